From an optimization exercise on the open Yosys and OpenROAD flow, aimed at small area and a short achievable clock period; shortcuts taken in it are not production practice.
Where RTL was checked, it was by simulation tests only, not by an equivalence proof against the original.
Runs are listed by start time; runs that overlapped did not see each other's results, and the first one shown may already differ from the original design.
The series may have gaps, and a smaller design here may also do less where the tests do not look.
The RTL of runs 2 to 13, 17, 19 to 21, 24, 25, 30, 31, 36 and 37 was laid out without a check of its function.
No driver is modelled on the clock port, so clocking that relies on it looks cheaper here than on a real chip.

===== design.v =====
		`timescale 1ns / 1ps
module lab4_2( 
              input wire      mode,
              input wire[2:0] opCode,
              input wire[3:0] value,
              input clk,
              input reset,
              output reg[9:0] result,
              output reg cacheFull,
              output reg invalidOp,
              output reg overflow);
	reg [2:0] opcode_array[0:31];
	reg [3:0] value_array[0:31];
	integer i;
	reg [10:0] counter;
	reg [10:0] counter2;
	reg [20:0] p0;
	reg [20:0] p1;
	reg [10:0] temp_for_p0_p1_change;	
	reg temp_for_bit_change;
	reg [6:0] PC;
	reg [6:0] begin_PC;
	reg flag;
    always @(posedge clk or posedge reset) begin 
		if(reset) begin
			for(i=0;i<32;i=i+1)begin
				opcode_array[i] = 0;
				value_array[i] = 0;
			end
		   invalidOp = 0;  
			cacheFull = 0;
			overflow = 0;
		   counter = 0;	  
		   counter2= 0;	  
		   p0 = 0;	  
		   p1 = 0;  
		   PC = 0;
		   flag = 0;
		   begin_PC = 0;
		   result = 0;
		end else begin
			if(mode == 1) begin 
				temp_for_p0_p1_change = p0;
			   if(opcode_array[PC] == 0) begin		  
					p0 = p0 + value_array[PC]; 			  
			   end
			   if(opcode_array[PC] == 1) begin
					p0 = p0 + p1 + value_array[PC];				  
			   end
			   if(opcode_array[PC] == 2) begin
					p0 = p0 * p1 + value_array[PC];					
			   end
			   if(opcode_array[PC] == 4) begin 
					counter2 = 0;
					for(i=0;i<10;i=i+1) begin			
						if(p0[i] == 1) counter2 = counter2 + 1; 						
					end			
					p0 = counter2;	  
			   end
			   if(opcode_array[PC] == 5) begin
					for(i=0;i<5;i=i+1) begin
						temp_for_bit_change = p0[i];			
						p0[i] = p0[9-i];			
						p0[9-i] = temp_for_bit_change;
					end
			   end
			   if(opcode_array[PC] == 6) begin					
					begin_PC = value_array[PC];
			   end
			   flag = 0;
			   for(i=10;i<21;i=i+1)begin				  
					if (p0[i] == 1) flag = 1;
					p0[i] = 0;
			   end
				if(flag == 0) begin		
					overflow = 0;	
				end	
				else begin	
					overflow = 1;	
				end
				PC = PC + 1;
				if(PC >= counter) begin  
					PC = begin_PC;			  
				end
				p1 = temp_for_p0_p1_change; 
				result = p0;
			end else begin 
				if(opCode == 3 || opCode == 7)begin	
					invalidOp = 1;	
				end else begin			
					invalidOp = 0;	
					if(counter > 31) begin		
						cacheFull = 1;		
					end else begin	
						opcode_array[counter] = opCode;	
						value_array[counter] = value;	
						counter = counter + 1;
					end
				end
			end
		end 		
    end
endmodule

===== run.sh =====
#!/bin/bash
# synth_recipe.tcl (not shown) runs the flow's synth.tcl, then flattens the netlist and writes it again
# the make line also repeats each setting of config.mk as NAME=value (left out here)
make -C /OpenROAD-flow-scripts/flow DESIGN_CONFIG=/design/flow/config.mk WORK_HOME=/design/flow/orfs CLKGATE_MAP_FILE= SYNTH_SCRIPT=/design/flow/synth_recipe.tcl finish

===== constraint.sdc =====
create_clock -name core_clock -period 12.5 [get_ports {clk}]
set_input_delay 2.5000 -clock core_clock [delete_from_list [all_inputs] [get_ports {clk}]]
set_output_delay 2.5000 -clock core_clock [all_outputs]
set_load 0.01 [all_outputs]

===== config.mk =====
export PLATFORM = sky130hd
export DESIGN_NAME = lab4_2
export DESIGN_NICKNAME = lab4_2
export VERILOG_FILES = /design/flow/design.v
export SDC_FILE = /design/flow/constraint.sdc
export NUM_CORES = 4
export LEC_CHECK = 0
export CAP_MARGIN = 20
export CORE_MARGIN = 2
export CORE_UTILIZATION = 40
export SLEW_MARGIN = 20

==> results.sh, run 1 <==
export IMPL_timing_hold_worst_start="counter[7]$_DFFE_PP0P_"
export IMPL_io_pins=23
export IMPL_htreeDepth=1
export IMPL_path_clk_slew_ns=0.06
export IMPL_cts_path_max_buffers=3
export IMPL_synth_top_area_cell="sky130_fd_sc_hd__dfrtp_1"
export IMPL_maxSlewViolCount=0
export IMPL_synthCells=1902
export IMPL_startpoint="PC[1]$_DFFE_PP0P_"
export IMPL_rows=81
export IMPL_cts_buffers=30
export IMPL_synth_flop_cell="sky130_fd_sc_hd__dfrtp_1"
export IMPL_timing_final_crit_period_ns=12.05
export IMPL_number_of_buffers_and_inverters_on_the_critical_path=6
export IMPL_timing_worst_slew_pin_value_ns=1.115
export IMPL_clock_tree_from_tritoncts="built"
export IMPL_crit_path_start_kind="flop"
export IMPL_drt_pass1_iter_count=5
export IMPL_finish_net_count=2148
export IMPL_holdBufCountCts=0
export IMPL_synth_edf_count=0
export IMPL_detailedRoute_firstIterationViolations=1356
export IMPL_report_final_hold_viol_count=0
export IMPL_postLayoutCoreUtil=0.4563
export IMPL_worst_path_max_delay_cell="sky130_fd_sc_hd__fa_2"
export IMPL_die_width_um=225.8
export IMPL_clock_sink_count=272
export IMPL_die_area_sq_um=51010
export IMPL_timing_fmax_ghz=0.08298
export IMPL_arrival_ns=12.51
export IMPL_synth_cell_area_sq_um=19690
export IMPL_antenna_violating_nets_post_route=0
export IMPL_number_of_antenna_violations_at_the_first_check_in_global_routing=0
export IMPL_synth_most_common_cell="sky130_fd_sc_hd__dfrtp_1"
export IMPL_cp_max_fo=9
export IMPL_floorplan_initialDensity=0.4038
export IMPL_clock_insertion_delay_worst_skew_ns=0.58
export IMPL_grt_use_total=0.2430
export IMPL_synthDominantCellAreaShare=0.3457
export IMPL_globalRoute_totalOverflow=0
export IMPL_syn_area_per_cell_sq_um=10.35
export IMPL_critical_path_max_stage_delay_ns=0.53
export IMPL_via_count_of_the_first_global_routing_pass=15150
export IMPL_post_dp_hpwl_um=44670
export IMPL_postSynth_asyncResetShare=1.000
export IMPL_cp_top_family="adder cells"
export IMPL_setup_worst_path_end_class="flop"
export IMPL_ys_top_cells_by_count="sky130_fd_sc_hd__dfrtp_1, sky130_fd_sc_hd__mux2_2, sky130_fd_sc_hd__nand2_1"
export IMPL_post_route_period_util=0.9641
export IMPL_path_class="reg -> reg"
export IMPL_io_buffers=22
export IMPL_syn_num_nets=2112
export IMPL_grt_first_pass_wirelength_um=94210
export IMPL_distinct_cell_type_count_of_the_synthesized_netlist=104
export IMPL_num_vias=15150
export IMPL_post_synth_main_area_contributors="sky130_fd_sc_hd__dfrtp_1, sky130_fd_sc_hd__mux2_2, sky130_fd_sc_hd__fa_1"
export IMPL_cap_violations=0
export IMPL_critical_path_reg2reg_startpoint="PC[1]$_DFFE_PP0P_"
export IMPL_run_status="complete, no violations"
export IMPL_share_of_final_layout_standard_cells_stronger_than_drive_strength_1=0.2411
export IMPL_crit_path_frequent_cell="sky130_fd_sc_hd__ha_1"
export IMPL_drc_errors=0
export IMPL_worstHoldPathType="reg -> reg"
export IMPL_maximum_number_of_pins_on_one_net_before_global_route_repair=120
export IMPL_wire_per_inst_um=23.25
export IMPL_core_area_sq_um=48750
export IMPL_diodes=0
export IMPL_slew_headroom=0.2538
export IMPL_viasPerCell=5.768
export IMPL_postRouteWirelength_um=61040
export IMPL_critical_path_required_ns=12.96
export IMPL_die_height_um=225.8
export IMPL_timing_final_setup_violations=0
export IMPL_root_buffer="sky130_fd_sc_hd__clkbuf_16"
export IMPL_synth_seq_cells=272
export IMPL_layout_area_overhead_vs_synth_pct=13.00
export IMPL_final_setup_skew_ns=0.02218
export IMPL_synth_warnings=3
export IMPL_yosysSeqAreaShare=0.3457
export IMPL_place_congestion=0.9299
==> timing repair <==
action                                 4_1_cts  5_1_grt
resized for setup                            4       35
setup buffers                                0        7
setup endpoints to repair                    1        6
endpoints found under the hold margin        0        0
pin swaps                                    0       13
==> flip-flops by register name (all words and copies together) (netlist names), 7 cells and up <==
signal and count:
opcode_array 96, PC 7, value_array 128, counter 11, begin_PC 7, p1 10
p0 10
==> per-layer routing <==
layer  vias to the layer above  GRT usage  wire length (um)
met4                         0    0.05148              1396
met5                         -          0                 0
li1                       6786          -                 -
met1                      7758     0.3557             27940
met2                       510     0.3846             27950
met3                        94    0.03071              3753
==> path summary, 6_finish.rpt <==
| kind | slack (ns) | depth (start not counted) | end |
|---|---|---|---|
| min in group asynchronous | 2.51 | 2 | PC[6]$_DFFE_PP0P_ |
| max | 0.45 | 54 | p0[4]$_DFFE_PP0P_ |
| max in group asynchronous | 8.35 | 3 | PC[3]$_DFFE_PP0P_ |
| min | 0.38 | 0 | counter[7]$_DFFE_PP0P_ |
| min reg2reg | 0.38 | 0 | counter[7]$_DFFE_PP0P_ |
| max reg2reg | 0.45 | 54 | p0[4]$_DFFE_PP0P_ |
==> cells by family after synthesis <==
kind of cell               synth area share
and+or+nand+nor                      0.1191
AOI/OAI and AO/OA                    0.1328
muxes                                0.1585
DFF                                  0.3457
buffers and inverters               0.05224
adders and majority gates            0.1603
xor gates and xnor gates            0.03127
==> area by class of cell <==
type / instances / area (sq um)
Clock buffer: 42 / 865.8
Multi-Input combinational cell: 1371 / 12050
Tap cell: 664 / 830.8
Sequential cell: 272 / 6810
Timing Repair Buffer: 115 / 940.9
Clock inverter: 14 / 187.7
Fill cell: 4600 / 26500
Inverter: 148 / 563.0
==> placed cells by master (no fill, tap or decap), types with 7 or more instances in the layout <==
cell / count
sky130_fd_sc_hd__dfrtp_1: 269
sky130_fd_sc_hd__mux2_2: 241
sky130_fd_sc_hd__nand2_1: 171
sky130_fd_sc_hd__inv_1: 145
sky130_fd_sc_hd__ha_1: 104
sky130_fd_sc_hd__buf_4: 91
sky130_fd_sc_hd__fa_1: 86
sky130_fd_sc_hd__a21oi_1: 76
sky130_fd_sc_hd__nor2_1: 71
sky130_fd_sc_hd__and2_1: 60
sky130_fd_sc_hd__o21ai_0: 47
sky130_fd_sc_hd__xnor2_1: 42
sky130_fd_sc_hd__nand3_1: 37
sky130_fd_sc_hd__a22oi_1: 31
sky130_fd_sc_hd__clkbuf_16: 30
sky130_fd_sc_hd__mux2i_1: 27
sky130_fd_sc_hd__clkdlybuf4s50_1: 20
sky130_fd_sc_hd__o21bai_1: 18
sky130_fd_sc_hd__a21o_1: 18
sky130_fd_sc_hd__nor2b_1: 16
sky130_fd_sc_hd__nand4_1: 16
sky130_fd_sc_hd__nand2b_1: 15
sky130_fd_sc_hd__a31oi_1: 14
sky130_fd_sc_hd__a22o_1: 14
sky130_fd_sc_hd__o211ai_1: 13
sky130_fd_sc_hd__nor3_1: 13
sky130_fd_sc_hd__o22ai_1: 13
sky130_fd_sc_hd__or3_1: 10
sky130_fd_sc_hd__xor2_1: 10
sky130_fd_sc_hd__and3_1: 10
sky130_fd_sc_hd__o21ai_1: 9
sky130_fd_sc_hd__o21a_1: 8
sky130_fd_sc_hd__a21oi_2: 8
sky130_fd_sc_hd__o31ai_1: 8
sky130_fd_sc_hd__or2_2: 7
sky130_fd_sc_hd__ha_2: 7
sky130_fd_sc_hd__clkbuf_8: 7
sky130_fd_sc_hd__clkinv_2: 7
==> worst reg2reg max path, delay by kind of cell, from the launching register on <==
family                     cells  cell delay, ns
buffers and inverters          6            0.49
DFF                            1            0.42
AOI/OAI and AO/OA             17            2.97
muxes                          3            0.38
and+or+nand+nor               10            1.92
adders and majority gates     18            5.77
==> through the flow <==
stage | TNS, ns | setup WS [ns] | cell area [sq um] | std cells | hold slack (ns)
5_1_grt | -0.02440 | -0.02440 | 22250 | 2626 | 0.3879
3_3_place_gp | 0 | 0.2570 | 20930 | 2562 | 0.3658
2_1_floorplan | 0 | 0.001148 | 19710 | 1902 | 0.4294
6_report | 0 | 0.4486 | 22250 | 2626 | 0.3757
3_5_place_dp | -0.05778 | -0.05778 | 20950 | 2562 | 0.3656
4_1_cts | 0 | 0.01593 | 22020 | 2618 | 0.3815
Power of run 1 is left out: the tool's default activity adds up to more than one toggle a clock period on the data nets, which glitch-free logic cannot reach.
==> inputs of run 2 (changes only) <==
==> design.v (replaced) <==
`timescale 1ns / 1ps
module lab4_2( 
              input wire      mode,
              input wire[2:0] opCode,
              input wire[3:0] value,
              input clk,
              input reset,
              output reg[9:0] result,
              output reg cacheFull,
              output reg invalidOp,
              output reg overflow);
	reg [223:0] cache;
	reg [5:0]   counter;
	reg [4:0]   PC;
	reg [3:0]   begin_PC;
	reg [9:0]   p1;           
	integer i, j;
	always @(posedge clk) begin
		for (i = 0; i < 32; i = i + 1)
			if (!counter[5] && counter[4:0] == i)
				cache[i*7 +: 7] <= {opCode, value};
	end
	wire       valid = counter[5] | (PC < counter[4:0]);
	wire [6:0] ent   = cache[PC*7 +: 7];
	wire [2:0] op    = valid ? ent[6:4] : 3'd0;
	wire [3:0] v     = valid ? ent[3:0] : 4'd0;
	wire [9:0] p0 = result;
	reg  [10:0] mlo;
	reg         mhi;
	always @* begin
		mlo = {7'd0, v};
		for (i = 0; i < 10; i = i + 1)
			mlo = mlo + ({11{p1[i]}} & ({1'b0, p0} << i));
		mhi = 1'b0;
		for (i = 0; i < 10; i = i + 1)
			for (j = 0; j < 10; j = j + 1)
				if (i + j >= 10) mhi = mhi | (p0[i] & p1[j]);
	end
	wire [11:0] sum = p0 + (op[0] ? p1 : 10'd0) + v;
	reg [3:0] pop;
	always @* begin
		pop = 0;
		for (i = 0; i < 10; i = i + 1) pop = pop + p0[i];
	end
	wire [9:0] rev = {p0[0], p0[1], p0[2], p0[3], p0[4], p0[5], p0[6], p0[7], p0[8], p0[9]};
	reg [9:0] n;
	reg       ovf;
	always @* begin
		case (op)
			3'd0, 3'd1: begin n = sum[9:0]; ovf = |sum[11:10]; end
			3'd2:       begin n = mlo[9:0]; ovf = mhi | mlo[10]; end
			3'd4:       begin n = {6'd0, pop}; ovf = 1'b0; end
			3'd5:       begin n = rev; ovf = 1'b0; end
			default:    begin n = p0; ovf = 1'b0; end
		endcase
	end
	wire [3:0] nbegin = (op == 3'd6) ? v : begin_PC;
	wire [5:0] pc1    = PC + 1'b1;
	always @(posedge clk or posedge reset) begin
		if (reset) begin
			result    <= 0;
			cacheFull <= 0;
			invalidOp <= 0;
			overflow  <= 0;
			counter   <= 0;
			PC        <= 0;
			begin_PC  <= 0;
			p1        <= 0;
		end else if (mode) begin
			result   <= n;
			overflow <= ovf;
			p1       <= p0;
			begin_PC <= nbegin;
			PC       <= (pc1 >= counter) ? {1'b0, nbegin} : pc1[4:0];
		end else if (opCode[1:0] == 2'b11) begin
			invalidOp <= 1'b1;
		end else begin
			invalidOp <= 1'b0;
			if (counter[5]) cacheFull <= 1'b1;
			else            counter   <= counter + 1'b1;
		end
	end
endmodule
==> results.sh, run 2 <==
export IMPL_clock_sink_count=262
export IMPL_synth_top_area_cell="sky130_fd_sc_hd__edfxtp_1"
export IMPL_cp_max_fo=33
export IMPL_crit_path_start_kind="flop"
export IMPL_antenna_violating_nets_post_route=0
export IMPL_cts_post_setup_buffers_inserted=0
export IMPL_worstHoldPathType="reg -> reg"
export IMPL_worst_r2r_path_depth=22
export IMPL_cts_buffers=29
export IMPL_post_synth_main_area_contributors="sky130_fd_sc_hd__edfxtp_1, sky130_fd_sc_hd__mux4_2, sky130_fd_sc_hd__fa_1"
export IMPL_maxSlewViolCount=0
export IMPL_fillerInstances=2941
export IMPL_largest_register_ffs=224
export IMPL_floorplan_initialDensity=0.4064
export IMPL_setup_worst_path_end_class="flop"
export IMPL_timing_hold_worst_path_depth=2
export IMPL_grt_first_pass_wirelength_um=50050
export IMPL_critical_path_required_ns=12.94
export IMPL_timing_hold_worst_start="invalidOp$_DFFE_PP0N_"
export IMPL_timing_final_crit_period_ns=6.629
export IMPL_slew_headroom=0.3351
export IMPL_number_of_buffers_and_inverters_on_the_critical_path=4
export IMPL_ys_top_cells_by_count="sky130_fd_sc_hd__edfxtp_1, sky130_fd_sc_hd__nand2_1, sky130_fd_sc_hd__inv_1"
export IMPL_maximum_number_of_pins_on_one_net_before_global_route_repair=39
export IMPL_root_buffer="sky130_fd_sc_hd__clkbuf_16"
export IMPL_viasPerCell=5.494
export IMPL_critical_path_reg2reg_startpoint="PC[0]$_DFFE_PP0P_"
export IMPL_most_common_layout_cells="sky130_fd_sc_hd__edfxtp_1, sky130_fd_sc_hd__nand2_1, sky130_fd_sc_hd__inv_1"
export IMPL_share_of_final_layout_standard_cells_stronger_than_drive_strength_1=0.1443
export IMPL_diodes=0
export IMPL_postRouteWirelength_um=31670
export IMPL_path_class="reg -> reg"
export IMPL_clock_insertion_delay_worst_skew_ns=0.56
export IMPL_cts_path_max_buffers=3
export IMPL_synth_flop_cell="sky130_fd_sc_hd__edfxtp_1"
export IMPL_path_clk_slew_ns=0.06
export IMPL_post_cts_resized=0
export IMPL_holdBufCountCts=0
export IMPL_number_of_antenna_violations_at_the_first_check_in_global_routing=0
export IMPL_cp_cell_sequence="buf_4 -> inv_1 -> ha_1 -> nor2b_1 -> o21a_1 -> o21ai_0 -> a211oi_1 -> nor2_1 -> fa_1 -> fa_1 -> fa_1 -> ha_1 -> ha_1 -> ha_1 -> inv_1 -> fa_1 -> inv_1 -> a21o_1 -> a21oi_1 -> xnor2_1 -> a221o_1 -> a2bb2oi_1"
export IMPL_htreeDepth=1
export IMPL_num_vias=7829
export IMPL_run_status="complete, no violations"
export IMPL_setup_reg_to_reg_worst_slack_ns=5.87
export IMPL_synth_most_common_cell="sky130_fd_sc_hd__edfxtp_1"
export IMPL_die_width_um=188.8
export IMPL_finish_net_count=1070
export IMPL_syn_num_nets=1043
export IMPL_report_final_hold_viol_count=0
export IMPL_grt_setup_unrepaired="no"
export IMPL_distinct_cell_type_count_of_the_synthesized_netlist=64
export IMPL_rows=67
export IMPL_timing_worst_slew_pin_value_ns=0.9936
export IMPL_r2r_end="result[9]$_DFFE_PP0P_"
export IMPL_yosysSeqAreaShare=0.5620
export IMPL_synth_seq_cells=262
export IMPL_drc_errors=0
export IMPL_synth_cell_area_sq_um=13660
export IMPL_synthDominantCellAreaShare=0.4924
export IMPL_drt_pass1_iter_count=7
export IMPL_synth_warnings=1
export IMPL_synth_edf_count=224
export IMPL_grt_use_total=0.1845
export IMPL_cp_top_family="adder cells"
export IMPL_timing_final_setup_violations=0
export IMPL_final_layout_setup_total_negative_slack_ns=0
export IMPL_layout_area_overhead_vs_synth_pct=11.80
export IMPL_wire_per_inst_um=22.22
export IMPL_arrival_ns=7.06
export IMPL_io_pins=23
export IMPL_detailedRoute_firstIterationViolations=763
export IMPL_globalRoute_totalOverflow=0
export IMPL_cap_violations=0
export IMPL_syn_area_per_cell_sq_um=14.74
export IMPL_most_frequent_standard_cell_in_the_layout_excluding_fill_and_tap_cells="sky130_fd_sc_hd__edfxtp_1"
export IMPL_clock_tree_from_tritoncts="built"
export IMPL_critical_path_max_stage_delay_ns=0.71
export IMPL_timing_fmax_ghz=0.1509
export IMPL_post_dp_hpwl_um=20510
export IMPL_whs_endpoint="invalidOp$_DFFE_PP0N_"
export IMPL_io_buffers=22
export IMPL_post_route_period_util=0.5303
export IMPL_final_setup_skew_ns=0.02374
export IMPL_postSynth_asyncResetShare=0.1450
export IMPL_die_area_sq_um=35650
export IMPL_die_height_um=188.8
export IMPL_synthCells=927
export IMPL_worst_path_max_delay_cell="sky130_fd_sc_hd__dfrtp_4"
export IMPL_core_area_sq_um=33620
export IMPL_place_congestion=0.8377
export IMPL_via_count_of_the_first_global_routing_pass=8089
run 2: cell types whose count changed in the layout (fill, tap and decap cells not counted), moves of 55 or more:
cell	delta
sky130_fd_sc_hd__dfrtp_1	-234
sky130_fd_sc_hd__mux2_2	-229
sky130_fd_sc_hd__edfxtp_1	+224
sky130_fd_sc_hd__nand2_1	-107
sky130_fd_sc_hd__inv_1	-85
sky130_fd_sc_hd__buf_4	-76
sky130_fd_sc_hd__a21oi_1	-55
run 2: metal layers:
layer	vias to the layer above	global-route usage	wire length [um]	share of wire
met1	4054	0.2711	14590	0.46
li1	3483	-	-	-
met2	247	0.2852	14440	0.46
met3	45	0.03595	2069	0.065
met5	-	0	0	0
met4	0	0.04147	575	0.018
run 2: tightest hold or removal path, delay by kind of cell, from the launching register on:
family | cells | cell delay (ns)
flops | 1 | 0.35
simple gates | 1 | 0.05
compound gates | 1 | 0.06
run 2: per-stage QoR:
step | worst slack (ns) | hold slack, ns | instance area [sq um] | utilization | cells
floorplan | 6.823 | 0.4795 | 13660 | - | 927
global placement | 5.969 | 0.4742 | 14340 | 0.4264 | 1371
detailed placement | 5.864 | 0.4869 | 14340 | 0.4264 | 1371
CTS | 5.824 | 0.5019 | 15280 | 0.4546 | 1425
global route | 5.305 | 0.5230 | 15270 | 0.4543 | 1425
finish | 5.871 | 0.4948 | 15270 | 0.4543 | 1425
run 2: area by class of cell:
class | count | area [sq um] | share of cell area
tap | 448 | 560.5 | 0.03670
clock inverter | 20 | 202.7 | 0.01327
multi-input combinational | 564 | 5533 | 0.3623
inverter | 60 | 225.2 | 0.01475
clock buffer | 34 | 744.5 | 0.04875
timing repair buffer | 37 | 322.8 | 0.02114
sequential | 262 | 7684 | 0.5031
run 2: cells by family (layout without fill, tap and decap cells):
group / count (synthesis) / count (layout) / share of synthesized area
AO/OA/AOI/OAI: 101 / 101 / 0.05148
XOR/XNOR: 32 / 32 / 0.02052
adder cells (fa/ha/maj): 106 / 106 / 0.1235
buffers and inverters: 101 / 151 / 0.03297
flip-flops: 262 / 262 / 0.5620
multiplexers: 105 / 105 / 0.1290
AND/OR/NAND/NOR: 220 / 220 / 0.08060
run 2: worst max-delay path by stage:
stage                                       end  cells after the start              start  slack (ns)
after floorplan           result[9]$_DFFE_PP0P_                     23  PC[1]$_DFFE_PP0P_        6.82
after global placement    result[9]$_DFFE_PP0P_                     22  PC[0]$_DFFE_PP0P_        5.97
after detailed placement  result[9]$_DFFE_PP0P_                     22  PC[0]$_DFFE_PP0P_        5.86
after CTS                 result[9]$_DFFE_PP0P_                     22  PC[0]$_DFFE_PP0P_        5.82
after global routing      result[9]$_DFFE_PP0P_                     22  PC[0]$_DFFE_PP0P_        5.30
final                     result[9]$_DFFE_PP0P_                     22  PC[0]$_DFFE_PP0P_        5.87
Power of run 2 is not shown: the default activity estimate is doubtful for this run.
==> inputs of run 3 (changes only) <==
--- a/config.mk
+++ b/config.mk
@@ -5,6 +5,7 @@
 export SDC_FILE = /design/flow/constraint.sdc
 export NUM_CORES = 4
 export LEC_CHECK = 0
+export ABC_CLOCK_PERIOD_IN_PS = 3000
 export CAP_MARGIN = 20
 export CORE_MARGIN = 2
 export CORE_UTILIZATION = 40
==> results.sh, run 3 <==
export IMPL_path_depth=22
export IMPL_drt_pass1_iter_count=7
export IMPL_synth_fa_ha_area_frac=0.1235
export IMPL_timing_worst_slew_pin_value_ns=0.9936
export IMPL_io_buffers=22
export IMPL_cp_top_family="adder cells"
export IMPL_worst_path_max_delay_cell="sky130_fd_sc_hd__dfrtp_4"
export IMPL_postRouteWirelength_um=31670
export IMPL_number_of_buffers_and_inverters_on_the_critical_path=4
export IMPL_synth_top_area_cell="sky130_fd_sc_hd__edfxtp_1"
export IMPL_timing_final_crit_period_ns=6.629
export IMPL_cts_post_setup_buffers_inserted=0
export IMPL_distinct_cell_type_count_of_the_synthesized_netlist=64
export IMPL_clock_sink_count=262
export IMPL_final_setup_skew_ns=0.02374
export IMPL_antenna_violating_nets_post_route=0
export IMPL_timing_hold_worst_start="invalidOp$_DFFE_PP0N_"
export IMPL_diodes=0
export IMPL_synthCells=927
export IMPL_grt_use_total=0.1845
export IMPL_critical_path_reg2reg_startpoint="PC[0]$_DFFE_PP0P_"
export IMPL_worst_r2r_path_depth=22
export IMPL_layout_area_overhead_vs_synth_pct=11.80
export IMPL_clock_tree_from_tritoncts="built"
export IMPL_syn_area_per_cell_sq_um=14.74
export IMPL_htreeDepth=1
export IMPL_die_width_um=188.8
export IMPL_core_area_sq_um=33620
export IMPL_report_final_hold_viol_count=0
export IMPL_finish_net_count=1070
export IMPL_most_common_layout_cells="sky130_fd_sc_hd__edfxtp_1, sky130_fd_sc_hd__nand2_1, sky130_fd_sc_hd__inv_1"
export IMPL_timing_final_setup_violations=0
export IMPL_synth_compound_gate_area_share=0.05147
export IMPL_crit_path_start_kind="flop"
export IMPL_synth_cell_area_sq_um=13660
export IMPL_holdBufCountCts=0
export IMPL_post_synth_main_area_contributors="sky130_fd_sc_hd__edfxtp_1, sky130_fd_sc_hd__mux4_2, sky130_fd_sc_hd__fa_1"
export IMPL_place_congestion=0.8377
export IMPL_globalRoute_totalOverflow=0
export IMPL_path_clk_slew_ns=0.06
export IMPL_root_buffer="sky130_fd_sc_hd__clkbuf_16"
export IMPL_ys_top_cells_by_count="sky130_fd_sc_hd__edfxtp_1, sky130_fd_sc_hd__nand2_1, sky130_fd_sc_hd__inv_1"
export IMPL_floorplan_initialDensity=0.4064
export IMPL_critical_path_required_ns=12.94
export IMPL_setup_worst_path_end_class="flop"
export IMPL_syn_num_nets=1043
export IMPL_yosysSeqAreaShare=0.5620
export IMPL_postSynth_asyncResetShare=0.1450
export IMPL_post_route_period_util=0.5303
export IMPL_arrival_ns=7.06
export IMPL_synth_seq_cells=262
export IMPL_cap_violations=0
export IMPL_grt_first_pass_wirelength_um=50050
export IMPL_muxShareOfSynthArea=0.1290
export IMPL_cp_max_fo=33
export IMPL_post_dp_hpwl_um=20510
export IMPL_via_count_of_the_first_global_routing_pass=8089
export IMPL_slew_headroom=0.3351
export IMPL_num_vias=7829
export IMPL_synth_flop_cell="sky130_fd_sc_hd__edfxtp_1"
export IMPL_run_status="complete, no violations"
export IMPL_rows=67
export IMPL_post_cts_resized=0
export IMPL_worst_setup_path_endpoint="result[9]$_DFFE_PP0P_"
export IMPL_wire_per_inst_um=22.22
export IMPL_io_pins=23
export IMPL_cp_cell_sequence="buf_4 -> inv_1 -> ha_1 -> nor2b_1 -> o21a_1 -> o21ai_0 -> a211oi_1 -> nor2_1 -> fa_1 -> fa_1 -> fa_1 -> ha_1 -> ha_1 -> ha_1 -> inv_1 -> fa_1 -> inv_1 -> a21o_1 -> a21oi_1 -> xnor2_1 -> a221o_1 -> a2bb2oi_1"
export IMPL_clock_insertion_delay_worst_skew_ns=0.56
export IMPL_die_height_um=188.8
export IMPL_largest_family_of_logic_cells_by_synthesized_area="multiplexers"
export IMPL_cts_path_max_buffers=3
export IMPL_most_frequent_standard_cell_in_the_layout_excluding_fill_and_tap_cells="sky130_fd_sc_hd__edfxtp_1"
export IMPL_die_area_sq_um=35650
export IMPL_synthXorXnorAreaFrac=0.02052
export IMPL_path_class="reg -> reg"
export IMPL_r2r_end="result[9]$_DFFE_PP0P_"
export IMPL_timing_fmax_ghz=0.1509
export IMPL_number_of_antenna_violations_at_the_first_check_in_global_routing=0
export IMPL_share_of_final_layout_standard_cells_stronger_than_drive_strength_1=0.1443
export IMPL_grt_setup_unrepaired="no"
export IMPL_detailedRoute_firstIterationViolations=763
export IMPL_final_layout_setup_total_negative_slack_ns=0
export IMPL_critical_path_max_stage_delay_ns=0.71
export IMPL_synth_most_common_cell="sky130_fd_sc_hd__edfxtp_1"
export IMPL_viasPerCell=5.494
export IMPL_largest_register_ffs=224
export IMPL_postLayoutCoreUtil=0.4543
export IMPL_maximum_number_of_pins_on_one_net_before_global_route_repair=39
export IMPL_synthDominantCellAreaShare=0.4924
export IMPL_worstHoldPathType="reg -> reg"
export IMPL_synth_warnings=1
export IMPL_startpoint="PC[0]$_DFFE_PP0P_"
export IMPL_setup_reg_to_reg_worst_slack_ns=5.87
export IMPL_maxSlewViolCount=0
export IMPL_cts_buffers=29
export IMPL_post_synth_and_or_nand_nor_area_fraction=0.08060
export IMPL_synth_edf_count=224
export IMPL_drc_errors=0
run 3: cell counts in the layout (fill, tap and decap cells not counted):
No cell type changed its count.
run 3: worst min-delay path by stage:
stage	to	slack, ns	cells after the start
finish	invalidOp$_DFFE_PP0N_	0.49	2
global route	invalidOp$_DFFE_PP0N_	0.52	2
CTS	invalidOp$_DFFE_PP0N_	0.50	2
floorplan	counter[3]$_DFFE_PP0P_	0.48	1
detailed placement	invalidOp$_DFFE_PP0N_	0.49	2
global placement	invalidOp$_DFFE_PP0N_	0.47	2
run 3: through the flow:
stage / area, sq um / hold WS (ns) / setup WS (ns) / cells
finish: 15270 / 0.4948 / 5.871 / 1425
global route: 15270 / 0.5230 / 5.305 / 1425
CTS: 15280 / 0.5019 / 5.824 / 1425
detailed placement: 14340 / 0.4869 / 5.864 / 1371
global placement: 14340 / 0.4742 / 5.969 / 1371
floorplan: 13660 / 0.4795 / 6.823 / 927
run 3: cell families (layout without fill, tap and decap cells):
kind of cell | count (synthesis) | in the layout
compound gates | 101 | 101
xor+xnor | 32 | 32
fa+ha+maj | 106 | 106
buf+inv | 101 | 151
flops | 262 | 262
mux | 105 | 105
simple gates | 220 | 220
run 3: worst register-to-register path: cells and delay by family (launching register included):
family	cells	cell delay [ns]
compound gates	7	1.50
buf+inv	4	0.94
flops	1	0.71
simple gates	2	0.45
xor+xnor	1	0.14
fa+ha+maj	8	2.73
run 3: layer usage:
metal,share of wire,up-vias,track usage
li1,-,3483,-
met1,0.46,4054,0.2711
met2,0.46,247,0.2852
met3,0.065,45,0.03595
met4,0.018,0,0.04147
met5,0,-,0
run 3: cell type report:
type                    count  area [sq um]
clock buffers              34         744.5
inverters                  60         225.2
flip-flops and latches    262          7684
well taps                 448         560.5
repair buffers             37         322.8
clock inverters            20         202.7
fillers                  2941         18340
multi-input cells         564          5533
Power of run 3 is not shown: the default activity estimate is doubtful for this run.
==> inputs of run 4 (changes only) <==
==> design.v (replaced) <==
`timescale 1ns / 1ps
module lab4_2( 
              input wire      mode,
              input wire[2:0] opCode,
              input wire[3:0] value,
              input clk,
              input reset,
              output reg[9:0] result,
              output reg cacheFull,
              output reg invalidOp,
              output reg overflow);
	reg [223:0] cache;
	reg [5:0]   counter;
	reg [4:0]   PC;
	reg [3:0]   begin_PC;
	reg [9:0]   p1;           
	reg [6:0]   IR;           
	integer i, j;
	always @(posedge clk) begin
		for (i = 0; i < 32; i = i + 1)
			if (!counter[5] && counter[4:0] == i)
				cache[i*7 +: 7] <= {opCode, value};
	end
	wire [9:0] p0 = result;
	wire [2:0] op = IR[6:4];
	wire [3:0] v  = IR[3:0];
	wire is1 = op[0] & ~op[2];
	wire is2 = op[1] & ~op[2];
	wire ar  = ~op[2];
	wire [9:0] pp0 = p0 & {10{p1[0] | ~is2}};
	wire [9:0] r1  = is2 ? {p0[8:0] & {9{p1[1]}}, 1'b0} : (p1 & {10{is1}});
	wire [9:0] pp2 = p0 & {10{p1[2] & is2}};
	wire [9:0] pp3 = p0 & {10{p1[3] & is2}};
	wire [9:0] pp4 = p0 & {10{p1[4] & is2}};
	wire [9:0] pp5 = p0 & {10{p1[5] & is2}};
	wire [9:0] pp6 = p0 & {10{p1[6] & is2}};
	wire [9:0] pp7 = p0 & {10{p1[7] & is2}};
	wire [9:0] pp8 = p0 & {10{p1[8] & is2}};
	wire [9:0] pp9 = p0 & {10{p1[9] & is2}};
	wire t_s1;
	wire t_c2;
	wire t_s3;
	wire t_c4;
	wire t_s5;
	wire t_c6;
	wire t_s7;
	wire t_c8;
	wire t_s9;
	wire t_c10;
	wire t_s11;
	wire t_c12;
	wire t_s13;
	wire t_c14;
	wire t_s15;
	wire t_c16;
	wire t_s17;
	wire t_c18;
	wire t_s19;
	wire t_c20;
	wire t_s21;
	wire t_c22;
	wire t_s23;
	wire t_c24;
	wire t_s25;
	wire t_c26;
	wire t_s27;
	wire t_c28;
	wire t_s29;
	wire t_c30;
	wire t_s31;
	wire t_c32;
	wire t_s33;
	wire t_c34;
	wire t_s35;
	wire t_c36;
	wire t_s37;
	wire t_c38;
	wire t_s39;
	wire t_c40;
	wire t_s41;
	wire t_c42;
	wire t_s43;
	wire t_c44;
	wire t_s45;
	wire t_c46;
	wire t_s47;
	wire t_c48;
	wire t_s49;
	wire t_c50;
	wire t_s51;
	wire t_c52;
	wire t_s53;
	wire t_c54;
	wire t_s55;
	wire t_c56;
	wire t_s57;
	wire t_c58;
	wire t_s59;
	wire t_c60;
	wire t_s61;
	wire t_c62;
	wire t_s63;
	wire t_c64;
	wire t_s65;
	wire t_c66;
	wire t_s67;
	wire t_c68;
	wire t_s69;
	wire t_c70;
	wire t_s71;
	wire t_c72;
	wire t_s73;
	wire t_c74;
	wire t_s75;
	wire t_c76;
	wire t_s77;
	wire t_c78;
	wire t_s79;
	wire t_c80;
	assign t_s1 = pp0[9] ^ r1[9];
	assign t_c2 = pp0[9] & r1[9];
	assign t_s3 = pp0[6] ^ r1[6];
	assign t_c4 = pp0[6] & r1[6];
	assign t_s5 = pp0[7] ^ r1[7] ^ pp2[5];
	assign t_c6 = (pp0[7] & r1[7]) | (pp0[7] & pp2[5]) | (r1[7] & pp2[5]);
	assign t_s7 = pp3[4] ^ pp4[3];
	assign t_c8 = pp3[4] & pp4[3];
	assign t_s9 = pp0[8] ^ r1[8] ^ pp2[6];
	assign t_c10 = (pp0[8] & r1[8]) | (pp0[8] & pp2[6]) | (r1[8] & pp2[6]);
	assign t_s11 = pp3[5] ^ pp4[4] ^ pp5[3];
	assign t_c12 = (pp3[5] & pp4[4]) | (pp3[5] & pp5[3]) | (pp4[4] & pp5[3]);
	assign t_s13 = pp6[2] ^ pp7[1];
	assign t_c14 = pp6[2] & pp7[1];
	assign t_s15 = pp2[7] ^ pp3[6] ^ pp4[5];
	assign t_c16 = (pp2[7] & pp3[6]) | (pp2[7] & pp4[5]) | (pp3[6] & pp4[5]);
	assign t_s17 = pp5[4] ^ pp6[3] ^ pp7[2];
	assign t_c18 = (pp5[4] & pp6[3]) | (pp5[4] & pp7[2]) | (pp6[3] & pp7[2]);
	assign t_s19 = pp8[1] ^ pp9[0] ^ t_s1;
	assign t_c20 = (pp8[1] & pp9[0]) | (pp8[1] & t_s1) | (pp9[0] & t_s1);
	assign t_s21 = pp0[3] ^ r1[3];
	assign t_c22 = pp0[3] & r1[3];
	assign t_s23 = pp0[4] ^ r1[4] ^ pp2[2];
	assign t_c24 = (pp0[4] & r1[4]) | (pp0[4] & pp2[2]) | (r1[4] & pp2[2]);
	assign t_s25 = pp0[5] ^ r1[5] ^ pp2[3];
	assign t_c26 = (pp0[5] & r1[5]) | (pp0[5] & pp2[3]) | (r1[5] & pp2[3]);
	assign t_s27 = pp3[2] ^ pp4[1];
	assign t_c28 = pp3[2] & pp4[1];
	assign t_s29 = pp2[4] ^ pp3[3] ^ pp4[2];
	assign t_c30 = (pp2[4] & pp3[3]) | (pp2[4] & pp4[2]) | (pp3[3] & pp4[2]);
	assign t_s31 = pp5[1] ^ pp6[0] ^ t_s3;
	assign t_c32 = (pp5[1] & pp6[0]) | (pp5[1] & t_s3) | (pp6[0] & t_s3);
	assign t_s33 = pp5[2] ^ pp6[1] ^ pp7[0];
	assign t_c34 = (pp5[2] & pp6[1]) | (pp5[2] & pp7[0]) | (pp6[1] & pp7[0]);
	assign t_s35 = t_s5 ^ t_s7 ^ t_c4;
	assign t_c36 = (t_s5 & t_s7) | (t_s5 & t_c4) | (t_s7 & t_c4);
	assign t_s37 = pp8[0] ^ t_s9 ^ t_s11;
	assign t_c38 = (pp8[0] & t_s9) | (pp8[0] & t_s11) | (t_s9 & t_s11);
	assign t_s39 = t_s13 ^ t_c6 ^ t_c8;
	assign t_c40 = (t_s13 & t_c6) | (t_s13 & t_c8) | (t_c6 & t_c8);
	assign t_s41 = t_s15 ^ t_s17 ^ t_s19;
	assign t_c42 = (t_s15 & t_s17) | (t_s15 & t_s19) | (t_s17 & t_s19);
	assign t_s43 = t_c10 ^ t_c12 ^ t_c14;
	assign t_c44 = (t_c10 & t_c12) | (t_c10 & t_c14) | (t_c12 & t_c14);
	assign t_s45 = pp0[2] ^ r1[2];
	assign t_c46 = pp0[2] & r1[2];
	assign t_s47 = pp2[1] ^ pp3[0] ^ v[3];
	assign t_c48 = (pp2[1] & pp3[0]) | (pp2[1] & v[3]) | (pp3[0] & v[3]);
	assign t_s49 = pp3[1] ^ pp4[0] ^ t_s23;
	assign t_c50 = (pp3[1] & pp4[0]) | (pp3[1] & t_s23) | (pp4[0] & t_s23);
	assign t_s51 = pp5[0] ^ t_s25 ^ t_s27;
	assign t_c52 = (pp5[0] & t_s25) | (pp5[0] & t_s27) | (t_s25 & t_s27);
	assign t_s53 = t_s29 ^ t_s31 ^ t_c26;
	assign t_c54 = (t_s29 & t_s31) | (t_s29 & t_c26) | (t_s31 & t_c26);
	assign t_s55 = t_s33 ^ t_s35 ^ t_c30;
	assign t_c56 = (t_s33 & t_s35) | (t_s33 & t_c30) | (t_s35 & t_c30);
	assign t_s57 = t_s37 ^ t_s39 ^ t_c34;
	assign t_c58 = (t_s37 & t_s39) | (t_s37 & t_c34) | (t_s39 & t_c34);
	assign t_s59 = t_s41 ^ t_s43 ^ t_c38;
	assign t_c60 = (t_s41 & t_s43) | (t_s41 & t_c38) | (t_s43 & t_c38);
	assign t_s61 = pp0[0] ^ r1[0];
	assign t_c62 = pp0[0] & r1[0];
	assign t_s63 = pp0[1] ^ r1[1] ^ v[1];
	assign t_c64 = (pp0[1] & r1[1]) | (pp0[1] & v[1]) | (r1[1] & v[1]);
	assign t_s65 = pp2[0] ^ v[2] ^ t_s45;
	assign t_c66 = (pp2[0] & v[2]) | (pp2[0] & t_s45) | (v[2] & t_s45);
	assign t_s67 = t_s21 ^ t_s47 ^ t_c46;
	assign t_c68 = (t_s21 & t_s47) | (t_s21 & t_c46) | (t_s47 & t_c46);
	assign t_s69 = t_c22 ^ t_s49 ^ t_c48;
	assign t_c70 = (t_c22 & t_s49) | (t_c22 & t_c48) | (t_s49 & t_c48);
	assign t_s71 = t_c24 ^ t_s51 ^ t_c50;
	assign t_c72 = (t_c24 & t_s51) | (t_c24 & t_c50) | (t_s51 & t_c50);
	assign t_s73 = t_c28 ^ t_s53 ^ t_c52;
	assign t_c74 = (t_c28 & t_s53) | (t_c28 & t_c52) | (t_s53 & t_c52);
	assign t_s75 = t_c32 ^ t_s55 ^ t_c54;
	assign t_c76 = (t_c32 & t_s55) | (t_c32 & t_c54) | (t_s55 & t_c54);
	assign t_s77 = t_c36 ^ t_s57 ^ t_c56;
	assign t_c78 = (t_c36 & t_s57) | (t_c36 & t_c56) | (t_s57 & t_c56);
	assign t_s79 = t_c40 ^ t_s59 ^ t_c58;
	assign t_c80 = (t_c40 & t_s59) | (t_c40 & t_c58) | (t_s59 & t_c58);
	wire [9:0]  ra = {t_s79, t_s77, t_s75, t_s73, t_s71, t_s69, t_s67, t_s65, t_s63, v[0]};
	wire [9:0]  rb = {t_c78, t_c76, t_c74, t_c72, t_c70, t_c68, t_c66, t_c64, t_c62, t_s61};
	wire [10:0] S  = ra + rb;
	reg hi;
	always @* begin
		hi = 1'b0;
		for (i = 1; i < 10; i = i + 1)
			for (j = 10 - i; j < 10; j = j + 1)
				hi = hi | (p0[i] & p1[j]);
	end
	wire ovf = ar & (S[10] | t_c2 | t_c16 | t_c18 | t_c20 | t_c42 | t_c44 | t_c60 | t_c80 | (is2 & hi));
	reg [3:0] pop;
	always @* begin
		pop = 0;
		for (i = 0; i < 10; i = i + 1) pop = pop + p0[i];
	end
	wire [9:0] rev = {p0[0], p0[1], p0[2], p0[3], p0[4], p0[5], p0[6], p0[7], p0[8], p0[9]};
	reg [9:0] n;
	always @* begin
		case (op)
			3'd4:    n = {6'd0, pop};
			3'd5:    n = rev;
			3'd6:    n = p0;
			default: n = S[9:0];
		endcase
	end
	wire       is6    = op[2] & op[1];
	wire [3:0] nbegin = is6 ? v : begin_PC;
	wire [5:0] pc1    = PC + 1'b1;
	wire       wrap   = pc1 >= counter;
	wire [4:0] npc    = wrap ? {1'b0, nbegin} : pc1[4:0];
	wire       nvalid = ~wrap | ({2'b0, nbegin} < counter);
	wire [6:0] nent   = cache[npc*7 +: 7];
	always @(posedge clk or posedge reset) begin
		if (reset) begin
			result    <= 0;
			cacheFull <= 0;
			invalidOp <= 0;
			overflow  <= 0;
			counter   <= 0;
			PC        <= 0;
			begin_PC  <= 0;
			p1        <= 0;
			IR        <= 0;
		end else if (mode) begin
			result   <= n;
			overflow <= ovf;
			p1       <= p0;
			begin_PC <= nbegin;
			PC       <= npc;
			IR       <= nvalid ? nent : 7'd0;
		end else if (opCode[1:0] == 2'b11) begin
			invalidOp <= 1'b1;
		end else begin
			invalidOp <= 1'b0;
			if (counter[5]) cacheFull <= 1'b1;
			else begin
				counter <= counter + 1'b1;
				if ({1'b0, PC} == counter) IR <= {opCode, value};
			end
		end
	end
endmodule
--- a/config.mk
+++ b/config.mk
@@ -5,7 +5,6 @@
 export SDC_FILE = /design/flow/constraint.sdc
 export NUM_CORES = 4
 export LEC_CHECK = 0
-export ABC_CLOCK_PERIOD_IN_PS = 3000
 export CAP_MARGIN = 20
 export CORE_MARGIN = 2
 export CORE_UTILIZATION = 40
==> results.sh, run 4 <==
export IMPL_yosysSeqAreaShare=0.5861
export IMPL_worstHoldPathType="reg -> reg"
export IMPL_run_status="complete, no violations"
export IMPL_final_layout_setup_total_negative_slack_ns=0
export IMPL_maxSlewViolCount=0
export IMPL_distinct_cell_type_count_of_the_synthesized_netlist=56
export IMPL_htreeDepth=1
export IMPL_rows=67
export IMPL_ys_top_cells_by_count="sky130_fd_sc_hd__edfxtp_1, sky130_fd_sc_hd__nand2_1, sky130_fd_sc_hd__inv_1"
export IMPL_post_dp_hpwl_um=20800
export IMPL_grt_first_pass_wirelength_um=50230
export IMPL_drt_pass1_iter_count=6
export IMPL_report_final_hold_viol_count=0
export IMPL_crit_path_start_kind="flop"
export IMPL_timing_worst_slew_pin_value_ns=0.9921
export IMPL_largest_register_ffs=224
export IMPL_syn_num_nets=1150
export IMPL_clock_sink_count=269
export IMPL_num_vias=8471
export IMPL_cap_violations=0
export IMPL_place_congestion=0.8802
export IMPL_die_width_um=187.0
export IMPL_floorplan_initialDensity=0.4026
export IMPL_grt_setup_unrepaired="no"
export IMPL_post_route_period_util=0.3950
export IMPL_globalRoute_totalOverflow=0
export IMPL_synthCells=1065
export IMPL_synth_warnings=1
export IMPL_core_area_sq_um=33280
export IMPL_post_synth_main_area_contributors="sky130_fd_sc_hd__edfxtp_1, sky130_fd_sc_hd__dfrtp_1, sky130_fd_sc_hd__fa_1"
export IMPL_cts_path_max_buffers=3
export IMPL_syn_area_per_cell_sq_um=12.58
export IMPL_io_buffers=22
export IMPL_cts_buffers=30
export IMPL_diodes=0
export IMPL_clock_tree_from_tritoncts="built"
export IMPL_post_cts_resized=0
export IMPL_synth_flop_cell="sky130_fd_sc_hd__edfxtp_1"
export IMPL_grt_use_total=0.1855
export IMPL_synth_seq_cells=269
export IMPL_layout_area_overhead_vs_synth_pct=12.36
export IMPL_number_of_antenna_violations_at_the_first_check_in_global_routing=0
export IMPL_slew_headroom=0.3386
export IMPL_cts_post_setup_buffers_inserted=0
export IMPL_viasPerCell=5.469
export IMPL_timing_fmax_ghz=0.2025
export IMPL_postSynth_asyncResetShare=0.1673
export IMPL_cp_max_fo=62
export IMPL_setup_worst_path_end_class="flop"
export IMPL_via_count_of_the_first_global_routing_pass=8343
export IMPL_synth_top_area_cell="sky130_fd_sc_hd__edfxtp_1"
export IMPL_synth_most_common_cell="sky130_fd_sc_hd__edfxtp_1"
export IMPL_most_common_layout_cells="sky130_fd_sc_hd__edfxtp_1, sky130_fd_sc_hd__nand2_1, sky130_fd_sc_hd__inv_1"
export IMPL_share_of_final_layout_standard_cells_stronger_than_drive_strength_1=0.1035
export IMPL_synth_cell_area_sq_um=13400
export IMPL_most_frequent_standard_cell_in_the_layout_excluding_fill_and_tap_cells="sky130_fd_sc_hd__edfxtp_1"
export IMPL_synthDominantCellAreaShare=0.5021
export IMPL_antenna_violating_nets_post_route=0
export IMPL_finish_net_count=1162
export IMPL_path_class="reg -> reg"
export IMPL_detailedRoute_firstIterationViolations=857
export IMPL_arrival_ns=5.40
export IMPL_die_area_sq_um=34970
export IMPL_postRouteWirelength_um=32310
export IMPL_timing_final_crit_period_ns=4.938
export IMPL_final_setup_skew_ns=0.02769
export IMPL_path_clk_slew_ns=0.07
export IMPL_critical_path_required_ns=12.96
export IMPL_clock_insertion_delay_worst_skew_ns=0.57
export IMPL_holdBufCountCts=0
export IMPL_maximum_number_of_pins_on_one_net_before_global_route_repair=63
export IMPL_timing_final_setup_violations=0
export IMPL_io_pins=23
export IMPL_drc_errors=0
export IMPL_wire_per_inst_um=20.86
export IMPL_die_height_um=187.0
export IMPL_synth_edf_count=224
export IMPL_root_buffer="sky130_fd_sc_hd__clkbuf_16"
run 4: cell types whose count changed after synthesis, sizes merged, moves of 10 or more:
cell    before  now
a21oi       21   42
a311oi       0   20
and2        50    7
and3        10   49
clkbuf      19   30
ha          58   36
mux2        16   48
mux2i       35   50
mux4        54    0
nand2       64  139
nor2        49   64
o21bai       2   12
o22ai        1   14
xnor2       27   12
run 4: path summary, 6_finish.rpt:
path	start	end	slack, ns	cells after the start
worst min register to register	cacheFull$_DFFE_PP0P_	cacheFull$_DFFE_PP0P_	0.45	1
worst min-delay path	cacheFull$_DFFE_PP0P_	cacheFull$_DFFE_PP0P_	0.45	1
min in group asynchronous	reset	IR[1]$_DFFE_PP0P_	2.41	2
max in group asynchronous	reset	p1[6]$_DFFE_PP0P_	9.56	2
worst max register to register	PC[0]$_DFFE_PP0P_	IR[0]$_DFFE_PP0P_	7.56	12
worst max-delay path	PC[0]$_DFFE_PP0P_	IR[0]$_DFFE_PP0P_	7.56	12
run 4: critical path, stage by stage, from the launching register on:
cell and delay, ns:
sky130_fd_sc_hd__dfrtp_1 0.46, sky130_fd_sc_hd__nand3_1 0.14, sky130_fd_sc_hd__xnor2_1 0.42, sky130_fd_sc_hd__ha_1 0.21
sky130_fd_sc_hd__o2111ai_1 0.12, sky130_fd_sc_hd__a32oi_2 0.84, sky130_fd_sc_hd__mux2_4 0.65, sky130_fd_sc_hd__buf_4 0.67
sky130_fd_sc_hd__nand2_1 0.34, sky130_fd_sc_hd__o22ai_1 0.23, sky130_fd_sc_hd__nor3_1 0.10, sky130_fd_sc_hd__a211o_1 0.27
sky130_fd_sc_hd__o32a_1 0.29
run 4: kinds of logic after synthesis:
logic type	after synthesis	synth area share
simple gates	308	0.1042
flops	269	0.5861
compound gates	171	0.08947
buf+inv	126	0.03857
mux	98	0.07798
fa+ha+maj	75	0.09189
xor+xnor	18	0.01177
run 4: final cells by class:
cell class              count  area, sq um
fillers                  3046        18230
flip-flops and latches    269         7853
multi-input cells         670         5069
clock buffers              36        773.2
well taps                 448        560.5
repair buffers             38        335.3
inverters                  68        256.5
clock inverters            20        206.4
run 4: stage by stage:
| step | area [sq um] | hold WS, ns | worst slack [ns] | std cells | utilization |
|---|---|---|---|---|---|
| floorplan | 13400 | 0.4726 | 8.063 | 1065 | - |
| global placement | 14070 | 0.4439 | 7.505 | 1493 | 0.4227 |
| detailed placement | 14070 | 0.4504 | 7.386 | 1493 | 0.4227 |
| CTS | 15050 | 0.4607 | 7.379 | 1549 | 0.4521 |
| global route | 15050 | 0.4665 | 7.264 | 1549 | 0.4523 |
| finish | 15050 | 0.4545 | 7.562 | 1549 | 0.4523 |
run 4: per-layer routing:
metal / wire (um) / track usage
met4: 815 / 0.04792
met1: 15040 / 0.2743
met2: 14480 / 0.2867
met5: 0 / 0
met3: 1976 / 0.02852
Power of run 4 is not shown: the default activity estimate is doubtful for this run.
==> inputs of run 5 (changes only) <==
==> flow/run.sh (new file) <==
#!/bin/bash
set -euo pipefail
bash standard.sh SETUP_SLACK_MARGIN=8.5 finish > standard.log 2>&1
==> standard.sh (new file) <==
#!/bin/bash
# synth_recipe.tcl (not shown) runs the flow's synth.tcl, then flattens the netlist and writes it again
# the make line also repeats each setting of config.mk as NAME=value (left out here)
make -C /OpenROAD-flow-scripts/flow DESIGN_CONFIG=/design/flow/config.mk WORK_HOME=/design/flow/orfs CLKGATE_MAP_FILE= SYNTH_SCRIPT=/design/flow/synth_recipe.tcl "${@:-finish}"
removed: run.sh
==> results.sh, run 5 <==
export IMPL_run_status="complete, no violations"
export IMPL_timing_final_setup_violations=0
export IMPL_final_layout_setup_total_negative_slack_ns=0
export IMPL_clock_tree_from_tritoncts="built"
export IMPL_post_dp_hpwl_um=21100
export IMPL_path_clk_slew_ns=0.06
export IMPL_timing_worst_slew_pin_value_ns=0.8505
export IMPL_synthXorXnorAreaFrac=0.01177
export IMPL_io_buffers=22
export IMPL_synth_warnings=1
export IMPL_synth_flop_cell="sky130_fd_sc_hd__edfxtp_1"
export IMPL_synth_cell_area_sq_um=13400
export IMPL_synth_compound_gate_area_share=0.08947
export IMPL_distinct_cell_type_count_of_the_synthesized_netlist=56
export IMPL_worstHoldPathType="reg -> reg"
export IMPL_post_synth_main_area_contributors="sky130_fd_sc_hd__edfxtp_1, sky130_fd_sc_hd__dfrtp_1, sky130_fd_sc_hd__fa_1"
export IMPL_postSynth_asyncResetShare=0.1673
export IMPL_detailedRoute_firstIterationViolations=848
export IMPL_arrival_ns=4.58
export IMPL_htreeDepth=1
export IMPL_num_vias=8928
export IMPL_timing_fmax_ghz=0.2397
export IMPL_antenna_violating_nets_post_route=0
export IMPL_wire_per_inst_um=21.95
export IMPL_syn_num_nets=1150
export IMPL_core_area_sq_um=33280
export IMPL_layout_area_overhead_vs_synth_pct=18.75
export IMPL_root_buffer="sky130_fd_sc_hd__clkbuf_16"
export IMPL_post_synth_and_or_nand_nor_area_fraction=0.1042
export IMPL_synthDominantCellAreaShare=0.5021
export IMPL_postRouteWirelength_um=35190
export IMPL_yosysSeqAreaShare=0.5861
export IMPL_diodes=0
export IMPL_largest_register_ffs=224
export IMPL_share_of_final_layout_standard_cells_stronger_than_drive_strength_1=0.1905
export IMPL_via_count_of_the_first_global_routing_pass=8694
export IMPL_crit_path_start_kind="flop"
export IMPL_maxSlewViolCount=0
export IMPL_report_final_hold_viol_count=0
export IMPL_drc_errors=0
export IMPL_maximum_number_of_pins_on_one_net_before_global_route_repair=63
export IMPL_synthCells=1065
export IMPL_post_route_period_util=0.3338
export IMPL_number_of_antenna_violations_at_the_first_check_in_global_routing=0
export IMPL_cap_violations=0
export IMPL_final_setup_skew_ns=0.02627
export IMPL_globalRoute_totalOverflow=0
export IMPL_die_width_um=187.0
export IMPL_largest_family_of_logic_cells_by_synthesized_area="simple AND/OR/NAND/NOR gates"
export IMPL_grt_use_total=0.1992
export IMPL_critical_path_required_ns=12.91
export IMPL_viasPerCell=5.570
export IMPL_place_congestion=0.8711
export IMPL_synth_top_area_cell="sky130_fd_sc_hd__edfxtp_1"
export IMPL_most_common_layout_cells="sky130_fd_sc_hd__edfxtp_1, sky130_fd_sc_hd__nand2_1, sky130_fd_sc_hd__nor2_1"
export IMPL_ys_top_cells_by_count="sky130_fd_sc_hd__edfxtp_1, sky130_fd_sc_hd__nand2_1, sky130_fd_sc_hd__inv_1"
export IMPL_timing_final_crit_period_ns=4.172
export IMPL_drt_pass1_iter_count=5
export IMPL_die_area_sq_um=34970
export IMPL_setup_worst_path_end_class="flop"
export IMPL_fillerInstances=2963
export IMPL_die_height_um=187.0
export IMPL_clock_insertion_delay_worst_skew_ns=0.57
export IMPL_holdBufCountCts=0
export IMPL_slew_headroom=0.4324
export IMPL_finish_net_count=1218
export IMPL_path_class="reg -> reg"
export IMPL_most_frequent_standard_cell_in_the_layout_excluding_fill_and_tap_cells="sky130_fd_sc_hd__edfxtp_1"
export IMPL_cts_buffers=29
export IMPL_cts_path_max_buffers=3
export IMPL_grt_setup_unrepaired="yes"
export IMPL_syn_area_per_cell_sq_um=12.58
export IMPL_rows=67
export IMPL_synth_edf_count=224
export IMPL_clock_sink_count=269
export IMPL_synth_fa_ha_area_frac=0.09189
export IMPL_cp_max_fo=4
export IMPL_io_pins=23
export IMPL_muxShareOfSynthArea=0.07798
export IMPL_grt_first_pass_wirelength_um=54030
export IMPL_synth_seq_cells=269
export IMPL_floorplan_initialDensity=0.4026
export IMPL_synth_most_common_cell="sky130_fd_sc_hd__edfxtp_1"
run 5: cell counts after synthesis:
Identical to the previous run, type by type.
run 5: path summary, 6_finish.rpt:
path / startpoint / to / slack [ns] / depth (start not counted)
worst min register to register: cacheFull$_DFFE_PP0P_ / cacheFull$_DFFE_PP0P_ / 0.47 / 1
max in group asynchronous: reset / result[1]$_DFFE_PP0P_ / 9.51 / 2
min in group asynchronous: reset / cacheFull$_DFFE_PP0P_ / 2.41 / 2
worst max register to register: IR[4]$_DFFE_PP0P_ / result[8]$_DFFE_PP0P_ / 8.33 / 14
worst min-delay path: cacheFull$_DFFE_PP0P_ / cacheFull$_DFFE_PP0P_ / 0.47 / 1
worst max-delay path: IR[4]$_DFFE_PP0P_ / result[8]$_DFFE_PP0P_ / 8.33 / 14
run 5: metal layers:
metal / vias to the layer above / wire length [um] / track usage
li1: 4022 / - / -
met1: 4502 / 15760 / 0.2938
met2: 345 / 16250 / 0.3124
met3: 59 / 2206 / 0.02420
met4: 0 / 974 / 0.05342
met5: - / 0 / 0
run 5: through the flow:
step                      hold WS [ns]  cells  utilization  setup WS [ns]  area [sq um]
final                           0.4733   1603       0.4781          8.328         15910
after global routing            0.5053   1603       0.4781          8.188         15910
after CTS                       0.4731   1589       0.4703          8.342         15650
after detailed placement        0.4565   1490       0.4234          7.301         14090
after global placement          0.4544   1490       0.4232          7.347         14090
after floorplan                 0.4726   1065            -          8.361         13460
run 5: cells by family (layout without fill, tap and decap cells):
| logic type | after synthesis | after routing |
|---|---|---|
| muxes | 98 | 99 |
| and+or+nand+nor | 308 | 310 |
| DFF | 269 | 269 |
| adders and majority gates | 75 | 75 |
| AOI/OAI and AO/OA | 171 | 171 |
| xor gates and xnor gates | 18 | 18 |
| buffers and inverters | 126 | 213 |
run 5: area by class of cell:
cell class	count	area, sq um	share of cell area
clock buffers	38	789.5	0.04962
clock inverters	15	216.5	0.01360
inverters	68	257.7	0.01620
multi-input cells	673	5336	0.3354
flip-flops and latches	269	7874	0.4949
well taps	448	560.5	0.03523
repair buffers	92	875.8	0.05505
run 5: repair_timing:
action	CTS	global route
pin swaps	14	8
resized for setup	54	24
cloned	3	2
endpoints found under the hold margin	0	0
buffers inserted	43	12
setup endpoints to repair	25	14
run 5: worst max-delay path, cell delays in order (launching register included):
cell and delay, ns:
sky130_fd_sc_hd__dfrtp_4 0.51, sky130_fd_sc_hd__nor3b_4 0.19, sky130_fd_sc_hd__buf_4 0.14, sky130_fd_sc_hd__a22o_1 0.24, sky130_fd_sc_hd__fa_1 0.51, sky130_fd_sc_hd__fa_1 0.50, sky130_fd_sc_hd__inv_1 0.05, sky130_fd_sc_hd__fa_1 0.49
sky130_fd_sc_hd__fa_1 0.52, sky130_fd_sc_hd__inv_2 0.05, sky130_fd_sc_hd__ha_4 0.25, sky130_fd_sc_hd__a21oi_2 0.18, sky130_fd_sc_hd__xnor2_1 0.10, sky130_fd_sc_hd__a211oi_1 0.21, sky130_fd_sc_hd__a21oi_1 0.06
Power of run 5 is left out: the tool's default activity adds up to more than one toggle a clock period on the data nets, which glitch-free logic cannot reach.
==> inputs of run 6 (changes only) <==
==> design.v (replaced) <==
`timescale 1ns / 1ps
module lab4_2( 
              input wire      mode,
              input wire[2:0] opCode,
              input wire[3:0] value,
              input clk,
              input reset,
              output reg[9:0] result,
              output reg cacheFull,
              output reg invalidOp,
              output reg overflow);
	reg [223:0] cache;
	reg [5:0]   counter;
	reg [4:0]   PC;
	reg [3:0]   begin_PC;
	reg [9:0]   p1;           
	reg [6:0]   IR;           
	reg         last;         
	integer i, j;
	always @(posedge clk) begin
		for (i = 0; i < 32; i = i + 1)
			if (!counter[5] && counter[4:0] == i)
				cache[i*7 +: 7] <= {opCode, value};
	end
	wire [9:0] p0 = result;
	wire [2:0] op = IR[6:4];
	wire [3:0] v  = IR[3:0];
	wire [9:0] pp0 = p0 & {10{p1[0]}};
	wire [9:0] pp1 = p0 & {10{p1[1]}};
	wire [9:0] pp2 = p0 & {10{p1[2]}};
	wire [9:0] pp3 = p0 & {10{p1[3]}};
	wire [9:0] pp4 = p0 & {10{p1[4]}};
	wire [9:0] pp5 = p0 & {10{p1[5]}};
	wire [9:0] pp6 = p0 & {10{p1[6]}};
	wire [9:0] pp7 = p0 & {10{p1[7]}};
	wire [9:0] pp8 = p0 & {10{p1[8]}};
	wire [9:0] pp9 = p0 & {10{p1[9]}};
	wire t0;
	wire t1;
	wire t2;
	wire t3;
	wire t4;
	wire t5;
	wire t6;
	wire t7;
	wire t8;
	wire t9;
	wire t10;
	wire t11;
	wire t12;
	wire t13;
	wire t14;
	wire t15;
	wire t16;
	wire t17;
	wire t18;
	wire t19;
	wire t20;
	wire t21;
	wire t22;
	wire t23;
	wire t24;
	wire t25;
	wire t26;
	wire t27;
	wire t28;
	wire t29;
	wire t30;
	wire t31;
	wire t32;
	wire t33;
	wire t34;
	wire t35;
	wire t36;
	wire t37;
	wire t38;
	wire t39;
	wire t40;
	wire t41;
	wire t42;
	wire t43;
	wire t44;
	wire t45;
	wire t46;
	wire t47;
	wire t48;
	wire t49;
	wire t50;
	wire t51;
	wire t52;
	wire t53;
	wire t54;
	wire t55;
	wire t56;
	wire t57;
	wire t58;
	wire t59;
	wire t60;
	wire t61;
	assign t0 = pp0[6] ^ pp1[5];
	assign t1 = pp0[6] & pp1[5];
	assign t2 = pp0[7] ^ pp1[6] ^ pp2[5];
	assign t3 = (pp0[7] & pp1[6]) | (pp0[7] & pp2[5]) | (pp1[6] & pp2[5]);
	assign t4 = pp3[4] ^ pp4[3];
	assign t5 = pp3[4] & pp4[3];
	assign t6 = pp0[8] ^ pp1[7] ^ pp2[6];
	assign t7 = (pp0[8] & pp1[7]) | (pp0[8] & pp2[6]) | (pp1[7] & pp2[6]);
	assign t8 = pp3[5] ^ pp4[4] ^ pp5[3];
	assign t9 = (pp3[5] & pp4[4]) | (pp3[5] & pp5[3]) | (pp4[4] & pp5[3]);
	assign t10 = pp6[2] ^ pp7[1];
	assign t11 = pp6[2] & pp7[1];
	assign t12 = pp0[3] ^ pp1[2];
	assign t13 = pp0[3] & pp1[2];
	assign t14 = pp0[4] ^ pp1[3] ^ pp2[2];
	assign t15 = (pp0[4] & pp1[3]) | (pp0[4] & pp2[2]) | (pp1[3] & pp2[2]);
	assign t16 = pp0[5] ^ pp1[4] ^ pp2[3];
	assign t17 = (pp0[5] & pp1[4]) | (pp0[5] & pp2[3]) | (pp1[4] & pp2[3]);
	assign t18 = pp3[2] ^ pp4[1];
	assign t19 = pp3[2] & pp4[1];
	assign t20 = pp2[4] ^ pp3[3] ^ pp4[2];
	assign t21 = (pp2[4] & pp3[3]) | (pp2[4] & pp4[2]) | (pp3[3] & pp4[2]);
	assign t22 = pp5[1] ^ pp6[0] ^ t0;
	assign t23 = (pp5[1] & pp6[0]) | (pp5[1] & t0) | (pp6[0] & t0);
	assign t24 = pp5[2] ^ pp6[1] ^ pp7[0];
	assign t25 = (pp5[2] & pp6[1]) | (pp5[2] & pp7[0]) | (pp6[1] & pp7[0]);
	assign t26 = t2 ^ t4 ^ t1;
	assign t27 = (t2 & t4) | (t2 & t1) | (t4 & t1);
	assign t28 = pp8[0] ^ t6 ^ t8;
	assign t29 = (pp8[0] & t6) | (pp8[0] & t8) | (t6 & t8);
	assign t30 = t10 ^ t3 ^ t5;
	assign t31 = (t10 & t3) | (t10 & t5) | (t3 & t5);
	assign t32 = pp0[2] ^ pp1[1];
	assign t33 = pp0[2] & pp1[1];
	assign t34 = pp2[1] ^ pp3[0] ^ v[3];
	assign t35 = (pp2[1] & pp3[0]) | (pp2[1] & v[3]) | (pp3[0] & v[3]);
	assign t36 = pp3[1] ^ pp4[0] ^ t14;
	assign t37 = (pp3[1] & pp4[0]) | (pp3[1] & t14) | (pp4[0] & t14);
	assign t38 = pp5[0] ^ t16 ^ t18;
	assign t39 = (pp5[0] & t16) | (pp5[0] & t18) | (t16 & t18);
	assign t40 = t20 ^ t22 ^ t17;
	assign t41 = (t20 & t22) | (t20 & t17) | (t22 & t17);
	assign t42 = t24 ^ t26 ^ t21;
	assign t43 = (t24 & t26) | (t24 & t21) | (t26 & t21);
	assign t44 = t28 ^ t30 ^ t25;
	assign t45 = (t28 & t30) | (t28 & t25) | (t30 & t25);
	assign t46 = pp0[1] ^ pp1[0];
	assign t47 = pp0[1] & pp1[0];
	assign t48 = pp2[0] ^ v[2] ^ t32;
	assign t49 = (pp2[0] & v[2]) | (pp2[0] & t32) | (v[2] & t32);
	assign t50 = t12 ^ t34 ^ t33;
	assign t51 = (t12 & t34) | (t12 & t33) | (t34 & t33);
	assign t52 = t13 ^ t36 ^ t35;
	assign t53 = (t13 & t36) | (t13 & t35) | (t36 & t35);
	assign t54 = t15 ^ t38 ^ t37;
	assign t55 = (t15 & t38) | (t15 & t37) | (t38 & t37);
	assign t56 = t19 ^ t40 ^ t39;
	assign t57 = (t19 & t40) | (t19 & t39) | (t40 & t39);
	assign t58 = t23 ^ t42 ^ t41;
	assign t59 = (t23 & t42) | (t23 & t41) | (t42 & t41);
	assign t60 = t27 ^ t44 ^ t43;
	assign t61 = (t27 & t44) | (t27 & t43) | (t44 & t43);
	wire [8:0] ra = {t60, t58, t56, t54, t52, t50, t48, v[1], pp0[0]};
	wire [8:0] rb = {t59, t57, t55, t53, t51, t49, t47, t46, v[0]};
	wire [9:0] lo = ra + rb;
	wire [17-1:0] c9 = {pp0[9], pp1[8], pp2[7], pp3[6], pp4[5], pp5[4], pp6[3], pp7[2], pp8[1], pp9[0], t7, t9, t11, t29, t31, t45, t61};
	reg par9, any9, two9;
	always @* begin
		par9 = 1'b0; any9 = 1'b0; two9 = 1'b0;
		for (i = 0; i < 17; i = i + 1) begin
			par9 = par9 ^ c9[i];
			two9 = two9 | (any9 & c9[i]);
			any9 = any9 | c9[i];
		end
	end
	reg hi;
	always @* begin
		hi = 1'b0;
		for (i = 1; i < 10; i = i + 1)
			for (j = 10 - i; j < 10; j = j + 1)
				hi = hi | (p0[i] & p1[j]);
	end
	wire [9:0] mul_n   = {par9 ^ lo[9], lo[8:0]};
	wire       mul_ovf = hi | two9 | (any9 & lo[9]);
	wire [11:0] sum = p0 + (op[0] ? p1 : 10'd0) + v;
	reg [3:0] pop;
	always @* begin
		pop = 0;
		for (i = 0; i < 10; i = i + 1) pop = pop + p0[i];
	end
	wire [9:0] rev = {p0[0], p0[1], p0[2], p0[3], p0[4], p0[5], p0[6], p0[7], p0[8], p0[9]};
	reg [9:0] n;
	reg       ovf;
	always @* begin
		case (op)
			3'd2:       begin n = mul_n;       ovf = mul_ovf; end
			3'd0, 3'd1: begin n = sum[9:0];    ovf = |sum[11:10]; end
			3'd4:       begin n = {6'd0, pop}; ovf = 1'b0; end
			3'd5:       begin n = rev;         ovf = 1'b0; end
			default:    begin n = p0;          ovf = 1'b0; end
		endcase
	end
	wire       is6    = op[2] & op[1];
	wire [3:0] nbegin = is6 ? v : begin_PC;
	wire [4:0] pc1    = PC + 1'b1;
	wire [4:0] npc    = last ? {1'b0, nbegin} : pc1;
	wire       nvalid = ~last | ({2'b0, nbegin} < counter);
	wire [6:0] nent   = cache[npc*7 +: 7];
	always @(posedge clk or posedge reset) begin
		if (reset) begin
			result    <= 0;
			cacheFull <= 0;
			invalidOp <= 0;
			overflow  <= 0;
			counter   <= 0;
			PC        <= 0;
			begin_PC  <= 0;
			p1        <= 0;
			IR        <= 0;
			last      <= 1'b1;
		end else if (mode) begin
			result   <= n;
			overflow <= ovf;
			p1       <= p0;
			begin_PC <= nbegin;
			PC       <= npc;
			IR       <= nvalid ? nent : 7'd0;
			last     <= ({1'b0, npc} + 1'b1) >= counter;
		end else if (opCode[1:0] == 2'b11) begin
			invalidOp <= 1'b1;
		end else begin
			invalidOp <= 1'b0;
			if (counter[5]) cacheFull <= 1'b1;
			else begin
				counter <= counter + 1'b1;
				last    <= {1'b0, PC} >= counter;
				if ({1'b0, PC} == counter) IR <= {opCode, value};
			end
		end
	end
endmodule
==> run.sh (new file) <==
#!/bin/bash
# synth_recipe.tcl (not shown) runs the flow's synth.tcl, then flattens the netlist and writes it again
# the make line also repeats each setting of config.mk as NAME=value (left out here)
make -C /OpenROAD-flow-scripts/flow DESIGN_CONFIG=/design/flow/config.mk WORK_HOME=/design/flow/orfs CLKGATE_MAP_FILE= SYNTH_SCRIPT=/design/flow/synth_recipe.tcl finish
removed: flow/run.sh
removed: standard.sh
==> results.sh, run 6 <==
export IMPL_synth_cell_area_sq_um=14280
export IMPL_htreeDepth=1
export IMPL_synth_flop_cell="sky130_fd_sc_hd__edfxtp_1"
export IMPL_postSynth_asyncResetShare=0.1704
export IMPL_crit_path_frequent_cell="sky130_fd_sc_hd__fa_1"
export IMPL_slew_headroom=0.2873
export IMPL_diodes=0
export IMPL_grt_first_pass_wirelength_um=55690
export IMPL_most_common_layout_cells="sky130_fd_sc_hd__edfxtp_1, sky130_fd_sc_hd__nand2_1, sky130_fd_sc_hd__nor2_1"
export IMPL_final_setup_skew_ns=0.01623
export IMPL_core_area_sq_um=35400
export IMPL_worstHoldPathType="reg -> reg"
export IMPL_path_clk_slew_ns=0.06
export IMPL_grt_use_total=0.1949
export IMPL_cap_violations=0
export IMPL_num_vias=9605
export IMPL_globalRoute_totalOverflow=0
export IMPL_crit_path_start_kind="flop"
export IMPL_cts_post_setup_buffers_inserted=0
export IMPL_syn_num_nets=1350
export IMPL_setup_reg_to_reg_worst_slack_ns=7.41
export IMPL_most_frequent_standard_cell_in_the_layout_excluding_fill_and_tap_cells="sky130_fd_sc_hd__edfxtp_1"
export IMPL_placed_area_sq_um=14900
export IMPL_arrival_ns=5.49
export IMPL_number_of_antenna_violations_at_the_first_check_in_global_routing=0
export IMPL_detailedRoute_firstIterationViolations=713
export IMPL_setup_worst_path_end_class="flop"
export IMPL_viasPerCell=5.558
export IMPL_via_count_of_the_first_global_routing_pass=9480
export IMPL_ys_top_cells_by_count="sky130_fd_sc_hd__edfxtp_1, sky130_fd_sc_hd__nand2_1, sky130_fd_sc_hd__nor2_1"
export IMPL_distinct_cell_type_count_of_the_synthesized_netlist=61
export IMPL_final_cell_area_sq_um=15820
export IMPL_timing_worst_slew_pin_value_ns=1.042
export IMPL_worst_path_max_delay_cell="sky130_fd_sc_hd__dfrtp_1"
export IMPL_timing_final_setup_violations=0
export IMPL_drt_pass1_iter_count=5
export IMPL_drc_errors=0
export IMPL_clock_sink_count=270
export IMPL_finish_net_count=1348
export IMPL_clock_insertion_delay_worst_skew_ns=0.55
export IMPL_timing_hold_worst_path_depth=1
export IMPL_grt_setup_unrepaired="no"
export IMPL_layout_area_overhead_vs_synth_pct=10.77
export IMPL_cts_buffers=28
export IMPL_cts_path_max_buffers=3
export IMPL_critical_path_max_stage_delay_ns=0.57
export IMPL_final_layout_setup_total_negative_slack_ns=0
export IMPL_yosysSeqAreaShare=0.5515
export IMPL_floorplan_initialDensity=0.4036
export IMPL_clock_tree_from_tritoncts="built"
export IMPL_root_buffer="sky130_fd_sc_hd__clkbuf_16"
export IMPL_synthCells=1247
export IMPL_post_route_period_util=0.4070
export IMPL_critical_path_reg2reg_startpoint="result[3]$_DFFE_PP0P_"
export IMPL_critical_path_required_ns=12.91
export IMPL_io_pins=23
export IMPL_synth_most_common_cell="sky130_fd_sc_hd__edfxtp_1"
export IMPL_report_final_hold_viol_count=0
export IMPL_timing_final_crit_period_ns=5.087
export IMPL_die_height_um=193.0
export IMPL_post_dp_hpwl_um=22880
export IMPL_post_synth_main_area_contributors="sky130_fd_sc_hd__edfxtp_1, sky130_fd_sc_hd__dfrtp_1, sky130_fd_sc_hd__nand2_1"
export IMPL_largest_register_ffs=224
export IMPL_postRouteWirelength_um=35400
export IMPL_holdWs_ns=0.4663
export IMPL_synth_top_area_cell="sky130_fd_sc_hd__edfxtp_1"
export IMPL_timing_fmax_ghz=0.1966
export IMPL_synth_warnings=1
export IMPL_maxSlewViolCount=0
export IMPL_syn_area_per_cell_sq_um=11.46
export IMPL_post_cts_resized=0
export IMPL_synthDominantCellAreaShare=0.4709
export IMPL_io_buffers=22
export IMPL_synth_seq_cells=270
export IMPL_whs_endpoint="cacheFull$_DFFE_PP0P_"
export IMPL_run_status="complete, no violations"
export IMPL_path_class="reg -> reg"
export IMPL_share_of_final_layout_standard_cells_stronger_than_drive_strength_1=0.08287
export IMPL_synth_edf_count=224
export IMPL_rows=69
export IMPL_cp_cell_sequence="and2_1 -> fa_1 -> fa_1 -> inv_1 -> fa_1 -> fa_1 -> inv_1 -> ha_1 -> and3_1 -> a311oi_1 -> xnor3_1 -> a2111oi_0 -> a21oi_1"
export IMPL_die_area_sq_um=37240
export IMPL_fillerInstances=3218
export IMPL_worst_r2r_path_depth=13
export IMPL_place_congestion=0.8088
export IMPL_maximum_number_of_pins_on_one_net_before_global_route_repair=65
export IMPL_cp_max_fo=15
export IMPL_r2r_end="result[9]$_DFFE_PP0P_"
export IMPL_timing_hold_worst_start="cacheFull$_DFFE_PP0P_"
export IMPL_holdBufCountCts=0
export IMPL_die_width_um=193.0
export IMPL_wire_per_inst_um=20.49
export IMPL_antenna_violating_nets_post_route=0
run 6: cell count changes after synthesis, moves of 20 or more:
cell                      delta
sky130_fd_sc_hd__ha_1       +20
sky130_fd_sc_hd__mux2i_1    -37
sky130_fd_sc_hd__nand4_1    +22
sky130_fd_sc_hd__mux2_2     -32
sky130_fd_sc_hd__nand2_1    +83
sky130_fd_sc_hd__and2_1     +41
sky130_fd_sc_hd__nand3_1    +35
run 6: how the worst max path moves through the flow:
| stage | depth (start not counted) | start | slack [ns] | to |
|---|---|---|---|---|
| 5_1_grt | 13 | result[3]$_DFFE_PP0P_ | 7.15 | result[9]$_DFFE_PP0P_ |
| 4_1_cts | 13 | result[3]$_DFFE_PP0P_ | 7.44 | result[9]$_DFFE_PP0P_ |
| 3_5_place_dp | 13 | result[3]$_DFFE_PP0P_ | 7.47 | result[9]$_DFFE_PP0P_ |
| 3_3_place_gp | 13 | result[3]$_DFFE_PP0P_ | 7.56 | result[9]$_DFFE_PP0P_ |
| 6_report | 13 | result[3]$_DFFE_PP0P_ | 7.41 | result[9]$_DFFE_PP0P_ |
| 2_1_floorplan | 14 | result[3]$_DFFE_PP0P_ | 7.73 | result[9]$_DFFE_PP0P_ |
run 6: cells by family after synthesis:
family / after synthesis / share of synthesized area
and+or+nand+nor: 487 / 0.1584
DFF: 270 / 0.5515
AOI/OAI and AO/OA: 197 / 0.09714
buffers and inverters: 129 / 0.03775
adders and majority gates: 95 / 0.1023
xor gates and xnor gates: 35 / 0.02242
muxes: 34 / 0.03039
run 6: layout make-up:
cell class                 instances  area [sq um]  share of cell area
clock buffer                      32         737.0             0.04657
clock inverter                    20         175.2             0.01107
inverter                          57         217.7             0.01376
multi-input combinational        848          5883              0.3718
sequential                       270          7879              0.4979
tap                              461         576.8             0.03645
timing repair buffer              40         355.3             0.02246
run 6: critical path: cells and delay by family (launching register included):
| kind | cells | cell delay [ns] |
|---|---|---|
| compound gates | 3 | 0.96 |
| xor+xnor | 1 | 0.50 |
| fa+ha+maj | 5 | 2.37 |
| buf+inv | 2 | 0.09 |
| flops | 1 | 0.57 |
| simple gates | 2 | 0.46 |
run 6: through the flow:
stage,util,instances,setup slack (ns)
detailed placement,0.4210,1676,7.466
global route,0.4470,1728,7.146
global placement,0.4208,1676,7.564
CTS,0.4467,1728,7.441
floorplan,-,1247,7.725
finish,0.4470,1728,7.413
run 6: routing by layer:
| metal | track usage | vias to the layer above | routed length [um] | part of all wire |
|---|---|---|---|---|
| met1 | 0.2719 | 4782 | 15840 | 0.45 |
| met2 | 0.3242 | 260 | 16970 | 0.48 |
| met4 | 0.05682 | 0 | 952 | 0.027 |
| met3 | 0.01991 | 53 | 1644 | 0.046 |
| met5 | 0 | - | 0 | 0 |
| li1 | - | 4510 | - | - |
Power of run 6 is not shown: the default activity estimate is doubtful for this run.
==> inputs of run 7 (changes only) <==
==> flow/run.sh (new file) <==
#!/bin/bash
set -euo pipefail
bash standard.sh SETUP_SLACK_MARGIN=8.5 finish > standard.log 2>&1
==> standard.sh (new file) <==
#!/bin/bash
# synth_recipe.tcl (not shown) runs the flow's synth.tcl, then flattens the netlist and writes it again
# the make line also repeats each setting of config.mk as NAME=value (left out here)
make -C /OpenROAD-flow-scripts/flow DESIGN_CONFIG=/design/flow/config.mk WORK_HOME=/design/flow/orfs CLKGATE_MAP_FILE= SYNTH_SCRIPT=/design/flow/synth_recipe.tcl "${@:-finish}"
removed: run.sh
==> results.sh, run 7 <==
export IMPL_timing_final_setup_violations=0
export IMPL_dp_slack_ns=7.750
export IMPL_drc_errors=0
export IMPL_root_buffer="sky130_fd_sc_hd__clkbuf_16"
export IMPL_diodes=0
export IMPL_grt_setup_unrepaired="yes"
export IMPL_cp_top_family="adder cells"
export IMPL_die_area_sq_um=37240
export IMPL_synth_fa_ha_area_frac=0.1023
export IMPL_synthCells=1247
export IMPL_syn_area_per_cell_sq_um=11.46
export IMPL_fillerInstances=3162
export IMPL_maximum_number_of_pins_on_one_net_before_global_route_repair=65
export IMPL_globalRoute_totalOverflow=0
export IMPL_report_final_hold_viol_count=0
export IMPL_multiInputGateArea_sq_um=6038
export IMPL_slew_headroom=0.2804
export IMPL_worst_path_max_delay_cell="sky130_fd_sc_hd__fa_1"
export IMPL_crit_path_frequent_cell="sky130_fd_sc_hd__fa_1"
export IMPL_core_area_sq_um=35400
export IMPL_muxShareOfSynthArea=0.03039
export IMPL_arrival_ns=4.80
export IMPL_worstHoldPathType="reg -> reg"
export IMPL_place_congestion=0.8363
export IMPL_htreeDepth=1
export IMPL_synthDominantCellAreaShare=0.4709
export IMPL_via_count_of_the_first_global_routing_pass=9804
export IMPL_floorplan_initialDensity=0.4036
export IMPL_syn_num_nets=1350
export IMPL_largest_register_ffs=224
export IMPL_path_class="reg -> reg"
export IMPL_timing_final_crit_period_ns=4.397
export IMPL_number_of_buffers_and_inverters_on_the_critical_path=2
export IMPL_finalWorstSetupSlack_ns=8.103
export IMPL_critical_path_max_stage_delay_ns=0.51
export IMPL_cts_path_max_buffers=3
export IMPL_synth_compound_gate_area_share=0.09714
export IMPL_synthXorXnorAreaFrac=0.02242
export IMPL_path_clk_slew_ns=0.06
export IMPL_largest_family_of_logic_cells_by_synthesized_area="simple AND/OR/NAND/NOR gates"
export IMPL_layout_area_overhead_vs_synth_pct=14.68
export IMPL_final_setup_skew_ns=0.01943
export IMPL_clock_insertion_delay_worst_skew_ns=0.56
export IMPL_post_route_period_util=0.3517
export IMPL_rows=69
export IMPL_drt_pass1_iter_count=5
export IMPL_critical_path_required_ns=12.91
export IMPL_grt_first_pass_wirelength_um=56680
export IMPL_synth_edf_count=224
export IMPL_timing_worst_slew_pin_value_ns=1.071
export IMPL_distinct_cell_type_count_of_the_synthesized_netlist=61
export IMPL_io_pins=23
export IMPL_die_height_um=193.0
export IMPL_die_width_um=193.0
export IMPL_synth_flop_cell="sky130_fd_sc_hd__edfxtp_1"
export IMPL_clock_sink_count=270
export IMPL_finish_net_count=1377
export IMPL_share_of_final_layout_standard_cells_stronger_than_drive_strength_1=0.1358
export IMPL_timing_fmax_ghz=0.2275
export IMPL_postSynth_asyncResetShare=0.1704
export IMPL_synth_most_common_cell="sky130_fd_sc_hd__edfxtp_1"
export IMPL_wire_per_inst_um=20.76
export IMPL_synth_cell_area_sq_um=14280
export IMPL_crit_path_start_kind="flop"
export IMPL_cts_buffers=28
export IMPL_setup_worst_path_end_class="flop"
export IMPL_synth_seq_cells=270
export IMPL_final_layout_setup_total_negative_slack_ns=0
export IMPL_clock_tree_from_tritoncts="built"
export IMPL_grt_use_total=0.1992
export IMPL_detailedRoute_firstIterationViolations=679
export IMPL_post_synth_and_or_nand_nor_area_fraction=0.1584
export IMPL_yosysSeqAreaShare=0.5515
export IMPL_sequential_cell_area_in_the_final_layout_sq_um=7896
export IMPL_synth_top_area_cell="sky130_fd_sc_hd__edfxtp_1"
export IMPL_post_synth_main_area_contributors="sky130_fd_sc_hd__edfxtp_1, sky130_fd_sc_hd__dfrtp_1, sky130_fd_sc_hd__nand2_1"
export IMPL_cp_cell_sequence="and2_4 -> fa_1 -> fa_1 -> inv_1 -> fa_1 -> fa_2 -> inv_2 -> fa_1 -> xnor2_2 -> xnor2_1 -> xnor2_1 -> xnor3_1 -> a2111oi_2 -> a21oi_1"
export IMPL_cp_max_fo=6
export IMPL_viasPerCell=5.567
export IMPL_synth_warnings=1
export IMPL_ys_top_cells_by_count="sky130_fd_sc_hd__edfxtp_1, sky130_fd_sc_hd__nand2_1, sky130_fd_sc_hd__nor2_1"
export IMPL_antenna_violating_nets_post_route=0
export IMPL_number_of_antenna_violations_at_the_first_check_in_global_routing=0
export IMPL_cap_violations=0
export IMPL_maxSlewViolCount=0
export IMPL_io_buffers=22
export IMPL_run_status="complete, no violations"
export IMPL_num_vias=9782
export IMPL_most_common_layout_cells="sky130_fd_sc_hd__edfxtp_1, sky130_fd_sc_hd__nand2_1, sky130_fd_sc_hd__nor2_1"
export IMPL_post_dp_hpwl_um=22560
export IMPL_holdBufCountCts=0
export IMPL_most_frequent_standard_cell_in_the_layout_excluding_fill_and_tap_cells="sky130_fd_sc_hd__edfxtp_1"
export IMPL_postRouteWirelength_um=36470
-- run 7: cell families after synthesis --
logic type | after synthesis
XOR/XNOR | 35
AO/OA/AOI/OAI | 197
flip-flops | 270
AND/OR/NAND/NOR | 487
adder cells (fa/ha/maj) | 95
multiplexers | 34
buffers and inverters | 129
-- run 7: metrics by stage --
stage | area [sq um] | hold WS, ns | std cells | utilization
3_5_place_dp | 14970 | 0.4524 | 1679 | 0.4228
5_1_grt | 16380 | 0.4802 | 1757 | 0.4628
2_1_floorplan | 14370 | 0.4408 | 1247 | -
3_3_place_gp | 14960 | 0.4530 | 1679 | 0.4226
6_report | 16380 | 0.4619 | 1757 | 0.4628
4_1_cts | 16300 | 0.4656 | 1757 | 0.4604
-- run 7: path summary, 6_finish.rpt --
check / from / to / slack, ns / cells past startpoint
max in group asynchronous: reset / result[3]$_DFFE_PP0P_ / 9.44 / 2
min reg2reg: cacheFull$_DFFE_PP0P_ / cacheFull$_DFFE_PP0P_ / 0.46 / 1
min: cacheFull$_DFFE_PP0P_ / cacheFull$_DFFE_PP0P_ / 0.46 / 1
min in group asynchronous: reset / p1[8]$_DFFE_PP0P_ / 2.42 / 2
max: p1[0]$_DFFE_PP0P_ / result[9]$_DFFE_PP0P_ / 8.10 / 14
max reg2reg: p1[0]$_DFFE_PP0P_ / result[9]$_DFFE_PP0P_ / 8.10 / 14
-- run 7: layer usage --
layer,part of all wire,global-route usage
met1,0.44,0.2689
met2,0.49,0.3351
met3,0.043,0.02317
met4,0.028,0.06789
met5,0,0
-- run 7: cell type report --
type,instances,area share
multi-input cells,848,0.3686
well taps,461,0.03521
clock inverters,18,0.01902
flip-flops and latches,270,0.4820
clock buffers,34,0.04476
inverters,57,0.01329
repair buffers,69,0.03712
-- run 7: worst register-to-register path, cell delays in order, from the launching register on --
cell and delay, ns:
sky130_fd_sc_hd__dfrtp_2 0.45, sky130_fd_sc_hd__and2_4 0.18, sky130_fd_sc_hd__fa_1 0.47, sky130_fd_sc_hd__fa_1 0.51
sky130_fd_sc_hd__inv_1 0.05, sky130_fd_sc_hd__fa_1 0.47, sky130_fd_sc_hd__fa_2 0.37, sky130_fd_sc_hd__inv_2 0.07
sky130_fd_sc_hd__fa_1 0.44, sky130_fd_sc_hd__xnor2_2 0.18, sky130_fd_sc_hd__xnor2_1 0.15, sky130_fd_sc_hd__xnor2_1 0.16
sky130_fd_sc_hd__xnor3_1 0.36, sky130_fd_sc_hd__a2111oi_2 0.31, sky130_fd_sc_hd__a21oi_1 0.08
-- run 7: repair_timing --
action | in CTS | in global routing
buffers inserted | 26 | 0
resized for setup | 44 | 18
setup endpoints to repair | 21 | 15
pin swaps | 12 | 12
Power of run 7 is not shown: the default activity estimate is doubtful for this run.
==> inputs of run 8 (changes only) <==
==> design.v: back to that of run 4 <==
==> run.sh (new file) <==
#!/bin/bash
# synth_recipe.tcl (not shown) runs the flow's synth.tcl, then flattens the netlist and writes it again
# the make line also repeats each setting of config.mk as NAME=value (left out here)
make -C /OpenROAD-flow-scripts/flow DESIGN_CONFIG=/design/flow/config.mk WORK_HOME=/design/flow/orfs CLKGATE_MAP_FILE= SYNTH_SCRIPT=/design/flow/synth_recipe.tcl finish
--- a/config.mk
+++ b/config.mk
@@ -7,5 +7,7 @@
 export LEC_CHECK = 0
 export CAP_MARGIN = 20
 export CORE_MARGIN = 2
-export CORE_UTILIZATION = 40
+export CORE_UTILIZATION = 60
+export CTS_BUF_LIST = sky130_fd_sc_hd__clkbuf_8
+export CTS_CLUSTER_SIZE = 40
 export SLEW_MARGIN = 20
removed: flow/run.sh
removed: standard.sh
==> results.sh, run 8 <==
export IMPL_run_status="complete, no violations"
export IMPL_stdcell_count=1408
export IMPL_viasPerCell=6.096
export IMPL_cap_violations=0
export IMPL_timing_fmax_ghz=0.2038
export IMPL_worst_path_max_delay_cell="sky130_fd_sc_hd__a32oi_2"
export IMPL_io_buffers=22
export IMPL_antenna_violating_nets_post_route=0
export IMPL_worstHoldPathType="reg -> reg"
export IMPL_postSynth_asyncResetShare=0.1673
export IMPL_post_route_period_util=0.3925
export IMPL_die_width_um=153.4
export IMPL_crit_path_frequent_cell="sky130_fd_sc_hd__mux2i_1"
export IMPL_cp_max_fo=62
export IMPL_cp_cell_sequence="nand3_1 -> xnor2_1 -> ha_1 -> o2111ai_1 -> a32oi_2 -> mux2_4 -> buf_4 -> mux2i_1 -> mux2i_1 -> mux2_2 -> a211o_1 -> o32a_1"
export IMPL_post_synth_main_area_contributors="sky130_fd_sc_hd__edfxtp_1, sky130_fd_sc_hd__dfrtp_1, sky130_fd_sc_hd__fa_1"
export IMPL_cp_top_family="compound AO/OA/AOI/OAI gates"
export IMPL_floorplan_initialDensity=0.6120
export IMPL_path_class="reg -> reg"
export IMPL_setup_worst_path_end_class="flop"
export IMPL_maximum_number_of_pins_on_one_net_before_global_route_repair=63
export IMPL_timing_final_crit_period_ns=4.906
export IMPL_cts_buffers=46
export IMPL_synthCells=1065
export IMPL_syn_area_per_cell_sq_um=12.58
export IMPL_critical_path_max_stage_delay_ns=0.79
export IMPL_io_pins=23
export IMPL_post_dp_hpwl_um=21150
export IMPL_final_setup_skew_ns=0.02140
export IMPL_synthDominantCellAreaShare=0.5021
export IMPL_wire_per_inst_um=23.02
export IMPL_drc_errors=0
export IMPL_final_layout_setup_total_negative_slack_ns=0
export IMPL_grt_setup_unrepaired="no"
export IMPL_placed_cells_incl_taps=1325
export IMPL_clock_sink_count=269
export IMPL_largest_register_ffs=224
export IMPL_slew_headroom=0.3903
export IMPL_finish_net_count=1178
export IMPL_maxSlewViolCount=0
export IMPL_post_cts_resized=0
export IMPL_crit_path_start_kind="flop"
export IMPL_holdWs_ns=0.4629
export IMPL_critical_path_required_ns=12.94
export IMPL_die_area_sq_um=23540
export IMPL_rows=54
export IMPL_num_vias=8583
export IMPL_die_height_um=153.4
export IMPL_place_congestion=0.9376
export IMPL_number_of_antenna_violations_at_the_first_check_in_global_routing=0
export IMPL_via_count_of_the_first_global_routing_pass=8313
export IMPL_clock_tree_from_tritoncts="built"
export IMPL_number_of_buffers_and_inverters_on_the_critical_path=1
export IMPL_holdBufCountCts=0
export IMPL_syn_num_nets=1150
export IMPL_synth_top_area_cell="sky130_fd_sc_hd__edfxtp_1"
export IMPL_synth_seq_cells=269
export IMPL_synth_warnings=1
export IMPL_report_final_hold_viol_count=0
export IMPL_arrival_ns=5.35
export IMPL_grt_first_pass_wirelength_um=50000
export IMPL_layout_area_overhead_vs_synth_pct=10.10
export IMPL_yosysSeqAreaShare=0.5861
export IMPL_ys_top_cells_by_count="sky130_fd_sc_hd__edfxtp_1, sky130_fd_sc_hd__nand2_1, sky130_fd_sc_hd__inv_1"
export IMPL_synth_cell_area_sq_um=13400
export IMPL_clock_insertion_delay_worst_skew_ns=0.56
export IMPL_core_area_sq_um=21890
export IMPL_globalRoute_totalOverflow=0
export IMPL_root_buffer="sky130_fd_sc_hd__clkbuf_8"
export IMPL_synth_edf_count=224
export IMPL_timing_final_setup_violations=0
export IMPL_detailedRoute_firstIterationViolations=771
export IMPL_distinct_cell_type_count_of_the_synthesized_netlist=56
export IMPL_most_common_layout_cells="sky130_fd_sc_hd__edfxtp_1, sky130_fd_sc_hd__nand2_1, sky130_fd_sc_hd__inv_1"
export IMPL_synth_most_common_cell="sky130_fd_sc_hd__edfxtp_1"
export IMPL_grt_use_total=0.2802
export IMPL_cts_post_setup_buffers_inserted=0
export IMPL_timing_worst_slew_pin_value_ns=0.9145
export IMPL_htreeDepth=2
export IMPL_cts_path_max_buffers=3
export IMPL_drt_pass1_iter_count=5
export IMPL_synth_flop_cell="sky130_fd_sc_hd__edfxtp_1"
export IMPL_final_cell_area_sq_um=14750
export IMPL_share_of_final_layout_standard_cells_stronger_than_drive_strength_1=0.1179
export IMPL_diodes=0
export IMPL_path_clk_slew_ns=0.06
export IMPL_placed_area_sq_um=13860
export IMPL_postRouteWirelength_um=32410
export IMPL_most_frequent_standard_cell_in_the_layout_excluding_fill_and_tap_cells="sky130_fd_sc_hd__edfxtp_1"
-- run 8: cell types whose count changed in the layout (fill, tap and decap cells not counted), sizes merged, moves of 20 or more --
| cell | delta |
|---|---|
| nand4 | -22 |
| nand3 | -35 |
| ha | -20 |
| buf | -31 |
| mux2 | +33 |
| inv | +24 |
| mux2i | +37 |
| nand2 | -83 |
| and2 | -41 |
-- run 8: layout make-up --
cell class                 count  area (sq um)
sequential                   269          7853
fill                        1626          7139
multi-input combinational    670          5069
clock buffer                  48         660.6
tap                          280         350.3
timing repair buffer          38         335.3
inverter                      68         256.5
clock inverter                35         227.7
-- run 8: kinds of logic (layout without fill, tap and decap cells) --
group | count (synthesis) | count (layout) | synth area share
adder cells (fa/ha/maj) | 75 | 75 | 0.09189
AND/OR/NAND/NOR | 308 | 308 | 0.1042
multiplexers | 98 | 98 | 0.07798
XOR/XNOR | 18 | 18 | 0.01177
AO/OA/AOI/OAI | 171 | 171 | 0.08947
buffers and inverters | 126 | 189 | 0.03857
flip-flops | 269 | 269 | 0.5861
-- run 8: routing by layer --
layer,up-vias,global-route usage,share of wire
li1,3943,-,-
met3,67,0.06096,0.078
met1,4248,0.4152,0.44
met5,-,0,0
met2,325,0.4175,0.45
met4,0,0.09262,0.027
-- run 8: final timing paths --
kind | startpoint | to | slack (ns) | depth (start not counted)
max | PC[0]$_DFFE_PP0P_ | IR[0]$_DFFE_PP0P_ | 7.59 | 12
min | cacheFull$_DFFE_PP0P_ | cacheFull$_DFFE_PP0P_ | 0.46 | 1
max reg2reg | PC[0]$_DFFE_PP0P_ | IR[0]$_DFFE_PP0P_ | 7.59 | 12
min reg2reg | cacheFull$_DFFE_PP0P_ | cacheFull$_DFFE_PP0P_ | 0.46 | 1
max in group asynchronous | reset | p1[4]$_DFFE_PP0P_ | 9.52 | 2
min in group asynchronous | reset | cacheFull$_DFFE_PP0P_ | 2.42 | 2
-- run 8: stage by stage --
stage	utilization	setup slack [ns]
after detailed placement	0.6330	7.449
after CTS	0.6736	7.442
final	0.6739	7.594
after floorplan	-	8.063
after global routing	0.6739	7.299
after global placement	0.6330	7.495
Power of run 8 is left out: the tool's default activity adds up to more than one toggle a clock period on the data nets, which glitch-free logic cannot reach.
==> inputs of run 9 (changes only) <==
--- a/config.mk
+++ b/config.mk
@@ -7,7 +7,7 @@
 export LEC_CHECK = 0
 export CAP_MARGIN = 20
 export CORE_MARGIN = 2
-export CORE_UTILIZATION = 60
-export CTS_BUF_LIST = sky130_fd_sc_hd__clkbuf_8
-export CTS_CLUSTER_SIZE = 40
+export CORE_UTILIZATION = 40
+export CTS_BUF_LIST = sky130_fd_sc_hd__clkbuf_4
+export CTS_CLUSTER_SIZE = 30
 export SLEW_MARGIN = 20
==> results.sh, run 9 <==
export IMPL_grt_setup_unrepaired="no"
export IMPL_cp_top_family="compound AO/OA/AOI/OAI gates"
export IMPL_arrival_ns=5.47
export IMPL_post_synth_main_area_contributors="sky130_fd_sc_hd__edfxtp_1, sky130_fd_sc_hd__dfrtp_1, sky130_fd_sc_hd__fa_1"
export IMPL_share_of_final_layout_standard_cells_stronger_than_drive_strength_1=0.1602
export IMPL_number_of_antenna_violations_at_the_first_check_in_global_routing=1
export IMPL_fillerInstances=3109
export IMPL_cp_max_fo=62
export IMPL_detailedRoute_firstIterationViolations=718
export IMPL_io_pins=23
export IMPL_run_status="complete, no violations"
export IMPL_rows=67
export IMPL_ys_top_cells_by_count="sky130_fd_sc_hd__edfxtp_1, sky130_fd_sc_hd__nand2_1, sky130_fd_sc_hd__inv_1"
export IMPL_largest_register_ffs=224
export IMPL_clock_insertion_delay_worst_skew_ns=0.74
export IMPL_final_cell_area_sq_um=15050
export IMPL_timing_final_crit_period_ns=4.901
export IMPL_setup_worst_path_end_class="flop"
export IMPL_worst_r2r_path_depth=12
export IMPL_cap_violations=0
export IMPL_core_area_sq_um=33280
export IMPL_finish_net_count=1207
export IMPL_timing_fmax_ghz=0.2040
export IMPL_critical_path_required_ns=13.07
export IMPL_timing_final_setup_violations=0
export IMPL_timing_hold_worst_start="cacheFull$_DFFE_PP0P_"
export IMPL_slew_headroom=0.3433
export IMPL_synth_flop_cell="sky130_fd_sc_hd__edfxtp_1"
export IMPL_num_vias=8744
export IMPL_cp_cell_sequence="nand3_1 -> xnor2_1 -> ha_1 -> o2111ai_1 -> a32oi_2 -> mux2_4 -> buf_4 -> nand2_1 -> o22ai_1 -> nor3_1 -> a211o_1 -> o32a_1"
export IMPL_synth_seq_cells=269
export IMPL_placed_area_sq_um=14070
export IMPL_globalRoute_totalOverflow=0
export IMPL_wire_per_inst_um=20.06
export IMPL_distinct_cell_type_count_of_the_synthesized_netlist=56
export IMPL_die_height_um=187.0
export IMPL_synth_warnings=1
export IMPL_cts_post_setup_buffers_inserted=0
export IMPL_syn_num_nets=1150
export IMPL_timing_worst_slew_pin_value_ns=0.9851
export IMPL_number_of_buffers_and_inverters_on_the_critical_path=1
export IMPL_htreeDepth=3
export IMPL_floorplan_initialDensity=0.4026
export IMPL_yosysSeqAreaShare=0.5861
export IMPL_post_cts_resized=0
export IMPL_maximum_number_of_pins_on_one_net_before_global_route_repair=63
export IMPL_cts_buffers=75
export IMPL_critical_path_reg2reg_startpoint="PC[2]$_DFFE_PP0P_"
export IMPL_place_congestion=0.8802
export IMPL_drc_errors=0
export IMPL_critical_path_max_stage_delay_ns=0.84
export IMPL_syn_area_per_cell_sq_um=12.58
export IMPL_die_width_um=187.0
export IMPL_most_common_layout_cells="sky130_fd_sc_hd__edfxtp_1, sky130_fd_sc_hd__nand2_1, sky130_fd_sc_hd__clkbuf_4"
export IMPL_crit_path_start_kind="flop"
export IMPL_synth_top_area_cell="sky130_fd_sc_hd__edfxtp_1"
export IMPL_cts_path_max_buffers=3
export IMPL_grt_first_pass_wirelength_um=51160
export IMPL_clock_sink_count=269
export IMPL_path_depth=12
export IMPL_clock_tree_from_tritoncts="built"
export IMPL_holdWs_ns=0.4555
export IMPL_synth_cell_area_sq_um=13400
export IMPL_synth_most_common_cell="sky130_fd_sc_hd__edfxtp_1"
export IMPL_final_setup_skew_ns=0.07363
export IMPL_timing_hold_worst_path_depth=1
export IMPL_die_area_sq_um=34970
export IMPL_most_frequent_standard_cell_in_the_layout_excluding_fill_and_tap_cells="sky130_fd_sc_hd__edfxtp_1"
export IMPL_layout_area_overhead_vs_synth_pct=12.31
export IMPL_viasPerCell=5.368
export IMPL_maxSlewViolCount=0
export IMPL_post_dp_hpwl_um=20800
export IMPL_root_buffer="sky130_fd_sc_hd__clkbuf_4"
export IMPL_report_final_hold_viol_count=0
export IMPL_worst_path_max_delay_cell="sky130_fd_sc_hd__a32oi_2"
export IMPL_post_route_period_util=0.3921
export IMPL_via_count_of_the_first_global_routing_pass=8736
export IMPL_holdBufCountCts=0
export IMPL_path_class="reg -> reg"
export IMPL_final_layout_setup_total_negative_slack_ns=0
export IMPL_postRouteWirelength_um=32690
export IMPL_synthCells=1065
export IMPL_worstHoldPathType="reg -> reg"
export IMPL_antenna_violating_nets_post_route=0
export IMPL_path_clk_slew_ns=0.07
export IMPL_synthDominantCellAreaShare=0.5021
export IMPL_synth_edf_count=224
export IMPL_drt_pass1_iter_count=6
export IMPL_io_buffers=22
export IMPL_startpoint="PC[2]$_DFFE_PP0P_"
export IMPL_grt_use_total=0.1900
export IMPL_postSynth_asyncResetShare=0.1673
==> run 9: cell count changes in the layout (fill, tap and decap cells not counted), moves of 2 or more <==
cell	change
sky130_fd_sc_hd__inv_1	-13
sky130_fd_sc_hd__bufinv_16	-2
sky130_fd_sc_hd__clkinv_4	+2
sky130_fd_sc_hd__clkbuf_4	+108
sky130_fd_sc_hd__clkinv_2	-6
sky130_fd_sc_hd__clkbuf_8	-48
sky130_fd_sc_hd__clkinv_1	+9
==> run 9: layout make-up <==
cell class | count | area, sq um | share of cell area
Tap cell | 448 | 560.5 | 0.03725
Multi-Input combinational cell | 670 | 5069 | 0.3369
Clock inverter | 27 | 160.2 | 0.01064
Timing Repair Buffer | 38 | 335.3 | 0.02229
Sequential cell | 269 | 7853 | 0.5219
Antenna cell | 1 | 2.502 | 0.0001663
Clock buffer | 108 | 810.8 | 0.05388
Inverter | 68 | 256.5 | 0.01705
==> run 9: through the flow <==
step	cells	setup slack, ns	util
after floorplan	1065	8.063	-
after global placement	1493	7.505	0.4227
after detailed placement	1493	7.386	0.4227
after CTS	1628	7.431	0.4519
after global routing	1629	7.243	0.4521
final	1629	7.599	0.4521
==> run 9: path summary, 6_finish.rpt <==
check	to	slack, ns
max in group asynchronous	p1[0]$_DFFE_PP0P_	9.64
worst max register to register	IR[0]$_DFFE_PP0P_	7.60
worst max-delay path	IR[0]$_DFFE_PP0P_	7.60
worst min register to register	cacheFull$_DFFE_PP0P_	0.46
min in group asynchronous	result[0]$_DFFE_PP0P_	2.28
worst min-delay path	cacheFull$_DFFE_PP0P_	0.46
==> run 9: cell families (layout without fill, tap and decap cells) <==
| group | count (synthesis) | count (layout) | share of synthesized area |
|---|---|---|---|
| DFF | 269 | 269 | 0.5861 |
| muxes | 98 | 98 | 0.07798 |
| other | 0 | 1 | 0 |
| AOI/OAI and AO/OA | 171 | 171 | 0.08947 |
| adders and majority gates | 75 | 75 | 0.09189 |
| buffers and inverters | 126 | 241 | 0.03857 |
| xor gates and xnor gates | 18 | 18 | 0.01177 |
| and+or+nand+nor | 308 | 308 | 0.1042 |
==> run 9: per-layer routing <==
metal | vias to the layer above | GRT usage | share of wire
met2 | 305 | 0.2895 | 0.45
met1 | 4317 | 0.2702 | 0.46
met3 | 77 | 0.03977 | 0.066
li1 | 4045 | - | -
met4 | 0 | 0.06685 | 0.026
met5 | - | 0 | 0
==> run 9: worst reg2reg max path, delay by kind of cell (launching register included) <==
kind / cells / cell delay [ns]
AOI/OAI and AO/OA: 5 / 1.74
xor gates and xnor gates: 1 / 0.42
adders and majority gates: 1 / 0.22
buffers and inverters: 1 / 0.69
DFF: 1 / 0.44
muxes: 1 / 0.65
and+or+nand+nor: 3 / 0.61
Power of run 9 is not shown: the default activity estimate is doubtful for this run.
==> inputs of run 10 (changes only) <==
--- a/config.mk
+++ b/config.mk
@@ -8,6 +8,6 @@
 export CAP_MARGIN = 20
 export CORE_MARGIN = 2
 export CORE_UTILIZATION = 40
-export CTS_BUF_LIST = sky130_fd_sc_hd__clkbuf_4
-export CTS_CLUSTER_SIZE = 30
+export CTS_CLUSTER_DIAMETER = 100
+export CTS_CLUSTER_SIZE = 24
 export SLEW_MARGIN = 20
==> results.sh, run 10 <==
export IMPL_holdBufCountCts=0
export IMPL_critical_path_required_ns=12.91
export IMPL_globalRoute_totalOverflow=0
export IMPL_clock_sink_count=269
export IMPL_largest_register_ffs=224
export IMPL_post_dp_hpwl_um=20800
export IMPL_sequential_cell_area_in_the_final_layout_sq_um=7853
export IMPL_detailedRoute_firstIterationViolations=807
export IMPL_worstHoldPathType="reg -> reg"
export IMPL_diodes=0
export IMPL_most_common_layout_cells="sky130_fd_sc_hd__edfxtp_1, sky130_fd_sc_hd__nand2_1, sky130_fd_sc_hd__inv_1"
export IMPL_num_vias=8360
export IMPL_io_buffers=22
export IMPL_largest_family_of_logic_cells_by_synthesized_area="simple AND/OR/NAND/NOR gates"
export IMPL_critical_path_reg2reg_startpoint="PC[0]$_DFFE_PP0P_"
export IMPL_final_layout_setup_total_negative_slack_ns=0
export IMPL_synth_most_common_cell="sky130_fd_sc_hd__edfxtp_1"
export IMPL_grt_use_total=0.1839
export IMPL_setup_worst_path_end_class="flop"
export IMPL_postRouteWirelength_um=31860
export IMPL_drt_pass1_iter_count=5
export IMPL_synth_edf_count=224
export IMPL_grt_first_pass_wirelength_um=49840
export IMPL_most_frequent_standard_cell_in_the_layout_excluding_fill_and_tap_cells="sky130_fd_sc_hd__edfxtp_1"
export IMPL_timing_fmax_ghz=0.2038
export IMPL_startpoint="PC[0]$_DFFE_PP0P_"
export IMPL_viasPerCell=5.504
export IMPL_cp_max_fo=62
export IMPL_wire_per_inst_um=20.98
export IMPL_synth_top_area_cell="sky130_fd_sc_hd__edfxtp_1"
export IMPL_floorplan_initialDensity=0.4026
export IMPL_timing_final_setup_violations=0
export IMPL_clock_tree_from_tritoncts="built"
export IMPL_cts_buffers=15
export IMPL_synth_seq_cells=269
export IMPL_postSynth_asyncResetShare=0.1673
export IMPL_syn_num_nets=1150
export IMPL_post_cts_resized=0
export IMPL_finish_net_count=1147
export IMPL_number_of_antenna_violations_at_the_first_check_in_global_routing=0
export IMPL_distinct_cell_type_count_of_the_synthesized_netlist=56
export IMPL_die_width_um=187.0
export IMPL_grt_setup_unrepaired="no"
export IMPL_yosysSeqAreaShare=0.5861
export IMPL_synth_compound_gate_area_share=0.08947
export IMPL_final_cell_area_sq_um=14510
export IMPL_syn_area_per_cell_sq_um=12.58
export IMPL_htreeDepth=1
export IMPL_maximum_number_of_pins_on_one_net_before_global_route_repair=63
export IMPL_post_synth_and_or_nand_nor_area_fraction=0.1042
export IMPL_via_count_of_the_first_global_routing_pass=8162
export IMPL_antenna_violating_nets_post_route=0
export IMPL_synthXorXnorAreaFrac=0.01177
export IMPL_muxShareOfSynthArea=0.07798
export IMPL_cts_post_setup_buffers_inserted=0
export IMPL_clock_insertion_delay_worst_skew_ns=0.51
export IMPL_slew_headroom=0.3573
export IMPL_report_final_hold_viol_count=0
export IMPL_path_class="reg -> reg"
export IMPL_arrival_ns=5.31
export IMPL_crit_path_start_kind="flop"
export IMPL_multiInputGateArea_sq_um=5069
export IMPL_die_area_sq_um=34970
export IMPL_ys_top_cells_by_count="sky130_fd_sc_hd__edfxtp_1, sky130_fd_sc_hd__nand2_1, sky130_fd_sc_hd__inv_1"
export IMPL_timing_hold_worst_start="cacheFull$_DFFE_PP0P_"
export IMPL_synth_flop_cell="sky130_fd_sc_hd__edfxtp_1"
export IMPL_place_congestion=0.8802
export IMPL_path_clk_slew_ns=0.10
export IMPL_placed_area_sq_um=14070
export IMPL_share_of_final_layout_standard_cells_stronger_than_drive_strength_1=0.08497
export IMPL_post_synth_main_area_contributors="sky130_fd_sc_hd__edfxtp_1, sky130_fd_sc_hd__dfrtp_1, sky130_fd_sc_hd__fa_1"
export IMPL_run_status="complete, no violations"
export IMPL_root_buffer="sky130_fd_sc_hd__clkbuf_16"
export IMPL_synthDominantCellAreaShare=0.5021
export IMPL_synth_fa_ha_area_frac=0.09189
export IMPL_synthCells=1065
export IMPL_cap_violations=0
export IMPL_maxSlewViolCount=0
export IMPL_rows=67
export IMPL_timing_worst_slew_pin_value_ns=0.9641
export IMPL_timing_final_crit_period_ns=4.907
export IMPL_cts_path_max_buffers=3
export IMPL_synth_cell_area_sq_um=13400
export IMPL_core_area_sq_um=33280
export IMPL_post_route_period_util=0.3925
export IMPL_io_pins=23
export IMPL_final_setup_skew_ns=0.02679
export IMPL_layout_area_overhead_vs_synth_pct=8.321
export IMPL_die_height_um=187.0
export IMPL_drc_errors=0
export IMPL_synth_warnings=1
export IMPL_fillerInstances=3097
## run 10: cell counts after synthesis
No cell type changed its count.
## run 10: kinds of logic after synthesis
group / Yosys count
muxes: 98
buffers and inverters: 126
DFF: 269
and+or+nand+nor: 308
AOI/OAI and AO/OA: 171
xor gates and xnor gates: 18
adders and majority gates: 75
## run 10: area by class of cell
type	instances	share of cell area
tap	448	0.03862
sequential	269	0.5411
clock buffer	23	0.02793
clock inverter	3	0.002328
inverter	68	0.01767
timing repair buffer	38	0.02311
multi-input combinational	670	0.3493
## run 10: final timing paths
kind,end,slack [ns],cells after the start
setup / recovery,IR[6]$_DFFE_PP0P_,7.59,12
hold / removal,cacheFull$_DFFE_PP0P_,0.46,1
setup reg to reg,IR[6]$_DFFE_PP0P_,7.59,12
hold reg to reg,cacheFull$_DFFE_PP0P_,0.46,1
max in group asynchronous,p1[4]$_DFFE_PP0P_,9.50,2
min in group asynchronous,cacheFull$_DFFE_PP0P_,2.46,2
## run 10: per-stage QoR
step | hold slack, ns | cells | utilization | setup slack, ns
after floorplan | 0.4726 | 1065 | - | 8.063
after global placement | 0.4439 | 1493 | 0.4227 | 7.505
after detailed placement | 0.4504 | 1493 | 0.4227 | 7.386
after CTS | 0.4718 | 1519 | 0.4359 | 7.360
after global routing | 0.4793 | 1519 | 0.4361 | 7.240
final | 0.4649 | 1519 | 0.4361 | 7.593
## run 10: per-layer routing
layer  share of wire  GRT usage  vias to the layer above
met3           0.056    0.02702                       44
met5               0          0                        -
met1            0.47     0.2729                     4199
met4           0.022    0.04121                        0
met2            0.45     0.2870                      269
li1                -          -                     3848
## run 10: critical path, cell delays in order, from the launching register on
cell,delay [ns]
sky130_fd_sc_hd__dfrtp_1,0.48
sky130_fd_sc_hd__nand3_1,0.15
sky130_fd_sc_hd__xnor2_1,0.42
sky130_fd_sc_hd__ha_1,0.21
sky130_fd_sc_hd__o2111ai_1,0.13
sky130_fd_sc_hd__a32oi_2,0.83
sky130_fd_sc_hd__mux2_4,0.65
sky130_fd_sc_hd__buf_4,0.68
sky130_fd_sc_hd__mux2i_1,0.27
sky130_fd_sc_hd__mux2i_1,0.12
sky130_fd_sc_hd__a211o_1,0.35
sky130_fd_sc_hd__and4_1,0.18
sky130_fd_sc_hd__o32a_1,0.27
Power of run 10 is not shown: the default activity estimate is doubtful for this run.
==> inputs of run 11 (changes only) <==
==> design.v (replaced) <==
`timescale 1ns / 1ps
module lab4_2( 
              input wire      mode,
              input wire[2:0] opCode,
              input wire[3:0] value,
              input clk,
              input reset,
              output reg[9:0] result,
              output reg cacheFull,
              output reg invalidOp,
              output reg overflow);
	reg [223:0] cache;
	reg [5:0]   counter;
	reg [5:0]   PN;           
	reg [3:0]   begin_PC;
	reg [9:0]   p1;           
	reg [11:0]  B3;           
	reg [6:0]   IR;           
	reg         last;         
	integer i;
	always @(posedge clk) begin
		for (i = 0; i < 32; i = i + 1)
			if (!counter[5] && counter[4:0] == i)
				cache[i*7 +: 7] <= {opCode, value};
	end
	wire [9:0] p0 = result;
	wire [2:0] op = IR[6:4];
	wire [3:0] v  = IR[3:0];
	wire is1 = op[0] & ~op[2];
	wire is2 = op[1] & ~op[2];
	wire ar  = ~op[2];
	wire [4:0] s1, s2, s3;
	genvar k;
	generate
		for (k = 0; k < 5; k = k + 1) begin : dig
			wire a1 = p0[2*k+1], a0 = p0[2*k];
			if (k == 0) begin : d0
				assign s1[k] = (is2 & ~a1 & a0) | is1;
			end else begin : dk
				assign s1[k] = is2 & ~a1 & a0;
			end
			assign s2[k] = is2 & a1 & ~a0;
			assign s3[k] = is2 & a1 & a0;
		end
	endgenerate
	wire [10:0] B2 = {p1, 1'b0};
	wire [9:0] r0 = ({10{s1[0]}} & p1)      | ({10{s2[0]}} & B2[9:0]) | ({10{s3[0]}} & B3[9:0]);
	wire [7:0] r1 = ({8{s1[1]}}  & p1[7:0]) | ({8{s2[1]}}  & B2[7:0]) | ({8{s3[1]}}  & B3[7:0]);
	wire [5:0] r2 = ({6{s1[2]}}  & p1[5:0]) | ({6{s2[2]}}  & B2[5:0]) | ({6{s3[2]}}  & B3[5:0]);
	wire [3:0] r3 = ({4{s1[3]}}  & p1[3:0]) | ({4{s2[3]}}  & B2[3:0]) | ({4{s3[3]}}  & B3[3:0]);
	wire [1:0] r4 = ({2{s1[4]}}  & p1[1:0]) | ({2{s2[4]}}  & B2[1:0]) | ({2{s3[4]}}  & B3[1:0]);
	wire [9:0] q  = p0 & {10{~op[1]}};
	wire t0;
	wire t1;
	wire t2;
	wire t3;
	wire t4;
	wire t5;
	wire t6;
	wire t7;
	wire t8;
	wire t9;
	wire t10;
	wire t11;
	wire t12;
	wire t13;
	wire t14;
	wire t15;
	wire t16;
	wire t17;
	wire t18;
	wire t19;
	wire t20;
	wire t21;
	wire t22;
	wire t23;
	wire t24;
	wire t25;
	wire t26;
	wire t27;
	wire t28;
	wire t29;
	wire t30;
	wire t31;
	wire t32;
	wire t33;
	wire t34;
	wire t35;
	wire t36;
	wire t37;
	wire t38;
	wire t39;
	wire t40;
	wire t41;
	wire t42;
	wire t43;
	wire t44;
	wire t45;
	wire t46;
	wire t47;
	assign t0 = q[6] ^ r0[6];
	assign t1 = q[6] & r0[6];
	assign t2 = q[7] ^ r0[7] ^ r1[5];
	assign t3 = (q[7] & r0[7]) | (q[7] & r1[5]) | (r0[7] & r1[5]);
	assign t4 = q[8] ^ r0[8] ^ r1[6];
	assign t5 = (q[8] & r0[8]) | (q[8] & r1[6]) | (r0[8] & r1[6]);
	assign t6 = r2[4] ^ r3[2];
	assign t7 = r2[4] & r3[2];
	assign t8 = q[9] ^ r0[9] ^ r1[7];
	assign t9 = (q[9] & r0[9]) | (q[9] & r1[7]) | (r0[9] & r1[7]);
	assign t10 = r2[5] ^ r3[3] ^ r4[1];
	assign t11 = (r2[5] & r3[3]) | (r2[5] & r4[1]) | (r3[3] & r4[1]);
	assign t12 = v[2] ^ q[2];
	assign t13 = v[2] & q[2];
	assign t14 = v[3] ^ q[3] ^ r0[3];
	assign t15 = (v[3] & q[3]) | (v[3] & r0[3]) | (q[3] & r0[3]);
	assign t16 = q[4] ^ r0[4] ^ r1[2];
	assign t17 = (q[4] & r0[4]) | (q[4] & r1[2]) | (r0[4] & r1[2]);
	assign t18 = q[5] ^ r0[5] ^ r1[3];
	assign t19 = (q[5] & r0[5]) | (q[5] & r1[3]) | (r0[5] & r1[3]);
	assign t20 = r1[4] ^ r2[2] ^ r3[0];
	assign t21 = (r1[4] & r2[2]) | (r1[4] & r3[0]) | (r2[2] & r3[0]);
	assign t22 = r2[3] ^ r3[1] ^ t2;
	assign t23 = (r2[3] & r3[1]) | (r2[3] & t2) | (r3[1] & t2);
	assign t24 = r4[0] ^ t4 ^ t6;
	assign t25 = (r4[0] & t4) | (r4[0] & t6) | (t4 & t6);
	assign t26 = t8 ^ t10 ^ t5;
	assign t27 = (t8 & t10) | (t8 & t5) | (t10 & t5);
	assign t28 = v[0] ^ q[0];
	assign t29 = v[0] & q[0];
	assign t30 = v[1] ^ q[1] ^ r0[1];
	assign t31 = (v[1] & q[1]) | (v[1] & r0[1]) | (q[1] & r0[1]);
	assign t32 = r0[2] ^ r1[0] ^ t12;
	assign t33 = (r0[2] & r1[0]) | (r0[2] & t12) | (r1[0] & t12);
	assign t34 = r1[1] ^ t14 ^ t13;
	assign t35 = (r1[1] & t14) | (r1[1] & t13) | (t14 & t13);
	assign t36 = r2[0] ^ t16 ^ t15;
	assign t37 = (r2[0] & t16) | (r2[0] & t15) | (t16 & t15);
	assign t38 = r2[1] ^ t18 ^ t17;
	assign t39 = (r2[1] & t18) | (r2[1] & t17) | (t18 & t17);
	assign t40 = t0 ^ t20 ^ t19;
	assign t41 = (t0 & t20) | (t0 & t19) | (t20 & t19);
	assign t42 = t1 ^ t22 ^ t21;
	assign t43 = (t1 & t22) | (t1 & t21) | (t22 & t21);
	assign t44 = t3 ^ t24 ^ t23;
	assign t45 = (t3 & t24) | (t3 & t23) | (t24 & t23);
	assign t46 = t7 ^ t26 ^ t25;
	assign t47 = (t7 & t26) | (t7 & t25) | (t26 & t25);
	wire [9:0]  ra = {t46, t44, t42, t40, t38, t36, t34, t32, t30, r0[0]};
	wire [9:0]  rb = {t45, t43, t41, t39, t37, t35, t33, t31, t29, t28};
	wire [10:0] S  = ra + rb;
	wire big = (s1[1] & (|p1[9:8])) | (s2[1] & (|p1[9:7])) | (s3[1] & (|B3[11:8])) |
	           (s1[2] & (|p1[9:6])) | (s2[2] & (|p1[9:5])) | (s3[2] & (|B3[11:6])) |
	           (s1[3] & (|p1[9:4])) | (s2[3] & (|p1[9:3])) | (s3[3] & (|B3[11:4])) |
	           (s1[4] & (|p1[9:2])) | (s2[4] & (|p1[9:1])) | (s3[4] & (|B3[11:2])) |
	           (s2[0] & p1[9]) | (s3[0] & (|B3[11:10]));
	wire ovf_ar = S[10] | t9 | t11 | t27 | t47 | big;
	reg [3:0] pop;
	always @* begin
		pop = 0;
		for (i = 0; i < 10; i = i + 1) pop = pop + p0[i];
	end
	wire [9:0] rev = {p0[0], p0[1], p0[2], p0[3], p0[4], p0[5], p0[6], p0[7], p0[8], p0[9]};
	reg [9:0] n;
	reg       ovf;
	always @* begin
		if (ar) begin
			n = S[9:0]; ovf = ovf_ar;
		end else begin
			ovf = 1'b0;
			case (op[1:0])
				2'd0:    n = {6'd0, pop};
				2'd1:    n = rev;
				default: n = p0;
			endcase
		end
	end
	wire       is6    = op[2] & op[1];
	wire [3:0] nbegin = is6 ? v : begin_PC;
	wire [4:0] npc    = last ? {1'b0, nbegin} : PN[4:0];
	wire [5:0] npn    = npc + 1'b1;
	wire       nvalid = ~last | ({2'b0, nbegin} < counter);
	wire [6:0] nent   = cache[npc*7 +: 7];
	wire [5:0] cnt1   = counter + 1'b1;
	always @(posedge clk or posedge reset) begin
		if (reset) begin
			result    <= 0;
			cacheFull <= 0;
			invalidOp <= 0;
			overflow  <= 0;
			counter   <= 0;
			PN        <= 6'd1;
			begin_PC  <= 0;
			p1        <= 0;
			B3        <= 0;
			IR        <= 0;
			last      <= 1'b1;
		end else if (mode) begin
			result   <= n;
			overflow <= ovf;
			p1       <= p0;
			B3       <= {2'b0, p0} + {1'b0, p0, 1'b0};
			begin_PC <= nbegin;
			PN       <= npn;
			IR       <= nvalid ? nent : 7'd0;
			last     <= npn >= counter;
		end else if (opCode[1:0] == 2'b11) begin
			invalidOp <= 1'b1;
		end else begin
			invalidOp <= 1'b0;
			if (counter[5]) cacheFull <= 1'b1;
			else begin
				counter <= cnt1;
				last    <= PN > counter;
				if (PN == cnt1) IR <= {opCode, value};
			end
		end
	end
endmodule
==> flow/run.sh (new file) <==
#!/bin/bash
set -euo pipefail
bash standard.sh SETUP_SLACK_MARGIN=8.5 finish > standard.log 2>&1
==> standard.sh (new file) <==
#!/bin/bash
# synth_recipe.tcl (not shown) runs the flow's synth.tcl, then flattens the netlist and writes it again
# the make line also repeats each setting of config.mk as NAME=value (left out here)
make -C /OpenROAD-flow-scripts/flow DESIGN_CONFIG=/design/flow/config.mk WORK_HOME=/design/flow/orfs CLKGATE_MAP_FILE= SYNTH_SCRIPT=/design/flow/synth_recipe.tcl "${@:-finish}"
removed: run.sh
==> results.sh, run 11 <==
export IMPL_distinct_cell_type_count_of_the_synthesized_netlist=69
export IMPL_maximum_number_of_pins_on_one_net_before_global_route_repair=60
export IMPL_synth_most_common_cell="sky130_fd_sc_hd__edfxtp_1"
export IMPL_num_vias=9827
export IMPL_timing_final_crit_period_ns=4.008
export IMPL_place_congestion=0.9103
export IMPL_post_dp_hpwl_um=23900
export IMPL_finish_net_count=1356
export IMPL_layout_area_overhead_vs_synth_pct=11.41
export IMPL_path_clk_slew_ns=0.09
export IMPL_worstHoldPathType="reg -> reg"
export IMPL_drt_pass1_iter_count=8
export IMPL_syn_num_nets=1325
export IMPL_synth_edf_count=224
export IMPL_wire_per_inst_um=22.32
export IMPL_antenna_violating_nets_post_route=0
export IMPL_most_frequent_standard_cell_in_the_layout_excluding_fill_and_tap_cells="sky130_fd_sc_hd__edfxtp_1"
export IMPL_synthDominantCellAreaShare=0.4617
export IMPL_placed_cells_incl_taps=1663
export IMPL_cts_path_max_buffers=3
export IMPL_critical_path_required_ns=12.88
export IMPL_syn_area_per_cell_sq_um=11.78
export IMPL_io_pins=23
export IMPL_synth_flop_cell="sky130_fd_sc_hd__edfxtp_1"
export IMPL_synth_seq_cells=282
export IMPL_post_route_period_util=0.3207
export IMPL_run_status="complete, no violations"
export IMPL_globalRoute_totalOverflow=0
export IMPL_arrival_ns=4.38
export IMPL_slew_headroom=0.2578
export IMPL_path_class="reg -> reg"
export IMPL_grt_setup_unrepaired="yes"
export IMPL_io_buffers=22
export IMPL_ys_top_cells_by_count="sky130_fd_sc_hd__edfxtp_1, sky130_fd_sc_hd__nand2_1, sky130_fd_sc_hd__nor2_1"
export IMPL_synth_warnings=1
export IMPL_via_count_of_the_first_global_routing_pass=9532
export IMPL_fillerInstances=3348
export IMPL_worst_r2r_path_depth=17
export IMPL_cp_max_fo=8
export IMPL_clock_insertion_delay_worst_skew_ns=0.53
export IMPL_grt_first_pass_wirelength_um=58390
export IMPL_maxSlewViolCount=0
export IMPL_synth_top_area_cell="sky130_fd_sc_hd__edfxtp_1"
export IMPL_drc_errors=0
export IMPL_die_area_sq_um=37960
export IMPL_floorplan_initialDensity=0.4076
export IMPL_stdcell_count=1740
export IMPL_whs_endpoint="cacheFull$_DFFE_PP0P_"
export IMPL_postRouteWirelength_um=38840
export IMPL_final_layout_setup_total_negative_slack_ns=0
export IMPL_core_area_sq_um=35740
export IMPL_largest_register_ffs=224
export IMPL_yosysSeqAreaShare=0.5615
export IMPL_final_setup_skew_ns=0.02218
export IMPL_timing_final_setup_violations=0
export IMPL_crit_path_start_kind="flop"
export IMPL_report_final_hold_viol_count=0
export IMPL_timing_worst_slew_pin_value_ns=1.111
export IMPL_r2r_end="result[9]$_DFFE_PP0P_"
export IMPL_cp_cell_sequence="nor2b_4 -> buf_6 -> nand2_4 -> nor2_4 -> a222oi_1 -> inv_1 -> fa_1 -> inv_1 -> fa_2 -> fa_1 -> inv_2 -> ha_4 -> a21o_1 -> a41oi_2 -> xor2_1 -> o21ai_1 -> a21boi_2"
export IMPL_worst_path_max_delay_cell="sky130_fd_sc_hd__fa_1"
export IMPL_synth_cell_area_sq_um=14570
export IMPL_timing_hold_worst_path_depth=1
export IMPL_viasPerCell=5.648
export IMPL_diodes=0
export IMPL_share_of_final_layout_standard_cells_stronger_than_drive_strength_1=0.1360
export IMPL_post_synth_main_area_contributors="sky130_fd_sc_hd__edfxtp_1, sky130_fd_sc_hd__dfrtp_1, sky130_fd_sc_hd__mux2i_1"
export IMPL_root_buffer="sky130_fd_sc_hd__clkbuf_16"
export IMPL_cp_top_family="adder cells"
export IMPL_number_of_buffers_and_inverters_on_the_critical_path=4
export IMPL_critical_path_max_stage_delay_ns=0.56
export IMPL_cap_violations=0
export IMPL_die_height_um=194.8
export IMPL_synthCells=1237
export IMPL_postLayoutCoreUtil=0.4541
export IMPL_most_common_layout_cells="sky130_fd_sc_hd__edfxtp_1, sky130_fd_sc_hd__nand2_1, sky130_fd_sc_hd__nor2_1"
export IMPL_clock_sink_count=282
export IMPL_die_width_um=194.8
export IMPL_setup_reg_to_reg_worst_slack_ns=8.49
export IMPL_timing_fmax_ghz=0.2495
export IMPL_setup_worst_path_end_class="flop"
export IMPL_cts_buffers=17
export IMPL_postSynth_asyncResetShare=0.2057
export IMPL_clock_tree_from_tritoncts="built"
export IMPL_rows=69
export IMPL_number_of_antenna_violations_at_the_first_check_in_global_routing=1
export IMPL_critical_path_reg2reg_startpoint="IR[5]$_DFFE_PP0P_"
export IMPL_timing_hold_worst_start="cacheFull$_DFFE_PP0P_"
export IMPL_detailedRoute_firstIterationViolations=968
export IMPL_htreeDepth=1
export IMPL_grt_use_total=0.2013
run 11: changes by cell type after synthesis, moves of 14 or more:
| cell | change |
|---|---|
| sky130_fd_sc_hd__o21ai_0 | +27 |
| sky130_fd_sc_hd__and3_1 | -45 |
| sky130_fd_sc_hd__nand2_1 | +37 |
| sky130_fd_sc_hd__a311oi_1 | -17 |
| sky130_fd_sc_hd__a21oi_1 | +23 |
| sky130_fd_sc_hd__mux2_2 | -14 |
| sky130_fd_sc_hd__buf_4 | +19 |
| sky130_fd_sc_hd__buf_2 | -16 |
| sky130_fd_sc_hd__nor2_1 | +29 |
| sky130_fd_sc_hd__mux2i_1 | +23 |
| sky130_fd_sc_hd__ha_1 | +14 |
run 11: area by class of cell:
type	instances	area (sq um)	share of cell area
Tap cell	461	576.8	0.03554
Clock buffer	23	447.9	0.02760
Sequential cell	282	8205	0.5056
Timing Repair Buffer	83	744.5	0.04587
Clock inverter	7	75.07	0.004626
Inverter	64	260.3	0.01604
Multi-Input combinational cell	820	5919	0.3647
run 11: logic make-up (layout without fill, tap and decap cells):
kind of cell               after synthesis  in the layout  synth area share
buffers and inverters                  137            177           0.04483
AOI/OAI and AO/OA                      228            229            0.1039
adders and majority gates               78             78           0.08142
muxes                                  107            107           0.07661
xor gates and xnor gates                24             24           0.01443
and+or+nand+nor                        381            382            0.1172
DFF                                    282            282            0.5615
run 11: how the worst max path moves through the flow:
stage,startpoint,to,cells after the start
global route,IR[6]$_DFFE_PP0P_,overflow$_DFFE_PP0P_,16
detailed placement,IR[5]$_DFFE_PP0P_,overflow$_DFFE_PP0P_,15
CTS,IR[6]$_DFFE_PP0P_,overflow$_DFFE_PP0P_,15
floorplan,IR[5]$_DFFE_PP0P_,result[9]$_DFFE_PP0P_,18
finish,IR[5]$_DFFE_PP0P_,result[9]$_DFFE_PP0P_,17
global placement,opCode[0],IR[0]$_DFFE_PP0P_,6
run 11: layer usage:
| layer | GRT usage | vias to the layer above | wire [um] |
|---|---|---|---|
| li1 | - | 4516 | - |
| met1 | 0.2792 | 4935 | 17200 |
| met2 | 0.3320 | 314 | 18330 |
| met3 | 0.02655 | 62 | 2206 |
| met4 | 0.05852 | 0 | 1107 |
| met5 | 0 | - | 0 |
run 11: timing repair:
action | CTS | global route
gates resized for setup | 52 | 17
pin swaps | 15 | 9
setup endpoints to repair | 28 | 15
cloned | 1 | 2
hold buffers | 0 | 0
buffers inserted | 35 | 9
run 11: metrics by stage:
step                worst slack (ns)  cell area [sq um]  hold WS (ns)
floorplan                      8.533              14590        0.4693
global placement               7.671              15090        0.4598
detailed placement             7.596              15090        0.4642
CTS                            8.496              16060        0.4864
global route                   8.300              16230        0.5045
finish                         8.492              16230        0.4809
Power of run 11 is not shown: the default activity estimate is doubtful for this run.
==> inputs of run 12 (changes only) <==
==> run.sh (new file) <==
#!/bin/bash
# synth_recipe.tcl (not shown) runs the flow's synth.tcl, then flattens the netlist and writes it again
# the make line also repeats each setting of config.mk as NAME=value (left out here)
make -C /OpenROAD-flow-scripts/flow DESIGN_CONFIG=/design/flow/config.mk WORK_HOME=/design/flow/orfs CLKGATE_MAP_FILE= SYNTH_SCRIPT=/design/flow/synth_recipe.tcl finish
removed: flow/run.sh
removed: standard.sh
==> results.sh, run 12 <==
export IMPL_path_clk_slew_ns=0.09
export IMPL_via_count_of_the_first_global_routing_pass=9330
export IMPL_post_route_period_util=0.4011
export IMPL_largest_register_ffs=224
export IMPL_share_of_final_layout_standard_cells_stronger_than_drive_strength_1=0.07661
export IMPL_ys_top_cells_by_count="sky130_fd_sc_hd__edfxtp_1, sky130_fd_sc_hd__nand2_1, sky130_fd_sc_hd__nor2_1"
export IMPL_setup_reg_to_reg_worst_slack_ns=7.49
export IMPL_critical_path_max_stage_delay_ns=0.90
export IMPL_dp_slack_ns=7.523
export IMPL_grt_setup_unrepaired="no"
export IMPL_syn_area_per_cell_sq_um=11.78
export IMPL_drc_errors=0
export IMPL_num_vias=9546
export IMPL_layout_area_overhead_vs_synth_pct=6.965
export IMPL_die_height_um=194.8
export IMPL_maximum_number_of_pins_on_one_net_before_global_route_repair=62
export IMPL_synth_seq_cells=282
export IMPL_crit_path_start_kind="flop"
export IMPL_worstHoldPathType="reg -> reg"
export IMPL_number_of_antenna_violations_at_the_first_check_in_global_routing=0
export IMPL_path_class="reg -> reg"
export IMPL_cp_max_fo=23
export IMPL_floorplan_initialDensity=0.4076
export IMPL_die_area_sq_um=37960
export IMPL_grt_first_pass_wirelength_um=56660
export IMPL_viasPerCell=5.655
export IMPL_synthCells=1237
export IMPL_worst_path_max_delay_cell="sky130_fd_sc_hd__dfrtp_1"
export IMPL_post_cts_resized=0
export IMPL_largest_family_of_logic_cells_by_synthesized_area="simple AND/OR/NAND/NOR gates"
export IMPL_grt_util_met1=0.2678
export IMPL_synth_most_common_cell="sky130_fd_sc_hd__edfxtp_1"
export IMPL_report_final_hold_viol_count=0
export IMPL_cts_post_setup_buffers_inserted=0
export IMPL_cp_top_family="adder cells"
export IMPL_rows=69
export IMPL_setup_worst_path_end_class="flop"
export IMPL_met3_demand_to_capacity_share_in_global_routing=0.02568
export IMPL_most_common_layout_cells="sky130_fd_sc_hd__edfxtp_1, sky130_fd_sc_hd__nand2_1, sky130_fd_sc_hd__nor2_1"
export IMPL_finish_net_count=1309
export IMPL_place_congestion=0.8889
export IMPL_grt_use_total=0.1932
export IMPL_synth_compound_gate_area_share=0.1039
export IMPL_root_buffer="sky130_fd_sc_hd__clkbuf_16"
export IMPL_htreeDepth=1
export IMPL_post_dp_hpwl_um=24450
export IMPL_global_route_usage_met2=0.3194
export IMPL_postRouteWirelength_um=36930
export IMPL_maxSlewViolCount=0
export IMPL_final_layout_setup_total_negative_slack_ns=0
export IMPL_antenna_violating_nets_post_route=0
export IMPL_yosysSeqAreaShare=0.5615
export IMPL_number_of_buffers_and_inverters_on_the_critical_path=4
export IMPL_cap_violations=0
export IMPL_synth_top_area_cell="sky130_fd_sc_hd__edfxtp_1"
export IMPL_muxShareOfSynthArea=0.07661
export IMPL_synth_flop_cell="sky130_fd_sc_hd__edfxtp_1"
export IMPL_diodes=0
export IMPL_wire_per_inst_um=21.88
export IMPL_synth_edf_count=224
export IMPL_synth_warnings=1
export IMPL_io_buffers=22
export IMPL_arrival_ns=5.37
export IMPL_slew_headroom=0.3631
export IMPL_post_synth_and_or_nand_nor_area_fraction=0.1172
export IMPL_synth_fa_ha_area_frac=0.08142
export IMPL_timing_final_setup_violations=0
export IMPL_clock_tree_from_tritoncts="built"
export IMPL_globalRoute_totalOverflow=0
export IMPL_drt_pass1_iter_count=5
export IMPL_cts_path_max_buffers=3
export IMPL_synthXorXnorAreaFrac=0.01443
export IMPL_synthDominantCellAreaShare=0.4617
export IMPL_clock_insertion_delay_worst_skew_ns=0.53
export IMPL_most_frequent_standard_cell_in_the_layout_excluding_fill_and_tap_cells="sky130_fd_sc_hd__edfxtp_1"
export IMPL_syn_num_nets=1325
export IMPL_grt_most_used_layer="met2"
export IMPL_run_status="complete, no violations"
export IMPL_postSynth_asyncResetShare=0.2057
export IMPL_critical_path_required_ns=12.86
export IMPL_synth_cell_area_sq_um=14570
export IMPL_timing_fmax_ghz=0.1995
export IMPL_timing_final_crit_period_ns=5.014
export IMPL_clock_sink_count=282
export IMPL_holdBufCountCts=0
export IMPL_final_setup_skew_ns=0.02408
export IMPL_timing_worst_slew_pin_value_ns=0.9533
export IMPL_io_pins=23
export IMPL_post_synth_main_area_contributors="sky130_fd_sc_hd__edfxtp_1, sky130_fd_sc_hd__dfrtp_1, sky130_fd_sc_hd__mux2i_1"
export IMPL_die_width_um=194.8
export IMPL_detailedRoute_firstIterationViolations=933
export IMPL_core_area_sq_um=35740
export IMPL_cts_buffers=17
export IMPL_finalWorstSetupSlack_ns=7.486
export IMPL_cp_cell_sequence="nor2b_1 -> buf_4 -> nand2_1 -> nor2_1 -> a222oi_1 -> inv_1 -> fa_1 -> inv_1 -> fa_1 -> fa_1 -> inv_1 -> ha_1 -> a21o_1 -> a41oi_1 -> xor2_1 -> o21ai_0 -> a21boi_0"
export IMPL_distinct_cell_type_count_of_the_synthesized_netlist=69
==> run 12: path summary, 6_finish.rpt <==
kind / startpoint / to / cells past startpoint
setup / recovery: IR[5]$_DFFE_PP0P_ / result[9]$_DFFE_PP0P_ / 17
hold / removal: cacheFull$_DFFE_PP0P_ / cacheFull$_DFFE_PP0P_ / 1
setup reg to reg: IR[5]$_DFFE_PP0P_ / result[9]$_DFFE_PP0P_ / 17
hold reg to reg: cacheFull$_DFFE_PP0P_ / cacheFull$_DFFE_PP0P_ / 1
max in group asynchronous: reset / IR[6]$_DFFE_PP0P_ / 3
min in group asynchronous: reset / p1[5]$_DFFE_PP0P_ / 3
==> run 12: routing by layer <==
metal  share of wire  wire, um
met4           0.027      1007
met3           0.052      1909
met5               0         0
met1            0.45     16530
met2            0.47     17490
==> run 12: area by class of cell <==
| cell class | count | area [sq um] |
|---|---|---|
| tap | 461 | 576.8 |
| timing repair buffer | 38 | 335.3 |
| fill | 3382 | 20160 |
| clock inverter | 7 | 72.57 |
| clock buffer | 18 | 429.2 |
| multi-input combinational | 818 | 5742 |
| inverter | 64 | 245.2 |
| sequential | 282 | 8182 |
==> run 12: cells by family (layout without fill, tap and decap cells) <==
kind of cell	after synthesis	in the layout
and+or+nand+nor	381	381
DFF	282	282
AOI/OAI and AO/OA	228	228
buffers and inverters	137	127
muxes	107	107
adders and majority gates	78	78
xor gates and xnor gates	24	24
==> run 12: metrics by stage <==
stage,hold WS (ns),util,std cells,cell area [sq um]
detailed placement,0.4514,0.4217,1663,15070
global placement,0.4498,0.4217,1663,15070
global route,0.5145,0.4360,1688,15580
CTS,0.4735,0.4357,1688,15570
finish,0.4671,0.4360,1688,15580
floorplan,0.4693,-,1237,14570
==> run 12: worst register-to-register path: stages, from the launching register on <==
cell                       delay (ns)
sky130_fd_sc_hd__dfrtp_1         0.90
sky130_fd_sc_hd__nor2b_1         0.22
sky130_fd_sc_hd__buf_4           0.21
sky130_fd_sc_hd__nand2_1         0.09
sky130_fd_sc_hd__nor2_1          0.53
sky130_fd_sc_hd__a222oi_1        0.18
sky130_fd_sc_hd__inv_1           0.12
sky130_fd_sc_hd__fa_1            0.41
sky130_fd_sc_hd__inv_1           0.08
sky130_fd_sc_hd__fa_1            0.43
sky130_fd_sc_hd__fa_1            0.51
sky130_fd_sc_hd__inv_1           0.04
sky130_fd_sc_hd__ha_1            0.33
sky130_fd_sc_hd__a21o_1          0.19
sky130_fd_sc_hd__a41oi_1         0.20
sky130_fd_sc_hd__xor2_1          0.16
sky130_fd_sc_hd__o21ai_0         0.08
sky130_fd_sc_hd__a21boi_0        0.15
Power of run 12 is not shown: the default activity estimate is doubtful for this run.
==> inputs of run 13 (changes only) <==
==> design.v: back to that of run 4 <==
==> flow/run.sh (new file) <==
#!/bin/bash
# Standard layout with two changes to how it is made:
#  - timing repair is asked for more setup margin than the clock period
#    needs, so it keeps shortening the worst paths;
#  - the port buffers are buf_4 cells (every port still gets its buffer).
set -euo pipefail
bash standard.sh SETUP_SLACK_MARGIN=9 \
  "BUFFER_PORTS_ARGS=-buffer_cell sky130_fd_sc_hd__buf_4" finish > standard.log 2>&1
==> standard.sh (new file) <==
#!/bin/bash
# synth_recipe.tcl (not shown) runs the flow's synth.tcl, then flattens the netlist and writes it again
# the make line also repeats each setting of config.mk as NAME=value (left out here)
make -C /OpenROAD-flow-scripts/flow DESIGN_CONFIG=/design/flow/config.mk WORK_HOME=/design/flow/orfs CLKGATE_MAP_FILE= SYNTH_SCRIPT=/design/flow/synth_recipe.tcl "${@:-finish}"
removed: run.sh
==> results.sh, run 13 <==
export IMPL_via_count_of_the_first_global_routing_pass=8769
export IMPL_slew_headroom=0.4329
export IMPL_most_frequent_standard_cell_in_the_layout_excluding_fill_and_tap_cells="sky130_fd_sc_hd__edfxtp_1"
export IMPL_timing_final_crit_period_ns=4.305
export IMPL_critical_path_required_ns=12.91
export IMPL_share_of_final_layout_standard_cells_stronger_than_drive_strength_1=0.2480
export IMPL_finish_net_count=1223
export IMPL_holdBufCountCts=0
export IMPL_synthCells=1065
export IMPL_synthDominantCellAreaShare=0.5021
export IMPL_cap_violations=0
export IMPL_diodes=0
export IMPL_die_area_sq_um=34970
export IMPL_detailedRoute_firstIterationViolations=744
export IMPL_postSynth_asyncResetShare=0.1673
export IMPL_arrival_ns=4.71
export IMPL_cp_cell_sequence="nor2b_4 -> buf_12 -> and2_4 -> buf_4 -> a22o_4 -> ha_4 -> fa_1 -> fa_1 -> fa_1 -> inv_1 -> fa_1 -> inv_2 -> ha_4 -> and3_4 -> o21ai_1 -> a22oi_1"
export IMPL_post_synth_main_area_contributors="sky130_fd_sc_hd__edfxtp_1, sky130_fd_sc_hd__dfrtp_1, sky130_fd_sc_hd__fa_1"
export IMPL_cts_buffers=15
export IMPL_drc_errors=0
export IMPL_die_height_um=187.0
export IMPL_most_common_layout_cells="sky130_fd_sc_hd__edfxtp_1, sky130_fd_sc_hd__nand2_1, sky130_fd_sc_hd__buf_4"
export IMPL_final_layout_setup_total_negative_slack_ns=0
export IMPL_synth_warnings=1
export IMPL_postRouteWirelength_um=36510
export IMPL_synth_flop_cell="sky130_fd_sc_hd__edfxtp_1"
export IMPL_multiInputGateArea_sq_um=5583
export IMPL_fillerInstances=2919
export IMPL_syn_num_nets=1150
export IMPL_distinct_cell_type_count_of_the_synthesized_netlist=56
export IMPL_io_buffers=22
export IMPL_synth_top_area_cell="sky130_fd_sc_hd__edfxtp_1"
export IMPL_cp_top_family="adder cells"
export IMPL_critical_path_max_stage_delay_ns=0.50
export IMPL_crit_path_frequent_cell="sky130_fd_sc_hd__fa_1"
export IMPL_timing_worst_slew_pin_value_ns=0.8476
export IMPL_synth_cell_area_sq_um=13400
export IMPL_path_class="reg -> reg"
export IMPL_sequential_cell_area_in_the_final_layout_sq_um=7879
export IMPL_timing_final_setup_violations=0
export IMPL_final_setup_skew_ns=0.02880
export IMPL_antenna_violating_nets_post_route=0
export IMPL_grt_setup_unrepaired="yes"
export IMPL_number_of_buffers_and_inverters_on_the_critical_path=4
export IMPL_path_clk_slew_ns=0.10
export IMPL_worst_path_max_delay_cell="sky130_fd_sc_hd__fa_1"
export IMPL_synth_most_common_cell="sky130_fd_sc_hd__edfxtp_1"
export IMPL_clock_sink_count=269
export IMPL_maximum_number_of_pins_on_one_net_before_global_route_repair=45
export IMPL_post_route_period_util=0.3444
export IMPL_cp_max_fo=4
export IMPL_cts_path_max_buffers=3
export IMPL_post_dp_hpwl_um=21290
export IMPL_drt_pass1_iter_count=5
export IMPL_grt_use_total=0.2035
export IMPL_synth_seq_cells=269
export IMPL_root_buffer="sky130_fd_sc_hd__clkbuf_16"
export IMPL_grt_first_pass_wirelength_um=54810
export IMPL_postLayoutCoreUtil=0.4778
export IMPL_layout_area_overhead_vs_synth_pct=18.69
export IMPL_timing_fmax_ghz=0.2323
export IMPL_rows=67
export IMPL_yosysSeqAreaShare=0.5861
export IMPL_wire_per_inst_um=22.92
export IMPL_core_area_sq_um=33280
export IMPL_place_congestion=0.9103
export IMPL_clock_tree_from_tritoncts="built"
export IMPL_ys_top_cells_by_count="sky130_fd_sc_hd__edfxtp_1, sky130_fd_sc_hd__nand2_1, sky130_fd_sc_hd__inv_1"
export IMPL_largest_register_ffs=224
export IMPL_run_status="complete, no violations"
export IMPL_number_of_antenna_violations_at_the_first_check_in_global_routing=0
export IMPL_num_vias=8990
export IMPL_globalRoute_totalOverflow=0
export IMPL_report_final_hold_viol_count=0
export IMPL_syn_area_per_cell_sq_um=12.58
export IMPL_worstHoldPathType="reg -> reg"
export IMPL_synth_edf_count=224
export IMPL_viasPerCell=5.643
export IMPL_maxSlewViolCount=0
export IMPL_die_width_um=187.0
export IMPL_floorplan_initialDensity=0.4026
export IMPL_htreeDepth=1
export IMPL_crit_path_start_kind="flop"
export IMPL_clock_insertion_delay_worst_skew_ns=0.50
export IMPL_io_pins=23
export IMPL_setup_worst_path_end_class="flop"
-- run 13: cell types whose count changed in the layout (fill, tap and decap cells not counted), sizes merged, moves of 23 or more --
cell   previous run  this run
nor2             93        64
and3              4        49
nand2           176       139
mux2i            74        50
o21ai            48        21
a21oi            65        42
buf              17       109
-- run 13: routing by layer --
layer,part of all wire,global-route usage
met1,0.44,0.2922
met2,0.46,0.3240
met3,0.076,0.03415
met4,0.025,0.04823
met5,0,0
-- run 13: cell type report --
cell class | count | area share
clock inverter | 3 | 0.001495
multi-input combinational | 672 | 0.3511
tap | 448 | 0.03525
timing repair buffer | 112 | 0.07530
clock buffer | 21 | 0.02502
inverter | 68 | 0.01637
sequential | 269 | 0.4955
-- run 13: final timing paths --
check / start / endpoint / slack, ns / depth (start not counted)
worst max-delay path: IR[5]$_DFFE_PP0P_ / result[9]$_DFFE_PP0P_ / 8.20 / 16
worst min-delay path: cacheFull$_DFFE_PP0P_ / cacheFull$_DFFE_PP0P_ / 0.50 / 1
worst max register to register: IR[5]$_DFFE_PP0P_ / result[9]$_DFFE_PP0P_ / 8.20 / 16
worst min register to register: cacheFull$_DFFE_PP0P_ / cacheFull$_DFFE_PP0P_ / 0.50 / 1
max in group asynchronous: reset / IR[4]$_DFFE_PP0P_ / 9.91 / 3
min in group asynchronous: reset / p1[4]$_DFFE_PP0P_ / 2.05 / 2
-- run 13: repair_timing --
action	in CTS	in global routing
buffers inserted	59	19
gates cloned	6	1
gates resized for setup	104	59
pin swaps	43	49
endpoints found under the setup margin	31	29
-- run 13: through the flow --
step	cell area [sq um]	setup slack (ns)	hold slack, ns	std cells
2_1_floorplan	13480	8.361	0.4726	1065
3_3_place_gp	13990	7.648	0.4497	1483
3_5_place_dp	14020	7.589	0.4615	1484
4_1_cts	15490	8.242	0.5038	1573
5_1_grt	15900	8.058	0.5121	1593
6_report	15900	8.195	0.4983	1593
-- run 13: kinds of logic after synthesis --
group / Yosys count / synth area share
flip-flops: 269 / 0.5861
AO/OA/AOI/OAI: 171 / 0.08947
buffers and inverters: 126 / 0.03857
adder cells (fa/ha/maj): 75 / 0.09189
XOR/XNOR: 18 / 0.01177
AND/OR/NAND/NOR: 308 / 0.1042
multiplexers: 98 / 0.07798
-- run 13: worst reg2reg max path: stages (launching register included) --
cell and delay, ns:
sky130_fd_sc_hd__dfrtp_2 0.46, sky130_fd_sc_hd__nor2b_4 0.15, sky130_fd_sc_hd__buf_12 0.13, sky130_fd_sc_hd__and2_4 0.17, sky130_fd_sc_hd__buf_4 0.13, sky130_fd_sc_hd__a22o_4 0.23
sky130_fd_sc_hd__ha_4 0.24, sky130_fd_sc_hd__fa_1 0.49, sky130_fd_sc_hd__fa_1 0.45, sky130_fd_sc_hd__fa_1 0.50, sky130_fd_sc_hd__inv_1 0.05, sky130_fd_sc_hd__fa_1 0.49
sky130_fd_sc_hd__inv_2 0.05, sky130_fd_sc_hd__ha_4 0.28, sky130_fd_sc_hd__and3_4 0.17, sky130_fd_sc_hd__o21ai_1 0.05, sky130_fd_sc_hd__a22oi_1 0.18
Power of run 13 is left out: the tool's default activity adds up to more than one toggle a clock period on the data nets, which glitch-free logic cannot reach.
==> inputs of run 14 (changes only) <==
==> design.v (replaced) <==
`timescale 1ns / 1ps
module lab4_2( 
              input wire      mode,
              input wire[2:0] opCode,
              input wire[3:0] value,
              input clk,
              input reset,
              output reg[9:0] result,
              output reg cacheFull,
              output reg invalidOp,
              output reg overflow);
	reg [223:0] cache;
	reg [5:0]   counter;
	reg [5:0]   PN;           
	reg [3:0]   begin_PC;
	reg [9:0]   p1;           
	reg [11:0]  B3;           
	reg [6:0]   IR;           
	reg         last;         
	integer i;
	always @(posedge clk) begin
		for (i = 0; i < 32; i = i + 1)
			if (!counter[5] && counter[4:0] == i)
				cache[i*7 +: 7] <= {opCode, value};
	end
	wire [9:0] p0 = result;
	wire [2:0] op = IR[6:4];
	wire [3:0] v  = IR[3:0];
	wire is1 = op[0] & ~op[2];
	wire is2 = op[1] & ~op[2];
	wire ar  = ~op[2];
	wire [4:0] s1, s2, s3;
	genvar k;
	generate
		for (k = 0; k < 5; k = k + 1) begin : dig
			wire a1 = p0[2*k+1], a0 = p0[2*k];
			if (k == 0) begin : d0
				assign s1[k] = (is2 & ~a1 & a0) | is1;
			end else begin : dk
				assign s1[k] = is2 & ~a1 & a0;
			end
			assign s2[k] = is2 & a1 & ~a0;
			assign s3[k] = is2 & a1 & a0;
		end
	endgenerate
	wire [10:0] B2 = {p1, 1'b0};
	wire [9:0] r0 = ({10{s1[0]}} & p1)      | ({10{s2[0]}} & B2[9:0]) | ({10{s3[0]}} & B3[9:0]);
	wire [7:0] r1 = ({8{s1[1]}}  & p1[7:0]) | ({8{s2[1]}}  & B2[7:0]) | ({8{s3[1]}}  & B3[7:0]);
	wire [5:0] r2 = ({6{s1[2]}}  & p1[5:0]) | ({6{s2[2]}}  & B2[5:0]) | ({6{s3[2]}}  & B3[5:0]);
	wire [3:0] r3 = ({4{s1[3]}}  & p1[3:0]) | ({4{s2[3]}}  & B2[3:0]) | ({4{s3[3]}}  & B3[3:0]);
	wire [1:0] r4 = ({2{s1[4]}}  & p1[1:0]) | ({2{s2[4]}}  & B2[1:0]) | ({2{s3[4]}}  & B3[1:0]);
	wire [9:0] q  = p0 & {10{~op[1]}};
	wire t0;
	wire t1;
	wire t2;
	wire t3;
	wire t4;
	wire t5;
	wire t6;
	wire t7;
	wire t8;
	wire t9;
	wire t10;
	wire t11;
	wire t12;
	wire t13;
	wire t14;
	wire t15;
	wire t16;
	wire t17;
	wire t18;
	wire t19;
	wire t20;
	wire t21;
	wire t22;
	wire t23;
	wire t24;
	wire t25;
	wire t26;
	wire t27;
	wire t28;
	wire t29;
	wire t30;
	wire t31;
	wire t32;
	wire t33;
	wire t34;
	wire t35;
	wire t36;
	wire t37;
	wire t38;
	wire t39;
	wire t40;
	wire t41;
	wire t42;
	wire t43;
	wire t44;
	wire t45;
	wire t46;
	wire t47;
	assign t0 = q[6] ^ r0[6];
	assign t1 = q[6] & r0[6];
	assign t2 = q[7] ^ r0[7] ^ r1[5];
	assign t3 = (q[7] & r0[7]) | (q[7] & r1[5]) | (r0[7] & r1[5]);
	assign t4 = q[8] ^ r0[8] ^ r1[6];
	assign t5 = (q[8] & r0[8]) | (q[8] & r1[6]) | (r0[8] & r1[6]);
	assign t6 = r2[4] ^ r3[2];
	assign t7 = r2[4] & r3[2];
	assign t8 = q[9] ^ r0[9] ^ r1[7];
	assign t9 = (q[9] & r0[9]) | (q[9] & r1[7]) | (r0[9] & r1[7]);
	assign t10 = r2[5] ^ r3[3] ^ r4[1];
	assign t11 = (r2[5] & r3[3]) | (r2[5] & r4[1]) | (r3[3] & r4[1]);
	assign t12 = v[2] ^ q[2];
	assign t13 = v[2] & q[2];
	assign t14 = v[3] ^ q[3] ^ r0[3];
	assign t15 = (v[3] & q[3]) | (v[3] & r0[3]) | (q[3] & r0[3]);
	assign t16 = q[4] ^ r0[4] ^ r1[2];
	assign t17 = (q[4] & r0[4]) | (q[4] & r1[2]) | (r0[4] & r1[2]);
	assign t18 = q[5] ^ r0[5] ^ r1[3];
	assign t19 = (q[5] & r0[5]) | (q[5] & r1[3]) | (r0[5] & r1[3]);
	assign t20 = r1[4] ^ r2[2] ^ r3[0];
	assign t21 = (r1[4] & r2[2]) | (r1[4] & r3[0]) | (r2[2] & r3[0]);
	assign t22 = r2[3] ^ r3[1] ^ t2;
	assign t23 = (r2[3] & r3[1]) | (r2[3] & t2) | (r3[1] & t2);
	assign t24 = r4[0] ^ t4 ^ t6;
	assign t25 = (r4[0] & t4) | (r4[0] & t6) | (t4 & t6);
	assign t26 = t8 ^ t10 ^ t5;
	assign t27 = (t8 & t10) | (t8 & t5) | (t10 & t5);
	assign t28 = v[0] ^ q[0];
	assign t29 = v[0] & q[0];
	assign t30 = v[1] ^ q[1] ^ r0[1];
	assign t31 = (v[1] & q[1]) | (v[1] & r0[1]) | (q[1] & r0[1]);
	assign t32 = r0[2] ^ r1[0] ^ t12;
	assign t33 = (r0[2] & r1[0]) | (r0[2] & t12) | (r1[0] & t12);
	assign t34 = r1[1] ^ t14 ^ t13;
	assign t35 = (r1[1] & t14) | (r1[1] & t13) | (t14 & t13);
	assign t36 = r2[0] ^ t16 ^ t15;
	assign t37 = (r2[0] & t16) | (r2[0] & t15) | (t16 & t15);
	assign t38 = r2[1] ^ t18 ^ t17;
	assign t39 = (r2[1] & t18) | (r2[1] & t17) | (t18 & t17);
	assign t40 = t0 ^ t20 ^ t19;
	assign t41 = (t0 & t20) | (t0 & t19) | (t20 & t19);
	assign t42 = t1 ^ t22 ^ t21;
	assign t43 = (t1 & t22) | (t1 & t21) | (t22 & t21);
	assign t44 = t3 ^ t24 ^ t23;
	assign t45 = (t3 & t24) | (t3 & t23) | (t24 & t23);
	assign t46 = t7 ^ t26 ^ t25;
	assign t47 = (t7 & t26) | (t7 & t25) | (t26 & t25);
	wire [9:0]  ra = {t46, t44, t42, t40, t38, t36, t34, t32, t30, r0[0]};
	wire [9:0]  rb = {t45, t43, t41, t39, t37, t35, t33, t31, t29, t28};
	wire [10:0] S  = ra + rb;
	wire big = (s1[1] & (|p1[9:8])) | (s2[1] & (|p1[9:7])) | (s3[1] & (|B3[11:8])) |
	           (s1[2] & (|p1[9:6])) | (s2[2] & (|p1[9:5])) | (s3[2] & (|B3[11:6])) |
	           (s1[3] & (|p1[9:4])) | (s2[3] & (|p1[9:3])) | (s3[3] & (|B3[11:4])) |
	           (s1[4] & (|p1[9:2])) | (s2[4] & (|p1[9:1])) | (s3[4] & (|B3[11:2])) |
	           (s2[0] & p1[9]) | (s3[0] & (|B3[11:10]));
	wire ovf_ar = S[10] | t9 | t11 | t27 | t47 | big;
	reg [3:0] pop;
	always @* begin
		pop = 0;
		for (i = 0; i < 10; i = i + 1) pop = pop + p0[i];
	end
	wire [9:0] rev = {p0[0], p0[1], p0[2], p0[3], p0[4], p0[5], p0[6], p0[7], p0[8], p0[9]};
	reg [9:0] n;
	reg       ovf;
	always @* begin
		if (ar) begin
			n = S[9:0]; ovf = ovf_ar;
		end else begin
			ovf = 1'b0;
			case (op[1:0])
				2'd0:    n = {6'd0, pop};
				2'd1:    n = rev;
				default: n = p0;
			endcase
		end
	end
	wire       is6    = op[2] & op[1];
	wire [3:0] nbegin = is6 ? v : begin_PC;
	wire [4:0] npc    = last ? {1'b0, nbegin} : PN[4:0];
	wire [5:0] npn    = npc + 1'b1;
	wire       nvalid = ~last | ({2'b0, nbegin} < counter);
	wire [6:0] nent   = cache[npc*7 +: 7];
	wire [5:0] cnt1   = counter + 1'b1;
	always @(posedge clk or posedge reset) begin
		if (reset) begin
			result    <= 0;
			cacheFull <= 0;
			invalidOp <= 0;
			overflow  <= 0;
			counter   <= 0;
			PN        <= 6'd1;
			begin_PC  <= 0;
			p1        <= 0;
			B3        <= 0;
			IR        <= 0;
			last      <= 1'b1;
		end else if (mode) begin
			result   <= n;
			overflow <= ovf;
			p1       <= p0;
			B3       <= {2'b0, p0} + {1'b0, p0, 1'b0};
			begin_PC <= nbegin;
			PN       <= npn;
			IR       <= nvalid ? nent : 7'd0;
			last     <= npn >= counter;
		end else begin
			if (!counter[5] && PN == cnt1)
				IR <= (opCode[1:0] == 2'b11) ? 7'd0 : {opCode, value};
			if (opCode[1:0] == 2'b11) begin
				invalidOp <= 1'b1;
			end else begin
				invalidOp <= 1'b0;
				if (counter[5]) cacheFull <= 1'b1;
				else begin
					counter <= cnt1;
					last    <= PN > counter;
				end
			end
		end
	end
endmodule
--- a/config.mk
+++ b/config.mk
@@ -8,6 +8,6 @@
 export CAP_MARGIN = 20
 export CORE_MARGIN = 2
 export CORE_UTILIZATION = 40
-export CTS_CLUSTER_DIAMETER = 100
-export CTS_CLUSTER_SIZE = 24
+export CTS_CLUSTER_DIAMETER = 120
+export CTS_CLUSTER_SIZE = 32
 export SLEW_MARGIN = 20
==> results.sh, run 14 <==
export IMPL_worst_path_max_delay_cell="sky130_fd_sc_hd__dfrtp_1"
export IMPL_most_common_layout_cells="sky130_fd_sc_hd__edfxtp_1, sky130_fd_sc_hd__nand2_1, sky130_fd_sc_hd__nor2_1"
export IMPL_synth_edf_count=224
export IMPL_synthDominantCellAreaShare=0.4636
export IMPL_rows=69
export IMPL_crit_path_start_kind="flop"
export IMPL_viasPerCell=5.709
export IMPL_detailedRoute_firstIterationViolations=978
export IMPL_final_setup_skew_ns=0.02230
export IMPL_holdBufCountCts=0
export IMPL_antenna_violating_nets_post_route=0
export IMPL_run_status="complete, no violations"
export IMPL_synth_cell_area_sq_um=14510
export IMPL_distinct_cell_type_count_of_the_synthesized_netlist=70
export IMPL_yosysSeqAreaShare=0.5639
export IMPL_ys_top_cells_by_count="sky130_fd_sc_hd__edfxtp_1, sky130_fd_sc_hd__nand2_1, sky130_fd_sc_hd__nor2_1"
export IMPL_finish_net_count=1388
export IMPL_number_of_buffers_and_inverters_on_the_critical_path=3
export IMPL_number_of_antenna_violations_at_the_first_check_in_global_routing=0
export IMPL_arrival_ns=1.27
export IMPL_most_frequent_standard_cell_in_the_layout_excluding_fill_and_tap_cells="sky130_fd_sc_hd__edfxtp_1"
export IMPL_worstHoldPathType="reg -> reg"
export IMPL_postSynth_asyncResetShare=0.2057
export IMPL_holdWs_ns=0.5120
export IMPL_place_congestion=0.8956
export IMPL_path_class="reg -> out"
export IMPL_postLayoutCoreUtil=0.4591
export IMPL_timing_final_crit_period_ns=3.767
export IMPL_critical_path_required_ns=10.00
export IMPL_post_synth_main_area_contributors="sky130_fd_sc_hd__edfxtp_1, sky130_fd_sc_hd__dfrtp_1, sky130_fd_sc_hd__nand2_1"
export IMPL_crit_path_frequent_cell="sky130_fd_sc_hd__buf_6"
export IMPL_setup_worst_path_end_class="primary output"
export IMPL_synth_flop_cell="sky130_fd_sc_hd__edfxtp_1"
export IMPL_wire_per_inst_um=22.24
export IMPL_grt_use_total=0.2055
export IMPL_postRouteWirelength_um=39250
export IMPL_critical_path_max_stage_delay_ns=0.41
export IMPL_grt_setup_unrepaired="yes"
export IMPL_drc_errors=0
export IMPL_layout_area_overhead_vs_synth_pct=12.84
export IMPL_clock_sink_count=282
export IMPL_slew_headroom=0.3721
export IMPL_syn_area_per_cell_sq_um=11.54
export IMPL_clock_tree_from_tritoncts="built"
export IMPL_syn_num_nets=1345
export IMPL_cp_max_fo=4
export IMPL_die_width_um=194.4
export IMPL_die_height_um=194.4
export IMPL_maxSlewViolCount=0
export IMPL_htreeDepth=1
export IMPL_timing_final_setup_violations=0
export IMPL_globalRoute_totalOverflow=0
export IMPL_largest_register_ffs=224
export IMPL_via_count_of_the_first_global_routing_pass=9864
export IMPL_cts_path_max_buffers=3
export IMPL_drt_pass1_iter_count=18
export IMPL_synthCells=1257
export IMPL_num_vias=10080
export IMPL_io_buffers=22
export IMPL_setup_reg_to_reg_worst_slack_ns=8.74
export IMPL_floorplan_initialDensity=0.4069
export IMPL_synth_most_common_cell="sky130_fd_sc_hd__edfxtp_1"
export IMPL_synth_seq_cells=282
export IMPL_path_clk_slew_ns=0.11
export IMPL_root_buffer="sky130_fd_sc_hd__clkbuf_16"
export IMPL_cts_buffers=13
export IMPL_synth_top_area_cell="sky130_fd_sc_hd__edfxtp_1"
export IMPL_report_final_hold_viol_count=0
export IMPL_timing_fmax_ghz=0.2655
export IMPL_timing_worst_slew_pin_value_ns=0.9384
export IMPL_synth_warnings=1
export IMPL_die_area_sq_um=37810
export IMPL_placed_cells_incl_taps=1678
export IMPL_cp_top_family="flip-flops"
export IMPL_stdcell_count=1765
export IMPL_final_layout_setup_total_negative_slack_ns=0
export IMPL_share_of_final_layout_standard_cells_stronger_than_drive_strength_1=0.1741
export IMPL_maximum_number_of_pins_on_one_net_before_global_route_repair=67
export IMPL_post_dp_hpwl_um=24380
export IMPL_core_area_sq_um=35660
export IMPL_cap_violations=0
export IMPL_io_pins=23
export IMPL_post_route_period_util=0.3014
export IMPL_diodes=0
export IMPL_clock_insertion_delay_worst_skew_ns=0.52
export IMPL_grt_first_pass_wirelength_um=59980
export IMPL_cp_cell_sequence="buf_12 -> buf_6 -> buf_6"
run 14: cell type report:
type | count | area [sq um]
Clock inverter | 5 | 47.55
Multi-Input combinational cell | 839 | 6000
Timing Repair Buffer | 96 | 883.3
Tap cell | 461 | 576.8
Sequential cell | 282 | 8205
Inverter | 68 | 307.8
Clock buffer | 14 | 350.3
Fill cell | 3229 | 19280
run 14: timing repair:
action | in CTS | in global routing
setup buffers | 53 | 14
pin swaps | 27 | 31
gates resized for setup | 91 | 38
endpoints found under the setup margin | 32 | 32
cloned | 1 | 0
run 14: stage by stage:
stage | cell area [sq um] | setup slack (ns)
final | 16370 | 8.733
after global routing | 16370 | 8.586
after global placement | 14980 | 7.896
after detailed placement | 14980 | 7.750
after floorplan | 14630 | 8.863
after CTS | 16120 | 8.747
run 14: logic make-up after synthesis:
logic type | count (synthesis) | share of synthesized area
adder cells (fa/ha/maj) | 78 | 0.08176
flip-flops | 282 | 0.5639
multiplexers | 84 | 0.05994
AO/OA/AOI/OAI | 233 | 0.1062
buffers and inverters | 137 | 0.04649
XOR/XNOR | 25 | 0.01509
AND/OR/NAND/NOR | 418 | 0.1267
run 14: final timing paths:
kind | from | to | depth (start not counted)
worst max-delay path | result[5]$_DFFE_PP0P_ | result[5] | 3
worst min-delay path | PN[0]$_DFFE_PP1P_ | PN[0]$_DFFE_PP1P_ | 2
worst max register to register | IR[5]$_DFFE_PP0P_ | result[9]$_DFFE_PP0P_ | 16
worst min register to register | PN[0]$_DFFE_PP1P_ | PN[0]$_DFFE_PP1P_ | 2
max in group asynchronous | reset | result[9]$_DFFE_PP0P_ | 3
min in group asynchronous | reset | invalidOp$_DFFE_PP0N_ | 3
run 14: worst reg2reg max path: cells and delay by family, from the launching register on:
| family | cells | cell delay (ns) |
|---|---|---|
| flops | 1 | 0.57 |
| buf+inv | 5 | 0.47 |
| simple gates | 2 | 0.12 |
| compound gates | 5 | 0.98 |
| fa+ha+maj | 4 | 1.54 |
run 14: per-layer routing:
layer	routed length (um)	vias to the layer above	global-route usage
met1	16890	5037	0.2748
met3	2129	84	0.02030
met2	18660	349	0.3462
met5	0	-	0
li1	-	4606	-
met4	1566	0	0.07949
Power of run 14 is not shown: the default activity estimate is doubtful for this run.
==> inputs of run 15 (changes only) <==
--- a/config.mk
+++ b/config.mk
@@ -7,7 +7,7 @@
 export LEC_CHECK = 0
 export CAP_MARGIN = 20
 export CORE_MARGIN = 2
-export CORE_UTILIZATION = 40
-export CTS_CLUSTER_DIAMETER = 120
-export CTS_CLUSTER_SIZE = 32
+export CORE_UTILIZATION = 60
+export CTS_CLUSTER_DIAMETER = 100
+export CTS_CLUSTER_SIZE = 24
 export SLEW_MARGIN = 20
==> results.sh, run 15 <==
export IMPL_crit_path_frequent_cell="sky130_fd_sc_hd__buf_6"
export IMPL_grt_first_pass_wirelength_um=59280
export IMPL_synth_most_common_cell="sky130_fd_sc_hd__edfxtp_1"
export IMPL_arrival_ns=1.28
export IMPL_setup_worst_path_end_class="primary output"
export IMPL_timing_worst_slew_pin_value_ns=1.031
export IMPL_viasPerCell=6.323
export IMPL_worstHoldPathType="reg -> reg"
export IMPL_die_area_sq_um=25440
export IMPL_grt_use_total=0.3061
export IMPL_final_layout_setup_total_negative_slack_ns=0
export IMPL_worst_path_max_delay_cell="sky130_fd_sc_hd__dfrtp_4"
export IMPL_synth_fa_ha_area_frac=0.08176
export IMPL_worst_r2r_path_depth=15
export IMPL_cts_buffers=16
export IMPL_post_dp_hpwl_um=24440
export IMPL_clock_insertion_delay_worst_skew_ns=0.51
export IMPL_share_of_final_layout_standard_cells_stronger_than_drive_strength_1=0.1658
export IMPL_finish_net_count=1382
export IMPL_postSynth_asyncResetShare=0.2057
export IMPL_drt_pass1_iter_count=6
export IMPL_synth_top_area_cell="sky130_fd_sc_hd__edfxtp_1"
export IMPL_drc_errors=0
export IMPL_most_frequent_standard_cell_in_the_layout_excluding_fill_and_tap_cells="sky130_fd_sc_hd__edfxtp_1"
export IMPL_synthDominantCellAreaShare=0.4636
export IMPL_antenna_violating_nets_post_route=0
export IMPL_cts_path_max_buffers=3
export IMPL_synth_flop_cell="sky130_fd_sc_hd__edfxtp_1"
export IMPL_slew_headroom=0.3116
export IMPL_run_status="complete, no violations"
export IMPL_via_count_of_the_first_global_routing_pass=9956
export IMPL_num_vias=10260
export IMPL_wire_per_inst_um=23.79
export IMPL_core_area_sq_um=23610
export IMPL_setup_reg_to_reg_worst_slack_ns=8.78
export IMPL_rows=56
export IMPL_synthXorXnorAreaFrac=0.01509
export IMPL_layout_area_overhead_vs_synth_pct=11.34
export IMPL_critical_path_required_ns=10.00
export IMPL_path_class="reg -> out"
export IMPL_critical_path_max_stage_delay_ns=0.54
export IMPL_synth_edf_count=224
export IMPL_cp_max_fo=5
export IMPL_timing_final_setup_violations=0
export IMPL_syn_num_nets=1345
export IMPL_muxShareOfSynthArea=0.05994
export IMPL_die_height_um=159.5
export IMPL_synth_seq_cells=282
export IMPL_holdBufCountCts=0
export IMPL_path_clk_slew_ns=0.09
export IMPL_postRouteWirelength_um=38590
export IMPL_synthCells=1257
export IMPL_cp_cell_sequence="buf_6 -> buf_6"
export IMPL_clock_tree_from_tritoncts="built"
export IMPL_worst_setup_path_endpoint="result[7]"
export IMPL_startpoint="result[7]$_DFFE_PP0P_"
export IMPL_report_final_hold_viol_count=0
export IMPL_post_synth_and_or_nand_nor_area_fraction=0.1267
export IMPL_cap_violations=0
export IMPL_timing_fmax_ghz=0.2643
export IMPL_maxSlewViolCount=0
export IMPL_ys_top_cells_by_count="sky130_fd_sc_hd__edfxtp_1, sky130_fd_sc_hd__nand2_1, sky130_fd_sc_hd__nor2_1"
export IMPL_largest_register_ffs=224
export IMPL_place_congestion=0.9288
export IMPL_syn_area_per_cell_sq_um=11.54
export IMPL_number_of_antenna_violations_at_the_first_check_in_global_routing=0
export IMPL_htreeDepth=1
export IMPL_globalRoute_totalOverflow=0
export IMPL_r2r_end="result[9]$_DFFE_PP0P_"
export IMPL_post_route_period_util=0.3027
export IMPL_maximum_number_of_pins_on_one_net_before_global_route_repair=61
export IMPL_synth_warnings=1
export IMPL_synth_cell_area_sq_um=14510
export IMPL_synth_compound_gate_area_share=0.1062
export IMPL_grt_setup_unrepaired="yes"
export IMPL_diodes=0
export IMPL_detailedRoute_firstIterationViolations=1108
export IMPL_yosysSeqAreaShare=0.5639
export IMPL_die_width_um=159.5
export IMPL_crit_path_start_kind="flop"
export IMPL_post_synth_main_area_contributors="sky130_fd_sc_hd__edfxtp_1, sky130_fd_sc_hd__dfrtp_1, sky130_fd_sc_hd__nand2_1"
export IMPL_critical_path_reg2reg_startpoint="IR[5]$_DFFE_PP0P_"
export IMPL_distinct_cell_type_count_of_the_synthesized_netlist=70
export IMPL_timing_final_crit_period_ns=3.783
export IMPL_final_setup_skew_ns=0.03179
export IMPL_most_common_layout_cells="sky130_fd_sc_hd__edfxtp_1, sky130_fd_sc_hd__nand2_1, sky130_fd_sc_hd__nor2_1"
export IMPL_largest_family_of_logic_cells_by_synthesized_area="simple AND/OR/NAND/NOR gates"
export IMPL_io_pins=23
export IMPL_clock_sink_count=282
export IMPL_floorplan_initialDensity=0.6144
export IMPL_timing_hold_worst_start="PN[0]$_DFFE_PP1P_"
export IMPL_root_buffer="sky130_fd_sc_hd__clkbuf_16"
export IMPL_io_buffers=22
run 15: cell families (layout without fill, tap and decap cells):
logic type	Yosys count	in the layout
xor gates and xnor gates	25	25
buffers and inverters	137	181
and+or+nand+nor	418	418
adders and majority gates	78	78
muxes	84	84
AOI/OAI and AO/OA	233	235
DFF	282	282
run 15: layout make-up:
| class | count | area (sq um) |
|---|---|---|
| Clock inverter | 3 | 41.29 |
| Sequential cell | 282 | 8204 |
| Inverter | 68 | 297.8 |
| Timing Repair Buffer | 86 | 783.3 |
| Fill cell | 1762 | 7460 |
| Tap cell | 319 | 399.1 |
| Clock buffer | 24 | 451.7 |
| Multi-Input combinational cell | 840 | 5976 |
run 15: per-layer routing:
layer  global-route usage  wire length [um]
met5             0.001894                 0
met2               0.4864             17900
met4               0.1467              2035
met1               0.4232             15600
met3              0.03803              3053
run 15: critical path, delay by kind of cell, from the launching register on:
kind / cells / cell delay, ns
flip-flops: 1 / 0.54
buffers and inverters: 2 / 0.25
run 15: how the worst min path moves through the flow:
stage | end | slack (ns) | depth (start not counted)
6_report | PN[0]$_DFFE_PP1P_ | 0.51 | 2
5_1_grt | PN[0]$_DFFE_PP1P_ | 0.52 | 2
4_1_cts | PN[0]$_DFFE_PP1P_ | 0.51 | 2
3_5_place_dp | cacheFull$_DFFE_PP0P_ | 0.46 | 1
3_3_place_gp | cacheFull$_DFFE_PP0P_ | 0.44 | 1
2_1_floorplan | begin_PC[0]$_DFFE_PP0P_ | 0.47 | 1
run 15: timing repair:
action | 4_1_cts | 5_1_grt
gates resized for setup | 78 | 38
pin swaps | 19 | 37
endpoints found under the hold margin | 0 | 0
buffers inserted | 46 | 11
setup endpoints to repair | 31 | 32
gates cloned | 1 | 1
run 15: through the flow:
stage                     hold slack, ns  utilization  cell area [sq um]  setup slack, ns  cells
final                             0.5080       0.6841              16150            8.717   1622
after floorplan                   0.4693            -              14630            8.863   1257
after detailed placement          0.4637       0.6267              14800            7.768   1536
after global placement            0.4414       0.6267              14800            7.912   1536
after global routing              0.5205       0.6841              16150            8.605   1622
after CTS                         0.5110       0.6742              15920            8.813   1610
Power of run 15 is not shown: the default activity estimate is doubtful for this run.
==> inputs of run 16 (changes only) <==
--- a/config.mk
+++ b/config.mk
@@ -7,7 +7,7 @@
 export LEC_CHECK = 0
 export CAP_MARGIN = 20
 export CORE_MARGIN = 2
-export CORE_UTILIZATION = 60
+export CORE_UTILIZATION = 40
 export CTS_CLUSTER_DIAMETER = 100
 export CTS_CLUSTER_SIZE = 24
 export SLEW_MARGIN = 20
==> results.sh, run 16 <==
export IMPL_htreeDepth=1
export IMPL_share_of_final_layout_standard_cells_stronger_than_drive_strength_1=0.1651
export IMPL_synth_edf_count=224
export IMPL_yosysSeqAreaShare=0.5639
export IMPL_syn_area_per_cell_sq_um=11.54
export IMPL_synth_seq_cells=282
export IMPL_critical_path_max_stage_delay_ns=0.52
export IMPL_floorplan_initialDensity=0.4069
export IMPL_cp_cell_sequence="buf_4 -> buf_6"
export IMPL_clock_insertion_delay_worst_skew_ns=0.52
export IMPL_synth_warnings=1
export IMPL_cp_max_fo=3
export IMPL_slew_headroom=0.4776
export IMPL_worst_path_max_delay_cell="sky130_fd_sc_hd__dfrtp_4"
export IMPL_placed_area_sq_um=14980
export IMPL_timing_final_setup_violations=0
export IMPL_io_buffers=22
export IMPL_startpoint="result[9]$_DFFE_PP0P_"
export IMPL_post_route_period_util=0.3045
export IMPL_worstHoldPathType="reg -> reg"
export IMPL_synth_cell_area_sq_um=14510
export IMPL_largest_register_ffs=224
export IMPL_timing_hold_worst_start="PN[0]$_DFFE_PP1P_"
export IMPL_report_final_hold_viol_count=0
export IMPL_synth_most_common_cell="sky130_fd_sc_hd__edfxtp_1"
export IMPL_drc_errors=0
export IMPL_wire_per_inst_um=22.19
export IMPL_finish_net_count=1379
export IMPL_detailedRoute_firstIterationViolations=935
export IMPL_rows=69
export IMPL_postSynth_asyncResetShare=0.2057
export IMPL_synth_flop_cell="sky130_fd_sc_hd__edfxtp_1"
export IMPL_final_layout_setup_total_negative_slack_ns=0
export IMPL_io_pins=23
export IMPL_crit_path_start_kind="flop"
export IMPL_via_count_of_the_first_global_routing_pass=9880
export IMPL_die_area_sq_um=37810
export IMPL_viasPerCell=5.685
export IMPL_synthCells=1257
export IMPL_num_vias=9988
export IMPL_globalRoute_totalOverflow=0
export IMPL_setup_worst_path_end_class="primary output"
export IMPL_final_cell_area_sq_um=16270
export IMPL_ys_top_cells_by_count="sky130_fd_sc_hd__edfxtp_1, sky130_fd_sc_hd__nand2_1, sky130_fd_sc_hd__nor2_1"
export IMPL_layout_area_overhead_vs_synth_pct=12.16
export IMPL_distinct_cell_type_count_of_the_synthesized_netlist=70
export IMPL_most_frequent_standard_cell_in_the_layout_excluding_fill_and_tap_cells="sky130_fd_sc_hd__edfxtp_1"
export IMPL_cts_path_max_buffers=3
export IMPL_die_height_um=194.4
export IMPL_grt_setup_unrepaired="yes"
export IMPL_core_area_sq_um=35660
export IMPL_maxSlewViolCount=0
export IMPL_drt_pass1_iter_count=17
export IMPL_syn_num_nets=1345
export IMPL_timing_worst_slew_pin_value_ns=0.7820
export IMPL_synthDominantCellAreaShare=0.4636
export IMPL_clock_sink_count=282
export IMPL_grt_first_pass_wirelength_um=59800
export IMPL_cts_buffers=16
export IMPL_maximum_number_of_pins_on_one_net_before_global_route_repair=67
export IMPL_final_setup_skew_ns=0.04045
export IMPL_arrival_ns=1.31
export IMPL_critical_path_required_ns=10.00
export IMPL_clock_tree_from_tritoncts="built"
export IMPL_timing_fmax_ghz=0.2627
export IMPL_diodes=0
export IMPL_post_synth_main_area_contributors="sky130_fd_sc_hd__edfxtp_1, sky130_fd_sc_hd__dfrtp_1, sky130_fd_sc_hd__nand2_1"
export IMPL_cap_violations=0
export IMPL_most_common_layout_cells="sky130_fd_sc_hd__edfxtp_1, sky130_fd_sc_hd__nand2_1, sky130_fd_sc_hd__nor2_1"
export IMPL_number_of_antenna_violations_at_the_first_check_in_global_routing=0
export IMPL_root_buffer="sky130_fd_sc_hd__clkbuf_16"
export IMPL_timing_final_crit_period_ns=3.807
export IMPL_antenna_violating_nets_post_route=0
export IMPL_synth_top_area_cell="sky130_fd_sc_hd__edfxtp_1"
export IMPL_path_clk_slew_ns=0.10
export IMPL_path_class="reg -> out"
export IMPL_critical_path_reg2reg_startpoint="IR[5]$_DFFE_PP0P_"
export IMPL_die_width_um=194.4
export IMPL_place_congestion=0.8956
export IMPL_postLayoutCoreUtil=0.4564
export IMPL_postRouteWirelength_um=39000
export IMPL_post_dp_hpwl_um=24380
export IMPL_run_status="complete, no violations"
export IMPL_grt_use_total=0.2047
[run 16: cell types whose count changed in the layout (fill, tap and decap cells not counted), sizes merged]
cell	delta
clkbuf	-4
clkinvlp	+1
clkinv	+1
a31o	-2
nor3	+1
inv	-1
buf	-3
[run 16: area by class of cell]
| type | count | area [sq um] |
|---|---|---|
| tap | 461 | 576.8 |
| sequential | 282 | 8205 |
| multi-input combinational | 839 | 5981 |
| clock inverter | 4 | 37.54 |
| fill | 3268 | 19380 |
| clock buffer | 19 | 432.9 |
| timing repair buffer | 84 | 745.7 |
| inverter | 68 | 292.8 |
[run 16: kinds of logic after synthesis]
family / Yosys count / synth area share
compound gates: 233 / 0.1062
xor+xnor: 25 / 0.01509
fa+ha+maj: 78 / 0.08176
buf+inv: 137 / 0.04649
flops: 282 / 0.5639
mux: 84 / 0.05994
simple gates: 418 / 0.1267
[run 16: per-layer routing]
layer  share of wire  track usage
met1            0.43       0.2764
met2            0.47       0.3417
met3           0.058      0.02048
met4           0.038      0.07892
met5               0            0
[run 16: critical path, delay by kind of cell, from the launching register on]
kind | cells | cell delay, ns
buffers and inverters | 2 | 0.28
flip-flops | 1 | 0.52
[run 16: path summary, 6_finish.rpt]
check                                        end  slack (ns)  depth (start not counted)
max reg2reg                result[9]$_DFFE_PP0P_        8.76                         16
max in group asynchronous  result[9]$_DFFE_PP0P_        9.68                          3
min                            PN[0]$_DFFE_PP1P_        0.51                          2
min reg2reg                    PN[0]$_DFFE_PP1P_        0.51                          2
max                                    result[9]        8.69                          2
min in group asynchronous  invalidOp$_DFFE_PP0N_        2.23                          3
[run 16: metrics by stage]
stage          setup WS, ns  hold slack (ns)  instances
3_5_place_dp          7.750           0.4580       1678
3_3_place_gp          7.896           0.4509       1678
5_1_grt               8.603           0.5155       1757
6_report              8.693           0.5114       1757
2_1_floorplan         8.863           0.4693       1257
4_1_cts               8.743           0.5100       1754
[run 16: what timing repair did]
item	CTS	global route
pin swaps	30	6
buffers inserted	52	3
hold buffers	0	0
setup endpoints to repair	32	31
cloned	1	0
resized for setup	93	16
Power of run 16 is not shown: the default activity estimate is doubtful for this run.
==> inputs of run 17 (changes only) <==
--- a/design.v
+++ b/design.v
@@ -16,6 +16,8 @@
 	reg [9:0]   p1;           
 	reg [11:0]  B3;           
 	reg [6:0]   IR;           
+	reg         IR2;          
+	reg [9:0]   p0n;          
 	reg         last;         
 	integer i;
 	always @(posedge clk) begin
@@ -23,11 +25,11 @@
 			if (!counter[5] && counter[4:0] == i)
 				cache[i*7 +: 7] <= {opCode, value};
 	end
-	wire [9:0] p0 = result;
+	wire [9:0] p0 = ~p0n;
 	wire [2:0] op = IR[6:4];
 	wire [3:0] v  = IR[3:0];
 	wire is1 = op[0] & ~op[2];
-	wire is2 = op[1] & ~op[2];
+	wire is2 = IR2;
 	wire ar  = ~op[2];
 	wire [4:0] s1, s2, s3;
 	genvar k;
@@ -194,19 +196,25 @@
 			p1        <= 0;
 			B3        <= 0;
 			IR        <= 0;
+			IR2       <= 1'b0;
+			p0n       <= 10'h3ff;
 			last      <= 1'b1;
 		end else if (mode) begin
 			result   <= n;
+			p0n      <= ~n;
 			overflow <= ovf;
 			p1       <= p0;
 			B3       <= {2'b0, p0} + {1'b0, p0, 1'b0};
 			begin_PC <= nbegin;
 			PN       <= npn;
 			IR       <= nvalid ? nent : 7'd0;
+			IR2      <= nvalid & ~nent[6] & nent[5];
 			last     <= npn >= counter;
 		end else begin
-			if (!counter[5] && PN == cnt1)
-				IR <= (opCode[1:0] == 2'b11) ? 7'd0 : {opCode, value};
+			if (!counter[5] && PN == cnt1) begin
+				IR  <= (opCode[1:0] == 2'b11) ? 7'd0 : {opCode, value};
+				IR2 <= opCode == 3'd2;
+			end
 			if (opCode[1:0] == 2'b11) begin
 				invalidOp <= 1'b1;
 			end else begin
==> results.sh, run 17 <==
export IMPL_distinct_cell_type_count_of_the_synthesized_netlist=60
export IMPL_run_status="complete, no violations"
export IMPL_cp_max_fo=4
export IMPL_stdcell_count=1791
export IMPL_globalRoute_totalOverflow=0
export IMPL_timing_fmax_ghz=0.2415
export IMPL_maximum_number_of_pins_on_one_net_before_global_route_repair=70
export IMPL_floorplan_initialDensity=0.4072
export IMPL_synth_edf_count=224
export IMPL_ys_top_cells_by_count="sky130_fd_sc_hd__edfxtp_1, sky130_fd_sc_hd__nand2_1, sky130_fd_sc_hd__nor2_1"
export IMPL_rows=70
export IMPL_syn_num_nets=1374
export IMPL_slew_headroom=0.3430
export IMPL_finish_net_count=1401
export IMPL_layout_area_overhead_vs_synth_pct=12.50
export IMPL_clock_insertion_delay_worst_skew_ns=0.52
export IMPL_setup_worst_path_end_class="flop"
export IMPL_core_area_sq_um=36790
export IMPL_place_congestion=0.8753
export IMPL_most_frequent_standard_cell_in_the_layout_excluding_fill_and_tap_cells="sky130_fd_sc_hd__edfxtp_1"
export IMPL_detailedRoute_firstIterationViolations=818
export IMPL_drt_pass1_iter_count=8
export IMPL_largest_register_ffs=224
export IMPL_number_of_antenna_violations_at_the_first_check_in_global_routing=0
export IMPL_wire_per_inst_um=21.12
export IMPL_crit_path_start_kind="flop"
export IMPL_via_count_of_the_first_global_routing_pass=9967
export IMPL_clock_sink_count=293
export IMPL_placed_area_sq_um=15620
export IMPL_synth_top_area_cell="sky130_fd_sc_hd__edfxtp_1"
export IMPL_timing_final_setup_violations=0
export IMPL_grt_first_pass_wirelength_um=59230
export IMPL_fillerInstances=3361
export IMPL_synth_most_common_cell="sky130_fd_sc_hd__edfxtp_1"
export IMPL_die_height_um=197.5
export IMPL_viasPerCell=5.610
export IMPL_grt_use_total=0.1967
export IMPL_timing_hold_worst_start="result[3]$_DFFE_PP0P_"
export IMPL_final_setup_skew_ns=0.01710
export IMPL_synthDominantCellAreaShare=0.4490
export IMPL_synth_seq_cells=293
export IMPL_die_area_sq_um=39010
export IMPL_final_layout_setup_total_negative_slack_ns=0
export IMPL_maxSlewViolCount=0
export IMPL_critical_path_reg2reg_startpoint="p0n[0]$_DFFE_PP1P_"
export IMPL_die_width_um=197.5
export IMPL_path_class="reg -> reg"
export IMPL_arrival_ns=4.58
export IMPL_postSynth_asyncResetShare=0.2355
export IMPL_cts_buffers=16
export IMPL_final_cell_area_sq_um=16850
export IMPL_syn_area_per_cell_sq_um=11.65
export IMPL_synthCells=1286
export IMPL_startpoint="p0n[0]$_DFFE_PP1P_"
export IMPL_critical_path_required_ns=12.94
export IMPL_report_final_hold_viol_count=0
export IMPL_placed_cells_incl_taps=1711
export IMPL_timing_final_crit_period_ns=4.141
export IMPL_path_clk_slew_ns=0.10
export IMPL_dp_slack_ns=7.729
export IMPL_worstHoldPathType="reg -> reg"
export IMPL_diodes=0
export IMPL_finalWorstSetupSlack_ns=8.359
export IMPL_io_buffers=22
export IMPL_share_of_final_layout_standard_cells_stronger_than_drive_strength_1=0.1618
export IMPL_drc_errors=0
export IMPL_post_route_period_util=0.3313
export IMPL_cap_violations=0
export IMPL_yosysSeqAreaShare=0.5653
export IMPL_root_buffer="sky130_fd_sc_hd__clkbuf_16"
export IMPL_htreeDepth=1
export IMPL_clock_tree_from_tritoncts="built"
export IMPL_synth_flop_cell="sky130_fd_sc_hd__edfxtp_1"
export IMPL_synth_cell_area_sq_um=14980
export IMPL_grt_setup_unrepaired="yes"
export IMPL_post_dp_hpwl_um=24250
export IMPL_post_synth_main_area_contributors="sky130_fd_sc_hd__edfxtp_1, sky130_fd_sc_hd__dfrtp_1, sky130_fd_sc_hd__mux2i_1"
export IMPL_antenna_violating_nets_post_route=0
export IMPL_timing_worst_slew_pin_value_ns=0.9819
export IMPL_io_pins=23
export IMPL_synth_warnings=1
export IMPL_postRouteWirelength_um=37830
export IMPL_most_common_layout_cells="sky130_fd_sc_hd__edfxtp_1, sky130_fd_sc_hd__nand2_1, sky130_fd_sc_hd__nor2_1"
export IMPL_cts_path_max_buffers=3
export IMPL_num_vias=10050
==> run 17: cell types whose count changed after synthesis, moves of 9 or more <==
cell / delta
sky130_fd_sc_hd__a21oi_1: -32
sky130_fd_sc_hd__and3_1: +16
sky130_fd_sc_hd__buf_2: +12
sky130_fd_sc_hd__buf_4: -19
sky130_fd_sc_hd__buf_6: -10
sky130_fd_sc_hd__clkbuf_1: +15
sky130_fd_sc_hd__dfstp_2: +10
sky130_fd_sc_hd__mux2i_1: +18
sky130_fd_sc_hd__nand2_1: -14
sky130_fd_sc_hd__nor4_1: -10
sky130_fd_sc_hd__o211ai_1: +9
sky130_fd_sc_hd__o21ai_0: +15
==> run 17: cell type report <==
class	instances	area, sq um	share of cell area
clock buffer	25	434.2	0.02576
clock inverter	3	62.56	0.003712
inverter	77	342.8	0.02034
multi-input combinational	841	6180	0.3667
sequential	293	8487	0.5036
tap	468	585.6	0.03475
timing repair buffer	84	760.7	0.04514
==> run 17: final timing paths <==
check	end	cells past startpoint	slack (ns)
hold / removal	result[3]$_DFFE_PP0P_	1	0.51
min in group asynchronous	B3[5]$_DFFE_PP0P_	3	2.31
max in group asynchronous	IR2$_DFFE_PP0P_	3	9.50
setup / recovery	p0n[9]$_DFFE_PP1P_	15	8.36
setup reg to reg	p0n[9]$_DFFE_PP1P_	15	8.36
hold reg to reg	result[3]$_DFFE_PP0P_	1	0.51
==> run 17: worst max-delay path, cell delays in order, from the launching register on <==
cell,delay [ns]
sky130_fd_sc_hd__dfstp_2,0.61
sky130_fd_sc_hd__inv_4,0.06
sky130_fd_sc_hd__and3_4,0.19
sky130_fd_sc_hd__a222oi_1,0.34
sky130_fd_sc_hd__inv_1,0.10
sky130_fd_sc_hd__fa_1,0.50
sky130_fd_sc_hd__inv_2,0.04
sky130_fd_sc_hd__fa_2,0.52
sky130_fd_sc_hd__inv_2,0.04
sky130_fd_sc_hd__fa_1,0.51
sky130_fd_sc_hd__ha_4,0.22
sky130_fd_sc_hd__and3_4,0.17
sky130_fd_sc_hd__a311oi_2,0.27
sky130_fd_sc_hd__xnor2_1,0.15
sky130_fd_sc_hd__nor2_1,0.08
sky130_fd_sc_hd__a211o_1,0.27
==> run 17: cell families after synthesis <==
logic type / Yosys count / share of synthesized area
XOR/XNOR: 23 / 0.01345
multiplexers: 111 / 0.08286
flip-flops: 293 / 0.5653
AND/OR/NAND/NOR: 407 / 0.1204
buffers and inverters: 152 / 0.03951
AO/OA/AOI/OAI: 222 / 0.09923
adder cells (fa/ha/maj): 78 / 0.07918
==> run 17: what timing repair did <==
action                     4_1_cts  5_1_grt
gates resized for setup         67       32
setup endpoints to repair       58       35
pin swaps                       24       38
setup buffers                   30       22
hold buffers                     0        0
==> run 17: through the flow <==
stage | hold slack (ns) | util
after floorplan | 0.4671 | -
after global placement | 0.4439 | 0.4246
after detailed placement | 0.4598 | 0.4246
after CTS | 0.5184 | 0.4503
after global routing | 0.5285 | 0.4581
final | 0.5099 | 0.4581
==> run 17: metal layers <==
layer	track usage	routed length [um]	up-vias	share of wire
met3	0.02510	1901	81	0.050
met4	0.06767	1459	0	0.039
met1	0.2568	16130	4981	0.43
met5	0	0	-	0
li1	-	-	4690	-
met2	0.3383	18340	295	0.48
Power of run 17 is not shown: the default activity estimate is doubtful for this run.
==> inputs of run 18 (changes only) <==
--- a/design.v
+++ b/design.v
@@ -16,8 +16,6 @@
 	reg [9:0]   p1;           
 	reg [11:0]  B3;           
 	reg [6:0]   IR;           
-	reg         IR2;          
-	reg [9:0]   p0n;          
 	reg         last;         
 	integer i;
 	always @(posedge clk) begin
@@ -25,11 +23,11 @@
 			if (!counter[5] && counter[4:0] == i)
 				cache[i*7 +: 7] <= {opCode, value};
 	end
-	wire [9:0] p0 = ~p0n;
+	wire [9:0] p0 = result;
 	wire [2:0] op = IR[6:4];
 	wire [3:0] v  = IR[3:0];
 	wire is1 = op[0] & ~op[2];
-	wire is2 = IR2;
+	wire is2 = op[1] & ~op[2];
 	wire ar  = ~op[2];
 	wire [4:0] s1, s2, s3;
 	genvar k;
@@ -196,25 +194,19 @@
 			p1        <= 0;
 			B3        <= 0;
 			IR        <= 0;
-			IR2       <= 1'b0;
-			p0n       <= 10'h3ff;
 			last      <= 1'b1;
 		end else if (mode) begin
 			result   <= n;
-			p0n      <= ~n;
 			overflow <= ovf;
 			p1       <= p0;
 			B3       <= {2'b0, p0} + {1'b0, p0, 1'b0};
 			begin_PC <= nbegin;
 			PN       <= npn;
 			IR       <= nvalid ? nent : 7'd0;
-			IR2      <= nvalid & ~nent[6] & nent[5];
 			last     <= npn >= counter;
 		end else begin
-			if (!counter[5] && PN == cnt1) begin
-				IR  <= (opCode[1:0] == 2'b11) ? 7'd0 : {opCode, value};
-				IR2 <= opCode == 3'd2;
-			end
+			if (!counter[5] && PN == cnt1)
+				IR <= (opCode[1:0] == 2'b11) ? 7'd0 : {opCode, value};
 			if (opCode[1:0] == 2'b11) begin
 				invalidOp <= 1'b1;
 			end else begin
--- a/config.mk
+++ b/config.mk
@@ -5,6 +5,7 @@
 export SDC_FILE = /design/flow/constraint.sdc
 export NUM_CORES = 4
 export LEC_CHECK = 0
+export ABC_AREA = 1
 export CAP_MARGIN = 20
 export CORE_MARGIN = 2
 export CORE_UTILIZATION = 40
==> results.sh, run 18 <==
export IMPL_clock_tree_from_tritoncts="built"
export IMPL_holdBufCountCts=0
export IMPL_grt_use_total=0.2124
export IMPL_timing_final_setup_violations=0
export IMPL_post_synth_main_area_contributors="sky130_fd_sc_hd__edfxtp_1, sky130_fd_sc_hd__nand3_1, sky130_fd_sc_hd__dfrtp_1"
export IMPL_syn_num_nets=1609
export IMPL_yosysSeqAreaShare=0.5565
export IMPL_timing_hold_worst_path_depth=2
export IMPL_die_height_um=195.7
export IMPL_postRouteWirelength_um=40540
export IMPL_run_status="complete, no violations"
export IMPL_synth_compound_gate_area_share=0.06877
export IMPL_cp_max_fo=5
export IMPL_wire_per_inst_um=20.03
export IMPL_postSynth_asyncResetShare=0.2057
export IMPL_clock_insertion_delay_worst_skew_ns=0.52
export IMPL_path_class="reg -> reg"
export IMPL_drt_pass1_iter_count=5
export IMPL_synthXorXnorAreaFrac=0.007150
export IMPL_cts_buffers=16
export IMPL_post_synth_and_or_nand_nor_area_fraction=0.2255
export IMPL_layout_area_overhead_vs_synth_pct=13.02
export IMPL_io_pins=23
export IMPL_distinct_cell_type_count_of_the_synthesized_netlist=44
export IMPL_setup_worst_path_end_class="flop"
export IMPL_synthCells=1521
export IMPL_io_buffers=22
export IMPL_floorplan_initialDensity=0.4035
export IMPL_num_vias=11090
export IMPL_fillerInstances=3429
export IMPL_muxShareOfSynthArea=0
export IMPL_clock_sink_count=282
export IMPL_finish_net_count=1639
export IMPL_place_congestion=0.8841
export IMPL_timing_worst_slew_pin_value_ns=0.9790
export IMPL_post_dp_hpwl_um=26170
export IMPL_syn_area_per_cell_sq_um=9.665
export IMPL_final_setup_skew_ns=0.03099
export IMPL_synth_fa_ha_area_frac=0.08069
export IMPL_most_common_layout_cells="sky130_fd_sc_hd__nand2_1, sky130_fd_sc_hd__nand3_1, sky130_fd_sc_hd__edfxtp_1"
export IMPL_worst_r2r_path_depth=21
export IMPL_synth_seq_cells=282
export IMPL_arrival_ns=4.60
export IMPL_worstHoldPathType="reg -> reg"
export IMPL_synthDominantCellAreaShare=0.4576
export IMPL_timing_final_crit_period_ns=4.175
export IMPL_most_frequent_standard_cell_in_the_layout_excluding_fill_and_tap_cells="sky130_fd_sc_hd__nand2_1"
export IMPL_rows=70
export IMPL_die_width_um=195.7
export IMPL_final_layout_setup_total_negative_slack_ns=0
export IMPL_r2r_end="overflow$_DFFE_PP0P_"
export IMPL_post_route_period_util=0.3340
export IMPL_die_area_sq_um=38300
export IMPL_ys_top_cells_by_count="sky130_fd_sc_hd__nand2_1, sky130_fd_sc_hd__nand3_1, sky130_fd_sc_hd__edfxtp_1"
export IMPL_via_count_of_the_first_global_routing_pass=10850
export IMPL_setup_reg_to_reg_worst_slack_ns=8.32
export IMPL_synth_edf_count=224
export IMPL_slew_headroom=0.3449
export IMPL_synth_flop_cell="sky130_fd_sc_hd__edfxtp_1"
export IMPL_synth_cell_area_sq_um=14700
export IMPL_root_buffer="sky130_fd_sc_hd__clkbuf_16"
export IMPL_htreeDepth=1
export IMPL_crit_path_start_kind="flop"
export IMPL_core_area_sq_um=36430
export IMPL_cap_violations=0
export IMPL_maxSlewViolCount=0
export IMPL_globalRoute_totalOverflow=0
export IMPL_synth_most_common_cell="sky130_fd_sc_hd__nand2_1"
export IMPL_critical_path_reg2reg_startpoint="IR[6]$_DFFE_PP0P_"
export IMPL_synth_warnings=1
export IMPL_whs_endpoint="begin_PC[3]$_DFFE_PP0P_"
export IMPL_detailedRoute_firstIterationViolations=922
export IMPL_critical_path_required_ns=12.92
export IMPL_synth_top_area_cell="sky130_fd_sc_hd__edfxtp_1"
export IMPL_viasPerCell=5.481
export IMPL_largest_register_ffs=224
export IMPL_largest_family_of_logic_cells_by_synthesized_area="simple AND/OR/NAND/NOR gates"
export IMPL_grt_setup_unrepaired="yes"
export IMPL_number_of_antenna_violations_at_the_first_check_in_global_routing=0
export IMPL_path_clk_slew_ns=0.10
export IMPL_cts_path_max_buffers=3
export IMPL_diodes=0
export IMPL_drc_errors=0
export IMPL_timing_hold_worst_start="begin_PC[3]$_DFFE_PP0P_"
export IMPL_report_final_hold_viol_count=0
export IMPL_grt_first_pass_wirelength_um=63220
export IMPL_share_of_final_layout_standard_cells_stronger_than_drive_strength_1=0.1298
export IMPL_timing_fmax_ghz=0.2395
export IMPL_antenna_violating_nets_post_route=0
export IMPL_maximum_number_of_pins_on_one_net_before_global_route_repair=67
## run 18: changes by cell type after synthesis, sizes merged, moves of 24 or more
cell,previous run,this run
buf,27,55
clkbuf,48,18
inv,75,134
mux2,24,0
mux2i,79,0
nand2,184,346
nand3,37,283
## run 18: what timing repair did
item	in CTS	in global routing
endpoints found under the setup margin	37	35
setup buffers	42	11
resized for setup	85	42
pin swaps	25	25
cloned	0	1
endpoints found under the hold margin	0	0
## run 18: kinds of logic (layout without fill, tap and decap cells)
family / after synthesis / count (layout)
simple gates: 768 / 768
fa+ha+maj: 78 / 78
buf+inv: 210 / 245
xor+xnor: 12 / 12
flops: 282 / 282
compound gates: 171 / 171
## run 18: metrics by stage
step	hold slack, ns	cells	util	setup slack [ns]	instance area (sq um)
2_1_floorplan	0.4455	1521	-	8.539	14780
3_3_place_gp	0.4608	1947	0.4178	7.596	15220
3_5_place_dp	0.4708	1947	0.4178	7.498	15220
4_1_cts	0.4950	2012	0.4491	8.384	16360
5_1_grt	0.5246	2024	0.4560	8.139	16610
6_report	0.4910	2024	0.4560	8.325	16610
## run 18: area by class of cell
cell class	instances	area [sq um]	share of cell area
Timing Repair Buffer	85	788.3	0.04744
Sequential cell	282	8198	0.4934
Inverter	137	564.3	0.03396
Tap cell	468	585.6	0.03524
Clock inverter	4	37.54	0.002259
Multi-Input combinational cell	1029	6008	0.3616
Clock buffer	19	432.9	0.02606
## run 18: metal layers
layer	GRT usage	up-vias	routed length (um)	part of all wire
met4	0.07520	0	1305	0.032
li1	-	5282	-	-
met5	0	-	0	0
met3	0.02080	73	1946	0.048
met2	0.3520	334	19430	0.48
met1	0.2933	5404	17860	0.44
## run 18: worst max path at each step
stage,from,endpoint,slack (ns),cells after the start
5_1_grt,IR[6]$_DFFE_PP0P_,result[8]$_DFFE_PP0P_,8.14,20
4_1_cts,IR[6]$_DFFE_PP0P_,result[8]$_DFFE_PP0P_,8.38,20
2_1_floorplan,IR[6]$_DFFE_PP0P_,result[8]$_DFFE_PP0P_,8.54,21
3_3_place_gp,IR[6]$_DFFE_PP0P_,result[8]$_DFFE_PP0P_,7.60,20
3_5_place_dp,IR[6]$_DFFE_PP0P_,result[8]$_DFFE_PP0P_,7.50,20
6_report,IR[6]$_DFFE_PP0P_,overflow$_DFFE_PP0P_,8.32,21
## run 18: critical path, cell delays in order (launching register included)
cell	delay (ns)
sky130_fd_sc_hd__dfrtp_4	0.45
sky130_fd_sc_hd__clkinvlp_4	0.13
sky130_fd_sc_hd__nand2_8	0.14
sky130_fd_sc_hd__clkinv_8	0.06
sky130_fd_sc_hd__a32oi_4	0.37
sky130_fd_sc_hd__buf_4	0.18
sky130_fd_sc_hd__buf_6	0.08
sky130_fd_sc_hd__buf_6	0.08
sky130_fd_sc_hd__o221ai_2	0.11
sky130_fd_sc_hd__fa_1	0.55
sky130_fd_sc_hd__inv_1	0.06
sky130_fd_sc_hd__fa_2	0.45
sky130_fd_sc_hd__fa_1	0.50
sky130_fd_sc_hd__inv_1	0.06
sky130_fd_sc_hd__ha_4	0.17
sky130_fd_sc_hd__a21oi_2	0.12
sky130_fd_sc_hd__nand3_1	0.07
sky130_fd_sc_hd__nand3b_1	0.16
sky130_fd_sc_hd__nor2_1	0.12
sky130_fd_sc_hd__nand3_2	0.08
sky130_fd_sc_hd__nand2_1	0.08
sky130_fd_sc_hd__nand2_1	0.05
Power of run 18 is not shown: the default activity estimate is doubtful for this run.
==> inputs of run 19 (changes only) <==
--- a/design.v
+++ b/design.v
@@ -5,7 +5,7 @@
               input wire[3:0] value,
               input clk,
               input reset,
-              output reg[9:0] result,
+              output wire[9:0] result,
               output reg cacheFull,
               output reg invalidOp,
               output reg overflow);
@@ -16,6 +16,9 @@
 	reg [9:0]   p1;           
 	reg [11:0]  B3;           
 	reg [6:0]   IR;           
+	reg [9:0]   p0;           
+	reg [9:0]   resn;         
+	assign result = ~resn;
 	reg         last;         
 	integer i;
 	always @(posedge clk) begin
@@ -23,7 +26,6 @@
 			if (!counter[5] && counter[4:0] == i)
 				cache[i*7 +: 7] <= {opCode, value};
 	end
-	wire [9:0] p0 = result;
 	wire [2:0] op = IR[6:4];
 	wire [3:0] v  = IR[3:0];
 	wire is1 = op[0] & ~op[2];
@@ -184,7 +186,8 @@
 	wire [5:0] cnt1   = counter + 1'b1;
 	always @(posedge clk or posedge reset) begin
 		if (reset) begin
-			result    <= 0;
+			p0        <= 0;
+			resn      <= 10'h3ff;
 			cacheFull <= 0;
 			invalidOp <= 0;
 			overflow  <= 0;
@@ -196,7 +199,8 @@
 			IR        <= 0;
 			last      <= 1'b1;
 		end else if (mode) begin
-			result   <= n;
+			p0       <= n;
+			resn     <= ~n;
 			overflow <= ovf;
 			p1       <= p0;
 			B3       <= {2'b0, p0} + {1'b0, p0, 1'b0};
--- a/config.mk
+++ b/config.mk
@@ -5,7 +5,6 @@
 export SDC_FILE = /design/flow/constraint.sdc
 export NUM_CORES = 4
 export LEC_CHECK = 0
-export ABC_AREA = 1
 export CAP_MARGIN = 20
 export CORE_MARGIN = 2
 export CORE_UTILIZATION = 40
==> results.sh, run 19 <==
export IMPL_path_class="reg -> reg"
export IMPL_syn_num_nets=1382
export IMPL_met3RoutedLength_um=2180
export IMPL_worst_path_max_delay_cell="sky130_fd_sc_hd__fa_1"
export IMPL_timing_fmax_ghz=0.2457
export IMPL_cp_max_fo=5
export IMPL_report_final_hold_viol_count=0
export IMPL_post_route_period_util=0.3256
export IMPL_setup_worst_path_end_class="flop"
export IMPL_slew_headroom=0.3971
export IMPL_distinct_cell_type_count_of_the_synthesized_netlist=68
export IMPL_post_dp_hpwl_um=25750
export IMPL_synthCells=1294
export IMPL_cp_cell_sequence="buf_12 -> nand2b_4 -> nor3_4 -> a222oi_1 -> inv_1 -> fa_1 -> inv_1 -> fa_1 -> inv_1 -> fa_1 -> ha_4 -> a21o_1 -> a221oi_4 -> mux2i_1 -> o221ai_1"
export IMPL_critical_path_max_stage_delay_ns=0.54
export IMPL_clock_insertion_delay_worst_skew_ns=0.54
export IMPL_die_width_um=197.4
export IMPL_antenna_violating_nets_post_route=0
export IMPL_synth_warnings=1
export IMPL_critical_path_reg2reg_startpoint="IR[5]$_DFFE_PP0P_"
export IMPL_htreeDepth=1
export IMPL_clock_tree_from_tritoncts="built"
export IMPL_grt_setup_unrepaired="yes"
export IMPL_worstHoldPathType="reg -> reg"
export IMPL_detailedRoute_firstIterationViolations=961
export IMPL_timing_worst_slew_pin_value_ns=0.9044
export IMPL_synth_edf_count=224
export IMPL_most_common_layout_cells="sky130_fd_sc_hd__edfxtp_1, sky130_fd_sc_hd__nand2_1, sky130_fd_sc_hd__nor2_1"
export IMPL_cap_violations=0
export IMPL_arrival_ns=4.46
export IMPL_finish_net_count=1424
export IMPL_postSynth_asyncResetShare=0.2329
export IMPL_timing_hold_worst_path_depth=2
export IMPL_io_pins=23
export IMPL_die_height_um=197.4
export IMPL_grt_use_total=0.2083
export IMPL_ys_top_cells_by_count="sky130_fd_sc_hd__edfxtp_1, sky130_fd_sc_hd__nand2_1, sky130_fd_sc_hd__nor2_1"
export IMPL_crit_path_start_kind="flop"
export IMPL_place_congestion=0.8780
export IMPL_via_count_of_the_first_global_routing_pass=10280
export IMPL_highest_signal_layer="met4"
export IMPL_die_area_sq_um=38970
export IMPL_r2r_end="p0[9]$_DFFE_PP0P_"
export IMPL_path_clk_slew_ns=0.10
export IMPL_timing_hold_worst_start="resn[0]$_DFFE_PP1P_"
export IMPL_wire_per_inst_um=22.36
export IMPL_timing_final_crit_period_ns=4.069
export IMPL_floorplan_initialDensity=0.4077
export IMPL_cts_path_max_buffers=3
export IMPL_largest_register_ffs=224
export IMPL_core_area_sq_um=36700
export IMPL_synth_cell_area_sq_um=14960
export IMPL_synth_seq_cells=292
export IMPL_holdBufCountCts=0
export IMPL_most_frequent_standard_cell_in_the_layout_excluding_fill_and_tap_cells="sky130_fd_sc_hd__edfxtp_1"
export IMPL_postRouteWirelength_um=40550
export IMPL_final_cell_area_sq_um=17020
export IMPL_synth_top_area_cell="sky130_fd_sc_hd__edfxtp_1"
export IMPL_detailroute_wirelength_met2_um=19590
export IMPL_final_setup_skew_ns=0.02643
export IMPL_whs_endpoint="resn[0]$_DFFE_PP1P_"
export IMPL_synthDominantCellAreaShare=0.4495
export IMPL_root_buffer="sky130_fd_sc_hd__clkbuf_16"
export IMPL_maxSlewViolCount=0
export IMPL_synth_flop_cell="sky130_fd_sc_hd__edfxtp_1"
export IMPL_final_layout_setup_total_negative_slack_ns=0
export IMPL_drt_pass1_iter_count=8
export IMPL_setup_reg_to_reg_worst_slack_ns=8.43
export IMPL_diodes=0
export IMPL_cts_buffers=16
export IMPL_globalRoute_totalOverflow=0
export IMPL_num_vias=10410
export IMPL_io_buffers=22
export IMPL_rows=70
export IMPL_critical_path_required_ns=12.89
export IMPL_run_status="complete, no violations"
export IMPL_share_of_final_layout_standard_cells_stronger_than_drive_strength_1=0.1768
export IMPL_synth_most_common_cell="sky130_fd_sc_hd__edfxtp_1"
export IMPL_placed_area_sq_um=15550
export IMPL_worst_r2r_path_depth=15
export IMPL_wl_met1_um=17920
export IMPL_layout_area_overhead_vs_synth_pct=13.77
export IMPL_viasPerCell=5.736
export IMPL_grt_first_pass_wirelength_um=62300
export IMPL_yosysSeqAreaShare=0.5643
export IMPL_clock_sink_count=292
export IMPL_startpoint="IR[5]$_DFFE_PP0P_"
export IMPL_drc_errors=0
export IMPL_maximum_number_of_pins_on_one_net_before_global_route_repair=71
export IMPL_number_of_antenna_violations_at_the_first_check_in_global_routing=0
export IMPL_syn_area_per_cell_sq_um=11.56
export IMPL_post_synth_main_area_contributors="sky130_fd_sc_hd__edfxtp_1, sky130_fd_sc_hd__dfrtp_1, sky130_fd_sc_hd__mux2i_1"
export IMPL_timing_final_setup_violations=0
## run 19: what timing repair did
item                                    in CTS  in global routing
pin swaps                                   36                 24
gates cloned                                 2                  1
hold endpoints to repair                     0                  0
gates resized for setup                     91                 45
setup buffers                               37                 21
endpoints found under the setup margin      46                 40
## run 19: kinds of logic after synthesis
family                     synth area share
AOI/OAI and AO/OA                    0.1086
xor gates and xnor gates            0.01229
adders and majority gates           0.07927
buffers and inverters               0.04256
DFF                                  0.5643
muxes                               0.07442
and+or+nand+nor                      0.1186
## run 19: final cells by class
| cell class | count | area (sq um) |
|---|---|---|
| well taps | 468 | 585.6 |
| flip-flops and latches | 292 | 8463 |
| inverters | 78 | 324.1 |
| fillers | 3300 | 19670 |
| multi-input cells | 857 | 6250 |
| clock buffers | 25 | 455.4 |
| clock inverters | 3 | 33.78 |
| repair buffers | 91 | 912.1 |
## run 19: per-layer routing
layer / GRT usage / up-vias
met5: 0 / -
met4: 0.04901 / 0
met3: 0.02083 / 57
met2: 0.3521 / 347
met1: 0.2900 / 5251
li1: - / 4750
## run 19: worst max-delay path by stage
| stage | slack (ns) | end | cells past startpoint |
|---|---|---|---|
| floorplan | 8.51 | p0[9]$_DFFE_PP0P_ | 16 |
| global placement | 7.96 | IR[6]$_DFFE_PP0P_ | 5 |
| detailed placement | 7.95 | p0[7]$_DFFE_PP0P_ | 6 |
| CTS | 8.46 | p0[9]$_DFFE_PP0P_ | 15 |
| global route | 8.20 | resn[9]$_DFFE_PP1P_ | 16 |
| finish | 8.43 | p0[9]$_DFFE_PP0P_ | 15 |
## run 19: per-stage QoR
step | worst slack (ns) | cells | hold WS, ns | utilization
global route | 8.203 | 1814 | 0.5165 | 0.4639
CTS | 8.462 | 1792 | 0.4970 | 0.4551
floorplan | 8.515 | 1294 | 0.4528 | -
global placement | 7.956 | 1725 | 0.4504 | 0.4237
detailed placement | 7.950 | 1725 | 0.4519 | 0.4237
finish | 8.431 | 1814 | 0.4954 | 0.4639
## run 19: worst max-delay path: cells and delay by family, from the launching register on
family	cells	cell delay (ns)
adders and majority gates	4	1.73
AOI/OAI and AO/OA	4	0.99
DFF	1	0.45
buffers and inverters	4	0.35
muxes	1	0.22
and+or+nand+nor	2	0.17
Power of run 19 is not shown: the default activity estimate is doubtful for this run.
==> inputs of run 20 (changes only) <==
--- a/design.v
+++ b/design.v
@@ -16,11 +16,12 @@
 	reg [9:0]   p1;           
 	reg [11:0]  B3;           
 	reg [6:0]   IR;           
+	reg         IR2;          
 	reg [9:0]   p0;           
 	reg [9:0]   resn;         
 	assign result = ~resn;
 	reg         last;         
-	integer i;
+	integer i, j;
 	always @(posedge clk) begin
 		for (i = 0; i < 32; i = i + 1)
 			if (!counter[5] && counter[4:0] == i)
@@ -29,8 +30,7 @@
 	wire [2:0] op = IR[6:4];
 	wire [3:0] v  = IR[3:0];
 	wire is1 = op[0] & ~op[2];
-	wire is2 = op[1] & ~op[2];
-	wire ar  = ~op[2];
+	wire is2 = IR2;
 	wire [4:0] s1, s2, s3;
 	genvar k;
 	generate
@@ -45,13 +45,23 @@
 			assign s3[k] = is2 & a1 & a0;
 		end
 	endgenerate
+	reg [3:0] pop;
+	always @* begin
+		pop = 0;
+		for (j = 0; j < 10; j = j + 1) pop = pop + p0[j];
+	end
+	wire [9:0] rev = {p0[0], p0[1], p0[2], p0[3], p0[4], p0[5], p0[6], p0[7], p0[8], p0[9]};
 	wire [10:0] B2 = {p1, 1'b0};
 	wire [9:0] r0 = ({10{s1[0]}} & p1)      | ({10{s2[0]}} & B2[9:0]) | ({10{s3[0]}} & B3[9:0]);
 	wire [7:0] r1 = ({8{s1[1]}}  & p1[7:0]) | ({8{s2[1]}}  & B2[7:0]) | ({8{s3[1]}}  & B3[7:0]);
 	wire [5:0] r2 = ({6{s1[2]}}  & p1[5:0]) | ({6{s2[2]}}  & B2[5:0]) | ({6{s3[2]}}  & B3[5:0]);
 	wire [3:0] r3 = ({4{s1[3]}}  & p1[3:0]) | ({4{s2[3]}}  & B2[3:0]) | ({4{s3[3]}}  & B3[3:0]);
 	wire [1:0] r4 = ({2{s1[4]}}  & p1[1:0]) | ({2{s2[4]}}  & B2[1:0]) | ({2{s3[4]}}  & B3[1:0]);
-	wire [9:0] q  = p0 & {10{~op[1]}};
+	wire       selp = ~(op[2] ^ op[1]);
+	wire       selr = op[2] & ~op[1] & op[0];
+	wire       selc = op[2] & ~op[1] & ~op[0];
+	wire [9:0] q  = ({10{selp}} & p0) | ({10{selr}} & rev) | ({10{selc}} & {6'd0, pop});
+	wire [3:0] va = v & {4{~op[2]}};
 	wire t0;
 	wire t1;
 	wire t2;
@@ -112,10 +122,10 @@
 	assign t9 = (q[9] & r0[9]) | (q[9] & r1[7]) | (r0[9] & r1[7]);
 	assign t10 = r2[5] ^ r3[3] ^ r4[1];
 	assign t11 = (r2[5] & r3[3]) | (r2[5] & r4[1]) | (r3[3] & r4[1]);
-	assign t12 = v[2] ^ q[2];
-	assign t13 = v[2] & q[2];
-	assign t14 = v[3] ^ q[3] ^ r0[3];
-	assign t15 = (v[3] & q[3]) | (v[3] & r0[3]) | (q[3] & r0[3]);
+	assign t12 = va[2] ^ q[2];
+	assign t13 = va[2] & q[2];
+	assign t14 = va[3] ^ q[3] ^ r0[3];
+	assign t15 = (va[3] & q[3]) | (va[3] & r0[3]) | (q[3] & r0[3]);
 	assign t16 = q[4] ^ r0[4] ^ r1[2];
 	assign t17 = (q[4] & r0[4]) | (q[4] & r1[2]) | (r0[4] & r1[2]);
 	assign t18 = q[5] ^ r0[5] ^ r1[3];
@@ -128,10 +138,10 @@
 	assign t25 = (r4[0] & t4) | (r4[0] & t6) | (t4 & t6);
 	assign t26 = t8 ^ t10 ^ t5;
 	assign t27 = (t8 & t10) | (t8 & t5) | (t10 & t5);
-	assign t28 = v[0] ^ q[0];
-	assign t29 = v[0] & q[0];
-	assign t30 = v[1] ^ q[1] ^ r0[1];
-	assign t31 = (v[1] & q[1]) | (v[1] & r0[1]) | (q[1] & r0[1]);
+	assign t28 = va[0] ^ q[0];
+	assign t29 = va[0] & q[0];
+	assign t30 = va[1] ^ q[1] ^ r0[1];
+	assign t31 = (va[1] & q[1]) | (va[1] & r0[1]) | (q[1] & r0[1]);
 	assign t32 = r0[2] ^ r1[0] ^ t12;
 	assign t33 = (r0[2] & r1[0]) | (r0[2] & t12) | (r1[0] & t12);
 	assign t34 = r1[1] ^ t14 ^ t13;
@@ -157,26 +167,8 @@
 	           (s1[4] & (|p1[9:2])) | (s2[4] & (|p1[9:1])) | (s3[4] & (|B3[11:2])) |
 	           (s2[0] & p1[9]) | (s3[0] & (|B3[11:10]));
 	wire ovf_ar = S[10] | t9 | t11 | t27 | t47 | big;
-	reg [3:0] pop;
-	always @* begin
-		pop = 0;
-		for (i = 0; i < 10; i = i + 1) pop = pop + p0[i];
-	end
-	wire [9:0] rev = {p0[0], p0[1], p0[2], p0[3], p0[4], p0[5], p0[6], p0[7], p0[8], p0[9]};
-	reg [9:0] n;
-	reg       ovf;
-	always @* begin
-		if (ar) begin
-			n = S[9:0]; ovf = ovf_ar;
-		end else begin
-			ovf = 1'b0;
-			case (op[1:0])
-				2'd0:    n = {6'd0, pop};
-				2'd1:    n = rev;
-				default: n = p0;
-			endcase
-		end
-	end
+	wire [9:0] n   = S[9:0];
+	wire       ovf = ovf_ar;
 	wire       is6    = op[2] & op[1];
 	wire [3:0] nbegin = is6 ? v : begin_PC;
 	wire [4:0] npc    = last ? {1'b0, nbegin} : PN[4:0];
@@ -197,6 +189,7 @@
 			p1        <= 0;
 			B3        <= 0;
 			IR        <= 0;
+			IR2       <= 1'b0;
 			last      <= 1'b1;
 		end else if (mode) begin
 			p0       <= n;
@@ -207,10 +200,13 @@
 			begin_PC <= nbegin;
 			PN       <= npn;
 			IR       <= nvalid ? nent : 7'd0;
+			IR2      <= nvalid & ~nent[6] & nent[5];
 			last     <= npn >= counter;
 		end else begin
-			if (!counter[5] && PN == cnt1)
-				IR <= (opCode[1:0] == 2'b11) ? 7'd0 : {opCode, value};
+			if (!counter[5] && PN == cnt1) begin
+				IR  <= (opCode[1:0] == 2'b11) ? 7'd0 : {opCode, value};
+				IR2 <= opCode == 3'd2;
+			end
 			if (opCode[1:0] == 2'b11) begin
 				invalidOp <= 1'b1;
 			end else begin
==> results.sh, run 20 <==
export IMPL_ys_top_cells_by_count="sky130_fd_sc_hd__edfxtp_1, sky130_fd_sc_hd__nand2_1, sky130_fd_sc_hd__inv_1"
export IMPL_antenna_violating_nets_post_route=0
export IMPL_timing_worst_slew_pin_value_ns=1.296
export IMPL_dp_slack_ns=6.535
export IMPL_report_final_hold_viol_count=0
export IMPL_via_count_of_the_first_global_routing_pass=9905
export IMPL_synthDominantCellAreaShare=0.4515
export IMPL_yosysSeqAreaShare=0.5684
export IMPL_most_frequent_standard_cell_in_the_layout_excluding_fill_and_tap_cells="sky130_fd_sc_hd__edfxtp_1"
export IMPL_maximum_number_of_pins_on_one_net_before_global_route_repair=70
export IMPL_io_pins=23
export IMPL_post_dp_hpwl_um=24910
export IMPL_cts_buffers=17
export IMPL_largest_register_ffs=224
export IMPL_cap_violations=0
export IMPL_synth_seq_cells=293
export IMPL_largest_family_of_logic_cells_by_synthesized_area="compound AO/OA/AOI/OAI gates"
export IMPL_drt_pass1_iter_count=5
export IMPL_grt_first_pass_wirelength_um=59760
export IMPL_synth_edf_count=224
export IMPL_multiInputGateArea_sq_um=6047
export IMPL_root_buffer="sky130_fd_sc_hd__clkbuf_16"
export IMPL_diodes=0
export IMPL_muxShareOfSynthArea=0.09019
export IMPL_postSynth_asyncResetShare=0.2355
export IMPL_post_synth_and_or_nand_nor_area_fraction=0.09414
export IMPL_holdWs_ns=0.5309
export IMPL_synthCells=1208
export IMPL_path_clk_slew_ns=0.09
export IMPL_cts_path_max_buffers=3
export IMPL_path_class="reg -> reg"
export IMPL_drc_errors=0
export IMPL_post_route_period_util=0.4410
export IMPL_worstHoldPathType="reg -> reg"
export IMPL_share_of_final_layout_standard_cells_stronger_than_drive_strength_1=0.1894
export IMPL_number_of_antenna_violations_at_the_first_check_in_global_routing=0
export IMPL_floorplan_initialDensity=0.4070
export IMPL_critical_path_reg2reg_startpoint="p0[5]$_DFFE_PP0P_"
export IMPL_timing_final_setup_violations=0
export IMPL_postRouteWirelength_um=39370
export IMPL_synth_cell_area_sq_um=14900
export IMPL_detailedRoute_firstIterationViolations=1072
export IMPL_die_height_um=197.0
export IMPL_timing_hold_worst_start="resn[6]$_DFFE_PP1P_"
export IMPL_cp_max_fo=3
export IMPL_synth_fa_ha_area_frac=0.08129
export IMPL_fillerInstances=3289
export IMPL_setup_reg_to_reg_worst_slack_ns=6.99
export IMPL_rows=70
export IMPL_die_area_sq_um=38810
export IMPL_htreeDepth=1
export IMPL_critical_path_required_ns=12.95
export IMPL_core_area_sq_um=36610
export IMPL_startpoint="p0[5]$_DFFE_PP0P_"
export IMPL_finish_net_count=1341
export IMPL_clock_sink_count=293
export IMPL_most_common_layout_cells="sky130_fd_sc_hd__edfxtp_1, sky130_fd_sc_hd__nand2_1, sky130_fd_sc_hd__nor2_1"
export IMPL_viasPerCell=5.771
export IMPL_num_vias=9983
export IMPL_distinct_cell_type_count_of_the_synthesized_netlist=69
export IMPL_timing_final_crit_period_ns=5.513
export IMPL_setup_worst_path_end_class="flop"
export IMPL_clock_insertion_delay_worst_skew_ns=0.53
export IMPL_synth_most_common_cell="sky130_fd_sc_hd__edfxtp_1"
export IMPL_post_synth_main_area_contributors="sky130_fd_sc_hd__edfxtp_1, sky130_fd_sc_hd__dfrtp_1, sky130_fd_sc_hd__ha_1"
export IMPL_place_congestion=0.8784
export IMPL_maxSlewViolCount=0
export IMPL_finalWorstSetupSlack_ns=6.987
export IMPL_grt_use_total=0.2019
export IMPL_globalRoute_totalOverflow=0
export IMPL_synth_compound_gate_area_share=0.1100
export IMPL_layout_area_overhead_vs_synth_pct=13.42
export IMPL_run_status="complete, no violations"
export IMPL_timing_fmax_ghz=0.1814
export IMPL_wire_per_inst_um=22.76
export IMPL_final_setup_skew_ns=0.02966
export IMPL_die_width_um=197.0
export IMPL_synth_top_area_cell="sky130_fd_sc_hd__edfxtp_1"
export IMPL_synth_warnings=1
export IMPL_io_buffers=22
export IMPL_final_layout_setup_total_negative_slack_ns=0
export IMPL_syn_area_per_cell_sq_um=12.33
export IMPL_syn_num_nets=1298
export IMPL_clock_tree_from_tritoncts="built"
export IMPL_sequential_cell_area_in_the_final_layout_sq_um=8484
export IMPL_crit_path_start_kind="flop"
export IMPL_grt_setup_unrepaired="yes"
export IMPL_synthXorXnorAreaFrac=0.01352
export IMPL_arrival_ns=5.96
export IMPL_slew_headroom=0.1343
export IMPL_synth_flop_cell="sky130_fd_sc_hd__edfxtp_1"
run 20: cell count changes in the layout (fill, tap and decap cells not counted), sizes merged, moves of 12 or more:
cell	previous run	this run
a21oi	70	58
inv	75	99
mux2i	82	61
mux4	2	20
nand2	177	122
nor2	109	77
run 20: critical path: stages (launching register included):
cell	delay [ns]
sky130_fd_sc_hd__dfrtp_2	0.44
sky130_fd_sc_hd__fa_1	0.55
sky130_fd_sc_hd__inv_2	0.04
sky130_fd_sc_hd__fa_1	0.46
sky130_fd_sc_hd__fa_1	0.51
sky130_fd_sc_hd__inv_2	0.05
sky130_fd_sc_hd__ha_4	0.15
sky130_fd_sc_hd__fa_2	0.35
sky130_fd_sc_hd__xnor2_2	0.15
sky130_fd_sc_hd__o21ai_1	0.07
sky130_fd_sc_hd__a22o_1	0.21
sky130_fd_sc_hd__ha_1	0.29
sky130_fd_sc_hd__inv_2	0.04
sky130_fd_sc_hd__fa_1	0.54
sky130_fd_sc_hd__inv_2	0.05
sky130_fd_sc_hd__ha_4	0.29
sky130_fd_sc_hd__nor2b_4	0.14
sky130_fd_sc_hd__o21ai_2	0.07
sky130_fd_sc_hd__a21boi_2	0.17
sky130_fd_sc_hd__o21ai_2	0.10
sky130_fd_sc_hd__a211o_1	0.32
sky130_fd_sc_hd__and3b_1	0.21
sky130_fd_sc_hd__o31a_1	0.24
run 20: logic make-up (layout without fill, tap and decap cells):
group                      after synthesis  count (layout)
and+or+nand+nor                        311             311
xor gates and xnor gates                23              23
adders and majority gates               80              80
muxes                                  105             105
buffers and inverters                  159             213
DFF                                    293             293
AOI/OAI and AO/OA                      237             237
run 20: per-stage QoR:
| step | instances | utilization | area, sq um |
|---|---|---|---|
| 2_1_floorplan | 1208 | - | 15010 |
| 5_1_grt | 1730 | 0.4616 | 16900 |
| 6_report | 1730 | 0.4616 | 16900 |
| 4_1_cts | 1705 | 0.4529 | 16580 |
| 3_5_place_dp | 1650 | 0.4249 | 15560 |
| 3_3_place_gp | 1650 | 0.4249 | 15560 |
run 20: repair_timing:
item / 4_1_cts / 5_1_grt
gates cloned: 2 / 2
gates resized for setup: 74 / 28
pin swaps: 12 / 14
setup buffers: 23 / 23
hold buffers: 0 / 0
setup endpoints to repair: 46 / 40
run 20: per-layer routing:
layer | global-route usage | share of wire
met4 | 0.05569 | 0.029
met2 | 0.3227 | 0.46
met1 | 0.2854 | 0.44
met5 | 0 | 0
met3 | 0.03405 | 0.071
run 20: path summary, 6_finish.rpt:
kind	endpoint	depth (start not counted)
min	resn[6]$_DFFE_PP1P_	2
min in group asynchronous	counter[1]$_DFFE_PP0P_	3
max in group asynchronous	p0[3]$_DFFE_PP0P_	3
max reg2reg	resn[8]$_DFFE_PP1P_	22
min reg2reg	resn[6]$_DFFE_PP1P_	2
max	resn[8]$_DFFE_PP1P_	22
run 20: area by class of cell:
type,count,share of cell area
multi-input cells,756,0.3578
clock inverters,5,0.004961
well taps,468,0.03465
inverters,98,0.02347
repair buffers,85,0.05005
clock buffers,25,0.02695
flip-flops and latches,293,0.5021
Power of run 20 is not shown: the default activity estimate is doubtful for this run.
==> inputs of run 21 (changes only) <==
--- a/design.v
+++ b/design.v
@@ -60,7 +60,7 @@
 	wire       selp = ~(op[2] ^ op[1]);
 	wire       selr = op[2] & ~op[1] & op[0];
 	wire       selc = op[2] & ~op[1] & ~op[0];
-	wire [9:0] q  = ({10{selp}} & p0) | ({10{selr}} & rev) | ({10{selc}} & {6'd0, pop});
+	wire [9:0] q  = ({10{selp}} & p0) | ({10{selr}} & rev);
 	wire [3:0] va = v & {4{~op[2]}};
 	wire t0;
 	wire t1;
@@ -167,7 +167,7 @@
 	           (s1[4] & (|p1[9:2])) | (s2[4] & (|p1[9:1])) | (s3[4] & (|B3[11:2])) |
 	           (s2[0] & p1[9]) | (s3[0] & (|B3[11:10]));
 	wire ovf_ar = S[10] | t9 | t11 | t27 | t47 | big;
-	wire [9:0] n   = S[9:0];
+	wire [9:0] n   = S[9:0] | {6'd0, pop & {4{selc}}};
 	wire       ovf = ovf_ar;
 	wire       is6    = op[2] & op[1];
 	wire [3:0] nbegin = is6 ? v : begin_PC;
==> results.sh, run 21 <==
export IMPL_num_vias=9754
export IMPL_timing_final_crit_period_ns=3.831
export IMPL_timing_hold_worst_path_depth=2
export IMPL_final_layout_setup_total_negative_slack_ns=0
export IMPL_die_width_um=195.4
export IMPL_report_final_hold_viol_count=0
export IMPL_maxSlewViolCount=0
export IMPL_arrival_ns=4.20
export IMPL_synthDominantCellAreaShare=0.4589
export IMPL_cts_path_max_buffers=3
export IMPL_path_clk_slew_ns=0.09
export IMPL_cp_cell_sequence="inv_1 -> ha_4 -> a22oi_1 -> fa_1 -> inv_1 -> fa_1 -> fa_1 -> ha_1 -> a211oi_1 -> nand4_1 -> a21oi_1 -> a41oi_1"
export IMPL_drc_errors=0
export IMPL_post_route_period_util=0.3065
export IMPL_timing_hold_worst_start="resn[7]$_DFFE_PP1P_"
export IMPL_share_of_final_layout_standard_cells_stronger_than_drive_strength_1=0.2131
export IMPL_post_dp_hpwl_um=24360
export IMPL_globalRoute_totalOverflow=0
export IMPL_cts_buffers=17
export IMPL_wire_per_inst_um=22.35
export IMPL_synth_top_area_cell="sky130_fd_sc_hd__edfxtp_1"
export IMPL_met3_demand_to_capacity_share_in_global_routing=0.02193
export IMPL_path_class="reg -> reg"
export IMPL_io_pins=23
export IMPL_postLayoutCoreUtil=0.4650
export IMPL_via_count_of_the_first_global_routing_pass=9562
export IMPL_most_common_layout_cells="sky130_fd_sc_hd__edfxtp_1, sky130_fd_sc_hd__nand2_1, sky130_fd_sc_hd__buf_4"
export IMPL_global_route_usage_met2=0.3282
export IMPL_rows=70
export IMPL_cp_max_fo=10
export IMPL_critical_path_reg2reg_startpoint="IR[5]$_DFFE_PP0P_"
export IMPL_r2r_end="overflow$_DFFE_PP0P_"
export IMPL_postRouteWirelength_um=38350
export IMPL_crit_path_frequent_cell="sky130_fd_sc_hd__fa_1"
export IMPL_synth_seq_cells=293
export IMPL_grt_util_met1=0.2709
export IMPL_grt_use_total=0.1959
export IMPL_whs_endpoint="resn[7]$_DFFE_PP1P_"
export IMPL_io_buffers=22
export IMPL_detailedRoute_firstIterationViolations=822
export IMPL_grt_setup_unrepaired="yes"
export IMPL_maximum_number_of_pins_on_one_net_before_global_route_repair=70
export IMPL_slew_headroom=0.3316
export IMPL_final_setup_skew_ns=0.01720
export IMPL_diodes=0
export IMPL_timing_worst_slew_pin_value_ns=0.9950
export IMPL_worst_r2r_path_depth=12
export IMPL_antenna_violating_nets_post_route=0
export IMPL_worstHoldPathType="reg -> reg"
export IMPL_largest_register_ffs=224
export IMPL_setup_reg_to_reg_worst_slack_ns=8.67
export IMPL_grt_most_used_layer="met2"
export IMPL_root_buffer="sky130_fd_sc_hd__clkbuf_16"
export IMPL_ys_top_cells_by_count="sky130_fd_sc_hd__edfxtp_1, sky130_fd_sc_hd__nand2_1, sky130_fd_sc_hd__inv_1, sky130_fd_sc_hd__nor2_1, sky130_fd_sc_hd__mux2i_1"
export IMPL_worst_path_max_delay_cell="sky130_fd_sc_hd__fa_1"
export IMPL_die_area_sq_um=38190
export IMPL_core_area_sq_um=36350
export IMPL_distinct_cell_type_count_of_the_synthesized_netlist=59
export IMPL_timing_final_setup_violations=0
export IMPL_synth_cell_area_sq_um=14660
export IMPL_yosysSeqAreaShare=0.5777
export IMPL_clock_sink_count=293
export IMPL_postSynth_asyncResetShare=0.2355
export IMPL_critical_path_max_stage_delay_ns=0.56
export IMPL_clock_tree_from_tritoncts="built"
export IMPL_run_status="complete, no violations"
export IMPL_syn_num_nets=1258
export IMPL_viasPerCell=5.684
export IMPL_die_height_um=195.4
export IMPL_grt_first_pass_wirelength_um=57680
export IMPL_synth_flop_cell="sky130_fd_sc_hd__edfxtp_1"
export IMPL_drt_pass1_iter_count=6
export IMPL_finish_net_count=1330
export IMPL_cap_violations=0
export IMPL_post_synth_main_area_contributors="sky130_fd_sc_hd__edfxtp_1, sky130_fd_sc_hd__dfrtp_1, sky130_fd_sc_hd__ha_1"
export IMPL_place_congestion=0.8619
export IMPL_syn_area_per_cell_sq_um=12.55
export IMPL_floorplan_initialDensity=0.4033
export IMPL_synth_edf_count=224
export IMPL_layout_area_overhead_vs_synth_pct=15.31
export IMPL_clock_insertion_delay_worst_skew_ns=0.52
export IMPL_synth_warnings=1
export IMPL_startpoint="IR[5]$_DFFE_PP0P_"
export IMPL_synth_most_common_cell="sky130_fd_sc_hd__edfxtp_1"
export IMPL_most_frequent_standard_cell_in_the_layout_excluding_fill_and_tap_cells="sky130_fd_sc_hd__edfxtp_1"
export IMPL_synthCells=1168
export IMPL_htreeDepth=1
export IMPL_crit_path_start_kind="flop"
export IMPL_setup_worst_path_end_class="flop"
export IMPL_timing_fmax_ghz=0.2610
export IMPL_number_of_antenna_violations_at_the_first_check_in_global_routing=0
export IMPL_critical_path_required_ns=12.87
[run 21: cell count changes in the layout (fill, tap and decap cells not counted), sizes merged, moves of 7 or more]
cell     before  now
a32oi         0   14
inv          99   81
nor2b        12   20
a2111oi       8    1
nand3        38   21
nand4         7   15
nand2       122  113
mux2         24   34
nor3         11   21
buf          80  101
and3          7   22
[run 21: stage by stage]
step | instance area (sq um) | instances | hold slack, ns | setup WS (ns)
6_report | 16900 | 1716 | 0.5387 | 8.669
5_1_grt | 16900 | 1716 | 0.5557 | 8.527
4_1_cts | 16290 | 1667 | 0.4987 | 8.692
3_5_place_dp | 15350 | 1613 | 0.4802 | 7.906
3_3_place_gp | 15350 | 1613 | 0.4780 | 7.982
2_1_floorplan | 14800 | 1168 | 0.4671 | 8.772
[run 21: logic make-up after synthesis]
| group | count (synthesis) | synth area share |
|---|---|---|
| AOI/OAI and AO/OA | 208 | 0.09680 |
| xor gates and xnor gates | 26 | 0.01554 |
| adders and majority gates | 80 | 0.08263 |
| buffers and inverters | 140 | 0.03722 |
| DFF | 293 | 0.5777 |
| muxes | 113 | 0.09484 |
| and+or+nand+nor | 308 | 0.09526 |
[run 21: cell type report]
| type | count | area (sq um) |
|---|---|---|
| timing repair buffer | 105 | 970.9 |
| clock inverter | 4 | 52.55 |
| sequential | 293 | 8488 |
| tap | 468 | 585.6 |
| timing repair inverter | 2 | 17.52 |
| multi-input combinational | 737 | 5992 |
| clock buffer | 23 | 447.9 |
| fill | 3273 | 19440 |
| inverter | 84 | 347.8 |
[run 21: worst max-delay path, delay by kind of cell (launching register included)]
family | cells | cell delay (ns)
adders and majority gates | 5 | 2.23
AOI/OAI and AO/OA | 4 | 0.73
and+or+nand+nor | 1 | 0.13
buffers and inverters | 2 | 0.15
DFF | 1 | 0.44
[run 21: how the worst max path moves through the flow]
stage	endpoint	slack, ns	cells past startpoint
after floorplan	p0[8]$_DFFE_PP0P_	8.77	15
after global placement	IR2$_DFFE_PP0P_	7.98	5
after detailed placement	IR2$_DFFE_PP0P_	7.91	5
after CTS	p0[9]$_DFFE_PP0P_	8.69	14
after global routing	p0[9]$_DFFE_PP0P_	8.53	14
final	overflow$_DFFE_PP0P_	8.67	12
[run 21: timing repair]
item | 4_1_cts | 5_1_grt
setup endpoints to repair | 47 | 33
cloned | 1 | 7
buffers inserted | 26 | 42
pin swaps | 16 | 20
resized for setup | 73 | 36
hold buffers | 0 | 0
[run 21: metal layers]
| metal | vias up | routed length [um] |
|---|---|---|
| met4 | 0 | 1146 |
| met2 | 312 | 18740 |
| li1 | 4437 | - |
| met1 | 4942 | 16510 |
| met5 | - | 0 |
| met3 | 63 | 1958 |
Power of run 21 is not shown: the default activity estimate is doubtful for this run.
==> inputs of run 22 (changes only) <==
==> design.v: back to that of run 14 <==
--- a/config.mk
+++ b/config.mk
@@ -8,6 +8,7 @@
 export CAP_MARGIN = 20
 export CORE_MARGIN = 2
 export CORE_UTILIZATION = 40
-export CTS_CLUSTER_DIAMETER = 100
-export CTS_CLUSTER_SIZE = 24
+export CTS_BUF_LIST = sky130_fd_sc_hd__clkbuf_8
+export CTS_CLUSTER_DIAMETER = 80
+export CTS_CLUSTER_SIZE = 16
 export SLEW_MARGIN = 20
==> results.sh, run 22 <==
export IMPL_run_status="complete, no violations"
export IMPL_timing_fmax_ghz=0.2558
export IMPL_io_buffers=22
export IMPL_finish_net_count=1390
export IMPL_synth_cell_area_sq_um=14510
export IMPL_share_of_final_layout_standard_cells_stronger_than_drive_strength_1=0.1676
export IMPL_synth_seq_cells=282
export IMPL_path_clk_slew_ns=0.10
export IMPL_synth_top_area_cell="sky130_fd_sc_hd__edfxtp_1"
export IMPL_critical_path_max_stage_delay_ns=0.47
export IMPL_slew_headroom=0.4489
export IMPL_maxSlewViolCount=0
export IMPL_timing_worst_slew_pin_value_ns=0.8250
export IMPL_maximum_number_of_pins_on_one_net_before_global_route_repair=67
export IMPL_antenna_violating_nets_post_route=0
export IMPL_path_class="reg -> out"
export IMPL_clock_insertion_delay_worst_skew_ns=0.59
export IMPL_crit_path_start_kind="flop"
export IMPL_grt_use_total=0.2070
export IMPL_globalRoute_totalOverflow=0
export IMPL_cts_buffers=23
export IMPL_largest_register_ffs=224
export IMPL_diodes=0
export IMPL_most_common_layout_cells="sky130_fd_sc_hd__edfxtp_1, sky130_fd_sc_hd__nand2_1, sky130_fd_sc_hd__nor2_1"
export IMPL_drc_errors=0
export IMPL_clock_tree_from_tritoncts="built"
export IMPL_die_area_sq_um=37810
export IMPL_synthCells=1257
export IMPL_synth_edf_count=224
export IMPL_via_count_of_the_first_global_routing_pass=9949
export IMPL_htreeDepth=1
export IMPL_root_buffer="sky130_fd_sc_hd__clkbuf_8"
export IMPL_worstHoldPathType="reg -> reg"
export IMPL_die_height_um=194.4
export IMPL_wire_per_inst_um=22.35
export IMPL_report_final_hold_viol_count=0
export IMPL_core_area_sq_um=35660
export IMPL_syn_area_per_cell_sq_um=11.54
export IMPL_number_of_antenna_violations_at_the_first_check_in_global_routing=0
export IMPL_syn_num_nets=1345
export IMPL_most_frequent_standard_cell_in_the_layout_excluding_fill_and_tap_cells="sky130_fd_sc_hd__edfxtp_1"
export IMPL_post_synth_main_area_contributors="sky130_fd_sc_hd__edfxtp_1, sky130_fd_sc_hd__dfrtp_1, sky130_fd_sc_hd__nand2_1"
export IMPL_grt_setup_unrepaired="yes"
export IMPL_synth_flop_cell="sky130_fd_sc_hd__edfxtp_1"
export IMPL_floorplan_initialDensity=0.4069
export IMPL_final_setup_skew_ns=0.03769
export IMPL_post_route_period_util=0.3128
export IMPL_final_layout_setup_total_negative_slack_ns=0
export IMPL_distinct_cell_type_count_of_the_synthesized_netlist=70
export IMPL_num_vias=10130
export IMPL_detailedRoute_firstIterationViolations=1069
export IMPL_postSynth_asyncResetShare=0.2057
export IMPL_cap_violations=0
export IMPL_timing_final_setup_violations=0
export IMPL_setup_worst_path_end_class="primary output"
export IMPL_cts_path_max_buffers=3
export IMPL_cp_max_fo=3
export IMPL_arrival_ns=1.41
export IMPL_place_congestion=0.8956
export IMPL_crit_path_frequent_cell="sky130_fd_sc_hd__buf_6"
export IMPL_layout_area_overhead_vs_synth_pct=12.19
export IMPL_die_width_um=194.4
export IMPL_post_dp_hpwl_um=24380
export IMPL_rows=69
export IMPL_clock_sink_count=282
export IMPL_synth_warnings=1
export IMPL_critical_path_required_ns=10.00
export IMPL_drt_pass1_iter_count=9
export IMPL_grt_first_pass_wirelength_um=60400
export IMPL_yosysSeqAreaShare=0.5639
export IMPL_worst_path_max_delay_cell="sky130_fd_sc_hd__dfrtp_2"
export IMPL_timing_final_crit_period_ns=3.910
export IMPL_synth_most_common_cell="sky130_fd_sc_hd__edfxtp_1"
export IMPL_io_pins=23
export IMPL_cp_cell_sequence="buf_4 -> buf_6 -> buf_6"
export IMPL_postRouteWirelength_um=39780
export IMPL_viasPerCell=5.690
export IMPL_synthDominantCellAreaShare=0.4636
export IMPL_ys_top_cells_by_count="sky130_fd_sc_hd__edfxtp_1, sky130_fd_sc_hd__nand2_1, sky130_fd_sc_hd__nor2_1"
==> run 22: changes by cell type after synthesis, sizes merged, moves of 11 or more <==
cell,before,now
inv,82,66
mux4,17,0
a31oi,10,23
nand3,21,41
and3,21,6
buf,21,36
nor2,80,99
mux2,34,23
nand2,113,202
a21oi,56,82
==> run 22: critical path: cells and delay by family (launching register included) <==
kind	cells	cell delay, ns
DFF	1	0.47
buffers and inverters	3	0.37
==> run 22: per-layer routing <==
layer	vias up	global-route usage	part of all wire
met5	-	0	0
met4	0	0.08746	0.045
met3	116	0.02603	0.060
met2	363	0.3430	0.47
met1	5040	0.2753	0.42
li1	4610	-	-
==> run 22: cell families after synthesis <==
| logic type | after synthesis | share of synthesized area |
|---|---|---|
| compound gates | 233 | 0.1062 |
| fa+ha+maj | 78 | 0.08176 |
| xor+xnor | 25 | 0.01509 |
| flops | 282 | 0.5639 |
| simple gates | 418 | 0.1267 |
| mux | 84 | 0.05994 |
| buf+inv | 137 | 0.04649 |
==> run 22: timing repair <==
item / 4_1_cts / 5_1_grt
hold buffers: 0 / 0
setup endpoints to repair: 31 / 30
pin swaps: 7 / 19
buffers inserted: 42 / 15
gates cloned: 2 / 1
resized for setup: 69 / 37
==> run 22: path summary, 6_finish.rpt <==
check	startpoint	to	slack, ns	cells past startpoint
max	result[1]$_DFFE_PP0P_	result[1]	8.59	3
min	PN[0]$_DFFE_PP1P_	PN[0]$_DFFE_PP1P_	0.51	2
min reg2reg	PN[0]$_DFFE_PP1P_	PN[0]$_DFFE_PP1P_	0.51	2
min in group asynchronous	reset	counter[4]$_DFFE_PP0P_	2.16	3
max in group asynchronous	reset	result[8]$_DFFE_PP0P_	9.73	3
max reg2reg	IR[5]$_DFFE_PP0P_	result[9]$_DFFE_PP0P_	8.70	16
==> run 22: area by class of cell <==
type	count	area, sq um
inverter	68	305.3
multi-input combinational	841	5952
timing repair buffer	86	792.0
tap	461	576.8
sequential	282	8205
clock inverter	19	127.6
fill	3275	19380
clock buffer	23	316.6
==> run 22: through the flow <==
| stage | instances | hold slack, ns | setup WS, ns | util | cell area, sq um |
|---|---|---|---|---|---|
| 2_1_floorplan | 1257 | 0.4693 | 8.863 | - | 14630 |
| 3_3_place_gp | 1678 | 0.4509 | 7.896 | 0.4200 | 14980 |
| 3_5_place_dp | 1678 | 0.4580 | 7.750 | 0.4200 | 14980 |
| 4_1_cts | 1764 | 0.5095 | 8.669 | 0.4484 | 15990 |
| 5_1_grt | 1780 | 0.5163 | 8.513 | 0.4565 | 16280 |
| 6_report | 1780 | 0.5105 | 8.590 | 0.4565 | 16280 |
Power of run 22 is not shown: the default activity estimate is doubtful for this run.
==> inputs of run 23 (changes only) <==
--- a/config.mk
+++ b/config.mk
@@ -8,7 +8,7 @@
 export CAP_MARGIN = 20
 export CORE_MARGIN = 2
 export CORE_UTILIZATION = 40
-export CTS_BUF_LIST = sky130_fd_sc_hd__clkbuf_8
-export CTS_CLUSTER_DIAMETER = 80
-export CTS_CLUSTER_SIZE = 16
+export CTS_CLUSTER_DIAMETER = 100
+export CTS_CLUSTER_SIZE = 24
 export SLEW_MARGIN = 20
+export TNS_END_PERCENT = 5
==> results.sh, run 23 <==
export IMPL_final_setup_skew_ns=0.03829
export IMPL_path_class="reg -> out"
export IMPL_crit_path_start_kind="flop"
export IMPL_globalRoute_totalOverflow=0
export IMPL_die_width_um=194.4
export IMPL_post_route_period_util=0.3088
export IMPL_diodes=0
export IMPL_number_of_antenna_violations_at_the_first_check_in_global_routing=0
export IMPL_detailedRoute_firstIterationViolations=883
export IMPL_num_vias=9975
export IMPL_dp_slack_ns=7.723
export IMPL_share_of_final_layout_standard_cells_stronger_than_drive_strength_1=0.1462
export IMPL_synth_seq_cells=282
export IMPL_final_layout_setup_total_negative_slack_ns=0
export IMPL_wl_met1_um=16750
export IMPL_worstHoldPathType="reg -> reg"
export IMPL_most_common_layout_cells="sky130_fd_sc_hd__edfxtp_1, sky130_fd_sc_hd__nand2_1, sky130_fd_sc_hd__nor2_1"
export IMPL_grt_first_pass_wirelength_um=59460
export IMPL_io_pins=23
export IMPL_io_buffers=22
export IMPL_syn_area_per_cell_sq_um=11.54
export IMPL_synth_cell_area_sq_um=14510
export IMPL_slew_headroom=0.3768
export IMPL_postRouteWirelength_um=38410
export IMPL_highest_signal_layer="met4"
export IMPL_clock_insertion_delay_worst_skew_ns=0.52
export IMPL_run_status="complete, no violations"
export IMPL_clock_sink_count=282
export IMPL_drt_pass1_iter_count=9
export IMPL_yosysSeqAreaShare=0.5639
export IMPL_holdWs_ns=0.4774
export IMPL_largest_register_ffs=224
export IMPL_critical_path_required_ns=10.00
export IMPL_cts_buffers=16
export IMPL_floorplan_initialDensity=0.4069
export IMPL_place_congestion=0.8880
export IMPL_htreeDepth=1
export IMPL_holdBufCountCts=0
export IMPL_timing_final_setup_violations=0
export IMPL_grt_setup_unrepaired="yes"
export IMPL_synth_edf_count=224
export IMPL_synthCells=1257
export IMPL_syn_num_nets=1345
export IMPL_cap_violations=0
export IMPL_wire_per_inst_um=21.98
export IMPL_arrival_ns=1.36
export IMPL_detailroute_wirelength_met2_um=18230
export IMPL_core_area_sq_um=35660
export IMPL_post_dp_hpwl_um=24580
export IMPL_report_final_hold_viol_count=0
export IMPL_rows=69
export IMPL_synth_flop_cell="sky130_fd_sc_hd__edfxtp_1"
export IMPL_antenna_violating_nets_post_route=0
export IMPL_die_height_um=194.4
export IMPL_postSynth_asyncResetShare=0.2057
export IMPL_finalWorstSetupSlack_ns=8.640
export IMPL_setup_worst_path_end_class="primary output"
export IMPL_synth_warnings=1
export IMPL_distinct_cell_type_count_of_the_synthesized_netlist=70
export IMPL_timing_final_crit_period_ns=3.860
export IMPL_timing_worst_slew_pin_value_ns=0.9314
export IMPL_viasPerCell=5.710
export IMPL_via_count_of_the_first_global_routing_pass=9843
export IMPL_synth_most_common_cell="sky130_fd_sc_hd__edfxtp_1"
export IMPL_most_frequent_standard_cell_in_the_layout_excluding_fill_and_tap_cells="sky130_fd_sc_hd__edfxtp_1"
export IMPL_timing_fmax_ghz=0.2591
export IMPL_maximum_number_of_pins_on_one_net_before_global_route_repair=67
export IMPL_maxSlewViolCount=0
export IMPL_clock_tree_from_tritoncts="built"
export IMPL_drc_errors=0
export IMPL_layout_area_overhead_vs_synth_pct=10.42
export IMPL_grt_use_total=0.2044
export IMPL_met3RoutedLength_um=2136
export IMPL_synthDominantCellAreaShare=0.4636
export IMPL_finish_net_count=1369
export IMPL_die_area_sq_um=37810
export IMPL_cts_path_max_buffers=3
export IMPL_cp_max_fo=2
export IMPL_post_synth_main_area_contributors="sky130_fd_sc_hd__edfxtp_1, sky130_fd_sc_hd__dfrtp_1, sky130_fd_sc_hd__nand2_1"
export IMPL_path_clk_slew_ns=0.09
export IMPL_synth_top_area_cell="sky130_fd_sc_hd__edfxtp_1"
export IMPL_root_buffer="sky130_fd_sc_hd__clkbuf_16"
export IMPL_ys_top_cells_by_count="sky130_fd_sc_hd__edfxtp_1, sky130_fd_sc_hd__nand2_1, sky130_fd_sc_hd__nor2_1"
run 23: area by class of cell:
cell class | instances | area (sq um)
repair buffers | 73 | 576.8
clock inverters | 3 | 35.03
inverters | 68 | 284.0
well taps | 461 | 576.8
multi-input cells | 840 | 5904
fillers | 3277 | 19640
clock buffers | 20 | 436.7
flip-flops and latches | 282 | 8205
run 23: routing by layer:
metal / vias to the layer above / global-route usage
met5: - / 0
met4: 0 / 0.06752
met3: 87 / 0.02412
met2: 331 / 0.3401
met1: 4990 / 0.2792
li1: 4567 / -
run 23: repair_timing:
item | 4_1_cts | 5_1_grt
endpoints found under the setup margin | 37 | 36
resized for setup | 41 | 20
pin swaps | 7 | 14
buffers inserted | 34 | 10
gates cloned | 2 | 0
run 23: worst paths after layout:
path | start | to | slack, ns | cells past startpoint
worst max register to register | IR[5]$_DFFE_PP0P_ | result[9]$_DFFE_PP0P_ | 8.68 | 14
worst max-delay path | result[1]$_DFFE_PP0P_ | result[1] | 8.64 | 3
min in group asynchronous | reset | PN[5]$_DFFE_PP0P_ | 2.21 | 3
worst min register to register | cacheFull$_DFFE_PP0P_ | cacheFull$_DFFE_PP0P_ | 0.48 | 1
worst min-delay path | cacheFull$_DFFE_PP0P_ | cacheFull$_DFFE_PP0P_ | 0.48 | 1
max in group asynchronous | reset | result[9]$_DFFE_PP0P_ | 9.69 | 3
run 23: stage by stage:
| step | instances | util | area (sq um) |
|---|---|---|---|
| 4_1_cts | 1737 | 0.4445 | 15850 |
| 3_3_place_gp | 1678 | 0.4197 | 14960 |
| 3_5_place_dp | 1678 | 0.4197 | 14960 |
| 6_report | 1747 | 0.4493 | 16020 |
| 5_1_grt | 1747 | 0.4493 | 16020 |
| 2_1_floorplan | 1257 | - | 14610 |
run 23: cell families after synthesis:
family,Yosys count,synth area share
and+or+nand+nor,418,0.1267
DFF,282,0.5639
AOI/OAI and AO/OA,233,0.1062
buffers and inverters,137,0.04649
muxes,84,0.05994
adders and majority gates,78,0.08176
xor gates and xnor gates,25,0.01509
run 23: worst max-delay path, stage by stage (launching register included):
cell and delay (ns):
sky130_fd_sc_hd__dfrtp_2 0.47, sky130_fd_sc_hd__buf_4 0.15, sky130_fd_sc_hd__buf_6 0.12, sky130_fd_sc_hd__buf_6 0.11
Power of run 23 is not shown: the default activity estimate is doubtful for this run.
==> inputs of run 24 (changes only) <==
--- a/design.v
+++ b/design.v
@@ -5,7 +5,7 @@
               input wire[3:0] value,
               input clk,
               input reset,
-              output reg[9:0] result,
+              output wire[9:0] result,
               output reg cacheFull,
               output reg invalidOp,
               output reg overflow);
@@ -16,18 +16,21 @@
 	reg [9:0]   p1;           
 	reg [11:0]  B3;           
 	reg [6:0]   IR;           
+	reg         IR2;          
+	reg [9:0]   p0;           
+	reg [9:0]   resn;         
+	assign result = ~resn;
 	reg         last;         
-	integer i;
+	integer i, j;
 	always @(posedge clk) begin
 		for (i = 0; i < 32; i = i + 1)
 			if (!counter[5] && counter[4:0] == i)
 				cache[i*7 +: 7] <= {opCode, value};
 	end
-	wire [9:0] p0 = result;
 	wire [2:0] op = IR[6:4];
 	wire [3:0] v  = IR[3:0];
 	wire is1 = op[0] & ~op[2];
-	wire is2 = op[1] & ~op[2];
+	wire is2 = IR2;
 	wire ar  = ~op[2];
 	wire [4:0] s1, s2, s3;
 	genvar k;
@@ -158,7 +161,7 @@
 	reg [3:0] pop;
 	always @* begin
 		pop = 0;
-		for (i = 0; i < 10; i = i + 1) pop = pop + p0[i];
+		for (j = 0; j < 10; j = j + 1) pop = pop + p0[j];
 	end
 	wire [9:0] rev = {p0[0], p0[1], p0[2], p0[3], p0[4], p0[5], p0[6], p0[7], p0[8], p0[9]};
 	reg [9:0] n;
@@ -184,7 +187,8 @@
 	wire [5:0] cnt1   = counter + 1'b1;
 	always @(posedge clk or posedge reset) begin
 		if (reset) begin
-			result    <= 0;
+			p0        <= 0;
+			resn      <= 10'h3ff;
 			cacheFull <= 0;
 			invalidOp <= 0;
 			overflow  <= 0;
@@ -194,19 +198,24 @@
 			p1        <= 0;
 			B3        <= 0;
 			IR        <= 0;
+			IR2       <= 1'b0;
 			last      <= 1'b1;
 		end else if (mode) begin
-			result   <= n;
+			p0       <= n;
+			resn     <= ~n;
 			overflow <= ovf;
 			p1       <= p0;
 			B3       <= {2'b0, p0} + {1'b0, p0, 1'b0};
 			begin_PC <= nbegin;
 			PN       <= npn;
 			IR       <= nvalid ? nent : 7'd0;
+			IR2      <= nvalid & ~nent[6] & nent[5];
 			last     <= npn >= counter;
 		end else begin
-			if (!counter[5] && PN == cnt1)
-				IR <= (opCode[1:0] == 2'b11) ? 7'd0 : {opCode, value};
+			if (!counter[5] && PN == cnt1) begin
+				IR  <= (opCode[1:0] == 2'b11) ? 7'd0 : {opCode, value};
+				IR2 <= opCode == 3'd2;
+			end
 			if (opCode[1:0] == 2'b11) begin
 				invalidOp <= 1'b1;
 			end else begin
--- a/config.mk
+++ b/config.mk
@@ -11,4 +11,3 @@
 export CTS_CLUSTER_DIAMETER = 100
 export CTS_CLUSTER_SIZE = 24
 export SLEW_MARGIN = 20
-export TNS_END_PERCENT = 5
==> results.sh, run 24 <==
export IMPL_finish_net_count=1486
export IMPL_synth_most_common_cell="sky130_fd_sc_hd__nand2_1"
export IMPL_synth_top_area_cell="sky130_fd_sc_hd__edfxtp_1"
export IMPL_globalRoute_totalOverflow=0
export IMPL_global_route_usage_met2=0.3603
export IMPL_distinct_cell_type_count_of_the_synthesized_netlist=73
export IMPL_holdBufCountCts=0
export IMPL_share_of_final_layout_standard_cells_stronger_than_drive_strength_1=0.2001
export IMPL_post_route_period_util=0.3118
export IMPL_final_setup_skew_ns=0.02707
export IMPL_grt_first_pass_wirelength_um=62820
export IMPL_path_clk_slew_ns=0.09
export IMPL_drc_errors=0
export IMPL_cp_top_family="adder cells"
export IMPL_cts_path_max_buffers=3
export IMPL_antenna_violating_nets_post_route=0
export IMPL_postSynth_asyncResetShare=0.2355
export IMPL_largest_register_ffs=224
export IMPL_diodes=0
export IMPL_clock_sink_count=293
export IMPL_synthCells=1343
export IMPL_crit_path_start_kind="flop"
export IMPL_critical_path_max_stage_delay_ns=0.49
export IMPL_multiInputGateArea_sq_um=6320
export IMPL_yosysSeqAreaShare=0.5633
export IMPL_fillerInstances=3364
export IMPL_via_count_of_the_first_global_routing_pass=10470
export IMPL_postRouteWirelength_um=41400
export IMPL_grt_use_total=0.2081
export IMPL_placed_cells_incl_taps=1774
export IMPL_num_vias=10750
export IMPL_synth_cell_area_sq_um=15030
export IMPL_stdcell_count=1883
export IMPL_syn_num_nets=1431
export IMPL_io_buffers=22
export IMPL_run_status="complete, no violations"
export IMPL_maxSlewViolCount=0
export IMPL_place_congestion=0.8911
export IMPL_met3_demand_to_capacity_share_in_global_routing=0.02402
export IMPL_grt_util_met1=0.2796
export IMPL_setup_worst_path_end_class="flop"
export IMPL_grt_most_used_layer="met2"
export IMPL_detailedRoute_firstIterationViolations=789
export IMPL_floorplan_initialDensity=0.4029
export IMPL_arrival_ns=4.31
export IMPL_io_pins=23
export IMPL_core_area_sq_um=37310
export IMPL_root_buffer="sky130_fd_sc_hd__clkbuf_16"
export IMPL_syn_area_per_cell_sq_um=11.19
export IMPL_synth_seq_cells=293
export IMPL_wire_per_inst_um=21.99
export IMPL_number_of_buffers_and_inverters_on_the_critical_path=4
export IMPL_viasPerCell=5.709
export IMPL_synthDominantCellAreaShare=0.4474
export IMPL_timing_worst_slew_pin_value_ns=0.9352
export IMPL_maximum_number_of_pins_on_one_net_before_global_route_repair=70
export IMPL_drt_pass1_iter_count=6
export IMPL_critical_path_required_ns=12.91
export IMPL_post_synth_main_area_contributors="sky130_fd_sc_hd__edfxtp_1, sky130_fd_sc_hd__dfrtp_1, sky130_fd_sc_hd__nand2_1"
export IMPL_rows=71
export IMPL_die_width_um=197.9
export IMPL_worst_path_max_delay_cell="sky130_fd_sc_hd__fa_1"
export IMPL_slew_headroom=0.3765
export IMPL_synth_edf_count=224
export IMPL_grt_setup_unrepaired="yes"
export IMPL_synth_warnings=1
export IMPL_cap_violations=0
export IMPL_startpoint="p0[0]$_DFFE_PP0P_"
export IMPL_timing_hold_worst_start="resn[0]$_DFFE_PP1P_"
export IMPL_die_height_um=197.9
export IMPL_timing_final_setup_violations=0
export IMPL_worstHoldPathType="reg -> reg"
export IMPL_sequential_cell_area_in_the_final_layout_sq_um=8496
export IMPL_most_common_layout_cells="sky130_fd_sc_hd__nand2_1, sky130_fd_sc_hd__edfxtp_1, sky130_fd_sc_hd__buf_4"
export IMPL_die_area_sq_um=39150
export IMPL_htreeDepth=1
export IMPL_setup_reg_to_reg_worst_slack_ns=8.60
export IMPL_report_final_hold_viol_count=0
export IMPL_clock_insertion_delay_worst_skew_ns=0.53
export IMPL_cts_buffers=17
export IMPL_clock_tree_from_tritoncts="built"
export IMPL_critical_path_reg2reg_startpoint="p0[0]$_DFFE_PP0P_"
export IMPL_cp_cell_sequence="inv_4 -> and3_4 -> a222oi_1 -> inv_1 -> fa_1 -> inv_1 -> fa_1 -> inv_1 -> fa_1 -> ha_4 -> and3_1 -> nand3_1 -> and4b_1 -> xnor2_2 -> o221a_2"
export IMPL_path_class="reg -> reg"
export IMPL_timing_fmax_ghz=0.2566
export IMPL_final_layout_setup_total_negative_slack_ns=0
export IMPL_ys_top_cells_by_count="sky130_fd_sc_hd__nand2_1, sky130_fd_sc_hd__edfxtp_1, sky130_fd_sc_hd__nor2_1"
export IMPL_cp_max_fo=6
export IMPL_timing_final_crit_period_ns=3.897
export IMPL_synth_flop_cell="sky130_fd_sc_hd__edfxtp_1"
export IMPL_post_dp_hpwl_um=24860
export IMPL_most_frequent_standard_cell_in_the_layout_excluding_fill_and_tap_cells="sky130_fd_sc_hd__nand2_1"
export IMPL_number_of_antenna_violations_at_the_first_check_in_global_routing=0
export IMPL_layout_area_overhead_vs_synth_pct=15.27
[run 24: worst min-delay path: stages (launching register included)]
cell                      delay [ns]
sky130_fd_sc_hd__dfstp_2        0.37
sky130_fd_sc_hd__inv_2          0.05
sky130_fd_sc_hd__o21ai_0        0.07
[run 24: metal layers]
| metal | vias to the layer above | routed length [um] |
|---|---|---|
| met5 | - | 0 |
| li1 | 4954 | - |
| met2 | 327 | 20380 |
| met3 | 63 | 2124 |
| met1 | 5406 | 17980 |
| met4 | 0 | 921 |
[run 24: cell type report]
class,instances,share of cell area
clock buffer,25,0.02628
clock inverter,5,0.003827
inverter,88,0.02361
multi-input combinational,888,0.3647
sequential,293,0.4903
tap,474,0.03422
timing repair buffer,110,0.05711
[run 24: logic make-up (layout without fill, tap and decap cells)]
group | after synthesis | count (layout) | share of synthesized area
mux | 53 | 53 | 0.03779
fa+ha+maj | 78 | 78 | 0.07890
buf+inv | 164 | 228 | 0.04794
flops | 293 | 293 | 0.5633
xor+xnor | 26 | 26 | 0.01515
compound gates | 237 | 239 | 0.1132
simple gates | 492 | 492 | 0.1437
[run 24: repair_timing]
item                                    in CTS  in global routing
setup buffers                               49                 27
endpoints found under the setup margin      53                 40
pin swaps                                   35                 34
cloned                                       1                  2
gates resized for setup                    117                 62
[run 24: final timing paths]
path                                       end  depth (start not counted)
max                          p0[9]$_DFFE_PP0P_                         15
min                        resn[0]$_DFFE_PP1P_                          2
max reg2reg                  p0[9]$_DFFE_PP0P_                         15
min reg2reg                resn[0]$_DFFE_PP1P_                          2
max in group asynchronous    p0[5]$_DFFE_PP0P_                          3
min in group asynchronous    p1[2]$_DFFE_PP0P_                          3
[run 24: metrics by stage]
stage / worst slack [ns] / hold slack, ns / util / cell area, sq um
after floorplan: 8.689 / 0.4739 / - / 15160
after global placement: 7.907 / 0.4451 / 0.4181 / 15600
after detailed placement: 7.876 / 0.4704 / 0.4181 / 15600
after CTS: 8.614 / 0.4989 / 0.4518 / 16860
after global routing: 8.381 / 0.5277 / 0.4645 / 17330
final: 8.603 / 0.4933 / 0.4645 / 17330
Power of run 24 is not shown: the default activity estimate is doubtful for this run.
==> inputs of run 25 (changes only) <==
--- a/design.v
+++ b/design.v
@@ -5,7 +5,7 @@
               input wire[3:0] value,
               input clk,
               input reset,
-              output wire[9:0] result,
+              output reg[9:0] result,
               output reg cacheFull,
               output reg invalidOp,
               output reg overflow);
@@ -17,9 +17,6 @@
 	reg [11:0]  B3;           
 	reg [6:0]   IR;           
 	reg         IR2;          
-	reg [9:0]   p0;           
-	reg [9:0]   resn;         
-	assign result = ~resn;
 	reg         last;         
 	integer i, j;
 	always @(posedge clk) begin
@@ -27,6 +24,7 @@
 			if (!counter[5] && counter[4:0] == i)
 				cache[i*7 +: 7] <= {opCode, value};
 	end
+	wire [9:0] p0 = result;
 	wire [2:0] op = IR[6:4];
 	wire [3:0] v  = IR[3:0];
 	wire is1 = op[0] & ~op[2];
@@ -187,8 +185,7 @@
 	wire [5:0] cnt1   = counter + 1'b1;
 	always @(posedge clk or posedge reset) begin
 		if (reset) begin
-			p0        <= 0;
-			resn      <= 10'h3ff;
+			result    <= 0;
 			cacheFull <= 0;
 			invalidOp <= 0;
 			overflow  <= 0;
@@ -201,8 +198,7 @@
 			IR2       <= 1'b0;
 			last      <= 1'b1;
 		end else if (mode) begin
-			p0       <= n;
-			resn     <= ~n;
+			result   <= n;
 			overflow <= ovf;
 			p1       <= p0;
 			B3       <= {2'b0, p0} + {1'b0, p0, 1'b0};
==> results.sh, run 25 <==
export IMPL_synth_cell_area_sq_um=14710
export IMPL_synth_warnings=1
export IMPL_post_dp_hpwl_um=23730
export IMPL_final_layout_setup_total_negative_slack_ns=0
export IMPL_detailroute_wirelength_met2_um=18650
export IMPL_clock_tree_from_tritoncts="built"
export IMPL_grt_first_pass_wirelength_um=60110
export IMPL_most_common_layout_cells="sky130_fd_sc_hd__edfxtp_1, sky130_fd_sc_hd__nand2_1, sky130_fd_sc_hd__nor2_1"
export IMPL_io_buffers=22
export IMPL_crit_path_frequent_cell="sky130_fd_sc_hd__buf_6"
export IMPL_met3RoutedLength_um=2305
export IMPL_path_class="reg -> out"
export IMPL_antenna_violating_nets_post_route=0
export IMPL_timing_final_crit_period_ns=3.816
export IMPL_post_synth_main_area_contributors="sky130_fd_sc_hd__edfxtp_1, sky130_fd_sc_hd__dfrtp_1, sky130_fd_sc_hd__nand2_1"
export IMPL_post_route_period_util=0.3053
export IMPL_startpoint="result[3]$_DFFE_PP0P_"
export IMPL_htreeDepth=1
export IMPL_globalRoute_totalOverflow=0
export IMPL_timing_worst_slew_pin_value_ns=1.033
export IMPL_critical_path_max_stage_delay_ns=0.44
export IMPL_io_pins=23
export IMPL_critical_path_required_ns=10.00
export IMPL_core_area_sq_um=36430
export IMPL_largest_register_ffs=224
export IMPL_clock_insertion_delay_worst_skew_ns=0.51
export IMPL_dp_slack_ns=8.090
export IMPL_worstHoldPathType="reg -> reg"
export IMPL_setup_reg_to_reg_worst_slack_ns=8.74
export IMPL_synthDominantCellAreaShare=0.4574
export IMPL_postSynth_asyncResetShare=0.2085
export IMPL_timing_final_setup_violations=0
export IMPL_die_area_sq_um=38310
export IMPL_number_of_antenna_violations_at_the_first_check_in_global_routing=0
export IMPL_finalWorstSetupSlack_ns=8.684
export IMPL_postRouteWirelength_um=38630
export IMPL_detailedRoute_firstIterationViolations=797
export IMPL_cap_violations=0
export IMPL_drt_pass1_iter_count=7
export IMPL_wire_per_inst_um=21.49
export IMPL_synth_flop_cell="sky130_fd_sc_hd__edfxtp_1"
export IMPL_crit_path_start_kind="flop"
export IMPL_path_depth=3
export IMPL_maxSlewViolCount=0
export IMPL_cp_top_family="flip-flops"
export IMPL_synth_edf_count=224
export IMPL_cts_buffers=16
export IMPL_synthCells=1291
export IMPL_critical_path_reg2reg_startpoint="result[0]$_DFFE_PP0P_"
export IMPL_final_setup_skew_ns=0.03312
export IMPL_yosysSeqAreaShare=0.5580
export IMPL_holdBufCountCts=0
export IMPL_ys_top_cells_by_count="sky130_fd_sc_hd__edfxtp_1, sky130_fd_sc_hd__nand2_1, sky130_fd_sc_hd__nor2_1"
export IMPL_cts_path_max_buffers=3
export IMPL_num_vias=10190
export IMPL_setup_worst_path_end_class="primary output"
export IMPL_via_count_of_the_first_global_routing_pass=10120
export IMPL_drc_errors=0
export IMPL_path_clk_slew_ns=0.09
export IMPL_arrival_ns=1.32
export IMPL_die_width_um=195.7
export IMPL_cp_max_fo=5
export IMPL_die_height_um=195.7
export IMPL_diodes=0
export IMPL_maximum_number_of_pins_on_one_net_before_global_route_repair=73
export IMPL_worst_r2r_path_depth=15
export IMPL_rows=70
export IMPL_wl_met1_um=16390
export IMPL_floorplan_initialDensity=0.4036
export IMPL_cp_cell_sequence="buf_6 -> buf_4 -> buf_6"
export IMPL_finish_net_count=1408
export IMPL_r2r_end="overflow$_DFFE_PP0P_"
export IMPL_distinct_cell_type_count_of_the_synthesized_netlist=71
export IMPL_synth_top_area_cell="sky130_fd_sc_hd__edfxtp_1"
export IMPL_viasPerCell=5.666
export IMPL_number_of_buffers_and_inverters_on_the_critical_path=3
export IMPL_holdWs_ns=0.5144
export IMPL_worst_path_max_delay_cell="sky130_fd_sc_hd__dfrtp_2"
export IMPL_place_congestion=0.9046
export IMPL_grt_setup_unrepaired="yes"
export IMPL_slew_headroom=0.3099
export IMPL_share_of_final_layout_standard_cells_stronger_than_drive_strength_1=0.1526
export IMPL_report_final_hold_viol_count=0
export IMPL_clock_sink_count=283
export IMPL_worst_setup_path_endpoint="result[3]"
export IMPL_grt_use_total=0.2021
export IMPL_root_buffer="sky130_fd_sc_hd__clkbuf_16"
export IMPL_postLayoutCoreUtil=0.4516
export IMPL_highest_signal_layer="met4"
export IMPL_synth_most_common_cell="sky130_fd_sc_hd__edfxtp_1"
export IMPL_most_frequent_standard_cell_in_the_layout_excluding_fill_and_tap_cells="sky130_fd_sc_hd__edfxtp_1"
export IMPL_syn_area_per_cell_sq_um=11.39
export IMPL_syn_num_nets=1379
export IMPL_layout_area_overhead_vs_synth_pct=11.89
export IMPL_run_status="complete, no violations"
export IMPL_synth_seq_cells=283
export IMPL_timing_fmax_ghz=0.2620
[run 25: cell count changes after synthesis, moves of 9 or more]
| cell | change |
|---|---|
| sky130_fd_sc_hd__a311oi_1 | -23 |
| sky130_fd_sc_hd__a31oi_1 | +10 |
| sky130_fd_sc_hd__buf_4 | +11 |
| sky130_fd_sc_hd__dfstp_2 | -10 |
| sky130_fd_sc_hd__inv_1 | -18 |
| sky130_fd_sc_hd__mux2i_1 | +20 |
| sky130_fd_sc_hd__nand2_1 | -42 |
| sky130_fd_sc_hd__nand3_1 | +13 |
| sky130_fd_sc_hd__nor2_1 | -9 |
[run 25: logic make-up after synthesis]
family          Yosys count  share of synthesized area
mux                      73                    0.05148
fa+ha+maj                78                    0.08066
simple gates            463                     0.1410
compound gates          217                     0.1039
xor+xnor                 27                    0.01608
buf+inv                 150                    0.04892
flops                   283                     0.5580
[run 25: final cells by class]
cell class                      instances  area (sq um)
Clock buffer                           25         455.4
Clock inverter                          3         36.28
Fill cell                            3382         19980
Tap cell                              468         585.6
Timing Repair Buffer                   88         833.3
Sequential cell                       283          8239
Inverter                               71         320.3
Multi-Input combinational cell        860          5983
[run 25: through the flow]
step / area, sq um / cells
2_1_floorplan: 14900 / 1291
5_1_grt: 16450 / 1798
6_report: 16450 / 1798
3_3_place_gp: 15200 / 1712
3_5_place_dp: 15200 / 1712
4_1_cts: 16230 / 1781
[run 25: worst reg2reg max path, stage by stage, from the launching register on]
cell	delay, ns
sky130_fd_sc_hd__dfrtp_2	0.49
sky130_fd_sc_hd__inv_2	0.06
sky130_fd_sc_hd__and3_4	0.20
sky130_fd_sc_hd__a222oi_1	0.41
sky130_fd_sc_hd__inv_1	0.11
sky130_fd_sc_hd__fa_2	0.54
sky130_fd_sc_hd__inv_2	0.04
sky130_fd_sc_hd__fa_2	0.34
sky130_fd_sc_hd__fa_1	0.51
sky130_fd_sc_hd__inv_1	0.05
sky130_fd_sc_hd__ha_2	0.17
sky130_fd_sc_hd__nand4b_1	0.18
sky130_fd_sc_hd__a211oi_2	0.20
sky130_fd_sc_hd__nand2_1	0.08
sky130_fd_sc_hd__a221oi_2	0.17
sky130_fd_sc_hd__a21oi_1	0.09
[run 25: what timing repair did]
item                                    CTS  global route
resized for setup                        67            19
pin swaps                                23            17
gates cloned                              1             2
buffers inserted                         40            15
endpoints found under the setup margin   33            25
endpoints found under the hold margin     0             0
[run 25: worst min path at each step]
stage,startpoint,endpoint,slack [ns],cells after the start
2_1_floorplan,IR[4]$_DFFE_PP0P_,IR[4]$_DFFE_PP0P_,0.47,2
4_1_cts,PN[0]$_DFFE_PP1P_,PN[0]$_DFFE_PP1P_,0.51,2
6_report,PN[0]$_DFFE_PP1P_,PN[0]$_DFFE_PP1P_,0.51,2
3_5_place_dp,cacheFull$_DFFE_PP0P_,cacheFull$_DFFE_PP0P_,0.45,1
5_1_grt,begin_PC[0]$_DFFE_PP0P_,begin_PC[0]$_DFFE_PP0P_,0.55,1
3_3_place_gp,cacheFull$_DFFE_PP0P_,cacheFull$_DFFE_PP0P_,0.45,1
[run 25: per-layer routing]
metal	track usage	vias to the layer above
met3	0.02269	76
met4	0.06622	0
li1	-	4714
met5	0	-
met1	0.2703	5081
met2	0.3456	316
Power of run 25 is not shown: the default activity estimate is doubtful for this run.
==> inputs of run 26 (changes only) <==
--- a/design.v
+++ b/design.v
@@ -16,9 +16,8 @@
 	reg [9:0]   p1;           
 	reg [11:0]  B3;           
 	reg [6:0]   IR;           
-	reg         IR2;          
 	reg         last;         
-	integer i, j;
+	integer i;
 	always @(posedge clk) begin
 		for (i = 0; i < 32; i = i + 1)
 			if (!counter[5] && counter[4:0] == i)
@@ -28,7 +27,7 @@
 	wire [2:0] op = IR[6:4];
 	wire [3:0] v  = IR[3:0];
 	wire is1 = op[0] & ~op[2];
-	wire is2 = IR2;
+	wire is2 = op[1] & ~op[2];
 	wire ar  = ~op[2];
 	wire [4:0] s1, s2, s3;
 	genvar k;
@@ -159,7 +158,7 @@
 	reg [3:0] pop;
 	always @* begin
 		pop = 0;
-		for (j = 0; j < 10; j = j + 1) pop = pop + p0[j];
+		for (i = 0; i < 10; i = i + 1) pop = pop + p0[i];
 	end
 	wire [9:0] rev = {p0[0], p0[1], p0[2], p0[3], p0[4], p0[5], p0[6], p0[7], p0[8], p0[9]};
 	reg [9:0] n;
@@ -195,7 +194,6 @@
 			p1        <= 0;
 			B3        <= 0;
 			IR        <= 0;
-			IR2       <= 1'b0;
 			last      <= 1'b1;
 		end else if (mode) begin
 			result   <= n;
@@ -205,13 +203,10 @@
 			begin_PC <= nbegin;
 			PN       <= npn;
 			IR       <= nvalid ? nent : 7'd0;
-			IR2      <= nvalid & ~nent[6] & nent[5];
 			last     <= npn >= counter;
 		end else begin
-			if (!counter[5] && PN == cnt1) begin
-				IR  <= (opCode[1:0] == 2'b11) ? 7'd0 : {opCode, value};
-				IR2 <= opCode == 3'd2;
-			end
+			if (!counter[5] && PN == cnt1)
+				IR <= (opCode[1:0] == 2'b11) ? 7'd0 : {opCode, value};
 			if (opCode[1:0] == 2'b11) begin
 				invalidOp <= 1'b1;
 			end else begin
--- a/config.mk
+++ b/config.mk
@@ -10,4 +10,5 @@
 export CORE_UTILIZATION = 40
 export CTS_CLUSTER_DIAMETER = 100
 export CTS_CLUSTER_SIZE = 24
+export PLACE_DENSITY = 0.8
 export SLEW_MARGIN = 20
==> results.sh, run 26 <==
export IMPL_run_status="complete, no violations"
export IMPL_final_setup_skew_ns=0.01689
export IMPL_finish_net_count=1386
export IMPL_root_buffer="sky130_fd_sc_hd__clkbuf_16"
export IMPL_globalRoute_totalOverflow=0
export IMPL_synth_flop_cell="sky130_fd_sc_hd__edfxtp_1"
export IMPL_drc_errors=0
export IMPL_diodes=0
export IMPL_yosysSeqAreaShare=0.5639
export IMPL_grt_use_total=0.2002
export IMPL_cp_max_fo=8
export IMPL_maximum_number_of_pins_on_one_net_before_global_route_repair=59
export IMPL_post_route_period_util=0.3147
export IMPL_timing_final_crit_period_ns=3.934
export IMPL_clock_insertion_delay_worst_skew_ns=0.51
export IMPL_most_common_layout_cells="sky130_fd_sc_hd__edfxtp_1, sky130_fd_sc_hd__nand2_1, sky130_fd_sc_hd__nor2_1"
export IMPL_largest_family_of_logic_cells_by_synthesized_area="simple AND/OR/NAND/NOR gates"
export IMPL_final_layout_setup_total_negative_slack_ns=0
export IMPL_critical_path_reg2reg_startpoint="IR[5]$_DFFE_PP0P_"
export IMPL_maxSlewViolCount=0
export IMPL_syn_num_nets=1345
export IMPL_viasPerCell=5.921
export IMPL_htreeDepth=1
export IMPL_ys_top_cells_by_count="sky130_fd_sc_hd__edfxtp_1, sky130_fd_sc_hd__nand2_1, sky130_fd_sc_hd__nor2_1"
export IMPL_postRouteWirelength_um=38870
export IMPL_distinct_cell_type_count_of_the_synthesized_netlist=70
export IMPL_share_of_final_layout_standard_cells_stronger_than_drive_strength_1=0.1659
export IMPL_crit_path_start_kind="flop"
export IMPL_cp_cell_sequence="buf_12 -> nand2_8 -> nor3_4 -> buf_4 -> a222oi_1 -> inv_1 -> fa_1 -> inv_1 -> fa_1 -> inv_1 -> fa_1 -> ha_4 -> nand2_2 -> o2111a_1 -> a31oi_1 -> o21bai_1"
export IMPL_drt_pass1_iter_count=6
export IMPL_startpoint="IR[5]$_DFFE_PP0P_"
export IMPL_largest_register_ffs=224
export IMPL_io_pins=23
export IMPL_clock_sink_count=282
export IMPL_path_class="reg -> reg"
export IMPL_synth_warnings=1
export IMPL_placed_area_sq_um=14980
export IMPL_antenna_violating_nets_post_route=0
export IMPL_place_congestion=0.9618
export IMPL_timing_final_setup_violations=0
export IMPL_cp_top_family="adder cells"
export IMPL_synthDominantCellAreaShare=0.4636
export IMPL_rows=69
export IMPL_grt_first_pass_wirelength_um=59800
export IMPL_die_height_um=194.4
export IMPL_path_clk_slew_ns=0.11
export IMPL_number_of_buffers_and_inverters_on_the_critical_path=5
export IMPL_worst_path_max_delay_cell="sky130_fd_sc_hd__dfrtp_4"
export IMPL_synth_cell_area_sq_um=14510
export IMPL_placed_cells_incl_taps=1679
export IMPL_arrival_ns=4.32
export IMPL_setup_worst_path_end_class="flop"
export IMPL_post_synth_main_area_contributors="sky130_fd_sc_hd__edfxtp_1, sky130_fd_sc_hd__dfrtp_1, sky130_fd_sc_hd__nand2_1"
export IMPL_stdcell_count=1769
export IMPL_number_of_antenna_violations_at_the_first_check_in_global_routing=0
export IMPL_synth_seq_cells=282
export IMPL_holdBufCountCts=0
export IMPL_synth_edf_count=224
export IMPL_io_buffers=22
export IMPL_path_depth=16
export IMPL_report_final_hold_viol_count=0
export IMPL_via_count_of_the_first_global_routing_pass=10460
export IMPL_timing_fmax_ghz=0.2542
export IMPL_synthXorXnorAreaFrac=0.01509
export IMPL_wire_per_inst_um=21.98
export IMPL_r2r_end="result[9]$_DFFE_PP0P_"
export IMPL_post_dp_hpwl_um=23120
export IMPL_final_cell_area_sq_um=16400
export IMPL_timing_worst_slew_pin_value_ns=0.8796
export IMPL_setup_reg_to_reg_worst_slack_ns=8.57
export IMPL_floorplan_initialDensity=0.4069
export IMPL_synthCells=1257
export IMPL_syn_area_per_cell_sq_um=11.54
export IMPL_clock_tree_from_tritoncts="built"
export IMPL_critical_path_required_ns=12.89
export IMPL_worst_r2r_path_depth=16
export IMPL_synth_compound_gate_area_share=0.1062
export IMPL_num_vias=10480
export IMPL_layout_area_overhead_vs_synth_pct=13.04
export IMPL_postSynth_asyncResetShare=0.2057
export IMPL_muxShareOfSynthArea=0.05994
export IMPL_synth_fa_ha_area_frac=0.08176
export IMPL_holdWs_ns=0.5011
export IMPL_die_area_sq_um=37810
export IMPL_worstHoldPathType="reg -> reg"
export IMPL_most_frequent_standard_cell_in_the_layout_excluding_fill_and_tap_cells="sky130_fd_sc_hd__edfxtp_1"
export IMPL_worst_setup_path_endpoint="result[9]$_DFFE_PP0P_"
export IMPL_critical_path_max_stage_delay_ns=0.53
export IMPL_synth_most_common_cell="sky130_fd_sc_hd__edfxtp_1"
export IMPL_cap_violations=0
export IMPL_core_area_sq_um=35660
export IMPL_die_width_um=194.4
export IMPL_slew_headroom=0.4136
export IMPL_detailedRoute_firstIterationViolations=1392
export IMPL_cts_path_max_buffers=3
export IMPL_grt_setup_unrepaired="yes"
export IMPL_post_synth_and_or_nand_nor_area_fraction=0.1267
export IMPL_synth_top_area_cell="sky130_fd_sc_hd__edfxtp_1"
export IMPL_cts_buffers=16
==> run 26: cell types whose count changed after synthesis, sizes merged, moves of 19 or more <==
cell and change:
nor2 +19, nand3 -23, and3 -28, a21oi +37
==> run 26: per-stage QoR <==
step / utilization / setup WS (ns)
after floorplan: - / 8.863
after global placement: 0.4202 / 7.806
after detailed placement: 0.4202 / 7.535
after CTS: 0.4546 / 8.736
after global routing: 0.4599 / 8.449
final: 0.4599 / 8.566
==> run 26: worst min-delay path by stage <==
| stage | start | end | depth (start not counted) |
|---|---|---|---|
| after floorplan | begin_PC[0]$_DFFE_PP0P_ | begin_PC[0]$_DFFE_PP0P_ | 1 |
| after global placement | cacheFull$_DFFE_PP0P_ | cacheFull$_DFFE_PP0P_ | 1 |
| after detailed placement | cacheFull$_DFFE_PP0P_ | cacheFull$_DFFE_PP0P_ | 1 |
| after CTS | PN[0]$_DFFE_PP1P_ | PN[0]$_DFFE_PP1P_ | 2 |
| after global routing | begin_PC[0]$_DFFE_PP0P_ | begin_PC[0]$_DFFE_PP0P_ | 1 |
| final | PN[0]$_DFFE_PP1P_ | PN[0]$_DFFE_PP1P_ | 2 |
==> run 26: logic make-up after synthesis <==
family,after synthesis
adders and majority gates,78
and+or+nand+nor,418
buffers and inverters,137
AOI/OAI and AO/OA,233
xor gates and xnor gates,25
muxes,84
DFF,282
==> run 26: layout make-up <==
class                   instances  area [sq um]
multi-input cells             841          5988
clock inverters                 5         77.57
clock buffers                  23         426.7
fillers                      3077         19260
inverters                      68         289.0
flip-flops and latches        282          8205
well taps                     461         576.8
repair buffers                 89         835.8
==> run 26: timing repair <==
item                                    in CTS  in global routing
endpoints found under the setup margin      36                 28
gates cloned                                 3                  1
gates resized for setup                     75                 24
buffers inserted                            51                  7
pin swaps                                    6                 11
==> run 26: per-layer routing <==
metal / routed length, um / global-route usage
met4: 1914 / 0.08405
met1: 15000 / 0.2595
met2: 18310 / 0.3333
met3: 3643 / 0.03384
met5: 0 / 0
==> run 26: worst reg2reg max path: cells and delay by family, from the launching register on <==
kind,cells,cell delay (ns)
fa+ha+maj,4,1.80
compound gates,4,0.78
flops,1,0.53
buf+inv,5,0.50
simple gates,3,0.20
Power of run 26 is not shown: the default activity estimate is doubtful for this run.
==> inputs of run 27 (changes only) <==
--- a/config.mk
+++ b/config.mk
@@ -8,7 +8,7 @@
 export CAP_MARGIN = 20
 export CORE_MARGIN = 2
 export CORE_UTILIZATION = 40
+export CTS_BUF_LIST = sky130_fd_sc_hd__clkbuf_4 sky130_fd_sc_hd__clkbuf_8 sky130_fd_sc_hd__clkbuf_16
 export CTS_CLUSTER_DIAMETER = 100
 export CTS_CLUSTER_SIZE = 24
-export PLACE_DENSITY = 0.8
 export SLEW_MARGIN = 20
==> results.sh, run 27 <==
export IMPL_run_status="complete, no violations"
export IMPL_antenna_violating_nets_post_route=0
export IMPL_whs_endpoint="PN[0]$_DFFE_PP1P_"
export IMPL_synthDominantCellAreaShare=0.4636
export IMPL_slew_headroom=0.4777
export IMPL_timing_hold_worst_start="PN[0]$_DFFE_PP1P_"
export IMPL_worst_r2r_path_depth=16
export IMPL_maxSlewViolCount=0
export IMPL_drc_errors=0
export IMPL_floorplan_initialDensity=0.4069
export IMPL_crit_path_start_kind="flop"
export IMPL_die_width_um=194.4
export IMPL_syn_area_per_cell_sq_um=11.54
export IMPL_io_buffers=22
export IMPL_grt_first_pass_wirelength_um=59820
export IMPL_number_of_antenna_violations_at_the_first_check_in_global_routing=0
export IMPL_htreeDepth=1
export IMPL_timing_hold_worst_path_depth=2
export IMPL_place_congestion=0.8956
export IMPL_most_common_layout_cells="sky130_fd_sc_hd__edfxtp_1, sky130_fd_sc_hd__nand2_1, sky130_fd_sc_hd__nor2_1"
export IMPL_timing_final_setup_violations=0
export IMPL_layout_area_overhead_vs_synth_pct=12.21
export IMPL_maximum_number_of_pins_on_one_net_before_global_route_repair=67
export IMPL_num_vias=10030
export IMPL_post_dp_hpwl_um=24380
export IMPL_clock_sink_count=282
export IMPL_cts_path_max_buffers=3
export IMPL_synth_cell_area_sq_um=14510
export IMPL_share_of_final_layout_standard_cells_stronger_than_drive_strength_1=0.1667
export IMPL_path_clk_slew_ns=0.10
export IMPL_wire_per_inst_um=22.18
export IMPL_grt_use_total=0.2047
export IMPL_fillerInstances=3266
export IMPL_syn_num_nets=1345
export IMPL_die_height_um=194.4
export IMPL_detailedRoute_firstIterationViolations=1002
export IMPL_via_count_of_the_first_global_routing_pass=9890
export IMPL_synth_warnings=1
export IMPL_synth_edf_count=224
export IMPL_postRouteWirelength_um=38980
export IMPL_timing_fmax_ghz=0.2624
export IMPL_timing_worst_slew_pin_value_ns=0.7819
export IMPL_grt_setup_unrepaired="yes"
export IMPL_setup_worst_path_end_class="primary output"
export IMPL_yosysSeqAreaShare=0.5639
export IMPL_worstHoldPathType="reg -> reg"
export IMPL_post_synth_main_area_contributors="sky130_fd_sc_hd__edfxtp_1, sky130_fd_sc_hd__dfrtp_1, sky130_fd_sc_hd__nand2_1"
export IMPL_final_layout_setup_total_negative_slack_ns=0
export IMPL_setup_reg_to_reg_worst_slack_ns=8.76
export IMPL_root_buffer="sky130_fd_sc_hd__clkbuf_16"
export IMPL_synthCells=1257
export IMPL_drt_pass1_iter_count=14
export IMPL_globalRoute_totalOverflow=0
export IMPL_distinct_cell_type_count_of_the_synthesized_netlist=70
export IMPL_most_frequent_standard_cell_in_the_layout_excluding_fill_and_tap_cells="sky130_fd_sc_hd__edfxtp_1"
export IMPL_r2r_end="result[9]$_DFFE_PP0P_"
export IMPL_core_area_sq_um=35660
export IMPL_die_area_sq_um=37810
export IMPL_ys_top_cells_by_count="sky130_fd_sc_hd__edfxtp_1, sky130_fd_sc_hd__nand2_1, sky130_fd_sc_hd__nor2_1"
export IMPL_synth_flop_cell="sky130_fd_sc_hd__edfxtp_1"
export IMPL_final_setup_skew_ns=0.04062
export IMPL_largest_register_ffs=224
export IMPL_post_route_period_util=0.3049
export IMPL_cp_max_fo=3
export IMPL_critical_path_reg2reg_startpoint="IR[5]$_DFFE_PP0P_"
export IMPL_postSynth_asyncResetShare=0.2057
export IMPL_clock_insertion_delay_worst_skew_ns=0.52
export IMPL_critical_path_required_ns=10.00
export IMPL_cap_violations=0
export IMPL_synth_seq_cells=282
export IMPL_io_pins=23
export IMPL_rows=69
export IMPL_arrival_ns=1.31
export IMPL_path_class="reg -> out"
export IMPL_synth_most_common_cell="sky130_fd_sc_hd__edfxtp_1"
export IMPL_report_final_hold_viol_count=0
export IMPL_viasPerCell=5.710
export IMPL_cts_buffers=16
export IMPL_clock_tree_from_tritoncts="built"
export IMPL_synth_top_area_cell="sky130_fd_sc_hd__edfxtp_1"
export IMPL_timing_final_crit_period_ns=3.811
export IMPL_diodes=0
export IMPL_finish_net_count=1379
[run 27: cell counts after synthesis]
No cell type changed its count.
[run 27: how the worst max path moves through the flow]
stage,from,to,slack [ns],cells after the start
final,result[9]$_DFFE_PP0P_,result[9],8.69,2
after global routing,IR[5]$_DFFE_PP0P_,result[9]$_DFFE_PP0P_,8.60,14
after detailed placement,IR[5]$_DFFE_PP0P_,result[8]$_DFFE_PP0P_,7.75,13
after floorplan,IR[6]$_DFFE_PP0P_,result[9]$_DFFE_PP0P_,8.86,17
after global placement,IR[5]$_DFFE_PP0P_,result[8]$_DFFE_PP0P_,7.90,13
after CTS,result[1]$_DFFE_PP0P_,result[1],8.74,2
[run 27: timing repair]
item | CTS | global route
buffers inserted | 52 | 3
setup endpoints to repair | 32 | 31
cloned | 1 | 0
gates resized for setup | 93 | 16
pin swaps | 30 | 6
hold buffers | 0 | 0
[run 27: per-layer routing]
layer,track usage,vias up,routed length (um)
li1,-,4575,-
met1,0.2764,5027,16690
met2,0.3418,345,18490
met3,0.02048,85,2261
met4,0.07892,0,1543
met5,0,-,0
[run 27: kinds of logic (layout without fill, tap and decap cells)]
family	count (synthesis)	after routing	share of synthesized area
compound gates	233	233	0.1062
flops	282	282	0.5639
buf+inv	137	175	0.04649
fa+ha+maj	78	78	0.08176
xor+xnor	25	25	0.01509
simple gates	418	419	0.1267
mux	84	84	0.05994
[run 27: through the flow]
step | hold slack [ns] | utilization | std cells | instance area [sq um] | setup slack, ns
final | 0.5113 | 0.4566 | 1757 | 16280 | 8.689
after global routing | 0.5155 | 0.4566 | 1757 | 16280 | 8.603
after CTS | 0.5100 | 0.4544 | 1754 | 16200 | 8.743
after detailed placement | 0.4580 | 0.4200 | 1678 | 14980 | 7.750
after global placement | 0.4509 | 0.4200 | 1678 | 14980 | 7.896
after floorplan | 0.4693 | - | 1257 | 14630 | 8.863
[run 27: worst max-delay path, cell delays in order (launching register included)]
cell and delay (ns):
sky130_fd_sc_hd__dfrtp_4 0.52, sky130_fd_sc_hd__buf_4 0.16, sky130_fd_sc_hd__buf_6 0.12
[run 27: layout make-up]
class	instances	area (sq um)	area share
Clock buffer	19	440.4	0.02705
Clock inverter	4	37.54	0.002306
Inverter	68	292.8	0.01798
Multi-Input combinational cell	839	5981	0.3674
Sequential cell	282	8205	0.5040
Tap cell	461	576.8	0.03543
Timing Repair Buffer	84	745.7	0.04581
Power of run 27 is not shown: the default activity estimate is doubtful for this run.
==> inputs of run 28 (changes only) <==
--- a/flow/run.sh
+++ b/flow/run.sh
@@ -4,5 +4,5 @@
 #    needs, so it keeps shortening the worst paths;
 #  - the port buffers are buf_4 cells (every port still gets its buffer).
 set -euo pipefail
-bash standard.sh SETUP_SLACK_MARGIN=9 \
+bash standard.sh SETUP_SLACK_MARGIN=9.5 \
   "BUFFER_PORTS_ARGS=-buffer_cell sky130_fd_sc_hd__buf_4" finish > standard.log 2>&1
--- a/config.mk
+++ b/config.mk
@@ -8,7 +8,6 @@
 export CAP_MARGIN = 20
 export CORE_MARGIN = 2
 export CORE_UTILIZATION = 40
-export CTS_BUF_LIST = sky130_fd_sc_hd__clkbuf_4 sky130_fd_sc_hd__clkbuf_8 sky130_fd_sc_hd__clkbuf_16
 export CTS_CLUSTER_DIAMETER = 100
 export CTS_CLUSTER_SIZE = 24
 export SLEW_MARGIN = 20
==> results.sh, run 28 <==
export IMPL_num_vias=10410
export IMPL_share_of_final_layout_standard_cells_stronger_than_drive_strength_1=0.2276
export IMPL_synth_seq_cells=282
export IMPL_cap_violations=0
export IMPL_drt_pass1_iter_count=7
export IMPL_core_area_sq_um=35660
export IMPL_grt_use_total=0.2161
export IMPL_cts_path_max_buffers=3
export IMPL_report_final_hold_viol_count=0
export IMPL_place_congestion=0.8919
export IMPL_globalRoute_totalOverflow=0
export IMPL_clock_insertion_delay_worst_skew_ns=0.52
export IMPL_layout_area_overhead_vs_synth_pct=19.30
export IMPL_wire_per_inst_um=23.21
export IMPL_io_buffers=22
export IMPL_run_status="complete, no violations"
export IMPL_most_common_layout_cells="sky130_fd_sc_hd__edfxtp_1, sky130_fd_sc_hd__nand2_1, sky130_fd_sc_hd__nor2_1"
export IMPL_yosysSeqAreaShare=0.5639
export IMPL_synth_edf_count=224
export IMPL_post_dp_hpwl_um=24460
export IMPL_htreeDepth=1
export IMPL_antenna_violating_nets_post_route=0
export IMPL_drc_errors=0
export IMPL_post_route_period_util=0.3024
export IMPL_critical_path_required_ns=12.91
export IMPL_die_width_um=194.4
export IMPL_grt_setup_unrepaired="yes"
export IMPL_synth_cell_area_sq_um=14510
export IMPL_most_frequent_standard_cell_in_the_layout_excluding_fill_and_tap_cells="sky130_fd_sc_hd__edfxtp_1"
export IMPL_largest_register_ffs=224
export IMPL_distinct_cell_type_count_of_the_synthesized_netlist=70
export IMPL_die_area_sq_um=37810
export IMPL_detailedRoute_firstIterationViolations=1163
export IMPL_synth_top_area_cell="sky130_fd_sc_hd__edfxtp_1"
export IMPL_clock_sink_count=282
export IMPL_setup_worst_path_end_class="flop"
export IMPL_finish_net_count=1424
export IMPL_worstHoldPathType="reg -> reg"
export IMPL_syn_num_nets=1345
export IMPL_maxSlewViolCount=0
export IMPL_synthDominantCellAreaShare=0.4636
export IMPL_timing_worst_slew_pin_value_ns=0.9461
export IMPL_clock_tree_from_tritoncts="built"
export IMPL_grt_first_pass_wirelength_um=62410
export IMPL_io_pins=23
export IMPL_timing_final_setup_violations=0
export IMPL_postSynth_asyncResetShare=0.2057
export IMPL_synth_flop_cell="sky130_fd_sc_hd__edfxtp_1"
export IMPL_floorplan_initialDensity=0.4069
export IMPL_path_clk_slew_ns=0.10
export IMPL_slew_headroom=0.3680
export IMPL_rows=69
export IMPL_viasPerCell=5.779
export IMPL_synth_warnings=1
export IMPL_crit_path_start_kind="flop"
export IMPL_root_buffer="sky130_fd_sc_hd__clkbuf_16"
export IMPL_cp_max_fo=8
export IMPL_synth_most_common_cell="sky130_fd_sc_hd__edfxtp_1"
export IMPL_postRouteWirelength_um=41800
export IMPL_syn_area_per_cell_sq_um=11.54
export IMPL_post_synth_main_area_contributors="sky130_fd_sc_hd__edfxtp_1, sky130_fd_sc_hd__dfrtp_1, sky130_fd_sc_hd__nand2_1"
export IMPL_final_setup_skew_ns=0.01829
export IMPL_maximum_number_of_pins_on_one_net_before_global_route_repair=66
export IMPL_final_layout_setup_total_negative_slack_ns=0
export IMPL_cts_buffers=16
export IMPL_timing_fmax_ghz=0.2645
export IMPL_ys_top_cells_by_count="sky130_fd_sc_hd__edfxtp_1, sky130_fd_sc_hd__nand2_1, sky130_fd_sc_hd__nor2_1"
export IMPL_arrival_ns=4.19
export IMPL_number_of_antenna_violations_at_the_first_check_in_global_routing=0
export IMPL_die_height_um=194.4
export IMPL_timing_final_crit_period_ns=3.780
export IMPL_synthCells=1257
export IMPL_via_count_of_the_first_global_routing_pass=10040
export IMPL_diodes=0
export IMPL_path_class="reg -> reg"
run 28: cell types whose count changed in the layout (fill, tap and decap cells not counted), moves of 7 or more:
cell / before / now
sky130_fd_sc_hd__buf_4: 61 / 84
sky130_fd_sc_hd__mux2_2: 23 / 3
sky130_fd_sc_hd__mux2_4: 0 / 20
sky130_fd_sc_hd__inv_1: 56 / 49
sky130_fd_sc_hd__o21ai_0: 25 / 17
sky130_fd_sc_hd__buf_6: 16 / 25
run 28: path summary, 6_finish.rpt:
kind                                        start                    end  slack [ns]  depth (start not counted)
max in group asynchronous                   reset  result[2]$_DFFE_PP0P_        9.88                          3
worst min register to register  PN[0]$_DFFE_PP1P_      PN[0]$_DFFE_PP1P_        0.52                          2
min in group asynchronous                   reset     B3[10]$_DFFE_PP0P_        2.14                          3
worst max-delay path            IR[5]$_DFFE_PP0P_  result[9]$_DFFE_PP0P_        8.72                         14
worst min-delay path            PN[0]$_DFFE_PP1P_      PN[0]$_DFFE_PP1P_        0.52                          2
worst max register to register  IR[5]$_DFFE_PP0P_  result[9]$_DFFE_PP0P_        8.72                         14
run 28: cells by family (layout without fill, tap and decap cells):
kind of cell	Yosys count	after routing	synth area share
adders and majority gates	78	78	0.08176
DFF	282	282	0.5639
and+or+nand+nor	418	419	0.1267
xor gates and xnor gates	25	25	0.01509
AOI/OAI and AO/OA	233	233	0.1062
muxes	84	84	0.05994
buffers and inverters	137	219	0.04649
run 28: area by class of cell:
cell class / instances / area, sq um
Fill cell: 3142 / 18350
Sequential cell: 282 / 8214
Multi-Input combinational cell: 839 / 6322
Timing Repair Buffer: 126 / 1330
Tap cell: 461 / 576.8
Clock buffer: 18 / 417.9
Inverter: 68 / 321.6
Clock inverter: 4 / 96.34
Timing Repair inverter: 3 / 28.78
run 28: what timing repair did:
action,in CTS,in global routing
buffers inserted,70,22
endpoints found under the setup margin,63,44
resized for setup,117,48
hold buffers,0,0
cloned,4,6
pin swaps,45,28
run 28: per-stage QoR:
step / hold WS (ns) / cells / util / setup slack, ns / cell area [sq um]
4_1_cts: 0.5216 / 1773 / 0.4721 / 8.735 / 16830
2_1_floorplan: 0.4693 / 1257 / - / 8.881 / 15000
5_1_grt: 0.5482 / 1801 / 0.4854 / 8.562 / 17310
3_5_place_dp: 0.4778 / 1677 / 0.4258 / 8.048 / 15180
3_3_place_gp: 0.4800 / 1677 / 0.4258 / 8.177 / 15180
6_report: 0.5188 / 1801 / 0.4854 / 8.720 / 17310
run 28: per-layer routing:
layer,up-vias,global-route usage,wire (um)
met5,-,0,0
met1,5234,0.2967,17690
met3,91,0.02447,2478
li1,4676,-,-
met2,407,0.3550,20100
met4,0,0.07920,1533
run 28: worst max-delay path, cell delays in order, from the launching register on:
cell                       delay [ns]
sky130_fd_sc_hd__dfrtp_4         0.55
sky130_fd_sc_hd__a31oi_4         0.23
sky130_fd_sc_hd__nor2_4          0.08
sky130_fd_sc_hd__a222oi_1        0.29
sky130_fd_sc_hd__inv_1           0.09
sky130_fd_sc_hd__fa_1            0.50
sky130_fd_sc_hd__inv_2           0.04
sky130_fd_sc_hd__fa_1            0.47
sky130_fd_sc_hd__inv_1           0.05
sky130_fd_sc_hd__fa_1            0.50
sky130_fd_sc_hd__ha_4            0.33
sky130_fd_sc_hd__nand2_2         0.05
sky130_fd_sc_hd__o2111a_1        0.24
sky130_fd_sc_hd__a31oi_1         0.14
sky130_fd_sc_hd__o21bai_1        0.09
Power of run 28 is not shown: the default activity estimate is doubtful for this run.
==> inputs of run 29 (changes only) <==
--- a/flow/run.sh
+++ b/flow/run.sh
@@ -4,5 +4,5 @@
 #    needs, so it keeps shortening the worst paths;
 #  - the port buffers are buf_4 cells (every port still gets its buffer).
 set -euo pipefail
-bash standard.sh SETUP_SLACK_MARGIN=9.5 \
+bash standard.sh SETUP_SLACK_MARGIN=8.8 \
   "BUFFER_PORTS_ARGS=-buffer_cell sky130_fd_sc_hd__buf_4" finish > standard.log 2>&1
==> results.sh, run 29 <==
export IMPL_syn_num_nets=1345
export IMPL_syn_area_per_cell_sq_um=11.54
export IMPL_io_buffers=22
export IMPL_timing_worst_slew_pin_value_ns=0.9052
export IMPL_synth_compound_gate_area_share=0.1062
export IMPL_maximum_number_of_pins_on_one_net_before_global_route_repair=67
export IMPL_detailedRoute_firstIterationViolations=1088
export IMPL_synth_edf_count=224
export IMPL_ys_top_cells_by_count="sky130_fd_sc_hd__edfxtp_1, sky130_fd_sc_hd__nand2_1, sky130_fd_sc_hd__nor2_1"
export IMPL_core_area_sq_um=35660
export IMPL_largest_family_of_logic_cells_by_synthesized_area="simple AND/OR/NAND/NOR gates"
export IMPL_synth_flop_cell="sky130_fd_sc_hd__edfxtp_1"
export IMPL_crit_path_start_kind="flop"
export IMPL_slew_headroom=0.3943
export IMPL_post_synth_and_or_nand_nor_area_fraction=0.1267
export IMPL_wire_per_inst_um=22.09
export IMPL_share_of_final_layout_standard_cells_stronger_than_drive_strength_1=0.1623
export IMPL_report_final_hold_viol_count=0
export IMPL_die_height_um=194.4
export IMPL_drc_errors=0
export IMPL_setup_reg_to_reg_worst_slack_ns=8.63
export IMPL_antenna_violating_nets_post_route=0
export IMPL_die_width_um=194.4
export IMPL_clock_sink_count=282
export IMPL_maxSlewViolCount=0
export IMPL_synthCells=1257
export IMPL_clock_tree_from_tritoncts="built"
export IMPL_largest_register_ffs=224
export IMPL_r2r_end="result[9]$_DFFE_PP0P_"
export IMPL_place_congestion=0.8860
export IMPL_yosysSeqAreaShare=0.5639
export IMPL_htreeDepth=1
export IMPL_drt_pass1_iter_count=10
export IMPL_cts_path_max_buffers=3
export IMPL_timing_final_setup_violations=0
export IMPL_startpoint="IR[5]$_DFFE_PP0P_"
export IMPL_synth_most_common_cell="sky130_fd_sc_hd__edfxtp_1"
export IMPL_run_status="complete, no violations"
export IMPL_final_layout_setup_total_negative_slack_ns=0
export IMPL_globalRoute_totalOverflow=0
export IMPL_critical_path_required_ns=12.92
export IMPL_arrival_ns=4.28
export IMPL_layout_area_overhead_vs_synth_pct=12.29
export IMPL_worst_setup_path_endpoint="result[9]$_DFFE_PP0P_"
export IMPL_clock_insertion_delay_worst_skew_ns=0.53
export IMPL_postRouteWirelength_um=39030
export IMPL_holdBufCountCts=0
export IMPL_post_dp_hpwl_um=24230
export IMPL_floorplan_initialDensity=0.4069
export IMPL_synth_warnings=1
export IMPL_grt_setup_unrepaired="yes"
export IMPL_postSynth_asyncResetShare=0.2057
export IMPL_io_pins=23
export IMPL_diodes=0
export IMPL_synth_cell_area_sq_um=14510
export IMPL_post_synth_main_area_contributors="sky130_fd_sc_hd__edfxtp_1, sky130_fd_sc_hd__dfrtp_1, sky130_fd_sc_hd__nand2_1"
export IMPL_via_count_of_the_first_global_routing_pass=9862
export IMPL_cts_buffers=17
export IMPL_cap_violations=0
export IMPL_timing_fmax_ghz=0.2586
export IMPL_viasPerCell=5.697
export IMPL_synth_seq_cells=282
export IMPL_path_clk_slew_ns=0.10
export IMPL_num_vias=10070
export IMPL_synth_top_area_cell="sky130_fd_sc_hd__edfxtp_1"
export IMPL_rows=69
export IMPL_muxShareOfSynthArea=0.05994
export IMPL_timing_final_crit_period_ns=3.867
export IMPL_die_area_sq_um=37810
export IMPL_critical_path_reg2reg_startpoint="IR[5]$_DFFE_PP0P_"
export IMPL_grt_use_total=0.2051
export IMPL_setup_worst_path_end_class="flop"
export IMPL_synth_fa_ha_area_frac=0.08176
export IMPL_root_buffer="sky130_fd_sc_hd__clkbuf_16"
export IMPL_worstHoldPathType="reg -> reg"
export IMPL_worst_r2r_path_depth=14
export IMPL_most_frequent_standard_cell_in_the_layout_excluding_fill_and_tap_cells="sky130_fd_sc_hd__edfxtp_1"
export IMPL_number_of_antenna_violations_at_the_first_check_in_global_routing=0
export IMPL_final_setup_skew_ns=0.02835
export IMPL_synthXorXnorAreaFrac=0.01509
export IMPL_synthDominantCellAreaShare=0.4636
export IMPL_post_route_period_util=0.3094
export IMPL_grt_first_pass_wirelength_um=59660
export IMPL_most_common_layout_cells="sky130_fd_sc_hd__edfxtp_1, sky130_fd_sc_hd__nand2_1, sky130_fd_sc_hd__nor2_1"
export IMPL_finish_net_count=1383
export IMPL_cp_max_fo=5
export IMPL_distinct_cell_type_count_of_the_synthesized_netlist=70
export IMPL_path_class="reg -> reg"
[run 29: changes by cell type in the layout (fill, tap and decap cells not counted), sizes merged]
cell and delta:
clkbuf +3, nor3 -1, inv -2, bufinv -2, buf -32, clkinvlp +1, bufbuf -3, clkinv +2
[run 29: how the worst min path moves through the flow]
stage	slack, ns	endpoint	startpoint	depth (start not counted)
after floorplan	0.47	begin_PC[0]$_DFFE_PP0P_	begin_PC[0]$_DFFE_PP0P_	1
after detailed placement	0.46	cacheFull$_DFFE_PP0P_	cacheFull$_DFFE_PP0P_	1
final	0.47	cacheFull$_DFFE_PP0P_	cacheFull$_DFFE_PP0P_	1
after global routing	0.49	cacheFull$_DFFE_PP0P_	cacheFull$_DFFE_PP0P_	1
after global placement	0.46	cacheFull$_DFFE_PP0P_	cacheFull$_DFFE_PP0P_	1
after CTS	0.48	cacheFull$_DFFE_PP0P_	cacheFull$_DFFE_PP0P_	1
[run 29: metrics by stage]
stage            util  cells  hold slack [ns]  instance area, sq um  setup slack (ns)
5_1_grt        0.4569   1767           0.4887                 16290             8.487
4_1_cts        0.4501   1751           0.4786                 16050             8.658
3_5_place_dp   0.4196   1680           0.4611                 14960             7.502
2_1_floorplan       -   1257           0.4693                 14580             8.773
3_3_place_gp   0.4196   1680           0.4554                 14960             7.657
6_report       0.4569   1767           0.4678                 16290             8.633
[run 29: cell type report]
cell class | count | area (sq um)
Tap cell | 461 | 576.8
Clock buffer | 24 | 451.7
Inverter | 68 | 300.3
Fill cell | 3278 | 19360
Timing Repair Buffer | 88 | 744.5
Sequential cell | 282 | 8202
Multi-Input combinational cell | 838 | 5942
Clock inverter | 6 | 73.82
[run 29: worst max-delay path, stage by stage (launching register included)]
cell	delay, ns
sky130_fd_sc_hd__dfrtp_4	0.55
sky130_fd_sc_hd__a31oi_4	0.22
sky130_fd_sc_hd__nor2_4	0.07
sky130_fd_sc_hd__a222oi_1	0.31
sky130_fd_sc_hd__inv_1	0.11
sky130_fd_sc_hd__fa_1	0.51
sky130_fd_sc_hd__inv_2	0.04
sky130_fd_sc_hd__fa_1	0.47
sky130_fd_sc_hd__inv_1	0.05
sky130_fd_sc_hd__fa_1	0.48
sky130_fd_sc_hd__ha_4	0.34
sky130_fd_sc_hd__nand2_2	0.07
sky130_fd_sc_hd__o2111a_1	0.24
sky130_fd_sc_hd__a31oi_1	0.22
sky130_fd_sc_hd__o21bai_2	0.09
[run 29: cells by family (layout without fill, tap and decap cells)]
kind of cell	count (synthesis)	after routing
AO/OA/AOI/OAI	233	233
XOR/XNOR	25	25
adder cells (fa/ha/maj)	78	78
buffers and inverters	137	186
flip-flops	282	282
multiplexers	84	84
AND/OR/NAND/NOR	418	418
[run 29: what timing repair did]
action                                  in CTS  in global routing
pin swaps                                   21                 28
endpoints found under the setup margin      28                 24
buffers inserted                            41                 16
gates resized for setup                     67                 32
[run 29: metal layers]
| layer | share of wire | global-route usage | wire length (um) | vias to the layer above |
|---|---|---|---|---|
| li1 | - | - | - | 4599 |
| met1 | 0.42 | 0.2783 | 16570 | 4961 |
| met2 | 0.47 | 0.3339 | 18450 | 420 |
| met3 | 0.068 | 0.03019 | 2658 | 87 |
| met4 | 0.035 | 0.07892 | 1348 | 0 |
| met5 | 0 | 0 | 0 | - |
Power of run 29 is not shown: the default activity estimate is doubtful for this run.
==> inputs of run 30 (changes only) <==
--- a/design.v
+++ b/design.v
@@ -17,7 +17,7 @@
 	reg [11:0]  B3;           
 	reg [6:0]   IR;           
 	reg         last;         
-	integer i;
+	integer i, j;
 	always @(posedge clk) begin
 		for (i = 0; i < 32; i = i + 1)
 			if (!counter[5] && counter[4:0] == i)
@@ -44,11 +44,55 @@
 		end
 	endgenerate
 	wire [10:0] B2 = {p1, 1'b0};
-	wire [9:0] r0 = ({10{s1[0]}} & p1)      | ({10{s2[0]}} & B2[9:0]) | ({10{s3[0]}} & B3[9:0]);
-	wire [7:0] r1 = ({8{s1[1]}}  & p1[7:0]) | ({8{s2[1]}}  & B2[7:0]) | ({8{s3[1]}}  & B3[7:0]);
-	wire [5:0] r2 = ({6{s1[2]}}  & p1[5:0]) | ({6{s2[2]}}  & B2[5:0]) | ({6{s3[2]}}  & B3[5:0]);
-	wire [3:0] r3 = ({4{s1[3]}}  & p1[3:0]) | ({4{s2[3]}}  & B2[3:0]) | ({4{s3[3]}}  & B3[3:0]);
-	wire [1:0] r4 = ({2{s1[4]}}  & p1[1:0]) | ({2{s2[4]}}  & B2[1:0]) | ({2{s3[4]}}  & B3[1:0]);
+	wire [9:0] G1 = p1 & {10{is2}};
+	wire [9:0] G2 = B2[9:0] & {10{is2}};
+	wire [9:0] G3 = B3[9:0] & {10{is2}};
+	wire [9:0] F0 = p1 & {10{is1}};
+	wire [9:0] F1 = G1 | F0;
+	wire [9:0] F2 = G2 | F0;
+	wire [9:0] F3 = G3 | F0;
+	reg  [9:0] r0;
+	reg  [7:0] r1;
+	reg  [5:0] r2;
+	reg  [3:0] r3;
+	reg  [1:0] r4;
+	always @* begin
+		for (i = 0; i < 10; i = i + 1)
+			case (p0[1:0])
+				2'd0: r0[i] = F0[i];
+				2'd1: r0[i] = F1[i];
+				2'd2: r0[i] = F2[i];
+				default: r0[i] = F3[i];
+			endcase
+		for (i = 0; i < 8; i = i + 1)
+			case (p0[3:2])
+				2'd0: r1[i] = 1'b0;
+				2'd1: r1[i] = G1[i];
+				2'd2: r1[i] = G2[i];
+				default: r1[i] = G3[i];
+			endcase
+		for (i = 0; i < 6; i = i + 1)
+			case (p0[5:4])
+				2'd0: r2[i] = 1'b0;
+				2'd1: r2[i] = G1[i];
+				2'd2: r2[i] = G2[i];
+				default: r2[i] = G3[i];
+			endcase
+		for (i = 0; i < 4; i = i + 1)
+			case (p0[7:6])
+				2'd0: r3[i] = 1'b0;
+				2'd1: r3[i] = G1[i];
+				2'd2: r3[i] = G2[i];
+				default: r3[i] = G3[i];
+			endcase
+		for (i = 0; i < 2; i = i + 1)
+			case (p0[9:8])
+				2'd0: r4[i] = 1'b0;
+				2'd1: r4[i] = G1[i];
+				2'd2: r4[i] = G2[i];
+				default: r4[i] = G3[i];
+			endcase
+	end
 	wire [9:0] q  = p0 & {10{~op[1]}};
 	wire t0;
 	wire t1;
@@ -158,7 +202,7 @@
 	reg [3:0] pop;
 	always @* begin
 		pop = 0;
-		for (i = 0; i < 10; i = i + 1) pop = pop + p0[i];
+		for (j = 0; j < 10; j = j + 1) pop = pop + p0[j];
 	end
 	wire [9:0] rev = {p0[0], p0[1], p0[2], p0[3], p0[4], p0[5], p0[6], p0[7], p0[8], p0[9]};
 	reg [9:0] n;
--- a/flow/run.sh
+++ b/flow/run.sh
@@ -4,5 +4,5 @@
 #    needs, so it keeps shortening the worst paths;
 #  - the port buffers are buf_4 cells (every port still gets its buffer).
 set -euo pipefail
-bash standard.sh SETUP_SLACK_MARGIN=8.8 \
+bash standard.sh SETUP_SLACK_MARGIN=9 \
   "BUFFER_PORTS_ARGS=-buffer_cell sky130_fd_sc_hd__buf_4" finish > standard.log 2>&1
==> results.sh, run 30 <==
export IMPL_syn_area_per_cell_sq_um=12.86
export IMPL_worst_r2r_path_depth=22
export IMPL_synthXorXnorAreaFrac=0.01751
export IMPL_post_route_period_util=0.3449
export IMPL_muxShareOfSynthArea=0.09618
export IMPL_postRouteWirelength_um=37000
export IMPL_synth_top_area_cell="sky130_fd_sc_hd__edfxtp_1"
export IMPL_path_class="reg -> reg"
export IMPL_synth_edf_count=224
export IMPL_worstHoldPathType="reg -> reg"
export IMPL_die_width_um=194.4
export IMPL_number_of_antenna_violations_at_the_first_check_in_global_routing=0
export IMPL_die_area_sq_um=37800
export IMPL_die_height_um=194.4
export IMPL_critical_path_reg2reg_startpoint="result[0]$_DFFE_PP0P_"
export IMPL_met3RoutedLength_um=1723
export IMPL_timing_worst_slew_pin_value_ns=0.9757
export IMPL_cts_buffers=17
export IMPL_synth_fa_ha_area_frac=0.09385
export IMPL_cap_violations=0
export IMPL_wire_per_inst_um=22.34
export IMPL_setup_worst_path_end_class="flop"
export IMPL_rows=69
export IMPL_number_of_buffers_and_inverters_on_the_critical_path=8
export IMPL_slew_headroom=0.3471
export IMPL_viasPerCell=5.634
export IMPL_r2r_end="overflow$_DFFE_PP0P_"
export IMPL_synth_seq_cells=282
export IMPL_maxSlewViolCount=0
export IMPL_post_synth_and_or_nand_nor_area_fraction=0.06771
export IMPL_grt_setup_unrepaired="yes"
export IMPL_via_count_of_the_first_global_routing_pass=9131
export IMPL_grt_use_total=0.1924
export IMPL_worst_setup_path_endpoint="overflow$_DFFE_PP0P_"
export IMPL_io_buffers=22
export IMPL_postSynth_asyncResetShare=0.2057
export IMPL_io_pins=23
export IMPL_place_congestion=0.9067
export IMPL_post_dp_hpwl_um=23520
export IMPL_root_buffer="sky130_fd_sc_hd__clkbuf_16"
export IMPL_globalRoute_totalOverflow=0
export IMPL_antenna_violating_nets_post_route=0
export IMPL_synthCells=1128
export IMPL_num_vias=9330
export IMPL_clock_insertion_delay_worst_skew_ns=0.53
export IMPL_largest_family_of_logic_cells_by_synthesized_area="compound AO/OA/AOI/OAI gates"
export IMPL_final_setup_skew_ns=0.02482
export IMPL_ys_top_cells_by_count="sky130_fd_sc_hd__edfxtp_1, sky130_fd_sc_hd__mux2i_1, sky130_fd_sc_hd__nor2_1"
export IMPL_clock_sink_count=282
export IMPL_cp_cell_sequence="inv_4 -> ha_4 -> nor2_4 -> nor2_4 -> a21o_4 -> a221o_1 -> o21ai_1 -> fa_1 -> inv_1 -> fa_1 -> inv_1 -> fa_1 -> inv_2 -> ha_4 -> nor4bb_2 -> nand2_1 -> buf_4 -> buf_4 -> buf_4 -> buf_4 -> o21ai_1 -> a31oi_1"
export IMPL_most_frequent_standard_cell_in_the_layout_excluding_fill_and_tap_cells="sky130_fd_sc_hd__edfxtp_1"
export IMPL_most_common_layout_cells="sky130_fd_sc_hd__edfxtp_1, sky130_fd_sc_hd__mux2i_1, sky130_fd_sc_hd__nor2_1"
export IMPL_setup_reg_to_reg_worst_slack_ns=8.19
export IMPL_highest_signal_layer="met4"
export IMPL_yosysSeqAreaShare=0.5640
export IMPL_post_synth_main_area_contributors="sky130_fd_sc_hd__edfxtp_1, sky130_fd_sc_hd__dfrtp_1, sky130_fd_sc_hd__mux2i_1"
export IMPL_critical_path_max_stage_delay_ns=0.54
export IMPL_holdWs_ns=0.5130
export IMPL_detailroute_wirelength_met2_um=18020
export IMPL_crit_path_start_kind="flop"
export IMPL_layout_area_overhead_vs_synth_pct=14.99
export IMPL_startpoint="result[0]$_DFFE_PP0P_"
export IMPL_clock_tree_from_tritoncts="built"
export IMPL_critical_path_required_ns=12.87
export IMPL_drt_pass1_iter_count=15
export IMPL_path_depth=22
export IMPL_timing_fmax_ghz=0.2320
export IMPL_synth_cell_area_sq_um=14510
export IMPL_path_clk_slew_ns=0.10
export IMPL_floorplan_initialDensity=0.4068
export IMPL_final_layout_setup_total_negative_slack_ns=0
export IMPL_synth_compound_gate_area_share=0.1234
export IMPL_cts_path_max_buffers=3
export IMPL_run_status="complete, no violations"
export IMPL_cp_max_fo=5
export IMPL_diodes=0
export IMPL_detailedRoute_firstIterationViolations=693
export IMPL_grt_first_pass_wirelength_um=56300
export IMPL_worst_path_max_delay_cell="sky130_fd_sc_hd__fa_1"
export IMPL_finish_net_count=1286
export IMPL_distinct_cell_type_count_of_the_synthesized_netlist=63
export IMPL_core_area_sq_um=35660
export IMPL_syn_num_nets=1230
export IMPL_postLayoutCoreUtil=0.4678
export IMPL_timing_final_setup_violations=0
export IMPL_largest_register_ffs=224
export IMPL_maximum_number_of_pins_on_one_net_before_global_route_repair=56
export IMPL_synthDominantCellAreaShare=0.4637
export IMPL_synth_warnings=1
export IMPL_cp_top_family="adder cells"
export IMPL_htreeDepth=1
export IMPL_timing_final_crit_period_ns=4.311
export IMPL_report_final_hold_viol_count=0
export IMPL_wl_met1_um=16450
export IMPL_arrival_ns=4.68
export IMPL_crit_path_frequent_cell="sky130_fd_sc_hd__buf_4"
export IMPL_synth_most_common_cell="sky130_fd_sc_hd__edfxtp_1"
export IMPL_share_of_final_layout_standard_cells_stronger_than_drive_strength_1=0.2017
export IMPL_synth_flop_cell="sky130_fd_sc_hd__edfxtp_1"
export IMPL_drc_errors=0
run 30: worst reg2reg max path: cells and delay by family (launching register included):
family,cells,cell delay [ns]
adders and majority gates,5,1.82
buffers and inverters,8,0.77
AOI/OAI and AO/OA,5,0.58
and+or+nand+nor,4,0.51
DFF,1,0.48
run 30: layer usage:
layer,vias to the layer above,global-route usage
li1,4321,-
met1,4729,0.2677
met2,234,0.3266
met3,46,0.02030
met4,0,0.04131
met5,-,0
run 30: cell type report:
type,instances,area [sq um]
flip-flops and latches,282,8194
repair buffers,100,983.4
inverters,53,212.7
clock buffers,24,451.7
clock inverters,6,71.32
well taps,461,576.8
fillers,3171,18980
multi-input cells,730,6190
run 30: what timing repair did:
| item | in CTS | in global routing |
|---|---|---|
| endpoints found under the setup margin | 31 | 32 |
| resized for setup | 58 | 59 |
| setup buffers | 50 | 18 |
| cloned | 2 | 2 |
| hold buffers | 0 | 0 |
| pin swaps | 10 | 29 |
run 30: kinds of logic (layout without fill, tap and decap cells):
kind of cell / Yosys count / count (layout)
xor+xnor: 29 / 29
fa+ha+maj: 92 / 92
buf+inv: 118 / 183
flops: 282 / 282
mux: 134 / 134
simple gates: 214 / 216
compound gates: 259 / 259
run 30: how the worst min path moves through the flow:
stage	from	end	slack [ns]	cells after the start
3_3_place_gp	invalidOp$_DFFE_PP0N_	invalidOp$_DFFE_PP0N_	0.48	2
5_1_grt	PN[0]$_DFFE_PP1P_	PN[0]$_DFFE_PP1P_	0.54	2
3_5_place_dp	invalidOp$_DFFE_PP0N_	invalidOp$_DFFE_PP0N_	0.49	2
6_report	PN[0]$_DFFE_PP1P_	PN[0]$_DFFE_PP1P_	0.51	2
4_1_cts	PN[0]$_DFFE_PP1P_	PN[0]$_DFFE_PP1P_	0.51	2
2_1_floorplan	begin_PC[0]$_DFFE_PP0P_	begin_PC[0]$_DFFE_PP0P_	0.47	1
run 30: through the flow:
stage	setup slack [ns]	area, sq um	cells
floorplan	8.452	14680	1128
global placement	7.712	15150	1554
detailed placement	7.711	15150	1554
CTS	8.276	16280	1636
global route	7.998	16680	1656
finish	8.189	16680	1656
Power of run 30 is not shown: the default activity estimate is doubtful for this run.
==> inputs of run 31 (changes only) <==
--- a/design.v
+++ b/design.v
@@ -14,7 +14,7 @@
 	reg [5:0]   PN;           
 	reg [3:0]   begin_PC;
 	reg [9:0]   p1;           
-	reg [11:0]  B3;           
+	reg [9:0]   B3;           
 	reg [6:0]   IR;           
 	reg         last;         
 	integer i, j;
@@ -44,55 +44,11 @@
 		end
 	endgenerate
 	wire [10:0] B2 = {p1, 1'b0};
-	wire [9:0] G1 = p1 & {10{is2}};
-	wire [9:0] G2 = B2[9:0] & {10{is2}};
-	wire [9:0] G3 = B3[9:0] & {10{is2}};
-	wire [9:0] F0 = p1 & {10{is1}};
-	wire [9:0] F1 = G1 | F0;
-	wire [9:0] F2 = G2 | F0;
-	wire [9:0] F3 = G3 | F0;
-	reg  [9:0] r0;
-	reg  [7:0] r1;
-	reg  [5:0] r2;
-	reg  [3:0] r3;
-	reg  [1:0] r4;
-	always @* begin
-		for (i = 0; i < 10; i = i + 1)
-			case (p0[1:0])
-				2'd0: r0[i] = F0[i];
-				2'd1: r0[i] = F1[i];
-				2'd2: r0[i] = F2[i];
-				default: r0[i] = F3[i];
-			endcase
-		for (i = 0; i < 8; i = i + 1)
-			case (p0[3:2])
-				2'd0: r1[i] = 1'b0;
-				2'd1: r1[i] = G1[i];
-				2'd2: r1[i] = G2[i];
-				default: r1[i] = G3[i];
-			endcase
-		for (i = 0; i < 6; i = i + 1)
-			case (p0[5:4])
-				2'd0: r2[i] = 1'b0;
-				2'd1: r2[i] = G1[i];
-				2'd2: r2[i] = G2[i];
-				default: r2[i] = G3[i];
-			endcase
-		for (i = 0; i < 4; i = i + 1)
-			case (p0[7:6])
-				2'd0: r3[i] = 1'b0;
-				2'd1: r3[i] = G1[i];
-				2'd2: r3[i] = G2[i];
-				default: r3[i] = G3[i];
-			endcase
-		for (i = 0; i < 2; i = i + 1)
-			case (p0[9:8])
-				2'd0: r4[i] = 1'b0;
-				2'd1: r4[i] = G1[i];
-				2'd2: r4[i] = G2[i];
-				default: r4[i] = G3[i];
-			endcase
-	end
+	wire [9:0] r0 = ({10{s1[0]}} & p1)      | ({10{s2[0]}} & B2[9:0]) | ({10{s3[0]}} & B3[9:0]);
+	wire [7:0] r1 = ({8{s1[1]}}  & p1[7:0]) | ({8{s2[1]}}  & B2[7:0]) | ({8{s3[1]}}  & B3[7:0]);
+	wire [5:0] r2 = ({6{s1[2]}}  & p1[5:0]) | ({6{s2[2]}}  & B2[5:0]) | ({6{s3[2]}}  & B3[5:0]);
+	wire [3:0] r3 = ({4{s1[3]}}  & p1[3:0]) | ({4{s2[3]}}  & B2[3:0]) | ({4{s3[3]}}  & B3[3:0]);
+	wire [1:0] r4 = ({2{s1[4]}}  & p1[1:0]) | ({2{s2[4]}}  & B2[1:0]) | ({2{s3[4]}}  & B3[1:0]);
 	wire [9:0] q  = p0 & {10{~op[1]}};
 	wire t0;
 	wire t1;
@@ -193,11 +149,11 @@
 	wire [9:0]  ra = {t46, t44, t42, t40, t38, t36, t34, t32, t30, r0[0]};
 	wire [9:0]  rb = {t45, t43, t41, t39, t37, t35, t33, t31, t29, t28};
 	wire [10:0] S  = ra + rb;
-	wire big = (s1[1] & (|p1[9:8])) | (s2[1] & (|p1[9:7])) | (s3[1] & (|B3[11:8])) |
-	           (s1[2] & (|p1[9:6])) | (s2[2] & (|p1[9:5])) | (s3[2] & (|B3[11:6])) |
-	           (s1[3] & (|p1[9:4])) | (s2[3] & (|p1[9:3])) | (s3[3] & (|B3[11:4])) |
-	           (s1[4] & (|p1[9:2])) | (s2[4] & (|p1[9:1])) | (s3[4] & (|B3[11:2])) |
-	           (s2[0] & p1[9]) | (s3[0] & (|B3[11:10]));
+	wire big = (s1[1] & (|p1[9:8])) | (s2[1] & (|p1[9:7])) | (s3[1] & (p1 >= 10'd86)) |
+	           (s1[2] & (|p1[9:6])) | (s2[2] & (|p1[9:5])) | (s3[2] & (p1 >= 10'd22)) |
+	           (s1[3] & (|p1[9:4])) | (s2[3] & (|p1[9:3])) | (s3[3] & (p1 >= 10'd6)) |
+	           (s1[4] & (|p1[9:2])) | (s2[4] & (|p1[9:1])) | (s3[4] & (p1 >= 10'd2)) |
+	           (s2[0] & p1[9]) | (s3[0] & (p1 >= 10'd342));
 	wire ovf_ar = S[10] | t9 | t11 | t27 | t47 | big;
 	reg [3:0] pop;
 	always @* begin
@@ -243,7 +199,7 @@
 			result   <= n;
 			overflow <= ovf;
 			p1       <= p0;
-			B3       <= {2'b0, p0} + {1'b0, p0, 1'b0};
+			B3       <= p0 + {p0[8:0], 1'b0};
 			begin_PC <= nbegin;
 			PN       <= npn;
 			IR       <= nvalid ? nent : 7'd0;
==> results.sh, run 31 <==
export IMPL_io_pins=23
export IMPL_slew_headroom=0.3293
export IMPL_timing_final_crit_period_ns=3.988
export IMPL_clock_sink_count=280
export IMPL_postSynth_asyncResetShare=0.2000
export IMPL_share_of_final_layout_standard_cells_stronger_than_drive_strength_1=0.1576
export IMPL_synthDominantCellAreaShare=0.4703
export IMPL_htreeDepth=1
export IMPL_holdBufCountCts=0
export IMPL_syn_area_per_cell_sq_um=12.03
export IMPL_cp_max_fo=11
export IMPL_arrival_ns=1.49
export IMPL_drc_errors=0
export IMPL_final_setup_skew_ns=0.03428
export IMPL_fillerInstances=3266
export IMPL_critical_path_reg2reg_startpoint="IR[5]$_DFFE_PP0P_"
export IMPL_ys_top_cells_by_count="sky130_fd_sc_hd__edfxtp_1, sky130_fd_sc_hd__nand2_1, sky130_fd_sc_hd__nor2_1"
export IMPL_synth_most_common_cell="sky130_fd_sc_hd__edfxtp_1"
export IMPL_drt_pass1_iter_count=9
export IMPL_core_area_sq_um=35400
export IMPL_critical_path_required_ns=10.00
export IMPL_path_class="reg -> out"
export IMPL_synthCells=1189
export IMPL_setup_worst_path_end_class="primary output"
export IMPL_io_buffers=22
export IMPL_syn_num_nets=1274
export IMPL_synth_seq_cells=280
export IMPL_num_vias=9705
export IMPL_critical_path_max_stage_delay_ns=0.75
export IMPL_synth_edf_count=224
export IMPL_maximum_number_of_pins_on_one_net_before_global_route_repair=57
export IMPL_root_buffer="sky130_fd_sc_hd__clkbuf_16"
export IMPL_place_congestion=0.9051
export IMPL_synth_cell_area_sq_um=14300
export IMPL_number_of_antenna_violations_at_the_first_check_in_global_routing=0
export IMPL_number_of_buffers_and_inverters_on_the_critical_path=1
export IMPL_grt_setup_unrepaired="yes"
export IMPL_detailedRoute_firstIterationViolations=1042
export IMPL_floorplan_initialDensity=0.4041
export IMPL_most_frequent_standard_cell_in_the_layout_excluding_fill_and_tap_cells="sky130_fd_sc_hd__edfxtp_1"
export IMPL_synth_top_area_cell="sky130_fd_sc_hd__edfxtp_1"
export IMPL_worst_path_max_delay_cell="sky130_fd_sc_hd__dfrtp_1"
export IMPL_via_count_of_the_first_global_routing_pass=9287
export IMPL_distinct_cell_type_count_of_the_synthesized_netlist=76
export IMPL_crit_path_start_kind="flop"
export IMPL_wire_per_inst_um=22.33
export IMPL_report_final_hold_viol_count=0
export IMPL_grt_use_total=0.2047
export IMPL_post_route_period_util=0.3190
export IMPL_grt_first_pass_wirelength_um=57550
export IMPL_rows=69
export IMPL_finish_net_count=1307
export IMPL_timing_fmax_ghz=0.2508
export IMPL_antenna_violating_nets_post_route=0
export IMPL_clock_tree_from_tritoncts="built"
export IMPL_largest_register_ffs=224
export IMPL_final_layout_setup_total_negative_slack_ns=0
export IMPL_synth_flop_cell="sky130_fd_sc_hd__edfxtp_1"
export IMPL_viasPerCell=5.736
export IMPL_cp_top_family="flip-flops"
export IMPL_yosysSeqAreaShare=0.5684
export IMPL_run_status="complete, no violations"
export IMPL_cts_path_max_buffers=3
export IMPL_cp_cell_sequence="buf_4"
export IMPL_maxSlewViolCount=0
export IMPL_diodes=0
export IMPL_cts_buffers=17
export IMPL_cap_violations=0
export IMPL_timing_worst_slew_pin_value_ns=1.004
export IMPL_post_dp_hpwl_um=24180
export IMPL_timing_final_setup_violations=0
export IMPL_path_clk_slew_ns=0.10
export IMPL_worstHoldPathType="reg -> reg"
export IMPL_globalRoute_totalOverflow=0
export IMPL_die_height_um=193.1
export IMPL_most_common_layout_cells="sky130_fd_sc_hd__edfxtp_1, sky130_fd_sc_hd__nand2_1, sky130_fd_sc_hd__nor2_1"
export IMPL_timing_hold_worst_start="begin_PC[0]$_DFFE_PP0P_"
export IMPL_postRouteWirelength_um=37790
export IMPL_die_area_sq_um=37290
export IMPL_startpoint="result[9]$_DFFE_PP0P_"
export IMPL_clock_insertion_delay_worst_skew_ns=0.53
export IMPL_die_width_um=193.1
export IMPL_post_synth_main_area_contributors="sky130_fd_sc_hd__edfxtp_1, sky130_fd_sc_hd__dfrtp_1, sky130_fd_sc_hd__mux2i_1"
export IMPL_layout_area_overhead_vs_synth_pct=12.04
export IMPL_synth_warnings=1
run 31: logic make-up (layout without fill, tap and decap cells):
family                     Yosys count  after routing  share of synthesized area
AOI/OAI and AO/OA                  221            221                     0.1082
xor gates and xnor gates            25             25                    0.01531
adders and majority gates           75             75                    0.08030
buffers and inverters              131            172                    0.04426
DFF                                280            280                     0.5684
muxes                              103            103                    0.07461
and+or+nand+nor                    354            355                     0.1089
run 31: repair_timing:
item / in CTS / in global routing
endpoints found under the setup margin: 34 / 31
cloned: 0 / 1
buffers inserted: 40 / 12
resized for setup: 62 / 22
pin swaps: 16 / 16
run 31: layout make-up:
| cell class | count | area [sq um] | area share |
|---|---|---|---|
| timing repair buffer | 81 | 719.4 | 0.04489 |
| sequential | 280 | 8154 | 0.5088 |
| clock inverter | 6 | 71.32 | 0.004450 |
| tap | 461 | 576.8 | 0.03599 |
| inverter | 63 | 269.0 | 0.01679 |
| clock buffer | 22 | 444.2 | 0.02772 |
| multi-input combinational | 779 | 5791 | 0.3613 |
run 31: path summary, 6_finish.rpt:
path | endpoint | slack, ns | cells after the start
max | result[9] | 8.51 | 1
min | begin_PC[0]$_DFFE_PP0P_ | 0.52 | 1
max in group asynchronous | result[7]$_DFFE_PP0P_ | 9.63 | 3
max reg2reg | overflow$_DFFE_PP0P_ | 8.53 | 18
min reg2reg | begin_PC[0]$_DFFE_PP0P_ | 0.52 | 1
min in group asynchronous | counter[0]$_DFFE_PP0P_ | 2.20 | 3
run 31: through the flow:
stage	cell area, sq um	hold slack (ns)	util	instances	setup slack (ns)
after floorplan	14450	0.4738	-	1189	8.812
after global placement	14820	0.4458	0.4188	1611	8.028
after detailed placement	14820	0.4528	0.4188	1611	7.950
after CTS	15850	0.5244	0.4476	1679	8.544
after global routing	16030	0.5436	0.4527	1692	8.395
final	16030	0.5196	0.4527	1692	8.512
run 31: layer usage:
layer / wire length (um) / up-vias / part of all wire / GRT usage
met5: 0 / - / 0 / 0
met4: 1414 / 0 / 0.037 / 0.07226
met3: 2812 / 78 / 0.074 / 0.03041
met2: 16930 / 380 / 0.45 / 0.3159
met1: 16630 / 4845 / 0.44 / 0.2949
li1: - / 4402 / - / -
Power of run 31 is not shown: the default activity estimate is doubtful for this run.
==> inputs of run 32 (changes only) <==
--- a/design.v
+++ b/design.v
@@ -14,10 +14,10 @@
 	reg [5:0]   PN;           
 	reg [3:0]   begin_PC;
 	reg [9:0]   p1;           
-	reg [9:0]   B3;           
+	reg [11:0]  B3;           
 	reg [6:0]   IR;           
 	reg         last;         
-	integer i, j;
+	integer i;
 	always @(posedge clk) begin
 		for (i = 0; i < 32; i = i + 1)
 			if (!counter[5] && counter[4:0] == i)
@@ -149,16 +149,16 @@
 	wire [9:0]  ra = {t46, t44, t42, t40, t38, t36, t34, t32, t30, r0[0]};
 	wire [9:0]  rb = {t45, t43, t41, t39, t37, t35, t33, t31, t29, t28};
 	wire [10:0] S  = ra + rb;
-	wire big = (s1[1] & (|p1[9:8])) | (s2[1] & (|p1[9:7])) | (s3[1] & (p1 >= 10'd86)) |
-	           (s1[2] & (|p1[9:6])) | (s2[2] & (|p1[9:5])) | (s3[2] & (p1 >= 10'd22)) |
-	           (s1[3] & (|p1[9:4])) | (s2[3] & (|p1[9:3])) | (s3[3] & (p1 >= 10'd6)) |
-	           (s1[4] & (|p1[9:2])) | (s2[4] & (|p1[9:1])) | (s3[4] & (p1 >= 10'd2)) |
-	           (s2[0] & p1[9]) | (s3[0] & (p1 >= 10'd342));
+	wire big = (s1[1] & (|p1[9:8])) | (s2[1] & (|p1[9:7])) | (s3[1] & (|B3[11:8])) |
+	           (s1[2] & (|p1[9:6])) | (s2[2] & (|p1[9:5])) | (s3[2] & (|B3[11:6])) |
+	           (s1[3] & (|p1[9:4])) | (s2[3] & (|p1[9:3])) | (s3[3] & (|B3[11:4])) |
+	           (s1[4] & (|p1[9:2])) | (s2[4] & (|p1[9:1])) | (s3[4] & (|B3[11:2])) |
+	           (s2[0] & p1[9]) | (s3[0] & (|B3[11:10]));
 	wire ovf_ar = S[10] | t9 | t11 | t27 | t47 | big;
 	reg [3:0] pop;
 	always @* begin
 		pop = 0;
-		for (j = 0; j < 10; j = j + 1) pop = pop + p0[j];
+		for (i = 0; i < 10; i = i + 1) pop = pop + p0[i];
 	end
 	wire [9:0] rev = {p0[0], p0[1], p0[2], p0[3], p0[4], p0[5], p0[6], p0[7], p0[8], p0[9]};
 	reg [9:0] n;
@@ -199,7 +199,7 @@
 			result   <= n;
 			overflow <= ovf;
 			p1       <= p0;
-			B3       <= p0 + {p0[8:0], 1'b0};
+			B3       <= {2'b0, p0} + {1'b0, p0, 1'b0};
 			begin_PC <= nbegin;
 			PN       <= npn;
 			IR       <= nvalid ? nent : 7'd0;
--- a/config.mk
+++ b/config.mk
@@ -10,4 +10,5 @@
 export CORE_UTILIZATION = 40
 export CTS_CLUSTER_DIAMETER = 100
 export CTS_CLUSTER_SIZE = 24
+export GPL_ROUTABILITY_DRIVEN = 0
 export SLEW_MARGIN = 20
==> results.sh, run 32 <==
export IMPL_run_status="complete, no violations"
export IMPL_most_common_layout_cells="sky130_fd_sc_hd__edfxtp_1, sky130_fd_sc_hd__nand2_1, sky130_fd_sc_hd__nor2_1"
export IMPL_diodes=0
export IMPL_critical_path_required_ns=10.00
export IMPL_synth_cell_area_sq_um=14510
export IMPL_placed_cells_incl_taps=1678
export IMPL_cap_violations=0
export IMPL_cp_max_fo=3
export IMPL_die_width_um=194.4
export IMPL_ys_top_cells_by_count="sky130_fd_sc_hd__edfxtp_1, sky130_fd_sc_hd__nand2_1, sky130_fd_sc_hd__nor2_1"
export IMPL_rows=69
export IMPL_io_pins=23
export IMPL_final_setup_skew_ns=0.04045
export IMPL_root_buffer="sky130_fd_sc_hd__clkbuf_16"
export IMPL_share_of_final_layout_standard_cells_stronger_than_drive_strength_1=0.1651
export IMPL_syn_area_per_cell_sq_um=11.54
export IMPL_synth_warnings=1
export IMPL_worst_setup_path_endpoint="result[9]"
export IMPL_timing_final_setup_violations=0
export IMPL_fillerInstances=3268
export IMPL_floorplan_initialDensity=0.4069
export IMPL_yosysSeqAreaShare=0.5639
export IMPL_crit_path_start_kind="flop"
export IMPL_postRouteWirelength_um=39000
export IMPL_die_height_um=194.4
export IMPL_post_synth_main_area_contributors="sky130_fd_sc_hd__edfxtp_1, sky130_fd_sc_hd__dfrtp_1, sky130_fd_sc_hd__nand2_1"
export IMPL_most_frequent_standard_cell_in_the_layout_excluding_fill_and_tap_cells="sky130_fd_sc_hd__edfxtp_1"
export IMPL_setup_reg_to_reg_worst_slack_ns=8.76
export IMPL_r2r_end="result[9]$_DFFE_PP0P_"
export IMPL_timing_worst_slew_pin_value_ns=0.7820
export IMPL_layout_area_overhead_vs_synth_pct=12.16
export IMPL_clock_sink_count=282
export IMPL_setup_worst_path_end_class="primary output"
export IMPL_synth_seq_cells=282
export IMPL_synth_edf_count=224
export IMPL_stdcell_count=1757
export IMPL_final_layout_setup_total_negative_slack_ns=0
export IMPL_finish_net_count=1379
export IMPL_post_route_period_util=0.3045
export IMPL_via_count_of_the_first_global_routing_pass=9880
export IMPL_arrival_ns=1.31
export IMPL_num_vias=9988
export IMPL_distinct_cell_type_count_of_the_synthesized_netlist=70
export IMPL_postSynth_asyncResetShare=0.2057
export IMPL_cts_path_max_buffers=3
export IMPL_timing_final_crit_period_ns=3.807
export IMPL_drc_errors=0
export IMPL_grt_first_pass_wirelength_um=59800
export IMPL_post_dp_hpwl_um=24380
export IMPL_grt_use_total=0.2047
export IMPL_syn_num_nets=1345
export IMPL_antenna_violating_nets_post_route=0
export IMPL_report_final_hold_viol_count=0
export IMPL_synth_most_common_cell="sky130_fd_sc_hd__edfxtp_1"
export IMPL_dp_slack_ns=7.750
export IMPL_largest_register_ffs=224
export IMPL_grt_setup_unrepaired="yes"
export IMPL_synthCells=1257
export IMPL_io_buffers=22
export IMPL_synth_top_area_cell="sky130_fd_sc_hd__edfxtp_1"
export IMPL_sequential_cell_area_in_the_final_layout_sq_um=8205
export IMPL_path_clk_slew_ns=0.10
export IMPL_viasPerCell=5.685
export IMPL_clock_tree_from_tritoncts="built"
export IMPL_core_area_sq_um=35660
export IMPL_maximum_number_of_pins_on_one_net_before_global_route_repair=67
export IMPL_globalRoute_totalOverflow=0
export IMPL_number_of_antenna_violations_at_the_first_check_in_global_routing=0
export IMPL_worstHoldPathType="reg -> reg"
export IMPL_startpoint="result[9]$_DFFE_PP0P_"
export IMPL_synth_flop_cell="sky130_fd_sc_hd__edfxtp_1"
export IMPL_worst_r2r_path_depth=16
export IMPL_cts_buffers=16
export IMPL_clock_insertion_delay_worst_skew_ns=0.52
export IMPL_drt_pass1_iter_count=17
export IMPL_die_area_sq_um=37810
export IMPL_multiInputGateArea_sq_um=5981
export IMPL_maxSlewViolCount=0
export IMPL_holdWs_ns=0.5114
export IMPL_htreeDepth=1
export IMPL_timing_fmax_ghz=0.2627
export IMPL_slew_headroom=0.4776
export IMPL_detailedRoute_firstIterationViolations=935
export IMPL_wire_per_inst_um=22.19
export IMPL_path_class="reg -> out"
export IMPL_synthDominantCellAreaShare=0.4636
export IMPL_finalWorstSetupSlack_ns=8.693
export IMPL_critical_path_reg2reg_startpoint="IR[5]$_DFFE_PP0P_"
## run 32: changes by cell type after synthesis, moves of 6 or more
cell                       previous run  this run
sky130_fd_sc_hd__nor2_1              87        97
sky130_fd_sc_hd__clkbuf_1            27        33
sky130_fd_sc_hd__buf_2               13         5
sky130_fd_sc_hd__o221ai_1             7         0
sky130_fd_sc_hd__mux2_1               6         0
sky130_fd_sc_hd__a21oi_1             55        79
sky130_fd_sc_hd__nor3_1               7        17
sky130_fd_sc_hd__mux2i_1             74        61
sky130_fd_sc_hd__nand2_1            160       198
## run 32: worst max-delay path: stages, from the launching register on
cell and delay, ns:
sky130_fd_sc_hd__dfrtp_4 0.52, sky130_fd_sc_hd__buf_4 0.16, sky130_fd_sc_hd__buf_6 0.12
## run 32: timing repair
item,CTS,global route
pin swaps,30,6
setup endpoints to repair,32,31
gates resized for setup,93,16
gates cloned,1,0
buffers inserted,52,3
hold buffers,0,0
hold endpoints to repair,0,0
## run 32: logic make-up after synthesis
| kind of cell | after synthesis | share of synthesized area |
|---|---|---|
| fa+ha+maj | 78 | 0.08176 |
| compound gates | 233 | 0.1062 |
| flops | 282 | 0.5639 |
| buf+inv | 137 | 0.04649 |
| mux | 84 | 0.05994 |
| xor+xnor | 25 | 0.01509 |
| simple gates | 418 | 0.1267 |
## run 32: how the worst min path moves through the flow
stage / from / end / slack [ns] / cells after the start
after floorplan: begin_PC[0]$_DFFE_PP0P_ / begin_PC[0]$_DFFE_PP0P_ / 0.47 / 1
after global placement: cacheFull$_DFFE_PP0P_ / cacheFull$_DFFE_PP0P_ / 0.45 / 1
after detailed placement: cacheFull$_DFFE_PP0P_ / cacheFull$_DFFE_PP0P_ / 0.46 / 1
after CTS: PN[0]$_DFFE_PP1P_ / PN[0]$_DFFE_PP1P_ / 0.51 / 2
after global routing: PN[0]$_DFFE_PP1P_ / PN[0]$_DFFE_PP1P_ / 0.52 / 2
final: PN[0]$_DFFE_PP1P_ / PN[0]$_DFFE_PP1P_ / 0.51 / 2
## run 32: layer usage
layer	GRT usage	wire length, um	vias up
met1	0.2764	16710	4963
met5	0	0	-
li1	-	-	4571
met4	0.07892	1496	0
met3	0.02048	2274	86
met2	0.3417	18520	368
## run 32: final cells by class
class | instances | share of cell area
flip-flops and latches | 282 | 0.5043
multi-input cells | 839 | 0.3676
repair buffers | 84 | 0.04583
well taps | 461 | 0.03545
clock buffers | 19 | 0.02661
inverters | 68 | 0.01799
clock inverters | 4 | 0.002307
## run 32: stage by stage
step	util	cell area [sq um]
2_1_floorplan	-	14630
5_1_grt	0.4564	16270
6_report	0.4564	16270
4_1_cts	0.4542	16190
3_3_place_gp	0.4200	14980
3_5_place_dp	0.4200	14980
Power of run 32 is not shown: the default activity estimate is doubtful for this run.
==> inputs of run 33 (changes only) <==
--- a/config.mk
+++ b/config.mk
@@ -7,8 +7,8 @@
 export LEC_CHECK = 0
 export CAP_MARGIN = 20
 export CORE_MARGIN = 2
-export CORE_UTILIZATION = 40
+export CORE_UTILIZATION = 50
 export CTS_CLUSTER_DIAMETER = 100
 export CTS_CLUSTER_SIZE = 24
-export GPL_ROUTABILITY_DRIVEN = 0
+export PLACE_DENSITY = 0.7
 export SLEW_MARGIN = 20
==> results.sh, run 33 <==
export IMPL_grt_first_pass_wirelength_um=58220
export IMPL_cts_path_max_buffers=3
export IMPL_yosysSeqAreaShare=0.5639
export IMPL_fillerInstances=2315
export IMPL_globalRoute_totalOverflow=0
export IMPL_detailedRoute_firstIterationViolations=1231
export IMPL_run_status="complete, no violations"
export IMPL_die_height_um=174.3
export IMPL_post_synth_main_area_contributors="sky130_fd_sc_hd__edfxtp_1, sky130_fd_sc_hd__dfrtp_1, sky130_fd_sc_hd__nand2_1"
export IMPL_critical_path_required_ns=12.90
export IMPL_syn_area_per_cell_sq_um=11.54
export IMPL_cts_buffers=16
export IMPL_arrival_ns=4.22
export IMPL_root_buffer="sky130_fd_sc_hd__clkbuf_16"
export IMPL_global_route_usage_met2=0.4096
export IMPL_finalWorstSetupSlack_ns=8.674
export IMPL_largest_register_ffs=224
export IMPL_maximum_number_of_pins_on_one_net_before_global_route_repair=65
export IMPL_synth_flop_cell="sky130_fd_sc_hd__edfxtp_1"
export IMPL_drc_errors=0
export IMPL_postLayoutCoreUtil=0.5656
export IMPL_synth_seq_cells=282
export IMPL_distinct_cell_type_count_of_the_synthesized_netlist=70
export IMPL_synth_cell_area_sq_um=14510
export IMPL_viasPerCell=6.094
export IMPL_timing_final_crit_period_ns=3.826
export IMPL_synthDominantCellAreaShare=0.4636
export IMPL_worstHoldPathType="reg -> reg"
export IMPL_floorplan_initialDensity=0.5068
export IMPL_diodes=0
export IMPL_maxSlewViolCount=0
export IMPL_via_count_of_the_first_global_routing_pass=9997
export IMPL_final_setup_skew_ns=0.03108
export IMPL_share_of_final_layout_standard_cells_stronger_than_drive_strength_1=0.1627
export IMPL_syn_num_nets=1345
export IMPL_layout_area_overhead_vs_synth_pct=11.60
export IMPL_number_of_antenna_violations_at_the_first_check_in_global_routing=0
export IMPL_wire_per_inst_um=22.51
export IMPL_clock_tree_from_tritoncts="built"
export IMPL_clock_sink_count=282
export IMPL_core_area_sq_um=28630
export IMPL_path_clk_slew_ns=0.11
export IMPL_drt_pass1_iter_count=6
export IMPL_synthCells=1257
export IMPL_cap_violations=0
export IMPL_path_class="reg -> reg"
export IMPL_num_vias=10240
export IMPL_grt_setup_unrepaired="yes"
export IMPL_io_pins=23
export IMPL_setup_worst_path_end_class="flop"
export IMPL_grt_use_total=0.2496
export IMPL_dp_slack_ns=7.705
export IMPL_clock_insertion_delay_worst_skew_ns=0.52
export IMPL_holdBufCountCts=0
export IMPL_crit_path_start_kind="flop"
export IMPL_postSynth_asyncResetShare=0.2057
export IMPL_synth_most_common_cell="sky130_fd_sc_hd__edfxtp_1"
export IMPL_post_route_period_util=0.3060
export IMPL_htreeDepth=1
export IMPL_report_final_hold_viol_count=0
export IMPL_antenna_violating_nets_post_route=0
export IMPL_timing_worst_slew_pin_value_ns=0.9054
export IMPL_met3_demand_to_capacity_share_in_global_routing=0.02953
export IMPL_timing_final_setup_violations=0
export IMPL_synth_warnings=1
export IMPL_place_congestion=0.9039
export IMPL_slew_headroom=0.3952
export IMPL_postRouteWirelength_um=37840
export IMPL_ys_top_cells_by_count="sky130_fd_sc_hd__edfxtp_1, sky130_fd_sc_hd__nand2_1, sky130_fd_sc_hd__nor2_1"
export IMPL_grt_util_met1=0.3405
export IMPL_timing_fmax_ghz=0.2614
export IMPL_synth_top_area_cell="sky130_fd_sc_hd__edfxtp_1"
export IMPL_most_frequent_standard_cell_in_the_layout_excluding_fill_and_tap_cells="sky130_fd_sc_hd__edfxtp_1"
export IMPL_die_area_sq_um=30390
export IMPL_die_width_um=174.3
export IMPL_final_cell_area_sq_um=16190
export IMPL_finish_net_count=1375
export IMPL_most_common_layout_cells="sky130_fd_sc_hd__edfxtp_1, sky130_fd_sc_hd__nand2_1, sky130_fd_sc_hd__nor2_1"
export IMPL_grt_most_used_layer="met2"
export IMPL_io_buffers=22
export IMPL_final_layout_setup_total_negative_slack_ns=0
export IMPL_post_dp_hpwl_um=23580
export IMPL_cp_max_fo=6
export IMPL_synth_edf_count=224
export IMPL_placed_area_sq_um=14860
export IMPL_rows=62
==> run 33: cell counts after synthesis <==
No cell type changed its count.
==> run 33: worst paths after layout <==
check | start | to | slack (ns) | cells after the start
worst max-delay path | IR[5]$_DFFE_PP0P_ | result[9]$_DFFE_PP0P_ | 8.67 | 15
worst min-delay path | PN[0]$_DFFE_PP1P_ | PN[0]$_DFFE_PP1P_ | 0.50 | 2
worst max register to register | IR[5]$_DFFE_PP0P_ | result[9]$_DFFE_PP0P_ | 8.67 | 15
worst min register to register | PN[0]$_DFFE_PP1P_ | PN[0]$_DFFE_PP1P_ | 0.50 | 2
max in group asynchronous | reset | result[8]$_DFFE_PP0P_ | 9.64 | 3
min in group asynchronous | reset | cacheFull$_DFFE_PP0P_ | 2.22 | 3
==> run 33: critical path, stage by stage (launching register included) <==
cell                       delay (ns)
sky130_fd_sc_hd__dfrtp_4         0.56
sky130_fd_sc_hd__nand2_8         0.10
sky130_fd_sc_hd__nor3_4          0.06
sky130_fd_sc_hd__buf_2           0.13
sky130_fd_sc_hd__a222oi_1        0.33
sky130_fd_sc_hd__inv_1           0.10
sky130_fd_sc_hd__fa_1            0.48
sky130_fd_sc_hd__inv_1           0.05
sky130_fd_sc_hd__fa_1            0.48
sky130_fd_sc_hd__inv_1           0.05
sky130_fd_sc_hd__fa_1            0.49
sky130_fd_sc_hd__ha_4            0.33
sky130_fd_sc_hd__nand2_2         0.06
sky130_fd_sc_hd__o2111a_1        0.24
sky130_fd_sc_hd__a31oi_1         0.16
sky130_fd_sc_hd__o21bai_1        0.08
==> run 33: routing by layer <==
metal	vias up	routed length (um)
met5	-	0
met4	0	1561
met3	105	2812
met2	477	18120
met1	5096	15340
li1	4566	-
==> run 33: cell type report <==
type                            instances  area (sq um)  area share
Sequential cell                       282          8213      0.5073
Multi-Input combinational cell        838          5944      0.3672
Timing Repair Buffer                   81         749.5     0.04629
Clock buffer                           26         480.5     0.02968
Tap cell                              384         480.5     0.02968
Inverter                               68         294.0     0.01816
Clock inverter                          2         28.78    0.001777
==> run 33: logic make-up (layout without fill, tap and decap cells) <==
| group | after synthesis | after routing | synth area share |
|---|---|---|---|
| AND/OR/NAND/NOR | 418 | 418 | 0.1267 |
| flip-flops | 282 | 282 | 0.5639 |
| AO/OA/AOI/OAI | 233 | 233 | 0.1062 |
| buffers and inverters | 137 | 177 | 0.04649 |
| multiplexers | 84 | 84 | 0.05994 |
| adder cells (fa/ha/maj) | 78 | 78 | 0.08176 |
| XOR/XNOR | 25 | 25 | 0.01509 |
==> run 33: what timing repair did <==
item / CTS / global route
setup buffers: 48 / 6
gates cloned: 0 / 1
endpoints found under the setup margin: 32 / 31
pin swaps: 22 / 19
gates resized for setup: 72 / 29
==> run 33: through the flow <==
stage / cells / hold WS, ns
2_1_floorplan: 1257 / 0.4693
3_3_place_gp: 1598 / 0.4672
3_5_place_dp: 1598 / 0.4684
4_1_cts: 1674 / 0.5048
5_1_grt: 1681 / 0.5371
6_report: 1681 / 0.5015
Power of run 33 is not shown: the default activity estimate is doubtful for this run.
==> inputs of run 34 (changes only) <==
==> flow/run.sh (replaced) <==
#!/bin/bash
# Standard layout with these changes to how it is made:
#  - timing repair is asked for more setup margin than the clock period
#    needs, so it keeps shortening the worst paths;
#  - after CTS, two more repair passes (flow/post_cts.tcl);
#  - the port buffers are buf_4 cells (every port still gets its buffer).
set -euo pipefail
bash standard.sh SETUP_SLACK_MARGIN=9 \
  "POST_CTS_TCL=$PWD/flow/post_cts.tcl" \
  "BUFFER_PORTS_ARGS=-buffer_cell sky130_fd_sc_hd__buf_4" finish > standard.log 2>&1
==> flow/post_cts.tcl (new file) <==
# A second timing repair pass after CTS, with the move sequence reordered,
# then legalize again.
repair_timing -setup -setup_margin 9 -repair_tns 100 -sequence "sizeup,swap,buffer,clone,split" -verbose
repair_timing -setup -setup_margin 9 -repair_tns 100 -verbose
detailed_placement
check_placement -verbose
--- a/config.mk
+++ b/config.mk
@@ -7,8 +7,7 @@
 export LEC_CHECK = 0
 export CAP_MARGIN = 20
 export CORE_MARGIN = 2
-export CORE_UTILIZATION = 50
+export CORE_UTILIZATION = 40
 export CTS_CLUSTER_DIAMETER = 100
 export CTS_CLUSTER_SIZE = 24
-export PLACE_DENSITY = 0.7
 export SLEW_MARGIN = 20
==> results.sh, run 34 <==
export IMPL_run_status="complete, no violations"
export IMPL_io_pins=23
export IMPL_clock_insertion_delay_worst_skew_ns=0.52
export IMPL_maximum_number_of_pins_on_one_net_before_global_route_repair=67
export IMPL_die_width_um=194.4
export IMPL_die_height_um=194.4
export IMPL_grt_use_total=0.2069
export IMPL_diodes=0
export IMPL_antenna_violating_nets_post_route=0
export IMPL_report_final_hold_viol_count=0
export IMPL_post_synth_and_or_nand_nor_area_fraction=0.1267
export IMPL_crit_path_start_kind="flop"
export IMPL_number_of_antenna_violations_at_the_first_check_in_global_routing=0
export IMPL_io_buffers=22
export IMPL_finish_net_count=1408
export IMPL_final_layout_setup_total_negative_slack_ns=0
export IMPL_timing_fmax_ghz=0.2617
export IMPL_core_area_sq_um=35660
export IMPL_muxShareOfSynthArea=0.05994
export IMPL_grt_setup_unrepaired="yes"
export IMPL_num_vias=10240
export IMPL_drt_pass1_iter_count=8
export IMPL_post_dp_hpwl_um=24380
export IMPL_synth_compound_gate_area_share=0.1062
export IMPL_synth_flop_cell="sky130_fd_sc_hd__edfxtp_1"
export IMPL_floorplan_initialDensity=0.4069
export IMPL_timing_final_setup_violations=0
export IMPL_detailedRoute_firstIterationViolations=1149
export IMPL_clock_sink_count=282
export IMPL_whs_endpoint="PN[0]$_DFFE_PP1P_"
export IMPL_clock_tree_from_tritoncts="built"
export IMPL_final_setup_skew_ns=0.03885
export IMPL_most_frequent_standard_cell_in_the_layout_excluding_fill_and_tap_cells="sky130_fd_sc_hd__edfxtp_1"
export IMPL_cap_violations=0
export IMPL_worstHoldPathType="reg -> reg"
export IMPL_grt_first_pass_wirelength_um=60490
export IMPL_path_class="reg -> reg"
export IMPL_syn_area_per_cell_sq_um=11.54
export IMPL_synthCells=1257
export IMPL_setup_reg_to_reg_worst_slack_ns=8.68
export IMPL_slew_headroom=0.4663
export IMPL_globalRoute_totalOverflow=0
export IMPL_synth_top_area_cell="sky130_fd_sc_hd__edfxtp_1"
export IMPL_syn_num_nets=1345
export IMPL_via_count_of_the_first_global_routing_pass=9951
export IMPL_critical_path_reg2reg_startpoint="IR[5]$_DFFE_PP0P_"
export IMPL_yosysSeqAreaShare=0.5639
export IMPL_r2r_end="result[9]$_DFFE_PP0P_"
export IMPL_layout_area_overhead_vs_synth_pct=15.03
export IMPL_synth_edf_count=224
export IMPL_drc_errors=0
export IMPL_postSynth_asyncResetShare=0.2057
export IMPL_synth_fa_ha_area_frac=0.08176
export IMPL_detailroute_wirelength_met2_um=19140
export IMPL_largest_register_ffs=224
export IMPL_synth_most_common_cell="sky130_fd_sc_hd__edfxtp_1"
export IMPL_post_synth_main_area_contributors="sky130_fd_sc_hd__edfxtp_1, sky130_fd_sc_hd__dfrtp_1, sky130_fd_sc_hd__nand2_1"
export IMPL_most_common_layout_cells="sky130_fd_sc_hd__edfxtp_1, sky130_fd_sc_hd__nand2_1, sky130_fd_sc_hd__nor2_1"
export IMPL_arrival_ns=4.26
export IMPL_cp_max_fo=6
export IMPL_highest_signal_layer="met4"
export IMPL_viasPerCell=5.733
export IMPL_synthDominantCellAreaShare=0.4636
export IMPL_ys_top_cells_by_count="sky130_fd_sc_hd__edfxtp_1, sky130_fd_sc_hd__nand2_1, sky130_fd_sc_hd__nor2_1"
export IMPL_synthXorXnorAreaFrac=0.01509
export IMPL_die_area_sq_um=37810
export IMPL_timing_worst_slew_pin_value_ns=0.7989
export IMPL_timing_final_crit_period_ns=3.822
export IMPL_maxSlewViolCount=0
export IMPL_synth_warnings=1
export IMPL_rows=69
export IMPL_met3RoutedLength_um=2369
export IMPL_share_of_final_layout_standard_cells_stronger_than_drive_strength_1=0.1932
export IMPL_timing_hold_worst_start="PN[0]$_DFFE_PP1P_"
export IMPL_fillerInstances=3221
export IMPL_distinct_cell_type_count_of_the_synthesized_netlist=70
export IMPL_timing_hold_worst_path_depth=2
export IMPL_place_congestion=0.8956
export IMPL_synth_seq_cells=282
export IMPL_postRouteWirelength_um=40030
export IMPL_post_route_period_util=0.3057
export IMPL_worst_r2r_path_depth=15
export IMPL_critical_path_required_ns=12.94
export IMPL_path_clk_slew_ns=0.10
export IMPL_synth_cell_area_sq_um=14510
export IMPL_largest_family_of_logic_cells_by_synthesized_area="simple AND/OR/NAND/NOR gates"
export IMPL_wire_per_inst_um=22.41
export IMPL_wl_met1_um=17050
export IMPL_setup_worst_path_end_class="flop"
==> run 34: layout make-up <==
class                      count  area, sq um  area share
clock buffer                  19        432.9     0.02594
clock inverter                 4        37.54    0.002249
inverter                      68        312.8     0.01874
multi-input combinational    839         6045      0.3622
sequential                   282         8205      0.4917
tap                          461        576.8     0.03456
timing repair buffer         113         1079     0.06463
==> run 34: critical path, stage by stage (launching register included) <==
cell and delay (ns):
sky130_fd_sc_hd__dfrtp_4 0.53, sky130_fd_sc_hd__buf_12 0.15, sky130_fd_sc_hd__nand2_8 0.08, sky130_fd_sc_hd__nor3_4 0.06, sky130_fd_sc_hd__a222oi_1 0.38, sky130_fd_sc_hd__inv_1 0.11, sky130_fd_sc_hd__fa_1 0.51, sky130_fd_sc_hd__inv_1 0.05
sky130_fd_sc_hd__fa_2 0.54, sky130_fd_sc_hd__fa_1 0.42, sky130_fd_sc_hd__inv_1 0.10, sky130_fd_sc_hd__ha_4 0.22, sky130_fd_sc_hd__nor3_2 0.18, sky130_fd_sc_hd__a21oi_1 0.06, sky130_fd_sc_hd__o21ai_0 0.21, sky130_fd_sc_hd__o21bai_1 0.14
==> run 34: kinds of logic after synthesis <==
group / after synthesis
xor gates and xnor gates: 25
adders and majority gates: 78
AOI/OAI and AO/OA: 233
muxes: 84
DFF: 282
buffers and inverters: 137
and+or+nand+nor: 418
==> run 34: worst max-delay path by stage <==
stage,from,endpoint,slack (ns),cells after the start
floorplan,IR[6]$_DFFE_PP0P_,result[9]$_DFFE_PP0P_,8.86,17
global placement,IR[5]$_DFFE_PP0P_,result[8]$_DFFE_PP0P_,7.90,13
detailed placement,IR[5]$_DFFE_PP0P_,result[8]$_DFFE_PP0P_,7.75,13
global route,result[9]$_DFFE_PP0P_,result[9]$_DFFE_PP0P_,8.49,18
finish,IR[5]$_DFFE_PP0P_,result[9]$_DFFE_PP0P_,8.68,15
==> run 34: through the flow <==
step                instance area, sq um  worst slack [ns]  std cells    util  hold slack, ns
global route                       16690             8.486       1786  0.4680          0.5155
global placement                   14980             7.896       1678  0.4200          0.4509
detailed placement                 14980             7.750       1678  0.4200          0.4580
floorplan                          14630             8.863       1257       -          0.4693
finish                             16690             8.678       1786  0.4680          0.5111
==> run 34: layer usage <==
layer	GRT usage	vias up
met5	0	-
met4	0.07664	0
met3	0.01961	84
met2	0.3477	405
met1	0.2796	5116
li1	-	4634
Power of run 34 is not shown: the default activity estimate is doubtful for this run.
==> inputs of run 35 (changes only) <==
==> flow/run.sh (replaced) <==
#!/bin/bash
# Standard layout with these changes to how it is made:
#  - timing repair is asked for more setup margin than the clock period
#    needs, so it keeps shortening the worst paths;
#  - CTS as the standard flow runs it, without dummy loads;
#  - the port buffers are buf_4 cells (every port still gets its buffer).
set -euo pipefail
bash standard.sh SETUP_SLACK_MARGIN=9 \
  "CTS_ARGS=-sink_clustering_enable -repair_clock_nets -sink_clustering_size 24 -sink_clustering_max_diameter 100 -dont_use_dummy_load" \
  "BUFFER_PORTS_ARGS=-buffer_cell sky130_fd_sc_hd__buf_4" finish > standard.log 2>&1
removed: flow/post_cts.tcl
==> results.sh, run 35 <==
export IMPL_synth_cell_area_sq_um=14510
export IMPL_maxSlewViolCount=0
export IMPL_finalWorstSetupSlack_ns=8.657
export IMPL_crit_path_start_kind="flop"
export IMPL_post_route_period_util=0.3074
export IMPL_crit_path_frequent_cell="sky130_fd_sc_hd__buf_6"
export IMPL_timing_hold_worst_path_depth=2
export IMPL_final_layout_setup_total_negative_slack_ns=0
export IMPL_finish_net_count=1378
export IMPL_antenna_violating_nets_post_route=0
export IMPL_setup_worst_path_end_class="primary output"
export IMPL_arrival_ns=1.34
export IMPL_synth_compound_gate_area_share=0.1062
export IMPL_synthXorXnorAreaFrac=0.01509
export IMPL_share_of_final_layout_standard_cells_stronger_than_drive_strength_1=0.1592
export IMPL_htreeDepth=1
export IMPL_synthDominantCellAreaShare=0.4636
export IMPL_run_status="complete, no violations"
export IMPL_distinct_cell_type_count_of_the_synthesized_netlist=70
export IMPL_timing_hold_worst_start="PN[0]$_DFFE_PP1P_"
export IMPL_synth_edf_count=224
export IMPL_timing_final_setup_violations=0
export IMPL_cts_path_max_buffers=3
export IMPL_detailedRoute_firstIterationViolations=981
export IMPL_rows=69
export IMPL_die_area_sq_um=37810
export IMPL_cp_cell_sequence="buf_4 -> buf_6 -> buf_6"
export IMPL_cp_max_fo=2
export IMPL_synth_seq_cells=282
export IMPL_core_area_sq_um=35660
export IMPL_grt_setup_unrepaired="yes"
export IMPL_cts_buffers=16
export IMPL_r2r_end="result[8]$_DFFE_PP0P_"
export IMPL_maximum_number_of_pins_on_one_net_before_global_route_repair=67
export IMPL_via_count_of_the_first_global_routing_pass=9744
export IMPL_die_width_um=194.4
export IMPL_critical_path_required_ns=10.00
export IMPL_timing_worst_slew_pin_value_ns=0.8035
export IMPL_post_synth_main_area_contributors="sky130_fd_sc_hd__edfxtp_1, sky130_fd_sc_hd__dfrtp_1, sky130_fd_sc_hd__nand2_1"
export IMPL_number_of_buffers_and_inverters_on_the_critical_path=3
export IMPL_viasPerCell=5.678
export IMPL_synth_warnings=1
export IMPL_holdBufCountCts=0
export IMPL_critical_path_max_stage_delay_ns=0.46
export IMPL_largest_register_ffs=224
export IMPL_whs_endpoint="PN[0]$_DFFE_PP1P_"
export IMPL_layout_area_overhead_vs_synth_pct=11.69
export IMPL_largest_family_of_logic_cells_by_synthesized_area="simple AND/OR/NAND/NOR gates"
export IMPL_global_route_usage_met2=0.3417
export IMPL_setup_reg_to_reg_worst_slack_ns=8.77
export IMPL_synth_most_common_cell="sky130_fd_sc_hd__edfxtp_1"
export IMPL_number_of_antenna_violations_at_the_first_check_in_global_routing=0
export IMPL_syn_num_nets=1345
export IMPL_io_buffers=22
export IMPL_post_synth_and_or_nand_nor_area_fraction=0.1267
export IMPL_globalRoute_totalOverflow=0
export IMPL_floorplan_initialDensity=0.4069
export IMPL_final_setup_skew_ns=0.04335
export IMPL_slew_headroom=0.4632
export IMPL_clock_tree_from_tritoncts="built"
export IMPL_stdcell_count=1749
export IMPL_met3_demand_to_capacity_share_in_global_routing=0.01874
export IMPL_num_vias=9931
export IMPL_muxShareOfSynthArea=0.05994
export IMPL_placed_cells_incl_taps=1678
export IMPL_report_final_hold_viol_count=0
export IMPL_synth_top_area_cell="sky130_fd_sc_hd__edfxtp_1"
export IMPL_most_common_layout_cells="sky130_fd_sc_hd__edfxtp_1, sky130_fd_sc_hd__nand2_1, sky130_fd_sc_hd__nor2_1"
export IMPL_diodes=0
export IMPL_synth_flop_cell="sky130_fd_sc_hd__edfxtp_1"
export IMPL_synthCells=1257
export IMPL_worst_r2r_path_depth=13
export IMPL_critical_path_reg2reg_startpoint="IR[5]$_DFFE_PP0P_"
export IMPL_cap_violations=0
export IMPL_syn_area_per_cell_sq_um=11.54
export IMPL_grt_first_pass_wirelength_um=59460
export IMPL_worstHoldPathType="reg -> reg"
export IMPL_place_congestion=0.8956
export IMPL_root_buffer="sky130_fd_sc_hd__clkbuf_16"
export IMPL_postRouteWirelength_um=38810
export IMPL_grt_util_met1=0.2756
export IMPL_synth_fa_ha_area_frac=0.08176
export IMPL_postSynth_asyncResetShare=0.2057
export IMPL_ys_top_cells_by_count="sky130_fd_sc_hd__edfxtp_1, sky130_fd_sc_hd__nand2_1, sky130_fd_sc_hd__nor2_1"
export IMPL_timing_final_crit_period_ns=3.843
export IMPL_worst_path_max_delay_cell="sky130_fd_sc_hd__dfrtp_2"
export IMPL_most_frequent_standard_cell_in_the_layout_excluding_fill_and_tap_cells="sky130_fd_sc_hd__edfxtp_1"
export IMPL_cp_top_family="flip-flops"
export IMPL_drt_pass1_iter_count=9
export IMPL_post_dp_hpwl_um=24380
export IMPL_grt_most_used_layer="met2"
export IMPL_io_pins=23
export IMPL_path_clk_slew_ns=0.09
export IMPL_wire_per_inst_um=22.19
export IMPL_clock_sink_count=282
export IMPL_clock_insertion_delay_worst_skew_ns=0.50
export IMPL_dp_slack_ns=7.750
export IMPL_drc_errors=0
export IMPL_yosysSeqAreaShare=0.5639
export IMPL_path_class="reg -> out"
export IMPL_timing_fmax_ghz=0.2602
export IMPL_die_height_um=194.4
export IMPL_grt_use_total=0.2037
run 35: cell types whose count changed in the layout (fill, tap and decap cells not counted), moves of 4 or more:
cell,previous run,this run
sky130_fd_sc_hd__a21oi_1,70,74
sky130_fd_sc_hd__a21oi_2,10,5
sky130_fd_sc_hd__buf_4,77,58
sky130_fd_sc_hd__buf_6,24,17
run 35: logic make-up (layout without fill, tap and decap cells):
family,Yosys count,after routing
AND/OR/NAND/NOR,418,419
adder cells (fa/ha/maj),78,78
AO/OA/AOI/OAI,233,233
multiplexers,84,84
flip-flops,282,282
buffers and inverters,137,167
XOR/XNOR,25,25
run 35: worst max-delay path by stage:
stage                                from               endpoint  slack (ns)  cells after the start
detailed placement      IR[5]$_DFFE_PP0P_  result[8]$_DFFE_PP0P_        7.75                     13
global placement        IR[5]$_DFFE_PP0P_  result[8]$_DFFE_PP0P_        7.90                     13
global route            IR[6]$_DFFE_PP0P_  result[9]$_DFFE_PP0P_        8.60                     16
CTS                 result[1]$_DFFE_PP0P_              result[1]        8.75                      2
floorplan               IR[6]$_DFFE_PP0P_  result[9]$_DFFE_PP0P_        8.86                     17
finish              result[1]$_DFFE_PP0P_              result[1]        8.66                      3
run 35: layout make-up:
| cell class | instances | area, sq um |
|---|---|---|
| inverters | 68 | 292.8 |
| multi-input cells | 839 | 5968 |
| well taps | 461 | 576.8 |
| repair buffers | 83 | 759.5 |
| clock buffers | 16 | 400.4 |
| fillers | 3259 | 19450 |
| flip-flops and latches | 282 | 8205 |
run 35: worst min-delay path: cells and delay by family (launching register included):
family	cells	cell delay, ns
DFF	1	0.39
and+or+nand+nor	1	0.08
AOI/OAI and AO/OA	1	0.05
run 35: stage by stage:
stage	hold slack, ns	util	area, sq um
finish	0.5102	0.4544	16200
global route	0.5143	0.4544	16200
CTS	0.5086	0.4476	15960
detailed placement	0.4580	0.4200	14980
global placement	0.4509	0.4200	14980
floorplan	0.4693	-	14630
run 35: timing repair:
action,4_1_cts,5_1_grt
resized for setup,76,33
pin swaps,10,11
setup endpoints to repair,32,30
gates cloned,1,0
setup buffers,43,11
run 35: routing by layer:
metal	up-vias	wire, um
met5	-	0
met4	0	1494
met3	79	2124
met2	347	18590
met1	4935	16600
li1	4570	-
Power of run 35 is not shown: the default activity estimate is doubtful for this run.
==> inputs of run 36 (changes only) <==
--- a/design.v
+++ b/design.v
@@ -14,10 +14,10 @@
 	reg [5:0]   PN;           
 	reg [3:0]   begin_PC;
 	reg [9:0]   p1;           
-	reg [11:0]  B3;           
+	reg [9:0]   B3;           
 	reg [6:0]   IR;           
 	reg         last;         
-	integer i;
+	integer i, j;
 	always @(posedge clk) begin
 		for (i = 0; i < 32; i = i + 1)
 			if (!counter[5] && counter[4:0] == i)
@@ -149,16 +149,16 @@
 	wire [9:0]  ra = {t46, t44, t42, t40, t38, t36, t34, t32, t30, r0[0]};
 	wire [9:0]  rb = {t45, t43, t41, t39, t37, t35, t33, t31, t29, t28};
 	wire [10:0] S  = ra + rb;
-	wire big = (s1[1] & (|p1[9:8])) | (s2[1] & (|p1[9:7])) | (s3[1] & (|B3[11:8])) |
-	           (s1[2] & (|p1[9:6])) | (s2[2] & (|p1[9:5])) | (s3[2] & (|B3[11:6])) |
-	           (s1[3] & (|p1[9:4])) | (s2[3] & (|p1[9:3])) | (s3[3] & (|B3[11:4])) |
-	           (s1[4] & (|p1[9:2])) | (s2[4] & (|p1[9:1])) | (s3[4] & (|B3[11:2])) |
-	           (s2[0] & p1[9]) | (s3[0] & (|B3[11:10]));
+	wire big = (s1[1] & (|p1[9:8])) | (s2[1] & (|p1[9:7])) | (s3[1] & (p1 >= 10'd86)) |
+	           (s1[2] & (|p1[9:6])) | (s2[2] & (|p1[9:5])) | (s3[2] & (p1 >= 10'd22)) |
+	           (s1[3] & (|p1[9:4])) | (s2[3] & (|p1[9:3])) | (s3[3] & (p1 >= 10'd6)) |
+	           (s1[4] & (|p1[9:2])) | (s2[4] & (|p1[9:1])) | (s3[4] & (p1 >= 10'd2)) |
+	           (s2[0] & p1[9]) | (s3[0] & (p1 >= 10'd342));
 	wire ovf_ar = S[10] | t9 | t11 | t27 | t47 | big;
 	reg [3:0] pop;
 	always @* begin
 		pop = 0;
-		for (i = 0; i < 10; i = i + 1) pop = pop + p0[i];
+		for (j = 0; j < 10; j = j + 1) pop = pop + p0[j];
 	end
 	wire [9:0] rev = {p0[0], p0[1], p0[2], p0[3], p0[4], p0[5], p0[6], p0[7], p0[8], p0[9]};
 	reg [9:0] n;
@@ -199,7 +199,7 @@
 			result   <= n;
 			overflow <= ovf;
 			p1       <= p0;
-			B3       <= {2'b0, p0} + {1'b0, p0, 1'b0};
+			B3       <= p0 + {p0[8:0], 1'b0};
 			begin_PC <= nbegin;
 			PN       <= npn;
 			IR       <= nvalid ? nent : 7'd0;
==> results.sh, run 36 <==
export IMPL_run_status="complete, no violations"
export IMPL_distinct_cell_type_count_of_the_synthesized_netlist=76
export IMPL_rows=69
export IMPL_critical_path_required_ns=12.85
export IMPL_largest_family_of_logic_cells_by_synthesized_area="simple AND/OR/NAND/NOR gates"
export IMPL_clock_sink_count=280
export IMPL_post_dp_hpwl_um=24180
export IMPL_syn_num_nets=1274
export IMPL_timing_final_crit_period_ns=3.976
export IMPL_postRouteWirelength_um=37510
export IMPL_via_count_of_the_first_global_routing_pass=9316
export IMPL_share_of_final_layout_standard_cells_stronger_than_drive_strength_1=0.1512
export IMPL_sequential_cell_area_in_the_final_layout_sq_um=8154
export IMPL_synth_edf_count=224
export IMPL_clock_insertion_delay_worst_skew_ns=0.53
export IMPL_cp_max_fo=7
export IMPL_antenna_violating_nets_post_route=0
export IMPL_path_clk_slew_ns=0.09
export IMPL_drc_errors=0
export IMPL_synth_compound_gate_area_share=0.1082
export IMPL_cts_buffers=17
export IMPL_synth_top_area_cell="sky130_fd_sc_hd__edfxtp_1"
export IMPL_multiInputGateArea_sq_um=5782
export IMPL_synth_most_common_cell="sky130_fd_sc_hd__edfxtp_1"
export IMPL_final_cell_area_sq_um=15920
export IMPL_synth_fa_ha_area_frac=0.08030
export IMPL_timing_worst_slew_pin_value_ns=1.019
export IMPL_num_vias=9686
export IMPL_floorplan_initialDensity=0.4041
export IMPL_largest_register_ffs=224
export IMPL_layout_area_overhead_vs_synth_pct=11.29
export IMPL_io_pins=23
export IMPL_htreeDepth=1
export IMPL_synth_flop_cell="sky130_fd_sc_hd__edfxtp_1"
export IMPL_grt_first_pass_wirelength_um=57340
export IMPL_ys_top_cells_by_count="sky130_fd_sc_hd__edfxtp_1, sky130_fd_sc_hd__nand2_1, sky130_fd_sc_hd__nor2_1"
export IMPL_yosysSeqAreaShare=0.5684
export IMPL_post_route_period_util=0.3180
export IMPL_synth_cell_area_sq_um=14300
export IMPL_synthCells=1189
export IMPL_holdBufCountCts=0
export IMPL_synthDominantCellAreaShare=0.4703
export IMPL_worstHoldPathType="reg -> reg"
export IMPL_most_common_layout_cells="sky130_fd_sc_hd__edfxtp_1, sky130_fd_sc_hd__nand2_1, sky130_fd_sc_hd__nor2_1"
export IMPL_muxShareOfSynthArea=0.07462
export IMPL_globalRoute_totalOverflow=0
export IMPL_arrival_ns=4.33
export IMPL_maximum_number_of_pins_on_one_net_before_global_route_repair=57
export IMPL_post_synth_main_area_contributors="sky130_fd_sc_hd__edfxtp_1, sky130_fd_sc_hd__dfrtp_1, sky130_fd_sc_hd__mux2i_1"
export IMPL_core_area_sq_um=35400
export IMPL_placed_area_sq_um=14820
export IMPL_crit_path_start_kind="flop"
export IMPL_holdWs_ns=0.5195
export IMPL_detailedRoute_firstIterationViolations=946
export IMPL_diodes=0
export IMPL_post_synth_and_or_nand_nor_area_fraction=0.1089
export IMPL_root_buffer="sky130_fd_sc_hd__clkbuf_16"
export IMPL_timing_final_setup_violations=0
export IMPL_synth_warnings=1
export IMPL_postSynth_asyncResetShare=0.2000
export IMPL_synth_seq_cells=280
export IMPL_report_final_hold_viol_count=0
export IMPL_cap_violations=0
export IMPL_timing_fmax_ghz=0.2515
export IMPL_io_buffers=22
export IMPL_wire_per_inst_um=22.35
export IMPL_path_class="reg -> reg"
export IMPL_most_frequent_standard_cell_in_the_layout_excluding_fill_and_tap_cells="sky130_fd_sc_hd__edfxtp_1"
export IMPL_maxSlewViolCount=0
export IMPL_number_of_antenna_violations_at_the_first_check_in_global_routing=0
export IMPL_final_setup_skew_ns=0.08671
export IMPL_place_congestion=0.9051
export IMPL_slew_headroom=0.3195
export IMPL_drt_pass1_iter_count=7
export IMPL_cts_path_max_buffers=3
export IMPL_die_height_um=193.1
export IMPL_setup_worst_path_end_class="flop"
export IMPL_grt_setup_unrepaired="yes"
export IMPL_die_width_um=193.1
export IMPL_die_area_sq_um=37290
export IMPL_fillerInstances=3267
export IMPL_synthXorXnorAreaFrac=0.01531
export IMPL_finish_net_count=1304
export IMPL_viasPerCell=5.772
export IMPL_syn_area_per_cell_sq_um=12.03
export IMPL_grt_use_total=0.2041
export IMPL_clock_tree_from_tritoncts="built"
export IMPL_final_layout_setup_total_negative_slack_ns=0
run 36: cell types whose count changed in the layout (fill, tap and decap cells not counted), sizes merged, moves of 6 or more:
cell,previous run,this run
mux2,23,29
nor3,18,8
nand2,202,161
o221ai,0,7
inv,65,59
mux2i,61,74
a221oi,2,9
nor2,99,88
a21oi,82,55
run 36: worst paths after layout:
path | from | end | slack [ns] | cells past startpoint
worst max-delay path | IR[5]$_DFFE_PP0P_ | overflow$_DFFE_PP0P_ | 8.52 | 17
worst min-delay path | begin_PC[0]$_DFFE_PP0P_ | begin_PC[0]$_DFFE_PP0P_ | 0.52 | 1
worst max register to register | IR[5]$_DFFE_PP0P_ | overflow$_DFFE_PP0P_ | 8.52 | 17
worst min register to register | begin_PC[0]$_DFFE_PP0P_ | begin_PC[0]$_DFFE_PP0P_ | 0.52 | 1
max in group asynchronous | reset | result[7]$_DFFE_PP0P_ | 9.59 | 3
min in group asynchronous | reset | IR[3]$_DFFE_PP0P_ | 2.23 | 3
run 36: through the flow:
stage               cells  utilization  worst slack (ns)
floorplan            1189            -             8.812
global placement     1611       0.4188             8.028
detailed placement   1611       0.4188             7.950
CTS                  1668       0.4455             8.514
global route         1678       0.4497             8.376
finish               1678       0.4497             8.524
run 36: kinds of logic (layout without fill, tap and decap cells):
| group | after synthesis | after routing |
|---|---|---|
| buffers and inverters | 131 | 159 |
| and+or+nand+nor | 354 | 354 |
| muxes | 103 | 103 |
| adders and majority gates | 75 | 75 |
| xor gates and xnor gates | 25 | 25 |
| AOI/OAI and AO/OA | 221 | 221 |
| DFF | 280 | 280 |
run 36: cell type report:
class                      instances  share of cell area
clock buffer                      17             0.02672
inverter                          63             0.01713
multi-input combinational        778              0.3632
sequential                       280              0.5122
tap                              461             0.03623
timing repair buffer              79             0.04449
run 36: metal layers:
metal / global-route usage / vias up / routed length (um)
met2: 0.3124 / 422 / 16780
met1: 0.2937 / 4796 / 16530
li1: - / 4389 / -
met3: 0.03005 / 79 / 2704
met5: 0 / - / 0
met4: 0.07925 / 0 / 1499
run 36: timing repair:
action	CTS	global route
pin swaps	18	13
cloned	0	0
buffers inserted	40	10
resized for setup	63	20
endpoints found under the setup margin	33	27
run 36: critical path, stage by stage (launching register included):
cell and delay, ns:
sky130_fd_sc_hd__dfrtp_4 0.52, sky130_fd_sc_hd__a31oi_4 0.21, sky130_fd_sc_hd__nor2_4 0.09, sky130_fd_sc_hd__buf_4 0.14
sky130_fd_sc_hd__buf_4 0.13, sky130_fd_sc_hd__a222oi_1 0.34, sky130_fd_sc_hd__inv_1 0.10, sky130_fd_sc_hd__fa_1 0.52
sky130_fd_sc_hd__inv_1 0.06, sky130_fd_sc_hd__fa_1 0.50, sky130_fd_sc_hd__inv_2 0.05, sky130_fd_sc_hd__ha_4 0.26
sky130_fd_sc_hd__inv_2 0.05, sky130_fd_sc_hd__o21bai_4 0.16, sky130_fd_sc_hd__a2111oi_4 0.10, sky130_fd_sc_hd__nor3_2 0.26
sky130_fd_sc_hd__nand3_1 0.11, sky130_fd_sc_hd__a32oi_1 0.22
Power of run 36 is not shown: the default activity estimate is doubtful for this run.
==> inputs of run 37 (changes only) <==
--- a/design.v
+++ b/design.v
@@ -16,6 +16,7 @@
 	reg [9:0]   p1;           
 	reg [9:0]   B3;           
 	reg [6:0]   IR;           
+	reg         IR2;          
 	reg         last;         
 	integer i, j;
 	always @(posedge clk) begin
@@ -27,7 +28,7 @@
 	wire [2:0] op = IR[6:4];
 	wire [3:0] v  = IR[3:0];
 	wire is1 = op[0] & ~op[2];
-	wire is2 = op[1] & ~op[2];
+	wire is2 = IR2;
 	wire ar  = ~op[2];
 	wire [4:0] s1, s2, s3;
 	genvar k;
@@ -194,6 +195,7 @@
 			p1        <= 0;
 			B3        <= 0;
 			IR        <= 0;
+			IR2       <= 1'b0;
 			last      <= 1'b1;
 		end else if (mode) begin
 			result   <= n;
@@ -203,10 +205,13 @@
 			begin_PC <= nbegin;
 			PN       <= npn;
 			IR       <= nvalid ? nent : 7'd0;
+			IR2      <= nvalid & ~nent[6] & nent[5];
 			last     <= npn >= counter;
 		end else begin
-			if (!counter[5] && PN == cnt1)
-				IR <= (opCode[1:0] == 2'b11) ? 7'd0 : {opCode, value};
+			if (!counter[5] && PN == cnt1) begin
+				IR  <= (opCode[1:0] == 2'b11) ? 7'd0 : {opCode, value};
+				IR2 <= opCode == 3'd2;
+			end
 			if (opCode[1:0] == 2'b11) begin
 				invalidOp <= 1'b1;
 			end else begin
==> results.sh, run 37 <==
export IMPL_most_frequent_standard_cell_in_the_layout_excluding_fill_and_tap_cells="sky130_fd_sc_hd__nand2_1"
export IMPL_cp_cell_sequence="and3_4 -> a222oi_1 -> inv_1 -> fa_1 -> inv_2 -> fa_1 -> inv_2 -> fa_1 -> ha_4 -> a21o_1 -> a31oi_2 -> mux2i_1 -> o211ai_1"
export IMPL_met3_demand_to_capacity_share_in_global_routing=0.01589
export IMPL_grt_util_met1=0.2780
export IMPL_die_height_um=195.0
export IMPL_number_of_antenna_violations_at_the_first_check_in_global_routing=0
export IMPL_startpoint="IR2$_DFFE_PP0P_"
export IMPL_critical_path_max_stage_delay_ns=0.53
export IMPL_grt_use_total=0.1947
export IMPL_timing_hold_worst_start="PN[0]$_DFFE_PP1P_"
export IMPL_path_class="reg -> reg"
export IMPL_maximum_number_of_pins_on_one_net_before_global_route_repair=106
export IMPL_stdcell_count=1748
export IMPL_place_congestion=0.9305
export IMPL_drt_pass1_iter_count=10
export IMPL_report_final_hold_viol_count=0
export IMPL_synth_warnings=1
export IMPL_via_count_of_the_first_global_routing_pass=9693
export IMPL_final_setup_skew_ns=0.07472
export IMPL_floorplan_initialDensity=0.4084
export IMPL_clock_insertion_delay_worst_skew_ns=0.52
export IMPL_global_route_usage_met2=0.3171
export IMPL_worstHoldPathType="reg -> reg"
export IMPL_cp_max_fo=4
export IMPL_syn_num_nets=1369
export IMPL_share_of_final_layout_standard_cells_stronger_than_drive_strength_1=0.1406
export IMPL_maxSlewViolCount=0
export IMPL_synth_flop_cell="sky130_fd_sc_hd__edfxtp_1"
export IMPL_cts_path_max_buffers=3
export IMPL_synth_seq_cells=281
export IMPL_io_buffers=22
export IMPL_setup_reg_to_reg_worst_slack_ns=8.58
export IMPL_num_vias=9908
export IMPL_placed_cells_incl_taps=1688
export IMPL_synthCells=1284
export IMPL_synth_cell_area_sq_um=14600
export IMPL_post_route_period_util=0.3139
export IMPL_final_layout_setup_total_negative_slack_ns=0
export IMPL_yosysSeqAreaShare=0.5588
export IMPL_sequential_cell_area_in_the_final_layout_sq_um=8184
export IMPL_holdBufCountCts=0
export IMPL_syn_area_per_cell_sq_um=11.37
export IMPL_io_pins=23
export IMPL_grt_most_used_layer="met2"
export IMPL_most_common_layout_cells="sky130_fd_sc_hd__nand2_1, sky130_fd_sc_hd__edfxtp_1, sky130_fd_sc_hd__nor2_1"
export IMPL_whs_endpoint="PN[0]$_DFFE_PP1P_"
export IMPL_cts_buffers=17
export IMPL_arrival_ns=4.24
export IMPL_crit_path_start_kind="flop"
export IMPL_multiInputGateArea_sq_um=5889
export IMPL_timing_final_crit_period_ns=3.924
export IMPL_slew_headroom=0.3615
export IMPL_post_dp_hpwl_um=22910
export IMPL_timing_fmax_ghz=0.2548
export IMPL_fillerInstances=3297
export IMPL_grt_setup_unrepaired="yes"
export IMPL_grt_first_pass_wirelength_um=57730
export IMPL_r2r_end="result[9]$_DFFE_PP0P_"
export IMPL_core_area_sq_um=35740
export IMPL_run_status="complete, no violations"
export IMPL_largest_register_ffs=224
export IMPL_postRouteWirelength_um=37300
export IMPL_layout_area_overhead_vs_synth_pct=9.730
export IMPL_post_synth_main_area_contributors="sky130_fd_sc_hd__edfxtp_1, sky130_fd_sc_hd__dfrtp_1, sky130_fd_sc_hd__nand2_1"
export IMPL_synth_edf_count=224
export IMPL_root_buffer="sky130_fd_sc_hd__clkbuf_16"
export IMPL_setup_worst_path_end_class="flop"
export IMPL_synthDominantCellAreaShare=0.4609
export IMPL_finish_net_count=1374
export IMPL_path_clk_slew_ns=0.09
export IMPL_synth_most_common_cell="sky130_fd_sc_hd__nand2_1"
export IMPL_worst_r2r_path_depth=13
export IMPL_antenna_violating_nets_post_route=0
export IMPL_worst_path_max_delay_cell="sky130_fd_sc_hd__fa_1"
export IMPL_critical_path_reg2reg_startpoint="IR2$_DFFE_PP0P_"
export IMPL_crit_path_frequent_cell="sky130_fd_sc_hd__fa_1"
export IMPL_htreeDepth=1
export IMPL_finalWorstSetupSlack_ns=8.576
export IMPL_critical_path_required_ns=12.82
export IMPL_globalRoute_totalOverflow=0
export IMPL_ys_top_cells_by_count="sky130_fd_sc_hd__nand2_1, sky130_fd_sc_hd__edfxtp_1, sky130_fd_sc_hd__nor2_1"
export IMPL_synth_top_area_cell="sky130_fd_sc_hd__edfxtp_1"
export IMPL_die_width_um=195.0
export IMPL_distinct_cell_type_count_of_the_synthesized_netlist=71
export IMPL_die_area_sq_um=38030
export IMPL_viasPerCell=5.668
export IMPL_clock_tree_from_tritoncts="built"
export IMPL_dp_slack_ns=8.032
export IMPL_rows=69
export IMPL_detailedRoute_firstIterationViolations=1009
export IMPL_postSynth_asyncResetShare=0.2028
export IMPL_timing_hold_worst_path_depth=2
export IMPL_timing_worst_slew_pin_value_ns=0.9557
export IMPL_diodes=0
export IMPL_clock_sink_count=281
export IMPL_drc_errors=0
export IMPL_timing_final_setup_violations=0
export IMPL_cap_violations=0
export IMPL_wire_per_inst_um=21.34
[run 37: cell count changes after synthesis, sizes merged, moves of 7 or more]
cell,previous run,this run
a21oi,55,62
a211oi,2,9
o22ai,15,2
a22oi,7,0
buf,41,54
and3,4,40
a2111oi,1,8
nand2,161,239
nand3,39,29
a311oi,1,22
mux2i,74,32
[run 37: layout make-up]
class | instances | area share
Sequential cell | 281 | 0.5110
Multi-Input combinational cell | 851 | 0.3677
Timing Repair Buffer | 71 | 0.04055
Tap cell | 461 | 0.03602
Clock buffer | 17 | 0.02656
Inverter | 67 | 0.01812
[run 37: metal layers]
metal | vias to the layer above | part of all wire
met5 | - | 0
met4 | 0 | 0.032
met3 | 62 | 0.045
met2 | 280 | 0.47
met1 | 4973 | 0.45
li1 | 4593 | -
[run 37: logic make-up (layout without fill, tap and decap cells)]
logic type | Yosys count | count (layout) | share of synthesized area
AND/OR/NAND/NOR | 458 | 458 | 0.1393
flip-flops | 281 | 281 | 0.5588
AO/OA/AOI/OAI | 231 | 231 | 0.1127
adder cells (fa/ha/maj) | 75 | 75 | 0.07870
buffers and inverters | 152 | 155 | 0.05058
XOR/XNOR | 26 | 26 | 0.01560
multiplexers | 61 | 61 | 0.04432
[run 37: timing repair]
action	CTS	global route
gates cloned	0	1
resized for setup	50	25
pin swaps	18	16
setup buffers	36	6
setup endpoints to repair	34	29
[run 37: worst max-delay path by stage]
stage                                        to  slack [ns]
after CTS                 result[9]$_DFFE_PP0P_        8.65
after detailed placement   overflow$_DFFE_PP0P_        8.03
after global routing      result[9]$_DFFE_PP0P_        8.41
final                     result[9]$_DFFE_PP0P_        8.58
after global placement     overflow$_DFFE_PP0P_        8.09
after floorplan               IR[5]$_DFFE_PP0P_        8.71
[run 37: worst max-delay path, delay by kind of cell, from the launching register on]
| family | cells | cell delay, ns |
|---|---|---|
| AOI/OAI and AO/OA | 4 | 0.89 |
| adders and majority gates | 4 | 1.74 |
| buffers and inverters | 3 | 0.21 |
| DFF | 1 | 0.52 |
| muxes | 1 | 0.21 |
| and+or+nand+nor | 1 | 0.20 |
[run 37: metrics by stage]
stage / hold slack [ns] / utilization / area (sq um)
5_1_grt: 0.5382 / 0.4481 / 16020
3_5_place_dp: 0.4466 / 0.4194 / 14990
4_1_cts: 0.5122 / 0.4437 / 15860
2_1_floorplan: 0.4628 / - / 14700
3_3_place_gp: 0.4438 / 0.4194 / 14990
6_report: 0.5106 / 0.4481 / 16020
Power of run 37 is not shown: the default activity estimate is doubtful for this run.
==> inputs of run 38 (changes only) <==
==> design.v: back to that of run 14 <==
==> flow/run.sh (replaced) <==
#!/bin/bash
# Standard layout with these changes to how it is made:
#  - timing repair is asked for more setup margin than the clock period
#    needs, so it keeps shortening the worst paths;
#  - CTS with clkbuf_8 buffers in clusters of up to 16 sinks, without dummy loads;
#  - the port buffers are buf_4 cells (every port still gets its buffer).
set -euo pipefail
bash standard.sh SETUP_SLACK_MARGIN=9 \
  "CTS_ARGS=-sink_clustering_enable -repair_clock_nets -sink_clustering_size 16 -sink_clustering_max_diameter 80 -buf_list sky130_fd_sc_hd__clkbuf_8 -dont_use_dummy_load" \
  "BUFFER_PORTS_ARGS=-buffer_cell sky130_fd_sc_hd__buf_4" finish > standard.log 2>&1
==> results.sh, run 38 <==
export IMPL_layout_area_overhead_vs_synth_pct=11.04
export IMPL_core_area_sq_um=35660
export IMPL_share_of_final_layout_standard_cells_stronger_than_drive_strength_1=0.1603
export IMPL_cap_violations=0
export IMPL_syn_num_nets=1345
export IMPL_die_width_um=194.4
export IMPL_root_buffer="sky130_fd_sc_hd__clkbuf_8"
export IMPL_cp_top_family="flip-flops"
export IMPL_globalRoute_totalOverflow=0
export IMPL_arrival_ns=1.43
export IMPL_die_area_sq_um=37810
export IMPL_synthXorXnorAreaFrac=0.01509
export IMPL_yosysSeqAreaShare=0.5639
export IMPL_drc_errors=0
export IMPL_timing_final_setup_violations=0
export IMPL_io_pins=23
export IMPL_place_congestion=0.8956
export IMPL_grt_setup_unrepaired="yes"
export IMPL_maxSlewViolCount=0
export IMPL_setup_worst_path_end_class="primary output"
export IMPL_syn_area_per_cell_sq_um=11.54
export IMPL_drt_pass1_iter_count=18
export IMPL_clock_insertion_delay_worst_skew_ns=0.58
export IMPL_cts_path_max_buffers=3
export IMPL_number_of_buffers_and_inverters_on_the_critical_path=3
export IMPL_synth_cell_area_sq_um=14510
export IMPL_grt_use_total=0.2048
export IMPL_num_vias=9943
export IMPL_timing_fmax_ghz=0.2547
export IMPL_largest_family_of_logic_cells_by_synthesized_area="simple AND/OR/NAND/NOR gates"
export IMPL_worstHoldPathType="reg -> reg"
export IMPL_holdBufCountCts=0
export IMPL_crit_path_start_kind="flop"
export IMPL_post_dp_hpwl_um=24380
export IMPL_rows=69
export IMPL_io_buffers=22
export IMPL_timing_worst_slew_pin_value_ns=0.8012
export IMPL_htreeDepth=1
export IMPL_path_clk_slew_ns=0.10
export IMPL_most_frequent_standard_cell_in_the_layout_excluding_fill_and_tap_cells="sky130_fd_sc_hd__edfxtp_1"
export IMPL_distinct_cell_type_count_of_the_synthesized_netlist=70
export IMPL_slew_headroom=0.4647
export IMPL_synth_edf_count=224
export IMPL_final_layout_setup_total_negative_slack_ns=0
export IMPL_post_synth_main_area_contributors="sky130_fd_sc_hd__edfxtp_1, sky130_fd_sc_hd__dfrtp_1, sky130_fd_sc_hd__nand2_1"
export IMPL_cts_buffers=23
export IMPL_critical_path_required_ns=10.00
export IMPL_postSynth_asyncResetShare=0.2057
export IMPL_number_of_antenna_violations_at_the_first_check_in_global_routing=1
export IMPL_synthDominantCellAreaShare=0.4636
export IMPL_synthCells=1257
export IMPL_clock_sink_count=282
export IMPL_synth_warnings=1
export IMPL_synth_flop_cell="sky130_fd_sc_hd__edfxtp_1"
export IMPL_final_setup_skew_ns=0.04165
export IMPL_clock_tree_from_tritoncts="built"
export IMPL_die_height_um=194.4
export IMPL_postRouteWirelength_um=39160
export IMPL_synth_top_area_cell="sky130_fd_sc_hd__edfxtp_1"
export IMPL_critical_path_max_stage_delay_ns=0.48
export IMPL_diodes=0
export IMPL_synth_seq_cells=282
export IMPL_run_status="complete, no violations"
export IMPL_muxShareOfSynthArea=0.05994
export IMPL_post_synth_and_or_nand_nor_area_fraction=0.1267
export IMPL_finish_net_count=1381
export IMPL_via_count_of_the_first_global_routing_pass=9783
export IMPL_synth_fa_ha_area_frac=0.08176
export IMPL_antenna_violating_nets_post_route=0
export IMPL_ys_top_cells_by_count="sky130_fd_sc_hd__edfxtp_1, sky130_fd_sc_hd__nand2_1, sky130_fd_sc_hd__nor2_1"
export IMPL_largest_register_ffs=224
export IMPL_synth_most_common_cell="sky130_fd_sc_hd__edfxtp_1"
export IMPL_grt_first_pass_wirelength_um=59690
export IMPL_maximum_number_of_pins_on_one_net_before_global_route_repair=67
export IMPL_wire_per_inst_um=22.35
export IMPL_synth_compound_gate_area_share=0.1062
export IMPL_viasPerCell=5.675
export IMPL_cp_cell_sequence="buf_4 -> buf_6 -> buf_6"
export IMPL_path_class="reg -> out"
export IMPL_report_final_hold_viol_count=0
export IMPL_post_route_period_util=0.3141
export IMPL_worst_path_max_delay_cell="sky130_fd_sc_hd__dfrtp_2"
export IMPL_cp_max_fo=3
export IMPL_detailedRoute_firstIterationViolations=911
export IMPL_crit_path_frequent_cell="sky130_fd_sc_hd__buf_6"
export IMPL_timing_final_crit_period_ns=3.926
export IMPL_floorplan_initialDensity=0.4069
export IMPL_most_common_layout_cells="sky130_fd_sc_hd__edfxtp_1, sky130_fd_sc_hd__nand2_1, sky130_fd_sc_hd__nor2_1"
## run 38: kinds of logic (layout without fill, tap and decap cells)
| logic type | after synthesis | in the layout |
|---|---|---|
| AND/OR/NAND/NOR | 418 | 419 |
| flip-flops | 282 | 282 |
| AO/OA/AOI/OAI | 233 | 233 |
| buffers and inverters | 137 | 170 |
| multiplexers | 84 | 84 |
| adder cells (fa/ha/maj) | 78 | 78 |
| XOR/XNOR | 25 | 25 |
## run 38: repair_timing
action | 4_1_cts | 5_1_grt
resized for setup | 66 | 40
pin swaps | 9 | 17
cloned | 1 | 0
setup endpoints to repair | 32 | 32
endpoints found under the hold margin | 0 | 0
buffers inserted | 41 | 9
## run 38: area by class of cell
type                       count  area [sq um]
clock buffer                  23         316.6
inverter                      68         305.3
fill                        3266         19550
sequential                   282          8205
tap                          461         576.8
timing repair buffer          79         742.0
multi-input combinational    839          5963
## run 38: metal layers
layer,routed length [um],track usage
met1,16980,0.2762
met2,18630,0.3417
met3,2069,0.02308
met4,1443,0.07635
met5,29,0
## run 38: worst paths after layout
| path | startpoint | end | slack [ns] | cells after the start |
|---|---|---|---|---|
| max | result[1]$_DFFE_PP0P_ | result[1] | 8.57 | 3 |
| min | PN[0]$_DFFE_PP1P_ | PN[0]$_DFFE_PP1P_ | 0.51 | 2 |
| max reg2reg | IR[5]$_DFFE_PP0P_ | overflow$_DFFE_PP0P_ | 8.71 | 14 |
| min reg2reg | PN[0]$_DFFE_PP1P_ | PN[0]$_DFFE_PP1P_ | 0.51 | 2 |
| max in group asynchronous | reset | result[9]$_DFFE_PP0P_ | 9.69 | 3 |
| min in group asynchronous | reset | B3[10]$_DFFE_PP0P_ | 2.18 | 3 |
## run 38: tightest hold or removal path: stages, from the launching register on
cell	delay, ns
sky130_fd_sc_hd__dfstp_2	0.39
sky130_fd_sc_hd__nor2_1	0.08
sky130_fd_sc_hd__a21oi_1	0.05
## run 38: stage by stage
step | hold slack [ns] | util | cells | setup slack, ns | instance area (sq um)
2_1_floorplan | 0.4693 | - | 1257 | 8.863 | 14630
3_3_place_gp | 0.4509 | 0.4200 | 1678 | 7.896 | 14980
3_5_place_dp | 0.4580 | 0.4200 | 1678 | 7.750 | 14980
4_1_cts | 0.5079 | 0.4445 | 1743 | 8.669 | 15850
5_1_grt | 0.5142 | 0.4518 | 1752 | 8.508 | 16110
6_report | 0.5086 | 0.4518 | 1752 | 8.574 | 16110
Power of run 38 is not shown: the default activity estimate is doubtful for this run.
==> inputs of run 39 (changes only) <==
==> flow/run.sh (replaced) <==
#!/bin/bash
# Standard layout with two changes to how it is made:
#  - timing repair is asked for more setup margin than the clock period
#    needs, so it keeps shortening the worst paths;
#  - the port buffers are buf_4 cells (every port still gets its buffer).
set -euo pipefail
bash standard.sh SETUP_SLACK_MARGIN=9 \
  "BUFFER_PORTS_ARGS=-buffer_cell sky130_fd_sc_hd__buf_4" finish > standard.log 2>&1
--- a/config.mk
+++ b/config.mk
@@ -11,3 +11,4 @@
 export CTS_CLUSTER_DIAMETER = 100
 export CTS_CLUSTER_SIZE = 24
 export SLEW_MARGIN = 20
+export TNS_END_PERCENT = 50
==> results.sh, run 39 <==
export IMPL_synth_cell_area_sq_um=14510
export IMPL_largest_register_ffs=224
export IMPL_slew_headroom=0.3583
export IMPL_grt_first_pass_wirelength_um=59620
export IMPL_synthCells=1257
export IMPL_postRouteWirelength_um=38910
export IMPL_maximum_number_of_pins_on_one_net_before_global_route_repair=67
export IMPL_crit_path_frequent_cell="sky130_fd_sc_hd__buf_6"
export IMPL_num_vias=10080
export IMPL_synth_warnings=1
export IMPL_grt_use_total=0.2051
export IMPL_die_width_um=194.4
export IMPL_io_pins=23
export IMPL_ys_top_cells_by_count="sky130_fd_sc_hd__edfxtp_1, sky130_fd_sc_hd__nand2_1, sky130_fd_sc_hd__nor2_1"
export IMPL_dp_slack_ns=7.723
export IMPL_cap_violations=0
export IMPL_synthDominantCellAreaShare=0.4636
export IMPL_setup_worst_path_end_class="primary output"
export IMPL_synth_edf_count=224
export IMPL_via_count_of_the_first_global_routing_pass=9885
export IMPL_die_area_sq_um=37810
export IMPL_maxSlewViolCount=0
export IMPL_detailedRoute_firstIterationViolations=1047
export IMPL_timing_worst_slew_pin_value_ns=0.9590
export IMPL_finalWorstSetupSlack_ns=8.649
export IMPL_worstHoldPathType="reg -> reg"
export IMPL_share_of_final_layout_standard_cells_stronger_than_drive_strength_1=0.1672
export IMPL_number_of_antenna_violations_at_the_first_check_in_global_routing=0
export IMPL_syn_num_nets=1345
export IMPL_cp_max_fo=2
export IMPL_rows=69
export IMPL_drc_errors=0
export IMPL_cts_path_max_buffers=3
export IMPL_critical_path_required_ns=10.00
export IMPL_critical_path_max_stage_delay_ns=0.47
export IMPL_crit_path_start_kind="flop"
export IMPL_clock_insertion_delay_worst_skew_ns=0.53
export IMPL_path_class="reg -> out"
export IMPL_floorplan_initialDensity=0.4069
export IMPL_report_final_hold_viol_count=0
export IMPL_worst_path_max_delay_cell="sky130_fd_sc_hd__dfrtp_2"
export IMPL_syn_area_per_cell_sq_um=11.54
export IMPL_most_frequent_standard_cell_in_the_layout_excluding_fill_and_tap_cells="sky130_fd_sc_hd__edfxtp_1"
export IMPL_postSynth_asyncResetShare=0.2057
export IMPL_path_clk_slew_ns=0.09
export IMPL_io_buffers=22
export IMPL_cts_buffers=16
export IMPL_postLayoutCoreUtil=0.4567
export IMPL_arrival_ns=1.35
export IMPL_core_area_sq_um=35660
export IMPL_timing_final_crit_period_ns=3.851
export IMPL_htreeDepth=1
export IMPL_layout_area_overhead_vs_synth_pct=12.25
export IMPL_die_height_um=194.4
export IMPL_viasPerCell=5.709
export IMPL_synth_seq_cells=282
export IMPL_final_setup_skew_ns=0.03995
export IMPL_synth_most_common_cell="sky130_fd_sc_hd__edfxtp_1"
export IMPL_antenna_violating_nets_post_route=0
export IMPL_wire_per_inst_um=22.04
export IMPL_holdBufCountCts=0
export IMPL_post_synth_main_area_contributors="sky130_fd_sc_hd__edfxtp_1, sky130_fd_sc_hd__dfrtp_1, sky130_fd_sc_hd__nand2_1"
export IMPL_distinct_cell_type_count_of_the_synthesized_netlist=70
export IMPL_post_dp_hpwl_um=24580
export IMPL_synth_flop_cell="sky130_fd_sc_hd__edfxtp_1"
export IMPL_diodes=0
export IMPL_root_buffer="sky130_fd_sc_hd__clkbuf_16"
export IMPL_finish_net_count=1387
export IMPL_yosysSeqAreaShare=0.5639
export IMPL_cp_cell_sequence="buf_6 -> buf_6 -> buf_6"
export IMPL_timing_fmax_ghz=0.2596
export IMPL_drt_pass1_iter_count=8
export IMPL_most_common_layout_cells="sky130_fd_sc_hd__edfxtp_1, sky130_fd_sc_hd__nand2_1, sky130_fd_sc_hd__nor2_1"
export IMPL_grt_setup_unrepaired="yes"
export IMPL_timing_final_setup_violations=0
export IMPL_post_route_period_util=0.3081
export IMPL_run_status="complete, no violations"
export IMPL_synth_top_area_cell="sky130_fd_sc_hd__edfxtp_1"
export IMPL_globalRoute_totalOverflow=0
export IMPL_clock_tree_from_tritoncts="built"
export IMPL_final_layout_setup_total_negative_slack_ns=0
export IMPL_clock_sink_count=282
export IMPL_place_congestion=0.8880
==> run 39: cells by family (layout without fill, tap and decap cells) <==
kind of cell,after synthesis,after routing,synth area share
compound gates,233,233,0.1062
flops,282,282,0.5639
xor+xnor,25,25,0.01509
fa+ha+maj,78,78,0.08176
buf+inv,137,182,0.04649
mux,84,84,0.05994
simple gates,418,420,0.1267
==> run 39: cell type report <==
| type | instances | area, sq um |
|---|---|---|
| Clock buffer | 20 | 436.7 |
| Sequential cell | 282 | 8207 |
| Fill cell | 3240 | 19370 |
| Multi-Input combinational cell | 840 | 5947 |
| Tap cell | 461 | 576.8 |
| Inverter | 68 | 291.5 |
| Timing Repair Buffer | 91 | 790.8 |
| Clock inverter | 3 | 35.03 |
==> run 39: what timing repair did <==
item	CTS	global route
gates resized for setup	58	40
setup endpoints to repair	37	34
buffers inserted	36	25
hold endpoints to repair	0	0
gates cloned	2	1
pin swaps	14	26
==> run 39: stage by stage <==
stage | instance area [sq um] | hold WS, ns | instances
finish | 16280 | 0.4775 | 1765
floorplan | 14610 | 0.4693 | 1257
CTS | 15910 | 0.4960 | 1739
detailed placement | 14960 | 0.4756 | 1678
global placement | 14960 | 0.4685 | 1678
global route | 16280 | 0.5139 | 1765
==> run 39: critical path: cells and delay by family (launching register included) <==
| kind | cells | cell delay (ns) |
|---|---|---|
| flip-flops | 1 | 0.47 |
| buffers and inverters | 3 | 0.35 |
==> run 39: path summary, 6_finish.rpt <==
path	from	endpoint	slack [ns]	cells after the start
setup / recovery	result[1]$_DFFE_PP0P_	result[1]	8.65	3
hold / removal	cacheFull$_DFFE_PP0P_	cacheFull$_DFFE_PP0P_	0.48	1
setup reg to reg	IR[5]$_DFFE_PP0P_	result[9]$_DFFE_PP0P_	8.72	14
hold reg to reg	cacheFull$_DFFE_PP0P_	cacheFull$_DFFE_PP0P_	0.48	1
max in group asynchronous	reset	result[9]$_DFFE_PP0P_	9.68	3
min in group asynchronous	reset	PN[5]$_DFFE_PP0P_	2.22	3
==> run 39: routing by layer <==
layer | global-route usage | part of all wire | vias up
met5 | 0 | 0 | -
met4 | 0.07436 | 0.033 | 0
met3 | 0.02447 | 0.064 | 82
met2 | 0.3367 | 0.48 | 357
met1 | 0.2814 | 0.43 | 5033
li1 | - | - | 4605
Power of run 39 is not shown: the default activity estimate is doubtful for this run.
==> inputs of run 40 (changes only) <==
--- a/config.mk
+++ b/config.mk
@@ -11,4 +11,4 @@
 export CTS_CLUSTER_DIAMETER = 100
 export CTS_CLUSTER_SIZE = 24
 export SLEW_MARGIN = 20
-export TNS_END_PERCENT = 50
+export TNS_END_PERCENT = 20
==> results.sh, run 40 <==
export IMPL_report_final_hold_viol_count=0
export IMPL_io_buffers=22
export IMPL_number_of_antenna_violations_at_the_first_check_in_global_routing=0
export IMPL_die_area_sq_um=37810
export IMPL_floorplan_initialDensity=0.4069
export IMPL_cts_buffers=16
export IMPL_maximum_number_of_pins_on_one_net_before_global_route_repair=67
export IMPL_setup_reg_to_reg_worst_slack_ns=8.70
export IMPL_timing_hold_worst_start="cacheFull$_DFFE_PP0P_"
export IMPL_timing_fmax_ghz=0.2591
export IMPL_critical_path_required_ns=10.00
export IMPL_largest_register_ffs=224
export IMPL_diodes=0
export IMPL_finish_net_count=1374
export IMPL_maxSlewViolCount=0
export IMPL_most_frequent_standard_cell_in_the_layout_excluding_fill_and_tap_cells="sky130_fd_sc_hd__edfxtp_1"
export IMPL_syn_num_nets=1345
export IMPL_synth_flop_cell="sky130_fd_sc_hd__edfxtp_1"
export IMPL_ys_top_cells_by_count="sky130_fd_sc_hd__edfxtp_1, sky130_fd_sc_hd__nand2_1, sky130_fd_sc_hd__nor2_1"
export IMPL_path_class="reg -> out"
export IMPL_synthDominantCellAreaShare=0.4636
export IMPL_root_buffer="sky130_fd_sc_hd__clkbuf_16"
export IMPL_syn_area_per_cell_sq_um=11.54
export IMPL_drc_errors=0
export IMPL_crit_path_start_kind="flop"
export IMPL_post_dp_hpwl_um=24580
export IMPL_viasPerCell=5.712
export IMPL_clock_sink_count=282
export IMPL_globalRoute_totalOverflow=0
export IMPL_antenna_violating_nets_post_route=0
export IMPL_r2r_end="result[9]$_DFFE_PP0P_"
export IMPL_distinct_cell_type_count_of_the_synthesized_netlist=70
export IMPL_slew_headroom=0.4012
export IMPL_synthCells=1257
export IMPL_wire_per_inst_um=21.97
export IMPL_synth_top_area_cell="sky130_fd_sc_hd__edfxtp_1"
export IMPL_final_layout_setup_total_negative_slack_ns=0
export IMPL_holdWs_ns=0.4775
export IMPL_clock_tree_from_tritoncts="built"
export IMPL_io_pins=23
export IMPL_setup_worst_path_end_class="primary output"
export IMPL_critical_path_reg2reg_startpoint="IR[5]$_DFFE_PP0P_"
export IMPL_synth_warnings=1
export IMPL_cts_path_max_buffers=3
export IMPL_timing_final_setup_violations=0
export IMPL_detailedRoute_firstIterationViolations=976
export IMPL_drt_pass1_iter_count=7
export IMPL_core_area_sq_um=35660
export IMPL_num_vias=10010
export IMPL_final_setup_skew_ns=0.04062
export IMPL_post_synth_main_area_contributors="sky130_fd_sc_hd__edfxtp_1, sky130_fd_sc_hd__dfrtp_1, sky130_fd_sc_hd__nand2_1"
export IMPL_grt_use_total=0.2046
export IMPL_rows=69
export IMPL_grt_first_pass_wirelength_um=59480
export IMPL_die_width_um=194.4
export IMPL_synth_seq_cells=282
export IMPL_timing_final_crit_period_ns=3.860
export IMPL_synth_edf_count=224
export IMPL_synth_most_common_cell="sky130_fd_sc_hd__edfxtp_1"
export IMPL_htreeDepth=1
export IMPL_post_route_period_util=0.3088
export IMPL_die_height_um=194.4
export IMPL_postRouteWirelength_um=38490
export IMPL_timing_hold_worst_path_depth=1
export IMPL_worstHoldPathType="reg -> reg"
export IMPL_timing_worst_slew_pin_value_ns=0.8964
export IMPL_arrival_ns=1.36
export IMPL_path_clk_slew_ns=0.09
export IMPL_worst_r2r_path_depth=14
export IMPL_postSynth_asyncResetShare=0.2057
export IMPL_layout_area_overhead_vs_synth_pct=11.35
export IMPL_share_of_final_layout_standard_cells_stronger_than_drive_strength_1=0.1549
export IMPL_whs_endpoint="cacheFull$_DFFE_PP0P_"
export IMPL_place_congestion=0.8880
export IMPL_run_status="complete, no violations"
export IMPL_clock_insertion_delay_worst_skew_ns=0.53
export IMPL_grt_setup_unrepaired="yes"
export IMPL_most_common_layout_cells="sky130_fd_sc_hd__edfxtp_1, sky130_fd_sc_hd__nand2_1, sky130_fd_sc_hd__nor2_1"
export IMPL_cp_max_fo=2
export IMPL_cap_violations=0
export IMPL_via_count_of_the_first_global_routing_pass=9868
export IMPL_yosysSeqAreaShare=0.5639
export IMPL_synth_cell_area_sq_um=14510
[run 40: area by class of cell]
type | count | area (sq um)
sequential | 282 | 8205
inverter | 68 | 307.8
fill | 3259 | 19500
timing repair buffer | 78 | 660.6
clock inverter | 3 | 35.03
clock buffer | 20 | 436.7
multi-input combinational | 840 | 5932
tap | 461 | 576.8
[run 40: per-layer routing]
layer	vias up	part of all wire	GRT usage
met2	346	0.48	0.3380
met4	0	0.032	0.07293
met3	81	0.060	0.02516
met1	5009	0.43	0.2788
met5	-	0	0
li1	4571	-	-
[run 40: critical path, cell delays in order, from the launching register on]
cell                      delay [ns]
sky130_fd_sc_hd__dfrtp_2        0.46
sky130_fd_sc_hd__buf_4          0.15
sky130_fd_sc_hd__buf_6          0.12
sky130_fd_sc_hd__buf_6          0.11
[run 40: cells by family after synthesis]
group,count (synthesis),share of synthesized area
adder cells (fa/ha/maj),78,0.08176
AND/OR/NAND/NOR,418,0.1267
XOR/XNOR,25,0.01509
buffers and inverters,137,0.04649
multiplexers,84,0.05994
flip-flops,282,0.5639
AO/OA/AOI/OAI,233,0.1062
[run 40: timing repair]
item                                    CTS  global route
gates resized for setup                  46            38
hold buffers                              0             0
cloned                                    2             0
setup buffers                            36            13
pin swaps                                11            20
endpoints found under the setup margin   37            35
[run 40: how the worst max path moves through the flow]
stage,start,endpoint,slack (ns),depth (start not counted)
floorplan,opCode[0],counter[3]$_DFFE_PP0P_,8.79,5
global placement,IR[5]$_DFFE_PP0P_,result[8]$_DFFE_PP0P_,7.90,13
detailed placement,IR[5]$_DFFE_PP0P_,result[8]$_DFFE_PP0P_,7.72,13
CTS,result[1]$_DFFE_PP0P_,result[1],8.74,2
global route,IR[6]$_DFFE_PP0P_,result[9]$_DFFE_PP0P_,8.61,16
finish,result[1]$_DFFE_PP0P_,result[1],8.64,3
[run 40: per-stage QoR]
stage                     std cells  cell area [sq um]  setup WS [ns]  utilization
after CTS                      1739              15870          8.736       0.4451
after global routing           1752              16150          8.611       0.4531
after global placement         1678              14960          7.899       0.4197
final                          1752              16150          8.640       0.4531
after floorplan                1257              14610          8.791            -
after detailed placement       1678              14960          7.723       0.4197
Power of run 40 is not shown: the default activity estimate is doubtful for this run.

## separate check: timing with driven ports
In the flow no input, the clock included, has a driving cell. The finished layouts below were timed again as built, in two steps. Step 1 sets driving cells, clkbuf_16 on the clock port and buf_2 on the other inputs (assumed; they add their load-dependent delay and slew). Step 2 adds t to the input delays and takes it off the output delays; t is the mean of the earliest and latest rising clock arrival at the registers after step 1. Input paths then give back, and output paths get back, about the clock's delay inside the block. Slacks: ideal / step 1 / step 2; pairs: ideal / step 1.
run | t, ns | setup WS [ns] | slew at the worst register clock pin (ns) | worst data-port slew with drivers (ns)
run 1 | 0.626 | 0.449 / 0.449 / 0.449 | 0.06 / 0.06 | 0.03
run 2 | 0.598 | 5.871 / 5.871 / 5.871 | 0.06 / 0.06 | 0.03
run 3 | 0.598 | 5.871 / 5.871 / 5.871 | 0.06 / 0.06 | 0.03
run 4 | 0.612 | 7.562 / 7.562 / 7.562 | 0.07 / 0.07 | 0.03
run 5 | 0.610 | 8.328 / 8.328 / 8.111 | 0.07 / 0.07 | 0.03
run 6 | 0.587 | 7.413 / 7.413 / 7.413 | 0.07 / 0.07 | 0.03
run 7 | 0.601 | 8.103 / 8.103 / 8.046 | 0.06 / 0.06 | 0.03
run 8 | 0.587 | 7.594 / 7.594 / 7.594 | 0.06 / 0.06 | 0.03
run 9 | 0.733 | 7.599 / 7.599 / 7.599 | 0.07 / 0.07 | 0.03
run 10 | 0.549 | 7.593 / 7.593 / 7.593 | 0.10 / 0.10 | 0.03
run 11 | 0.572 | 8.492 / 8.485 / 8.059 | 0.10 / 0.10 | 0.03
run 12 | 0.565 | 7.486 / 7.486 / 7.486 | 0.10 / 0.10 | 0.03
run 13 | 0.542 | 8.195 / 8.195 / 8.195 | 0.10 / 0.10 | 0.06
run 14 | 0.548 | 8.733 / 8.685 / 8.446 | 0.12 / 0.12 | 0.04
run 15 | 0.547 | 8.717 / 8.666 / 8.432 | 0.10 / 0.10 | 0.04
run 16 | 0.547 | 8.693 / 8.645 / 8.476 | 0.10 / 0.10 | 0.04
run 17 | 0.558 | 8.359 / 8.359 / 8.359 | 0.10 / 0.10 | 0.06
run 18 | 0.558 | 8.325 / 8.325 / 8.325 | 0.10 / 0.10 | 0.07
run 19 | 0.572 | 8.431 / 8.430 / 8.248 | 0.11 / 0.11 | 0.06
run 20 | 0.565 | 6.987 / 6.987 / 6.987 | 0.11 / 0.11 | 0.03
run 21 | 0.560 | 8.669 / 8.669 / 8.563 | 0.10 / 0.10 | 0.06
run 22 | 0.617 | 8.590 / 8.546 / 8.484 | 0.11 / 0.11 | 0.04
run 23 | 0.553 | 8.640 / 8.592 / 8.390 | 0.10 / 0.10 | 0.03
run 24 | 0.568 | 8.603 / 8.603 / 8.370 | 0.10 / 0.10 | 0.14
run 25 | 0.546 | 8.684 / 8.636 / 8.516 | 0.11 / 0.11 | 0.14
run 26 | 0.560 | 8.566 / 8.566 / 8.475 | 0.11 / 0.11 | 0.04
run 27 | 0.547 | 8.689 / 8.641 / 8.466 | 0.10 / 0.10 | 0.04
run 28 | 0.573 | 8.720 / 8.707 / 8.720 | 0.10 / 0.10 | 0.18
run 29 | 0.561 | 8.633 / 8.599 / 8.286 | 0.10 / 0.10 | 0.03
run 30 | 0.568 | 8.189 / 8.189 / 8.189 | 0.10 / 0.10 | 0.04
run 31 | 0.565 | 8.512 / 8.460 / 8.509 | 0.10 / 0.10 | 0.06
run 32 | 0.547 | 8.693 / 8.645 / 8.476 | 0.10 / 0.10 | 0.04
run 33 | 0.557 | 8.674 / 8.674 / 8.418 | 0.11 / 0.11 | 0.09
run 34 | 0.545 | 8.678 / 8.678 / 8.416 | 0.10 / 0.10 | 0.04
run 35 | 0.530 | 8.657 / 8.608 / 8.491 | 0.10 / 0.10 | 0.04
run 36 | 0.537 | 8.524 / 8.524 / 8.524 | 0.10 / 0.10 | 0.06
run 37 | 0.537 | 8.576 / 8.576 / 8.480 | 0.10 / 0.10 | 0.13
run 38 | 0.600 | 8.574 / 8.528 / 8.450 | 0.11 / 0.11 | 0.04
run 39 | 0.557 | 8.649 / 8.597 / 8.407 | 0.10 / 0.10 | 0.03
run 40 | 0.554 | 8.640 / 8.592 / 8.480 | 0.10 / 0.10 | 0.04
After both steps setup and hold are still met in every run listed. For run 11, which loses most, drivers alone change the setup slack by -0.007 ns; drivers and shift together by -0.433 ns.
